This design comes from an exercise in tuning for small area, a short achievable clock period and few clock cycles per item on the open sky130 flow, not from production work.
At most, simulation tests tie the RTL to the original design; equivalence was not proved.
Order is by start time. A run may have started before the one above it ended, and the first run may already hold edits.
Not every run is shown, and edits may drop behaviour that the tests do not exercise.
No functional check of the RTL was part of runs 1 to 3, 6, 7, 12 to 16, 19, 21, 23 and 30.

==> flow/design.v <==
module bitcoin_hash(input logic clk, reset_n, start,
	input logic [15:0] message_addr, output_addr,
	output logic done, mem_we,
	output logic [15:0] mem_addr,
	output logic [31:0] mem_write_data,
	input logic [31:0] mem_read_data);
	enum logic [3:0]{IDLE, S0, S1, S2, S3, S4, S5, S6, S7, S8} state;
	logic [15:0] read_address, write_address;  
	logic [15:0] read_to, write_from;  
	function logic [31:0] k(input logic [7:0] i);
		case (i)
			8'd0: k = 32'h428a2f98;
			8'd1: k = 32'h71374491;
			8'd2: k = 32'hb5c0fbcf;
			8'd3: k = 32'he9b5dba5;
			8'd4: k = 32'h3956c25b;
			8'd5: k = 32'h59f111f1;
			8'd6: k = 32'h923f82a4;
			8'd7: k = 32'hab1c5ed5;
			8'd8: k = 32'hd807aa98;
			8'd9: k = 32'h12835b01;
			8'd10: k = 32'h243185be;
			8'd11: k = 32'h550c7dc3;
			8'd12: k = 32'h72be5d74;
			8'd13: k = 32'h80deb1fe;
			8'd14: k = 32'h9bdc06a7;
			8'd15: k = 32'hc19bf174;
			8'd16: k = 32'he49b69c1;
			8'd17: k = 32'hefbe4786;
			8'd18: k = 32'h0fc19dc6;
			8'd19: k = 32'h240ca1cc;
			8'd20: k = 32'h2de92c6f;
			8'd21: k = 32'h4a7484aa;
			8'd22: k = 32'h5cb0a9dc;
			8'd23: k = 32'h76f988da;
			8'd24: k = 32'h983e5152;
			8'd25: k = 32'ha831c66d;
			8'd26: k = 32'hb00327c8;
			8'd27: k = 32'hbf597fc7;
			8'd28: k = 32'hc6e00bf3;
			8'd29: k = 32'hd5a79147;
			8'd30: k = 32'h06ca6351;
			8'd31: k = 32'h14292967;
			8'd32: k = 32'h27b70a85;
			8'd33: k = 32'h2e1b2138;
			8'd34: k = 32'h4d2c6dfc;
			8'd35: k = 32'h53380d13;
			8'd36: k = 32'h650a7354;
			8'd37: k = 32'h766a0abb;
			8'd38: k = 32'h81c2c92e;
			8'd39: k = 32'h92722c85;
			8'd40: k = 32'ha2bfe8a1;
			8'd41: k = 32'ha81a664b;
			8'd42: k = 32'hc24b8b70;
			8'd43: k = 32'hc76c51a3;
			8'd44: k = 32'hd192e819;
			8'd45: k = 32'hd6990624;
			8'd46: k = 32'hf40e3585;
			8'd47: k = 32'h106aa070;
			8'd48: k = 32'h19a4c116;
			8'd49: k = 32'h1e376c08;
			8'd50: k = 32'h2748774c;
			8'd51: k = 32'h34b0bcb5;
			8'd52: k = 32'h391c0cb3;
			8'd53: k = 32'h4ed8aa4a;
			8'd54: k = 32'h5b9cca4f;
			8'd55: k = 32'h682e6ff3;
			8'd56: k = 32'h748f82ee;
			8'd57: k = 32'h78a5636f;
			8'd58: k = 32'h84c87814;
			8'd59: k = 32'h8cc70208;
			8'd60: k = 32'h90befffa;
			8'd61: k = 32'ha4506ceb;
			8'd62: k = 32'hbef9a3f7;
			8'd63: k = 32'hc67178f2;
			default: k = 32'h00000000;
		endcase
	endfunction
	function logic [31:0] h_const(input logic [2:0] i);
		case (i)
			3'd0: h_const = 32'h6a09e667;
			3'd1: h_const = 32'hbb67ae85;
			3'd2: h_const = 32'h3c6ef372;
			3'd3: h_const = 32'ha54ff53a;
			3'd4: h_const = 32'h510e527f;
			3'd5: h_const = 32'h9b05688c;
			3'd6: h_const = 32'h1f83d9ab;
			3'd7: h_const = 32'h5be0cd19;
		endcase
	endfunction
	logic [31:0] w[32], AtoH[8], h[8], h0[8]; 
	logic [31:0] m16, m17, m18; 	 
	logic [31:0] t0,t00;  
	logic [1:0] round;  
	logic [7:0] t, t_plus_one;  
	logic [3:0] n;  
	logic commonOp;
	function logic [31:0] rrot(input logic [31:0] x, input logic [7:0] r);
		rrot = (x >> r) | (x << (32-r));
	endfunction
	logic [31:0] wtnew;
	always_comb begin : wtnew_calc
		logic [31:0] s0, s1;
			s0 = rrot(w[1],7)^rrot(w[1],18)^(w[1]>>3);
			s1 = rrot(w[14],17)^rrot(w[14],19)^(w[14]>>10);
			wtnew = w[0] + s0 + w[9] + s1;
	end
	logic [255:0] opAtoH;
	always_comb begin : opAtoH_calc
		logic [31:0] t1, t2, s1, ch, s0, maj;
			s1 					= rrot(AtoH[4], 6) ^ rrot(AtoH[4], 11) ^ rrot(AtoH[4], 25);
			ch 					= (AtoH[4] & AtoH[5]) ^ ((~AtoH[4]) & AtoH[6]);
			s0 					= rrot(AtoH[0], 2) ^ rrot(AtoH[0], 13) ^ rrot(AtoH[0], 22);
			maj 				= (AtoH[0] & AtoH[1]) ^ (AtoH[0] & AtoH[2]) ^ (AtoH[1] & AtoH[2]);
			t1 					= s1 + ch + t0;
			t2 					= s0 + maj;
			opAtoH = {t1 + t2, AtoH[0], AtoH[1], AtoH[2], AtoH[3] + t1, AtoH[4], AtoH[5], AtoH[6]};
	end
	always_ff @(posedge clk, negedge reset_n) begin
		if (!reset_n) begin
			state <= IDLE;
			done <= 1;
			mem_we <= 0;
			mem_addr <= 0;
		end else begin
			if (commonOp) begin
				{AtoH[0],AtoH[1],AtoH[2],AtoH[3],AtoH[4],AtoH[5],AtoH[6],AtoH[7]} <= opAtoH;
				t0		<= AtoH[6] + k(t_plus_one) + w[15];
				for (int n = 0; n < 15; n++) w[n] <= w[n+1];
				if (round ==0 && t<14) w[15] <= mem_read_data;
				else if (round !=0 && t<14) w[15] <= w[16];
				else w[15] <= wtnew;
				for (int m = 16; m < 31; m++) w[m] <= w[m+1];
			end 
			case (state)
			IDLE: begin
				mem_we			<= 0;
				n				<= 0;
				for (int i=0; i<8; i++) h[i] <= h_const(i[2:0]);
				if (start) begin
					state 			<= S0;
					mem_addr 		<= message_addr; 
					read_address	<= message_addr + 1;
					write_address	<= output_addr;
					done			<= 0;
				end else begin
					done			<= 1;
				end
			end
			S0: begin
				state			<= S1;
				mem_addr 		<= read_address; 
				read_address	<= read_address + 1;
			end
			S1: begin
				state			<= S2;
				commonOp		<= 0;
				t_plus_one		<= 0;
				mem_addr 		<= read_address; 
				read_address	<= read_address + 1;
				for (int n = 0; n < 15; n++) w[n] <= w[n+1];
				w[15] <= mem_read_data;
			end
			S2: begin 
				state			<= S3;
				commonOp		<= 1;
				t				<= t_plus_one;
				t_plus_one		<= t_plus_one + 1;
				round			<= 0;
				mem_addr 		<= read_address; 
				read_address	<= read_address + 1;
				for (int n = 0; n < 15; n++) w[n] <= w[n+1];
				w[15] 			<= mem_read_data;
				t0				<= h[7] + k(8'd0) + w[15];
				for(int i=0;i<8;i++) AtoH[i] <= h[i];
			end
			S3: begin
				if (t==63) begin
					state 			<= S4;
					commonOp		<= 0;
					t_plus_one		<= 0;
				end else begin
					t				<= t_plus_one;
					t_plus_one		<= t_plus_one + 1;
				end
				mem_addr 		<= read_address; 
				read_address	<= read_address + 1;
				if (t_plus_one == 15) m16 <= mem_read_data;
				if (t_plus_one == 16) m17 <= mem_read_data;
				if (t_plus_one == 17) m18 <= mem_read_data;
			end
			S4: begin  
				state 			<= S5;
				commonOp		<= 1;
				round			<= 1;
				t				<= t_plus_one;
				t_plus_one		<= t_plus_one + 1;
				w[14]				<= m16;
				w[15]				<= m17;
				w[16]				<= m18;
				w[17]				<= n;						
				w[18]				<= 32'h80000000;
				for(int i=19;i<29;i++) w[i] <= 32'h00000000;
				w[29] 				<= 32'd640;
				for(int i=0;i<8;i++) AtoH[i] <= h[i] + AtoH[i];	 
				for(int i=0;i<8;i++) h0[i] <= h[i] + AtoH[i];	 
				for(int i=0;i<8;i++) h[i] <= h[i] + AtoH[i];	 
				t0					<= h[7] + AtoH[7] + k(8'd0) + m16;
				t00					<= h[7] + AtoH[7] + k(8'd0) + m16;
			end
			S5: begin
				if (t==63) begin
					state 			<= S6;
					commonOp		<= 0;
					t_plus_one		<= 0;
				end else begin
					t				<= t_plus_one;
					t_plus_one		<= t_plus_one + 1;
				end
			end
			S6: begin  
				state 			<= S7;
				commonOp		<= 1;
				round			<= 2;
				t				<= t_plus_one;
				t_plus_one		<= t_plus_one + 1;
				for(int i=0;i<8;i++)  w[i+14] <= h[i] + AtoH[i];
				w[22]			<= 32'h80000000;				
				for(int j=23;j<29;j++) w[j] <= 32'h00000000;
				w[29] 			<= 32'd256;
				for (int i=0; i<8; i++) h[i] <= h_const(i[2:0]);
				for (int i=0; i<8; i++) AtoH[i] <= h_const(i[2:0]);
				t0				<= h_const(3'd7) + k(8'd0) + h[0] + AtoH[0];
			end
			S7: begin
				if (t==63) begin
					state 			<= S8;
					commonOp		<= 0;
					t_plus_one		<= 0;
				end else begin
					t				<= t_plus_one;
					t_plus_one		<= t_plus_one + 1;
				end
			end
			S8: begin
				if (n==15)
					state			<= IDLE;
				else begin
					state 			<= S5;
					commonOp		<= 1;
					round			<= 1;
					t				<= t_plus_one;
					t_plus_one		<= t_plus_one + 1;
				end
				n				<= n + 1;
				round			<= 3;
				for(int i=0;i<8;i++) h[i] <= h[i] + AtoH[i];	 
				mem_we			<= 1;
				mem_addr		<= write_address + n;
				mem_write_data	<= h[0] + AtoH[0];
				w[14]				<= m16;
				w[15]				<= m17;
				w[16]				<= m18;
				w[17]				<= n+1;						
				w[18]				<= 32'h80000000;
				for(int i=19;i<29;i++) w[i] <= 32'h00000000;
				w[29] 				<= 32'd640;
				for(int i=0;i<8;i++) AtoH[i] <= h0[i];
				for(int i=0;i<8;i++) h[i] <= h0[i];
				t0					<= t00;
			end
		endcase
		end
	end
endmodule
==> flow/run.sh <==
#!/bin/bash
# synth_recipe.tcl (not shown) runs the flow's synth.tcl, then flattens the netlist and writes it again
# the make line also repeats each setting of config.mk as NAME=value (left out here)
make -C /OpenROAD-flow-scripts/flow DESIGN_CONFIG=/design/flow/config.mk WORK_HOME=/design/flow/orfs CLKGATE_MAP_FILE= SYNTH_SCRIPT=/design/flow/synth_recipe.tcl finish
==> flow/config.mk <==
export PLATFORM = sky130hd
export DESIGN_NAME = bitcoin_hash
export DESIGN_NICKNAME = bitcoin_hash
export VERILOG_FILES = /design/flow/design.v
export SDC_FILE = /design/flow/constraint.sdc
export NUM_CORES = 4
export LEC_CHECK = 0
export CAP_MARGIN = 20
export CORE_MARGIN = 2
export CORE_UTILIZATION = 40
export SLEW_MARGIN = 20
==> flow/constraint.sdc <==
create_clock -name core_clock -period 9.0 [get_ports {clk}]
set_input_delay 1.8000 -clock core_clock [delete_from_list [all_inputs] [get_ports {clk}]]
set_output_delay 1.8000 -clock core_clock [all_outputs]
set_load 0.01 [all_outputs]
==> results.py, run 1 <==
metrics = {
    "status": {
        "status": "complete, no violations",
    },
    "placement": {
        "portBuffers": 116,
        "gp_congestion": 0.979,
        "post-dp-hpwl_um": 290000,
        "dpl.cell_count": 12500,
    },
    "route": {
        "first_pass_iters": 8,
        "routed_wl_um": 402000,
        "ant_nets": 0,
        "drt_iter0_drc": 11700,
        "wl_per_cell_um": 31.1,
        "vias_per_cell": 6.21,
        "drcViolationCount": 0,
        "via_count": 80200,
    },
    "cts": {
        "clkSlewWorstSetupHoldPaths_ns": 0.07,
        "cts_buffer_depth": 3,
        "cts.htree.levels": 4,
        "cts_tree": "built",
        "clock_latency_ns": 0.95,
        "ctsRootBufferMaster": "clkbuf_16",
        "cts_setup_buffers": 0,
        "numCtsBuffers": 200,
        "ctsHoldBuffers": 0,
        "cts_resized": 0,
        "cts.sinks": 1790,
    },
    "yosys": {
        "syn-num-nets": 10200,
        "synth.avg_cell_area_um2": 11.1,
        "synth_compound_area_frac": 0.185,
        "netlist_instances": 9346,
        "synthAdderAreaFrac": 0.108,
        "synthArstFlopShare": 0.0123,
        "synth_top_family_by_area": "compound AO/OA/AOI/OAI gates",
        "synth_area_leaders": "edfxtp_1 50%, ha_1 7.2%, o21ai_0 4.2%",
        "synth_simple_gate_area_frac": 0.0824,
        "synth.area.mux_share": 0.00691,
        "yosysTopAreaCell": "edfxtp_1",
        "synth_flop_cell": "edfxtp_1",
        "yosysSeqAreaShare": 0.514,
        "synth_top_area_share": 0.502,
        "synth.distinct_cells": 101,
        "yosys_warnings": 37,
        "synth_edf_count": 1736,
        "post_synth_xor_area_fraction": 0.0610,
        "synth-seq-cells": 1790,
        "synth_area_um2": 104000,
    },
    "sta": {
        "finClkSkew_ns": 0.106,
        "post-route-min-period_ns": 7.79,
        "fin_crit_sh": 0.866,
        "setup-tns-final_ns": 0,
        "slew_headroom": 0.193,
        "rsz0062_at_grt": "no",
        "fmax_mhz": 128,
        "finalSetupViolations": 0,
        "final_hold_viol_count": 0,
        "worst_slew_pin_slew_ns": 1.21,
        "drv_slew": 0,
    },
    "layout": {
        "final_cell_mix": "1736 x edfxtp_1, 867 x o21ai_0, 739 x nand2_1, 729 x a21oi_1, 688 x inv_1",
        "fin_cells": 12900,
        "final_common_cell": "edfxtp_1",
        "fin_nets": 10200,
        "drive_gt1_frac": 0.0586,
        "area_growth_pct": 11.6,
    },
    "floorplan": {
        "placementRows": 186,
        "die_h_um": 513,
        "fp.dieW_um": 513,
        "fp.coreArea_um2": 257000,
        "die_area_um2": 263000,
        "initial_utilization": 0.403,
        "io_pins": 117,
    },
    "worst_setup_path": {
        "crit_fanout": 6,
        "arrival_ns": 8.40,
        "startpoint_type": "flop",
        "rrSetupSlack_ns": 1.21,
        "crit_required_ns": 9.61,
        "criticalPathCategory": "reg2reg",
        "end_kind": "flop",
    },
    "global_route": {
        "grt_start_max_net_pins": 183,
        "grt_pass1_wl_um": 563000,
        "grt_usage": 0.296,
        "grt_pass1_vias": 76100,
        "antenna_found_initial": 25,
        "grt-ovfl-total": 0,
    },
    "min_path": {
        "hp-class": "reg2reg",
    },
    "run": {
        "maxCapViolations": 0,
    },
}
==> state kept, by name, indices dropped and copies added, names as in the netlist, 4 cells and up, named ones only <==
| name | cells |
|---|---|
| w | 721 |
| AtoH | 256 |
| h0 | 256 |
| h | 256 |
| m16 | 32 |
| m17 | 32 |
| m18 | 32 |
| mem_write_data | 32 |
| t00 | 32 |
| t0 | 32 |
| mem_addr | 16 |
| read_address | 16 |
| write_address | 16 |
| t | 8 |
| t_plus_one | 8 |
| n | 4 |
| state | 4 |
==> cells in the mapped netlist, types with 24 or more instances <==
| master | instances |
|---|---|
| o211ai_1 | 61 |
| o21bai_1 | 65 |
| nand4_1 | 41 |
| a31oi_1 | 74 |
| a22o_1 | 34 |
| mux2i_1 | 66 |
| a221o_1 | 81 |
| xnor2_1 | 490 |
| or3_1 | 24 |
| nand2b_1 | 84 |
| dfxtp_1 | 32 |
| nor3_1 | 102 |
| nor2_1 | 367 |
| a22oi_1 | 91 |
| nand3_1 | 207 |
| xor2_1 | 232 |
| inv_1 | 689 |
| a21o_1 | 255 |
| a222oi_1 | 130 |
| o21ai_0 | 869 |
| and3_1 | 69 |
| ha_1 | 597 |
| buf_2 | 29 |
| buf_1 | 65 |
| edfxtp_1 | 1736 |
| a21oi_1 | 731 |
| nand2_1 | 746 |
| a211oi_1 | 68 |
| fa_1 | 183 |
| a221oi_1 | 108 |
| o221ai_1 | 34 |
| nor2b_1 | 54 |
| and2_1 | 54 |
| o31ai_1 | 31 |
| clkbuf_1 | 366 |
| o21a_1 | 104 |
==> path summary, 6_finish.rpt <==
check                       startpoint     endpoint  cells past startpoint
hold / removal                w[11][2]     w[10][2]                      0
hold reg to reg               w[11][2]     w[10][2]                      0
min in group asynchronous      reset_n     state[0]                      2
setup reg to reg           AtoH[4][13]  AtoH[0][31]                     27
max in group asynchronous      reset_n         done                      2
setup / recovery           AtoH[4][13]  AtoH[0][31]                     27
==> final cells by class <==
cell class                      count  area [um^2]
Sequential cell                  1790        53300
Tap cell                         3384         4230
Clock inverter                    138         1730
Inverter                          697         2630
Multi-Input combinational cell   6392        46200
Antenna cell                       12         30.0
Clock buffer                      237         5190
Timing Repair Buffer              259         2410
Fill cell                       23800       142000
==> routing by layer <==
metal  global-route usage  up-vias  part of all wire
met5                    0        -           0.00015
li1                     -    34800                 -
met4                0.131        8             0.052
met2                0.445     4576              0.43
met1                0.410    40100              0.41
met3               0.0660      724              0.10
==> worst max-delay path, cell delays in order, from the launching register on <==
cell	delay (ns)
edfxtp_1	0.57
xor2_1	0.23
xnor2_1	0.30
fa_1	0.48
inv_1	0.11
ha_1	0.25
a211oi_1	0.34
o211ai_1	0.22
a31oi_1	0.59
o21ai_0	0.28
a21oi_1	0.30
inv_1	0.10
a31o_2	0.25
a21o_1	0.21
xor2_1	0.21
inv_1	0.12
fa_1	0.49
inv_1	0.05
ha_1	0.38
and3_1	0.29
nand4_1	0.22
a211o_1	0.38
a31oi_1	0.34
nor2_1	0.09
o21a_1	0.21
o21ai_0	0.24
xnor2_1	0.15
o221ai_1	0.14
==> per-stage QoR <==
| step | hold WS (ns) | util | setup WS, ns | cell area, um^2 |
|---|---|---|---|---|
| final | 0.390 | 0.450 | 1.21 | 116000 |
| after global routing | 0.396 | 0.450 | 0.864 | 116000 |
| after detailed placement | 0.405 | 0.423 | 1.21 | 109000 |
| after CTS | 0.381 | 0.450 | 1.24 | 116000 |
| after global placement | 0.400 | 0.423 | 1.24 | 109000 |
| after floorplan | 0.400 | - | 0.811 | 104000 |
==> logic make-up (layout without fill, tap and decap cells) <==
family | Yosys count | after routing
xor+xnor | 722 | 722
compound gates | 2970 | 2970
simple gates | 1846 | 1846
mux | 71 | 71
buf+inv | 1164 | 1331
fa+ha+maj | 783 | 783
other cells | 0 | 12
flops | 1790 | 1790
Power of run 1 is not shown: default switching activity piles up to over one toggle a cycle in this logic, so the estimate is an artifact.
==> run 2: changes to the inputs <==
==> flow/design.v (replaced) <==
module bitcoin_hash(input logic clk, reset_n, start,
	input logic [15:0] message_addr, output_addr,
	output logic done, mem_we,
	output logic [15:0] mem_addr,
	output logic [31:0] mem_write_data,
	input logic [31:0] mem_read_data);
	function automatic logic [31:0] k(input logic [5:0] i);
		case (i)
			6'd0: k = 32'h428a2f98;
			6'd1: k = 32'h71374491;
			6'd2: k = 32'hb5c0fbcf;
			6'd3: k = 32'he9b5dba5;
			6'd4: k = 32'h3956c25b;
			6'd5: k = 32'h59f111f1;
			6'd6: k = 32'h923f82a4;
			6'd7: k = 32'hab1c5ed5;
			6'd8: k = 32'hd807aa98;
			6'd9: k = 32'h12835b01;
			6'd10: k = 32'h243185be;
			6'd11: k = 32'h550c7dc3;
			6'd12: k = 32'h72be5d74;
			6'd13: k = 32'h80deb1fe;
			6'd14: k = 32'h9bdc06a7;
			6'd15: k = 32'hc19bf174;
			6'd16: k = 32'he49b69c1;
			6'd17: k = 32'hefbe4786;
			6'd18: k = 32'h0fc19dc6;
			6'd19: k = 32'h240ca1cc;
			6'd20: k = 32'h2de92c6f;
			6'd21: k = 32'h4a7484aa;
			6'd22: k = 32'h5cb0a9dc;
			6'd23: k = 32'h76f988da;
			6'd24: k = 32'h983e5152;
			6'd25: k = 32'ha831c66d;
			6'd26: k = 32'hb00327c8;
			6'd27: k = 32'hbf597fc7;
			6'd28: k = 32'hc6e00bf3;
			6'd29: k = 32'hd5a79147;
			6'd30: k = 32'h06ca6351;
			6'd31: k = 32'h14292967;
			6'd32: k = 32'h27b70a85;
			6'd33: k = 32'h2e1b2138;
			6'd34: k = 32'h4d2c6dfc;
			6'd35: k = 32'h53380d13;
			6'd36: k = 32'h650a7354;
			6'd37: k = 32'h766a0abb;
			6'd38: k = 32'h81c2c92e;
			6'd39: k = 32'h92722c85;
			6'd40: k = 32'ha2bfe8a1;
			6'd41: k = 32'ha81a664b;
			6'd42: k = 32'hc24b8b70;
			6'd43: k = 32'hc76c51a3;
			6'd44: k = 32'hd192e819;
			6'd45: k = 32'hd6990624;
			6'd46: k = 32'hf40e3585;
			6'd47: k = 32'h106aa070;
			6'd48: k = 32'h19a4c116;
			6'd49: k = 32'h1e376c08;
			6'd50: k = 32'h2748774c;
			6'd51: k = 32'h34b0bcb5;
			6'd52: k = 32'h391c0cb3;
			6'd53: k = 32'h4ed8aa4a;
			6'd54: k = 32'h5b9cca4f;
			6'd55: k = 32'h682e6ff3;
			6'd56: k = 32'h748f82ee;
			6'd57: k = 32'h78a5636f;
			6'd58: k = 32'h84c87814;
			6'd59: k = 32'h8cc70208;
			6'd60: k = 32'h90befffa;
			6'd61: k = 32'ha4506ceb;
			6'd62: k = 32'hbef9a3f7;
			default: k = 32'hc67178f2;
		endcase
	endfunction
	function automatic logic [31:0] iv(input logic [2:0] i);
		case (i)
			3'd0: iv = 32'h6a09e667;
			3'd1: iv = 32'hbb67ae85;
			3'd2: iv = 32'h3c6ef372;
			3'd3: iv = 32'ha54ff53a;
			3'd4: iv = 32'h510e527f;
			3'd5: iv = 32'h9b05688c;
			3'd6: iv = 32'h1f83d9ab;
			default: iv = 32'h5be0cd19;
		endcase
	endfunction
	function automatic logic [31:0] ror(input logic [31:0] x, input int r);
		ror = (x >> r) | (x << (32 - r));
	endfunction
	logic [31:0] a, b, c, d, e, f, g, h;
	logic [31:0] w [16];
	logic [31:0] mid [8];
	logic [31:0] p;
	logic [7:0] u;
	logic [5:0] kj;
	logic [4:0] n;
	logic b1, run;
	logic [31:0] s0, s1, ch, maj, t1, a_new, e_new;
	always_comb begin
		s1 = ror(e, 6) ^ ror(e, 11) ^ ror(e, 25);
		ch = (e & f) ^ (~e & g);
		s0 = ror(a, 2) ^ ror(a, 13) ^ ror(a, 22);
		maj = (a & b) ^ (a & c) ^ (b & c);
		t1 = p + s1 + ch;
		a_new = t1 + s0 + maj;
		e_new = t1 + d;
	end
	logic st_mid, st_iv, park, ff_first, ff_on, mid_shift, fold;
	logic blk2_setup, w_mem, w_form, w_ff, w_nonce, w_pad, w_640, w_256;
	always_comb begin
		blk2_setup = run && !b1 && u == 8'd0;
		st_mid = blk2_setup;
		st_iv = run && u == 8'd66;
		park = run && (b1 ? u == 8'd131 : u == 8'd65);
		ff_first = park;
		ff_on = run && (b1 ? (u >= 8'd131 && u <= 8'd138) : (u >= 8'd65 && u <= 8'd72));
		mid_shift = ff_on;
		fold = run && !b1 && u == 8'd129;
		w_form = run && ((u >= 8'd81 && u <= 8'd128) || (!b1 && u >= 8'd15 && u <= 8'd62));
		w_mem = run && (b1 ? ((u >= 8'd65 && u <= 8'd80) || u == 8'd138)
		                   : (u == 8'd129 || u == 8'd0 || u == 8'd1));
		w_ff = run && !b1 && u >= 8'd65 && u <= 8'd72;
		w_nonce = run && !b1 && u == 8'd2;
		w_pad = run && !b1 && (u == 8'd3 || u == 8'd73);
		w_640 = run && !b1 && u == 8'd14;
		w_256 = run && !b1 && u == 8'd80;
	end
	logic [31:0] ff_x, ff_y, ff;
	always_comb begin
		ff_x = b1 ? iv(3'(u - 8'd131)) : mid[0];
		ff_y = ff_first ? a : w[0];
		ff = ff_x + ff_y;
	end
	logic [31:0] wf, wnew;
	always_comb begin
		wf = (ror(w[14], 17) ^ ror(w[14], 19) ^ (w[14] >> 10)) + w[9]
		   + (ror(w[1], 7) ^ ror(w[1], 18) ^ (w[1] >> 3)) + w[0];
		wnew = ({32{w_form}} & wf) | ({32{w_mem}} & mem_read_data) | ({32{w_ff}} & ff)
		     | ({32{w_nonce}} & {27'd0, n}) | (w_pad ? 32'h80000000 : 32'd0)
		     | (w_640 ? 32'd640 : 32'd0) | (w_256 ? 32'd256 : 32'd0);
	end
	logic [31:0] p_h, p_k;
	always_comb begin
		p_h = st_iv ? iv(3'd7) : (blk2_setup ? mid[7] : g);
		p_k = fold ? 32'h307b5f59 : k(kj);	 
	end
	always_ff @(posedge clk) begin
		if (st_mid) begin
			a <= mid[0]; b <= mid[1]; c <= mid[2]; d <= mid[3];
			e <= mid[4]; f <= mid[5]; g <= mid[6]; h <= mid[7];
		end else if (st_iv) begin
			a <= iv(0); b <= iv(1); c <= iv(2); d <= iv(3);
			e <= iv(4); f <= iv(5); g <= iv(6); h <= iv(7);
		end else begin
			a <= a_new; b <= a; c <= b; d <= c;
			e <= e_new; f <= e; g <= f; h <= g;
		end
		mem_write_data <= a_new;
		p <= p_h + p_k + w[15];
		for (int i = 0; i < 15; i++) w[i] <= w[i+1];
		w[15] <= wnew;
		if (park) begin
			w[0] <= b; w[1] <= c; w[2] <= d; w[3] <= e;
			w[4] <= f; w[5] <= g; w[6] <= h;
		end
		if (mid_shift) begin
			for (int i = 0; i < 7; i++) mid[i] <= mid[i+1];
			mid[7] <= b1 ? ff : mid[0];
		end
		if (u == 8'd65 || u == 8'd129 || u == 8'd138) kj <= 6'd0;
		else kj <= kj + 6'd1;
	end
	always_ff @(posedge clk, negedge reset_n) begin
		if (!reset_n) begin
			run <= 0;
			b1 <= 0;
			u <= 0;
			n <= 0;
			done <= 1;
			mem_we <= 0;
			mem_addr <= 0;
		end else begin
			mem_we <= 0;
			mem_addr <= mem_addr + 16'd1;
			u <= u + 8'd1;
			if (!run) begin
				done <= !start;
				if (start) begin
					run <= 1;
					b1 <= 1;
					u <= 8'd64;
					n <= 5'd31;
					mem_addr <= message_addr;
				end
			end else if (b1) begin
				if (u == 8'd136) mem_addr <= message_addr + 16'd16;
				if (u == 8'd138) begin
					b1 <= 0;
					u <= 8'd0;
				end
			end else begin
				if (u == 8'd127) mem_addr <= message_addr + 16'd16;
				if (u == 8'd129) u <= 8'd0;
				if (u == 8'd0 && n != 5'd31) begin
					mem_we <= 1;
					mem_addr <= output_addr + {12'd0, n[3:0]};
					if (n == 5'd15) run <= 0;
				end
				if (u == 8'd1) n <= n + 5'd1;
			end
		end
	end
endmodule
==> results.py, run 2 <==
metrics = {
    "worst_setup_path": {
        "criticalPathCategory": "reg2reg",
        "rr_worst_depth": 27,
        "rrSetupSlack_ns": 1.53,
        "crit_fanout": 6,
        "startpoint_type": "flop",
        "reg2reg_from": "e[27]",
        "end_kind": "flop",
        "r2r_end": "a[31]",
        "crit_required_ns": 9.67,
        "arrival_ns": 8.14,
    },
    "sta": {
        "final_hold_viol_count": 0,
        "fin_crit_sh": 0.830,
        "finClkSkew_ns": 0.0886,
        "rsz0062_at_grt": "no",
        "fmax_mhz": 134,
        "post-route-min-period_ns": 7.47,
        "drv_slew": 0,
        "setup-tns-final_ns": 0,
        "worst_slew_pin_slew_ns": 1.10,
        "setup_ws_ns": 1.53,
        "slew_headroom": 0.261,
        "finalSetupViolations": 0,
    },
    "floorplan": {
        "fp.dieW_um": 374,
        "die_area_um2": 140000,
        "placementRows": 135,
        "io_pins": 117,
        "fp.coreArea_um2": 136000,
        "initial_utilization": 0.404,
        "die_h_um": 374,
    },
    "cts": {
        "cts_tree": "built",
        "cts_buffer_depth": 3,
        "clkSlewWorstSetupHoldPaths_ns": 0.07,
        "ctsRootBufferMaster": "clkbuf_16",
        "cts.htree.levels": 3,
        "numCtsBuffers": 116,
        "cts.sinks": 1159,
        "clock_latency_ns": 0.79,
        "cts_setup_buffers": 0,
        "ctsHoldBuffers": 0,
        "cts_resized": 0,
    },
    "layout": {
        "top_regs": "w x512, mid x256",
        "multiInputGateArea_um2": 26900,
        "final_cell_mix": "870 x dfxtp_1, 637 x nand2_1, 328 x xnor2_1, 319 x o21ai_0, 294 x a21oi_1",
        "top_register": "w",
        "fin_nets": 5826,
        "final_common_cell": "dfxtp_1",
        "drive_gt1_frac": 0.110,
        "area_growth_pct": 13.0,
        "final_util": 0.457,
        "nFillCells": 12800,
        "largest_reg_flops": 512,
        "regArea_um2": 25900,
    },
    "yosys": {
        "synth_top_cells_by_count": "870 x dfxtp_1, 638 x nand2_1, 331 x xnor2_1",
        "synth.most_common_cell": "dfxtp_1",
        "synth.distinct_cells": 93,
        "netlist_instances": 5369,
        "synth_edf_count": 256,
        "synth_area_um2": 54900,
        "synth.avg_cell_area_um2": 10.2,
        "synth_flop_cell": "dfxtp_1",
        "synth-seq-cells": 1159,
        "synth_top_area_share": 0.317,
        "yosysTopAreaCell": "dfxtp_1",
        "synthArstFlopShare": 0.0285,
        "syn-num-nets": 5817,
        "synth_area_leaders": "dfxtp_1 32%, edfxtp_1 14%, fa_1 5.9%",
        "yosysSeqAreaShare": 0.473,
        "yosys_warnings": 3,
    },
    "placement": {
        "portBuffers": 116,
        "gp_congestion": 0.992,
        "post-dp-hpwl_um": 163000,
        "dp_slack_ns": 1.66,
    },
    "min_path": {
        "hold_end": "w[12][27]",
        "worstHoldStart": "w[13][27]",
        "whs_path_depth": 0,
        "hp-class": "reg2reg",
    },
    "route": {
        "drcViolationCount": 0,
        "first_pass_iters": 8,
        "routed_wl_um": 211000,
        "wl_per_cell_um": 29.1,
        "vias_per_cell": 5.70,
        "via_count": 41400,
        "drt_iter0_drc": 5260,
        "ant_nets": 0,
    },
    "global_route": {
        "grt_start_max_net_pins": 143,
        "grt-ovfl-total": 0,
        "grt_pass1_wl_um": 295000,
        "grt_pass1_vias": 39300,
        "antenna_found_initial": 9,
        "grt_usage": 0.294,
    },
    "status": {
        "status": "complete, no violations",
    },
    "run": {
        "maxCapViolations": 0,
    },
}
==> run 2: final cells by class <==
class | instances | share of cell area
repair buffers | 185 | 0.0274
clock inverters | 60 | 0.0138
well taps | 1781 | 0.0359
multi-input cells | 3637 | 0.434
flip-flops and latches | 1159 | 0.418
inverters | 279 | 0.0169
diodes | 6 | 0.000242
clock buffers | 159 | 0.0540
==> run 2: worst max path at each step <==
stage | startpoint | to | slack, ns
final | e[27] | a[31] | 1.53
after global routing | e[27] | a[31] | 1.23
after CTS | e[27] | a[31] | 1.62
after detailed placement | e[27] | a[31] | 1.66
after global placement | e[13] | a[31] | 1.64
after floorplan | b1 | mid[0][0] | 0.34
==> run 2: metal layers <==
layer | global-route usage | wire [um] | up-vias
li1 | - | - | 18600
met1 | 0.407 | 91000 | 20500
met2 | 0.447 | 92100 | 1964
met3 | 0.0640 | 19200 | 304
met4 | 0.113 | 9190 | 4
met5 | 0 | 28 | -
==> run 2: critical path, stage by stage, from the launching register on <==
cell	delay, ns
dfxtp_1	0.50
xor2_1	0.26
xnor2_1	0.12
fa_1	0.53
inv_1	0.06
ha_1	0.27
a21o_1	0.18
a21oi_1	0.23
o21bai_1	0.12
o31a_1	0.29
o211a_1	0.27
o31ai_1	0.42
a21oi_1	0.17
a21o_1	0.22
a31o_2	0.25
xor2_1	0.43
fa_1	0.52
ha_1	0.37
a21oi_1	0.18
nand2_1	0.11
or4_1	0.51
o31ai_1	0.09
nor2_1	0.15
a211oi_2	0.26
nor3_1	0.11
a2111oi_2	0.41
xnor2_1	0.14
a22o_1	0.19
==> run 2: through the flow <==
| step | instance area [um^2] | hold slack, ns | cells |
|---|---|---|---|
| 2_1_floorplan | 54900 | 0.310 | 5369 |
| 4_1_cts | 62000 | 0.323 | 7260 |
| 3_3_place_gp | 57800 | 0.310 | 7041 |
| 5_1_grt | 62000 | 0.323 | 7260 |
| 3_5_place_dp | 57800 | 0.312 | 7041 |
| 6_report | 62000 | 0.313 | 7266 |
==> run 2: cells by family (layout without fill, tap and decap cells) <==
group	Yosys count	count (layout)	share of synthesized area
XOR/XNOR	460	460	0.0739
AO/OA/AOI/OAI	1119	1119	0.130
other	0	6	0
flip-flops	1159	1159	0.473
buffers and inverters	573	683	0.0396
multiplexers	317	317	0.0640
adder cells (fa/ha/maj)	402	402	0.113
AND/OR/NAND/NOR	1339	1339	0.107
Power of run 2 is left out for the same reason.
==> run 3: changes to the inputs <==
--- a/flow/config.mk
+++ b/flow/config.mk
@@ -8,4 +8,5 @@
 export CAP_MARGIN = 20
 export CORE_MARGIN = 2
 export CORE_UTILIZATION = 40
+export SETUP_SLACK_MARGIN = 5
 export SLEW_MARGIN = 20
==> results.py, run 3 <==
metrics = {
    "sta": {
        "worst_slew_pin_slew_ns": 1.12,
        "fin_crit_sh": 0.705,
        "slew_headroom": 0.253,
        "post-route-min-period_ns": 6.34,
        "setup-tns-final_ns": 0,
        "fmax_mhz": 158,
        "drv_slew": 0,
        "finalSetupViolations": 0,
        "rsz0062_at_grt": "yes",
        "final_hold_viol_count": 0,
        "finClkSkew_ns": 0.0935,
    },
    "cts": {
        "clkSlewWorstSetupHoldPaths_ns": 0.06,
        "clock_latency_ns": 0.82,
        "cts_tree": "built",
        "cts.sinks": 1159,
        "cts.htree.levels": 3,
        "numCtsBuffers": 117,
        "cts_buffer_depth": 3,
        "ctsRootBufferMaster": "clkbuf_16",
    },
    "layout": {
        "fin_area_um2": 69800,
        "fin_nets": 6131,
        "top_regs": "w x512, mid x256",
        "final_common_cell": "dfxtp_1",
        "top_register": "w",
        "area_growth_pct": 27.2,
        "final_util": 0.514,
        "final_cell_mix": "819 x dfxtp_1, 612 x nand2_1, 257 x mux2_2, 256 x edfxtp_1, 252 x o21ai_0",
        "drive_gt1_frac": 0.263,
        "largest_reg_flops": 512,
    },
    "route": {
        "drcViolationCount": 0,
        "drt_iter0_drc": 4821,
        "wl_per_cell_um": 29.5,
        "ant_nets": 0,
        "wl_met3_um": 21100,
        "top_layer": "met5",
        "first_pass_iters": 6,
        "routed_wl_um": 224000,
        "met2_length_um": 98500,
        "via_count": 43800,
        "wl_met1_um": 92000,
        "vias_per_cell": 5.77,
    },
    "yosys": {
        "synth.distinct_cells": 93,
        "synth_edf_count": 256,
        "yosys_warnings": 3,
        "synth_area_um2": 54900,
        "syn-num-nets": 5817,
        "synth_area_leaders": "dfxtp_1 32%, edfxtp_1 14%, fa_1 5.9%",
        "yosysTopAreaCell": "dfxtp_1",
        "synth_top_cells_by_count": "870 x dfxtp_1, 638 x nand2_1, 331 x xnor2_1",
        "synth.most_common_cell": "dfxtp_1",
        "synth_flop_cell": "dfxtp_1",
        "synthArstFlopShare": 0.0285,
        "synth-seq-cells": 1159,
        "yosysSeqAreaShare": 0.473,
        "synth_top_area_share": 0.317,
        "synth.avg_cell_area_um2": 10.2,
        "netlist_instances": 5369,
    },
    "global_route": {
        "antenna_found_initial": 17,
        "grt_pass1_wl_um": 310000,
        "grt_usage": 0.309,
        "grt_pass1_vias": 41600,
        "grt-ovfl-total": 0,
        "grt_start_max_net_pins": 158,
    },
    "floorplan": {
        "die_h_um": 374,
        "placementRows": 135,
        "initial_utilization": 0.404,
        "die_area_um2": 140000,
        "fp.coreArea_um2": 136000,
        "fp.dieW_um": 374,
        "io_pins": 117,
    },
    "worst_setup_path": {
        "crit_end": "a[25]",
        "r2r_end": "a[25]",
        "criticalPathCategory": "reg2reg",
        "startpoint": "e[13]",
        "reg2reg_from": "e[13]",
        "path_buf_inv": 3,
        "startpoint_type": "flop",
        "path_depth": 29,
        "rrSetupSlack_ns": 2.66,
        "rr_worst_depth": 29,
        "path_delay_family": "compound AO/OA/AOI/OAI gates",
        "crit_required_ns": 9.68,
        "crit_fanout": 3,
        "end_kind": "flop",
        "crit_slowest_cell": "fa_2",
        "cpPeakStageDelay_ns": 0.63,
        "arrival_ns": 7.02,
    },
    "status": {
        "status": "complete, no violations",
    },
    "placement": {
        "post-dp-hpwl_um": 163000,
        "portBuffers": 116,
        "gp_congestion": 0.982,
        "placed_cell_area_um2": 58300,
    },
    "min_path": {
        "hp-class": "reg2reg",
    },
    "run": {
        "maxCapViolations": 0,
    },
}
==> run 3: final cells by class <==
| type | instances | area [um^2] |
|---|---|---|
| clock inverters | 76 | 826 |
| well taps | 1781 | 2230 |
| fillers | 12000 | 66000 |
| diodes | 12 | 30.0 |
| multi-input cells | 3640 | 31400 |
| inverters | 279 | 1080 |
| clock buffers | 148 | 3250 |
| flip-flops and latches | 1159 | 26100 |
| repair buffers | 486 | 4870 |
==> run 3: worst reg2reg max path, delay by kind of cell, from the launching register on <==
kind	cells	cell delay [ns]
compound gates	15	2.71
xor+xnor	4	0.68
fa+ha+maj	4	1.63
buf+inv	3	0.31
flops	1	0.37
simple gates	3	0.58
==> run 3: kinds of logic after synthesis <==
family          count (synthesis)  share of synthesized area
mux                           317                     0.0640
xor+xnor                      460                     0.0739
fa+ha+maj                     402                      0.113
simple gates                 1339                      0.107
flops                        1159                      0.473
compound gates               1119                      0.130
buf+inv                       573                     0.0396
==> run 3: worst min path at each step <==
stage / start / endpoint / slack [ns] / depth (start not counted)
2_1_floorplan: w[11][0] / w[10][0] / 0.31 / 0
3_3_place_gp: w[11][1] / w[10][1] / 0.31 / 0
3_5_place_dp: w[11][30] / w[10][30] / 0.31 / 0
4_1_cts: w[12][29] / w[11][29] / 0.31 / 0
5_1_grt: w[11][30] / w[10][30] / 0.33 / 0
6_report: w[8][11] / w[7][11] / 0.31 / 0
==> run 3: what timing repair did <==
item                                    CTS  global route
pin swaps                               218           234
hold buffers                              0             0
endpoints found under the setup margin  386           382
resized for setup                       636           313
buffers inserted                        206            96
gates cloned                             12             1
==> run 3: routing by layer <==
layer / vias up / track usage
met4: 10 / 0.150
met5: - / 0
met2: 2217 / 0.468
met3: 467 / 0.0636
met1: 21800 / 0.420
li1: 19200 / -
==> run 3: metrics by stage <==
step	setup slack [ns]	hold WS [ns]	cells
after floorplan	2.99	0.310	5369
final	2.66	0.306	7581
after detailed placement	1.96	0.312	7029
after global placement	1.98	0.310	7029
after global routing	2.43	0.328	7569
after CTS	2.67	0.311	7471
Power of run 3 is left out for the same reason.
==> run 4: changes to the inputs <==
--- a/flow/design.v
+++ b/flow/design.v
@@ -84,6 +84,9 @@
 			default: iv = 32'h5be0cd19;
 		endcase
 	endfunction
+	function automatic logic [63:0] csa(input logic [31:0] x, y, z);
+		csa = {x ^ y ^ z, ((x & y) | (x & z) | (y & z)) << 1};
+	endfunction
 	function automatic logic [31:0] ror(input logic [31:0] x, input int r);
 		ror = (x >> r) | (x << (32 - r));
 	endfunction
@@ -95,15 +98,19 @@
 	logic [5:0] kj;
 	logic [4:0] n;
 	logic b1, run;
-	logic [31:0] s0, s1, ch, maj, t1, a_new, e_new;
+	logic [31:0] s0, s1, ch, maj, a_new, e_new;
+	logic [31:0] x1s, x1c, x2s, x2c, x3s, x3c, x4s, x4c;
 	always_comb begin
 		s1 = ror(e, 6) ^ ror(e, 11) ^ ror(e, 25);
 		ch = (e & f) ^ (~e & g);
 		s0 = ror(a, 2) ^ ror(a, 13) ^ ror(a, 22);
 		maj = (a & b) ^ (a & c) ^ (b & c);
-		t1 = p + s1 + ch;
-		a_new = t1 + s0 + maj;
-		e_new = t1 + d;
+		{x1s, x1c} = csa(p, s1, ch);
+		{x2s, x2c} = csa(x1s, x1c, d);
+		e_new = x2s + x2c;
+		{x3s, x3c} = csa(x1s, x1c, s0);
+		{x4s, x4c} = csa(x3s, x3c, maj);
+		a_new = x4s + x4c;
 	end
 	logic st_mid, st_iv, park, ff_first, ff_on, mid_shift, fold;
 	logic blk2_setup, w_mem, w_form, w_ff, w_nonce, w_pad, w_640, w_256;
@@ -131,10 +138,12 @@
 		ff_y = ff_first ? a : w[0];
 		ff = ff_x + ff_y;
 	end
-	logic [31:0] wf, wnew;
-	always_comb begin
-		wf = (ror(w[14], 17) ^ ror(w[14], 19) ^ (w[14] >> 10)) + w[9]
-		   + (ror(w[1], 7) ^ ror(w[1], 18) ^ (w[1] >> 3)) + w[0];
+	logic [31:0] wf, wnew, y1s, y1c, y2s, y2c;
+	always_comb begin
+		{y1s, y1c} = csa(ror(w[14], 17) ^ ror(w[14], 19) ^ (w[14] >> 10), w[9],
+		                 ror(w[1], 7) ^ ror(w[1], 18) ^ (w[1] >> 3));
+		{y2s, y2c} = csa(y1s, y1c, w[0]);
+		wf = y2s + y2c;
 		wnew = ({32{w_form}} & wf) | ({32{w_mem}} & mem_read_data) | ({32{w_ff}} & ff)
 		     | ({32{w_nonce}} & {27'd0, n}) | (w_pad ? 32'h80000000 : 32'd0)
 		     | (w_640 ? 32'd640 : 32'd0) | (w_256 ? 32'd256 : 32'd0);
--- a/flow/config.mk
+++ b/flow/config.mk
@@ -5,6 +5,7 @@
 export SDC_FILE = /design/flow/constraint.sdc
 export NUM_CORES = 4
 export LEC_CHECK = 0
+export ABC_CLOCK_PERIOD_IN_PS = 3500
 export CAP_MARGIN = 20
 export CORE_MARGIN = 2
 export CORE_UTILIZATION = 40
==> results.py, run 4 <==
metrics = {
    "yosys": {
        "synth.distinct_cells": 100,
        "synthArstFlopShare": 0.0285,
        "synth_flop_cell": "dfxtp_1",
        "synth_edf_count": 256,
        "yosysSeqAreaShare": 0.472,
        "synth.avg_cell_area_um2": 10.4,
        "synth_top_family_by_area": "adder cells",
        "synth-seq-cells": 1159,
        "post_synth_xor_area_fraction": 0.0708,
        "netlist_instances": 5283,
        "synth.most_common_cell": "dfxtp_1",
        "synth_top_cells_by_count": "870 x dfxtp_1, 645 x nand2_1, 387 x inv_1",
        "synthAdderAreaFrac": 0.128,
        "synth.area.mux_share": 0.0656,
        "synth_area_leaders": "dfxtp_1 32%, edfxtp_1 14%, fa_1 8.0%",
        "yosys_warnings": 3,
        "synth_area_um2": 54900,
        "synth_top_area_share": 0.317,
        "yosysTopAreaCell": "dfxtp_1",
        "synth_simple_gate_area_frac": 0.0951,
        "syn-num-nets": 5759,
        "synth_compound_area_frac": 0.119,
    },
    "placement": {
        "gp_congestion": 1.00,
        "post-dp-hpwl_um": 161000,
        "portBuffers": 116,
        "dpl.cell_count": 6954,
    },
    "route": {
        "first_pass_iters": 7,
        "drcViolationCount": 0,
        "vias_per_cell": 5.77,
        "via_count": 43100,
        "drt_iter0_drc": 5076,
        "wl_per_cell_um": 30.0,
        "ant_nets": 0,
        "routed_wl_um": 224000,
    },
    "layout": {
        "multiInputGateArea_um2": 30500,
        "largest_reg_flops": 512,
        "drive_gt1_frac": 0.257,
        "area_growth_pct": 26.3,
        "final_common_cell": "dfxtp_1",
        "top_regs": "w x512, mid x256",
        "final_cell_mix": "812 x dfxtp_1, 620 x nand2_1, 345 x inv_1, 277 x mux2_2, 264 x o21ai_0",
        "top_register": "w",
        "fin_cells": 7472,
        "nFillCells": 12000,
        "fin_nets": 6056,
        "regArea_um2": 26100,
    },
    "worst_setup_path": {
        "cpPeakStageDelay_ns": 0.41,
        "startpoint_type": "flop",
        "crit_fanout": 7,
        "crit_top_cell": "buf_6",
        "arrival_ns": 5.43,
        "criticalPathCategory": "reg2reg",
        "crit_chain": "or2_4, buf_6, buf_6, buf_6, buf_6, nor3_4, a22oi_2, nor3_4, buf_12, buf_12, buf_16, buf_4, mux2_2, ha_2, inv_1, nor2_2, a31oi_4, nand3_2, a31o_4, a211oi_4, o21ai_2, a21o_1, xor2_1, mux2_4",
        "end_kind": "flop",
        "crit_slowest_cell": "dfrtp_1",
        "crit_required_ns": 9.52,
    },
    "cts": {
        "cts_tree": "built",
        "cts.htree.levels": 3,
        "ctsHoldBuffers": 0,
        "ctsRootBufferMaster": "clkbuf_16",
        "numCtsBuffers": 116,
        "clkSlewWorstSetupHoldPaths_ns": 0.07,
        "clock_latency_ns": 0.79,
        "cts.sinks": 1159,
        "cts_buffer_depth": 3,
    },
    "sta": {
        "rsz0062_at_grt": "yes",
        "final_hold_viol_count": 0,
        "fin_crit_sh": 0.545,
        "setup-tns-final_ns": 0,
        "post-route-min-period_ns": 4.91,
        "fmax_mhz": 204,
        "finClkSkew_ns": 0.0626,
        "finalSetupViolations": 0,
        "slew_headroom": 0.339,
        "drv_slew": 0,
        "worst_slew_pin_slew_ns": 0.983,
    },
    "min_path": {
        "hp-class": "reg2reg",
    },
    "run": {
        "maxCapViolations": 0,
    },
    "floorplan": {
        "die_h_um": 374,
        "die_area_um2": 140000,
        "fp.coreArea_um2": 136000,
        "placementRows": 135,
        "io_pins": 117,
        "initial_utilization": 0.404,
        "fp.dieW_um": 374,
    },
    "global_route": {
        "grt_usage": 0.311,
        "grt_pass1_wl_um": 312000,
        "grt-ovfl-total": 0,
        "grt_start_max_net_pins": 70,
        "grt_pass1_vias": 40700,
        "antenna_found_initial": 33,
    },
    "status": {
        "status": "complete, no violations",
    },
}
run 4: cell count changes after synthesis, sizes merged, moves of 30 or more:
cell    delta
a21oi     -49
buf       +41
clkbuf    -42
fa        +58
ha        -30
inv      +110
nand3     -49
nor2      -34
run 4: cells by family after synthesis:
family	Yosys count
mux	321
simple gates	1213
flops	1159
xor+xnor	444
buf+inv	682
compound gates	1027
fa+ha+maj	437
run 4: final cells by class:
class | instances | share of cell area
multi-input cells | 3445 | 0.440
inverters | 388 | 0.0213
flip-flops and latches | 1159 | 0.377
well taps | 1781 | 0.0321
clock buffers | 168 | 0.0491
diodes | 9 | 0.000325
clock inverters | 52 | 0.0117
repair buffers | 470 | 0.0687
run 4: per-stage QoR:
stage	cell area [um^2]	hold WS [ns]	setup WS, ns	utilization
detailed placement	58200	0.312	2.90	0.428
finish	69300	0.310	4.09	0.511
CTS	67500	0.311	4.12	0.497
global placement	58200	0.310	3.04	0.428
floorplan	55500	0.310	4.40	-
global route	69300	0.316	3.93	0.510
run 4: worst paths after layout:
path | from | to | cells after the start | slack [ns]
worst max-delay path | u[5] | mid[7][29] | 24 | 4.09
min in group asynchronous | reset_n | u[1] | 2 | 1.49
worst min register to register | w[13][3] | w[12][3] | 0 | 0.31
worst max register to register | u[5] | mid[7][29] | 24 | 4.09
worst min-delay path | w[13][3] | w[12][3] | 0 | 0.31
max in group asynchronous | reset_n | u[2] | 2 | 7.11
run 4: critical path: cells and delay by family (launching register included):
family                     cells  cell delay [ns]
xor gates and xnor gates       1             0.15
DFF                            1             0.41
and+or+nand+nor                5             0.86
adders and majority gates      1             0.28
buffers and inverters          9             1.16
AOI/OAI and AO/OA              6             1.22
muxes                          2             0.59
run 4: per-layer routing:
metal  part of all wire  GRT usage  up-vias
li1                   -          -    18600
met5            0.00011          0        -
met3              0.097     0.0695      498
met2               0.42      0.451     2356
met1               0.43      0.440    21600
met4              0.056      0.143        4
run 4: what timing repair did:
action	in CTS	in global routing
pin swaps	264	164
resized for setup	652	230
gates cloned	14	0
setup buffers	192	83
setup endpoints to repair	439	226
Testbench counts for the RTL of run 4, summed over its fixed seeds: cycles 51,792, jobs 24.
Power of run 4 is left out for the same reason.
==> run 5: changes to the inputs <==
--- a/flow/config.mk
+++ b/flow/config.mk
@@ -5,7 +5,6 @@
 export SDC_FILE = /design/flow/constraint.sdc
 export NUM_CORES = 4
 export LEC_CHECK = 0
-export ABC_CLOCK_PERIOD_IN_PS = 3500
 export CAP_MARGIN = 20
 export CORE_MARGIN = 2
 export CORE_UTILIZATION = 40
==> results.py, run 5 <==
metrics = {
    "status": {
        "status": "complete, no violations",
    },
    "layout": {
        "top_regs": "w x512, mid x256",
        "area_growth_pct": 26.3,
        "final_cell_mix": "812 x dfxtp_1, 620 x nand2_1, 345 x inv_1, 277 x mux2_2, 264 x o21ai_0",
        "top_register": "w",
        "drive_gt1_frac": 0.257,
        "fin_cells": 7472,
        "largest_reg_flops": 512,
        "final_common_cell": "dfxtp_1",
        "nFillCells": 12000,
        "final_util": 0.511,
        "fin_nets": 6056,
    },
    "cts": {
        "ctsRootBufferMaster": "clkbuf_16",
        "cts.htree.levels": 3,
        "ctsHoldBuffers": 0,
        "cts_buffer_depth": 3,
        "cts_tree": "built",
        "clock_latency_ns": 0.79,
        "cts.sinks": 1159,
        "numCtsBuffers": 116,
        "clkSlewWorstSetupHoldPaths_ns": 0.07,
    },
    "min_path": {
        "hp-class": "reg2reg",
    },
    "route": {
        "drt_iter0_drc": 5076,
        "routed_wl_um": 224000,
        "via_count": 43100,
        "ant_nets": 0,
        "vias_per_cell": 5.77,
        "wl_per_cell_um": 30.0,
        "drcViolationCount": 0,
        "first_pass_iters": 7,
    },
    "yosys": {
        "synth_edf_count": 256,
        "netlist_instances": 5283,
        "syn-num-nets": 5759,
        "synth-seq-cells": 1159,
        "synthArstFlopShare": 0.0285,
        "synth.distinct_cells": 100,
        "synth.most_common_cell": "dfxtp_1",
        "synth_area_um2": 54900,
        "synth_top_area_share": 0.317,
        "yosysSeqAreaShare": 0.472,
        "yosys_warnings": 3,
        "synth.avg_cell_area_um2": 10.4,
        "synth_flop_cell": "dfxtp_1",
        "synth_top_cells_by_count": "870 x dfxtp_1, 645 x nand2_1, 387 x inv_1",
        "yosysTopAreaCell": "dfxtp_1",
        "synth_area_leaders": "dfxtp_1 32%, edfxtp_1 14%, fa_1 8.0%",
    },
    "worst_setup_path": {
        "criticalPathCategory": "reg2reg",
        "crit_chain": "or2_4, buf_6, buf_6, buf_6, buf_6, nor3_4, a22oi_2, nor3_4, buf_12, buf_12, buf_16, buf_4, mux2_2, ha_2, inv_1, nor2_2, a31oi_4, nand3_2, a31o_4, a211oi_4, o21ai_2, a21o_1, xor2_1, mux2_4",
        "crit_slowest_cell": "dfrtp_1",
        "path_delay_family": "compound AO/OA/AOI/OAI gates",
        "startpoint_type": "flop",
        "end_kind": "flop",
        "crit_fanout": 7,
        "crit_required_ns": 9.52,
        "arrival_ns": 5.43,
        "cpPeakStageDelay_ns": 0.41,
        "path_buf_inv": 9,
        "crit_top_cell": "buf_6",
    },
    "floorplan": {
        "placementRows": 135,
        "initial_utilization": 0.404,
        "io_pins": 117,
        "die_area_um2": 140000,
        "fp.dieW_um": 374,
        "fp.coreArea_um2": 136000,
        "die_h_um": 374,
    },
    "placement": {
        "portBuffers": 116,
        "gp_congestion": 1.00,
        "post-dp-hpwl_um": 161000,
        "dpl.cell_count": 6954,
        "dp_slack_ns": 2.90,
    },
    "sta": {
        "final_hold_viol_count": 0,
        "rsz0062_at_grt": "yes",
        "fmax_mhz": 204,
        "setup-tns-final_ns": 0,
        "post-route-min-period_ns": 4.91,
        "finalSetupViolations": 0,
        "drv_slew": 0,
        "finClkSkew_ns": 0.0626,
        "setup_ws_ns": 4.09,
        "fin_crit_sh": 0.545,
        "worst_slew_pin_slew_ns": 0.983,
        "slew_headroom": 0.339,
    },
    "global_route": {
        "grt_start_max_net_pins": 70,
        "antenna_found_initial": 33,
        "grt_pass1_vias": 40700,
        "grt_pass1_wl_um": 312000,
        "grt_usage": 0.311,
        "grt-ovfl-total": 0,
    },
    "run": {
        "maxCapViolations": 0,
    },
}
## run 5: layer usage
metal  up-vias  GRT usage  routed length [um]
met4         4      0.143               12500
met1     21600      0.440               96000
li1      18600          -                   -
met3       498     0.0695               21700
met2      2356      0.451               94100
met5         -          0                  24
## run 5: area by class of cell
| type | count | area [um^2] | share of cell area |
|---|---|---|---|
| Multi-Input combinational cell | 3445 | 30500 | 0.440 |
| Inverter | 388 | 1480 | 0.0213 |
| Tap cell | 1781 | 2230 | 0.0321 |
| Clock buffer | 168 | 3400 | 0.0491 |
| Sequential cell | 1159 | 26100 | 0.377 |
| Antenna cell | 9 | 22.5 | 0.000325 |
| Clock inverter | 52 | 812 | 0.0117 |
| Timing Repair Buffer | 470 | 4760 | 0.0687 |
## run 5: final timing paths
| path | from | to | slack (ns) | depth (start not counted) |
|---|---|---|---|---|
| min reg2reg | w[13][3] | w[12][3] | 0.31 | 0 |
| min in group asynchronous | reset_n | u[1] | 1.49 | 2 |
| max in group asynchronous | reset_n | u[2] | 7.11 | 2 |
| max reg2reg | u[5] | mid[7][29] | 4.09 | 24 |
| min | w[13][3] | w[12][3] | 0.31 | 0 |
| max | u[5] | mid[7][29] | 4.09 | 24 |
## run 5: cell families (layout without fill, tap and decap cells)
kind of cell             Yosys count  in the layout  synth area share
AO/OA/AOI/OAI                   1027           1027             0.119
other                              0              9                 0
adder cells (fa/ha/maj)          437            437             0.128
buffers and inverters            682           1078            0.0484
flip-flops                      1159           1159             0.472
multiplexers                     321            321            0.0656
AND/OR/NAND/NOR                 1213           1216            0.0951
XOR/XNOR                         444            444            0.0708
## run 5: timing repair
action	CTS	global route
gates cloned	14	0
setup endpoints to repair	439	226
buffers inserted	192	83
pin swaps	264	164
resized for setup	652	230
## run 5: through the flow
stage / cell area [um^2] / hold WS, ns
finish: 69300 / 0.310
global route: 69300 / 0.316
CTS: 67500 / 0.311
detailed placement: 58200 / 0.312
global placement: 58200 / 0.310
floorplan: 55500 / 0.310
Power of run 5 is left out for the same reason.
==> run 6: changes to the inputs <==
--- a/flow/design.v
+++ b/flow/design.v
@@ -112,30 +112,55 @@
 		{x4s, x4c} = csa(x3s, x3c, maj);
 		a_new = x4s + x4c;
 	end
-	logic st_mid, st_iv, park, ff_first, ff_on, mid_shift, fold;
-	logic blk2_setup, w_mem, w_form, w_ff, w_nonce, w_pad, w_640, w_256;
-	always_comb begin
-		blk2_setup = run && !b1 && u == 8'd0;
-		st_mid = blk2_setup;
-		st_iv = run && u == 8'd66;
-		park = run && (b1 ? u == 8'd131 : u == 8'd65);
-		ff_first = park;
-		ff_on = run && (b1 ? (u >= 8'd131 && u <= 8'd138) : (u >= 8'd65 && u <= 8'd72));
-		mid_shift = ff_on;
-		fold = run && !b1 && u == 8'd129;
-		w_form = run && ((u >= 8'd81 && u <= 8'd128) || (!b1 && u >= 8'd15 && u <= 8'd62));
-		w_mem = run && (b1 ? ((u >= 8'd65 && u <= 8'd80) || u == 8'd138)
-		                   : (u == 8'd129 || u == 8'd0 || u == 8'd1));
-		w_ff = run && !b1 && u >= 8'd65 && u <= 8'd72;
-		w_nonce = run && !b1 && u == 8'd2;
-		w_pad = run && !b1 && (u == 8'd3 || u == 8'd73);
-		w_640 = run && !b1 && u == 8'd14;
-		w_256 = run && !b1 && u == 8'd80;
+	logic run_n, b1_n;
+	logic [7:0] u_n;
+	always_comb begin
+		run_n = run;
+		b1_n = b1;
+		u_n = u + 8'd1;
+		if (!run) begin
+			if (start) begin
+				run_n = 1;
+				b1_n = 1;
+				u_n = 8'd64;
+			end
+		end else if (b1) begin
+			if (u == 8'd138) begin
+				b1_n = 0;
+				u_n = 8'd0;
+			end
+		end else begin
+			if (u == 8'd129) u_n = 8'd0;
+			if (u == 8'd0 && n == 5'd15) run_n = 0;
+		end
+	end
+	logic st_mid, st_iv, park, ff_on, fold, kj_clr;
+	logic w_mem, w_form, w_ff, w_nonce, w_pad, w_640, w_256;
+	always_ff @(posedge clk, negedge reset_n) begin
+		if (!reset_n) begin
+			st_mid <= 0; st_iv <= 0; park <= 0; ff_on <= 0; fold <= 0; kj_clr <= 0;
+			w_mem <= 0; w_form <= 0; w_ff <= 0; w_nonce <= 0; w_pad <= 0; w_640 <= 0; w_256 <= 0;
+		end else begin
+			st_mid <= run_n && !b1_n && u_n == 8'd0;
+			st_iv <= run_n && u_n == 8'd66;
+			park <= run_n && (b1_n ? u_n == 8'd131 : u_n == 8'd65);
+			ff_on <= run_n && (b1_n ? (u_n >= 8'd131 && u_n <= 8'd138) : (u_n >= 8'd65 && u_n <= 8'd72));
+			fold <= run_n && !b1_n && u_n == 8'd129;
+			kj_clr <= u_n == 8'd65 || (b1_n ? (u_n == 8'd130 || u_n == 8'd138) : u_n == 8'd129);
+			w_form <= run_n && ((u_n >= 8'd81 && u_n <= 8'd128) || (!b1_n && u_n >= 8'd15 && u_n <= 8'd62));
+			w_mem <= run_n && (b1_n ? ((u_n >= 8'd65 && u_n <= 8'd80) || u_n == 8'd138)
+			                        : (u_n == 8'd129 || u_n == 8'd0 || u_n == 8'd1));
+			w_ff <= run_n && !b1_n && u_n >= 8'd65 && u_n <= 8'd72;
+			w_nonce <= run_n && !b1_n && u_n == 8'd2;
+			w_pad <= run_n && !b1_n && (u_n == 8'd3 || u_n == 8'd73);
+			w_640 <= run_n && !b1_n && u_n == 8'd14;
+			w_256 <= run_n && !b1_n && u_n == 8'd80;
+		end
 	end
 	logic [31:0] ff_x, ff_y, ff;
 	always_comb begin
-		ff_x = b1 ? iv(3'(u - 8'd131)) : mid[0];
-		ff_y = ff_first ? a : w[0];
+		ff_x = b1 ? iv(kj[2:0]) : mid[0];
+		ff_y = park ? a : w[0];
 		ff = ff_x + ff_y;
 	end
 	logic [31:0] wf, wnew, y1s, y1c, y2s, y2c;
@@ -150,7 +175,7 @@
 	end
 	logic [31:0] p_h, p_k;
 	always_comb begin
-		p_h = st_iv ? iv(3'd7) : (blk2_setup ? mid[7] : g);
+		p_h = st_iv ? iv(3'd7) : (st_mid ? mid[7] : g);
 		p_k = fold ? 32'h307b5f59 : k(kj);	 
 	end
 	always_ff @(posedge clk) begin
@@ -172,11 +197,11 @@
 			w[0] <= b; w[1] <= c; w[2] <= d; w[3] <= e;
 			w[4] <= f; w[5] <= g; w[6] <= h;
 		end
-		if (mid_shift) begin
+		if (ff_on) begin
 			for (int i = 0; i < 7; i++) mid[i] <= mid[i+1];
 			mid[7] <= b1 ? ff : mid[0];
 		end
-		if (u == 8'd65 || u == 8'd129 || u == 8'd138) kj <= 6'd0;
+		if (kj_clr) kj <= 6'd0;
 		else kj <= kj + 6'd1;
 	end
 	always_ff @(posedge clk, negedge reset_n) begin
@@ -189,31 +214,24 @@
 			mem_we <= 0;
 			mem_addr <= 0;
 		end else begin
+			run <= run_n;
+			b1 <= b1_n;
+			u <= u_n;
 			mem_we <= 0;
 			mem_addr <= mem_addr + 16'd1;
-			u <= u + 8'd1;
 			if (!run) begin
 				done <= !start;
 				if (start) begin
-					run <= 1;
-					b1 <= 1;
-					u <= 8'd64;
 					n <= 5'd31;
 					mem_addr <= message_addr;
 				end
 			end else if (b1) begin
 				if (u == 8'd136) mem_addr <= message_addr + 16'd16;
-				if (u == 8'd138) begin
-					b1 <= 0;
-					u <= 8'd0;
-				end
 			end else begin
 				if (u == 8'd127) mem_addr <= message_addr + 16'd16;
-				if (u == 8'd129) u <= 8'd0;
 				if (u == 8'd0 && n != 5'd31) begin
 					mem_we <= 1;
 					mem_addr <= output_addr + {12'd0, n[3:0]};
-					if (n == 5'd15) run <= 0;
 				end
 				if (u == 8'd1) n <= n + 5'd1;
 			end
==> results.py, run 6 <==
metrics = {
    "status": {
        "status": "complete, no violations",
    },
    "floorplan": {
        "placementRows": 136,
        "die_area_um2": 141000,
        "io_pins": 117,
        "die_h_um": 376,
        "fp.dieW_um": 376,
        "fp.coreArea_um2": 137000,
        "initial_utilization": 0.403,
    },
    "route": {
        "ant_nets": 0,
        "via_count": 42100,
        "drcViolationCount": 0,
        "first_pass_iters": 6,
        "routed_wl_um": 219000,
        "wl_per_cell_um": 30.0,
        "drt_iter0_drc": 4734,
        "vias_per_cell": 5.77,
    },
    "worst_setup_path": {
        "arrival_ns": 5.43,
        "startpoint_type": "flop",
        "end_kind": "flop",
        "criticalPathCategory": "reg2reg",
        "reg2reg_from": "e[26]",
        "startpoint": "e[26]",
        "crit_fanout": 4,
        "crit_required_ns": 9.65,
    },
    "layout": {
        "regArea_um2": 26500,
        "area_growth_pct": 23.9,
        "multiInputGateArea_um2": 29800,
        "final_common_cell": "dfxtp_1",
        "top_register": "w",
        "top_regs": "w x512, mid x256",
        "largest_reg_flops": 512,
        "fin_nets": 5858,
        "fin_area_um2": 68500,
        "nFillCells": 12000,
        "drive_gt1_frac": 0.247,
        "final_cell_mix": "799 x dfxtp_1, 348 x inv_1, 297 x nand2_1, 287 x mux2_2, 261 x nor2_1",
    },
    "global_route": {
        "grt-ovfl-total": 0,
        "grt_pass1_wl_um": 305000,
        "grt_usage": 0.302,
        "grt_start_max_net_pins": 111,
        "grt_pass1_vias": 40200,
        "antenna_found_initial": 10,
    },
    "yosys": {
        "synthArstFlopShare": 0.0392,
        "synth.avg_cell_area_um2": 10.8,
        "synth_edf_count": 256,
        "yosysTopAreaCell": "dfxtp_1",
        "synth.distinct_cells": 86,
        "yosysSeqAreaShare": 0.475,
        "synth_flop_cell": "dfxtp_1",
        "syn-num-nets": 5572,
        "synth-seq-cells": 1172,
        "yosys_warnings": 3,
        "synth_area_leaders": "dfxtp_1 32%, edfxtp_1 14%, fa_1 7.9%",
        "synth_top_cells_by_count": "870 x dfxtp_1, 377 x inv_1, 314 x xnor2_1",
        "synth.most_common_cell": "dfxtp_1",
        "synth_top_area_share": 0.315,
        "synth_area_um2": 55300,
        "netlist_instances": 5097,
    },
    "sta": {
        "rsz0062_at_grt": "yes",
        "fmax_mhz": 209,
        "post-route-min-period_ns": 4.78,
        "finalSetupViolations": 0,
        "drv_slew": 0,
        "slew_headroom": 0.231,
        "worst_slew_pin_slew_ns": 1.14,
        "finClkSkew_ns": 0.0521,
        "setup-tns-final_ns": 0,
        "whs_ns": 0.286,
        "final_hold_viol_count": 0,
        "fin_crit_sh": 0.532,
    },
    "placement": {
        "gp_congestion": 0.991,
        "placed_cell_area_um2": 58400,
        "post-dp-hpwl_um": 159000,
        "portBuffers": 116,
    },
    "cts": {
        "cts_buffer_depth": 3,
        "numCtsBuffers": 119,
        "cts.sinks": 1172,
        "cts.htree.levels": 3,
        "ctsHoldBuffers": 0,
        "clkSlewWorstSetupHoldPaths_ns": 0.07,
        "clock_latency_ns": 0.77,
        "ctsRootBufferMaster": "clkbuf_16",
        "cts_tree": "built",
    },
    "min_path": {
        "worstHoldStart": "w[8][0]",
        "hp-class": "reg2reg",
    },
    "run": {
        "maxCapViolations": 0,
    },
}
==> run 6: stage by stage <==
step | util | setup slack, ns | std cells
detailed placement | 0.425 | 3.37 | 6789
global route | 0.499 | 4.11 | 7283
floorplan | - | 4.61 | 5097
global placement | 0.425 | 3.39 | 6789
finish | 0.499 | 4.22 | 7286
CTS | 0.485 | 4.28 | 7186
==> run 6: what timing repair did <==
action / 4_1_cts / 5_1_grt
buffers inserted: 158 / 95
gates cloned: 13 / 1
gates resized for setup: 537 / 244
setup endpoints to repair: 196 / 130
pin swaps: 240 / 191
==> run 6: path summary, 6_finish.rpt <==
kind / endpoint / slack (ns) / depth (start not counted)
max in group asynchronous: ff_on / 7.26 / 2
min reg2reg: w[7][0] / 0.29 / 0
max reg2reg: a[23] / 4.22 / 20
max: a[23] / 4.22 / 20
min: w[7][0] / 0.29 / 0
min in group asynchronous: mem_addr[8] / 1.18 / 2
==> run 6: metal layers <==
metal | part of all wire | track usage
met1 | 0.43 | 0.432
met2 | 0.42 | 0.447
met3 | 0.088 | 0.0511
met4 | 0.057 | 0.136
met5 | 0 | 0
==> run 6: cells by family after synthesis <==
logic type | synth area share
xor gates and xnor gates | 0.0683
DFF | 0.475
buffers and inverters | 0.0454
and+or+nand+nor | 0.0771
adders and majority gates | 0.127
muxes | 0.0651
AOI/OAI and AO/OA | 0.142
==> run 6: layout make-up <==
type,count,share of cell area
Multi-Input combinational cell,3263,0.434
Sequential cell,1172,0.386
Timing Repair Buffer,443,0.0652
Clock buffer,160,0.0482
Tap cell,1794,0.0328
Inverter,382,0.0217
Clock inverter,66,0.0111
Timing Repair inverter,2,0.000256
Antenna cell,4,0.000146
==> run 6: critical path: stages, from the launching register on <==
cell	delay, ns
dfxtp_4	0.41
xnor2_4	0.16
xnor2_2	0.22
fa_1	0.48
inv_2	0.08
fa_1	0.42
fa_1	0.49
inv_1	0.04
ha_2	0.18
fa_2	0.36
a211o_1	0.30
nand4_1	0.17
a31oi_4	0.14
a21o_4	0.26
a41oi_4	0.19
buf_4	0.15
buf_6	0.08
nand2b_1	0.06
a21oi_2	0.18
xnor2_2	0.10
a22o_1	0.19
Power of run 6 is left out for the same reason.
==> run 7: changes to the inputs <==
--- a/flow/config.mk
+++ b/flow/config.mk
@@ -7,6 +7,6 @@
 export LEC_CHECK = 0
 export CAP_MARGIN = 20
 export CORE_MARGIN = 2
-export CORE_UTILIZATION = 40
+export CORE_UTILIZATION = 60
 export SETUP_SLACK_MARGIN = 5
 export SLEW_MARGIN = 20
==> results.py, run 7 <==
metrics = {
    "layout": {
        "multiInputGateArea_um2": 30000,
        "final_util": 0.740,
        "nFillCells": 6137,
        "regArea_um2": 26500,
        "final_cell_mix": "797 x dfxtp_1, 344 x inv_1, 300 x nand2_1, 285 x mux2_2, 263 x nor2_1",
        "area_growth_pct": 22.5,
        "top_register": "w",
        "fin_area_um2": 67700,
        "drive_gt1_frac": 0.251,
        "final_common_cell": "dfxtp_1",
        "fin_nets": 5814,
        "top_regs": "w x512, mid x256",
        "largest_reg_flops": 512,
    },
    "global_route": {
        "grt-ovfl-total": 0,
        "grt_usage": 0.443,
        "grt_pass1_vias": 41200,
        "grt_start_max_net_pins": 131,
        "grt_pass1_wl_um": 297000,
        "antenna_found_initial": 15,
    },
    "placement": {
        "post-dp-hpwl_um": 149000,
        "portBuffers": 116,
        "gp_congestion": 1.04,
        "placed_cell_area_um2": 57500,
        "dp_slack_ns": 3.45,
    },
    "min_path": {
        "hold_end": "w[7][21]",
        "hp-class": "reg2reg",
        "worstHoldStart": "w[8][21]",
        "whs_path_depth": 0,
    },
    "worst_setup_path": {
        "reg2reg_from": "e[6]",
        "criticalPathCategory": "reg2reg",
        "crit_fanout": 5,
        "rr_worst_depth": 20,
        "arrival_ns": 5.51,
        "crit_required_ns": 9.68,
        "end_kind": "flop",
        "r2r_end": "a[29]",
        "rrSetupSlack_ns": 4.17,
        "startpoint_type": "flop",
    },
    "cts": {
        "cts_buffer_depth": 3,
        "cts.htree.levels": 3,
        "cts.sinks": 1172,
        "clkSlewWorstSetupHoldPaths_ns": 0.07,
        "ctsRootBufferMaster": "clkbuf_16",
        "numCtsBuffers": 116,
        "ctsHoldBuffers": 0,
        "cts_tree": "built",
        "clock_latency_ns": 0.76,
    },
    "yosys": {
        "synth-seq-cells": 1172,
        "synth.avg_cell_area_um2": 10.8,
        "netlist_instances": 5097,
        "yosys_warnings": 3,
        "synth_area_leaders": "dfxtp_1 32%, edfxtp_1 14%, fa_1 7.9%",
        "synth.most_common_cell": "dfxtp_1",
        "synth_flop_cell": "dfxtp_1",
        "synth_edf_count": 256,
        "synth_top_cells_by_count": "870 x dfxtp_1, 377 x inv_1, 314 x xnor2_1",
        "synth_top_area_share": 0.315,
        "yosysTopAreaCell": "dfxtp_1",
        "synthArstFlopShare": 0.0392,
        "synth.distinct_cells": 86,
        "synth_area_um2": 55300,
        "yosysSeqAreaShare": 0.475,
        "syn-num-nets": 5572,
    },
    "floorplan": {
        "fp.coreArea_um2": 91500,
        "io_pins": 117,
        "die_h_um": 308,
        "placementRows": 111,
        "initial_utilization": 0.604,
        "die_area_um2": 94600,
        "fp.dieW_um": 308,
    },
    "status": {
        "status": "complete, no violations",
    },
    "route": {
        "wl_per_cell_um": 32.3,
        "drt_iter0_drc": 6061,
        "drcViolationCount": 0,
        "via_count": 43400,
        "ant_nets": 0,
        "routed_wl_um": 214000,
        "vias_per_cell": 6.53,
        "first_pass_iters": 7,
    },
    "sta": {
        "slew_headroom": 0.223,
        "fin_crit_sh": 0.537,
        "rsz0062_at_grt": "yes",
        "fmax_mhz": 207,
        "worst_slew_pin_slew_ns": 1.17,
        "final_hold_viol_count": 0,
        "finClkSkew_ns": 0.0440,
        "finalSetupViolations": 0,
        "post-route-min-period_ns": 4.83,
        "drv_slew": 0,
        "setup_ws_ns": 4.17,
        "setup-tns-final_ns": 0,
    },
    "run": {
        "maxCapViolations": 0,
    },
}
[run 7: timing repair]
action	CTS	global route
endpoints found under the setup margin	185	134
gates resized for setup	549	261
endpoints found under the hold margin	0	0
buffers inserted	164	63
pin swaps	205	194
gates cloned	16	2
[run 7: worst max-delay path, cell delays in order (launching register included)]
cell       delay [ns]
dfxtp_4          0.39
xor2_4           0.21
xnor2_4          0.37
fa_2             0.53
inv_2            0.10
ha_4             0.12
inv_1            0.05
fa_1             0.50
inv_1            0.05
ha_2             0.19
fa_2             0.36
a211o_1          0.30
nand4_1          0.17
a31oi_4          0.14
a21o_1           0.22
a41oi_2          0.24
o211ai_1         0.14
buf_4            0.18
a41oi_2          0.17
xnor2_2          0.14
a2bb2oi_1        0.18
[run 7: worst max-delay path by stage]
stage	from	endpoint	depth (start not counted)
final	e[6]	a[29]	20
after global routing	e[26]	mem_write_data[31]	17
after CTS	e[6]	a[29]	18
after detailed placement	e[27]	e[31]	15
after global placement	e[27]	e[31]	15
after floorplan	e[1]	a[29]	18
[run 7: layout make-up]
class | count | share of cell area
Antenna cell | 6 | 0.000222
Clock buffer | 155 | 0.0484
Clock inverter | 66 | 0.0116
Inverter | 382 | 0.0218
Multi-Input combinational cell | 3263 | 0.443
Sequential cell | 1172 | 0.391
Tap cell | 1186 | 0.0219
Timing Repair Buffer | 402 | 0.0613
Timing Repair inverter | 2 | 0.000259
[run 7: metrics by stage]
step	hold slack [ns]	std cells
floorplan	0.310	5097
global placement	0.310	6162
detailed placement	0.312	6162
CTS	0.317	6563
global route	0.321	6629
finish	0.314	6634
[run 7: cell families (layout without fill, tap and decap cells)]
family / count (synthesis) / in the layout / share of synthesized area
flops: 1172 / 1172 / 0.475
simple gates: 938 / 940 / 0.0771
mux: 322 / 322 / 0.0651
other cells: 0 / 6 / 0
compound gates: 1135 / 1135 / 0.142
fa+ha+maj: 435 / 435 / 0.127
buf+inv: 664 / 1007 / 0.0454
xor+xnor: 431 / 431 / 0.0683
[run 7: routing by layer]
| metal | up-vias | routed length (um) | global-route usage |
|---|---|---|---|
| met5 | - | 80 | 0 |
| met4 | 10 | 18400 | 0.285 |
| li1 | 18300 | - | - |
| met3 | 755 | 26900 | 0.129 |
| met1 | 21200 | 78000 | 0.565 |
| met2 | 3051 | 91200 | 0.660 |
Power of run 7 is left out for the same reason.
==> run 8: changes to the inputs <==
--- a/flow/design.v
+++ b/flow/design.v
@@ -99,18 +99,19 @@
 	logic [4:0] n;
 	logic b1, run;
 	logic [31:0] s0, s1, ch, maj, a_new, e_new;
-	logic [31:0] x1s, x1c, x2s, x2c, x3s, x3c, x4s, x4c;
+	logic [31:0] x1s, x1c, x2s, x2c, x3s, x3c, x4s, x4c, x5s, x5c;
 	always_comb begin
 		s1 = ror(e, 6) ^ ror(e, 11) ^ ror(e, 25);
 		ch = (e & f) ^ (~e & g);
 		s0 = ror(a, 2) ^ ror(a, 13) ^ ror(a, 22);
 		maj = (a & b) ^ (a & c) ^ (b & c);
-		{x1s, x1c} = csa(p, s1, ch);
-		{x2s, x2c} = csa(x1s, x1c, d);
+		{x1s, x1c} = csa(p, ch, d);
+		{x2s, x2c} = csa(x1s, x1c, s1);
 		e_new = x2s + x2c;
-		{x3s, x3c} = csa(x1s, x1c, s0);
-		{x4s, x4c} = csa(x3s, x3c, maj);
-		a_new = x4s + x4c;
+		{x3s, x3c} = csa(p, ch, maj);
+		{x4s, x4c} = csa(x3s, x3c, s1);
+		{x5s, x5c} = csa(x4s, x4c, s0);
+		a_new = x5s + x5c;
 	end
 	logic run_n, b1_n;
 	logic [7:0] u_n;
--- a/flow/config.mk
+++ b/flow/config.mk
@@ -7,6 +7,6 @@
 export LEC_CHECK = 0
 export CAP_MARGIN = 20
 export CORE_MARGIN = 2
-export CORE_UTILIZATION = 60
+export CORE_UTILIZATION = 40
 export SETUP_SLACK_MARGIN = 5
 export SLEW_MARGIN = 20
==> results.py, run 8 <==
metrics = {
    "status": {
        "status": "complete, no violations",
    },
    "min_path": {
        "hp-class": "reg2reg",
        "whs_path_depth": 0,
        "worstHoldStart": "w[13][7]",
        "hold_end": "w[12][7]",
    },
    "yosys": {
        "synth_area_leaders": "dfxtp_1 31%, edfxtp_1 14%, fa_1 8.8%",
        "synth_edf_count": 256,
        "yosysSeqAreaShare": 0.464,
        "synth_flop_cell": "dfxtp_1",
        "yosys_warnings": 3,
        "syn-num-nets": 5906,
        "synth_area_um2": 56600,
        "netlist_instances": 5400,
        "synth_top_area_share": 0.308,
        "synth.distinct_cells": 92,
        "yosysTopAreaCell": "dfxtp_1",
        "synth-seq-cells": 1172,
        "synth.avg_cell_area_um2": 10.5,
        "synth.most_common_cell": "dfxtp_1",
        "synth_top_cells_by_count": "870 x dfxtp_1, 406 x inv_1, 385 x nand2_1",
        "synthArstFlopShare": 0.0392,
    },
    "layout": {
        "final_common_cell": "dfxtp_1",
        "nFillCells": 12700,
        "area_growth_pct": 22.4,
        "regArea_um2": 26500,
        "drive_gt1_frac": 0.230,
        "largest_reg_flops": 512,
        "top_register": "w",
        "multiInputGateArea_um2": 30400,
        "fin_area_um2": 69300,
        "final_cell_mix": "778 x dfxtp_1, 393 x inv_1, 376 x nand2_1, 335 x nor2_1, 305 x o21ai_0",
        "fin_nets": 6143,
        "top_regs": "w x512, mid x256",
    },
    "cts": {
        "cts_buffer_depth": 3,
        "clock_latency_ns": 0.78,
        "ctsHoldBuffers": 0,
        "cts.sinks": 1172,
        "clkSlewWorstSetupHoldPaths_ns": 0.06,
        "ctsRootBufferMaster": "clkbuf_16",
        "numCtsBuffers": 120,
        "cts_tree": "built",
        "cts.htree.levels": 3,
    },
    "sta": {
        "fin_crit_sh": 0.515,
        "worst_slew_pin_slew_ns": 1.11,
        "fmax_mhz": 216,
        "finalSetupViolations": 0,
        "rsz0062_at_grt": "yes",
        "drv_slew": 0,
        "finClkSkew_ns": 0.0705,
        "final_hold_viol_count": 0,
        "setup-tns-final_ns": 0,
        "slew_headroom": 0.257,
        "post-route-min-period_ns": 4.63,
    },
    "worst_setup_path": {
        "startpoint_type": "flop",
        "crit_fanout": 3,
        "end_kind": "flop",
        "crit_chain": "buf_6, maj3_2, fa_1, inv_2, fa_1, inv_2, fa_1, ha_1, a21o_1, a21oi_2, nand3b_1, a31oi_4, buf_6, a21oi_4, o21bai_1, a211oi_2, nor2_4, a22o_1",
        "arrival_ns": 5.25,
        "rr_worst_depth": 18,
        "crit_required_ns": 9.62,
        "r2r_end": "a[22]",
        "crit_slowest_cell": "fa_1",
        "cpPeakStageDelay_ns": 0.52,
        "rrSetupSlack_ns": 4.37,
        "reg2reg_from": "a[2]",
        "crit_top_cell": "fa_1",
        "criticalPathCategory": "reg2reg",
    },
    "floorplan": {
        "die_area_um2": 145000,
        "fp.dieW_um": 380,
        "placementRows": 138,
        "initial_utilization": 0.401,
        "die_h_um": 380,
        "fp.coreArea_um2": 141000,
        "io_pins": 117,
    },
    "route": {
        "first_pass_iters": 8,
        "ant_nets": 0,
        "drt_iter0_drc": 5353,
        "drcViolationCount": 0,
        "via_count": 43300,
        "wl_per_cell_um": 28.2,
        "routed_wl_um": 216000,
        "vias_per_cell": 5.66,
    },
    "global_route": {
        "grt_usage": 0.288,
        "antenna_found_initial": 22,
        "grt_pass1_vias": 40900,
        "grt_start_max_net_pins": 141,
        "grt_pass1_wl_um": 301000,
        "grt-ovfl-total": 0,
    },
    "placement": {
        "placed_cell_area_um2": 59700,
        "post-dp-hpwl_um": 155000,
        "portBuffers": 116,
        "gp_congestion": 0.996,
    },
    "run": {
        "maxCapViolations": 0,
    },
}
-- run 8: cell types whose count changed after synthesis, moves of 31 or more --
cell      before  now
nand2_1      312  385
o22a_1        98    8
nand2b_1      47   79
o21ai_0      225  349
a21oi_1      223  259
fa_1         219  250
nor2_1       283  359
-- run 8: stage by stage --
step | hold slack (ns) | utilization | setup slack [ns] | instances
3_5_place_dp | 0.312 | 0.423 | 3.24 | 7164
2_1_floorplan | 0.310 | - | 4.63 | 5400
5_1_grt | 0.312 | 0.491 | 4.26 | 7635
3_3_place_gp | 0.310 | 0.423 | 3.24 | 7164
6_report | 0.298 | 0.492 | 4.37 | 7641
4_1_cts | 0.301 | 0.479 | 4.41 | 7556
-- run 8: final cells by class --
class                   count  area share
well taps                1890      0.0341
diodes                      8    0.000289
flip-flops and latches   1172       0.382
multi-input cells        3522       0.439
repair buffers            409      0.0600
clock inverters            68      0.0129
inverters                 412      0.0225
clock buffers             160      0.0490
-- run 8: how the worst max path moves through the flow --
stage	startpoint	to	cells after the start
global route	a[1]	a[19]	18
floorplan	a[15]	a[30]	17
CTS	a[14]	mem_write_data[30]	16
finish	a[2]	a[22]	18
detailed placement	st_mid	p[28]	16
global placement	st_mid	p[28]	16
-- run 8: cell families after synthesis --
family,share of synthesized area
AOI/OAI and AO/OA,0.128
xor gates and xnor gates,0.0668
adders and majority gates,0.135
buffers and inverters,0.0471
DFF,0.464
muxes,0.0649
and+or+nand+nor,0.0946
-- run 8: per-layer routing --
metal | share of wire | global-route usage | up-vias | wire, um
met2 | 0.42 | 0.418 | 2361 | 90500
met4 | 0.062 | 0.144 | 8 | 13400
met5 | 0.00019 | 0 | - | 42
met1 | 0.41 | 0.401 | 21400 | 88900
met3 | 0.11 | 0.0669 | 510 | 22700
li1 | - | - | 19000 | -
-- run 8: critical path, delay by kind of cell, from the launching register on --
family	cells	cell delay, ns
buf+inv	4	0.36
flops	1	0.31
fa+ha+maj	5	2.15
compound gates	7	1.30
simple gates	2	0.34
-- run 8: timing repair --
action / 4_1_cts / 5_1_grt
gates resized for setup: 474 / 257
buffers inserted: 156 / 75
endpoints found under the setup margin: 178 / 130
pin swaps: 159 / 205
gates cloned: 8 / 2
Testbench counts for the RTL of run 8, summed over its fixed seeds: cycles 51,792, jobs 24.
Power of run 8 is left out for the same reason.
==> run 9: changes to the inputs <==
--- a/flow/config.mk
+++ b/flow/config.mk
@@ -5,6 +5,7 @@
 export SDC_FILE = /design/flow/constraint.sdc
 export NUM_CORES = 4
 export LEC_CHECK = 0
+export ABC_AREA = 1
 export CAP_MARGIN = 20
 export CORE_MARGIN = 2
 export CORE_UTILIZATION = 40
==> results.py, run 9 <==
metrics = {
    "floorplan": {
        "initial_utilization": 0.402,
        "placementRows": 140,
        "die_area_um2": 149000,
        "fp.dieW_um": 386,
        "die_h_um": 386,
        "io_pins": 117,
        "fp.coreArea_um2": 145000,
    },
    "layout": {
        "largest_reg_flops": 512,
        "drive_gt1_frac": 0.146,
        "fin_nets": 7394,
        "top_register": "w",
        "fin_cells": 8918,
        "final_common_cell": "nand2_1",
        "final_cell_mix": "1077 x nand2_1, 949 x inv_1, 763 x dfxtp_1, 598 x nor2_1, 439 x a21oi_1",
        "final_util": 0.477,
        "top_regs": "w x512, mid x256",
        "area_growth_pct": 18.7,
    },
    "global_route": {
        "grt_pass1_vias": 46800,
        "grt-ovfl-total": 0,
        "antenna_found_initial": 19,
        "grt_start_max_net_pins": 153,
        "grt_pass1_wl_um": 350000,
        "grt_usage": 0.335,
    },
    "yosys": {
        "yosys_warnings": 3,
        "synth_compound_area_frac": 0.109,
        "syn-num-nets": 7248,
        "synth_flop_cell": "dfxtp_1",
        "netlist_instances": 6742,
        "synthAdderAreaFrac": 0.128,
        "synth_top_cells_by_count": "1125 x nand2_1, 998 x inv_1, 870 x dfxtp_1",
        "synth_simple_gate_area_frac": 0.165,
        "synth-seq-cells": 1172,
        "synth_top_family_by_area": "simple AND/OR/NAND/NOR gates",
        "synth_top_area_share": 0.299,
        "synthArstFlopShare": 0.0392,
        "synth_area_leaders": "dfxtp_1 30%, edfxtp_1 13%, fa_1 8.6%",
        "post_synth_xor_area_fraction": 0.0500,
        "yosysSeqAreaShare": 0.450,
        "synth.area.mux_share": 0.0149,
        "synth.most_common_cell": "nand2_1",
        "synth_area_um2": 58300,
        "synth.avg_cell_area_um2": 8.65,
        "synth_edf_count": 256,
        "synth.distinct_cells": 68,
        "yosysTopAreaCell": "dfxtp_1",
    },
    "cts": {
        "ctsRootBufferMaster": "clkbuf_16",
        "clock_latency_ns": 0.81,
        "cts.sinks": 1172,
        "cts_buffer_depth": 3,
        "clkSlewWorstSetupHoldPaths_ns": 0.07,
        "cts.htree.levels": 3,
        "cts_tree": "built",
        "numCtsBuffers": 121,
    },
    "placement": {
        "portBuffers": 116,
        "post-dp-hpwl_um": 197000,
        "dpl.cell_count": 8577,
        "gp_congestion": 1.06,
    },
    "sta": {
        "finalSetupViolations": 0,
        "slew_headroom": 0.287,
        "final_hold_viol_count": 0,
        "rsz0062_at_grt": "yes",
        "finClkSkew_ns": 0.0747,
        "fin_crit_sh": 0.458,
        "post-route-min-period_ns": 4.13,
        "fmax_mhz": 242,
        "setup-tns-final_ns": 0,
        "drv_slew": 0,
        "worst_slew_pin_slew_ns": 1.07,
    },
    "worst_setup_path": {
        "end_kind": "flop",
        "arrival_ns": 4.80,
        "path_buf_inv": 4,
        "path_delay_family": "adder cells",
        "criticalPathCategory": "reg2reg",
        "startpoint_type": "flop",
        "crit_slowest_cell": "fa_2",
        "cpPeakStageDelay_ns": 0.58,
        "crit_fanout": 5,
        "crit_required_ns": 9.68,
        "crit_chain": "maj3_1, fa_1, inv_1, fa_1, inv_2, fa_2, ha_4, inv_2, o21bai_1, a31oi_1, o21ai_0, nor2_1, nand2_1, nand2_1, nand3_2, o21ai_1, inv_1",
    },
    "status": {
        "status": "complete, no violations",
    },
    "route": {
        "wl_per_cell_um": 28.6,
        "vias_per_cell": 5.52,
        "drt_iter0_drc": 5552,
        "first_pass_iters": 6,
        "drcViolationCount": 0,
        "routed_wl_um": 255000,
        "via_count": 49200,
        "ant_nets": 0,
    },
    "min_path": {
        "hp-class": "reg2reg",
    },
    "run": {
        "maxCapViolations": 0,
    },
}
==> run 9: layer usage <==
metal / wire length, um / part of all wire / vias up / GRT usage
li1: - / - / 21900 / -
met1: 105000 / 0.41 / 24300 / 0.453
met2: 112000 / 0.44 / 2342 / 0.515
met3: 21900 / 0.086 / 550 / 0.0595
met4: 15800 / 0.062 / 12 / 0.166
met5: 78 / 0.00031 / - / 0
==> run 9: layout make-up <==
class	count	area (um^2)
Fill cell	13900	76000
Inverter	1014	3870
Timing Repair Buffer	265	2750
Multi-Input combinational cell	4314	29400
Sequential cell	1172	26500
Antenna cell	8	20.0
Clock inverter	58	728
Tap cell	1917	2400
Clock buffer	170	3500
==> run 9: logic make-up after synthesis <==
group,count (synthesis)
XOR/XNOR,333
multiplexers,77
adder cells (fa/ha/maj),450
flip-flops,1172
AND/OR/NAND/NOR,2306
buffers and inverters,1256
AO/OA/AOI/OAI,1148
==> run 9: final timing paths <==
path | start | end | slack, ns | depth (start not counted)
worst max-delay path | a[28] | a[29] | 4.87 | 17
worst min-delay path | w[11][8] | w[10][8] | 0.30 | 0
worst max register to register | a[28] | a[29] | 4.87 | 17
worst min register to register | w[11][8] | w[10][8] | 0.30 | 0
max in group asynchronous | reset_n | st_mid | 7.21 | 2
min in group asynchronous | reset_n | mem_we | 1.18 | 2
==> run 9: what timing repair did <==
action                                  4_1_cts  5_1_grt
hold buffers                                  0        0
pin swaps                                    44      120
gates resized for setup                     441      361
cloned                                        7        4
setup buffers                                33       61
endpoints found under the setup margin      190      121
==> run 9: through the flow <==
stage	hold WS (ns)	setup slack [ns]	area, um^2
global placement	0.310	3.42	61300
finish	0.295	4.87	69200
CTS	0.294	4.89	67400
floorplan	0.310	5.10	58300
global route	0.296	4.77	69200
detailed placement	0.312	3.37	61300
==> run 9: worst reg2reg max path, cell delays in order, from the launching register on <==
cell	delay [ns]
dfxtp_2	0.36
maj3_1	0.39
fa_1	0.55
inv_1	0.08
fa_1	0.55
inv_2	0.09
fa_2	0.59
ha_4	0.25
inv_2	0.13
o21bai_1	0.12
a31oi_1	0.18
o21ai_0	0.11
nor2_1	0.15
nand2_1	0.07
nand2_1	0.09
nand3_2	0.13
o21ai_1	0.11
inv_1	0.05
Power of run 9 is left out for the same reason.
==> run 10: changes to the inputs <==
--- a/flow/config.mk
+++ b/flow/config.mk
@@ -5,9 +5,10 @@
 export SDC_FILE = /design/flow/constraint.sdc
 export NUM_CORES = 4
 export LEC_CHECK = 0
-export ABC_AREA = 1
 export CAP_MARGIN = 20
 export CORE_MARGIN = 2
 export CORE_UTILIZATION = 40
+export CTS_BUF_LIST = sky130_fd_sc_hd__clkbuf_8
+export CTS_CLUSTER_SIZE = 30
 export SETUP_SLACK_MARGIN = 5
 export SLEW_MARGIN = 20
==> results.py, run 10 <==
metrics = {
    "worst_setup_path": {
        "crit_slowest_cell": "fa_1",
        "end_kind": "flop",
        "path_delay_family": "adder cells",
        "startpoint_type": "flop",
        "criticalPathCategory": "reg2reg",
        "crit_chain": "a21o_1, o21ai_0, fa_2, fa_1, inv_1, fa_1, ha_2, fa_2, a21oi_4, nor2b_4, a221oi_4, buf_6, a21boi_4, a21boi_2, o21ai_2, a311oi_2, xnor2_2, o31a_1",
        "crit_fanout": 4,
        "rr_worst_depth": 18,
        "crit_required_ns": 9.82,
        "path_buf_inv": 2,
        "arrival_ns": 5.48,
        "path_depth": 18,
        "cpPeakStageDelay_ns": 0.51,
    },
    "sta": {
        "drv_slew": 0,
        "fin_crit_sh": 0.518,
        "finClkSkew_ns": 0.0820,
        "worst_slew_pin_slew_ns": 1.11,
        "final_hold_viol_count": 0,
        "fmax_mhz": 215,
        "rsz0062_at_grt": "yes",
        "post-route-min-period_ns": 4.66,
        "slew_headroom": 0.258,
        "finalSetupViolations": 0,
        "setup-tns-final_ns": 0,
        "whs_ns": 0.291,
    },
    "layout": {
        "drive_gt1_frac": 0.238,
        "final_util": 0.491,
        "largest_reg_flops": 512,
        "area_growth_pct": 22.3,
        "final_common_cell": "dfxtp_1",
        "top_regs": "w x512, mid x256",
        "top_register": "w",
        "fin_cells": 7762,
        "fin_nets": 6209,
        "final_cell_mix": "776 x dfxtp_1, 463 x inv_1, 373 x nand2_1, 335 x nor2_1, 307 x o21ai_0",
    },
    "global_route": {
        "grtUsageMet2": 0.426,
        "grt_usage": 0.292,
        "grtUsageMet3": 0.0635,
        "busiest_layer": "met2",
        "grt_pass1_wl_um": 304000,
        "grt_pass1_vias": 41600,
        "antenna_found_initial": 25,
        "met1_usage": 0.405,
        "grt-ovfl-total": 0,
        "grt_start_max_net_pins": 141,
    },
    "status": {
        "status": "complete, no violations",
    },
    "cts": {
        "cts.sinks": 1172,
        "cts.htree.levels": 4,
        "cts_tree": "built",
        "clock_latency_ns": 0.94,
        "numCtsBuffers": 191,
        "cts_buffer_depth": 3,
        "ctsHoldBuffers": 0,
        "clkSlewWorstSetupHoldPaths_ns": 0.07,
        "ctsRootBufferMaster": "clkbuf_8",
    },
    "yosys": {
        "synth-seq-cells": 1172,
        "synthArstFlopShare": 0.0392,
        "synth_area_um2": 56600,
        "netlist_instances": 5400,
        "synth_edf_count": 256,
        "synth_flop_cell": "dfxtp_1",
        "syn-num-nets": 5906,
        "synth_top_area_share": 0.308,
        "synth.distinct_cells": 92,
        "synth_top_cells_by_count": "870 x dfxtp_1, 406 x inv_1, 385 x nand2_1",
        "yosysTopAreaCell": "dfxtp_1",
        "yosysSeqAreaShare": 0.464,
        "yosys_warnings": 3,
        "synth_area_leaders": "dfxtp_1 31%, edfxtp_1 14%, fa_1 8.8%",
        "synth.avg_cell_area_um2": 10.5,
        "synth.most_common_cell": "dfxtp_1",
    },
    "route": {
        "drt_iter0_drc": 5287,
        "wl_per_cell_um": 28.0,
        "vias_per_cell": 5.65,
        "first_pass_iters": 6,
        "via_count": 43900,
        "ant_nets": 0,
        "drcViolationCount": 0,
        "routed_wl_um": 218000,
    },
    "placement": {
        "portBuffers": 116,
        "post-dp-hpwl_um": 155000,
        "gp_congestion": 0.996,
        "dpl.cell_count": 7164,
    },
    "floorplan": {
        "die_area_um2": 145000,
        "fp.dieW_um": 380,
        "die_h_um": 380,
        "fp.coreArea_um2": 141000,
        "io_pins": 117,
        "placementRows": 138,
        "initial_utilization": 0.401,
    },
    "min_path": {
        "hp-class": "reg2reg",
        "whs_path_depth": 0,
    },
    "run": {
        "maxCapViolations": 0,
    },
}
-- run 10: changes by cell type in the layout (fill, tap and decap cells not counted), sizes merged, moves of 56 or more --
cell and change:
nand2b +78, buf +140, xnor2 +190, o21ai -61
nand3 -264, a21oi -238, nor2 -289, nand2 -750
inv -531, a22o +56, xor2 -91, mux2 +226
-- run 10: logic make-up after synthesis --
kind of cell | Yosys count | synth area share
AO/OA/AOI/OAI | 1123 | 0.128
XOR/XNOR | 432 | 0.0668
adder cells (fa/ha/maj) | 469 | 0.135
buffers and inverters | 707 | 0.0471
flip-flops | 1172 | 0.464
multiplexers | 328 | 0.0649
AND/OR/NAND/NOR | 1169 | 0.0946
-- run 10: metal layers --
| layer | vias to the layer above | wire length [um] |
|---|---|---|
| met1 | 21700 | 90600 |
| met3 | 480 | 21700 |
| met2 | 2463 | 92000 |
| met5 | - | 36 |
| met4 | 6 | 13300 |
| li1 | 19200 | - |
-- run 10: final timing paths --
path	startpoint	endpoint	slack [ns]
max reg2reg	b[0]	a[19]	4.34
max	b[0]	a[19]	4.34
min in group asynchronous	reset_n	mem_addr[3]	0.98
min reg2reg	w[10][17]	w[9][17]	0.29
max in group asynchronous	reset_n	st_iv	7.49
min	w[10][17]	w[9][17]	0.29
-- run 10: what timing repair did --
action                                  4_1_cts  5_1_grt
pin swaps                                   159      208
endpoints found under the setup margin      177      124
resized for setup                           510      219
gates cloned                                 10        1
hold endpoints to repair                      0        0
setup buffers                               152       73
-- run 10: stage by stage --
step / setup slack (ns) / cell area [um^2]
floorplan: 4.63 / 57000
global placement: 3.24 / 59700
detailed placement: 3.24 / 59700
CTS: 4.40 / 67700
global route: 4.21 / 69300
finish: 4.34 / 69300
-- run 10: final cells by class --
type,count,area (um^2)
diodes,4,10.0
clock buffers,223,3070
clock inverters,135,1150
fillers,12800,71800
inverters,412,1560
multi-input cells,3522,30500
flip-flops and latches,1172,26500
well taps,1890,2360
repair buffers,404,4100
Power of run 10 is left out for the same reason.
==> run 11: changes to the inputs <==
==> flow/config.mk (replaced) <==
export PLATFORM = sky130hd
export DESIGN_NAME = bitcoin_hash
export DESIGN_NICKNAME = bitcoin_hash
export VERILOG_FILES = /design/flow/design.v
export SDC_FILE = /design/flow/constraint.sdc
export NUM_CORES = 4
export LEC_CHECK = 0
export ABC_AREA = 1
export CAP_MARGIN = 20
export CORE_MARGIN = 2
export CORE_UTILIZATION = 40
export SETUP_SLACK_MARGIN = 4
export SLEW_MARGIN = 20
==> results.py, run 11 <==
metrics = {
    "floorplan": {
        "io_pins": 117,
        "die_area_um2": 149000,
        "placementRows": 140,
        "fp.coreArea_um2": 145000,
        "initial_utilization": 0.402,
        "die_h_um": 386,
        "fp.dieW_um": 386,
    },
    "layout": {
        "top_regs": "w x512, mid x256",
        "fin_nets": 7290,
        "area_growth_pct": 12.5,
        "final_cell_mix": "1125 x nand2_1, 997 x inv_1, 857 x dfxtp_1, 638 x nor2_1, 495 x a21oi_1",
        "top_register": "w",
        "regArea_um2": 26300,
        "final_common_cell": "nand2_1",
        "nFillCells": 14200,
        "drive_gt1_frac": 0.0615,
        "multiInputGateArea_um2": 27300,
        "largest_reg_flops": 512,
    },
    "worst_setup_path": {
        "rrSetupSlack_ns": 4.10,
        "crit_slowest_cell": "o21ai_0",
        "crit_fanout": 6,
        "rr_worst_depth": 14,
        "criticalPathCategory": "reg2reg",
        "crit_required_ns": 9.72,
        "cpPeakStageDelay_ns": 0.65,
        "startpoint_type": "flop",
        "end_kind": "flop",
        "r2r_end": "a[21]",
        "reg2reg_from": "e[20]",
        "path_delay_family": "adder cells",
        "crit_chain": "o21ai_0, fa_1, inv_1, fa_1, inv_1, fa_1, ha_1, a21oi_1, o21ai_0, a21oi_1, nand3_1, xor2_1, nand2_1, o21ai_0",
        "arrival_ns": 5.62,
        "path_buf_inv": 2,
    },
    "cts": {
        "clock_latency_ns": 0.80,
        "cts_setup_buffers": 0,
        "cts.htree.levels": 3,
        "cts_tree": "built",
        "cts.sinks": 1172,
        "cts_buffer_depth": 3,
        "numCtsBuffers": 121,
        "ctsRootBufferMaster": "clkbuf_16",
        "ctsHoldBuffers": 0,
        "clkSlewWorstSetupHoldPaths_ns": 0.06,
    },
    "route": {
        "first_pass_iters": 10,
        "routed_wl_um": 246000,
        "ant_nets": 0,
        "wl_per_cell_um": 27.9,
        "drcViolationCount": 0,
        "drt_iter0_drc": 5449,
        "vias_per_cell": 5.44,
        "via_count": 47900,
    },
    "yosys": {
        "synth_area_um2": 58300,
        "syn-num-nets": 7248,
        "synth_top_area_share": 0.299,
        "synth_top_cells_by_count": "1125 x nand2_1, 998 x inv_1, 870 x dfxtp_1",
        "yosys_warnings": 3,
        "yosysTopAreaCell": "dfxtp_1",
        "synth_area_leaders": "dfxtp_1 30%, edfxtp_1 13%, fa_1 8.6%",
        "synth_edf_count": 256,
        "synthArstFlopShare": 0.0392,
        "synth.avg_cell_area_um2": 8.65,
        "synth.distinct_cells": 68,
        "yosysSeqAreaShare": 0.450,
        "netlist_instances": 6742,
        "synth.most_common_cell": "nand2_1",
        "synth_flop_cell": "dfxtp_1",
        "synth-seq-cells": 1172,
    },
    "min_path": {
        "worstHoldStart": "w[11][8]",
        "whs_path_depth": 0,
        "hp-class": "reg2reg",
        "hold_end": "w[10][8]",
    },
    "sta": {
        "worst_slew_pin_slew_ns": 1.07,
        "rsz0062_at_grt": "no",
        "fmax_mhz": 204,
        "fin_crit_sh": 0.545,
        "final_hold_viol_count": 0,
        "setup_ws_ns": 4.10,
        "slew_headroom": 0.287,
        "finClkSkew_ns": 0.0701,
        "finalSetupViolations": 0,
        "post-route-min-period_ns": 4.90,
        "setup-tns-final_ns": 0,
        "drv_slew": 0,
    },
    "global_route": {
        "grt_pass1_wl_um": 343000,
        "grt_start_max_net_pins": 153,
        "grt-ovfl-total": 0,
        "grt_usage": 0.327,
        "grt_pass1_vias": 46100,
        "antenna_found_initial": 22,
    },
    "placement": {
        "portBuffers": 116,
        "post-dp-hpwl_um": 197000,
        "gp_congestion": 1.06,
        "dp_slack_ns": 3.37,
    },
    "run": {
        "maxCapViolations": 0,
    },
    "status": {
        "status": "complete, no violations",
    },
}
[run 11: kinds of logic after synthesis]
logic type               synth area share
AND/OR/NAND/NOR                     0.165
buffers and inverters              0.0823
flip-flops                          0.450
AO/OA/AOI/OAI                       0.109
adder cells (fa/ha/maj)             0.128
XOR/XNOR                           0.0500
multiplexers                       0.0149
[run 11: worst max path at each step]
stage | depth (start not counted) | end | startpoint | slack (ns)
final | 14 | a[21] | e[20] | 4.10
after global routing | 18 | a[31] | e[29] | 4.00
after CTS | 20 | a[31] | e[1] | 4.00
after detailed placement | 17 | p[26] | st_iv | 3.37
after global placement | 17 | p[26] | st_iv | 3.42
after floorplan | 22 | a[29] | e[1] | 5.10
[run 11: what timing repair did]
action,4_1_cts,5_1_grt
gates resized for setup,7,25
gates cloned,1,0
setup endpoints to repair,15,34
[run 11: layout make-up]
type,instances,area share
Multi-Input combinational cell,4314,0.416
Sequential cell,1172,0.401
Inverter,1014,0.0581
Clock buffer,170,0.0533
Tap cell,1917,0.0366
Timing Repair Buffer,161,0.0241
Clock inverter,58,0.0111
Antenna cell,7,0.000267
[run 11: routing by layer]
| metal | wire length (um) | track usage | up-vias |
|---|---|---|---|
| met5 | 96 | 0 | - |
| met4 | 13400 | 0.153 | 14 |
| met3 | 21200 | 0.0575 | 489 |
| met2 | 108000 | 0.504 | 2319 |
| met1 | 103000 | 0.446 | 23300 |
| li1 | - | - | 21800 |
[run 11: metrics by stage]
stage | hold WS (ns) | utilization | cell area (um^2) | std cells
2_1_floorplan | 0.310 | - | 58300 | 6742
3_3_place_gp | 0.310 | 0.422 | 61300 | 8577
4_1_cts | 0.294 | 0.452 | 65600 | 8806
5_1_grt | 0.296 | 0.452 | 65600 | 8808
6_report | 0.294 | 0.452 | 65600 | 8813
3_5_place_dp | 0.312 | 0.422 | 61300 | 8577
Power of run 11 is left out for the same reason.
==> run 12: changes to the inputs <==
--- a/flow/design.v
+++ b/flow/design.v
@@ -90,28 +90,27 @@
 	function automatic logic [31:0] ror(input logic [31:0] x, input int r);
 		ror = (x >> r) | (x << (32 - r));
 	endfunction
-	logic [31:0] a, b, c, d, e, f, g, h;
+	logic [31:0] A, B, C, E, F, G, T, P, Q, GK;
 	logic [31:0] w [16];
+	logic [31:0] wpart;
 	logic [31:0] mid [8];
-	logic [31:0] p;
 	logic [7:0] u;
 	logic [5:0] kj;
 	logic [4:0] n;
 	logic b1, run;
-	logic [31:0] s0, s1, ch, maj, a_new, e_new;
-	logic [31:0] x1s, x1c, x2s, x2c, x3s, x3c, x4s, x4c, x5s, x5c;
-	always_comb begin
-		s1 = ror(e, 6) ^ ror(e, 11) ^ ror(e, 25);
-		ch = (e & f) ^ (~e & g);
-		s0 = ror(a, 2) ^ ror(a, 13) ^ ror(a, 22);
-		maj = (a & b) ^ (a & c) ^ (b & c);
-		{x1s, x1c} = csa(p, ch, d);
-		{x2s, x2c} = csa(x1s, x1c, s1);
-		e_new = x2s + x2c;
-		{x3s, x3c} = csa(p, ch, maj);
-		{x4s, x4c} = csa(x3s, x3c, s1);
-		{x5s, x5c} = csa(x4s, x4c, s0);
-		a_new = x5s + x5c;
+	logic [31:0] s0, s1, ch, maj, a_comp, e_comp, t_comp;
+	logic [31:0] es, ec, ts, tc, as, ac;
+	always_comb begin
+		s1 = ror(E, 6) ^ ror(E, 11) ^ ror(E, 25);
+		ch = (E & F) ^ (~E & G);
+		s0 = ror(A, 2) ^ ror(A, 13) ^ ror(A, 22);
+		maj = (A & B) ^ (A & C) ^ (B & C);
+		{es, ec} = csa(Q, ch, s1);
+		e_comp = es + ec;
+		{ts, tc} = csa(P, ch, s1);
+		t_comp = ts + tc;
+		{as, ac} = csa(T, maj, s0);
+		a_comp = as + ac;
 	end
 	logic run_n, b1_n;
 	logic [7:0] u_n;
@@ -126,81 +125,92 @@
 				u_n = 8'd64;
 			end
 		end else if (b1) begin
-			if (u == 8'd138) begin
+			if (u == 8'd139) begin
 				b1_n = 0;
 				u_n = 8'd0;
 			end
 		end else begin
-			if (u == 8'd129) u_n = 8'd0;
+			if (u == 8'd130) u_n = 8'd0;
 			if (u == 8'd0 && n == 5'd15) run_n = 0;
 		end
 	end
-	logic st_mid, st_iv, park, ff_on, fold, kj_clr;
-	logic w_mem, w_form, w_ff, w_nonce, w_pad, w_640, w_256;
+	logic st_mid, st_iv, ka_mid, ka_iv, pre_mid, pre_iv, fold_mid, fold_iv, kj_clr;
+	logic park, mid_rot, mid_ld, mid_first;
+	logic w_mem, w_form, w_ff, w_ac, w_g, w_nonce, w_pad, w_640, w_256;
 	always_ff @(posedge clk, negedge reset_n) begin
 		if (!reset_n) begin
-			st_mid <= 0; st_iv <= 0; park <= 0; ff_on <= 0; fold <= 0; kj_clr <= 0;
-			w_mem <= 0; w_form <= 0; w_ff <= 0; w_nonce <= 0; w_pad <= 0; w_640 <= 0; w_256 <= 0;
+			st_mid <= 0; st_iv <= 0; ka_mid <= 0; ka_iv <= 0; pre_mid <= 0; pre_iv <= 0;
+			fold_mid <= 0; fold_iv <= 0; kj_clr <= 0;
+			park <= 0; mid_rot <= 0; mid_ld <= 0; mid_first <= 0;
+			w_mem <= 0; w_form <= 0; w_ff <= 0; w_ac <= 0; w_g <= 0;
+			w_nonce <= 0; w_pad <= 0; w_640 <= 0; w_256 <= 0;
 		end else begin
 			st_mid <= run_n && !b1_n && u_n == 8'd0;
 			st_iv <= run_n && u_n == 8'd66;
+			ka_mid <= run_n && !b1_n && u_n == 8'd1;
+			ka_iv <= run_n && u_n == 8'd67;
+			pre_mid <= run_n && (b1_n ? u_n == 8'd139 : u_n == 8'd130);
+			pre_iv <= run_n && u_n == 8'd65;
+			kj_clr <= u_n == 8'd64 || (b1_n ? u_n == 8'd138 : u_n == 8'd129);
+			fold_mid <= run_n && !b1_n && u_n == 8'd63;
+			fold_iv <= run_n && u_n == 8'd129;
 			park <= run_n && (b1_n ? u_n == 8'd131 : u_n == 8'd65);
-			ff_on <= run_n && (b1_n ? (u_n >= 8'd131 && u_n <= 8'd138) : (u_n >= 8'd65 && u_n <= 8'd72));
-			fold <= run_n && !b1_n && u_n == 8'd129;
-			kj_clr <= u_n == 8'd65 || (b1_n ? (u_n == 8'd130 || u_n == 8'd138) : u_n == 8'd129);
+			mid_rot <= run_n && !b1_n && u_n >= 8'd65 && u_n <= 8'd72;
+			mid_ld <= run_n && b1_n && u_n >= 8'd131 && u_n <= 8'd138;
+			mid_first <= run_n && b1_n && u_n == 8'd131;
 			w_form <= run_n && ((u_n >= 8'd81 && u_n <= 8'd128) || (!b1_n && u_n >= 8'd15 && u_n <= 8'd62));
-			w_mem <= run_n && (b1_n ? ((u_n >= 8'd65 && u_n <= 8'd80) || u_n == 8'd138)
-			                        : (u_n == 8'd129 || u_n == 8'd0 || u_n == 8'd1));
-			w_ff <= run_n && !b1_n && u_n >= 8'd65 && u_n <= 8'd72;
+			w_mem <= run_n && (b1_n ? ((u_n >= 8'd65 && u_n <= 8'd80) || u_n == 8'd139)
+			                        : (u_n == 8'd130 || u_n == 8'd0 || u_n == 8'd1));
+			w_g <= run_n && (b1_n ? u_n == 8'd130 : u_n == 8'd64);
+			w_ac <= run_n && !b1_n && u_n == 8'd65;
+			w_ff <= run_n && !b1_n && u_n >= 8'd66 && u_n <= 8'd72;
 			w_nonce <= run_n && !b1_n && u_n == 8'd2;
 			w_pad <= run_n && !b1_n && (u_n == 8'd3 || u_n == 8'd73);
 			w_640 <= run_n && !b1_n && u_n == 8'd14;
 			w_256 <= run_n && !b1_n && u_n == 8'd80;
 		end
 	end
-	logic [31:0] ff_x, ff_y, ff;
-	always_comb begin
-		ff_x = b1 ? iv(kj[2:0]) : mid[0];
-		ff_y = park ? a : w[0];
-		ff = ff_x + ff_y;
-	end
-	logic [31:0] wf, wnew, y1s, y1c, y2s, y2c;
-	always_comb begin
-		{y1s, y1c} = csa(ror(w[14], 17) ^ ror(w[14], 19) ^ (w[14] >> 10), w[9],
-		                 ror(w[1], 7) ^ ror(w[1], 18) ^ (w[1] >> 3));
-		{y2s, y2c} = csa(y1s, y1c, w[0]);
-		wf = y2s + y2c;
+	logic [31:0] ff;
+	always_comb ff = (b1 ? iv(3'(u - 8'd131)) : mid[0]) + w[8];
+	logic [31:0] wf, wnew, ws, wc;
+	always_comb begin
+		wf = (ror(w[14], 17) ^ ror(w[14], 19) ^ (w[14] >> 10)) + wpart;
+		{ws, wc} = csa(w[10], ror(w[2], 7) ^ ror(w[2], 18) ^ (w[2] >> 3), w[1]);
 		wnew = ({32{w_form}} & wf) | ({32{w_mem}} & mem_read_data) | ({32{w_ff}} & ff)
+		     | ({32{w_ac}} & a_comp) | ({32{w_g}} & G)
 		     | ({32{w_nonce}} & {27'd0, n}) | (w_pad ? 32'h80000000 : 32'd0)
 		     | (w_640 ? 32'd640 : 32'd0) | (w_256 ? 32'd256 : 32'd0);
 	end
-	logic [31:0] p_h, p_k;
-	always_comb begin
-		p_h = st_iv ? iv(3'd7) : (st_mid ? mid[7] : g);
-		p_k = fold ? 32'h307b5f59 : k(kj);	 
+	logic [31:0] gk_h, fold, q_d, ps, pc, qs, qc;
+	always_comb begin
+		gk_h = pre_mid ? mid[7] : pre_iv ? iv(3'd7) : st_mid ? mid[6] : st_iv ? iv(3'd6) : F;
+		fold = fold_mid ? mid[0] : fold_iv ? iv(3'd0) : 32'd0;
+		q_d = st_mid ? mid[3] : st_iv ? iv(3'd3) : B;
+		{ps, pc} = csa(GK, w[15], fold);
+		{qs, qc} = csa(GK, w[15], q_d);
 	end
 	always_ff @(posedge clk) begin
-		if (st_mid) begin
-			a <= mid[0]; b <= mid[1]; c <= mid[2]; d <= mid[3];
-			e <= mid[4]; f <= mid[5]; g <= mid[6]; h <= mid[7];
-		end else if (st_iv) begin
-			a <= iv(0); b <= iv(1); c <= iv(2); d <= iv(3);
-			e <= iv(4); f <= iv(5); g <= iv(6); h <= iv(7);
-		end else begin
-			a <= a_new; b <= a; c <= b; d <= c;
-			e <= e_new; f <= e; g <= f; h <= g;
-		end
-		mem_write_data <= a_new;
-		p <= p_h + p_k + w[15];
+		T <= t_comp;
+		E <= st_mid ? mid[4] : st_iv ? iv(3'd4) : e_comp;
+		F <= st_mid ? mid[5] : st_iv ? iv(3'd5) : E;
+		G <= st_mid ? mid[6] : st_iv ? iv(3'd6) : F;
+		A <= st_mid ? mid[1] : st_iv ? iv(3'd1) : ka_mid ? mid[0] : ka_iv ? iv(3'd0) : a_comp;
+		B <= st_mid ? mid[2] : st_iv ? iv(3'd2) : A;
+		C <= st_mid ? mid[3] : st_iv ? iv(3'd3) : B;
+		mem_write_data <= a_comp;
+		GK <= gk_h + k(kj);
+		P <= ps + pc;
+		Q <= qs + qc;
+		wpart <= ws + wc;
 		for (int i = 0; i < 15; i++) w[i] <= w[i+1];
 		w[15] <= wnew;
 		if (park) begin
-			w[0] <= b; w[1] <= c; w[2] <= d; w[3] <= e;
-			w[4] <= f; w[5] <= g; w[6] <= h;
-		end
-		if (ff_on) begin
+			w[8] <= A; w[9] <= B; w[10] <= C;
+			w[11] <= E; w[12] <= F; w[13] <= G;
+		end
+		if (mid_rot || mid_ld) begin
 			for (int i = 0; i < 7; i++) mid[i] <= mid[i+1];
-			mid[7] <= b1 ? ff : mid[0];
+			mid[7] <= mid_ld ? (mid_first ? a_comp : ff) : mid[0];
 		end
 		if (kj_clr) kj <= 6'd0;
 		else kj <= kj + 6'd1;
@@ -227,9 +237,9 @@
 					mem_addr <= message_addr;
 				end
 			end else if (b1) begin
-				if (u == 8'd136) mem_addr <= message_addr + 16'd16;
+				if (u == 8'd137) mem_addr <= message_addr + 16'd16;
 			end else begin
-				if (u == 8'd127) mem_addr <= message_addr + 16'd16;
+				if (u == 8'd128) mem_addr <= message_addr + 16'd16;
 				if (u == 8'd0 && n != 5'd31) begin
 					mem_we <= 1;
 					mem_addr <= output_addr + {12'd0, n[3:0]};
--- a/flow/config.mk
+++ b/flow/config.mk
@@ -9,5 +9,5 @@
 export CAP_MARGIN = 20
 export CORE_MARGIN = 2
 export CORE_UTILIZATION = 40
-export SETUP_SLACK_MARGIN = 4
+export SETUP_SLACK_MARGIN = 5
 export SLEW_MARGIN = 20
==> results.py, run 12 <==
metrics = {
    "yosys": {
        "yosysTopAreaCell": "dfxtp_1",
        "yosys_warnings": 3,
        "synth_simple_gate_area_frac": 0.189,
        "synth_area_leaders": "dfxtp_1 28%, edfxtp_1 12%, nand2_1 9.7%",
        "yosysSeqAreaShare": 0.413,
        "synth_top_cells_by_count": "1702 x nand2_1, 1291 x inv_1, 902 x dfxtp_1",
        "synth_top_family_by_area": "simple AND/OR/NAND/NOR gates",
        "synth_top_area_share": 0.275,
        "syn-num-nets": 8728,
        "synth.most_common_cell": "nand2_1",
        "synthArstFlopShare": 0.0453,
        "synthAdderAreaFrac": 0.120,
        "synth_compound_area_frac": 0.120,
        "synth_edf_count": 256,
        "synth_flop_cell": "dfxtp_1",
        "synth.area.mux_share": 0.00995,
        "synth_area_um2": 65600,
        "synth.avg_cell_area_um2": 8.04,
        "synth-seq-cells": 1213,
        "synth.distinct_cells": 63,
        "netlist_instances": 8157,
        "post_synth_xor_area_fraction": 0.0583,
    },
    "global_route": {
        "grt_pass1_wl_um": 432000,
        "grt_usage": 0.371,
        "grt_start_max_net_pins": 198,
        "grt_pass1_vias": 55600,
        "antenna_found_initial": 35,
        "grt-ovfl-total": 0,
    },
    "route": {
        "first_pass_iters": 7,
        "routed_wl_um": 319000,
        "ant_nets": 0,
        "vias_per_cell": 5.63,
        "drt_iter0_drc": 8095,
        "wl_per_cell_um": 30.1,
        "via_count": 59600,
        "drcViolationCount": 0,
    },
    "floorplan": {
        "die_area_um2": 167000,
        "die_h_um": 409,
        "fp.coreArea_um2": 163000,
        "fp.dieW_um": 409,
        "io_pins": 117,
        "initial_utilization": 0.403,
        "placementRows": 148,
    },
    "placement": {
        "gp_congestion": 1.05,
        "dp_slack_ns": 3.65,
        "portBuffers": 116,
        "post-dp-hpwl_um": 261000,
        "placed_cell_area_um2": 69100,
    },
    "cts": {
        "clock_latency_ns": 0.81,
        "clkSlewWorstSetupHoldPaths_ns": 0.07,
        "cts_tree": "built",
        "ctsHoldBuffers": 0,
        "cts.htree.levels": 4,
        "ctsRootBufferMaster": "clkbuf_16",
        "cts.sinks": 1213,
        "cts_buffer_depth": 3,
        "numCtsBuffers": 136,
    },
    "sta": {
        "post-route-min-period_ns": 4.00,
        "fin_crit_sh": 0.444,
        "rsz0062_at_grt": "yes",
        "drv_slew": 0,
        "slew_headroom": 0.158,
        "final_hold_viol_count": 0,
        "finClkSkew_ns": 0.0366,
        "worst_slew_pin_slew_ns": 1.26,
        "finalSetupViolations": 0,
        "setup-tns-final_ns": 0,
        "whs_ns": 0.313,
        "setup_ws_ns": 5.00,
        "fmax_mhz": 250,
    },
    "layout": {
        "area_growth_pct": 14.3,
        "top_register": "w",
        "nFillCells": 16100,
        "top_regs": "w x480, mid x256",
        "final_cell_mix": "1686 x nand2_1, 1285 x inv_1, 865 x dfxtp_1, 635 x nor2_1, 538 x a21oi_1",
        "fin_area_um2": 75000,
        "final_common_cell": "nand2_1",
        "largest_reg_flops": 480,
        "drive_gt1_frac": 0.0733,
        "fin_nets": 8864,
    },
    "min_path": {
        "hp-class": "reg2reg",
    },
    "worst_setup_path": {
        "crit_fanout": 30,
        "end_kind": "flop",
        "criticalPathCategory": "reg2reg",
        "crit_required_ns": 9.68,
        "arrival_ns": 4.67,
        "startpoint_type": "flop",
    },
    "run": {
        "maxCapViolations": 0,
    },
    "status": {
        "status": "complete, no violations",
    },
}
run 12: cell count changes after synthesis, sizes merged, moves of 28 or more:
cell   delta
a21oi    +53
dfxtp    +32
fa       -54
ha      +119
inv     +306
nand2   +577
nand3    +57
nand4    +30
nor3     +28
o21ai    +89
o22ai    +46
xnor2    +49
xor2     +55
run 12: layout make-up:
class,instances,area (um^2),share of cell area
Multi-Input combinational cell,5404,33200,0.443
Sequential cell,1213,27200,0.362
Inverter,1321,5000,0.0667
Clock buffer,188,3910,0.0521
Tap cell,2175,2720,0.0363
Timing Repair Buffer,216,2080,0.0278
Clock inverter,66,840,0.0112
Antenna cell,16,40.0,0.000534
Timing Repair inverter,1,7.51,0.000100
run 12: worst max-delay path: stages (launching register included):
cell	delay (ns)
dfrtp_4	0.57
nor2_4	0.10
buf_12	0.14
inv_8	0.15
buf_8	0.29
o22ai_1	0.16
a21oi_1	0.96
ha_1	0.46
a21oi_1	0.24
nor2_1	0.08
a211oi_1	0.16
o21ai_0	0.11
a21oi_1	0.13
nand2_1	0.08
xor2_1	0.14
run 12: kinds of logic (layout without fill, tap and decap cells):
| family | Yosys count | count (layout) |
|---|---|---|
| XOR/XNOR | 437 | 437 |
| adder cells (fa/ha/maj) | 513 | 513 |
| multiplexers | 58 | 58 |
| buffers and inverters | 1540 | 1792 |
| AO/OA/AOI/OAI | 1403 | 1403 |
| AND/OR/NAND/NOR | 2993 | 2993 |
| other | 0 | 16 |
| flip-flops | 1213 | 1213 |
run 12: per-stage QoR:
stage | utilization | instances
after floorplan | - | 8157
after global placement | 0.424 | 10300
after detailed placement | 0.424 | 10300
after CTS | 0.456 | 10600
after global routing | 0.461 | 10600
final | 0.461 | 10600
run 12: metal layers:
layer,vias up,part of all wire,global-route usage
li1,26500,-,-
met1,28700,0.40,0.494
met2,3589,0.41,0.536
met3,771,0.11,0.0936
met4,30,0.075,0.231
met5,-,0.00056,0
run 12: worst paths after layout:
| path | startpoint | to | slack, ns | cells after the start |
|---|---|---|---|---|
| max | st_mid | GK[31] | 5.00 | 14 |
| min | w[7][28] | w[6][28] | 0.31 | 0 |
| max reg2reg | st_mid | GK[31] | 5.00 | 14 |
| min reg2reg | w[7][28] | w[6][28] | 0.31 | 0 |
| max in group asynchronous | reset_n | park | 6.96 | 2 |
| min in group asynchronous | reset_n | mem_addr[2] | 0.93 | 1 |
run 12: what timing repair did:
item | CTS | global route
setup buffers | 10 | 30
gates cloned | 0 | 2
setup endpoints to repair | 146 | 133
pin swaps | 3 | 13
gates resized for setup | 93 | 126
Power of run 12 is left out for the same reason.
==> run 13: changes to the inputs <==
--- a/flow/config.mk
+++ b/flow/config.mk
@@ -11,3 +11,4 @@
 export CORE_UTILIZATION = 40
 export SETUP_SLACK_MARGIN = 5
 export SLEW_MARGIN = 20
+export TNS_END_PERCENT = 10
==> results.py, run 13 <==
metrics = {
    "yosys": {
        "synth_area_leaders": "dfxtp_1 28%, edfxtp_1 12%, nand2_1 9.7%",
        "synth-seq-cells": 1213,
        "synth_top_area_share": 0.275,
        "synth_edf_count": 256,
        "synth_top_cells_by_count": "1702 x nand2_1, 1291 x inv_1, 902 x dfxtp_1",
        "yosysTopAreaCell": "dfxtp_1",
        "synth.avg_cell_area_um2": 8.04,
        "syn-num-nets": 8728,
        "yosys_warnings": 3,
        "synth_flop_cell": "dfxtp_1",
        "synthArstFlopShare": 0.0453,
        "netlist_instances": 8157,
        "synth.most_common_cell": "nand2_1",
        "yosysSeqAreaShare": 0.413,
        "synth.distinct_cells": 63,
        "synth_area_um2": 65600,
    },
    "sta": {
        "post-route-min-period_ns": 4.15,
        "finClkSkew_ns": 0.0293,
        "drv_slew": 0,
        "worst_slew_pin_slew_ns": 1.29,
        "finalSetupViolations": 0,
        "fmax_mhz": 241,
        "rsz0062_at_grt": "yes",
        "final_hold_viol_count": 0,
        "fin_crit_sh": 0.461,
        "slew_headroom": 0.140,
        "setup-tns-final_ns": 0,
    },
    "min_path": {
        "whs_path_depth": 0,
        "worstHoldStart": "w[7][28]",
        "hp-class": "reg2reg",
        "hold_end": "w[6][28]",
    },
    "worst_setup_path": {
        "r2r_end": "Q[29]",
        "cpPeakStageDelay_ns": 0.59,
        "crit_slowest_cell": "dfrtp_4",
        "path_delay_family": "adder cells",
        "crit_fanout": 24,
        "path_buf_inv": 3,
        "reg2reg_from": "st_mid",
        "rrSetupSlack_ns": 4.85,
        "crit_chain": "nor2_4, clkinv_4, o22ai_1, fa_1, inv_1, ha_1, inv_1, fa_1, o21ai_1, a21oi_2, o21ai_2, nand2_1, nand2_1, nand3_1, nand3_1, nand2_1",
        "startpoint_type": "flop",
        "path_depth": 16,
        "end_kind": "flop",
        "arrival_ns": 4.83,
        "crit_top_cell": "nand2_1",
        "crit_required_ns": 9.68,
        "rr_worst_depth": 16,
        "criticalPathCategory": "reg2reg",
    },
    "route": {
        "wl_per_cell_um": 30.0,
        "via_count": 59500,
        "drt_iter0_drc": 8529,
        "first_pass_iters": 6,
        "routed_wl_um": 318000,
        "drcViolationCount": 0,
        "vias_per_cell": 5.61,
        "ant_nets": 0,
    },
    "layout": {
        "top_regs": "w x480, mid x256",
        "regArea_um2": 27200,
        "drive_gt1_frac": 0.0703,
        "multiInputGateArea_um2": 33100,
        "fin_nets": 8865,
        "final_common_cell": "nand2_1",
        "top_register": "w",
        "largest_reg_flops": 480,
        "final_cell_mix": "1684 x nand2_1, 1285 x inv_1, 874 x dfxtp_1, 636 x nor2_1, 537 x a21oi_1",
        "nFillCells": 16100,
        "area_growth_pct": 14.1,
    },
    "cts": {
        "ctsRootBufferMaster": "clkbuf_16",
        "clock_latency_ns": 0.80,
        "cts_tree": "built",
        "clkSlewWorstSetupHoldPaths_ns": 0.07,
        "numCtsBuffers": 136,
        "cts.sinks": 1213,
        "cts_buffer_depth": 3,
        "cts.htree.levels": 4,
    },
    "global_route": {
        "antenna_found_initial": 37,
        "grt-ovfl-total": 0,
        "grt_pass1_vias": 55700,
        "grt_usage": 0.371,
        "grtUsageMet2": 0.535,
        "grt_pass1_wl_um": 432000,
        "busiest_layer": "met2",
        "grtUsageMet3": 0.0903,
        "met1_usage": 0.495,
        "grt_start_max_net_pins": 198,
    },
    "floorplan": {
        "io_pins": 117,
        "placementRows": 148,
        "die_h_um": 409,
        "fp.dieW_um": 409,
        "initial_utilization": 0.403,
        "die_area_um2": 167000,
        "fp.coreArea_um2": 163000,
    },
    "run": {
        "maxCapViolations": 0,
    },
    "placement": {
        "gp_congestion": 1.05,
        "post-dp-hpwl_um": 261000,
        "portBuffers": 116,
    },
    "status": {
        "status": "complete, no violations",
    },
}
## run 13: layer usage
metal,wire [um],up-vias,part of all wire
met5,174,-,0.00055
met2,131000,3551,0.41
met1,129000,28600,0.41
li1,-,26600,-
met4,23500,28,0.074
met3,34600,727,0.11
## run 13: layout make-up
type                       count  share of cell area
clock buffer                 188              0.0522
timing repair buffer         217              0.0274
antenna                       17            0.000568
inverter                    1321              0.0667
clock inverter                66              0.0112
timing repair inverter         1            0.000100
tap                         2175              0.0364
sequential                  1213               0.363
multi-input combinational   5404               0.442
## run 13: worst register-to-register path, cell delays in order (launching register included)
cell and delay (ns):
dfrtp_4 0.59, nor2_4 0.20, clkinv_4 0.23, o22ai_1 0.30, fa_1 0.47, inv_1 0.07, ha_1 0.22, inv_1 0.09
fa_1 0.47, o21ai_1 0.27, a21oi_2 0.20, o21ai_2 0.31, nand2_1 0.10, nand2_1 0.21, nand3_1 0.15, nand3_1 0.11
nand2_1 0.06
## run 13: stage by stage
step	std cells	worst slack (ns)	hold slack, ns	area (um^2)	utilization
floorplan	8157	5.43	0.310	65600	-
global placement	10300	3.65	0.310	69100	0.424
detailed placement	10300	3.65	0.312	69100	0.424
CTS	10600	4.89	0.314	74200	0.456
global route	10600	4.79	0.320	74800	0.459
finish	10600	4.85	0.313	74800	0.460
## run 13: worst max-delay path by stage
| stage | slack, ns | end | startpoint |
|---|---|---|---|
| 2_1_floorplan | 5.43 | Q[19] | st_mid |
| 3_3_place_gp | 3.65 | P[17] | fold_mid |
| 3_5_place_dp | 3.65 | P[17] | fold_mid |
| 4_1_cts | 4.89 | mid[7][29] | u[0] |
| 5_1_grt | 4.79 | Q[29] | st_mid |
| 6_report | 4.85 | Q[29] | st_mid |
## run 13: repair_timing
item | in CTS | in global routing
pin swaps | 2 | 8
hold buffers | 0 | 0
resized for setup | 62 | 111
endpoints found under the setup margin | 146 | 150
setup buffers | 10 | 31
cloned | 0 | 1
## run 13: cell families (layout without fill, tap and decap cells)
group           Yosys count  count (layout)  synth area share
simple gates           2993            2993             0.189
buf+inv                1540            1793            0.0896
mux                      58              58           0.00995
fa+ha+maj               513             513             0.120
other cells               0              17                 0
compound gates         1403            1403             0.120
xor+xnor                437             437            0.0583
flops                  1213            1213             0.413
Power of run 13 is left out for the same reason.
==> run 14: changes to the inputs <==
--- a/flow/design.v
+++ b/flow/design.v
@@ -90,28 +90,13 @@
 	function automatic logic [31:0] ror(input logic [31:0] x, input int r);
 		ror = (x >> r) | (x << (32 - r));
 	endfunction
-	logic [31:0] A, B, C, E, F, G, T, P, Q, GK;
+	logic [31:0] A, B, C, E, F, G, T, P;
 	logic [31:0] w [16];
-	logic [31:0] wpart;
 	logic [31:0] mid [8];
 	logic [7:0] u;
 	logic [5:0] kj;
 	logic [4:0] n;
 	logic b1, run;
-	logic [31:0] s0, s1, ch, maj, a_comp, e_comp, t_comp;
-	logic [31:0] es, ec, ts, tc, as, ac;
-	always_comb begin
-		s1 = ror(E, 6) ^ ror(E, 11) ^ ror(E, 25);
-		ch = (E & F) ^ (~E & G);
-		s0 = ror(A, 2) ^ ror(A, 13) ^ ror(A, 22);
-		maj = (A & B) ^ (A & C) ^ (B & C);
-		{es, ec} = csa(Q, ch, s1);
-		e_comp = es + ec;
-		{ts, tc} = csa(P, ch, s1);
-		t_comp = ts + tc;
-		{as, ac} = csa(T, maj, s0);
-		a_comp = as + ac;
-	end
 	logic run_n, b1_n;
 	logic [7:0] u_n;
 	always_comb begin
@@ -134,12 +119,12 @@
 			if (u == 8'd0 && n == 5'd15) run_n = 0;
 		end
 	end
-	logic st_mid, st_iv, ka_mid, ka_iv, pre_mid, pre_iv, fold_mid, fold_iv, kj_clr;
+	logic st_mid, st_iv, ka_mid, ka_iv, fold_mid, fold_iv, kj_clr;
 	logic park, mid_rot, mid_ld, mid_first;
 	logic w_mem, w_form, w_ff, w_ac, w_g, w_nonce, w_pad, w_640, w_256;
 	always_ff @(posedge clk, negedge reset_n) begin
 		if (!reset_n) begin
-			st_mid <= 0; st_iv <= 0; ka_mid <= 0; ka_iv <= 0; pre_mid <= 0; pre_iv <= 0;
+			st_mid <= 0; st_iv <= 0; ka_mid <= 0; ka_iv <= 0;
 			fold_mid <= 0; fold_iv <= 0; kj_clr <= 0;
 			park <= 0; mid_rot <= 0; mid_ld <= 0; mid_first <= 0;
 			w_mem <= 0; w_form <= 0; w_ff <= 0; w_ac <= 0; w_g <= 0;
@@ -149,11 +134,9 @@
 			st_iv <= run_n && u_n == 8'd66;
 			ka_mid <= run_n && !b1_n && u_n == 8'd1;
 			ka_iv <= run_n && u_n == 8'd67;
-			pre_mid <= run_n && (b1_n ? u_n == 8'd139 : u_n == 8'd130);
-			pre_iv <= run_n && u_n == 8'd65;
-			kj_clr <= u_n == 8'd64 || (b1_n ? u_n == 8'd138 : u_n == 8'd129);
-			fold_mid <= run_n && !b1_n && u_n == 8'd63;
-			fold_iv <= run_n && u_n == 8'd129;
+			kj_clr <= u_n == 8'd65 || (b1_n ? u_n == 8'd139 : u_n == 8'd130);
+			fold_mid <= run_n && !b1_n && u_n == 8'd64;
+			fold_iv <= run_n && u_n == 8'd130;
 			park <= run_n && (b1_n ? u_n == 8'd131 : u_n == 8'd65);
 			mid_rot <= run_n && !b1_n && u_n >= 8'd65 && u_n <= 8'd72;
 			mid_ld <= run_n && b1_n && u_n >= 8'd131 && u_n <= 8'd138;
@@ -170,38 +153,51 @@
 			w_256 <= run_n && !b1_n && u_n == 8'd80;
 		end
 	end
+	logic [31:0] s0, s1, ch, maj, fold, a_comp, e_comp, t_comp;
+	logic [31:0] e1s, e1c, e2s, e2c, t1s, t1c, t2s, t2c, as, ac;
+	always_comb begin
+		s1 = ror(E, 6) ^ ror(E, 11) ^ ror(E, 25);
+		ch = (E & F) ^ (~E & G);
+		s0 = ror(A, 2) ^ ror(A, 13) ^ ror(A, 22);
+		maj = (A & B) ^ (A & C) ^ (B & C);
+		fold = fold_mid ? mid[0] : fold_iv ? iv(3'd0) : 32'd0;
+		{e1s, e1c} = csa(P, ch, C);
+		{e2s, e2c} = csa(e1s, e1c, s1);
+		e_comp = e2s + e2c;
+		{t1s, t1c} = csa(P, ch, fold);
+		{t2s, t2c} = csa(t1s, t1c, s1);
+		t_comp = t2s + t2c;
+		{as, ac} = csa(T, maj, s0);
+		a_comp = as + ac;
+	end
 	logic [31:0] ff;
 	always_comb ff = (b1 ? iv(3'(u - 8'd131)) : mid[0]) + w[8];
-	logic [31:0] wf, wnew, ws, wc;
-	always_comb begin
-		wf = (ror(w[14], 17) ^ ror(w[14], 19) ^ (w[14] >> 10)) + wpart;
-		{ws, wc} = csa(w[10], ror(w[2], 7) ^ ror(w[2], 18) ^ (w[2] >> 3), w[1]);
+	logic [31:0] wf, wnew, y1s, y1c, y2s, y2c;
+	always_comb begin
+		{y1s, y1c} = csa(ror(w[14], 17) ^ ror(w[14], 19) ^ (w[14] >> 10), w[9],
+		                 ror(w[1], 7) ^ ror(w[1], 18) ^ (w[1] >> 3));
+		{y2s, y2c} = csa(y1s, y1c, w[0]);
+		wf = y2s + y2c;
 		wnew = ({32{w_form}} & wf) | ({32{w_mem}} & mem_read_data) | ({32{w_ff}} & ff)
 		     | ({32{w_ac}} & a_comp) | ({32{w_g}} & G)
 		     | ({32{w_nonce}} & {27'd0, n}) | (w_pad ? 32'h80000000 : 32'd0)
 		     | (w_640 ? 32'd640 : 32'd0) | (w_256 ? 32'd256 : 32'd0);
 	end
-	logic [31:0] gk_h, fold, q_d, ps, pc, qs, qc;
-	always_comb begin
-		gk_h = pre_mid ? mid[7] : pre_iv ? iv(3'd7) : st_mid ? mid[6] : st_iv ? iv(3'd6) : F;
-		fold = fold_mid ? mid[0] : fold_iv ? iv(3'd0) : 32'd0;
-		q_d = st_mid ? mid[3] : st_iv ? iv(3'd3) : B;
-		{ps, pc} = csa(GK, w[15], fold);
-		{qs, qc} = csa(GK, w[15], q_d);
-	end
+	logic [31:0] p_h, ps, pc;
+	always_comb begin
+		p_h = st_mid ? mid[7] : st_iv ? iv(3'd7) : G;
+		{ps, pc} = csa(p_h, k(kj), w[15]);
+	end
+	assign mem_write_data = A;
 	always_ff @(posedge clk) begin
 		T <= t_comp;
+		P <= ps + pc;
 		E <= st_mid ? mid[4] : st_iv ? iv(3'd4) : e_comp;
 		F <= st_mid ? mid[5] : st_iv ? iv(3'd5) : E;
 		G <= st_mid ? mid[6] : st_iv ? iv(3'd6) : F;
-		A <= st_mid ? mid[1] : st_iv ? iv(3'd1) : ka_mid ? mid[0] : ka_iv ? iv(3'd0) : a_comp;
-		B <= st_mid ? mid[2] : st_iv ? iv(3'd2) : A;
+		A <= ka_mid ? mid[0] : ka_iv ? iv(3'd0) : a_comp;
+		B <= st_mid ? mid[2] : st_iv ? iv(3'd2) : ka_mid ? mid[1] : ka_iv ? iv(3'd1) : A;
 		C <= st_mid ? mid[3] : st_iv ? iv(3'd3) : B;
-		mem_write_data <= a_comp;
-		GK <= gk_h + k(kj);
-		P <= ps + pc;
-		Q <= qs + qc;
-		wpart <= ws + wc;
 		for (int i = 0; i < 15; i++) w[i] <= w[i+1];
 		w[15] <= wnew;
 		if (park) begin
--- a/flow/config.mk
+++ b/flow/config.mk
@@ -11,4 +11,3 @@
 export CORE_UTILIZATION = 40
 export SETUP_SLACK_MARGIN = 5
 export SLEW_MARGIN = 20
-export TNS_END_PERCENT = 10
==> results.py, run 14 <==
metrics = {
    "status": {
        "status": "complete, no violations",
    },
    "global_route": {
        "grt_start_max_net_pins": 85,
        "grt_pass1_wl_um": 390000,
        "grt-ovfl-total": 0,
        "antenna_found_initial": 24,
        "grt_pass1_vias": 48900,
        "grt_usage": 0.374,
    },
    "layout": {
        "final_util": 0.474,
        "largest_reg_flops": 512,
        "top_register": "w",
        "final_cell_mix": "1217 x nand2_1, 1030 x inv_1, 717 x dfxtp_1, 515 x nor2_1, 423 x a21oi_1",
        "top_regs": "w x512, mid x256",
        "drive_gt1_frac": 0.124,
        "area_growth_pct": 17.5,
        "nFillCells": 14200,
        "final_common_cell": "nand2_1",
        "fin_nets": 7605,
    },
    "sta": {
        "post-route-min-period_ns": 4.05,
        "setup-tns-final_ns": 0,
        "fmax_mhz": 247,
        "whs_ns": 0.318,
        "finalSetupViolations": 0,
        "final_hold_viol_count": 0,
        "drv_slew": 0,
        "worst_slew_pin_slew_ns": 1.15,
        "rsz0062_at_grt": "yes",
        "finClkSkew_ns": 0.0415,
        "setup_ws_ns": 4.95,
        "slew_headroom": 0.232,
        "fin_crit_sh": 0.450,
    },
    "min_path": {
        "hold_end": "w[5][15]",
        "worstHoldStart": "w[6][15]",
        "whs_path_depth": 0,
        "hp-class": "reg2reg",
    },
    "worst_setup_path": {
        "end_kind": "flop",
        "criticalPathCategory": "reg2reg",
        "startpoint_type": "flop",
        "r2r_end": "mid[7][29]",
        "reg2reg_from": "u[1]",
        "rrSetupSlack_ns": 4.95,
        "rr_worst_depth": 23,
        "arrival_ns": 4.54,
        "crit_required_ns": 9.48,
        "crit_fanout": 7,
    },
    "yosys": {
        "synth.most_common_cell": "nand2_1",
        "synth.distinct_cells": 71,
        "synth.avg_cell_area_um2": 8.50,
        "synth-seq-cells": 1115,
        "yosys_warnings": 3,
        "synth_area_leaders": "dfxtp_1 27%, edfxtp_1 13%, fa_1 8.6%",
        "synth_edf_count": 256,
        "synth_area_um2": 58800,
        "synthArstFlopShare": 0.0475,
        "synth_top_area_share": 0.275,
        "yosysSeqAreaShare": 0.428,
        "netlist_instances": 6910,
        "synth_flop_cell": "dfxtp_1",
        "synth_top_cells_by_count": "1251 x nand2_1, 1052 x inv_1, 806 x dfxtp_1",
        "yosysTopAreaCell": "dfxtp_1",
        "syn-num-nets": 7444,
    },
    "placement": {
        "dp_slack_ns": 3.56,
        "portBuffers": 116,
        "post-dp-hpwl_um": 233000,
        "gp_congestion": 1.09,
    },
    "route": {
        "via_count": 51600,
        "drcViolationCount": 0,
        "ant_nets": 0,
        "wl_per_cell_um": 31.7,
        "vias_per_cell": 5.67,
        "drt_iter0_drc": 6660,
        "routed_wl_um": 288000,
        "first_pass_iters": 7,
    },
    "cts": {
        "clkSlewWorstSetupHoldPaths_ns": 0.07,
        "cts.htree.levels": 3,
        "cts_tree": "built",
        "cts_buffer_depth": 3,
        "clock_latency_ns": 0.78,
        "numCtsBuffers": 116,
        "cts.sinks": 1115,
        "ctsRootBufferMaster": "clkbuf_16",
    },
    "run": {
        "maxCapViolations": 0,
    },
    "floorplan": {
        "initial_utilization": 0.403,
        "placementRows": 140,
        "io_pins": 117,
        "fp.coreArea_um2": 146000,
        "die_area_um2": 150000,
        "die_h_um": 387,
        "fp.dieW_um": 387,
    },
}
## run 14: kinds of logic after synthesis
logic type	Yosys count	share of synthesized area
compound gates	1229	0.118
xor+xnor	368	0.0549
fa+ha+maj	497	0.137
buf+inv	1292	0.0835
flops	1115	0.428
mux	60	0.0115
simple gates	2349	0.168
## run 14: layer usage
| metal | part of all wire | wire, um | up-vias | GRT usage |
|---|---|---|---|---|
| li1 | - | - | 22700 | - |
| met1 | 0.41 | 118000 | 25200 | 0.511 |
| met2 | 0.42 | 120000 | 3089 | 0.547 |
| met3 | 0.11 | 31600 | 578 | 0.0877 |
| met4 | 0.066 | 18900 | 14 | 0.200 |
| met5 | 0.00029 | 84 | - | 0 |
## run 14: what timing repair did
item                                    4_1_cts  5_1_grt
gates resized for setup                     278      301
cloned                                        2        3
endpoints found under the setup margin      150       98
hold buffers                                  0        0
setup buffers                                31       51
pin swaps                                    27       57
## run 14: how the worst max path moves through the flow
stage	start	end	slack, ns	cells after the start
after CTS	u[0]	mid[7][18]	4.91	19
after detailed placement	u[0]	mid[7][18]	3.56	19
after global routing	u[1]	mid[7][29]	4.78	23
final	u[1]	mid[7][29]	4.95	23
after global placement	fold_mid	T[23]	3.38	16
after floorplan	u[0]	mid[7][22]	5.36	25
## run 14: critical path, cell delays in order, from the launching register on
cell and delay [ns]:
dfrtp_2 0.47, ha_4 0.20, nand2_2 0.08, inv_2 0.06, nor2_4 0.21, clkinv_4 0.13, buf_4 0.16, a21oi_4 0.17
nor2_2 0.10, nor3_4 0.26, buf_4 0.16, a22oi_1 0.10, ha_4 0.38, nand2_1 0.16, nor2_2 0.22, nand2_1 0.12
nor3_1 0.15, nand2_1 0.15, nand2_1 0.09, nand2_1 0.06, nand2_1 0.06, nand2_1 0.05, nand3_1 0.09, nand2_1 0.15
## run 14: cell type report
| class | count | area, um^2 | share of cell area |
|---|---|---|---|
| Multi-Input combinational cell | 4503 | 30600 | 0.443 |
| Antenna cell | 10 | 25.0 | 0.000362 |
| Inverter | 1078 | 4090 | 0.0593 |
| Tap cell | 1917 | 2400 | 0.0347 |
| Timing Repair Buffer | 257 | 2500 | 0.0362 |
| Clock inverter | 61 | 797 | 0.0115 |
| Sequential cell | 1115 | 25300 | 0.367 |
| Clock buffer | 159 | 3310 | 0.0479 |
## run 14: metrics by stage
stage / area, um^2 / std cells
final: 69100 / 9100
after CTS: 67400 / 9036
after global routing: 69000 / 9091
after floorplan: 58800 / 6910
after detailed placement: 61900 / 8783
after global placement: 61900 / 8782
Power of run 14 is left out for the same reason.
==> run 15: changes to the inputs <==
--- a/flow/config.mk
+++ b/flow/config.mk
@@ -11,3 +11,4 @@
 export CORE_UTILIZATION = 40
 export SETUP_SLACK_MARGIN = 5
 export SLEW_MARGIN = 20
+export TNS_END_PERCENT = 10
==> results.py, run 15 <==
metrics = {
    "yosys": {
        "yosys_warnings": 3,
        "yosysTopAreaCell": "dfxtp_1",
        "synth_top_cells_by_count": "1251 x nand2_1, 1052 x inv_1, 806 x dfxtp_1",
        "yosysSeqAreaShare": 0.428,
        "synth.avg_cell_area_um2": 8.50,
        "synthArstFlopShare": 0.0475,
        "synth.most_common_cell": "nand2_1",
        "synth_flop_cell": "dfxtp_1",
        "synth_area_leaders": "dfxtp_1 27%, edfxtp_1 13%, fa_1 8.6%",
        "synth_top_area_share": 0.275,
        "synth-seq-cells": 1115,
        "syn-num-nets": 7444,
        "synth_area_um2": 58800,
        "synth_edf_count": 256,
        "netlist_instances": 6910,
        "synth.distinct_cells": 71,
    },
    "worst_setup_path": {
        "crit_required_ns": 9.65,
        "arrival_ns": 4.79,
        "startpoint_type": "flop",
        "criticalPathCategory": "reg2reg",
        "crit_fanout": 5,
        "end_kind": "flop",
    },
    "cts": {
        "cts.htree.levels": 3,
        "ctsRootBufferMaster": "clkbuf_16",
        "clock_latency_ns": 0.78,
        "cts_tree": "built",
        "clkSlewWorstSetupHoldPaths_ns": 0.07,
        "cts.sinks": 1115,
        "numCtsBuffers": 116,
        "cts_buffer_depth": 3,
    },
    "layout": {
        "largest_reg_flops": 512,
        "final_common_cell": "nand2_1",
        "top_register": "w",
        "fin_nets": 7580,
        "final_cell_mix": "1226 x nand2_1, 1038 x inv_1, 732 x dfxtp_1, 524 x nor2_1, 441 x a21oi_1",
        "area_growth_pct": 16.1,
        "top_regs": "w x512, mid x256",
        "drive_gt1_frac": 0.107,
        "fin_area_um2": 68200,
    },
    "sta": {
        "setup-tns-final_ns": 0,
        "post-route-min-period_ns": 4.14,
        "final_hold_viol_count": 0,
        "worst_slew_pin_slew_ns": 1.18,
        "finalSetupViolations": 0,
        "finClkSkew_ns": 0.0402,
        "drv_slew": 0,
        "rsz0062_at_grt": "yes",
        "fin_crit_sh": 0.460,
        "fmax_mhz": 242,
        "slew_headroom": 0.211,
    },
    "route": {
        "routed_wl_um": 287000,
        "vias_per_cell": 5.67,
        "drt_iter0_drc": 6828,
        "drcViolationCount": 0,
        "wl_per_cell_um": 31.6,
        "via_count": 51500,
        "first_pass_iters": 6,
        "ant_nets": 0,
    },
    "placement": {
        "post-dp-hpwl_um": 233000,
        "placed_cell_area_um2": 61900,
        "gp_congestion": 1.09,
        "portBuffers": 116,
    },
    "run": {
        "maxCapViolations": 0,
    },
    "floorplan": {
        "placementRows": 140,
        "initial_utilization": 0.403,
        "die_h_um": 387,
        "io_pins": 117,
        "fp.dieW_um": 387,
        "die_area_um2": 150000,
        "fp.coreArea_um2": 146000,
    },
    "global_route": {
        "grt_pass1_wl_um": 390000,
        "grt_usage": 0.374,
        "antenna_found_initial": 20,
        "grt_start_max_net_pins": 85,
        "grt_pass1_vias": 48800,
        "grt-ovfl-total": 0,
    },
    "status": {
        "status": "complete, no violations",
    },
    "min_path": {
        "hp-class": "reg2reg",
    },
}
[run 15: cell types whose count changed in the layout (fill, tap and decap cells not counted), sizes merged]
cell      before   now
inv         1082  1085
clkinvlp       9     6
diode         10    13
clkbuf       163   159
buf          136   115
[run 15: worst paths after layout]
check / cells past startpoint / from / end / slack, ns
max: 15 / A[12] / w[15][17] / 4.86
min: 0 / w[6][15] / w[5][15] / 0.32
max reg2reg: 15 / A[12] / w[15][17] / 4.86
min reg2reg: 0 / w[6][15] / w[5][15] / 0.32
max in group asynchronous: 2 / reset_n / st_mid / 7.21
min in group asynchronous: 2 / reset_n / mem_addr[9] / 1.18
[run 15: critical path, stage by stage, from the launching register on]
cell and delay, ns:
dfxtp_2 0.44, buf_4 0.21, maj3_1 0.48, fa_1 0.51, ha_1 0.37, nand2_1 0.10
o21ai_0 0.40, inv_1 0.11, nand3_1 0.22, nand2_1 0.11, nand2_1 0.08, nand2_1 0.11
nand3_1 0.41, nand3_1 0.13, inv_1 0.20, nand3_1 0.11
[run 15: layer usage]
metal  part of all wire  vias to the layer above  global-route usage  routed length (um)
li1                   -                    22700                   -                   -
met1               0.41                    25300               0.511              118000
met2               0.42                     2912               0.549              120000
met3               0.11                      554              0.0881               30300
met4              0.062                       20               0.193               17900
met5            0.00047                        -                   0                 134
[run 15: final cells by class]
class                   instances  area, um^2
inverters                    1078        4080
fillers                     14300       77500
diodes                         13        32.5
well taps                    1917        2400
multi-input cells            4503       30100
flip-flops and latches       1115       25300
clock inverters                61         797
repair buffers                232        2210
clock buffers                 159        3310
[run 15: metrics by stage]
step / util / std cells / hold slack (ns) / setup slack (ns)
2_1_floorplan: - / 6910 / 0.310 / 5.36
3_3_place_gp: 0.425 / 8782 / 0.310 / 3.38
3_5_place_dp: 0.425 / 8783 / 0.312 / 3.56
4_1_cts: 0.461 / 9032 / 0.319 / 4.82
5_1_grt: 0.468 / 9066 / 0.321 / 4.85
6_report: 0.468 / 9078 / 0.315 / 4.86
[run 15: what timing repair did]
item	4_1_cts	5_1_grt
setup buffers	27	33
gates cloned	2	0
hold buffers	0	0
setup endpoints to repair	150	109
resized for setup	221	221
pin swaps	18	38
[run 15: cells by family after synthesis]
logic type,count (synthesis),synth area share
adder cells (fa/ha/maj),497,0.137
XOR/XNOR,368,0.0549
multiplexers,60,0.0115
flip-flops,1115,0.428
AO/OA/AOI/OAI,1229,0.118
AND/OR/NAND/NOR,2349,0.168
buffers and inverters,1292,0.0835
Power of run 15 is left out for the same reason.
==> run 16: changes to the inputs <==
--- a/flow/config.mk
+++ b/flow/config.mk
@@ -8,7 +8,8 @@
 export ABC_AREA = 1
 export CAP_MARGIN = 20
 export CORE_MARGIN = 2
-export CORE_UTILIZATION = 40
+export CORE_UTILIZATION = 50
+export PLACE_DENSITY = 0.8
 export SETUP_SLACK_MARGIN = 5
 export SLEW_MARGIN = 20
 export TNS_END_PERCENT = 10
==> results.py, run 16 <==
metrics = {
    "sta": {
        "finClkSkew_ns": 0.0585,
        "finalSetupViolations": 0,
        "setup-tns-final_ns": 0,
        "rsz0062_at_grt": "yes",
        "slew_headroom": 0.207,
        "fmax_mhz": 236,
        "fin_crit_sh": 0.471,
        "worst_slew_pin_slew_ns": 1.19,
        "drv_slew": 0,
        "final_hold_viol_count": 0,
        "post-route-min-period_ns": 4.24,
        "whs_ns": 0.317,
    },
    "floorplan": {
        "fp.coreArea_um2": 116000,
        "die_area_um2": 120000,
        "placementRows": 125,
        "die_h_um": 347,
        "fp.dieW_um": 347,
        "initial_utilization": 0.505,
        "io_pins": 117,
    },
    "global_route": {
        "grt_pass1_vias": 49500,
        "grt-ovfl-total": 0,
        "grt_start_max_net_pins": 201,
        "grt_usage": 0.451,
        "grt_pass1_wl_um": 378000,
        "antenna_found_initial": 23,
    },
    "placement": {
        "gp_congestion": 1.14,
        "portBuffers": 116,
        "post-dp-hpwl_um": 221000,
    },
    "route": {
        "met2_length_um": 113000,
        "wl_per_cell_um": 32.0,
        "first_pass_iters": 6,
        "wl_met1_um": 103000,
        "routed_wl_um": 276000,
        "vias_per_cell": 6.08,
        "wl_met3_um": 37700,
        "ant_nets": 0,
        "drcViolationCount": 0,
        "top_layer": "met5",
        "via_count": 52600,
        "drt_iter0_drc": 7934,
    },
    "layout": {
        "fin_nets": 7533,
        "final_common_cell": "nand2_1",
        "largest_reg_flops": 512,
        "drive_gt1_frac": 0.0996,
        "top_register": "w",
        "area_growth_pct": 14.3,
        "final_cell_mix": "1236 x nand2_1, 1040 x inv_1, 721 x dfxtp_1, 521 x nor2_1, 452 x a21oi_1",
        "nFillCells": 10400,
        "final_util": 0.577,
        "top_regs": "w x512, mid x256",
    },
    "cts": {
        "cts_tree": "built",
        "clkSlewWorstSetupHoldPaths_ns": 0.07,
        "cts_buffer_depth": 3,
        "ctsRootBufferMaster": "clkbuf_16",
        "cts.sinks": 1115,
        "numCtsBuffers": 112,
        "clock_latency_ns": 0.79,
        "cts.htree.levels": 3,
    },
    "worst_setup_path": {
        "arrival_ns": 4.80,
        "crit_top_cell": "nand2_1",
        "crit_chain": "xnor2_1, xor2_1, inv_1, fa_1, ha_2, fa_1, nand3_1, nand2_1, nand2_1, nand2_1, xor2_1, o21ai_0, o22ai_1",
        "criticalPathCategory": "reg2reg",
        "crit_fanout": 7,
        "crit_slowest_cell": "xor2_1",
        "startpoint_type": "flop",
        "crit_required_ns": 9.56,
        "cpPeakStageDelay_ns": 0.93,
        "end_kind": "flop",
    },
    "yosys": {
        "yosysSeqAreaShare": 0.428,
        "synth_area_leaders": "dfxtp_1 27%, edfxtp_1 13%, fa_1 8.6%",
        "synth_flop_cell": "dfxtp_1",
        "synth_top_area_share": 0.275,
        "netlist_instances": 6910,
        "synth-seq-cells": 1115,
        "synth_top_cells_by_count": "1251 x nand2_1, 1052 x inv_1, 806 x dfxtp_1",
        "yosys_warnings": 3,
        "synth_edf_count": 256,
        "yosysTopAreaCell": "dfxtp_1",
        "synth_area_um2": 58800,
        "synth.distinct_cells": 71,
        "synth.avg_cell_area_um2": 8.50,
        "synthArstFlopShare": 0.0475,
        "syn-num-nets": 7444,
        "synth.most_common_cell": "nand2_1",
    },
    "min_path": {
        "hp-class": "reg2reg",
    },
    "status": {
        "status": "complete, no violations",
    },
    "run": {
        "maxCapViolations": 0,
    },
}
-- run 16: kinds of logic after synthesis --
logic type	share of synthesized area
multiplexers	0.0115
adder cells (fa/ha/maj)	0.137
XOR/XNOR	0.0549
buffers and inverters	0.0835
flip-flops	0.428
AND/OR/NAND/NOR	0.168
AO/OA/AOI/OAI	0.118
-- run 16: what timing repair did --
| action | CTS | global route |
|---|---|---|
| cloned | 1 | 0 |
| buffers inserted | 21 | 15 |
| resized for setup | 182 | 240 |
| hold buffers | 0 | 0 |
| pin swaps | 12 | 31 |
| setup endpoints to repair | 162 | 114 |
-- run 16: per-layer routing --
| metal | global-route usage | vias to the layer above |
|---|---|---|
| met2 | 0.637 | 3880 |
| met3 | 0.160 | 793 |
| li1 | - | 22600 |
| met4 | 0.299 | 18 |
| met5 | 0 | - |
| met1 | 0.579 | 25300 |
-- run 16: final cells by class --
type                    count  area, um^2  share of cell area
repair buffers            189        1860              0.0277
diodes                     20        50.0            0.000745
clock buffers             154        3170              0.0472
well taps                1524        1910              0.0284
clock inverters            59         798              0.0119
inverters                1078        4060              0.0604
flip-flops and latches   1115       25300               0.377
multi-input cells        4503       30000               0.446
-- run 16: worst max-delay path, delay by kind of cell (launching register included) --
family,cells,cell delay [ns]
xor gates and xnor gates,3,1.29
adders and majority gates,3,1.23
DFF,1,0.48
AOI/OAI and AO/OA,2,0.45
and+or+nand+nor,4,0.46
buffers and inverters,1,0.09
-- run 16: through the flow --
stage               area [um^2]  std cells  setup WS (ns)
detailed placement        61300       8372           3.82
finish                    67200       8642           4.76
floorplan                 58800       6910           5.36
global route              67100       8622           4.79
global placement          61300       8372           3.51
CTS                       66100       8607           4.84
-- run 16: final timing paths --
path,from,endpoint,slack [ns],cells past startpoint
setup reg to reg,A[14],mid[7][7],4.76,13
hold reg to reg,w[6][2],w[5][2],0.32,0
max in group asynchronous,reset_n,fold_mid,7.19,2
min in group asynchronous,reset_n,mem_we,1.15,2
setup / recovery,A[14],mid[7][7],4.76,13
hold / removal,w[6][2],w[5][2],0.32,0
Power of run 16 is left out for the same reason.
==> run 17: changes to the inputs <==
==> flow/design.v: back to that of run 8 <==
==> results.py, run 17 <==
metrics = {
    "min_path": {
        "worstHoldStart": "w[10][10]",
        "whs_path_depth": 0,
        "hp-class": "reg2reg",
    },
    "yosys": {
        "netlist_instances": 6742,
        "synthArstFlopShare": 0.0392,
        "synth_edf_count": 256,
        "yosysSeqAreaShare": 0.450,
        "synth.avg_cell_area_um2": 8.65,
        "synth-seq-cells": 1172,
        "synth_flop_cell": "dfxtp_1",
        "yosys_warnings": 3,
        "synth.distinct_cells": 68,
        "synth_top_cells_by_count": "1125 x nand2_1, 998 x inv_1, 870 x dfxtp_1",
        "syn-num-nets": 7248,
        "synth_area_leaders": "dfxtp_1 30%, edfxtp_1 13%, fa_1 8.6%",
        "synth_area_um2": 58300,
        "synth_top_area_share": 0.299,
        "synth.most_common_cell": "nand2_1",
        "yosysTopAreaCell": "dfxtp_1",
    },
    "layout": {
        "area_growth_pct": 15.2,
        "fin_area_um2": 67200,
        "drive_gt1_frac": 0.117,
        "final_cell_mix": "1094 x nand2_1, 966 x inv_1, 789 x dfxtp_1, 615 x nor2_1, 467 x a21oi_1",
        "final_common_cell": "nand2_1",
        "largest_reg_flops": 512,
        "top_register": "w",
        "top_regs": "w x512, mid x256",
        "nFillCells": 10200,
        "fin_nets": 7351,
    },
    "sta": {
        "rsz0062_at_grt": "yes",
        "finalSetupViolations": 0,
        "finClkSkew_ns": 0.0738,
        "drv_slew": 0,
        "setup_ws_ns": 4.66,
        "final_hold_viol_count": 0,
        "slew_headroom": 0.272,
        "fin_crit_sh": 0.482,
        "setup-tns-final_ns": 0,
        "worst_slew_pin_slew_ns": 1.09,
        "post-route-min-period_ns": 4.34,
        "fmax_mhz": 231,
    },
    "route": {
        "wl_per_cell_um": 28.1,
        "drt_iter0_drc": 6548,
        "ant_nets": 0,
        "drcViolationCount": 0,
        "first_pass_iters": 9,
        "via_count": 49200,
        "routed_wl_um": 238000,
        "vias_per_cell": 5.80,
    },
    "global_route": {
        "antenna_found_initial": 8,
        "grt_usage": 0.389,
        "grt_start_max_net_pins": 137,
        "grt_pass1_wl_um": 333000,
        "grt_pass1_vias": 46900,
        "grt-ovfl-total": 0,
    },
    "placement": {
        "placed_cell_area_um2": 60700,
        "dp_slack_ns": 3.74,
        "post-dp-hpwl_um": 186000,
        "gp_congestion": 1.04,
        "portBuffers": 116,
    },
    "worst_setup_path": {
        "rr_worst_depth": 17,
        "criticalPathCategory": "reg2reg",
        "arrival_ns": 4.95,
        "end_kind": "flop",
        "startpoint": "a[30]",
        "startpoint_type": "flop",
        "reg2reg_from": "a[30]",
        "crit_fanout": 4,
        "crit_required_ns": 9.61,
    },
    "cts": {
        "clock_latency_ns": 0.77,
        "cts.htree.levels": 3,
        "cts.sinks": 1172,
        "cts_buffer_depth": 3,
        "numCtsBuffers": 119,
        "clkSlewWorstSetupHoldPaths_ns": 0.07,
        "ctsRootBufferMaster": "clkbuf_16",
        "ctsHoldBuffers": 0,
        "cts_tree": "built",
    },
    "floorplan": {
        "die_h_um": 346,
        "placementRows": 125,
        "io_pins": 117,
        "initial_utilization": 0.503,
        "fp.coreArea_um2": 116000,
        "fp.dieW_um": 346,
        "die_area_um2": 119000,
    },
    "status": {
        "status": "complete, no violations",
    },
    "run": {
        "maxCapViolations": 0,
    },
}
## run 17: cell count changes after synthesis, sizes merged, moves of 18 or more
cell and delta:
a21oi +29, o22ai -31, inv -65, buf +22
nor2 +90, ha -26, nand4 -25, a22oi -26
nand2 -134, maj3 -19, xor2 -30, dfxtp +64
mux2 +18, o21ai -37
## run 17: final cells by class
cell class,instances,area [um^2],share of cell area
Tap cell,1524,1910,0.0284
Clock buffer,160,3380,0.0503
Antenna cell,8,20.0,0.000298
Inverter,1014,3840,0.0572
Timing Repair Buffer,224,2130,0.0317
Sequential cell,1172,26500,0.394
Multi-Input combinational cell,4314,28500,0.425
Clock inverter,65,886,0.0132
## run 17: timing repair
item	4_1_cts	5_1_grt
buffers inserted	23	45
endpoints found under the setup margin	177	143
endpoints found under the hold margin	0	0
pin swaps	25	77
gates resized for setup	278	245
## run 17: cells by family after synthesis
logic type                 Yosys count  synth area share
muxes                               77            0.0149
DFF                               1172             0.450
AOI/OAI and AO/OA                 1148             0.109
and+or+nand+nor                   2306             0.165
adders and majority gates          450             0.128
buffers and inverters             1256            0.0823
xor gates and xnor gates           333            0.0500
## run 17: metrics by stage
step            util  hold WS, ns  instances
3_3_place_gp   0.524        0.310       8180
4_1_cts        0.569        0.318       8428
6_report       0.579        0.323       8481
5_1_grt        0.579        0.328       8473
3_5_place_dp   0.524        0.312       8180
2_1_floorplan      -        0.310       6742
## run 17: path summary, 6_finish.rpt
path,to,slack [ns]
max,mem_write_data[31],4.66
min,w[9][10],0.32
max reg2reg,mem_write_data[31],4.66
min reg2reg,w[9][10],0.32
max in group asynchronous,ff_on,7.25
min in group asynchronous,u[7],1.21
## run 17: critical path: stages, from the launching register on
cell	delay [ns]
dfxtp_4	0.45
buf_4	0.21
o21ai_2	0.10
fa_1	0.56
fa_2	0.49
fa_2	0.68
inv_2	0.08
ha_4	0.30
inv_1	0.09
nor3_4	0.19
nand2_2	0.08
nor3_2	0.17
nand2_1	0.09
nand3b_1	0.29
inv_1	0.11
nand2_2	0.09
nand2_4	0.05
buf_4	0.13
## run 17: metal layers
metal / track usage / vias to the layer above / routed length (um)
li1: - / 21900 / -
met1: 0.489 / 23600 / 88100
met2: 0.606 / 3037 / 106000
met3: 0.0755 / 704 / 24300
met4: 0.267 / 8 / 20200
met5: 0 / - / 44
Testbench counts for the RTL of run 17, summed over its fixed seeds: cycles 51,792, jobs 24.
Power of run 17 is left out for the same reason.
==> run 18: changes to the inputs <==
==> flow/flow/run.sh (new file) <==
#!/bin/bash
# The standard layout, with the timing repair free to change a cell's
# footprint when it resizes it (the platform default keeps the footprint).
set -euo pipefail
bash standard.sh synth > synth.log 2>&1
bash standard.sh MATCH_CELL_FOOTPRINT=0 finish > layout.log 2>&1
==> flow/standard.sh (new file) <==
#!/bin/bash
# synth_recipe.tcl (not shown) runs the flow's synth.tcl, then flattens the netlist and writes it again
# the make line also repeats each setting of config.mk as NAME=value (left out here)
make -C /OpenROAD-flow-scripts/flow DESIGN_CONFIG=/design/flow/config.mk WORK_HOME=/design/flow/orfs CLKGATE_MAP_FILE= SYNTH_SCRIPT=/design/flow/synth_recipe.tcl "${@:-finish}"
--- a/flow/config.mk
+++ b/flow/config.mk
@@ -8,8 +8,7 @@
 export ABC_AREA = 1
 export CAP_MARGIN = 20
 export CORE_MARGIN = 2
-export CORE_UTILIZATION = 50
-export PLACE_DENSITY = 0.8
+export CORE_UTILIZATION = 40
 export SETUP_SLACK_MARGIN = 5
 export SLEW_MARGIN = 20
 export TNS_END_PERCENT = 10
removed: flow/run.sh
==> results.py, run 18 <==
metrics = {
    "route": {
        "routed_wl_um": 253000,
        "drcViolationCount": 0,
        "via_count": 48600,
        "vias_per_cell": 5.46,
        "drt_iter0_drc": 5574,
        "ant_nets": 0,
        "wl_per_cell_um": 28.4,
        "first_pass_iters": 6,
    },
    "run": {
        "maxCapViolations": 0,
    },
    "cts": {
        "cts.sinks": 1172,
        "cts_tree": "built",
        "clock_latency_ns": 0.81,
        "clkSlewWorstSetupHoldPaths_ns": 0.07,
        "ctsRootBufferMaster": "clkbuf_16",
        "numCtsBuffers": 121,
        "cts.htree.levels": 3,
        "cts_buffer_depth": 3,
    },
    "floorplan": {
        "placementRows": 140,
        "initial_utilization": 0.402,
        "die_h_um": 386,
        "die_area_um2": 149000,
        "fp.dieW_um": 386,
        "io_pins": 117,
        "fp.coreArea_um2": 145000,
    },
    "worst_setup_path": {
        "rrSetupSlack_ns": 4.92,
        "crit_required_ns": 9.71,
        "reg2reg_from": "a[24]",
        "rr_worst_depth": 17,
        "startpoint": "a[24]",
        "criticalPathCategory": "reg2reg",
        "crit_fanout": 6,
        "r2r_end": "a[25]",
        "startpoint_type": "flop",
        "end_kind": "flop",
        "arrival_ns": 4.78,
    },
    "layout": {
        "largest_reg_flops": 512,
        "top_regs": "w x512, mid x256",
        "drive_gt1_frac": 0.132,
        "area_growth_pct": 17.2,
        "final_cell_mix": "1082 x nand2_1, 955 x inv_1, 774 x dfxtp_1, 604 x nor2_1, 452 x a21oi_1",
        "fin_nets": 7365,
        "final_common_cell": "nand2_1",
        "final_util": 0.471,
        "top_register": "w",
    },
    "placement": {
        "portBuffers": 116,
        "dp_slack_ns": 3.37,
        "gp_congestion": 1.06,
        "post-dp-hpwl_um": 197000,
    },
    "yosys": {
        "synth.distinct_cells": 68,
        "yosysSeqAreaShare": 0.450,
        "netlist_instances": 6742,
        "synth_top_area_share": 0.299,
        "synth.most_common_cell": "nand2_1",
        "synth_area_um2": 58300,
        "synth_edf_count": 256,
        "synth-seq-cells": 1172,
        "synth_flop_cell": "dfxtp_1",
        "syn-num-nets": 7248,
        "synthArstFlopShare": 0.0392,
        "synth_area_leaders": "dfxtp_1 30%, edfxtp_1 13%, fa_1 8.6%",
        "synth_top_cells_by_count": "1125 x nand2_1, 998 x inv_1, 870 x dfxtp_1",
        "synth.avg_cell_area_um2": 8.65,
        "yosysTopAreaCell": "dfxtp_1",
        "yosys_warnings": 3,
    },
    "sta": {
        "worst_slew_pin_slew_ns": 1.11,
        "fmax_mhz": 245,
        "setup-tns-final_ns": 0,
        "drv_slew": 0,
        "setup_ws_ns": 4.92,
        "final_hold_viol_count": 0,
        "finClkSkew_ns": 0.0790,
        "finalSetupViolations": 0,
        "fin_crit_sh": 0.453,
        "slew_headroom": 0.255,
        "post-route-min-period_ns": 4.08,
        "rsz0062_at_grt": "yes",
    },
    "min_path": {
        "worstHoldStart": "w[11][8]",
        "hold_end": "w[10][8]",
        "hp-class": "reg2reg",
        "whs_path_depth": 0,
    },
    "global_route": {
        "grt_pass1_wl_um": 350000,
        "antenna_found_initial": 22,
        "grt_start_max_net_pins": 153,
        "grt_pass1_vias": 46500,
        "grt-ovfl-total": 0,
        "grt_usage": 0.334,
    },
    "status": {
        "status": "complete, no violations",
    },
}
## run 18: changes by cell type in the layout (fill, tap and decap cells not counted), sizes merged
cell | previous run | this run
clkbuf | 160 | 178
buf | 109 | 113
bufinv | 13 | 9
inv | 1023 | 1020
diode | 8 | 6
## run 18: per-layer routing
layer | global-route usage | share of wire | vias to the layer above
met4 | 0.161 | 0.064 | 18
met2 | 0.514 | 0.44 | 2353
met1 | 0.453 | 0.41 | 23700
met3 | 0.0604 | 0.092 | 568
met5 | 0 | 0.00048 | -
li1 | - | - | 21900
## run 18: layout make-up
type                       instances  area [um^2]
timing repair buffer             236         2400
clock buffer                     170         3500
multi-input combinational       4314        29000
clock inverter                    58          728
inverter                        1014         3860
sequential                      1172        26500
tap                             1917         2400
fill                           13900        76900
antenna                            6         15.0
## run 18: stage by stage
stage / hold slack [ns] / cell area [um^2] / std cells
floorplan: 0.310 / 58300 / 6742
global placement: 0.310 / 61300 / 8577
detailed placement: 0.312 / 61300 / 8577
CTS: 0.294 / 66800 / 8831
global route: 0.297 / 68400 / 8883
finish: 0.296 / 68400 / 8887
## run 18: worst max-delay path by stage
| stage | end | slack, ns | depth (start not counted) |
|---|---|---|---|
| 4_1_cts | a[20] | 4.89 | 17 |
| 3_3_place_gp | p[26] | 3.42 | 17 |
| 5_1_grt | w[15][13] | 4.83 | 15 |
| 3_5_place_dp | p[26] | 3.37 | 17 |
| 6_report | a[25] | 4.92 | 17 |
| 2_1_floorplan | a[29] | 5.10 | 22 |
## run 18: kinds of logic (layout without fill, tap and decap cells)
family,after synthesis,after routing,synth area share
AOI/OAI and AO/OA,1148,1148,0.109
DFF,1172,1172,0.450
xor gates and xnor gates,333,333,0.0500
other,0,6,0
buffers and inverters,1256,1478,0.0823
adders and majority gates,450,450,0.128
and+or+nand+nor,2306,2306,0.165
muxes,77,77,0.0149
## run 18: what timing repair did
item | in CTS | in global routing
hold buffers | 0 | 0
pin swaps | 21 | 96
gates resized for setup | 333 | 342
endpoints found under the setup margin | 190 | 136
gates cloned | 7 | 2
buffers inserted | 19 | 48
## run 18: critical path, cell delays in order (launching register included)
cell and delay, ns:
dfxtp_1 0.33, buf_12 0.16, maj3_2 0.32, fa_1 0.52, inv_2 0.06, fa_1 0.47
inv_2 0.17, fa_1 0.49, ha_4 0.30, buf_4 0.15, a21oi_4 0.14, o21a_1 0.19
a21boi_2 0.21, nand3_1 0.09, nand2_1 0.10, nand2_4 0.09, o21ai_1 0.12, inv_1 0.05
Power of run 18 is left out for the same reason.
==> run 19: changes to the inputs <==
==> flow/design.v: back to that of run 14 <==
==> results.py, run 19 <==
metrics = {
    "layout": {
        "area_growth_pct": 16.0,
        "drive_gt1_frac": 0.107,
        "final_cell_mix": "1229 x nand2_1, 1035 x inv_1, 733 x dfxtp_1, 525 x nor2_1, 441 x a21oi_1",
        "fin_area_um2": 68100,
        "final_util": 0.468,
        "top_register": "w",
        "largest_reg_flops": 512,
        "fin_nets": 7585,
        "top_regs": "w x512, mid x256",
        "final_common_cell": "nand2_1",
    },
    "min_path": {
        "hold_end": "w[5][15]",
        "whs_path_depth": 0,
        "worstHoldStart": "w[6][15]",
        "hp-class": "reg2reg",
    },
    "cts": {
        "clkSlewWorstSetupHoldPaths_ns": 0.07,
        "clock_latency_ns": 0.78,
        "cts_buffer_depth": 3,
        "numCtsBuffers": 116,
        "cts_tree": "built",
        "cts.sinks": 1115,
        "cts.htree.levels": 3,
        "ctsHoldBuffers": 0,
        "ctsRootBufferMaster": "clkbuf_16",
    },
    "sta": {
        "setup_ws_ns": 4.90,
        "finClkSkew_ns": 0.0402,
        "final_hold_viol_count": 0,
        "post-route-min-period_ns": 4.10,
        "rsz0062_at_grt": "yes",
        "finalSetupViolations": 0,
        "setup-tns-final_ns": 0,
        "fin_crit_sh": 0.456,
        "worst_slew_pin_slew_ns": 1.21,
        "slew_headroom": 0.191,
        "fmax_mhz": 244,
        "drv_slew": 0,
    },
    "global_route": {
        "antenna_found_initial": 19,
        "grtUsageMet3": 0.0909,
        "grtUsageMet2": 0.545,
        "grt_pass1_wl_um": 390000,
        "grt_usage": 0.373,
        "grt-ovfl-total": 0,
        "met1_usage": 0.509,
        "grt_pass1_vias": 48800,
        "busiest_layer": "met2",
        "grt_start_max_net_pins": 85,
    },
    "yosys": {
        "synth_flop_cell": "dfxtp_1",
        "synth_edf_count": 256,
        "yosys_warnings": 3,
        "syn-num-nets": 7444,
        "synth.avg_cell_area_um2": 8.50,
        "synth_top_cells_by_count": "1251 x nand2_1, 1052 x inv_1, 806 x dfxtp_1",
        "synth.most_common_cell": "nand2_1",
        "synth_area_leaders": "dfxtp_1 27%, edfxtp_1 13%, fa_1 8.6%",
        "synth-seq-cells": 1115,
        "netlist_instances": 6910,
        "synth_top_area_share": 0.275,
        "synthArstFlopShare": 0.0475,
        "yosysTopAreaCell": "dfxtp_1",
        "synth.distinct_cells": 71,
        "synth_area_um2": 58800,
        "yosysSeqAreaShare": 0.428,
    },
    "worst_setup_path": {
        "rr_worst_depth": 13,
        "crit_fanout": 6,
        "cpPeakStageDelay_ns": 0.86,
        "r2r_end": "mid[7][8]",
        "crit_chain": "buf_4, xnor2_1, xor2_1, inv_1, fa_1, ha_1, a21oi_1, o21ai_0, inv_1, nand2_1, xor2_1, o21ai_0, o22ai_1",
        "reg2reg_from": "A[7]",
        "path_buf_inv": 3,
        "criticalPathCategory": "reg2reg",
        "crit_required_ns": 9.60,
        "end_kind": "flop",
        "crit_slowest_cell": "xor2_1",
        "path_delay_family": "XOR/XNOR gates",
        "rrSetupSlack_ns": 4.90,
        "startpoint_type": "flop",
        "arrival_ns": 4.70,
    },
    "floorplan": {
        "fp.dieW_um": 387,
        "die_area_um2": 150000,
        "die_h_um": 387,
        "initial_utilization": 0.403,
        "io_pins": 117,
        "fp.coreArea_um2": 146000,
        "placementRows": 140,
    },
    "route": {
        "vias_per_cell": 5.67,
        "first_pass_iters": 6,
        "wl_per_cell_um": 31.6,
        "drcViolationCount": 0,
        "routed_wl_um": 287000,
        "via_count": 51400,
        "drt_iter0_drc": 6842,
        "ant_nets": 0,
    },
    "status": {
        "status": "complete, no violations",
    },
    "placement": {
        "post-dp-hpwl_um": 233000,
        "portBuffers": 116,
        "dp_slack_ns": 3.56,
        "placed_cell_area_um2": 61900,
        "gp_congestion": 1.09,
    },
    "run": {
        "maxCapViolations": 0,
    },
}
==> run 19: cells by family (layout without fill, tap and decap cells) <==
family | count (synthesis) | count (layout) | share of synthesized area
xor gates and xnor gates | 368 | 368 | 0.0549
AOI/OAI and AO/OA | 1229 | 1229 | 0.118
muxes | 60 | 60 | 0.0115
adders and majority gates | 497 | 497 | 0.137
DFF | 1115 | 1115 | 0.428
other | 0 | 3 | 0
and+or+nand+nor | 2349 | 2349 | 0.168
buffers and inverters | 1292 | 1535 | 0.0835
==> run 19: per-stage QoR <==
| stage | hold slack, ns | cells |
|---|---|---|
| detailed placement | 0.312 | 8783 |
| finish | 0.314 | 9073 |
| global route | 0.321 | 9071 |
| global placement | 0.310 | 8782 |
| floorplan | 0.310 | 6910 |
| CTS | 0.319 | 9036 |
==> run 19: repair_timing <==
action	CTS	global route
setup endpoints to repair	150	110
resized for setup	226	208
pin swaps	19	35
gates cloned	2	0
endpoints found under the hold margin	0	0
buffers inserted	31	34
==> run 19: worst max-delay path by stage <==
stage,endpoint,cells after the start,start,slack (ns)
2_1_floorplan,mid[7][22],25,u[0],5.36
3_3_place_gp,T[23],16,fold_mid,3.38
3_5_place_dp,mid[7][18],19,u[0],3.56
4_1_cts,w[15][24],17,w[14][3],4.82
5_1_grt,T[30],12,mid[0][25],4.85
6_report,mid[7][8],13,A[7],4.90
==> run 19: area by class of cell <==
cell class / count / area, um^2
Antenna cell: 3 / 7.51
Clock inverter: 61 / 797
Inverter: 1078 / 4100
Timing Repair Buffer: 237 / 2210
Tap cell: 1917 / 2400
Fill cell: 14300 / 77600
Multi-Input combinational cell: 4503 / 30000
Clock buffer: 159 / 3310
Sequential cell: 1115 / 25300
==> run 19: layer usage <==
metal / vias to the layer above / share of wire
met5: - / 0.00048
met4: 20 / 0.064
met3: 564 / 0.11
met2: 2954 / 0.42
met1: 25200 / 0.41
li1: 22700 / -
Power of run 19 is left out for the same reason.
==> run 20: changes to the inputs <==
==> flow/design.v: back to that of run 8 <==
==> flow/run.sh (new file) <==
#!/bin/bash
# synth_recipe.tcl (not shown) runs the flow's synth.tcl, then flattens the netlist and writes it again
# the make line also repeats each setting of config.mk as NAME=value (left out here)
make -C /OpenROAD-flow-scripts/flow DESIGN_CONFIG=/design/flow/config.mk WORK_HOME=/design/flow/orfs CLKGATE_MAP_FILE= SYNTH_SCRIPT=/design/flow/synth_recipe.tcl finish
removed: flow/flow/run.sh
removed: flow/standard.sh
==> results.py, run 20 <==
metrics = {
    "yosys": {
        "synth_flop_cell": "dfxtp_1",
        "yosys_warnings": 3,
        "synth_compound_area_frac": 0.109,
        "synth_top_area_share": 0.299,
        "synth-seq-cells": 1172,
        "synthArstFlopShare": 0.0392,
        "synthAdderAreaFrac": 0.128,
        "synth.most_common_cell": "nand2_1",
        "syn-num-nets": 7248,
        "synth.avg_cell_area_um2": 8.65,
        "synth_area_um2": 58300,
        "synth_edf_count": 256,
        "synth_area_leaders": "dfxtp_1 30%, edfxtp_1 13%, fa_1 8.6%",
        "synth_top_cells_by_count": "1125 x nand2_1, 998 x inv_1, 870 x dfxtp_1",
        "synth_simple_gate_area_frac": 0.165,
        "synth_top_family_by_area": "simple AND/OR/NAND/NOR gates",
        "post_synth_xor_area_fraction": 0.0500,
        "yosysTopAreaCell": "dfxtp_1",
        "yosysSeqAreaShare": 0.450,
        "synth.area.mux_share": 0.0149,
        "netlist_instances": 6742,
        "synth.distinct_cells": 68,
    },
    "sta": {
        "rsz0062_at_grt": "yes",
        "finalSetupViolations": 0,
        "whs_ns": 0.295,
        "drv_slew": 0,
        "worst_slew_pin_slew_ns": 1.13,
        "setup_ws_ns": 4.88,
        "slew_headroom": 0.246,
        "finClkSkew_ns": 0.0731,
        "final_hold_viol_count": 0,
        "setup-tns-final_ns": 0,
        "post-route-min-period_ns": 4.12,
        "fin_crit_sh": 0.457,
        "fmax_mhz": 243,
    },
    "global_route": {
        "grt_pass1_vias": 46500,
        "grt_pass1_wl_um": 350000,
        "grt_start_max_net_pins": 153,
        "antenna_found_initial": 18,
        "grt_usage": 0.334,
        "grt-ovfl-total": 0,
    },
    "route": {
        "wl_per_cell_um": 28.4,
        "vias_per_cell": 5.48,
        "drcViolationCount": 0,
        "via_count": 48600,
        "first_pass_iters": 6,
        "ant_nets": 0,
        "routed_wl_um": 252000,
        "drt_iter0_drc": 5813,
    },
    "worst_setup_path": {
        "crit_required_ns": 9.64,
        "crit_slowest_cell": "fa_1",
        "end_kind": "flop",
        "crit_fanout": 4,
        "arrival_ns": 4.75,
        "crit_chain": "inv_1, a21oi_2, fa_1, inv_1, fa_1, inv_1, fa_1, ha_2, fa_2, nand2_1, nand2_2, nand3b_1, nand2_4, buf_4, xor2_1, o21ai_0",
        "startpoint_type": "flop",
        "cpPeakStageDelay_ns": 0.51,
        "criticalPathCategory": "reg2reg",
    },
    "floorplan": {
        "die_h_um": 386,
        "io_pins": 117,
        "initial_utilization": 0.402,
        "die_area_um2": 149000,
        "fp.coreArea_um2": 145000,
        "placementRows": 140,
        "fp.dieW_um": 386,
    },
    "run": {
        "maxCapViolations": 0,
    },
    "layout": {
        "final_util": 0.470,
        "final_common_cell": "nand2_1",
        "top_regs": "w x512, mid x256",
        "largest_reg_flops": 512,
        "fin_nets": 7357,
        "nFillCells": 13900,
        "drive_gt1_frac": 0.130,
        "area_growth_pct": 17.0,
        "top_register": "w",
        "final_cell_mix": "1083 x nand2_1, 954 x inv_1, 776 x dfxtp_1, 609 x nor2_1, 453 x a21oi_1",
    },
    "cts": {
        "clkSlewWorstSetupHoldPaths_ns": 0.06,
        "ctsRootBufferMaster": "clkbuf_16",
        "clock_latency_ns": 0.81,
        "cts.sinks": 1172,
        "cts_tree": "built",
        "cts.htree.levels": 3,
        "cts_buffer_depth": 3,
        "numCtsBuffers": 121,
        "ctsHoldBuffers": 0,
    },
    "min_path": {
        "hp-class": "reg2reg",
    },
    "placement": {
        "portBuffers": 116,
        "gp_congestion": 1.06,
        "dp_slack_ns": 3.37,
        "post-dp-hpwl_um": 197000,
    },
    "status": {
        "status": "complete, no violations",
    },
}
-- run 20: cell count changes in the layout (fill, tap and decap cells not counted), moves of 43 or more --
cell,change
nand2_1,-146
inv_1,-81
dfxtp_1,+43
o21ai_0,-62
nor2_1,+84
-- run 20: layout make-up --
class | instances | area [um^2] | area share
diodes | 3 | 7.51 | 0.000110
flip-flops and latches | 1172 | 26500 | 0.388
repair buffers | 228 | 2380 | 0.0349
clock buffers | 170 | 3500 | 0.0512
clock inverters | 58 | 728 | 0.0107
multi-input cells | 4314 | 28900 | 0.423
well taps | 1917 | 2400 | 0.0351
inverters | 1014 | 3850 | 0.0565
-- run 20: final timing paths --
| kind | from | endpoint | slack (ns) | depth (start not counted) |
|---|---|---|---|---|
| max reg2reg | b[1] | a[7] | 4.88 | 16 |
| max | b[1] | a[7] | 4.88 | 16 |
| min in group asynchronous | reset_n | mem_we | 1.17 | 2 |
| max in group asynchronous | reset_n | st_mid | 7.21 | 2 |
| min | w[11][8] | w[10][8] | 0.29 | 0 |
| min reg2reg | w[11][8] | w[10][8] | 0.29 | 0 |
-- run 20: cells by family after synthesis --
kind of cell	after synthesis
AND/OR/NAND/NOR	2306
adder cells (fa/ha/maj)	450
flip-flops	1172
XOR/XNOR	333
AO/OA/AOI/OAI	1148
buffers and inverters	1256
multiplexers	77
-- run 20: worst max-delay path, delay by kind of cell (launching register included) --
family                     cells  cell delay (ns)
adders and majority gates      5             2.06
buffers and inverters          4             0.39
and+or+nand+nor                4             0.41
xor gates and xnor gates       1             0.51
AOI/OAI and AO/OA              2             0.25
DFF                            1             0.32
-- run 20: what timing repair did --
item	in CTS	in global routing
gates resized for setup	336	311
endpoints found under the setup margin	190	134
pin swaps	21	94
gates cloned	7	1
setup buffers	19	41
-- run 20: through the flow --
| stage | area (um^2) | std cells |
|---|---|---|
| global route | 68200 | 8875 |
| global placement | 61300 | 8577 |
| CTS | 66900 | 8831 |
| floorplan | 58300 | 6742 |
| detailed placement | 61300 | 8577 |
| finish | 68200 | 8876 |
-- run 20: per-layer routing --
layer  GRT usage  share of wire  vias up
met5           0        0.00038        -
met4       0.157          0.058       14
met3      0.0618          0.092      540
met2       0.516           0.44     2450
met1       0.452           0.41    23700
li1            -              -    21900
Testbench counts for the RTL of run 20, summed over its fixed seeds: cycles 51,792, jobs 24.
Power of run 20 is left out for the same reason.
==> run 21: changes to the inputs <==
==> flow/design.v: back to that of run 14 <==
--- a/flow/config.mk
+++ b/flow/config.mk
@@ -5,7 +5,6 @@
 export SDC_FILE = /design/flow/constraint.sdc
 export NUM_CORES = 4
 export LEC_CHECK = 0
-export ABC_AREA = 1
 export CAP_MARGIN = 20
 export CORE_MARGIN = 2
 export CORE_UTILIZATION = 40
==> results.py, run 21 <==
metrics = {
    "worst_setup_path": {
        "criticalPathCategory": "reg2reg",
        "startpoint_type": "flop",
        "crit_fanout": 11,
        "crit_slowest_cell": "a21oi_1",
        "reg2reg_from": "u[1]",
        "rr_worst_depth": 13,
        "crit_end": "mid[7][30]",
        "path_depth": 13,
        "end_kind": "flop",
        "r2r_end": "mid[7][30]",
        "crit_required_ns": 9.49,
        "rrSetupSlack_ns": 4.64,
        "path_delay_family": "compound AO/OA/AOI/OAI gates",
        "crit_chain": "inv_1, ha_4, a21oi_1, ha_1, nor2b_2, o31a_1, o31ai_4, a211oi_4, nor3_4, nor3_2, or4_4, and2_4, a221o_1",
        "startpoint": "u[1]",
        "cpPeakStageDelay_ns": 0.51,
        "arrival_ns": 4.85,
        "path_buf_inv": 1,
    },
    "yosys": {
        "yosysSeqAreaShare": 0.443,
        "synth_top_cells_by_count": "806 x dfxtp_1, 474 x inv_1, 328 x nand2_1",
        "synth_top_area_share": 0.285,
        "syn-num-nets": 6026,
        "synth_area_leaders": "dfxtp_1 28%, edfxtp_1 14%, fa_1 8.9%",
        "synth.avg_cell_area_um2": 10.3,
        "synth.distinct_cells": 89,
        "synth-seq-cells": 1115,
        "yosys_warnings": 3,
        "yosysTopAreaCell": "dfxtp_1",
        "netlist_instances": 5492,
        "synthArstFlopShare": 0.0475,
        "synth.most_common_cell": "dfxtp_1",
        "synth_flop_cell": "dfxtp_1",
        "synth_edf_count": 256,
        "synth_area_um2": 56700,
    },
    "layout": {
        "top_regs": "w x512, mid x256",
        "fin_nets": 6178,
        "area_growth_pct": 18.9,
        "final_cell_mix": "700 x dfxtp_1, 466 x inv_1, 319 x nand2_1, 308 x nor2_1, 296 x xnor2_1",
        "drive_gt1_frac": 0.184,
        "top_register": "w",
        "final_util": 0.478,
        "final_common_cell": "dfxtp_1",
        "largest_reg_flops": 512,
    },
    "floorplan": {
        "die_h_um": 381,
        "placementRows": 138,
        "die_area_um2": 145000,
        "initial_utilization": 0.402,
        "io_pins": 117,
        "fp.coreArea_um2": 141000,
        "fp.dieW_um": 381,
    },
    "min_path": {
        "whs_path_depth": 0,
        "hp-class": "reg2reg",
    },
    "route": {
        "vias_per_cell": 5.88,
        "routed_wl_um": 229000,
        "first_pass_iters": 10,
        "drcViolationCount": 0,
        "drt_iter0_drc": 4913,
        "ant_nets": 0,
        "via_count": 44900,
        "wl_per_cell_um": 30.0,
    },
    "cts": {
        "cts_buffer_depth": 3,
        "clock_latency_ns": 0.75,
        "clkSlewWorstSetupHoldPaths_ns": 0.06,
        "ctsRootBufferMaster": "clkbuf_16",
        "cts.htree.levels": 3,
        "cts.sinks": 1115,
        "cts_tree": "built",
        "numCtsBuffers": 115,
    },
    "placement": {
        "portBuffers": 116,
        "gp_congestion": 1.02,
        "post-dp-hpwl_um": 170000,
        "dp_slack_ns": 3.05,
    },
    "sta": {
        "whs_ns": 0.317,
        "finalSetupViolations": 0,
        "worst_slew_pin_slew_ns": 1.00,
        "fmax_mhz": 230,
        "rsz0062_at_grt": "yes",
        "setup_ws_ns": 4.64,
        "drv_slew": 0,
        "fin_crit_sh": 0.484,
        "slew_headroom": 0.327,
        "final_hold_viol_count": 0,
        "finClkSkew_ns": 0.0357,
        "setup-tns-final_ns": 0,
        "post-route-min-period_ns": 4.36,
    },
    "global_route": {
        "grt_pass1_wl_um": 317000,
        "grt_usage": 0.304,
        "grt_start_max_net_pins": 72,
        "grt-ovfl-total": 0,
        "antenna_found_initial": 21,
        "grt_pass1_vias": 42600,
    },
    "run": {
        "maxCapViolations": 0,
    },
    "status": {
        "status": "complete, no violations",
    },
}
## run 21: cell types whose count changed after synthesis, sizes merged, moves of 64 or more
cell	previous run	this run
nand3	342	91
nand2	1135	328
inv	1011	474
dfxtp	870	806
mux2	77	207
a21oi	498	320
xor2	200	127
o21ai	418	267
nor2	649	322
xnor2	133	322
clkbuf	173	269
## run 21: per-stage QoR
stage / instance area [um^2] / cells
2_1_floorplan: 56700 / 5492
5_1_grt: 67400 / 7634
6_report: 67400 / 7639
4_1_cts: 65900 / 7578
3_3_place_gp: 59600 / 7259
3_5_place_dp: 59600 / 7259
## run 21: logic make-up after synthesis
family,count (synthesis),share of synthesized area
muxes,251,0.0493
xor gates and xnor gates,449,0.0693
AOI/OAI and AO/OA,1284,0.152
buffers and inverters,784,0.0522
and+or+nand+nor,1111,0.0921
DFF,1115,0.443
adders and majority gates,498,0.142
## run 21: repair_timing
action,CTS,global route
endpoints found under the setup margin,172,126
pin swaps,122,88
setup buffers,99,51
hold buffers,0,0
cloned,3,5
resized for setup,398,209
## run 21: final cells by class
cell class / count / area (um^2)
clock inverter: 54 / 634
multi-input combinational: 3596 / 30600
inverter: 479 / 1810
antenna: 5 / 12.5
fill: 13000 / 73600
timing repair buffer: 337 / 3160
sequential: 1115 / 25400
clock buffer: 163 / 3410
tap: 1890 / 2360
## run 21: worst min path at each step
stage                     startpoint        to
after floorplan              w[2][0]   w[1][0]
after global placement      w[2][16]  w[1][16]
after detailed placement    w[2][21]  w[1][21]
after CTS                   w[7][19]  w[6][19]
after global routing        w[4][16]  w[3][16]
final                       w[7][19]  w[6][19]
## run 21: metal layers
metal	track usage	vias up	routed length, um
li1	-	19500	-
met1	0.384	22400	88400
met2	0.469	2415	101000
met3	0.0675	643	22500
met4	0.199	24	17700
met5	0	-	169
Power of run 21 is left out for the same reason.
==> run 22: changes to the inputs <==
==> flow/design.v: back to that of run 8 <==
--- a/flow/config.mk
+++ b/flow/config.mk
@@ -5,9 +5,10 @@
 export SDC_FILE = /design/flow/constraint.sdc
 export NUM_CORES = 4
 export LEC_CHECK = 0
-export CAP_MARGIN = 20
+export ABC_AREA = 1
+export CAP_MARGIN = 0
 export CORE_MARGIN = 2
 export CORE_UTILIZATION = 40
 export SETUP_SLACK_MARGIN = 5
-export SLEW_MARGIN = 20
+export SLEW_MARGIN = 0
 export TNS_END_PERCENT = 10
==> results.py, run 22 <==
metrics = {
    "route": {
        "drcViolationCount": 0,
        "drt_iter0_drc": 5813,
        "routed_wl_um": 252000,
        "ant_nets": 0,
        "via_count": 48600,
        "vias_per_cell": 5.48,
        "first_pass_iters": 6,
        "wl_per_cell_um": 28.4,
    },
    "yosys": {
        "synth_top_cells_by_count": "1125 x nand2_1, 998 x inv_1, 870 x dfxtp_1",
        "synth-seq-cells": 1172,
        "synth_flop_cell": "dfxtp_1",
        "synth_area_um2": 58300,
        "synth.distinct_cells": 68,
        "yosys_warnings": 3,
        "synth.avg_cell_area_um2": 8.65,
        "syn-num-nets": 7248,
        "synth_top_area_share": 0.299,
        "synth_edf_count": 256,
        "synthArstFlopShare": 0.0392,
        "synth_area_leaders": "dfxtp_1 30%, edfxtp_1 13%, fa_1 8.6%",
        "synth.most_common_cell": "nand2_1",
        "netlist_instances": 6742,
        "yosysSeqAreaShare": 0.450,
        "yosysTopAreaCell": "dfxtp_1",
    },
    "worst_setup_path": {
        "crit_slowest_cell": "fa_1",
        "criticalPathCategory": "reg2reg",
        "arrival_ns": 4.75,
        "startpoint_type": "flop",
        "cpPeakStageDelay_ns": 0.51,
        "path_delay_family": "adder cells",
        "end_kind": "flop",
        "crit_required_ns": 9.64,
        "crit_chain": "inv_1, a21oi_2, fa_1, inv_1, fa_1, inv_1, fa_1, ha_2, fa_2, nand2_1, nand2_2, nand3b_1, nand2_4, buf_4, xor2_1, o21ai_0",
        "crit_fanout": 4,
        "path_buf_inv": 4,
    },
    "sta": {
        "fmax_mhz": 243,
        "slew_headroom": 0.246,
        "rsz0062_at_grt": "yes",
        "final_hold_viol_count": 0,
        "drv_slew": 0,
        "finalSetupViolations": 0,
        "setup-tns-final_ns": 0,
        "fin_crit_sh": 0.457,
        "post-route-min-period_ns": 4.12,
        "worst_slew_pin_slew_ns": 1.13,
        "finClkSkew_ns": 0.0731,
    },
    "placement": {
        "gp_congestion": 1.06,
        "portBuffers": 116,
        "post-dp-hpwl_um": 197000,
    },
    "layout": {
        "area_growth_pct": 17.0,
        "nFillCells": 13900,
        "largest_reg_flops": 512,
        "drive_gt1_frac": 0.130,
        "top_register": "w",
        "final_cell_mix": "1083 x nand2_1, 954 x inv_1, 776 x dfxtp_1, 609 x nor2_1, 453 x a21oi_1",
        "fin_nets": 7357,
        "top_regs": "w x512, mid x256",
        "final_common_cell": "nand2_1",
    },
    "global_route": {
        "grt_pass1_wl_um": 350000,
        "grt_start_max_net_pins": 153,
        "grt_usage": 0.334,
        "antenna_found_initial": 18,
        "grt-ovfl-total": 0,
        "grt_pass1_vias": 46500,
    },
    "floorplan": {
        "die_h_um": 386,
        "placementRows": 140,
        "initial_utilization": 0.402,
        "io_pins": 117,
        "fp.dieW_um": 386,
        "fp.coreArea_um2": 145000,
        "die_area_um2": 149000,
    },
    "cts": {
        "ctsRootBufferMaster": "clkbuf_16",
        "ctsHoldBuffers": 0,
        "cts_tree": "built",
        "cts.htree.levels": 3,
        "cts_buffer_depth": 3,
        "cts.sinks": 1172,
        "clkSlewWorstSetupHoldPaths_ns": 0.06,
        "clock_latency_ns": 0.81,
        "numCtsBuffers": 121,
    },
    "run": {
        "maxCapViolations": 0,
    },
    "status": {
        "status": "complete, no violations",
    },
    "min_path": {
        "hp-class": "reg2reg",
    },
}
## run 22: cell count changes after synthesis, moves of 73 or more
cell | before | now
nand2_1 | 328 | 1125
mux2_2 | 207 | 77
nand3_1 | 91 | 336
nor2_1 | 322 | 640
a21oi_1 | 320 | 495
o21ai_0 | 264 | 403
xor2_1 | 127 | 200
inv_1 | 474 | 998
xnor2_1 | 322 | 133
clkbuf_1 | 269 | 172
## run 22: final timing paths
check	start	to	slack (ns)	cells after the start
max	b[1]	a[7]	4.88	16
min	w[11][8]	w[10][8]	0.29	0
max reg2reg	b[1]	a[7]	4.88	16
min reg2reg	w[11][8]	w[10][8]	0.29	0
max in group asynchronous	reset_n	st_mid	7.21	2
min in group asynchronous	reset_n	mem_we	1.17	2
## run 22: what timing repair did
action                                 4_1_cts  5_1_grt
gates resized for setup                    336      311
setup endpoints to repair                  190      134
endpoints found under the hold margin        0        0
pin swaps                                   21       94
gates cloned                                 7        1
buffers inserted                            19       41
## run 22: logic make-up (layout without fill, tap and decap cells)
kind of cell | Yosys count | after routing | share of synthesized area
adders and majority gates | 450 | 450 | 0.128
other | 0 | 3 | 0
buffers and inverters | 1256 | 1470 | 0.0823
AOI/OAI and AO/OA | 1148 | 1148 | 0.109
xor gates and xnor gates | 333 | 333 | 0.0500
and+or+nand+nor | 2306 | 2306 | 0.165
DFF | 1172 | 1172 | 0.450
muxes | 77 | 77 | 0.0149
## run 22: metal layers
metal / global-route usage / share of wire / up-vias
met1: 0.452 / 0.41 / 23700
met3: 0.0618 / 0.092 / 540
met5: 0 / 0.00038 / -
met2: 0.516 / 0.44 / 2450
met4: 0.157 / 0.058 / 14
li1: - / - / 21900
## run 22: stage by stage
stage | cell area [um^2] | hold WS (ns) | util | setup WS, ns | std cells
final | 68200 | 0.295 | 0.470 | 4.88 | 8876
after detailed placement | 61300 | 0.312 | 0.422 | 3.37 | 8577
after global routing | 68200 | 0.296 | 0.470 | 4.80 | 8875
after global placement | 61300 | 0.310 | 0.422 | 3.42 | 8577
after CTS | 66900 | 0.294 | 0.461 | 4.89 | 8831
after floorplan | 58300 | 0.310 | - | 5.10 | 6742
## run 22: area by class of cell
type / instances / area [um^2] / share of cell area
Timing Repair Buffer: 228 / 2380 / 0.0349
Clock inverter: 58 / 728 / 0.0107
Sequential cell: 1172 / 26500 / 0.388
Tap cell: 1917 / 2400 / 0.0351
Multi-Input combinational cell: 4314 / 28900 / 0.423
Inverter: 1014 / 3850 / 0.0565
Clock buffer: 170 / 3500 / 0.0512
Antenna cell: 3 / 7.51 / 0.000110
Testbench counts for the RTL of run 22, summed over its fixed seeds: cycles 51,792, jobs 24.
Power of run 22 is left out for the same reason.
==> run 23: changes to the inputs <==
--- a/flow/design.v
+++ b/flow/design.v
@@ -90,29 +90,13 @@
 	function automatic logic [31:0] ror(input logic [31:0] x, input int r);
 		ror = (x >> r) | (x << (32 - r));
 	endfunction
-	logic [31:0] a, b, c, d, e, f, g, h;
+	logic [31:0] A, B, C, E, F, G, T, P, Q;
 	logic [31:0] w [16];
 	logic [31:0] mid [8];
-	logic [31:0] p;
 	logic [7:0] u;
 	logic [5:0] kj;
 	logic [4:0] n;
 	logic b1, run;
-	logic [31:0] s0, s1, ch, maj, a_new, e_new;
-	logic [31:0] x1s, x1c, x2s, x2c, x3s, x3c, x4s, x4c, x5s, x5c;
-	always_comb begin
-		s1 = ror(e, 6) ^ ror(e, 11) ^ ror(e, 25);
-		ch = (e & f) ^ (~e & g);
-		s0 = ror(a, 2) ^ ror(a, 13) ^ ror(a, 22);
-		maj = (a & b) ^ (a & c) ^ (b & c);
-		{x1s, x1c} = csa(p, ch, d);
-		{x2s, x2c} = csa(x1s, x1c, s1);
-		e_new = x2s + x2c;
-		{x3s, x3c} = csa(p, ch, maj);
-		{x4s, x4c} = csa(x3s, x3c, s1);
-		{x5s, x5c} = csa(x4s, x4c, s0);
-		a_new = x5s + x5c;
-	end
 	logic run_n, b1_n;
 	logic [7:0] u_n;
 	always_comb begin
@@ -126,44 +110,66 @@
 				u_n = 8'd64;
 			end
 		end else if (b1) begin
-			if (u == 8'd138) begin
+			if (u == 8'd139) begin
 				b1_n = 0;
 				u_n = 8'd0;
 			end
 		end else begin
-			if (u == 8'd129) u_n = 8'd0;
+			if (u == 8'd130) u_n = 8'd0;
 			if (u == 8'd0 && n == 5'd15) run_n = 0;
 		end
 	end
-	logic st_mid, st_iv, park, ff_on, fold, kj_clr;
-	logic w_mem, w_form, w_ff, w_nonce, w_pad, w_640, w_256;
+	logic st_mid, st_iv, ka_mid, ka_iv, fold_mid, fold_iv, kj_clr;
+	logic park, mid_rot, mid_ld, mid_first;
+	logic w_mem, w_form, w_ff, w_ac, w_g, w_nonce, w_pad, w_640, w_256;
 	always_ff @(posedge clk, negedge reset_n) begin
 		if (!reset_n) begin
-			st_mid <= 0; st_iv <= 0; park <= 0; ff_on <= 0; fold <= 0; kj_clr <= 0;
-			w_mem <= 0; w_form <= 0; w_ff <= 0; w_nonce <= 0; w_pad <= 0; w_640 <= 0; w_256 <= 0;
+			st_mid <= 0; st_iv <= 0; ka_mid <= 0; ka_iv <= 0;
+			fold_mid <= 0; fold_iv <= 0; kj_clr <= 0;
+			park <= 0; mid_rot <= 0; mid_ld <= 0; mid_first <= 0;
+			w_mem <= 0; w_form <= 0; w_ff <= 0; w_ac <= 0; w_g <= 0;
+			w_nonce <= 0; w_pad <= 0; w_640 <= 0; w_256 <= 0;
 		end else begin
 			st_mid <= run_n && !b1_n && u_n == 8'd0;
 			st_iv <= run_n && u_n == 8'd66;
+			ka_mid <= run_n && !b1_n && u_n == 8'd1;
+			ka_iv <= run_n && u_n == 8'd67;
+			kj_clr <= u_n == 8'd65 || (b1_n ? u_n == 8'd139 : u_n == 8'd130);
+			fold_mid <= run_n && !b1_n && u_n == 8'd63;
+			fold_iv <= run_n && u_n == 8'd129;
 			park <= run_n && (b1_n ? u_n == 8'd131 : u_n == 8'd65);
-			ff_on <= run_n && (b1_n ? (u_n >= 8'd131 && u_n <= 8'd138) : (u_n >= 8'd65 && u_n <= 8'd72));
-			fold <= run_n && !b1_n && u_n == 8'd129;
-			kj_clr <= u_n == 8'd65 || (b1_n ? (u_n == 8'd130 || u_n == 8'd138) : u_n == 8'd129);
+			mid_rot <= run_n && !b1_n && u_n >= 8'd65 && u_n <= 8'd72;
+			mid_ld <= run_n && b1_n && u_n >= 8'd131 && u_n <= 8'd138;
+			mid_first <= run_n && b1_n && u_n == 8'd131;
 			w_form <= run_n && ((u_n >= 8'd81 && u_n <= 8'd128) || (!b1_n && u_n >= 8'd15 && u_n <= 8'd62));
-			w_mem <= run_n && (b1_n ? ((u_n >= 8'd65 && u_n <= 8'd80) || u_n == 8'd138)
-			                        : (u_n == 8'd129 || u_n == 8'd0 || u_n == 8'd1));
-			w_ff <= run_n && !b1_n && u_n >= 8'd65 && u_n <= 8'd72;
+			w_mem <= run_n && (b1_n ? ((u_n >= 8'd65 && u_n <= 8'd80) || u_n == 8'd139)
+			                        : (u_n == 8'd130 || u_n == 8'd0 || u_n == 8'd1));
+			w_g <= run_n && (b1_n ? u_n == 8'd130 : u_n == 8'd64);
+			w_ac <= run_n && !b1_n && u_n == 8'd65;
+			w_ff <= run_n && !b1_n && u_n >= 8'd66 && u_n <= 8'd72;
 			w_nonce <= run_n && !b1_n && u_n == 8'd2;
 			w_pad <= run_n && !b1_n && (u_n == 8'd3 || u_n == 8'd73);
 			w_640 <= run_n && !b1_n && u_n == 8'd14;
 			w_256 <= run_n && !b1_n && u_n == 8'd80;
 		end
 	end
-	logic [31:0] ff_x, ff_y, ff;
-	always_comb begin
-		ff_x = b1 ? iv(kj[2:0]) : mid[0];
-		ff_y = park ? a : w[0];
-		ff = ff_x + ff_y;
-	end
+	logic [31:0] s0, s1, ch, maj, fold, a_comp, e_comp, t_comp;
+	logic [31:0] e1s, e1c, t1s, t1c, as, ac;
+	always_comb begin
+		s1 = ror(E, 6) ^ ror(E, 11) ^ ror(E, 25);
+		ch = (E & F) ^ (~E & G);
+		s0 = ror(A, 2) ^ ror(A, 13) ^ ror(A, 22);
+		maj = (A & B) ^ (A & C) ^ (B & C);
+		fold = fold_mid ? mid[0] : fold_iv ? iv(3'd0) : 32'd0;
+		{e1s, e1c} = csa(Q, ch, s1);
+		e_comp = e1s + e1c;
+		{t1s, t1c} = csa(P, ch, s1);
+		t_comp = t1s + t1c;
+		{as, ac} = csa(T, maj, s0);
+		a_comp = as + ac;
+	end
+	logic [31:0] ff;
+	always_comb ff = (b1 ? iv(3'(u - 8'd131)) : mid[0]) + w[8];
 	logic [31:0] wf, wnew, y1s, y1c, y2s, y2c;
 	always_comb begin
 		{y1s, y1c} = csa(ror(w[14], 17) ^ ror(w[14], 19) ^ (w[14] >> 10), w[9],
@@ -171,36 +177,39 @@
 		{y2s, y2c} = csa(y1s, y1c, w[0]);
 		wf = y2s + y2c;
 		wnew = ({32{w_form}} & wf) | ({32{w_mem}} & mem_read_data) | ({32{w_ff}} & ff)
+		     | ({32{w_ac}} & a_comp) | ({32{w_g}} & G)
 		     | ({32{w_nonce}} & {27'd0, n}) | (w_pad ? 32'h80000000 : 32'd0)
 		     | (w_640 ? 32'd640 : 32'd0) | (w_256 ? 32'd256 : 32'd0);
 	end
-	logic [31:0] p_h, p_k;
-	always_comb begin
-		p_h = st_iv ? iv(3'd7) : (st_mid ? mid[7] : g);
-		p_k = fold ? 32'h307b5f59 : k(kj);	 
-	end
+	logic [31:0] p_h, q_d, kk, p1s, p1c, ps, pc, q1s, q1c, qs, qc;
+	always_comb begin
+		p_h = st_mid ? mid[7] : st_iv ? iv(3'd7) : G;
+		q_d = st_mid ? mid[3] : st_iv ? iv(3'd3) : B;
+		kk = k(kj);
+		{p1s, p1c} = csa(p_h, kk, w[15]);
+		{ps, pc} = csa(p1s, p1c, fold);
+		{q1s, q1c} = csa(p1s, p1c, q_d);
+	end
+	assign mem_write_data = A;
 	always_ff @(posedge clk) begin
-		if (st_mid) begin
-			a <= mid[0]; b <= mid[1]; c <= mid[2]; d <= mid[3];
-			e <= mid[4]; f <= mid[5]; g <= mid[6]; h <= mid[7];
-		end else if (st_iv) begin
-			a <= iv(0); b <= iv(1); c <= iv(2); d <= iv(3);
-			e <= iv(4); f <= iv(5); g <= iv(6); h <= iv(7);
-		end else begin
-			a <= a_new; b <= a; c <= b; d <= c;
-			e <= e_new; f <= e; g <= f; h <= g;
-		end
-		mem_write_data <= a_new;
-		p <= p_h + p_k + w[15];
+		T <= t_comp;
+		P <= ps + pc;
+		Q <= q1s + q1c;
+		E <= st_mid ? mid[4] : st_iv ? iv(3'd4) : e_comp;
+		F <= st_mid ? mid[5] : st_iv ? iv(3'd5) : E;
+		G <= st_mid ? mid[6] : st_iv ? iv(3'd6) : F;
+		A <= ka_mid ? mid[0] : ka_iv ? iv(3'd0) : a_comp;
+		B <= st_mid ? mid[2] : st_iv ? iv(3'd2) : ka_mid ? mid[1] : ka_iv ? iv(3'd1) : A;
+		C <= B;
 		for (int i = 0; i < 15; i++) w[i] <= w[i+1];
 		w[15] <= wnew;
 		if (park) begin
-			w[0] <= b; w[1] <= c; w[2] <= d; w[3] <= e;
-			w[4] <= f; w[5] <= g; w[6] <= h;
-		end
-		if (ff_on) begin
+			w[8] <= A; w[9] <= B; w[10] <= C;
+			w[11] <= E; w[12] <= F; w[13] <= G;
+		end
+		if (mid_rot || mid_ld) begin
 			for (int i = 0; i < 7; i++) mid[i] <= mid[i+1];
-			mid[7] <= b1 ? ff : mid[0];
+			mid[7] <= mid_ld ? (mid_first ? a_comp : ff) : mid[0];
 		end
 		if (kj_clr) kj <= 6'd0;
 		else kj <= kj + 6'd1;
@@ -227,9 +236,9 @@
 					mem_addr <= message_addr;
 				end
 			end else if (b1) begin
-				if (u == 8'd136) mem_addr <= message_addr + 16'd16;
+				if (u == 8'd137) mem_addr <= message_addr + 16'd16;
 			end else begin
-				if (u == 8'd127) mem_addr <= message_addr + 16'd16;
+				if (u == 8'd128) mem_addr <= message_addr + 16'd16;
 				if (u == 8'd0 && n != 5'd31) begin
 					mem_we <= 1;
 					mem_addr <= output_addr + {12'd0, n[3:0]};
--- a/flow/config.mk
+++ b/flow/config.mk
@@ -6,9 +6,9 @@
 export NUM_CORES = 4
 export LEC_CHECK = 0
 export ABC_AREA = 1
-export CAP_MARGIN = 0
+export CAP_MARGIN = 20
 export CORE_MARGIN = 2
 export CORE_UTILIZATION = 40
 export SETUP_SLACK_MARGIN = 5
-export SLEW_MARGIN = 0
+export SLEW_MARGIN = 20
 export TNS_END_PERCENT = 10
==> results.py, run 23 <==
metrics = {
    "global_route": {
        "grt-ovfl-total": 0,
        "grt_pass1_wl_um": 391000,
        "grt_start_max_net_pins": 175,
        "grt_usage": 0.356,
        "antenna_found_initial": 13,
        "grt_pass1_vias": 51000,
    },
    "min_path": {
        "hold_end": "w[1][16]",
        "whs_path_depth": 0,
        "hp-class": "reg2reg",
        "worstHoldStart": "w[2][16]",
    },
    "yosys": {
        "synth_top_cells_by_count": "1394 x nand2_1, 1097 x inv_1, 838 x dfxtp_1",
        "netlist_instances": 7365,
        "synthArstFlopShare": 0.0462,
        "yosys_warnings": 3,
        "synth-seq-cells": 1147,
        "yosysSeqAreaShare": 0.421,
        "syn-num-nets": 7930,
        "yosysTopAreaCell": "dfxtp_1",
        "synth.most_common_cell": "nand2_1",
        "synth_edf_count": 256,
        "synth_top_area_share": 0.274,
        "synth_flop_cell": "dfxtp_1",
        "synth_area_um2": 61300,
        "synth_area_leaders": "dfxtp_1 27%, edfxtp_1 13%, nand2_1 8.5%",
        "synth.avg_cell_area_um2": 8.33,
        "synth.distinct_cells": 64,
    },
    "layout": {
        "drive_gt1_frac": 0.0995,
        "top_register": "w",
        "fin_cells": 9613,
        "top_regs": "w x512, mid x256",
        "area_growth_pct": 15.7,
        "final_cell_mix": "1360 x nand2_1, 1087 x inv_1, 762 x dfxtp_1, 573 x nor2_1, 473 x a21oi_1",
        "largest_reg_flops": 512,
        "final_common_cell": "nand2_1",
        "nFillCells": 15000,
        "fin_nets": 8031,
    },
    "route": {
        "wl_per_cell_um": 29.7,
        "ant_nets": 0,
        "first_pass_iters": 6,
        "routed_wl_um": 286000,
        "drt_iter0_drc": 6106,
        "vias_per_cell": 5.55,
        "drcViolationCount": 0,
        "via_count": 53300,
    },
    "worst_setup_path": {
        "startpoint": "E[5]",
        "arrival_ns": 4.67,
        "reg2reg_from": "E[5]",
        "crit_fanout": 6,
        "rr_worst_depth": 11,
        "end_kind": "flop",
        "cpPeakStageDelay_ns": 0.70,
        "criticalPathCategory": "reg2reg",
        "crit_slowest_cell": "dfxtp_1",
        "r2r_end": "T[30]",
        "crit_top_cell": "inv_1",
        "crit_chain": "o21ai_0, fa_1, inv_1, ha_1, a21oi_1, inv_1, a31oi_1, o21ai_2, nand3_1, nand2_1, xor2_1",
        "rrSetupSlack_ns": 4.91,
        "startpoint_type": "flop",
        "crit_required_ns": 9.58,
    },
    "cts": {
        "cts_tree": "built",
        "cts_buffer_depth": 3,
        "clkSlewWorstSetupHoldPaths_ns": 0.07,
        "clock_latency_ns": 0.79,
        "numCtsBuffers": 121,
        "ctsRootBufferMaster": "clkbuf_16",
        "cts.htree.levels": 3,
        "cts.sinks": 1147,
    },
    "floorplan": {
        "die_h_um": 396,
        "fp.coreArea_um2": 152000,
        "die_area_um2": 156000,
        "fp.dieW_um": 396,
        "placementRows": 143,
        "initial_utilization": 0.403,
        "io_pins": 117,
    },
    "sta": {
        "slew_headroom": 0.180,
        "rsz0062_at_grt": "yes",
        "post-route-min-period_ns": 4.09,
        "whs_ns": 0.320,
        "fmax_mhz": 244,
        "worst_slew_pin_slew_ns": 1.22,
        "final_hold_viol_count": 0,
        "fin_crit_sh": 0.455,
        "finalSetupViolations": 0,
        "drv_slew": 0,
        "setup_ws_ns": 4.91,
        "setup-tns-final_ns": 0,
        "finClkSkew_ns": 0.0567,
    },
    "placement": {
        "dp_slack_ns": 3.46,
        "dpl.cell_count": 9324,
        "post-dp-hpwl_um": 230000,
        "gp_congestion": 1.03,
        "portBuffers": 116,
    },
    "run": {
        "maxCapViolations": 0,
    },
    "status": {
        "status": "complete, no violations",
    },
}
## run 23: layout make-up
cell class	count	area [um^2]	share of cell area
timing repair inverter	1	11.3	0.000159
inverter	1117	4230	0.0596
multi-input combinational	4861	31800	0.448
timing repair buffer	217	2190	0.0309
sequential	1147	26000	0.366
clock inverter	63	792	0.0112
antenna	8	20.0	0.000282
tap	2030	2540	0.0358
clock buffer	169	3460	0.0487
## run 23: per-layer routing
metal | share of wire | track usage | vias to the layer above | routed length [um]
met5 | 0.000063 | 0 | - | 18
met4 | 0.068 | 0.201 | 2 | 19300
met3 | 0.082 | 0.0656 | 565 | 23500
met2 | 0.45 | 0.559 | 2539 | 128000
met1 | 0.40 | 0.460 | 26100 | 115000
li1 | - | - | 24100 | -
## run 23: logic make-up (layout without fill, tap and decap cells)
kind of cell,Yosys count,count (layout),share of synthesized area
compound gates,1310,1310,0.118
xor+xnor,389,389,0.0556
fa+ha+maj,528,528,0.137
buf+inv,1358,1567,0.0841
flops,1147,1147,0.421
mux,51,51,0.00937
other cells,0,8,0
simple gates,2582,2583,0.175
## run 23: repair_timing
item / 4_1_cts / 5_1_grt
cloned: 3 / 3
pin swaps: 19 / 27
endpoints found under the setup margin: 167 / 129
resized for setup: 227 / 270
hold buffers: 0 / 0
setup buffers: 28 / 15
## run 23: how the worst max path moves through the flow
stage | end | slack (ns) | cells after the start
floorplan | P[23] | 4.95 | 19
global placement | Q[23] | 3.51 | 17
detailed placement | Q[23] | 3.46 | 16
CTS | P[22] | 4.76 | 18
global route | Q[25] | 4.83 | 17
finish | T[30] | 4.91 | 11
## run 23: metrics by stage
stage               cell area, um^2   util
floorplan                     61300      -
global placement              64500  0.424
detailed placement            64500  0.424
CTS                           69800  0.459
global route                  70900  0.466
finish                        71000  0.467
## run 23: worst max-delay path: cells and delay by family, from the launching register on
family          cells  cell delay [ns]
flops               1             0.70
fa+ha+maj           2             1.01
compound gates      4             1.39
buf+inv             2             0.16
xor+xnor            1             0.47
simple gates        2             0.17
Power of run 23 is left out for the same reason.
==> run 24: changes to the inputs <==
==> flow/design.v: back to that of run 8 <==
--- a/flow/config.mk
+++ b/flow/config.mk
@@ -9,6 +9,8 @@
 export CAP_MARGIN = 20
 export CORE_MARGIN = 2
 export CORE_UTILIZATION = 40
+export CTS_CLUSTER_DIAMETER = 60
+export CTS_CLUSTER_SIZE = 25
 export SETUP_SLACK_MARGIN = 5
 export SLEW_MARGIN = 20
 export TNS_END_PERCENT = 10
==> results.py, run 24 <==
metrics = {
    "placement": {
        "post-dp-hpwl_um": 197000,
        "placed_cell_area_um2": 61300,
        "gp_congestion": 1.06,
        "portBuffers": 116,
    },
    "yosys": {
        "netlist_instances": 6742,
        "synth_top_area_share": 0.299,
        "synth.distinct_cells": 68,
        "yosysTopAreaCell": "dfxtp_1",
        "synth_edf_count": 256,
        "synth_flop_cell": "dfxtp_1",
        "synth_top_cells_by_count": "1125 x nand2_1, 998 x inv_1, 870 x dfxtp_1",
        "yosysSeqAreaShare": 0.450,
        "synth.most_common_cell": "nand2_1",
        "synth-seq-cells": 1172,
        "synth_area_leaders": "dfxtp_1 30%, edfxtp_1 13%, fa_1 8.6%",
        "yosys_warnings": 3,
        "syn-num-nets": 7248,
        "synth.avg_cell_area_um2": 8.65,
        "synthArstFlopShare": 0.0392,
        "synth_area_um2": 58300,
    },
    "sta": {
        "finClkSkew_ns": 0.0437,
        "fmax_mhz": 246,
        "drv_slew": 0,
        "post-route-min-period_ns": 4.06,
        "worst_slew_pin_slew_ns": 1.12,
        "finalSetupViolations": 0,
        "final_hold_viol_count": 0,
        "rsz0062_at_grt": "yes",
        "fin_crit_sh": 0.451,
        "slew_headroom": 0.254,
        "setup-tns-final_ns": 0,
    },
    "cts": {
        "ctsHoldBuffers": 0,
        "clock_latency_ns": 0.79,
        "cts_tree": "built",
        "ctsRootBufferMaster": "clkbuf_16",
        "numCtsBuffers": 103,
        "cts.htree.levels": 3,
        "cts_buffer_depth": 3,
        "cts.sinks": 1172,
        "clkSlewWorstSetupHoldPaths_ns": 0.09,
    },
    "route": {
        "routed_wl_um": 254000,
        "first_pass_iters": 6,
        "drt_iter0_drc": 5790,
        "drcViolationCount": 0,
        "vias_per_cell": 5.50,
        "ant_nets": 0,
        "wl_per_cell_um": 28.6,
        "via_count": 48800,
    },
    "layout": {
        "top_register": "w",
        "fin_area_um2": 68200,
        "largest_reg_flops": 512,
        "nFillCells": 13900,
        "area_growth_pct": 16.9,
        "top_regs": "w x512, mid x256",
        "fin_nets": 7359,
        "drive_gt1_frac": 0.134,
        "final_cell_mix": "1085 x nand2_1, 952 x inv_1, 774 x dfxtp_1, 604 x nor2_1, 447 x a21oi_1",
        "final_common_cell": "nand2_1",
    },
    "floorplan": {
        "die_area_um2": 149000,
        "placementRows": 140,
        "fp.coreArea_um2": 145000,
        "initial_utilization": 0.402,
        "fp.dieW_um": 386,
        "io_pins": 117,
        "die_h_um": 386,
    },
    "worst_setup_path": {
        "startpoint_type": "flop",
        "arrival_ns": 4.70,
        "cpPeakStageDelay_ns": 0.53,
        "end_kind": "flop",
        "crit_required_ns": 9.64,
        "crit_fanout": 4,
        "crit_chain": "inv_1, o21ai_2, o21ai_2, fa_2, fa_1, inv_2, fa_1, ha_2, fa_2, nand2_2, nand2_2, nand3b_1, nand2_4, a21oi_4, buf_4, xor2_2, o21ai_0",
        "criticalPathCategory": "reg2reg",
        "crit_slowest_cell": "fa_1",
    },
    "global_route": {
        "grt-ovfl-total": 0,
        "grt_start_max_net_pins": 153,
        "grt_pass1_vias": 46400,
        "grt_pass1_wl_um": 350000,
        "grtUsageMet3": 0.0620,
        "grtUsageMet2": 0.511,
        "met1_usage": 0.454,
        "grt_usage": 0.335,
        "busiest_layer": "met2",
        "antenna_found_initial": 22,
    },
    "run": {
        "maxCapViolations": 0,
    },
    "min_path": {
        "hp-class": "reg2reg",
    },
    "status": {
        "status": "complete, no violations",
    },
}
==> run 24: changes by cell type in the layout (fill, tap and decap cells not counted), sizes merged, moves of 21 or more <==
cell    change
inv        -66
o22ai      -23
clkbuf     -56
xnor2      -35
xor2       -21
mux2       +26
buf        +24
dfxtp      +32
nand2     -262
nand4      -39
o21ai      -82
nor2       +27
ha         -56
==> run 24: worst max-delay path, delay by kind of cell, from the launching register on <==
family / cells / cell delay [ns]
and+or+nand+nor: 4 / 0.40
buffers and inverters: 3 / 0.28
DFF: 1 / 0.34
xor gates and xnor gates: 1 / 0.32
AOI/OAI and AO/OA: 4 / 0.57
adders and majority gates: 5 / 2.02
==> run 24: final timing paths <==
check / slack (ns) / endpoint / start / depth (start not counted)
max: 4.94 / a[11] / b[0] / 17
max in group asynchronous: 7.23 / st_mid / reset_n / 2
min: 0.32 / w[7][29] / w[8][29] / 0
min in group asynchronous: 1.17 / mem_addr[11] / reset_n / 2
min reg2reg: 0.32 / w[7][29] / w[8][29] / 0
max reg2reg: 4.94 / a[11] / b[0] / 17
==> run 24: per-stage QoR <==
step,hold slack [ns],cells,util,worst slack (ns)
detailed placement,0.312,8577,0.422,3.37
CTS,0.316,8809,0.458,4.90
global placement,0.310,8577,0.422,3.42
finish,0.322,8863,0.469,4.94
floorplan,0.310,6742,-,5.10
global route,0.327,8859,0.469,4.85
==> run 24: area by class of cell <==
| type | count | area [um^2] | area share |
|---|---|---|---|
| Inverter | 1014 | 3870 | 0.0568 |
| Clock buffer | 111 | 2660 | 0.0390 |
| Timing Repair Buffer | 248 | 2640 | 0.0387 |
| Antenna cell | 6 | 15.0 | 0.000220 |
| Tap cell | 1917 | 2400 | 0.0352 |
| Multi-Input combinational cell | 4314 | 29000 | 0.426 |
| Sequential cell | 1172 | 26500 | 0.389 |
| Clock inverter | 81 | 1030 | 0.0151 |
==> run 24: layer usage <==
metal  wire (um)  part of all wire
met1      105000              0.41
met2      110000              0.43
met3       22300             0.088
met4       16300             0.064
met5          69           0.00027
==> run 24: cell families (layout without fill, tap and decap cells) <==
family | after synthesis | in the layout | synth area share
and+or+nand+nor | 2306 | 2306 | 0.165
buffers and inverters | 1256 | 1454 | 0.0823
DFF | 1172 | 1172 | 0.450
AOI/OAI and AO/OA | 1148 | 1148 | 0.109
adders and majority gates | 450 | 450 | 0.128
xor gates and xnor gates | 333 | 333 | 0.0500
muxes | 77 | 77 | 0.0149
other | 0 | 6 | 0
==> run 24: repair_timing <==
| action | in CTS | in global routing |
|---|---|---|
| endpoints found under the setup margin | 192 | 136 |
| pin swaps | 42 | 109 |
| gates cloned | 8 | 3 |
| endpoints found under the hold margin | 0 | 0 |
| setup buffers | 32 | 45 |
| resized for setup | 368 | 338 |
Testbench counts for the RTL of run 24, summed over its fixed seeds: cycles 51,792, jobs 24.
Power of run 24 is left out for the same reason.
==> run 25: changes to the inputs <==
--- a/flow/design.v
+++ b/flow/design.v
@@ -136,11 +136,11 @@
 		end
 	end
 	logic st_mid, st_iv, park, ff_on, fold, kj_clr;
-	logic w_mem, w_form, w_ff, w_nonce, w_pad, w_640, w_256;
+	logic w_mem, w_form, w_ff, w_g, w_nonce, w_pad, w_640, w_256;
 	always_ff @(posedge clk, negedge reset_n) begin
 		if (!reset_n) begin
 			st_mid <= 0; st_iv <= 0; park <= 0; ff_on <= 0; fold <= 0; kj_clr <= 0;
-			w_mem <= 0; w_form <= 0; w_ff <= 0; w_nonce <= 0; w_pad <= 0; w_640 <= 0; w_256 <= 0;
+			w_mem <= 0; w_form <= 0; w_ff <= 0; w_g <= 0; w_nonce <= 0; w_pad <= 0; w_640 <= 0; w_256 <= 0;
 		end else begin
 			st_mid <= run_n && !b1_n && u_n == 8'd0;
 			st_iv <= run_n && u_n == 8'd66;
@@ -152,6 +152,7 @@
 			w_mem <= run_n && (b1_n ? ((u_n >= 8'd65 && u_n <= 8'd80) || u_n == 8'd138)
 			                        : (u_n == 8'd129 || u_n == 8'd0 || u_n == 8'd1));
 			w_ff <= run_n && !b1_n && u_n >= 8'd65 && u_n <= 8'd72;
+			w_g <= run_n && (b1_n ? u_n == 8'd130 : u_n == 8'd64);
 			w_nonce <= run_n && !b1_n && u_n == 8'd2;
 			w_pad <= run_n && !b1_n && (u_n == 8'd3 || u_n == 8'd73);
 			w_640 <= run_n && !b1_n && u_n == 8'd14;
@@ -161,7 +162,7 @@
 	logic [31:0] ff_x, ff_y, ff;
 	always_comb begin
 		ff_x = b1 ? iv(kj[2:0]) : mid[0];
-		ff_y = park ? a : w[0];
+		ff_y = park ? a : w[8];
 		ff = ff_x + ff_y;
 	end
 	logic [31:0] wf, wnew, y1s, y1c, y2s, y2c;
@@ -171,7 +172,7 @@
 		{y2s, y2c} = csa(y1s, y1c, w[0]);
 		wf = y2s + y2c;
 		wnew = ({32{w_form}} & wf) | ({32{w_mem}} & mem_read_data) | ({32{w_ff}} & ff)
-		     | ({32{w_nonce}} & {27'd0, n}) | (w_pad ? 32'h80000000 : 32'd0)
+		     | ({32{w_g}} & g) | ({32{w_nonce}} & {27'd0, n}) | (w_pad ? 32'h80000000 : 32'd0)
 		     | (w_640 ? 32'd640 : 32'd0) | (w_256 ? 32'd256 : 32'd0);
 	end
 	logic [31:0] p_h, p_k;
@@ -195,8 +196,8 @@
 		for (int i = 0; i < 15; i++) w[i] <= w[i+1];
 		w[15] <= wnew;
 		if (park) begin
-			w[0] <= b; w[1] <= c; w[2] <= d; w[3] <= e;
-			w[4] <= f; w[5] <= g; w[6] <= h;
+			w[8] <= b; w[9] <= c; w[10] <= d;
+			w[11] <= e; w[12] <= f; w[13] <= g;
 		end
 		if (ff_on) begin
 			for (int i = 0; i < 7; i++) mid[i] <= mid[i+1];
==> results.py, run 25 <==
metrics = {
    "min_path": {
        "hp-class": "reg2reg",
        "worstHoldStart": "w[2][16]",
        "whs_path_depth": 0,
        "hold_end": "w[1][16]",
    },
    "worst_setup_path": {
        "startpoint_type": "flop",
        "cpPeakStageDelay_ns": 0.57,
        "crit_chain": "maj3_1, fa_1, inv_1, fa_1, inv_1, fa_2, ha_4, a21oi_1, o21a_1, nor2_1, o21ai_1, nand4_1, nand3_1, o21ai_0",
        "end_kind": "flop",
        "path_delay_family": "adder cells",
        "reg2reg_from": "a[11]",
        "crit_fanout": 4,
        "path_buf_inv": 2,
        "criticalPathCategory": "reg2reg",
        "rr_worst_depth": 14,
        "crit_required_ns": 9.62,
        "rrSetupSlack_ns": 4.88,
        "r2r_end": "a[24]",
        "arrival_ns": 4.74,
        "crit_slowest_cell": "fa_2",
    },
    "placement": {
        "gp_congestion": 1.02,
        "portBuffers": 116,
        "post-dp-hpwl_um": 191000,
    },
    "sta": {
        "setup-tns-final_ns": 0,
        "worst_slew_pin_slew_ns": 1.15,
        "fmax_mhz": 243,
        "finalSetupViolations": 0,
        "drv_slew": 0,
        "final_hold_viol_count": 0,
        "slew_headroom": 0.230,
        "finClkSkew_ns": 0.0638,
        "rsz0062_at_grt": "yes",
        "whs_ns": 0.322,
        "post-route-min-period_ns": 4.12,
        "fin_crit_sh": 0.458,
    },
    "cts": {
        "cts_tree": "built",
        "ctsHoldBuffers": 0,
        "cts_buffer_depth": 3,
        "ctsRootBufferMaster": "clkbuf_16",
        "cts.htree.levels": 3,
        "clock_latency_ns": 0.77,
        "clkSlewWorstSetupHoldPaths_ns": 0.08,
        "cts.sinks": 1141,
        "numCtsBuffers": 97,
    },
    "floorplan": {
        "die_h_um": 383,
        "initial_utilization": 0.402,
        "io_pins": 117,
        "die_area_um2": 147000,
        "fp.coreArea_um2": 143000,
        "fp.dieW_um": 383,
        "placementRows": 139,
    },
    "yosys": {
        "post_synth_xor_area_fraction": 0.0519,
        "synth-seq-cells": 1141,
        "netlist_instances": 6645,
        "synth_compound_area_frac": 0.120,
        "synth_top_area_share": 0.292,
        "synth.area.mux_share": 0.00960,
        "synth_flop_cell": "dfxtp_1",
        "yosys_warnings": 3,
        "synth_edf_count": 256,
        "synth_top_cells_by_count": "1026 x nand2_1, 1017 x inv_1, 838 x dfxtp_1",
        "synth_area_um2": 57500,
        "synth.distinct_cells": 69,
        "synth_simple_gate_area_frac": 0.159,
        "synth.avg_cell_area_um2": 8.65,
        "synthAdderAreaFrac": 0.130,
        "synthArstFlopShare": 0.0412,
        "syn-num-nets": 7151,
        "synth_top_family_by_area": "simple AND/OR/NAND/NOR gates",
        "yosysTopAreaCell": "dfxtp_1",
        "synth.most_common_cell": "nand2_1",
        "yosysSeqAreaShare": 0.446,
        "synth_area_leaders": "dfxtp_1 29%, edfxtp_1 13%, fa_1 8.7%",
    },
    "layout": {
        "top_regs": "w x512, mid x256",
        "top_register": "w",
        "area_growth_pct": 15.4,
        "largest_reg_flops": 512,
        "final_cell_mix": "1000 x nand2_1, 988 x inv_1, 743 x dfxtp_1, 578 x nor2_1, 488 x a21oi_1",
        "final_common_cell": "nand2_1",
        "drive_gt1_frac": 0.116,
        "nFillCells": 13800,
        "fin_nets": 7229,
    },
    "route": {
        "first_pass_iters": 6,
        "drcViolationCount": 0,
        "via_count": 47700,
        "vias_per_cell": 5.47,
        "ant_nets": 0,
        "routed_wl_um": 241000,
        "drt_iter0_drc": 4933,
        "wl_per_cell_um": 27.7,
    },
    "global_route": {
        "grt-ovfl-total": 0,
        "antenna_found_initial": 14,
        "grt_usage": 0.320,
        "grt_pass1_wl_um": 333000,
        "grt_pass1_vias": 45600,
        "grt_start_max_net_pins": 152,
    },
    "run": {
        "maxCapViolations": 0,
    },
    "status": {
        "status": "complete, no violations",
    },
}
-- run 25: area by class of cell --
type / instances / area [um^2] / share of cell area
diodes: 7 / 17.5 / 0.000264
clock buffers: 105 / 2540 / 0.0383
clock inverters: 77 / 1190 / 0.0180
inverters: 1033 / 3940 / 0.0593
multi-input cells: 4235 / 28400 / 0.427
flip-flops and latches: 1141 / 25900 / 0.390
well taps: 1903 / 2380 / 0.0359
repair buffers: 214 / 2050 / 0.0309
repair inverters: 1 / 11.3 / 0.000170
-- run 25: logic make-up after synthesis --
| logic type | Yosys count |
|---|---|
| DFF | 1141 |
| and+or+nand+nor | 2160 |
| AOI/OAI and AO/OA | 1236 |
| buffers and inverters | 1269 |
| muxes | 49 |
| adders and majority gates | 449 |
| xor gates and xnor gates | 341 |
-- run 25: stage by stage --
step	setup slack, ns	instances	utilization	area, um^2
final	4.88	8716	0.464	66400
after global routing	4.80	8709	0.463	66300
after CTS	4.84	8679	0.456	65200
after detailed placement	3.71	8471	0.422	60500
after global placement	3.71	8471	0.422	60500
after floorplan	5.06	6645	-	57500
-- run 25: worst max path at each step --
stage           start                  to  slack (ns)  cells after the start
2_1_floorplan    e[1]  mem_write_data[31]        5.06                     19
3_3_place_gp     e[4]               a[13]        3.71                     15
3_5_place_dp     e[4]               a[13]        3.71                     15
4_1_cts        st_mid               p[27]        4.84                     15
5_1_grt         a[28]               a[29]        4.80                     18
6_report        a[11]               a[24]        4.88                     14
-- run 25: what timing repair did --
| item | in CTS | in global routing |
|---|---|---|
| setup endpoints to repair | 168 | 144 |
| setup buffers | 26 | 28 |
| resized for setup | 290 | 254 |
| pin swaps | 33 | 39 |
| cloned | 0 | 2 |
-- run 25: metal layers --
metal | GRT usage | up-vias | share of wire
met5 | 0 | - | 0.00030
met4 | 0.202 | 12 | 0.077
met3 | 0.0511 | 525 | 0.081
met2 | 0.494 | 2281 | 0.44
met1 | 0.419 | 23300 | 0.40
li1 | - | 21600 | -
Testbench counts for the RTL of run 25, summed over its fixed seeds: cycles 51,792, jobs 24.
Power of run 25 is left out for the same reason.
==> run 26: changes to the inputs <==
--- a/flow/design.v
+++ b/flow/design.v
@@ -136,11 +136,11 @@
 		end
 	end
 	logic st_mid, st_iv, park, ff_on, fold, kj_clr;
-	logic w_mem, w_form, w_ff, w_g, w_nonce, w_pad, w_640, w_256;
+	logic w_mem, w_form, w_ff, w_nonce, w_pad, w_640, w_256;
 	always_ff @(posedge clk, negedge reset_n) begin
 		if (!reset_n) begin
 			st_mid <= 0; st_iv <= 0; park <= 0; ff_on <= 0; fold <= 0; kj_clr <= 0;
-			w_mem <= 0; w_form <= 0; w_ff <= 0; w_g <= 0; w_nonce <= 0; w_pad <= 0; w_640 <= 0; w_256 <= 0;
+			w_mem <= 0; w_form <= 0; w_ff <= 0; w_nonce <= 0; w_pad <= 0; w_640 <= 0; w_256 <= 0;
 		end else begin
 			st_mid <= run_n && !b1_n && u_n == 8'd0;
 			st_iv <= run_n && u_n == 8'd66;
@@ -152,7 +152,6 @@
 			w_mem <= run_n && (b1_n ? ((u_n >= 8'd65 && u_n <= 8'd80) || u_n == 8'd138)
 			                        : (u_n == 8'd129 || u_n == 8'd0 || u_n == 8'd1));
 			w_ff <= run_n && !b1_n && u_n >= 8'd65 && u_n <= 8'd72;
-			w_g <= run_n && (b1_n ? u_n == 8'd130 : u_n == 8'd64);
 			w_nonce <= run_n && !b1_n && u_n == 8'd2;
 			w_pad <= run_n && !b1_n && (u_n == 8'd3 || u_n == 8'd73);
 			w_640 <= run_n && !b1_n && u_n == 8'd14;
@@ -162,7 +161,7 @@
 	logic [31:0] ff_x, ff_y, ff;
 	always_comb begin
 		ff_x = b1 ? iv(kj[2:0]) : mid[0];
-		ff_y = park ? a : w[8];
+		ff_y = park ? a : w[0];
 		ff = ff_x + ff_y;
 	end
 	logic [31:0] wf, wnew, y1s, y1c, y2s, y2c;
@@ -172,7 +171,7 @@
 		{y2s, y2c} = csa(y1s, y1c, w[0]);
 		wf = y2s + y2c;
 		wnew = ({32{w_form}} & wf) | ({32{w_mem}} & mem_read_data) | ({32{w_ff}} & ff)
-		     | ({32{w_g}} & g) | ({32{w_nonce}} & {27'd0, n}) | (w_pad ? 32'h80000000 : 32'd0)
+		     | ({32{w_nonce}} & {27'd0, n}) | (w_pad ? 32'h80000000 : 32'd0)
 		     | (w_640 ? 32'd640 : 32'd0) | (w_256 ? 32'd256 : 32'd0);
 	end
 	logic [31:0] p_h, p_k;
@@ -196,8 +195,8 @@
 		for (int i = 0; i < 15; i++) w[i] <= w[i+1];
 		w[15] <= wnew;
 		if (park) begin
-			w[8] <= b; w[9] <= c; w[10] <= d;
-			w[11] <= e; w[12] <= f; w[13] <= g;
+			w[0] <= b; w[1] <= c; w[2] <= d; w[3] <= e;
+			w[4] <= f; w[5] <= g; w[6] <= h;
 		end
 		if (ff_on) begin
 			for (int i = 0; i < 7; i++) mid[i] <= mid[i+1];
--- a/flow/config.mk
+++ b/flow/config.mk
@@ -9,8 +9,8 @@
 export CAP_MARGIN = 20
 export CORE_MARGIN = 2
 export CORE_UTILIZATION = 40
-export CTS_CLUSTER_DIAMETER = 60
-export CTS_CLUSTER_SIZE = 25
+export CTS_CLUSTER_DIAMETER = 75
+export CTS_CLUSTER_SIZE = 30
 export SETUP_SLACK_MARGIN = 5
 export SLEW_MARGIN = 20
 export TNS_END_PERCENT = 10
==> results.py, run 26 <==
metrics = {
    "worst_setup_path": {
        "end_kind": "flop",
        "criticalPathCategory": "reg2reg",
        "crit_required_ns": 9.64,
        "startpoint_type": "flop",
        "arrival_ns": 4.73,
        "crit_fanout": 6,
    },
    "cts": {
        "ctsRootBufferMaster": "clkbuf_16",
        "cts_buffer_depth": 3,
        "clock_latency_ns": 0.75,
        "cts_tree": "built",
        "clkSlewWorstSetupHoldPaths_ns": 0.10,
        "cts.htree.levels": 3,
        "numCtsBuffers": 78,
        "cts.sinks": 1172,
    },
    "layout": {
        "fin_nets": 7330,
        "fin_cells": 8814,
        "final_cell_mix": "1081 x nand2_1, 956 x inv_1, 775 x dfxtp_1, 608 x nor2_1, 450 x a21oi_1",
        "final_common_cell": "nand2_1",
        "nFillCells": 14000,
        "drive_gt1_frac": 0.125,
        "regArea_um2": 26500,
        "top_register": "w",
        "area_growth_pct": 15.5,
        "largest_reg_flops": 512,
        "multiInputGateArea_um2": 28900,
        "top_regs": "w x512, mid x256",
    },
    "yosys": {
        "synthArstFlopShare": 0.0392,
        "syn-num-nets": 7248,
        "synth.most_common_cell": "nand2_1",
        "netlist_instances": 6742,
        "yosys_warnings": 3,
        "synth_flop_cell": "dfxtp_1",
        "synth_edf_count": 256,
        "synth_top_cells_by_count": "1125 x nand2_1, 998 x inv_1, 870 x dfxtp_1",
        "synth.distinct_cells": 68,
        "synth-seq-cells": 1172,
        "synth_area_leaders": "dfxtp_1 30%, edfxtp_1 13%, fa_1 8.6%",
        "synth.avg_cell_area_um2": 8.65,
        "yosysSeqAreaShare": 0.450,
        "yosysTopAreaCell": "dfxtp_1",
        "synth_top_area_share": 0.299,
        "synth_area_um2": 58300,
    },
    "sta": {
        "setup_ws_ns": 4.91,
        "rsz0062_at_grt": "yes",
        "final_hold_viol_count": 0,
        "whs_ns": 0.309,
        "drv_slew": 0,
        "fin_crit_sh": 0.455,
        "setup-tns-final_ns": 0,
        "fmax_mhz": 244,
        "slew_headroom": 0.285,
        "post-route-min-period_ns": 4.09,
        "finalSetupViolations": 0,
        "worst_slew_pin_slew_ns": 1.07,
        "finClkSkew_ns": 0.0416,
    },
    "floorplan": {
        "placementRows": 140,
        "fp.coreArea_um2": 145000,
        "die_h_um": 386,
        "fp.dieW_um": 386,
        "initial_utilization": 0.402,
        "die_area_um2": 149000,
        "io_pins": 117,
    },
    "route": {
        "via_count": 48500,
        "ant_nets": 0,
        "routed_wl_um": 252000,
        "drcViolationCount": 0,
        "wl_per_cell_um": 28.6,
        "vias_per_cell": 5.50,
        "drt_iter0_drc": 5711,
        "first_pass_iters": 8,
    },
    "placement": {
        "dpl.cell_count": 8577,
        "gp_congestion": 1.06,
        "portBuffers": 116,
        "dp_slack_ns": 3.37,
        "post-dp-hpwl_um": 197000,
    },
    "global_route": {
        "grt-ovfl-total": 0,
        "grt_pass1_vias": 46100,
        "grt_usage": 0.334,
        "antenna_found_initial": 20,
        "grt_pass1_wl_um": 349000,
        "grt_start_max_net_pins": 153,
    },
    "status": {
        "status": "complete, no violations",
    },
    "min_path": {
        "hp-class": "reg2reg",
    },
    "run": {
        "maxCapViolations": 0,
    },
}
## run 26: layout make-up
| type | instances | area share |
|---|---|---|
| antenna | 10 | 0.000371 |
| clock buffer | 82 | 0.0298 |
| clock inverter | 61 | 0.0153 |
| inverter | 1014 | 0.0573 |
| multi-input combinational | 4314 | 0.430 |
| sequential | 1172 | 0.393 |
| tap | 1917 | 0.0356 |
| timing repair buffer | 244 | 0.0385 |
## run 26: logic make-up after synthesis
group                      share of synthesized area
AOI/OAI and AO/OA                              0.109
xor gates and xnor gates                      0.0500
DFF                                            0.450
muxes                                         0.0149
and+or+nand+nor                                0.165
adders and majority gates                      0.128
buffers and inverters                         0.0823
## run 26: worst paths after layout
| check | from | cells past startpoint | endpoint | slack [ns] |
|---|---|---|---|---|
| max | e[7] | 16 | e[27] | 4.91 |
| min in group asynchronous | reset_n | 2 | mem_we | 1.20 |
| max in group asynchronous | reset_n | 2 | st_iv | 7.21 |
| max reg2reg | e[7] | 16 | e[27] | 4.91 |
| min | w[11][8] | 0 | w[10][8] | 0.31 |
| min reg2reg | w[11][8] | 0 | w[10][8] | 0.31 |
## run 26: routing by layer
layer / up-vias / global-route usage / part of all wire
met5: - / 0 / 0.00040
met4: 14 / 0.165 / 0.058
met3: 527 / 0.0612 / 0.089
met2: 2370 / 0.511 / 0.44
met1: 23800 / 0.453 / 0.41
li1: 21800 / - / -
## run 26: through the flow
step	util	area [um^2]
2_1_floorplan	-	58300
3_3_place_gp	0.422	61300
3_5_place_dp	0.422	61300
4_1_cts	0.454	66000
5_1_grt	0.464	67400
6_report	0.464	67400
## run 26: timing repair
action / in CTS / in global routing
hold buffers: 0 / 0
gates cloned: 9 / 1
pin swaps: 42 / 88
setup buffers: 31 / 43
resized for setup: 374 / 294
endpoints found under the setup margin: 193 / 136
## run 26: critical path: stages, from the launching register on
cell     delay [ns]
dfxtp_4        0.42
nand2_1        0.12
o21ai_4        0.10
fa_1           0.48
inv_1          0.05
fa_1           0.50
inv_1          0.05
ha_1           0.37
nand2_1        0.13
nor2_1         0.38
nand4_1        0.15
o21ai_1        0.60
nand3_1        0.28
nand3_1        0.14
nand2_1        0.05
nand3_1        0.10
nand2_1        0.07
Testbench counts for the RTL of run 26, summed over its fixed seeds: cycles 51,792, jobs 24.
Power of run 26 is left out for the same reason.
==> run 27: changes to the inputs <==
--- a/flow/design.v
+++ b/flow/design.v
@@ -136,11 +136,11 @@
 		end
 	end
 	logic st_mid, st_iv, park, ff_on, fold, kj_clr;
-	logic w_mem, w_form, w_ff, w_nonce, w_pad, w_640, w_256;
+	logic w_mem, w_form, w_ff, w_g, w_nonce, w_pad, w_640, w_256;
 	always_ff @(posedge clk, negedge reset_n) begin
 		if (!reset_n) begin
 			st_mid <= 0; st_iv <= 0; park <= 0; ff_on <= 0; fold <= 0; kj_clr <= 0;
-			w_mem <= 0; w_form <= 0; w_ff <= 0; w_nonce <= 0; w_pad <= 0; w_640 <= 0; w_256 <= 0;
+			w_mem <= 0; w_form <= 0; w_ff <= 0; w_g <= 0; w_nonce <= 0; w_pad <= 0; w_640 <= 0; w_256 <= 0;
 		end else begin
 			st_mid <= run_n && !b1_n && u_n == 8'd0;
 			st_iv <= run_n && u_n == 8'd66;
@@ -152,6 +152,7 @@
 			w_mem <= run_n && (b1_n ? ((u_n >= 8'd65 && u_n <= 8'd80) || u_n == 8'd138)
 			                        : (u_n == 8'd129 || u_n == 8'd0 || u_n == 8'd1));
 			w_ff <= run_n && !b1_n && u_n >= 8'd65 && u_n <= 8'd72;
+			w_g <= run_n && (b1_n ? u_n == 8'd130 : u_n == 8'd64);
 			w_nonce <= run_n && !b1_n && u_n == 8'd2;
 			w_pad <= run_n && !b1_n && (u_n == 8'd3 || u_n == 8'd73);
 			w_640 <= run_n && !b1_n && u_n == 8'd14;
@@ -161,7 +162,7 @@
 	logic [31:0] ff_x, ff_y, ff;
 	always_comb begin
 		ff_x = b1 ? iv(kj[2:0]) : mid[0];
-		ff_y = park ? a : w[0];
+		ff_y = park ? a : w[8];
 		ff = ff_x + ff_y;
 	end
 	logic [31:0] wf, wnew, y1s, y1c, y2s, y2c;
@@ -171,7 +172,7 @@
 		{y2s, y2c} = csa(y1s, y1c, w[0]);
 		wf = y2s + y2c;
 		wnew = ({32{w_form}} & wf) | ({32{w_mem}} & mem_read_data) | ({32{w_ff}} & ff)
-		     | ({32{w_nonce}} & {27'd0, n}) | (w_pad ? 32'h80000000 : 32'd0)
+		     | ({32{w_g}} & g) | ({32{w_nonce}} & {27'd0, n}) | (w_pad ? 32'h80000000 : 32'd0)
 		     | (w_640 ? 32'd640 : 32'd0) | (w_256 ? 32'd256 : 32'd0);
 	end
 	logic [31:0] p_h, p_k;
@@ -195,8 +196,8 @@
 		for (int i = 0; i < 15; i++) w[i] <= w[i+1];
 		w[15] <= wnew;
 		if (park) begin
-			w[0] <= b; w[1] <= c; w[2] <= d; w[3] <= e;
-			w[4] <= f; w[5] <= g; w[6] <= h;
+			w[8] <= b; w[9] <= c; w[10] <= d;
+			w[11] <= e; w[12] <= f; w[13] <= g;
 		end
 		if (ff_on) begin
 			for (int i = 0; i < 7; i++) mid[i] <= mid[i+1];
--- a/flow/config.mk
+++ b/flow/config.mk
@@ -9,8 +9,9 @@
 export CAP_MARGIN = 20
 export CORE_MARGIN = 2
 export CORE_UTILIZATION = 40
-export CTS_CLUSTER_DIAMETER = 75
-export CTS_CLUSTER_SIZE = 30
+export CTS_CLUSTER_DIAMETER = 60
+export CTS_CLUSTER_SIZE = 25
+export GPL_ROUTABILITY_DRIVEN = 0
 export SETUP_SLACK_MARGIN = 5
 export SLEW_MARGIN = 20
 export TNS_END_PERCENT = 10
==> results.py, run 27 <==
metrics = {
    "yosys": {
        "synth.most_common_cell": "nand2_1",
        "synth-seq-cells": 1141,
        "synthArstFlopShare": 0.0412,
        "yosysTopAreaCell": "dfxtp_1",
        "synth_area_um2": 57500,
        "netlist_instances": 6645,
        "synth_top_cells_by_count": "1026 x nand2_1, 1017 x inv_1, 838 x dfxtp_1",
        "synth.distinct_cells": 69,
        "syn-num-nets": 7151,
        "synth_top_area_share": 0.292,
        "synth_area_leaders": "dfxtp_1 29%, edfxtp_1 13%, fa_1 8.7%",
        "yosysSeqAreaShare": 0.446,
        "synth_flop_cell": "dfxtp_1",
        "synth_edf_count": 256,
        "yosys_warnings": 3,
        "synth.avg_cell_area_um2": 8.65,
    },
    "layout": {
        "final_cell_mix": "1004 x nand2_1, 986 x inv_1, 751 x dfxtp_1, 583 x nor2_1, 487 x a21oi_1",
        "final_common_cell": "nand2_1",
        "fin_nets": 7205,
        "largest_reg_flops": 512,
        "top_regs": "w x512, mid x256",
        "drive_gt1_frac": 0.108,
        "top_register": "w",
        "area_growth_pct": 14.6,
    },
    "min_path": {
        "worstHoldStart": "w[7][22]",
        "hp-class": "reg2reg",
        "hold_end": "w[6][22]",
        "whs_path_depth": 0,
    },
    "worst_setup_path": {
        "startpoint_type": "flop",
        "crit_top_cell": "inv_1",
        "r2r_end": "a[19]",
        "crit_slowest_cell": "fa_2",
        "criticalPathCategory": "reg2reg",
        "path_buf_inv": 5,
        "reg2reg_from": "a[7]",
        "crit_fanout": 6,
        "crit_chain": "buf_6, maj3_2, fa_2, inv_2, fa_1, inv_1, fa_2, ha_4, nand2_2, nor2_2, nand2_1, inv_1, a21oi_2, nor2_1, o21bai_1, nand3_2, nand2_1, inv_1",
        "cpPeakStageDelay_ns": 0.56,
        "arrival_ns": 4.75,
        "rrSetupSlack_ns": 4.87,
        "path_delay_family": "adder cells",
        "rr_worst_depth": 18,
        "end_kind": "flop",
        "crit_required_ns": 9.62,
    },
    "sta": {
        "setup-tns-final_ns": 0,
        "whs_ns": 0.323,
        "fin_crit_sh": 0.459,
        "finalSetupViolations": 0,
        "slew_headroom": 0.196,
        "drv_slew": 0,
        "rsz0062_at_grt": "yes",
        "finClkSkew_ns": 0.0618,
        "post-route-min-period_ns": 4.13,
        "final_hold_viol_count": 0,
        "fmax_mhz": 242,
        "worst_slew_pin_slew_ns": 1.21,
    },
    "route": {
        "first_pass_iters": 7,
        "vias_per_cell": 5.55,
        "routed_wl_um": 221000,
        "via_count": 48200,
        "wl_per_cell_um": 25.4,
        "drt_iter0_drc": 6165,
        "ant_nets": 0,
        "drcViolationCount": 0,
    },
    "floorplan": {
        "io_pins": 117,
        "fp.dieW_um": 383,
        "fp.coreArea_um2": 143000,
        "initial_utilization": 0.402,
        "placementRows": 139,
        "die_area_um2": 147000,
        "die_h_um": 383,
    },
    "placement": {
        "portBuffers": 116,
        "post-dp-hpwl_um": 172000,
    },
    "cts": {
        "numCtsBuffers": 91,
        "cts_buffer_depth": 3,
        "cts.sinks": 1141,
        "ctsRootBufferMaster": "clkbuf_16",
        "clkSlewWorstSetupHoldPaths_ns": 0.09,
        "clock_latency_ns": 0.77,
        "cts_tree": "built",
        "cts.htree.levels": 3,
    },
    "global_route": {
        "grt_pass1_vias": 45100,
        "grt_pass1_wl_um": 311000,
        "antenna_found_initial": 12,
        "grt-ovfl-total": 0,
        "grt_usage": 0.292,
        "grt_start_max_net_pins": 165,
    },
    "status": {
        "status": "complete, no violations",
    },
    "run": {
        "maxCapViolations": 0,
    },
}
## run 27: cell types whose count changed in the layout (fill, tap and decap cells not counted), sizes merged, moves of 13 or more
| cell | delta |
|---|---|
| dfxtp | -32 |
| clkbuf | +15 |
| xnor2 | +13 |
| a21oi | +31 |
| mux2 | -28 |
| clkinvlp | +13 |
| nor2 | -26 |
| nand3 | -15 |
| buf | -39 |
| o21ai | +35 |
| inv | +13 |
| nand2 | -100 |
## run 27: how the worst max path moves through the flow
| stage | from | end | slack [ns] | cells past startpoint |
|---|---|---|---|---|
| 2_1_floorplan | e[1] | mem_write_data[31] | 5.06 | 19 |
| 3_3_place_gp | e[4] | a[13] | 3.99 | 15 |
| 5_1_grt | a[17] | a[24] | 4.78 | 17 |
| 3_5_place_dp | e[4] | a[13] | 3.98 | 15 |
| 4_1_cts | e[3] | a[16] | 4.86 | 17 |
| 6_report | a[7] | a[19] | 4.87 | 18 |
## run 27: kinds of logic (layout without fill, tap and decap cells)
logic type      count (synthesis)  count (layout)  synth area share
fa+ha+maj                     449             449             0.130
mux                            49              49           0.00960
simple gates                 2160            2160             0.159
xor+xnor                      341             341            0.0519
buf+inv                      1269            1401            0.0842
other cells                     0               7                 0
compound gates               1236            1236             0.120
flops                        1141            1141             0.446
## run 27: per-stage QoR
stage	cell area, um^2	setup WS [ns]	cells	utilization
after floorplan	57500	5.06	6645	-
after global placement	60400	3.99	8459	0.422
after detailed placement	60400	3.98	8459	0.422
after CTS	64700	4.86	8645	0.452
after global routing	65900	4.78	8682	0.460
final	65900	4.87	8687	0.460
## run 27: layout make-up
cell class                 count  area, um^2
timing repair buffer         197        1950
clock inverter                75        1140
multi-input combinational   4235       28300
fill                       13600       77300
tap                         1903        2380
inverter                    1033        3930
sequential                  1141       25900
clock buffer                  96        2350
antenna                        7        17.5
## run 27: layer usage
metal,GRT usage,share of wire,up-vias
met3,0.0670,0.12,619
met4,0.167,0.074,8
met1,0.393,0.39,23100
li1,-,-,21500
met5,0,0.00028,-
met2,0.430,0.42,2976
## run 27: what timing repair did
action | CTS | global route
cloned | 0 | 1
pin swaps | 21 | 58
resized for setup | 242 | 259
hold buffers | 0 | 0
endpoints found under the setup margin | 167 | 140
buffers inserted | 15 | 34
Testbench counts for the RTL of run 27, summed over its fixed seeds: cycles 51,792, jobs 24.
Power of run 27 is left out for the same reason.
==> run 28: changes to the inputs <==
--- a/flow/config.mk
+++ b/flow/config.mk
@@ -11,7 +11,6 @@
 export CORE_UTILIZATION = 40
 export CTS_CLUSTER_DIAMETER = 60
 export CTS_CLUSTER_SIZE = 25
-export GPL_ROUTABILITY_DRIVEN = 0
 export SETUP_SLACK_MARGIN = 5
 export SLEW_MARGIN = 20
-export TNS_END_PERCENT = 10
+export TNS_END_PERCENT = 3
==> results.py, run 28 <==
metrics = {
    "worst_setup_path": {
        "crit_required_ns": 9.69,
        "criticalPathCategory": "reg2reg",
        "arrival_ns": 4.78,
        "startpoint_type": "flop",
        "crit_chain": "inv_1, nand2_1, o21ai_4, fa_1, inv_1, fa_1, inv_1, ha_1, a21oi_1, o21ai_0, nor2_1, o21ai_2, o21ai_0, o21ai_0, inv_1",
        "crit_top_cell": "inv_1",
        "cpPeakStageDelay_ns": 0.64,
        "crit_fanout": 6,
        "crit_slowest_cell": "o21ai_0",
        "end_kind": "flop",
    },
    "cts": {
        "cts.sinks": 1141,
        "clkSlewWorstSetupHoldPaths_ns": 0.08,
        "cts_tree": "built",
        "cts.htree.levels": 3,
        "numCtsBuffers": 97,
        "ctsHoldBuffers": 0,
        "cts_buffer_depth": 3,
        "ctsRootBufferMaster": "clkbuf_16",
        "clock_latency_ns": 0.77,
    },
    "yosys": {
        "yosys_warnings": 3,
        "synth_area_leaders": "dfxtp_1 29%, edfxtp_1 13%, fa_1 8.7%",
        "synthAdderAreaFrac": 0.130,
        "post_synth_xor_area_fraction": 0.0519,
        "yosysSeqAreaShare": 0.446,
        "syn-num-nets": 7151,
        "synth_compound_area_frac": 0.120,
        "synthArstFlopShare": 0.0412,
        "synth_simple_gate_area_frac": 0.159,
        "synth_top_family_by_area": "simple AND/OR/NAND/NOR gates",
        "synth.most_common_cell": "nand2_1",
        "synth.distinct_cells": 69,
        "netlist_instances": 6645,
        "synth-seq-cells": 1141,
        "synth_edf_count": 256,
        "synth_top_area_share": 0.292,
        "synth.area.mux_share": 0.00960,
        "yosysTopAreaCell": "dfxtp_1",
        "synth.avg_cell_area_um2": 8.65,
        "synth_top_cells_by_count": "1026 x nand2_1, 1017 x inv_1, 838 x dfxtp_1",
        "synth_area_um2": 57500,
        "synth_flop_cell": "dfxtp_1",
    },
    "sta": {
        "fin_crit_sh": 0.455,
        "worst_slew_pin_slew_ns": 1.23,
        "finClkSkew_ns": 0.0653,
        "setup-tns-final_ns": 0,
        "finalSetupViolations": 0,
        "setup_ws_ns": 4.91,
        "rsz0062_at_grt": "yes",
        "final_hold_viol_count": 0,
        "fmax_mhz": 244,
        "slew_headroom": 0.178,
        "post-route-min-period_ns": 4.09,
        "drv_slew": 0,
    },
    "placement": {
        "portBuffers": 116,
        "dp_slack_ns": 3.71,
        "gp_congestion": 1.02,
        "dpl.cell_count": 8471,
        "post-dp-hpwl_um": 191000,
    },
    "route": {
        "drt_iter0_drc": 5105,
        "drcViolationCount": 0,
        "vias_per_cell": 5.46,
        "top_layer": "met5",
        "wl_per_cell_um": 27.6,
        "ant_nets": 0,
        "met2_length_um": 105000,
        "via_count": 47500,
        "first_pass_iters": 6,
        "routed_wl_um": 240000,
        "wl_met1_um": 96800,
        "wl_met3_um": 19600,
    },
    "status": {
        "status": "complete, no violations",
    },
    "layout": {
        "drive_gt1_frac": 0.107,
        "final_common_cell": "nand2_1",
        "fin_nets": 7211,
        "fin_cells": 8696,
        "final_cell_mix": "1003 x nand2_1, 991 x inv_1, 762 x dfxtp_1, 580 x nor2_1, 493 x a21oi_1",
        "top_register": "w",
        "top_regs": "w x512, mid x256",
        "area_growth_pct": 14.7,
        "nFillCells": 13900,
        "largest_reg_flops": 512,
        "final_util": 0.461,
    },
    "global_route": {
        "grt_start_max_net_pins": 152,
        "grt_pass1_wl_um": 333000,
        "grt-ovfl-total": 0,
        "antenna_found_initial": 13,
        "grt_pass1_vias": 45500,
        "grt_usage": 0.320,
    },
    "floorplan": {
        "fp.coreArea_um2": 143000,
        "io_pins": 117,
        "initial_utilization": 0.402,
        "die_area_um2": 147000,
        "placementRows": 139,
        "fp.dieW_um": 383,
        "die_h_um": 383,
    },
    "min_path": {
        "hp-class": "reg2reg",
    },
    "run": {
        "maxCapViolations": 0,
    },
}
-- run 28: layout make-up --
class / instances / area, um^2 / share of cell area
Antenna cell: 5 / 12.5 / 0.000190
Clock buffer: 105 / 2540 / 0.0385
Clock inverter: 77 / 1190 / 0.0181
Inverter: 1033 / 3930 / 0.0596
Multi-Input combinational cell: 4235 / 28200 / 0.428
Sequential cell: 1141 / 25800 / 0.391
Tap cell: 1903 / 2380 / 0.0361
Timing Repair Buffer: 197 / 1870 / 0.0284
-- run 28: what timing repair did --
item                                    CTS  global route
pin swaps                                19            44
endpoints found under the setup margin  168           148
resized for setup                       243           229
hold endpoints to repair                  0             0
setup buffers                            13            25
-- run 28: cells by family after synthesis --
family                   after synthesis
adder cells (fa/ha/maj)              449
AO/OA/AOI/OAI                       1236
flip-flops                          1141
multiplexers                          49
AND/OR/NAND/NOR                     2160
XOR/XNOR                             341
buffers and inverters               1269
-- run 28: final timing paths --
check | endpoint | slack (ns) | depth (start not counted) | start
worst max-delay path | e[9] | 4.91 | 15 | e[4]
worst min-delay path | w[1][16] | 0.32 | 0 | w[2][16]
worst max register to register | e[9] | 4.91 | 15 | e[4]
worst min register to register | w[1][16] | 0.32 | 0 | w[2][16]
max in group asynchronous | park | 7.31 | 2 | reset_n
min in group asynchronous | mem_addr[5] | 1.17 | 2 | reset_n
-- run 28: through the flow --
step	area [um^2]	hold slack, ns
after detailed placement	60500	0.312
after global placement	60500	0.310
after CTS	65000	0.326
final	65900	0.322
after floorplan	57500	0.310
after global routing	65900	0.323
-- run 28: routing by layer --
metal,global-route usage,vias to the layer above
li1,-,21500
met1,0.421,23100
met2,0.496,2310
met3,0.0471,519
met4,0.196,12
met5,0,-
-- run 28: critical path: cells and delay by family, from the launching register on --
kind / cells / cell delay [ns]
AO/OA/AOI/OAI: 6 / 1.55
adder cells (fa/ha/maj): 3 / 1.34
buffers and inverters: 4 / 0.33
flip-flops: 1 / 0.44
AND/OR/NAND/NOR: 2 / 0.36
Power of run 28 is left out for the same reason.
==> run 29: changes to the inputs <==
--- a/flow/config.mk
+++ b/flow/config.mk
@@ -9,6 +9,7 @@
 export CAP_MARGIN = 20
 export CORE_MARGIN = 2
 export CORE_UTILIZATION = 40
+export CTS_BUF_LIST = sky130_fd_sc_hd__clkbuf_4 sky130_fd_sc_hd__clkbuf_16
 export CTS_CLUSTER_DIAMETER = 60
 export CTS_CLUSTER_SIZE = 25
 export SETUP_SLACK_MARGIN = 5
==> results.py, run 29 <==
metrics = {
    "cts": {
        "cts_buffer_depth": 3,
        "clock_latency_ns": 0.77,
        "clkSlewWorstSetupHoldPaths_ns": 0.08,
        "ctsRootBufferMaster": "clkbuf_16",
        "cts.htree.levels": 3,
        "cts.sinks": 1141,
        "cts_tree": "built",
        "numCtsBuffers": 97,
    },
    "yosys": {
        "yosysTopAreaCell": "dfxtp_1",
        "synth_top_cells_by_count": "1026 x nand2_1, 1017 x inv_1, 838 x dfxtp_1",
        "synth_flop_cell": "dfxtp_1",
        "synth.most_common_cell": "nand2_1",
        "synth-seq-cells": 1141,
        "synth_area_um2": 57500,
        "yosysSeqAreaShare": 0.446,
        "synthArstFlopShare": 0.0412,
        "netlist_instances": 6645,
        "synth.distinct_cells": 69,
        "syn-num-nets": 7151,
        "yosys_warnings": 3,
        "synth.avg_cell_area_um2": 8.65,
        "synth_edf_count": 256,
        "synth_top_area_share": 0.292,
        "synth_area_leaders": "dfxtp_1 29%, edfxtp_1 13%, fa_1 8.7%",
    },
    "sta": {
        "fin_crit_sh": 0.464,
        "setup-tns-final_ns": 0,
        "rsz0062_at_grt": "yes",
        "post-route-min-period_ns": 4.18,
        "worst_slew_pin_slew_ns": 1.16,
        "finClkSkew_ns": 0.0647,
        "final_hold_viol_count": 0,
        "fmax_mhz": 239,
        "slew_headroom": 0.229,
        "drv_slew": 0,
        "finalSetupViolations": 0,
    },
    "global_route": {
        "grt_pass1_vias": 45500,
        "grt_start_max_net_pins": 152,
        "grt-ovfl-total": 0,
        "grt_pass1_wl_um": 333000,
        "grt_usage": 0.320,
        "antenna_found_initial": 13,
    },
    "floorplan": {
        "die_area_um2": 147000,
        "placementRows": 139,
        "io_pins": 117,
        "initial_utilization": 0.402,
        "fp.coreArea_um2": 143000,
        "fp.dieW_um": 383,
        "die_h_um": 383,
    },
    "layout": {
        "final_util": 0.459,
        "fin_area_um2": 65700,
        "nFillCells": 13900,
        "largest_reg_flops": 512,
        "area_growth_pct": 14.2,
        "drive_gt1_frac": 0.102,
        "fin_nets": 7203,
        "fin_cells": 8691,
        "top_regs": "w x512, mid x256",
        "final_common_cell": "nand2_1",
        "final_cell_mix": "1005 x nand2_1, 995 x inv_1, 761 x dfxtp_1, 583 x nor2_1, 498 x a21oi_1",
        "top_register": "w",
    },
    "placement": {
        "portBuffers": 116,
        "gp_congestion": 1.02,
        "post-dp-hpwl_um": 191000,
        "placed_cell_area_um2": 60500,
        "dpl.cell_count": 8471,
    },
    "worst_setup_path": {
        "criticalPathCategory": "reg2reg",
        "startpoint_type": "flop",
        "arrival_ns": 4.80,
        "crit_required_ns": 9.62,
        "end_kind": "flop",
        "crit_fanout": 6,
        "rr_worst_depth": 15,
    },
    "route": {
        "drcViolationCount": 0,
        "wl_per_cell_um": 27.6,
        "via_count": 47300,
        "first_pass_iters": 7,
        "drt_iter0_drc": 5055,
        "ant_nets": 0,
        "vias_per_cell": 5.45,
        "routed_wl_um": 240000,
    },
    "min_path": {
        "hp-class": "reg2reg",
        "whs_path_depth": 0,
    },
    "status": {
        "status": "complete, no violations",
    },
    "run": {
        "maxCapViolations": 0,
    },
}
## run 29: cell types whose count changed in the layout (fill, tap and decap cells not counted), sizes merged
cell | previous run | this run
buf | 82 | 74
clkbuf | 105 | 103
clkinv | 27 | 29
diode | 5 | 8
## run 29: logic make-up after synthesis
group / after synthesis / synth area share
buffers and inverters: 1269 / 0.0842
muxes: 49 / 0.00960
xor gates and xnor gates: 341 / 0.0519
DFF: 1141 / 0.446
adders and majority gates: 449 / 0.130
AOI/OAI and AO/OA: 1236 / 0.120
and+or+nand+nor: 2160 / 0.159
## run 29: what timing repair did
item	CTS	global route
setup buffers	15	15
endpoints found under the setup margin	168	148
endpoints found under the hold margin	0	0
pin swaps	24	24
hold buffers	0	0
resized for setup	250	179
## run 29: cell type report
| type | instances | area (um^2) | area share |
|---|---|---|---|
| inverters | 1033 | 3930 | 0.0599 |
| well taps | 1903 | 2380 | 0.0363 |
| repair buffers | 189 | 1800 | 0.0274 |
| flip-flops and latches | 1141 | 25800 | 0.393 |
| clock buffers | 103 | 2520 | 0.0384 |
| diodes | 8 | 20.0 | 0.000305 |
| multi-input cells | 4235 | 28000 | 0.427 |
| clock inverters | 79 | 1200 | 0.0182 |
## run 29: critical path, stage by stage, from the launching register on
cell and delay, ns:
dfxtp_1 0.32, buf_6 0.18, maj3_2 0.36, fa_1 0.51
inv_1 0.10, fa_2 0.54, inv_1 0.08, fa_1 0.49
ha_4 0.29, a21oi_2 0.19, o21a_1 0.20, nor2_1 0.08
o21ai_1 0.23, nand4_1 0.16, nand3_1 0.18, o21ai_0 0.13
## run 29: path summary, 6_finish.rpt
check	startpoint	endpoint	slack [ns]
min in group asynchronous	reset_n	mem_addr[5]	1.17
max in group asynchronous	reset_n	ff_on	7.30
hold / removal	w[2][16]	w[1][16]	0.32
setup / recovery	a[9]	a[24]	4.82
setup reg to reg	a[9]	a[24]	4.82
hold reg to reg	w[2][16]	w[1][16]	0.32
## run 29: per-layer routing
layer | track usage | part of all wire | wire length, um
met3 | 0.0517 | 0.080 | 19200
met2 | 0.494 | 0.44 | 105000
met4 | 0.201 | 0.075 | 18000
met5 | 0 | 0.00023 | 56
met1 | 0.419 | 0.41 | 97200
## run 29: stage by stage
step	hold WS, ns	worst slack, ns
2_1_floorplan	0.310	5.06
3_3_place_gp	0.310	3.71
3_5_place_dp	0.312	3.71
4_1_cts	0.326	4.84
5_1_grt	0.323	4.76
6_report	0.322	4.82
Power of run 29 is left out for the same reason.
==> run 30: changes to the inputs <==
--- a/flow/design.v
+++ b/flow/design.v
@@ -99,19 +99,18 @@
 	logic [4:0] n;
 	logic b1, run;
 	logic [31:0] s0, s1, ch, maj, a_new, e_new;
-	logic [31:0] x1s, x1c, x2s, x2c, x3s, x3c, x4s, x4c, x5s, x5c;
+	logic [31:0] x1s, x1c, x2s, x2c, x3s, x3c, x4s, x4c;
 	always_comb begin
 		s1 = ror(e, 6) ^ ror(e, 11) ^ ror(e, 25);
 		ch = (e & f) ^ (~e & g);
 		s0 = ror(a, 2) ^ ror(a, 13) ^ ror(a, 22);
 		maj = (a & b) ^ (a & c) ^ (b & c);
-		{x1s, x1c} = csa(p, ch, d);
-		{x2s, x2c} = csa(x1s, x1c, s1);
+		{x1s, x1c} = csa(p, ch, s1);
+		{x2s, x2c} = csa(x1s, x1c, d);
 		e_new = x2s + x2c;
-		{x3s, x3c} = csa(p, ch, maj);
-		{x4s, x4c} = csa(x3s, x3c, s1);
-		{x5s, x5c} = csa(x4s, x4c, s0);
-		a_new = x5s + x5c;
+		{x3s, x3c} = csa(x1s, x1c, maj);
+		{x4s, x4c} = csa(x3s, x3c, s0);
+		a_new = x4s + x4c;
 	end
 	logic run_n, b1_n;
 	logic [7:0] u_n;
--- a/flow/config.mk
+++ b/flow/config.mk
@@ -9,7 +9,6 @@
 export CAP_MARGIN = 20
 export CORE_MARGIN = 2
 export CORE_UTILIZATION = 40
-export CTS_BUF_LIST = sky130_fd_sc_hd__clkbuf_4 sky130_fd_sc_hd__clkbuf_16
 export CTS_CLUSTER_DIAMETER = 60
 export CTS_CLUSTER_SIZE = 25
 export SETUP_SLACK_MARGIN = 5
==> results.py, run 30 <==
metrics = {
    "status": {
        "status": "complete, no violations",
    },
    "global_route": {
        "grt_pass1_wl_um": 346000,
        "antenna_found_initial": 16,
        "grt_usage": 0.339,
        "grt-ovfl-total": 0,
        "grt_pass1_vias": 46000,
        "grt_start_max_net_pins": 135,
    },
    "min_path": {
        "hp-class": "reg2reg",
        "worstHoldStart": "w[7][3]",
    },
    "worst_setup_path": {
        "rr_worst_depth": 20,
        "crit_chain": "inv_1, o21ai_0, fa_1, inv_1, fa_1, fa_1, inv_1, ha_1, a21oi_1, nand2_4, nand2_2, nand2_4, nand2_2, o211ai_1, a21oi_1, inv_1, nand2_1, nand3_1, nand2_1, inv_1",
        "crit_slowest_cell": "fa_1",
        "path_delay_family": "adder cells",
        "path_buf_inv": 5,
        "criticalPathCategory": "reg2reg",
        "arrival_ns": 5.11,
        "cpPeakStageDelay_ns": 0.54,
        "crit_required_ns": 9.65,
        "rrSetupSlack_ns": 4.53,
        "end_kind": "flop",
        "path_depth": 20,
        "crit_end": "a[19]",
        "crit_fanout": 5,
        "startpoint_type": "flop",
        "reg2reg_from": "g[4]",
        "crit_top_cell": "inv_1",
        "r2r_end": "a[19]",
        "startpoint": "g[4]",
    },
    "placement": {
        "gp_congestion": 1.06,
        "post-dp-hpwl_um": 203000,
        "dpl.cell_count": 8479,
        "portBuffers": 116,
        "dp_slack_ns": 4.13,
    },
    "layout": {
        "final_common_cell": "nand2_1",
        "final_cell_mix": "1055 x nand2_1, 1027 x inv_1, 775 x dfxtp_1, 620 x nor2_1, 545 x a21oi_1",
        "area_growth_pct": 14.2,
        "fin_nets": 7204,
        "final_util": 0.462,
        "drive_gt1_frac": 0.0768,
        "nFillCells": 13800,
        "largest_reg_flops": 512,
        "top_register": "w",
        "fin_cells": 8703,
        "top_regs": "w x512, mid x256",
    },
    "yosys": {
        "synth_top_family_by_area": "simple AND/OR/NAND/NOR gates",
        "synth-seq-cells": 1141,
        "synthAdderAreaFrac": 0.119,
        "synth_simple_gate_area_frac": 0.160,
        "synth_top_cells_by_count": "1070 x nand2_1, 1038 x inv_1, 838 x dfxtp_1",
        "synth.area.mux_share": 0.00239,
        "synth.distinct_cells": 62,
        "synth_edf_count": 256,
        "synth.most_common_cell": "nand2_1",
        "yosysTopAreaCell": "dfxtp_1",
        "synth_top_area_share": 0.297,
        "yosys_warnings": 3,
        "synth_compound_area_frac": 0.127,
        "synth_area_leaders": "dfxtp_1 30%, edfxtp_1 14%, fa_1 7.7%",
        "synthArstFlopShare": 0.0412,
        "synth.avg_cell_area_um2": 8.49,
        "post_synth_xor_area_fraction": 0.0529,
        "synth_flop_cell": "dfxtp_1",
        "syn-num-nets": 7140,
        "netlist_instances": 6665,
        "yosysSeqAreaShare": 0.453,
        "synth_area_um2": 56600,
    },
    "cts": {
        "cts.sinks": 1141,
        "clkSlewWorstSetupHoldPaths_ns": 0.09,
        "clock_latency_ns": 0.78,
        "ctsRootBufferMaster": "clkbuf_16",
        "numCtsBuffers": 105,
        "cts_tree": "built",
        "cts_buffer_depth": 3,
        "cts.htree.levels": 3,
        "ctsHoldBuffers": 0,
    },
    "sta": {
        "final_hold_viol_count": 0,
        "setup-tns-final_ns": 0,
        "rsz0062_at_grt": "yes",
        "worst_slew_pin_slew_ns": 1.14,
        "fmax_mhz": 224,
        "finalSetupViolations": 0,
        "finClkSkew_ns": 0.0416,
        "slew_headroom": 0.236,
        "post-route-min-period_ns": 4.47,
        "setup_ws_ns": 4.53,
        "fin_crit_sh": 0.496,
        "drv_slew": 0,
    },
    "route": {
        "ant_nets": 0,
        "first_pass_iters": 6,
        "via_count": 47600,
        "vias_per_cell": 5.46,
        "wl_per_cell_um": 28.8,
        "routed_wl_um": 251000,
        "drcViolationCount": 0,
        "drt_iter0_drc": 5373,
    },
    "floorplan": {
        "placementRows": 137,
        "io_pins": 117,
        "fp.coreArea_um2": 140000,
        "die_area_um2": 144000,
        "die_h_um": 380,
        "initial_utilization": 0.404,
        "fp.dieW_um": 380,
    },
    "run": {
        "maxCapViolations": 0,
    },
}
==> run 30: cells by family after synthesis <==
group,after synthesis
buf+inv,1263
flops,1141
mux,12
simple gates,2193
fa+ha+maj,408
compound gates,1306
xor+xnor,342
==> run 30: worst min path at each step <==
stage               cells after the start  slack [ns]  endpoint
CTS                                     0        0.32   w[6][3]
finish                                  0        0.32   w[6][3]
floorplan                               0        0.31   w[1][0]
global placement                        0        0.31   w[3][0]
global route                            0        0.32   w[6][3]
detailed placement                      0        0.31  w[1][30]
==> run 30: timing repair <==
| item | 4_1_cts | 5_1_grt |
|---|---|---|
| endpoints found under the setup margin | 166 | 164 |
| gates resized for setup | 216 | 71 |
| gates cloned | 0 | 0 |
| buffers inserted | 12 | 7 |
| pin swaps | 19 | 16 |
==> run 30: routing by layer <==
| metal | up-vias | global-route usage | routed length, um |
|---|---|---|---|
| met3 | 566 | 0.0533 | 19100 |
| li1 | 21600 | - | - |
| met1 | 23000 | 0.428 | 98900 |
| met5 | - | 0 | 27 |
| met4 | 4 | 0.237 | 21200 |
| met2 | 2305 | 0.531 | 111000 |
==> run 30: area by class of cell <==
class | count | area [um^2] | share of cell area
Antenna cell | 6 | 15.0 | 0.000232
Sequential cell | 1141 | 25800 | 0.399
Multi-Input combinational cell | 4261 | 26800 | 0.415
Inverter | 1043 | 3950 | 0.0612
Clock inverter | 81 | 1140 | 0.0177
Timing Repair Buffer | 177 | 1730 | 0.0267
Tap cell | 1876 | 2350 | 0.0363
Clock buffer | 118 | 2780 | 0.0431
==> run 30: worst reg2reg max path: cells and delay by family (launching register included) <==
kind | cells | cell delay, ns
DFF | 1 | 0.30
adders and majority gates | 4 | 1.88
and+or+nand+nor | 7 | 0.57
buffers and inverters | 5 | 0.69
AOI/OAI and AO/OA | 4 | 0.91
==> run 30: per-stage QoR <==
step,cell area [um^2],hold slack (ns)
5_1_grt,64600,0.316
6_report,64600,0.317
3_5_place_dp,59600,0.312
3_3_place_gp,59600,0.311
2_1_floorplan,56600,0.310
4_1_cts,64300,0.316
Power of run 30 is left out for the same reason.
==> run 31: changes to the inputs <==
--- a/flow/design.v
+++ b/flow/design.v
@@ -99,18 +99,19 @@
 	logic [4:0] n;
 	logic b1, run;
 	logic [31:0] s0, s1, ch, maj, a_new, e_new;
-	logic [31:0] x1s, x1c, x2s, x2c, x3s, x3c, x4s, x4c;
+	logic [31:0] x1s, x1c, x2s, x2c, x3s, x3c, x4s, x4c, x5s, x5c;
 	always_comb begin
 		s1 = ror(e, 6) ^ ror(e, 11) ^ ror(e, 25);
 		ch = (e & f) ^ (~e & g);
 		s0 = ror(a, 2) ^ ror(a, 13) ^ ror(a, 22);
 		maj = (a & b) ^ (a & c) ^ (b & c);
-		{x1s, x1c} = csa(p, ch, s1);
-		{x2s, x2c} = csa(x1s, x1c, d);
+		{x1s, x1c} = csa(p, ch, d);
+		{x2s, x2c} = csa(x1s, x1c, s1);
 		e_new = x2s + x2c;
-		{x3s, x3c} = csa(x1s, x1c, maj);
-		{x4s, x4c} = csa(x3s, x3c, s0);
-		a_new = x4s + x4c;
+		{x3s, x3c} = csa(p, ch, maj);
+		{x4s, x4c} = csa(x3s, x3c, s1);
+		{x5s, x5c} = csa(x4s, x4c, s0);
+		a_new = x5s + x5c;
 	end
 	logic run_n, b1_n;
 	logic [7:0] u_n;
--- a/flow/config.mk
+++ b/flow/config.mk
@@ -11,6 +11,6 @@
 export CORE_UTILIZATION = 40
 export CTS_CLUSTER_DIAMETER = 60
 export CTS_CLUSTER_SIZE = 25
-export SETUP_SLACK_MARGIN = 5
+export SETUP_SLACK_MARGIN = 4.7
 export SLEW_MARGIN = 20
 export TNS_END_PERCENT = 3
==> results.py, run 31 <==
metrics = {
    "status": {
        "status": "complete, no violations",
    },
    "floorplan": {
        "fp.dieW_um": 383,
        "initial_utilization": 0.402,
        "fp.coreArea_um2": 143000,
        "io_pins": 117,
        "placementRows": 139,
        "die_h_um": 383,
        "die_area_um2": 147000,
    },
    "cts": {
        "ctsRootBufferMaster": "clkbuf_16",
        "numCtsBuffers": 97,
        "ctsHoldBuffers": 0,
        "cts.htree.levels": 3,
        "cts_buffer_depth": 3,
        "clkSlewWorstSetupHoldPaths_ns": 0.09,
        "cts.sinks": 1141,
        "clock_latency_ns": 0.78,
        "cts_tree": "built",
    },
    "yosys": {
        "synth_top_cells_by_count": "1026 x nand2_1, 1017 x inv_1, 838 x dfxtp_1",
        "synth_area_um2": 57500,
        "netlist_instances": 6645,
        "synth.avg_cell_area_um2": 8.65,
        "synth_flop_cell": "dfxtp_1",
        "yosys_warnings": 3,
        "synth.most_common_cell": "nand2_1",
        "synthArstFlopShare": 0.0412,
        "synth_edf_count": 256,
        "synth-seq-cells": 1141,
        "synth.distinct_cells": 69,
        "synth_top_area_share": 0.292,
        "yosysSeqAreaShare": 0.446,
        "synth_area_leaders": "dfxtp_1 29%, edfxtp_1 13%, fa_1 8.7%",
        "yosysTopAreaCell": "dfxtp_1",
        "syn-num-nets": 7151,
    },
    "route": {
        "via_count": 47100,
        "ant_nets": 0,
        "vias_per_cell": 5.44,
        "routed_wl_um": 238000,
        "wl_per_cell_um": 27.4,
        "drt_iter0_drc": 4869,
        "wl_met1_um": 97300,
        "drcViolationCount": 0,
        "first_pass_iters": 8,
        "wl_met3_um": 18600,
        "met2_length_um": 104000,
        "top_layer": "met5",
    },
    "placement": {
        "gp_congestion": 1.02,
        "post-dp-hpwl_um": 191000,
        "portBuffers": 116,
        "dpl.cell_count": 8471,
    },
    "sta": {
        "post-route-min-period_ns": 4.38,
        "final_hold_viol_count": 0,
        "worst_slew_pin_slew_ns": 1.17,
        "rsz0062_at_grt": "yes",
        "fin_crit_sh": 0.486,
        "finClkSkew_ns": 0.0666,
        "fmax_mhz": 228,
        "finalSetupViolations": 0,
        "slew_headroom": 0.211,
        "drv_slew": 0,
        "setup-tns-final_ns": 0,
    },
    "min_path": {
        "hp-class": "reg2reg",
        "whs_path_depth": 0,
    },
    "worst_setup_path": {
        "startpoint_type": "flop",
        "rrSetupSlack_ns": 4.62,
        "crit_chain": "buf_4, maj3_1, fa_1, inv_1, fa_1, inv_1, fa_1, ha_1, nand2_1, nor2_1, inv_1, o31ai_1, xor2_1, nand2_1, nand2_1",
        "crit_fanout": 6,
        "crit_slowest_cell": "fa_1",
        "cpPeakStageDelay_ns": 0.47,
        "criticalPathCategory": "reg2reg",
        "arrival_ns": 5.06,
        "crit_required_ns": 9.68,
        "rr_worst_depth": 15,
        "end_kind": "flop",
    },
    "run": {
        "maxCapViolations": 0,
    },
    "layout": {
        "top_regs": "w x512, mid x256",
        "area_growth_pct": 12.3,
        "fin_nets": 7177,
        "nFillCells": 14000,
        "top_register": "w",
        "final_common_cell": "nand2_1",
        "final_cell_mix": "1025 x nand2_1, 1012 x inv_1, 800 x dfxtp_1, 598 x nor2_1, 517 x a21oi_1",
        "fin_cells": 8664,
        "largest_reg_flops": 512,
        "drive_gt1_frac": 0.0697,
    },
    "global_route": {
        "grt_start_max_net_pins": 152,
        "antenna_found_initial": 12,
        "grt_pass1_vias": 45300,
        "grt-ovfl-total": 0,
        "grt_pass1_wl_um": 332000,
        "grt_usage": 0.319,
    },
}
[run 31: cell types whose count changed after synthesis, moves of 21 or more]
cell,previous run,this run
o21ai_0,488,421
nand2_1,1070,1026
mux2_2,12,49
a21oi_1,558,527
fa_1,219,250
nor2_1,636,607
inv_1,1038,1017
[run 31: through the flow]
| step | util | setup slack, ns | area [um^2] | hold WS (ns) |
|---|---|---|---|---|
| 3_3_place_gp | 0.422 | 3.71 | 60500 | 0.310 |
| 6_report | 0.451 | 4.62 | 64600 | 0.323 |
| 3_5_place_dp | 0.422 | 3.71 | 60500 | 0.312 |
| 4_1_cts | 0.449 | 4.57 | 64300 | 0.326 |
| 2_1_floorplan | - | 5.06 | 57500 | 0.310 |
| 5_1_grt | 0.451 | 4.50 | 64500 | 0.323 |
[run 31: area by class of cell]
class                      count  area, um^2  share of cell area
antenna                        7        17.5            0.000271
clock buffer                 105        2540              0.0394
clock inverter                77        1190              0.0184
inverter                    1033        3910              0.0605
multi-input combinational   4235       27300               0.422
sequential                  1141       25700               0.398
tap                         1903        2380              0.0369
timing repair buffer         163        1560              0.0241
[run 31: kinds of logic after synthesis]
group                      share of synthesized area
AOI/OAI and AO/OA                              0.120
xor gates and xnor gates                      0.0519
adders and majority gates                      0.130
buffers and inverters                         0.0842
DFF                                            0.446
muxes                                        0.00960
and+or+nand+nor                                0.159
[run 31: worst paths after layout]
| check | endpoint | from |
|---|---|---|
| max in group asynchronous | park | reset_n |
| max | a[17] | a[9] |
| max reg2reg | a[17] | a[9] |
| min in group asynchronous | mem_addr[5] | reset_n |
| min | w[4][16] | w[5][16] |
| min reg2reg | w[4][16] | w[5][16] |
[run 31: repair_timing]
action,4_1_cts,5_1_grt
gates resized for setup,66,79
pin swaps,2,5
setup buffers,2,2
setup endpoints to repair,105,121
[run 31: per-layer routing]
metal  track usage  vias up
met5             0        -
met4         0.199       12
met3        0.0516      491
met2         0.493     2192
met1         0.417    23000
li1              -    21500
[run 31: worst max-delay path, delay by kind of cell, from the launching register on]
family | cells | cell delay (ns)
DFF | 1 | 0.30
buffers and inverters | 4 | 0.65
and+or+nand+nor | 4 | 0.57
xor gates and xnor gates | 1 | 0.32
AOI/OAI and AO/OA | 1 | 0.31
adders and majority gates | 5 | 2.18
Testbench counts for the RTL of run 31, summed over its fixed seeds: cycles 51,792, jobs 24.
Power of run 31 is left out for the same reason.
==> run 32: changes to the inputs <==
--- a/flow/config.mk
+++ b/flow/config.mk
@@ -11,6 +11,6 @@
 export CORE_UTILIZATION = 40
 export CTS_CLUSTER_DIAMETER = 60
 export CTS_CLUSTER_SIZE = 25
-export SETUP_SLACK_MARGIN = 4.7
+export SETUP_SLACK_MARGIN = 5
 export SLEW_MARGIN = 20
-export TNS_END_PERCENT = 3
+export TNS_END_PERCENT = 1
==> results.py, run 32 <==
metrics = {
    "yosys": {
        "netlist_instances": 6645,
        "synth.avg_cell_area_um2": 8.65,
        "synth.distinct_cells": 69,
        "yosysTopAreaCell": "dfxtp_1",
        "synth-seq-cells": 1141,
        "synth_top_area_share": 0.292,
        "syn-num-nets": 7151,
        "synth_flop_cell": "dfxtp_1",
        "synthArstFlopShare": 0.0412,
        "synth_top_cells_by_count": "1026 x nand2_1, 1017 x inv_1, 838 x dfxtp_1",
        "yosysSeqAreaShare": 0.446,
        "synth_area_leaders": "dfxtp_1 29%, edfxtp_1 13%, fa_1 8.7%",
        "synth_area_um2": 57500,
        "yosys_warnings": 3,
        "synth.most_common_cell": "nand2_1",
        "synth_edf_count": 256,
    },
    "sta": {
        "fin_crit_sh": 0.457,
        "rsz0062_at_grt": "yes",
        "drv_slew": 0,
        "final_hold_viol_count": 0,
        "setup_ws_ns": 4.88,
        "fmax_mhz": 243,
        "post-route-min-period_ns": 4.12,
        "slew_headroom": 0.230,
        "finClkSkew_ns": 0.0622,
        "whs_ns": 0.322,
        "setup-tns-final_ns": 0,
        "worst_slew_pin_slew_ns": 1.15,
        "finalSetupViolations": 0,
    },
    "route": {
        "ant_nets": 0,
        "routed_wl_um": 240000,
        "wl_per_cell_um": 27.6,
        "drcViolationCount": 0,
        "vias_per_cell": 5.45,
        "drt_iter0_drc": 5027,
        "via_count": 47400,
        "first_pass_iters": 8,
    },
    "worst_setup_path": {
        "startpoint_type": "flop",
        "criticalPathCategory": "reg2reg",
        "path_buf_inv": 3,
        "path_delay_family": "adder cells",
        "crit_chain": "a21oi_1, a21oi_4, fa_1, inv_1, fa_1, inv_1, fa_1, ha_1, nand2_1, nor2_1, inv_1, nor2_2, nand3_1, nand3_1, nand2_1, nand3_1, o21ai_0",
        "crit_fanout": 5,
        "cpPeakStageDelay_ns": 0.51,
        "path_depth": 17,
        "arrival_ns": 4.74,
        "crit_slowest_cell": "fa_1",
        "rr_worst_depth": 17,
        "end_kind": "flop",
        "crit_required_ns": 9.62,
    },
    "cts": {
        "clock_latency_ns": 0.77,
        "ctsRootBufferMaster": "clkbuf_16",
        "ctsHoldBuffers": 0,
        "cts_buffer_depth": 3,
        "cts.htree.levels": 3,
        "cts.sinks": 1141,
        "clkSlewWorstSetupHoldPaths_ns": 0.08,
        "numCtsBuffers": 97,
        "cts_tree": "built",
    },
    "run": {
        "maxCapViolations": 0,
    },
    "layout": {
        "top_regs": "w x512, mid x256",
        "drive_gt1_frac": 0.102,
        "final_cell_mix": "1003 x nand2_1, 994 x inv_1, 767 x dfxtp_1, 581 x nor2_1, 496 x a21oi_1",
        "area_growth_pct": 14.4,
        "fin_nets": 7209,
        "largest_reg_flops": 512,
        "fin_area_um2": 65800,
        "final_common_cell": "nand2_1",
        "top_register": "w",
    },
    "floorplan": {
        "initial_utilization": 0.402,
        "placementRows": 139,
        "fp.coreArea_um2": 143000,
        "fp.dieW_um": 383,
        "die_h_um": 383,
        "die_area_um2": 147000,
        "io_pins": 117,
    },
    "global_route": {
        "grt_pass1_vias": 45400,
        "grt_start_max_net_pins": 152,
        "grt-ovfl-total": 0,
        "antenna_found_initial": 13,
        "grt_usage": 0.320,
        "grt_pass1_wl_um": 333000,
    },
    "status": {
        "status": "complete, no violations",
    },
    "placement": {
        "dp_slack_ns": 3.71,
        "post-dp-hpwl_um": 191000,
        "portBuffers": 116,
        "placed_cell_area_um2": 60500,
        "gp_congestion": 1.02,
    },
    "min_path": {
        "whs_path_depth": 0,
        "hp-class": "reg2reg",
    },
}
==> run 32: logic make-up after synthesis <==
kind of cell	Yosys count	synth area share
AND/OR/NAND/NOR	2160	0.159
XOR/XNOR	341	0.0519
AO/OA/AOI/OAI	1236	0.120
flip-flops	1141	0.446
buffers and inverters	1269	0.0842
multiplexers	49	0.00960
adder cells (fa/ha/maj)	449	0.130
==> run 32: through the flow <==
stage,cells,util
2_1_floorplan,6645,-
6_report,8697,0.460
3_3_place_gp,8471,0.422
5_1_grt,8689,0.460
3_5_place_dp,8471,0.422
4_1_cts,8662,0.453
==> run 32: final cells by class <==
| class | count | area, um^2 |
|---|---|---|
| inverters | 1033 | 3930 |
| flip-flops and latches | 1141 | 25800 |
| diodes | 8 | 20.0 |
| well taps | 1903 | 2380 |
| repair inverters | 1 | 11.3 |
| multi-input cells | 4235 | 28100 |
| repair buffers | 194 | 1840 |
| fillers | 13900 | 77300 |
| clock buffers | 105 | 2540 |
| clock inverters | 77 | 1190 |
==> run 32: repair_timing <==
action	4_1_cts	5_1_grt
gates resized for setup	209	222
cloned	0	1
endpoints found under the setup margin	168	148
pin swaps	12	40
setup buffers	9	26
==> run 32: metal layers <==
layer | GRT usage | routed length (um)
met5 | 0 | 58
met1 | 0.420 | 97900
met2 | 0.493 | 105000
met4 | 0.201 | 18100
met3 | 0.0497 | 18900
==> run 32: final timing paths <==
check                               to  slack, ns     start
max in group asynchronous         park       7.29   reset_n
hold reg to reg               w[1][16]       0.32  w[2][16]
setup / recovery                 a[24]       4.88     a[23]
min in group asynchronous  mem_addr[5]       1.17   reset_n
hold / removal                w[1][16]       0.32  w[2][16]
setup reg to reg                 a[24]       4.88     a[23]
==> run 32: worst register-to-register path, delay by kind of cell (launching register included) <==
family	cells	cell delay, ns
AO/OA/AOI/OAI	3	0.49
adder cells (fa/ha/maj)	4	1.91
buffers and inverters	3	0.23
flip-flops	1	0.42
AND/OR/NAND/NOR	7	0.93
Power of run 32 is left out for the same reason.

==> afterwards: timing with drivers on the ports <==
In the flow no input, the clock included, has a driving cell. The finished layouts below were timed again as built, in two steps.
Step 1 sets driving cells, clkbuf_16 on the clock port and buf_2 on the other inputs (assumed; they add their load-dependent delay and slew).
Step 2 moves the port delays by t, midway between the first and last clock arrival at a register: inputs arrive t later, outputs are due t later. That takes back most of the time a late clock gives input paths.
a / b / c = no drivers / after step 1 / after step 2; a / b = the first two.
| run | shift t [ns] | slack for setup (ns) | latest minus earliest clock arrival (ns) | slew at the worst register clock pin (ns) | worst slew at a driven data input, ns |
|---|---|---|---|---|---|
| run 1 | 0.998 | 1.210 / 1.210 / 1.210 | 0.110 / 0.110 | 0.07 / 0.07 | 0.31 |
| run 2 | 0.816 | 1.528 / 1.528 / 1.528 | 0.092 / 0.093 | 0.07 / 0.07 | 0.07 |
| run 3 | 0.843 | 2.655 / 2.655 / 2.655 | 0.094 / 0.094 | 0.07 / 0.07 | 0.07 |
| run 4 | 0.840 | 4.093 / 4.093 / 4.093 | 0.063 / 0.063 | 0.07 / 0.07 | 0.07 |
| run 5 | 0.840 | 4.093 / 4.093 / 4.093 | 0.063 / 0.063 | 0.07 / 0.07 | 0.07 |
| run 6 | 0.829 | 4.216 / 4.216 / 4.216 | 0.053 / 0.053 | 0.07 / 0.07 | 0.10 |
| run 7 | 0.807 | 4.170 / 4.170 / 4.170 | 0.047 / 0.047 | 0.07 / 0.07 | 0.07 |
| run 8 | 0.821 | 4.367 / 4.367 / 4.367 | 0.070 / 0.071 | 0.07 / 0.07 | 0.06 |
| run 9 | 0.856 | 4.875 / 4.875 / 4.249 | 0.076 / 0.076 | 0.07 / 0.07 | 0.11 |
| run 10 | 0.987 | 4.339 / 4.339 / 4.339 | 0.088 / 0.088 | 0.07 / 0.07 | 0.07 |
| run 11 | 0.855 | 4.099 / 4.099 / 4.099 | 0.071 / 0.071 | 0.07 / 0.07 | 0.11 |
| run 12 | 0.885 | 5.005 / 5.005 / 4.563 | 0.039 / 0.039 | 0.07 / 0.07 | 0.10 |
| run 13 | 0.885 | 4.853 / 4.853 / 4.577 | 0.034 / 0.034 | 0.07 / 0.07 | 0.10 |
| run 14 | 0.841 | 4.947 / 4.939 / 4.410 | 0.044 / 0.044 | 0.08 / 0.08 | 0.14 |
| run 15 | 0.845 | 4.861 / 4.861 / 4.389 | 0.045 / 0.045 | 0.08 / 0.08 | 0.14 |
| run 16 | 0.843 | 4.757 / 4.757 / 4.396 | 0.065 / 0.064 | 0.07 / 0.07 | 0.11 |
| run 17 | 0.815 | 4.662 / 4.662 / 4.561 | 0.075 / 0.075 | 0.07 / 0.07 | 0.09 |
| run 18 | 0.862 | 4.924 / 4.924 / 4.187 | 0.080 / 0.080 | 0.07 / 0.07 | 0.11 |
| run 19 | 0.845 | 4.900 / 4.900 / 4.397 | 0.042 / 0.042 | 0.08 / 0.08 | 0.14 |
| run 20 | 0.859 | 4.884 / 4.884 / 4.259 | 0.074 / 0.074 | 0.07 / 0.07 | 0.11 |
| run 21 | 0.803 | 4.645 / 4.645 / 4.105 | 0.036 / 0.037 | 0.07 / 0.07 | 0.12 |
| run 22 | 0.859 | 4.884 / 4.884 / 4.259 | 0.074 / 0.074 | 0.07 / 0.07 | 0.11 |
| run 23 | 0.839 | 4.908 / 4.908 / 4.710 | 0.057 / 0.057 | 0.07 / 0.07 | 0.13 |
| run 24 | 0.850 | 4.937 / 4.937 / 4.257 | 0.044 / 0.044 | 0.10 / 0.10 | 0.11 |
| run 25 | 0.824 | 4.880 / 4.880 / 4.513 | 0.064 / 0.065 | 0.09 / 0.09 | 0.15 |
| run 26 | 0.810 | 4.906 / 4.906 / 4.335 | 0.053 / 0.054 | 0.12 / 0.12 | 0.11 |
| run 27 | 0.825 | 4.870 / 4.870 / 4.488 | 0.063 / 0.063 | 0.10 / 0.10 | 0.11 |
| run 28 | 0.823 | 4.908 / 4.908 / 4.516 | 0.066 / 0.066 | 0.10 / 0.10 | 0.14 |
| run 29 | 0.824 | 4.824 / 4.824 / 4.516 | 0.066 / 0.065 | 0.10 / 0.10 | 0.15 |
| run 30 | 0.835 | 4.534 / 4.534 / 4.305 | 0.047 / 0.048 | 0.10 / 0.10 | 0.08 |
| run 31 | 0.828 | 4.622 / 4.622 / 4.521 | 0.067 / 0.067 | 0.10 / 0.10 | 0.16 |
| run 32 | 0.824 | 4.884 / 4.884 / 4.505 | 0.063 / 0.063 | 0.10 / 0.10 | 0.17 |
After both steps setup and hold are still met in every run listed. The setup slack of run 18, which loses most, moves by 0.000 ns with the drivers and by -0.737 ns with both steps.
